This design comes from an exercise in tuning for small area, a short achievable clock period and few clock cycles per item on the open sky130 flow, not from production work. RTL that was checked went through simulation tests only; none was proved equivalent to the original. Order is by start time. A run may have started before the one above it ended, and the first run may already hold edits. Some runs may be left out. An edit can pass the tests and still lose a function that they never use. Only the layout flow was run in runs 6 to 10, 13 to 17, 21 and 24; the RTL was not checked for function there.

## flow/config.mk

```make
export PLATFORM = sky130hd
export DESIGN_NAME = mod_mul64_module
export DESIGN_NICKNAME = mod_mul64_module
export VERILOG_FILES = /design/flow/design.v
export SDC_FILE = /design/flow/constraint.sdc
export NUM_CORES = 4
export LEC_CHECK = 0
export CAP_MARGIN = 20
export CORE_MARGIN = 2
export CORE_UTILIZATION = 40
export SLEW_MARGIN = 20
```

## flow/constraint.sdc

```tcl
create_clock -name core_clock -period 6.0 [get_ports {clk}]
set_input_delay 1.2000 -clock core_clock [delete_from_list [all_inputs] [get_ports {clk}]]
set_output_delay 1.2000 -clock core_clock [all_outputs]
set_load 0.01 [all_outputs]
```

## flow/design.v

```verilog
`timescale 1ns / 1ps
module mul_module
#(
    parameter A_WIDTH = 64,
    parameter B_WIDTH = 64,
    parameter P_WIDTH = A_WIDTH + B_WIDTH
)
(
    input clk,
    input rst,
    input start,
    input [A_WIDTH-1:0] A,
    input [B_WIDTH-1:0] B,
    output [P_WIDTH-1:0] P,
    output done,
    output [7:0] cnt
    );
    reg [1:0] state;
    localparam IDLE = 2'b00;
    localparam CALC = 2'b01;
    localparam DONE = 2'b10;
    reg [B_WIDTH-1:0] B_reg;
    reg [P_WIDTH-1:0] P_reg;
    reg done_reg;
    reg [7:0] count;
    always@(posedge clk, posedge rst) begin
        if(rst) begin
            state <= IDLE;
            B_reg <= 'b0;
            P_reg <= 'b0;
            count <= 'b0;
            done_reg <= 1'b0;
        end
        else begin
            case(state)
                IDLE: begin
                    if(start) begin
                        B_reg <= B;
                        P_reg <= 'b0;
                        count <= 'b0;
                        done_reg <= 1'b0;
                        state <= CALC;
                    end
                end
                CALC: begin
                    if(count < B_WIDTH) begin
                        P_reg <= {P_reg[P_WIDTH-2:0], 1'b0} + (B_reg[B_WIDTH-1] ? {{B_WIDTH{1'b0}}, A} : {P_WIDTH{1'b0}});
                        B_reg <= {B_reg[B_WIDTH-2:0], 1'b0};  
                        count <= count + 1;
                    end
                    else begin
                        done_reg <= 1'b1;
                        state <= DONE;
                    end
                end
                DONE: begin
                    if(!start) begin
                        state <= IDLE;
                        done_reg <= 1'b0;
                    end
                end
                default: state <= IDLE;  
            endcase
        end
    end
    assign P = P_reg;
    assign done = done_reg;
    assign cnt = count;
endmodule
`timescale 1ns / 1ps
module div_module
#(  parameter N = 64,
    parameter M = 64
)
(
    input clk,
    input rst,
    input start,
    input [N-1:0] dividend,
    input [M-1:0] divisor,
    output [N-1:0] quotient,
    output [M-1:0] remainder,
    output done,
    output [7:0] cnt
);
    reg [1:0] state;
    localparam IDLE = 2'b00;
    localparam CALC = 2'b01;
    localparam DONE = 2'b10;
    reg [N-1:0] dividend_reg;
    reg [M-1:0] divisor_reg;
    reg [N-1:0] quotient_reg;
    reg [M:0] remainder_reg;
    reg [7:0] count;
    reg done_reg;
    always@(posedge clk, posedge rst) begin
        if(rst) begin
            state <= IDLE;
            dividend_reg <= 'b0;
            divisor_reg <= 'b0;
            quotient_reg <= 'b0;
            remainder_reg <= 'b0;
            count <= 'b0;
            done_reg <= 1'b0;
        end
        else begin
            case(state)
                IDLE: begin
                    if(start) begin
                        state <= CALC;
                        dividend_reg <= dividend;  
                        divisor_reg <= divisor;    
                        quotient_reg <= 'b0;  
                        remainder_reg <= 'b0;  
                        count <= 'b0;  
                        done_reg <= 1'b0;  
                    end
                end
                CALC: begin
                    if(count < N) begin
                        if({remainder_reg[M-1:0], dividend_reg[N-1]} >= divisor_reg) begin
                            remainder_reg <= {remainder_reg[M-1:0], dividend_reg[N-1]} - {1'b0, divisor_reg};  
                            quotient_reg <= {quotient_reg[N-2:0], 1'b1};  
                        end
                        else begin
                            remainder_reg <= {remainder_reg[M-1:0], dividend_reg[N-1]};  
                            quotient_reg <= {quotient_reg[N-2:0], 1'b0};
                        end
                        dividend_reg <= {dividend_reg[N-2:0], 1'b0};  
                        count <= count + 1'b1;  
                    end
                    else begin
                        done_reg <= 1'b1;  
                        state <= DONE;  
                    end
                end
                DONE: begin
                    if(!start) begin
                        state <= IDLE;  
                        done_reg <= 1'b0;
                    end
                end
                default: state <= IDLE;  
            endcase
        end
    end
    assign quotient = quotient_reg;
    assign remainder = remainder_reg[M-1:0];
    assign done = done_reg;
    assign cnt = count;
endmodule
`timescale 1ns / 1ps
module mod_mul64_module
#(
    parameter A_WIDTH = 64,
    parameter B_WIDTH = 64,
    parameter N_WIDTH = 64
)
(
    input clk,
    input rst,
    input start,
    input [A_WIDTH-1:0] A,
    input [B_WIDTH-1:0] B,
    input [N_WIDTH-1:0] N,
    output [N_WIDTH-1:0] P,
    output done
);
    reg [1:0] state;
    localparam IDLE = 2'b00;
    localparam WAIT_MUL = 2'b01;
    localparam WAIT_DIV = 2'b10;
    localparam DONE = 2'b11;
    wire [A_WIDTH+B_WIDTH-1:0] mul_result;
    wire [N_WIDTH-1:0] mod_result;
    reg mul_start, div_start;
    wire mul_done, div_done;
    reg done_reg;
    mul_module #(
        .A_WIDTH(A_WIDTH),
        .B_WIDTH(B_WIDTH),
        .P_WIDTH(A_WIDTH + B_WIDTH)
    )
    mul_module_inst(
        .clk(clk),
        .rst(rst),
        .start(mul_start),
        .A(A),
        .B(B),
        .P(mul_result),
        .done(mul_done),
        .cnt()
    );
    div_module #(
        .N(A_WIDTH + B_WIDTH),
        .M(N_WIDTH)
    )
    div_module_inst(
        .clk(clk),
        .rst(rst),
        .start(div_start),
        .dividend(mul_result),
        .divisor(N),
        .quotient(),
        .remainder(mod_result),
        .done(div_done),
        .cnt()
    );
    always @(posedge clk, posedge rst) begin
        if (rst) begin
            state <= IDLE;
            done_reg <= 1'b0;
            mul_start <= 1'b0;
            div_start <= 1'b0;
        end
        else begin
            case (state)
                IDLE: begin
                    if (start) begin
                        state <= WAIT_MUL;
                        done_reg <= 1'b0;
                        mul_start <= 1'b1;
                        div_start <= 1'b0;
                    end
                end
                WAIT_MUL: begin
                    if (mul_done) begin
                        state <= WAIT_DIV;
                        mul_start <= 1'b0;
                        div_start <= 1'b1;
                    end
                end
                WAIT_DIV: begin
                    if (div_done) begin
                        state <= DONE;
                        div_start <= 1'b0;
                        done_reg <= 1'b1;
                    end
                end
                DONE: begin
                    if (!start) begin
                        state <= IDLE;
                    end
                end
                default: state <= IDLE;
            endcase
        end
    end
    assign P = mod_result;
    assign done = done_reg;
endmodule
```

## flow/run.sh

```bash
#!/bin/bash
# synth_recipe.tcl (not shown) runs the flow's synth.tcl, then flattens the netlist and writes it again
# the make line also repeats each setting of config.mk as NAME=value (left out here)
make -C /OpenROAD-flow-scripts/flow DESIGN_CONFIG=/design/flow/config.mk WORK_HOME=/design/flow/orfs CLKGATE_MAP_FILE= SYNTH_SCRIPT=/design/flow/synth_recipe.tcl finish
```

==> results of run 1 <==
[how the worst max path moves through the flow]
stage,cells after the start,startpoint,end,slack [ps]
floorplan,1,rst,div_module_inst.count[0],-1630
global placement,15,A[2],mul_module_inst.P_reg[98],640
detailed placement,15,A[4],mul_module_inst.P_reg[98],560
CTS,15,mul_module_inst.B_reg[63],mul_module_inst.P_reg[106],1140
global route,15,mul_module_inst.B_reg[63],mul_module_inst.P_reg[106],680
finish,15,A[2],mul_module_inst.P_reg[106],1120
[critical path, cell delays in order]
cell and delay, ps:
clkdlybuf4s50_1 390, and2_1 190, ha_1 290, a21oi_1 80
nand4b_1 260, a2111oi_2 600, nand4bb_1 240, nand4b_1 220
a2111oi_2 450, buf_4 200, o211ai_1 150, a21oi_4 230
nor2_2 200, o311a_1 410, a221o_1 260
[layout by cell type (no fill, tap or decap), types with 73 or more instances in the layout]
master	n
nand2_1	627
dfrtp_1	475
o21ai_0	436
clkdlybuf4s50_1	259
a21oi_1	177
nor2_1	172
mux2i_1	143
ha_1	133
inv_1	110
xor2_1	81
nand3_1	79
xnor2_1	78
and2_1	73
[through the flow]
stage | setup slack (ps) | hold slack (ps) | instance area (µm²)
6_report | 1120 | 476 | 34500
5_1_grt | 678 | 495 | 34500
4_1_cts | 1140 | 481 | 34500
3_5_place_dp | 562 | 466 | 32600
3_3_place_gp | 638 | 460 | 32600
2_1_floorplan | -1630 | 446 | 29200
[routing by layer]
metal,vias up,global-route usage (%)
met5,-,0
met4,0,5.52
met3,112,2.65
met2,535,33.2
met1,11900,30.1
li1,12400,-
[Yosys cell counts (23+ instances only)]
library cell,n
and3_1,45
nand4_1,70
and2_1,73
dfrtp_1,475
mux2i_1,143
o21bai_1,25
a21o_1,72
a31oi_1,69
inv_1,112
xnor2_1,78
nand2_1,628
o21ai_0,436
nor3_1,34
a22o_1,23
ha_1,133
nand3_1,79
xor2_1,81
a21oi_1,177
clkbuf_1,201
nor2_1,175
[area by class of cell]
type                       count  area share (%)
clock buffer                  79            4.75
clock inverter                18           0.548
inverter                     112            1.23
multi-input combinational   2640            46.9
sequential                   475            34.5
tap                          959            3.48
timing repair buffer         289            8.56
[cells by family after synthesis]
family | share of synthesized area, %
mux | 4.97
flops | 40.6
fa+ha+maj | 5.83
xor+xnor | 4.76
buf+inv | 4.33
compound gates | 20.4
simple gates | 19.0
==> metrics.md, run 1 <==
| Metric | Value |
|---|---|
| WHS Path Cells | 2 |
| Min-delay src | div_module_inst.dividend_reg[126] |
| GRT Total Usage | 20.9% |
| Post-synthesis cell area | 29200 µm² |
| Crit Path Max Fanout | 24 |
| Initial antenna violation count | 0 |
| Critical path arrival | 5370 ps |
| DIE WIDTH | 274 µm |
| Clock-pin transition on the worst setup and hold timing paths | 60 ps |
| Most used DFF post-synth | dfrtp_1 |
| Port Buffers | 259 |
| DRC Markers | 0 |
| Max-cap violations | 0 |
| H-tree Lvls | 2 |
| Chip height | 274 µm |
| Seq. cell area | 11900 µm² |
| Num rows | 99 |
| Endpoint type of the worst setup path | flop |
| # hold bufs at CTS | 0 |
| Minimum clock period | 4880 ps |
| Die area | 75300 µm² |
| Layout Skew | 21.6 ps |
| Max layer used | met4 |
| Worst r2r dst | mul_module_inst.P_reg[106] |
| Fill cell count | 7073 |
| Met1 Wirelength | 38300 µm |
| Clock latency (worst-skew pair) | 620 ps |
| Worst-margin pin slew | 971 ps |
| Cells on worst reg2reg path | 15 |
| Fin cells | 4572 |
| Seq cells post-synth | 475 |
| DR WL met2 | 36000 µm |
| Critical R2R Launch | mul_module_inst.B_reg[63] |
| First-pass GRT wire length | 130000 µm |
| GP Congestion | 0.922 |
| Gr ovfl total | 0 |
| Count of cell types in the netlist | 79 |
| Hold Path Sink | div_module_inst.dividend_reg[126] |
| Met3 routed WL | 3510 µm |
| Net count after synthesis | 3777 |
| CTS tree | built |
| # Post-CTS Setup Buffers | 0 |
| Via count | 24.9k |
| Worst min path class | flop to flop |
| Detailed Route Iter0 Violations | 1747 |
| Share of layout cells above drive strength 1 | 4.62% |
| Via-to-Cell Ratio | 5.45 |
| Crit Path Class | primary input to flop |
| Largest net degree at the start of global routing | 181 |
| Clock Tree Buf Depth | 3 |
| Area Growth Syn to Fin | 17.8% |
| Async SR Flop Fraction | 100% |
| Top cells by area, synth | dfrtp_1 41%, nand2_1 8.1%, o21ai_0 7.5% |
| DP Cell Count | 4475 |
| CTS Sinks | 475 |
| Seq/Total Area, Yosys | 40.6% |
| Share of the synthesized area in the top cell type | 40.6% |
| Worst Path Required | 6480 ps |
| Mean Syn Cell Area | 8.48 µm² |
| Final setup viols | 0 |
| Initial DRT Pass Iterations | 5 |
| Area of the multi-input gates | 16200 µm² |
| Final ANT Viol Nets | 0 |
| Max Clock Freq | 205 MHz |
| Post-DP HPWL | 56200 µm |
| Final core utilization | 47.4% |
| RSZ-0062 raised after global routing | false |
| Avg WL per Cell | 17.4 µm |
| Number of synthesized flops with an enable pin | 0 |
| Clk root buf | clkbuf_16 |
| Synth warn | 3 |
| Initial Utilization | 40.2% |
| I/O pin count | 260 |
| Final wirelength | 79800 µm |
| Post-Route Setup TNS | 0 ps |
| Total CTS buffers | 56 |
| Hold Violations, Final | 0 |
| Fin. max-slew vios | 0 |
| Post-CTS Resized | 0 |
| Status | complete, no violations |
| Vias in the first global route | 24.1k |
| Core Region | 72700 µm² |
| Nets | 3904 |
| Max_slew headroom | 35.3% |
| Startpoint types | primary input |
| Tcrit/Tclk final | 81.4% |
| Flop2flop setup slack | 1210 ps |
| Post-synth top area cell | dfrtp_1 |
| Antenna diode count | 0 |
| Mapped Cells | 3447 |
Testbench counts, summed over its fixed seeds: cycles 38,400, ops 192.
Power of run 1 is not shown: the default activity estimate is doubtful for this run.
==> inputs of run 2 (changes only) <==
==> flow/design.v (replaced) <==
`timescale 1ns / 1ps
module mod_mul64_module
#(
    parameter A_WIDTH = 64,
    parameter B_WIDTH = 64,
    parameter N_WIDTH = 64
)
(
    input clk,
    input rst,
    input start,
    input [A_WIDTH-1:0] A,
    input [B_WIDTH-1:0] B,
    input [N_WIDTH-1:0] N,
    output [N_WIDTH-1:0] P,
    output done
);
    localparam W = 67;
    localparam IDLE = 3'd0;
    localparam NORM = 3'd1;
    localparam LOOP = 3'd2;
    localparam CADD = 3'd3;
    localparam CONV = 3'd4;
    localparam SHR  = 3'd5;
    reg [2:0] state;
    reg done_reg;
    reg [5:0] sc;
    reg [6:0] cnt;
    reg b_reg;
    reg [63:0] n_reg;
    reg [3:0] a_hi;
    reg [W-1:0] S, C;
    wire c_zero = ~|C;
    wire in_loop = (state == LOOP);
    wire conv_fin = (state == CONV) && c_zero && !S[W-1];
    wire m2 = in_loop && (cnt != 7'd0);                     
    wire mh = ((state == SHR) || (conv_fin && sc != 6'd0));  
    wire m1 = !in_loop && !mh;                               
    wire add_n = (state == CADD) || ((state == CONV) && c_zero && S[W-1]);
    wire [W-1:0] s_in = ({W{m2}} & {S[W-2:0], 1'b0})
                      | ({W{m1}} & S)
                      | ({W{mh}} & {1'b0, S[W-1:1]});
    wire [W-1:0] c_in = ({W{m2}} & {C[W-2:0], 1'b0})
                      | ({W{!in_loop}} & C);
    wire xb = in_loop & b_reg;
    wire [W-1:0] x = {3'b000, {4{xb}} & a_hi, {60{xb}} & A[59:0]};
    wire [W-1:0] s1 = s_in ^ c_in ^ x;
    wire [W-1:0] maj1 = (s_in & c_in) | (s_in & x) | (c_in & x);
    wire [W-1:0] c1 = {maj1[W-2:0], 1'b0};
    wire [5:0] g = s1[W-1:W-6] + c1[W-1:W-6];
    wire [5:0] u = g + 6'd48;
    wire [2:0] xf = {1'b1, n_reg[62:61]};
    wire [5:0] t0 = 6'd46 - {3'b000, xf};        
    wire [5:0] tm1 = 6'd45 - {2'b00, xf, 1'b0};  
    wire ge2 = (u >= 6'd48);
    wire ge1 = (u >= 6'd47);
    wire ge0 = (u >= t0);
    wire gem1 = (u >= tm1);
    wire q_p2 = ge2;
    wire q_p1 = ge1 & !ge2;
    wire q_m1 = gem1 & !ge0;
    wire q_m2 = !gem1;
    wire sel1 = (in_loop & (q_p1 | q_m1)) | add_n;
    wire sel2 = in_loop & (q_p2 | q_m2);
    wire neg  = in_loop & (q_p2 | q_p1);
    wire [W-1:0] y = (({W{sel1}} & {3'b000, n_reg})
                   |  ({W{sel2}} & {2'b00, n_reg, 1'b0})) ^ {W{neg}};
    wire [W-1:0] s2 = s1 ^ c1 ^ y;
    wire [W-1:0] maj2 = (s1 & c1) | (s1 & y) | (c1 & y);
    wire [W-1:0] c2 = {maj2[W-2:0], neg};
    always @(posedge clk) begin
        S <= s2;
        C <= c2;
        a_hi <= A[63:60];
    end
    wire [6:0] cnt_n = cnt + 7'd1;
    wire [5:0] bidx = ~cnt_n[5:0];
    always @(posedge clk) begin
        if (state == IDLE)
            n_reg <= N;
        else if (state == NORM)
            n_reg <= {n_reg[62:0], 1'b0};
    end
    always @(posedge clk, posedge rst) begin
        if (rst) begin
            state <= IDLE;
            done_reg <= 1'b0;
            sc <= 6'd0;
            cnt <= 7'd0;
            b_reg <= 1'b0;
        end
        else begin
            case (state)
                IDLE: begin
                    b_reg <= B[63];
                    cnt <= 7'd0;
                    sc <= 6'd0;
                    if (start) begin
                        done_reg <= 1'b0;
                        state <= N[63] ? LOOP : NORM;
                    end
                end
                NORM: begin
                    sc <= sc + 6'd1;
                    if (n_reg[62])
                        state <= LOOP;
                end
                LOOP: begin
                    cnt <= cnt_n;
                    b_reg <= !cnt_n[6] & B[bidx];
                    if (cnt == {1'b0, sc} + 7'd63)
                        state <= CADD;
                end
                CADD: begin
                    state <= CONV;
                end
                CONV: begin
                    if (conv_fin) begin
                        if (sc != 6'd0) begin
                            sc <= sc - 6'd1;
                            if (sc == 6'd1) begin
                                state <= IDLE;
                                done_reg <= 1'b1;
                            end
                            else
                                state <= SHR;
                        end
                        else begin
                            state <= IDLE;
                            done_reg <= 1'b1;
                        end
                    end
                end
                SHR: begin
                    sc <= sc - 6'd1;
                    if (sc == 6'd1) begin
                        state <= IDLE;
                        done_reg <= 1'b1;
                    end
                end
                default: state <= IDLE;
            endcase
        end
    end
    assign P = S[63:0];
    assign done = done_reg;
endmodule
==> metrics.md, run 2 <==
| Metric | Value |
|---|---|
| Most frequent cells in the layout | 259 x clkdlybuf4s50_1, 192 x buf_4, 146 x inv_1 |
| Detailed Route Iter0 Violations | 870 (-50%) |
| Total CTS buffers | 26 (-54%) |
| Share of layout cells above drive strength 1 | 28.7% (+24 points) |
| Nets | 2143 (-45%) |
| Fill cell count | 3282 (-54%) |
| Mapped Cells | 1448 (-58%) |
| CP Capture Point | S[49] |
| Max_slew headroom | 35.8% (+0.56 points) |
| Status | complete, but fails checks |
| Count leader, synth | inv_1 |
| Clock-pin transition on the worst setup and hold timing paths | 60 ps (about the same) |
| Num rows | 71 (-28%) |
| Count of cell types in the netlist | 59 (-25%) |
| Async SR Flop Fraction | 8.18% (-92 points) |
| Critical Path Stages | 26 (+11) |
| Initial Utilization | 40.3% (+0.11 points) |
| Final setup viols | 128 (+128) |
| Via count | 13.0k (-48%) |
| First-pass GRT wire length | 75000 µm (-42%) |
| I/O pin count | 260 (unchanged) |
| Share of the synthesized area in the top cell type | 18.3% (-22 points) |
| Max-cap violations | 0 (unchanged) |
| Worst min path class | flop to flop |
| Buffers & Inverters on Critical Path | 4 (+2) |
| CP max stage cell | or4_4 |
| CP Launch Point | C[46] |
| Post-synthesis cell area | 15100 µm² (-48%) |
| DRC Markers | 0 (unchanged) |
| Max Clock Freq | 145 MHz (-29%) |
| Crit Path Class | flop to flop |
| Flop2flop setup slack | -910 ps (-2120 ps) |
| Worst-margin pin slew | 960 ps (-10.7 ps) |
| Most used DFF post-synth | dfxtp_1 |
| Avg WL per Cell | 21.1 µm (+21%) |
| GP Congestion | 0.941 (+2.0%) |
| Area Growth Syn to Fin | 39.5% |
| Final wirelength | 49100 µm (-38%) |
| Endpoint type of the worst setup path | flop |
| Final worst slack | -906 ps (-2020 ps) |
| Initial antenna violation count | 1 (+1) |
| Largest net degree at the start of global routing | 54 (-70%) |
| Number of synthesized flops with an enable pin | 64 (+64) |
| CTS Sinks | 220 (-54%) |
| Critical R2R Launch | C[46] |
| Clk root buf | clkbuf_16 |
| Seq cells post-synth | 220 (-54%) |
| Hold WS | 496 ps (+19.6 ps) |
| Startpoint types | flop |
| Commonest non-fill, non-tap cell in the layout | clkdlybuf4s50_1 |
| Clock latency (worst-skew pair) | 530 ps (-90 ps) |
| CTS tree | built |
| Layout Skew | 9.49 ps (-12.1 ps) |
| Seq/Total Area, Yosys | 34.0% (-6.7 points) |
| Hold Violations, Final | 0 (unchanged) |
| Clock Tree Buf Depth | 3 (unchanged) |
| RSZ-0062 raised after global routing | true |
| Cell family with most CP delay | simple AND/OR/NAND/NOR gates |
| Top cells by area, synth | dfxtp_1 18%, fa_1 17%, edfxtp_1 13% |
| Via-to-Cell Ratio | 5.57 (+2.3%) |
| Core Region | 37500 µm² (-48%) |
| Net count after synthesis | 1800 (-52%) |
| Layout check faults | setup timing |
| Post-DP HPWL | 35800 µm (-36%) |
| # hold bufs at CTS | 0 (unchanged) |
| Chip height | 198 µm (-28%) |
| Worst r2r dst | S[49] |
| Gr ovfl total | 0 (unchanged) |
| H-tree Lvls | 1 (-1) |
| Post-synth top area cell | dfxtp_1 |
| GRT Total Usage | 24.4% (+3.5 points) |
| Die area | 39400 µm² (-48%) |
| Critical path arrival | 7320 ps (+1950 ps) |
| Port Buffers | 259 (unchanged) |
| Tcrit/Tclk final | 115% (+34 points) |
| Initial DRT Pass Iterations | 5 (unchanged) |
| Vias in the first global route | 13.0k (-46%) |
| DIE WIDTH | 198 µm (-28%) |
| Synth warn | 1 (-2) |
| Worst Path Required | 6410 ps (-70 ps) |
| Fin. max-slew vios | 0 (unchanged) |
| Final ANT Viol Nets | 0 (unchanged) |
| Cells on worst reg2reg path | 26 (+11) |
| Largest stage delay, worst path | 590 ps (about the same) |
| Crit Path Max Fanout | 33 (+38%) |
| Mean Syn Cell Area | 10.4 µm² (+23%) |
| Minimum clock period | 6910 ps (+2020 ps) |
| DP Cell Count | 2223 (-50%) |
| Min-delay src | b_reg |
| Fin cells | 2323 (-49%) |
| Commonest cells in the netlist | 149 x inv_1, 138 x a21oi_1, 138 x dfxtp_1 |
==> run 2: cell count changes after synthesis, sizes merged, moves of 73 or more <==
cell    delta
fa       +128
o21ai    -421
dfxtp    +138
dfrtp    -457
nand2    -523
xor2      -73
mux2i    -142
ha       -106
nor2     -156
and2      -73
clkbuf   -110
==> run 2: per-stage QoR <==
stage	utilization [%]	worst slack [ps]	area, µm²	TNS (ps)
final	56.3	-906	21100	-97640
after global routing	56.3	-1120	21100	-127870
after CTS	55.4	-768	20800	-86000
after detailed placement	51.7	-988	19400	-113210
after global placement	51.7	-901	19400	-101570
after floorplan	-	-557	15600	-54890
==> run 2: layout make-up <==
cell class / instances / area, µm² / share of cell area, %
multi-input combinational: 912 / 9310 / 44.1
sequential: 220 / 5140 / 24.4
timing repair buffer: 482 / 4600 / 21.8
clock buffer: 42 / 815 / 3.86
tap: 511 / 639 / 3.03
inverter: 149 / 559 / 2.65
clock inverter: 6 / 32.5 / 0.154
antenna: 1 / 2.50 / 0.0119
==> run 2: cells by family (layout without fill, tap and decap cells) <==
group	count (synthesis)	after routing	share of synthesized area (%)
adder cells (fa/ha/maj)	157	157	19.4
XOR/XNOR	21	21	1.27
buffers and inverters	316	679	9.85
AO/OA/AOI/OAI	385	385	18.6
other	0	1	0
flip-flops	220	220	34.0
AND/OR/NAND/NOR	263	263	8.96
multiplexers	86	86	7.89
==> run 2: worst reg2reg max path, delay by kind of cell (launching register included) <==
kind	cells	cell delay [ps]
buffers and inverters	4	490
adder cells (fa/ha/maj)	6	1930
AND/OR/NAND/NOR	9	2740
XOR/XNOR	1	110
AO/OA/AOI/OAI	6	1150
flip-flops	1	390
==> run 2: repair_timing <==
item,in CTS,in global routing
pin swaps,32,82
endpoints found under the setup margin,129,130
setup buffers,41,7
gates resized for setup,59,46
cloned,1,5
==> run 2: worst min-delay path by stage <==
stage | to | slack [ps] | cells after the start
after detailed placement | b_reg | 490 | 2
final | b_reg | 500 | 2
after CTS | b_reg | 500 | 2
after floorplan | b_reg | 460 | 2
after global placement | b_reg | 480 | 2
after global routing | b_reg | 560 | 2
==> run 2: metal layers <==
layer | track usage [%] | routed length (µm) | vias to the layer above
met5 | 0 | 0 | -
met4 | 6.36 | 1170 | 0
met3 | 3.05 | 2870 | 76
met2 | 40.8 | 23300 | 470
met1 | 33.6 | 21700 | 6501
li1 | - | - | 5903
Testbench counts for the RTL of run 2, summed over its fixed seeds: cycles 14,378, ops 192.
Power of run 2 is not shown: the default activity estimate is doubtful for this run.
==> inputs of run 3 (changes only) <==
==> flow/design.v (replaced) <==
`timescale 1ns / 1ps
module mod_mul64_module
#(
    parameter A_WIDTH = 64,
    parameter B_WIDTH = 64,
    parameter N_WIDTH = 64
)
(
    input clk,
    input rst,
    input start,
    input [A_WIDTH-1:0] A,
    input [B_WIDTH-1:0] B,
    input [N_WIDTH-1:0] N,
    output [N_WIDTH-1:0] P,
    output done
);
    localparam W = 68;
    localparam IDLE = 3'd0;
    localparam NORM = 3'd1;
    localparam LOOP = 3'd2;
    localparam CONV = 3'd3;
    localparam SHR  = 3'd4;
    reg [2:0] state;
    reg done_reg;
    reg [5:0] sc;
    reg [6:0] cnt;
    reg b_reg;
    reg md2;     
    reg md1;     
    reg mdh;     
    reg mda;     
    reg [63:0] n_reg;
    reg [3:0] a_hi;
    reg [W-1:0] S, C;
    wire mlp = md2;
    wire mh1 = md1 & !(start & (state == IDLE));
    wire [W-1:0] s_in = ({W{md2}} & {S[W-2:0], 1'b0})
                      | ({W{mh1}} & S)
                      | ({W{mdh}} & {1'b0, S[W-1:1]});
    wire [W-1:0] c_in = ({W{md2}} & {C[W-2:0], 1'b0})
                      | ({W{mh1 | mdh}} & C);
    wire xb = mlp & b_reg;
    wire [W-1:0] x = {4'b0000, {4{xb}} & a_hi, {60{xb}} & A[59:0]};
    wire [W-1:0] s1 = s_in ^ c_in ^ x;
    wire [W-1:0] maj1 = (s_in & c_in) | (s_in & x) | (c_in & x);
    wire [W-1:0] c1 = {maj1[W-2:0], 1'b0};
    wire [7:0] e_s = S[W-2:W-9];
    wire [7:0] e_c = C[W-2:W-9];
    wire [7:0] e_x = {4'b0000, {4{b_reg}} & a_hi};
    wire [7:0] e_s1 = e_s ^ e_c ^ e_x;
    wire [7:0] e_c1 = (e_s & e_c) | (e_s & e_x) | (e_c & e_x);
    wire [6:0] f;
    add7 u_add7 (.a(e_s1[7:1]), .b(e_c1[6:0]), .s(f));
    wire neg_f = f[6];
    wire [5:0] fl = f[5:0];
    wire ge2 = !neg_f;
    wire ge1 = !neg_f | (fl == 6'd63);
    reg ge0, gem1;
    always @(*) begin
        case (n_reg[62:61])
            2'd0: begin ge0 = !neg_f | (fl >= 6'd58); gem1 = !neg_f | (fl >= 6'd53); end
            2'd1: begin ge0 = !neg_f | (fl >= 6'd57); gem1 = !neg_f | (fl >= 6'd51); end
            2'd2: begin ge0 = !neg_f | (fl >= 6'd56); gem1 = !neg_f | (fl >= 6'd49); end
            default: begin ge0 = !neg_f | (fl >= 6'd55); gem1 = !neg_f | (fl >= 6'd47); end
        endcase
    end
    wire sub2 = mlp & ge2;
    wire sub1 = mlp & ge1 & !ge2;
    wire add1 = (mlp & gem1 & !ge0) | mda;
    wire add2 = mlp & !gem1;
    wire neg = sub1 | sub2;
    wire [W-1:0] n1 = {4'b0000, n_reg};
    wire [W-1:0] n2 = {3'b000, n_reg, 1'b0};
    wire [W-1:0] y = ({W{add1}} & n1) | ({W{add2}} & n2)
                   | ({W{sub1}} & ~n1) | ({W{sub2}} & ~n2);
    wire [W-1:0] s2 = s1 ^ c1 ^ y;
    wire [W-1:0] maj2 = (s1 & c1) | (s1 & y) | (c1 & y);
    wire [W-1:0] c2 = {maj2[W-2:0], neg};
    always @(posedge clk) begin
        S <= s2;
        C <= c2;
        a_hi <= A[63:60];
    end
    wire [W-1:0] h_s = S ^ C;
    wire [W-1:0] h_c = {S[W-2:0] & C[W-2:0], 1'b0};
    wire cz_next = ~|(h_s & h_c);
    wire neg_next = h_s[W-1] ^ h_c[W-1];
    wire [6:0] cnt_n = cnt + 7'd1;
    wire [5:0] bidx = ~cnt_n[5:0];
    always @(posedge clk) begin
        if (state == IDLE)
            n_reg <= N;
        else if (state == NORM)
            n_reg <= {n_reg[62:0], 1'b0};
    end
    always @(posedge clk, posedge rst) begin
        if (rst) begin
            state <= IDLE;
            done_reg <= 1'b0;
            sc <= 6'd0;
            cnt <= 7'd0;
            b_reg <= 1'b0;
            md2 <= 1'b0;
            md1 <= 1'b1;
            mdh <= 1'b0;
            mda <= 1'b0;
        end
        else begin
            md2 <= 1'b0;
            md1 <= 1'b0;
            mdh <= 1'b0;
            mda <= 1'b0;
            case (state)
                IDLE: begin
                    b_reg <= B[63];
                    cnt <= 7'd0;
                    sc <= 6'd0;
                    if (start) begin
                        done_reg <= 1'b0;
                        if (N[63]) begin
                            state <= LOOP;
                            md2 <= 1'b1;
                        end
                        else
                            state <= NORM;
                    end
                    else
                        md1 <= 1'b1;
                end
                NORM: begin
                    sc <= sc + 6'd1;
                    if (n_reg[62]) begin
                        state <= LOOP;
                        md2 <= 1'b1;
                    end
                end
                LOOP: begin
                    cnt <= cnt_n;
                    b_reg <= !cnt_n[6] & B[bidx];
                    if (cnt == {1'b0, sc} + 7'd63) begin
                        state <= CONV;
                        md1 <= 1'b1;
                        mda <= 1'b1;
                    end
                    else
                        md2 <= 1'b1;
                end
                CONV: begin
                    md1 <= 1'b1;
                    if (!mda && cz_next) begin
                        if (neg_next)
                            mda <= 1'b1;
                        else if (sc != 6'd0) begin
                            state <= SHR;
                            md1 <= 1'b0;
                            mdh <= 1'b1;
                        end
                        else begin
                            state <= IDLE;
                            done_reg <= 1'b1;
                        end
                    end
                end
                SHR: begin
                    sc <= sc - 6'd1;
                    if (sc == 6'd1) begin
                        state <= IDLE;
                        done_reg <= 1'b1;
                        md1 <= 1'b1;
                    end
                    else
                        mdh <= 1'b1;
                end
                default: state <= IDLE;
            endcase
        end
    end
    assign P = S[63:0];
    assign done = done_reg;
endmodule
module add7 (
    input [6:0] a,
    input [6:0] b,
    output [6:0] s
);
    wire [6:0] g0 = a & b;
    wire [6:0] p0 = a ^ b;
    wire [6:0] g1, p1;
    assign g1[0] = g0[0];
    assign p1[0] = p0[0];
    genvar i;
    generate
        for (i = 1; i < 7; i = i + 1) begin : l1
            assign g1[i] = g0[i] | (p0[i] & g0[i-1]);
            assign p1[i] = p0[i] & p0[i-1];
        end
    endgenerate
    wire [6:0] g2, p2;
    assign g2[1:0] = g1[1:0];
    assign p2[1:0] = p1[1:0];
    generate
        for (i = 2; i < 7; i = i + 1) begin : l2
            assign g2[i] = g1[i] | (p1[i] & g1[i-2]);
            assign p2[i] = p1[i] & p1[i-2];
        end
    endgenerate
    wire [6:0] g3;
    assign g3[3:0] = g2[3:0];
    generate
        for (i = 4; i < 7; i = i + 1) begin : l3
            assign g3[i] = g2[i] | (p2[i] & g2[i-4]);
        end
    endgenerate
    assign s = p0 ^ {g3[5:0], 1'b0};
endmodule
==> metrics.md, run 3 <==
| Metric | Value |
|---|---|
| Detailed Route Iter0 Violations | 1482 (+70%) |
| Post-synthesis cell area | 16500 µm² (+9.3%) |
| Count leader, synth | nand2_1 |
| Initial antenna violation count | 3 (+2) |
| Largest net degree at the start of global routing | 97 (+80%) |
| Crit Path Class | flop to flop |
| Post-DP HPWL | 38200 µm (+6.6%) |
| Num rows | 74 (+4.2%) |
| Worst r2r dst | S[39] |
| Seq cells post-synth | 226 (+2.7%) |
| # Post-CTS Setup Buffers | 0 (-100%) |
| Post-synth top area cell | dfxtp_1 |
| # hold bufs at CTS | 0 (unchanged) |
| WHS Path Cells | 2 (unchanged) |
| Via-to-Cell Ratio | 5.83 (+4.6%) |
| Final wirelength | 52200 µm (+6.4%) |
| Startpoint types | flop |
| Max Clock Freq | 207 MHz (+43%) |
| Avg WL per Cell | 22.6 µm (+6.7%) |
| Initial Utilization | 40.5% (+0.13 points) |
| Port Buffers | 259 (unchanged) |
| GP Congestion | 0.840 (-11%) |
| Share of layout cells above drive strength 1 | 9.26% (-19 points) |
| Post-Route Setup TNS | 0 ps (+97640 ps) |
| I/O pin count | 260 (unchanged) |
| CTS tree | built |
| DIE WIDTH | 207 µm (+4.4%) |
| Max_slew headroom | 28.3% (-7.5 points) |
| Final ANT Viol Nets | 0 (unchanged) |
| Hold Violations, Final | 0 (unchanged) |
| Seq/Total Area, Yosys | 31.9% (-2.0 points) |
| GRT Total Usage | 24.1% (-0.33 points) |
| Nets | 2172 (+1.4%) |
| CTS Sinks | 226 (+2.7%) |
| Gr ovfl total | 0 (unchanged) |
| Mapped Cells | 1625 (+12%) |
| Critical path arrival | 5250 ps (-2070 ps) |
| Post-CTS Resized | 0 (-100%) |
| Most frequent cells in the layout | 259 x clkdlybuf4s50_1, 217 x nand2_1, 162 x inv_1 |
| Total CTS buffers | 28 (+7.7%) |
| Fill cell count | 3710 (+13%) |
| Clock Tree Buf Depth | 3 (unchanged) |
| Number of synthesized flops with an enable pin | 64 (unchanged) |
| Flop2flop setup slack | 1170 ps (+2080 ps) |
| Chip height | 207 µm (+4.4%) |
| Max-cap violations | 0 (unchanged) |
| Via count | 13.5k (+4.2%) |
| First-pass GRT wire length | 81900 µm (+9.2%) |
| Cells on worst reg2reg path | 14 (-46%) |
| Critical R2R Launch | b_reg |
| Share of the synthesized area in the top cell type | 17.0% (-1.3 points) |
| Async SR Flop Fraction | 9.73% (+1.6 points) |
| RSZ-0062 raised after global routing | false |
| Fin. max-slew vios | 0 (unchanged) |
| Count of cell types in the netlist | 71 (+20%) |
| Commonest cells in the netlist | 218 x nand2_1, 162 x inv_1, 140 x dfxtp_1 |
| Clk root buf | clkbuf_16 |
| Vias in the first global route | 13.5k (+3.8%) |
| Commonest non-fill, non-tap cell in the layout | clkdlybuf4s50_1 |
| Worst-margin pin slew | 1080 ps (+115 ps) |
| Mean Syn Cell Area | 10.2 µm² (-2.6%) |
| Area Growth Syn to Fin | 20.9% |
| Die area | 42900 µm² (+9.1%) |
| Hold Path Sink | done_reg |
| Top cells by area, synth | dfxtp_1 17%, fa_1 16%, edfxtp_1 12% |
| Synth warn | 1 (unchanged) |
| Clock-pin transition on the worst setup and hold timing paths | 60 ps (about the same) |
| Initial DRT Pass Iterations | 7 (+2) |
| Most used DFF post-synth | dfxtp_1 |
| Final setup viols | 0 (-100%) |
| Net count after synthesis | 2037 (+13%) |
| Min-delay src | done_reg |
| Status | complete, no violations |
| Core Region | 40800 µm² (+8.9%) |
| DRC Markers | 0 (unchanged) |
| Tcrit/Tclk final | 80.4% (-35 points) |
| Endpoint type of the worst setup path | flop |
| Layout Skew | 24.1 ps (+14.6 ps) |
| Clock latency (worst-skew pair) | 560 ps (+30 ps) |
| Worst Path Required | 6430 ps (+20 ps) |
| Worst min path class | flop to flop |
| Crit Path Max Fanout | 38 (+15%) |
| Minimum clock period | 4830 ps (-2080 ps) |
| H-tree Lvls | 1 (unchanged) |
==> run 3: cell types whose count changed in the layout (fill, tap and decap cells not counted), sizes merged, moves of 63 or more <==
| cell | change |
|---|---|
| buf | -201 |
| a21oi | -119 |
| nand2 | +113 |
| a22oi | +77 |
| a222oi | +67 |
| a211o | +63 |
| and3 | -63 |
| o22ai | +63 |
==> run 3: area by class of cell <==
cell class	count	area (µm²)	share of cell area, %
multi-input cells	1065	9680	48.5
diodes	1	2.50	0.0125
clock inverters	14	92.6	0.464
repair buffers	276	2770	13.9
inverters	163	612	3.06
flip-flops and latches	226	5280	26.5
clock buffers	38	861	4.31
well taps	532	666	3.33
==> run 3: kinds of logic after synthesis <==
group	share of synthesized area, %
compound gates	19.6
buf+inv	9.57
simple gates	8.01
flops	31.9
fa+ha+maj	22.5
mux	7.04
xor+xnor	1.33
==> run 3: how the worst max path moves through the flow <==
stage,startpoint,end,slack [ps]
after floorplan,b_reg,S[62],1920
after global placement,b_reg,S[26],1370
after detailed placement,b_reg,S[48],1250
after CTS,b_reg,S[33],1250
after global routing,b_reg,S[42],910
final,b_reg,S[39],1170
==> run 3: critical path: stages (launching register included) <==
cell and delay, ps:
dfrtp_1 500, nand2_1 120, fa_1 500, inv_1 50, ha_1 210, fa_1 480, a211oi_2 300, nor2_2 90
xnor2_1 200, o31ai_1 370, a31o_2 640, buf_12 300, o22ai_1 110, a211o_1 300, fa_1 500
==> run 3: layer usage <==
| layer | wire length, µm | vias to the layer above | global-route usage [%] | part of all wire [%] |
|---|---|---|---|---|
| met3 | 4480 | 81 | 4.67 | 8.6 |
| met5 | 0 | - | 0 | 0 |
| li1 | - | 6125 | - | - |
| met2 | 23900 | 632 | 37.4 | 46 |
| met4 | 1690 | 0 | 7.59 | 3.2 |
| met1 | 22100 | 6656 | 33.8 | 42 |
==> run 3: stage by stage <==
step                area (µm²)  std cells  utilization, %  worst slack (ps)  hold slack, ps
global route             20000       2315            48.9               908             559
finish                   20000       2315            48.9              1170             533
global placement         19000       2261            46.5              1370             530
detailed placement       19000       2261            46.5              1250             532
floorplan                16500       1625               -              1920             511
CTS                      19900       2313            48.8              1250             547
Testbench counts for the RTL of run 3, summed over its fixed seeds: cycles 14,350, ops 192.
Power of run 3 is not shown: the default activity estimate is doubtful for this run.
==> inputs of run 4 (changes only) <==
==> flow/design.v (replaced) <==
`timescale 1ns / 1ps
module mod_mul64_module
#(
    parameter A_WIDTH = 64,
    parameter B_WIDTH = 64,
    parameter N_WIDTH = 64
)
(
    input clk,
    input rst,
    input start,
    input [A_WIDTH-1:0] A,
    input [B_WIDTH-1:0] B,
    input [N_WIDTH-1:0] N,
    output [N_WIDTH-1:0] P,
    output done
);
    localparam W = 68;
    localparam IDLE = 3'd0;
    localparam NORM = 3'd1;
    localparam LOOP = 3'd2;
    localparam CONV = 3'd3;
    localparam SHR  = 3'd4;
    reg [2:0] state;
    reg done_reg;
    reg [5:0] sc;
    reg [6:0] cnt;
    reg b_cur;       
    reg b_nxt;       
    reg b_nn;        
    reg md2;         
    reg md1;         
    reg mdh;         
    reg mda;         
    reg t2, t1, t0, tm1;
    reg [63:0] n_reg;
    reg [7:0] u3;    
    reg [7:0] k0;    
    reg [7:0] km1;   
    reg [W-1:0] S, C;
    wire ml = md2;
    wire hold = md1 & !(start & (state == IDLE));
    wire [W-1:0] s_in = ({W{md2}} & {S[W-2:0], 1'b0})
                      | ({W{hold}} & S)
                      | ({W{mdh}} & {1'b0, S[W-1:1]});
    wire [W-1:0] c_in = ({W{md2}} & {C[W-2:0], 1'b0})
                      | ({W{hold | mdh}} & C);
    wire q_s2 = t2;
    wire q_s1 = t1 & !t2;
    wire q_a1 = (tm1 & !t0) | mda;
    wire q_a2 = !tm1;
    wire [W-1:0] n1 = {4'b0000, n_reg};
    wire [W-1:0] n2 = {3'b000, n_reg, 1'b0};
    wire [W-1:0] y = ({W{q_a1}} & n1) | ({W{q_a2}} & n2)
                   | ({W{q_s1}} & ~n1) | ({W{q_s2}} & ~n2);
    wire neg = q_s1 | q_s2;
    wire [W-1:0] s1 = s_in ^ c_in ^ y;
    wire [W-1:0] maj1 = (s_in & c_in) | (s_in & y) | (c_in & y);
    wire [W-1:0] c1 = {maj1[W-2:0], neg};
    wire xb = ml & b_cur;
    wire [W-1:0] x = {4'b0000, {64{xb}} & A};
    wire [W-1:0] s2 = s1 ^ c1 ^ x;
    wire [W-1:0] maj2 = (s1 & c1) | (s1 & x) | (c1 & x);
    wire [W-1:0] c2 = {maj2[W-2:0], 1'b0};
    always @(posedge clk) begin
        S <= s2;
        C <= c2;
    end
    wire [7:0] u1 = S[W-3:W-10];
    wire [7:0] u2 = C[W-3:W-10];
    wire [7:0] u4 = ({8{q_a1}} & {3'b000, n_reg[63:59]})
                  | ({8{q_a2}} & {2'b00, n_reg[63:58]})
                  | ({8{q_s1}} & {3'b111, ~n_reg[63:59]})
                  | ({8{q_s2}} & {2'b11, ~n_reg[63:58]});
    wire [7:0] e_s1 = u1 ^ u2 ^ u3;
    wire [7:0] e_c1 = {(u1[6:0] & u2[6:0]) | (u1[6:0] & u3[6:0]) | (u2[6:0] & u3[6:0]), 1'b0};
    wire [7:0] e_s2 = e_s1 ^ e_c1 ^ u4;
    wire [7:0] e_c2 = {(e_s1[6:0] & e_c1[6:0]) | (e_s1[6:0] & u4[6:0]) | (e_c1[6:0] & u4[6:0]), 1'b0};
    wire lt2, lt1, lt0, ltm1;
    sign3 u_s2  (.a(e_s2), .b(e_c2), .k(8'd0), .s(lt2));
    sign3 u_s1  (.a(e_s2), .b(e_c2), .k(8'd4), .s(lt1));
    sign3 u_s0  (.a(e_s2), .b(e_c2), .k(k0),   .s(lt0));
    sign3 u_sm1 (.a(e_s2), .b(e_c2), .k(km1),  .s(ltm1));
    wire ge2 = !lt2;
    wire ge1 = !lt1;
    wire ge0 = !lt0;
    wire gem1 = !ltm1;
    wire [W-1:0] h_s = S ^ C;
    wire [W-1:0] h_c = {S[W-2:0] & C[W-2:0], 1'b0};
    wire cz_next = ~|(h_s & h_c);
    wire neg_next = h_s[W-1] ^ h_c[W-1];
    wire [6:0] cnt_3 = cnt + 7'd3;
    wire b_n3 = !cnt_3[6] & B[~cnt_3[5:0]];
    wire last = (cnt == {1'b0, sc} + 7'd63);
    wire [63:0] n_next = (state == IDLE) ? N :
                         (state == NORM) ? {n_reg[62:0], 1'b0} : n_reg;
    always @(posedge clk) begin
        n_reg <= n_next;
        k0 <= {4'b0001, n_next[62:60]} + 8'd5;
        km1 <= {3'b001, n_next[62:60], 1'b0} + 8'd6;
    end
    wire [5:0] a15 = a15_n[6:1];
    wire [6:0] a15_n = {2'b00, A[63:59]} + {1'b0, A[63:59], 1'b0};
    function [7:0] u3_of(input bh, input bl);
        u3_of = (bh & bl) ? {2'b00, a15} :
                bh ? {3'b000, A[63:59]} :
                bl ? {4'b0000, A[63:60]} : 8'd0;
    endfunction
    always @(posedge clk, posedge rst) begin
        if (rst) begin
            state <= IDLE;
            done_reg <= 1'b0;
            sc <= 6'd0;
            cnt <= 7'd0;
            b_cur <= 1'b0;
            b_nxt <= 1'b0;
            b_nn <= 1'b0;
            u3 <= 8'd0;
            md2 <= 1'b0;
            md1 <= 1'b1;
            mdh <= 1'b0;
            mda <= 1'b0;
            t2 <= 1'b0;
            t1 <= 1'b0;
            t0 <= 1'b1;
            tm1 <= 1'b1;
        end
        else begin
            md2 <= 1'b0;
            md1 <= 1'b0;
            mdh <= 1'b0;
            mda <= 1'b0;
            t2 <= 1'b0;
            t1 <= 1'b0;
            t0 <= 1'b1;
            tm1 <= 1'b1;
            case (state)
                IDLE: begin
                    b_cur <= B[63];
                    b_nxt <= B[62];
                    b_nn <= B[61];
                    u3 <= u3_of(B[63], B[62]);
                    cnt <= 7'd0;
                    sc <= 6'd0;
                    if (start) begin
                        done_reg <= 1'b0;
                        if (N[63]) begin
                            state <= LOOP;
                            md2 <= 1'b1;
                            t2 <= 1'b1;
                            t1 <= 1'b1;
                        end
                        else
                            state <= NORM;
                    end
                    else
                        md1 <= 1'b1;
                end
                NORM: begin
                    sc <= sc + 6'd1;
                    if (n_reg[62]) begin
                        state <= LOOP;
                        md2 <= 1'b1;
                        t2 <= 1'b1;
                        t1 <= 1'b1;
                    end
                end
                LOOP: begin
                    cnt <= cnt + 7'd1;
                    b_cur <= b_nxt;
                    b_nxt <= b_nn;
                    b_nn <= b_n3;
                    u3 <= u3_of(b_nxt, b_nn);
                    if (last) begin
                        state <= CONV;
                        md1 <= 1'b1;
                        mda <= 1'b1;
                    end
                    else begin
                        md2 <= 1'b1;
                        t2 <= ge2;
                        t1 <= ge1;
                        t0 <= ge0;
                        tm1 <= gem1;
                    end
                end
                CONV: begin
                    md1 <= 1'b1;
                    if (!mda && cz_next) begin
                        if (neg_next)
                            mda <= 1'b1;
                        else if (sc != 6'd0) begin
                            state <= SHR;
                            md1 <= 1'b0;
                            mdh <= 1'b1;
                        end
                        else begin
                            state <= IDLE;
                            done_reg <= 1'b1;
                        end
                    end
                end
                SHR: begin
                    sc <= sc - 6'd1;
                    if (sc == 6'd1) begin
                        state <= IDLE;
                        done_reg <= 1'b1;
                        md1 <= 1'b1;
                    end
                    else
                        mdh <= 1'b1;
                end
                default: state <= IDLE;
            endcase
        end
    end
    assign P = S[63:0];
    assign done = done_reg;
endmodule
module sign3 (
    input [7:0] a,
    input [7:0] b,
    input [7:0] k,
    output s
);
    wire [7:0] x = a ^ b ^ k;
    wire [7:0] y = {(a[6:0] & b[6:0]) | (a[6:0] & k[6:0]) | (b[6:0] & k[6:0]), 1'b0};
    wire [6:0] g0 = x[6:0] & y[6:0];
    wire [6:0] p0 = x[6:0] ^ y[6:0];
    wire [6:0] g1, p1, g2, p2, g3;
    genvar i;
    generate
        for (i = 0; i < 7; i = i + 1) begin : pf
            if (i < 1) begin : a1
                assign g1[i] = g0[i];
                assign p1[i] = p0[i];
            end else begin : b1
                assign g1[i] = g0[i] | (p0[i] & g0[i-1]);
                assign p1[i] = p0[i] & p0[i-1];
            end
            if (i < 2) begin : a2
                assign g2[i] = g1[i];
                assign p2[i] = p1[i];
            end else begin : b2
                assign g2[i] = g1[i] | (p1[i] & g1[i-2]);
                assign p2[i] = p1[i] & p1[i-2];
            end
            if (i < 4) begin : a3
                assign g3[i] = g2[i];
            end else begin : b3
                assign g3[i] = g2[i] | (p2[i] & g2[i-4]);
            end
        end
    endgenerate
    assign s = x[7] ^ y[7] ^ g3[6];
endmodule
==> metrics.md, run 4 <==
| Metric | Value |
|---|---|
| Flop2flop setup slack | 1620 ps (+450 ps) |
| Initial antenna violation count | 1 (-2) |
| Count of cell types in the netlist | 70 (-1.4%) |
| Worst Path Required | 6500 ps (+70 ps) |
| # Post-CTS Setup Buffers | 0 (unchanged) |
| Startpoint types | flop |
| Largest family of logic cells by synthesized area | adder cells |
| Chip height | 214 µm (+3.5%) |
| Share of layout cells above drive strength 1 | 5.13% (-4.1 points) |
| Mean Syn Cell Area | 10.2 µm² (+0.15%) |
| Clock Tree Buf Depth | 3 (unchanged) |
| Avg WL per Cell | 21.8 µm (-3.2%) |
| Worst-margin pin slew | 1210 ps (+130 ps) |
| CTS Sinks | 242 (+7.1%) |
| Synth Area in Compound Gates | 17.0% (-2.6 points) |
| Gr ovfl total | 0 (unchanged) |
| Final setup viols | 0 (unchanged) |
| Port Buffers | 259 (unchanged) |
| GP Congestion | 0.909 (+8.2%) |
| XOR/XNOR Fraction of Synth Area | 1.68% (+0.35 points) |
| Post-DP HPWL | 39900 µm (+4.5%) |
| Portion of netlist area occupied by mux cells | 6.09% (-0.96 points) |
| Clock latency (worst-skew pair) | 580 ps (+20 ps) |
| Commonest cells in the netlist | 169 x nand2_1, 151 x fa_1, 147 x dfxtp_1 |
| Max Clock Freq | 228 MHz (+10%) |
| Clock-pin transition on the worst setup and hold timing paths | 60 ps (about the same) |
| Post-synthesis simple-gate area fraction | 10.2% (+2.1 points) |
| First-pass GRT wire length | 84700 µm (+3.4%) |
| Most frequent cells in the layout | 259 x clkdlybuf4s50_1, 167 x nand2_1, 151 x fa_1 |
| Antenna diode count | 0 (-1) |
| DP Cell Count | 2424 (+7.2%) |
| Seq/Total Area, Yosys | 31.8% (-0.16 points) |
| Most used DFF post-synth | dfxtp_1 |
| CTS tree | built |
| Crit Path Max Fanout | 20 (-47%) |
| RSZ-0062 raised after global routing | false |
| Crit Path Class | flop to flop |
| Die area | 46000 µm² (+7.1%) |
| Max_slew headroom | 19.7% (-8.6 points) |
| Final ANT Viol Nets | 0 (unchanged) |
| Clk root buf | clkbuf_16 |
| Fill cell count | 4100 (+11%) |
| Largest net degree at the start of global routing | 114 (+18%) |
| Post-synth top area cell | fa_1 |
| Fin. max-slew vios | 0 (unchanged) |
| Tcrit/Tclk final | 73.0% (-7.5 points) |
| Commonest non-fill, non-tap cell in the layout | clkdlybuf4s50_1 |
| GRT Total Usage | 23.4% (-0.68 points) |
| Minimum clock period | 4380 ps (-448 ps) |
| Top cells by area, synth | fa_1 17%, dfxtp_1 17%, edfxtp_1 10% |
| Num rows | 77 (+4.1%) |
| Count leader, synth | nand2_1 |
| Vias in the first global route | 14.1k (+4.3%) |
| Initial Utilization | 40.3% (-0.13 points) |
| I/O pin count | 260 (unchanged) |
| Seq. cell area | 5640 µm² (+6.7%) |
| Seq cells post-synth | 242 (+7.1%) |
| Final core utilization | 48.2% (-0.74 points) |
| Area Growth Syn to Fin | 19.4% |
| Initial DRT Pass Iterations | 7 (unchanged) |
| Core Region | 43900 µm² (+7.6%) |
| Final wirelength | 54200 µm (+3.7%) |
| Via count | 13.9k (+2.7%) |
| Fin cells | 2481 (+7.2%) |
| Layout Skew | 16.1 ps (-7.99 ps) |
| Post-CTS Resized | 0 (unchanged) |
| Post-synthesis cell area | 17700 µm² (+7.2%) |
| Async SR Flop Fraction | 14.0% (+4.3 points) |
| Max-cap violations | 0 (unchanged) |
| Share of the synthesized area in the top cell type | 17.1% (+0.098 points) |
| H-tree Lvls | 1 (unchanged) |
| # hold bufs at CTS | 0 (unchanged) |
| Area of the multi-input gates | 10600 µm² (+9.1%) |
| Synth warn | 1 (unchanged) |
| DRC Markers | 0 (unchanged) |
| Mapped Cells | 1740 (+7.1%) |
| Hold Violations, Final | 0 (unchanged) |
| Net count after synthesis | 2189 (+7.5%) |
| Post-Synth Adder-Cell Area | 24.6% (+2.0 points) |
| Max FFs per register | 68 |
| Nets | 2314 (+6.5%) |
| Number of synthesized flops with an enable pin | 61 (-4.7%) |
| Post-Route Setup TNS | 0 ps (unchanged) |
| Critical path arrival | 4880 ps (-370 ps) |
| Via-to-Cell Ratio | 5.59 (-4.1%) |
| Status | complete, no violations |
| DIE WIDTH | 214 µm (+3.5%) |
| Detailed Route Iter0 Violations | 1658 (+12%) |
| Total CTS buffers | 30 (+7.1%) |
| Endpoint type of the worst setup path | flop |
| Worst min path class | flop to flop |
[run 4: changes by cell type after synthesis, sizes merged, moves of 24 or more]
| cell | delta |
|---|---|
| inv | -24 |
| nand2 | -49 |
| mux2 | -61 |
| a211o | -62 |
| o22ai | -61 |
| nor2 | +74 |
| a22o | +52 |
| and3 | +60 |
| mux2i | +62 |
| o211ai | +58 |
| a22oi | -49 |
[run 4: layout make-up]
type,instances,share of cell area [%]
Clock buffer,51,4.36
Clock inverter,5,0.242
Inverter,139,2.47
Multi-Input combinational cell,1177,49.9
Sequential cell,242,26.6
Tap cell,592,3.50
Timing Repair Buffer,275,12.9
[run 4: stage by stage]
step | hold WS [ps] | setup slack (ps) | area [µm²]
after floorplan | 450 | 2170 | 17700
after global placement | 469 | 1560 | 20200
after detailed placement | 479 | 1520 | 20200
after CTS | 494 | 1680 | 21100
after global routing | 525 | 1350 | 21200
final | 491 | 1620 | 21200
[run 4: routing by layer]
layer  track usage (%)  wire (µm)  up-vias
li1                  -          -     6453
met5                 0          0        -
met3              3.79       3620       59
met2              38.2      25600      481
met1              32.4      23800     6870
met4              5.74       1080        0
[run 4: worst max-delay path, cell delays in order, from the launching register on]
cell and delay [ps]:
dfrtp_1 760, inv_1 190, nand2_2 390, o21ai_0 150, a21oi_1 340, fa_1 500
inv_1 150, fa_1 440, ha_1 290, a41oi_1 240, o21ai_0 130, maj3_1 360
a21oi_1 170, xnor2_1 140, nand2b_1 80
[run 4: worst paths after layout]
check                            from        to  depth (start not counted)
worst min register to register  u3[3]     u3[3]                          2
worst min-delay path            u3[3]     u3[3]                          2
max in group asynchronous         rst  state[0]                          3
worst max-delay path               t2        t0                         14
worst max register to register     t2        t0                         14
min in group asynchronous         rst  done_reg                          3
[run 4: cell families (layout without fill, tap and decap cells)]
family / after synthesis / after routing
compound gates: 408 / 408
simple gates: 391 / 391
buf+inv: 321 / 470
fa+ha+maj: 258 / 258
flops: 242 / 242
mux: 86 / 86
xor+xnor: 34 / 34
Testbench counts for the RTL of run 4, summed over its fixed seeds: cycles 14,248, ops 192.
Power of run 4 is not shown: the default activity estimate is doubtful for this run.
==> inputs of run 5 (changes only) <==
--- a/flow/config.mk
+++ b/flow/config.mk
@@ -8,4 +8,5 @@
 export CAP_MARGIN = 20
 export CORE_MARGIN = 2
-export CORE_UTILIZATION = 40
+export CORE_UTILIZATION = 65
+export SETUP_SLACK_MARGIN = 1.5
 export SLEW_MARGIN = 20
==> metrics.md, run 5 <==
| Metric | Value |
|---|---|
| Chip height | 169 µm (-21%) |
| Post-Route Setup TNS | 0 ps (unchanged) |
| Fin. max-slew vios | 0 (unchanged) |
| Num rows | 60 (-22%) |
| Share of the synthesized area in the top cell type | 17.1% (unchanged) |
| Area Growth Syn to Fin | 17.0% |
| Nets | 2310 (-0.17%) |
| Antenna diode count | 0 (unchanged) |
| Clk root buf | clkbuf_16 |
| Hold WS | 517 ps (+25.4 ps) |
| # hold bufs at CTS | 0 (unchanged) |
| Top cells by area, synth | fa_1 17%, dfxtp_1 17%, edfxtp_1 10% |
| DP Cell Count | 2173 (-10%) |
| Net count after synthesis | 2189 (unchanged) |
| RSZ-0062 raised after global routing | false |
| Endpoint type of the worst setup path | flop |
| First-pass GRT wire length | 79000 µm (-6.7%) |
| Critical path arrival | 4610 ps (-270 ps) |
| DRC Markers | 0 (unchanged) |
| Largest net degree at the start of global routing | 108 (-5.3%) |
| Portion of netlist area occupied by mux cells | 6.09% (unchanged) |
| Tcrit/Tclk final | 69.3% (-3.7 points) |
| Layout Skew | 8.36 ps (-7.70 ps) |
| Hold Violations, Final | 0 (unchanged) |
| Max_slew headroom | 28.9% (+9.3 points) |
| Initial antenna violation count | 0 (-1) |
| Max-cap violations | 0 (unchanged) |
| Mapped Cells | 1740 (unchanged) |
| GP Congestion | 0.972 (+7.0%) |
| # Post-CTS Setup Buffers | 0 (unchanged) |
| Worst min path class | flop to flop |
| GRT Total Usage | 35.1% (+12 points) |
| Crit Path Class | flop to flop |
| Final setup viols | 0 (unchanged) |
| Setup WS pre-CTS | 1620 ps (+98.0 ps) |
| Commonest cells in the netlist | 169 x nand2_1, 151 x fa_1, 147 x dfxtp_1 |
| Via-to-Cell Ratio | 6.49 (+16%) |
| Worst Path Required | 6460 ps (-40 ps) |
| DIE WIDTH | 169 µm (-21%) |
| Port Buffers | 259 (unchanged) |
| Fin cells | 2222 (-10%) |
| Seq/Total Area, Yosys | 31.8% (unchanged) |
| Post-Synth Adder-Cell Area | 24.6% (unchanged) |
| Commonest non-fill, non-tap cell in the layout | clkdlybuf4s50_1 |
| Vias in the first global route | 14.5k (+2.4%) |
| H-tree Lvls | 1 (unchanged) |
| Detailed Route Iter0 Violations | 2249 (+36%) |
| Crit Path Max Fanout | 36 (+80%) |
| Synth Area in Compound Gates | 17.0% (unchanged) |
| Max Clock Freq | 241 MHz (+5.3%) |
| Status | complete, no violations |
| Seq cells post-synth | 242 (unchanged) |
| Count leader, synth | nand2_1 |
| Post-DP HPWL | 36000 µm (-9.7%) |
| Area of the multi-input gates | 10600 µm² (about the same) |
| Worst-margin pin slew | 1070 ps (-139 ps) |
| Most used DFF post-synth | dfxtp_1 |
| Final wirelength | 49900 µm (-7.9%) |
| Async SR Flop Fraction | 14.0% (unchanged) |
| Clock Tree Buf Depth | 3 (unchanged) |
| Final worst slack | 1840 ps (+221 ps) |
| Post-synthesis cell area | 17700 µm² (unchanged) |
| Share of layout cells above drive strength 1 | 5.10% (-0.031 points) |
| Avg WL per Cell | 22.5 µm (+2.9%) |
| Total CTS buffers | 27 (-10%) |
| Largest family of logic cells by synthesized area | adder cells |
| Initial DRT Pass Iterations | 10 (+3) |
| Max FFs per register | 68 (unchanged) |
| Core Region | 26900 µm² (-39%) |
| Fill cell count | 1818 (-56%) |
| I/O pin count | 260 (unchanged) |
| CTS Sinks | 242 (unchanged) |
| Die area | 28600 µm² (-38%) |
| Post-synthesis simple-gate area fraction | 10.2% (unchanged) |
| Clock-pin transition on the worst setup and hold timing paths | 60 ps (about the same) |
| Post-synth top area cell | fa_1 |
| Mean Syn Cell Area | 10.2 µm² (unchanged) |
| Gr ovfl total | 0 (unchanged) |
| Startpoint types | flop |
| Final ANT Viol Nets | 0 (unchanged) |
| Number of synthesized flops with an enable pin | 61 (unchanged) |
| Initial Utilization | 65.9% (+26 points) |
| Synth warn | 1 (unchanged) |
| Via count | 14.4k (+4.0%) |
| Minimum clock period | 4160 ps (-221 ps) |
| CTS tree | built |
| Most frequent cells in the layout | 259 x clkdlybuf4s50_1, 167 x nand2_1, 151 x fa_1 |
| XOR/XNOR Fraction of Synth Area | 1.68% (unchanged) |
| Seq. cell area | 5640 µm² (about the same) |
| Clock latency (worst-skew pair) | 530 ps (-50 ps) |
| Count of cell types in the netlist | 70 (unchanged) |
[run 5: cell counts after synthesis]
No cell type changed its count.
[run 5: cell type report]
class                      instances  share of cell area, %
clock buffer                      40                   3.73
clock inverter                     9                  0.452
inverter                         139                   2.52
multi-input combinational       1177                   51.0
sequential                       242                   27.2
tap                              341                   2.06
timing repair buffer             274                   13.1
[run 5: critical path, stage by stage (launching register included)]
cell	delay (ps)
dfstp_4	840
buf_8	340
nand2_1	90
o21ai_0	80
o21ai_0	100
a21o_1	210
inv_1	90
fa_1	400
inv_1	140
fa_1	440
ha_1	310
a21oi_1	110
o21ai_0	120
maj3_1	370
a21oi_1	210
xnor2_1	140
nand2b_1	70
[run 5: path summary, 6_finish.rpt]
check	slack (ps)	cells past startpoint	startpoint	to
worst max-delay path	1840	16	tm1	t0
worst min-delay path	520	2	u3[2]	u3[2]
worst max register to register	1840	16	tm1	t0
worst min register to register	520	2	u3[2]	u3[2]
max in group asynchronous	4560	3	rst	state[0]
min in group asynchronous	1080	3	rst	u3[4]
[run 5: logic make-up after synthesis]
family / after synthesis
AND/OR/NAND/NOR: 391
XOR/XNOR: 34
AO/OA/AOI/OAI: 408
multiplexers: 86
adder cells (fa/ha/maj): 258
buffers and inverters: 321
flip-flops: 242
[run 5: timing repair]
action | CTS | global route
gates resized for setup | 0 | 4
hold endpoints to repair | 0 | 0
endpoints found under the setup margin | 0 | 2
[run 5: layer usage]
metal / up-vias / GRT usage, % / wire, µm
li1: 6448 / - / -
met1: 6995 / 46.3 / 19200
met2: 841 / 60.2 / 24200
met3: 133 / 5.54 / 4780
met4: 0 / 10.9 / 1710
met5: - / 0 / 0
[run 5: stage by stage]
step,util (%),area [µm²]
finish,77.2,20700
global route,77.2,20700
CTS,77.1,20700
detailed placement,73.9,19900
global placement,73.9,19900
floorplan,-,17700
Power of run 5 is not shown: the default activity estimate is doubtful for this run.
==> inputs of run 6 (changes only) <==
--- a/flow/design.v
+++ b/flow/design.v
@@ -33,12 +33,16 @@
     reg mdh;         
     reg mda;         
+    reg cadd;        
     reg t2, t1, t0, tm1;
     reg [63:0] n_reg;
-    reg [7:0] u3;    
-    reg [7:0] k0;    
-    reg [7:0] km1;   
+    reg [7:0] v2;    
+    reg [7:0] v1;    
+    reg [7:0] v0;    
+    reg [7:0] vm1;   
+    reg [4:0] a5;    
+    reg [5:0] a15;   
     reg [W-1:0] S, C;
     wire ml = md2;
-    wire hold = md1 & !(start & (state == IDLE));
+    wire hold = md1;
     wire [W-1:0] s_in = ({W{md2}} & {S[W-2:0], 1'b0})
                       | ({W{hold}} & S)
@@ -73,38 +77,39 @@
                   | ({8{q_s1}} & {3'b111, ~n_reg[63:59]})
                   | ({8{q_s2}} & {2'b11, ~n_reg[63:58]});
-    wire [7:0] e_s1 = u1 ^ u2 ^ u3;
-    wire [7:0] e_c1 = {(u1[6:0] & u2[6:0]) | (u1[6:0] & u3[6:0]) | (u2[6:0] & u3[6:0]), 1'b0};
-    wire [7:0] e_s2 = e_s1 ^ e_c1 ^ u4;
-    wire [7:0] e_c2 = {(e_s1[6:0] & e_c1[6:0]) | (e_s1[6:0] & u4[6:0]) | (e_c1[6:0] & u4[6:0]), 1'b0};
     wire lt2, lt1, lt0, ltm1;
-    sign3 u_s2  (.a(e_s2), .b(e_c2), .k(8'd0), .s(lt2));
-    sign3 u_s1  (.a(e_s2), .b(e_c2), .k(8'd4), .s(lt1));
-    sign3 u_s0  (.a(e_s2), .b(e_c2), .k(k0),   .s(lt0));
-    sign3 u_sm1 (.a(e_s2), .b(e_c2), .k(km1),  .s(ltm1));
+    sign4 u_s2  (.a(u1), .b(u2), .c(v2),  .d(u4), .s(lt2));
+    sign4 u_s1  (.a(u1), .b(u2), .c(v1),  .d(u4), .s(lt1));
+    sign4 u_s0  (.a(u1), .b(u2), .c(v0),  .d(u4), .s(lt0));
+    sign4 u_sm1 (.a(u1), .b(u2), .c(vm1), .d(u4), .s(ltm1));
     wire ge2 = !lt2;
     wire ge1 = !lt1;
     wire ge0 = !lt0;
     wire gem1 = !ltm1;
-    wire [W-1:0] h_s = S ^ C;
-    wire [W-1:0] h_c = {S[W-2:0] & C[W-2:0], 1'b0};
-    wire cz_next = ~|(h_s & h_c);
-    wire neg_next = h_s[W-1] ^ h_c[W-1];
+    wire c_zero = ~|C;
+    wire fin = (state == CONV) && !cadd && c_zero;
+    wire done_now = fin && !S[W-1] && (sc == 6'd0);
     wire [6:0] cnt_3 = cnt + 7'd3;
     wire b_n3 = !cnt_3[6] & B[~cnt_3[5:0]];
     wire last = (cnt == {1'b0, sc} + 7'd63);
     wire [63:0] n_next = (state == IDLE) ? N :
-                         (state == NORM) ? {n_reg[62:0], 1'b0} : n_reg;
+                         (state == NORM && !n_reg[63]) ? {n_reg[62:0], 1'b0} : n_reg;
     always @(posedge clk) begin
         n_reg <= n_next;
-        k0 <= {4'b0001, n_next[62:60]} + 8'd5;
-        km1 <= {3'b001, n_next[62:60], 1'b0} + 8'd6;
-    end
-    wire [5:0] a15 = a15_n[6:1];
+        a5 <= A[63:59];
+        a15 <= a15_n[6:1];
+    end
     wire [6:0] a15_n = {2'b00, A[63:59]} + {1'b0, A[63:59], 1'b0};
-    function [7:0] u3_of(input bh, input bl);
-        u3_of = (bh & bl) ? {2'b00, a15} :
-                bh ? {3'b000, A[63:59]} :
-                bl ? {4'b0000, A[63:60]} : 8'd0;
-    endfunction
+    wire u3_h = (state == LOOP) ? b_nxt : b_cur;
+    wire u3_l = (state == LOOP) ? b_nn : b_nxt;
+    wire [7:0] u3_n = (u3_h & u3_l) ? {2'b00, a15} :
+                      u3_h ? {3'b000, a5} :
+                      u3_l ? {4'b0000, a5[4:1]} : 8'd0;
+    wire [7:0] fx_n = {5'b00001, n_next[62:60]};
+    always @(posedge clk) begin
+        v2 <= u3_n;
+        v1 <= u3_n + 8'd4;
+        v0 <= u3_n + fx_n + 8'd5;
+        vm1 <= u3_n + {fx_n[6:0], 1'b0} + 8'd6;
+    end
     always @(posedge clk, posedge rst) begin
         if (rst) begin
@@ -116,9 +121,9 @@
             b_nxt <= 1'b0;
             b_nn <= 1'b0;
-            u3 <= 8'd0;
             md2 <= 1'b0;
             md1 <= 1'b1;
             mdh <= 1'b0;
             mda <= 1'b0;
+            cadd <= 1'b0;
             t2 <= 1'b0;
             t1 <= 1'b0;
@@ -127,4 +132,5 @@
         end
         else begin
+            cadd <= 1'b0;
             md2 <= 1'b0;
             md1 <= 1'b0;
@@ -140,17 +146,9 @@
                     b_nxt <= B[62];
                     b_nn <= B[61];
-                    u3 <= u3_of(B[63], B[62]);
                     cnt <= 7'd0;
                     sc <= 6'd0;
                     if (start) begin
                         done_reg <= 1'b0;
-                        if (N[63]) begin
-                            state <= LOOP;
-                            md2 <= 1'b1;
-                            t2 <= 1'b1;
-                            t1 <= 1'b1;
-                        end
-                        else
-                            state <= NORM;
+                        state <= NORM;
                     end
                     else
@@ -158,6 +156,7 @@
                 end
                 NORM: begin
-                    sc <= sc + 6'd1;
-                    if (n_reg[62]) begin
+                    if (!n_reg[63])
+                        sc <= sc + 6'd1;
+                    if (n_reg[63] || n_reg[62]) begin
                         state <= LOOP;
                         md2 <= 1'b1;
@@ -171,9 +170,10 @@
                     b_nxt <= b_nn;
                     b_nn <= b_n3;
-                    u3 <= u3_of(b_nxt, b_nn);
                     if (last) begin
                         state <= CONV;
                         md1 <= 1'b1;
-                        mda <= 1'b1;
+                        cadd <= 1'b1;
+                        t0 <= 1'b0;
+                        tm1 <= gem1;
                     end
                     else begin
@@ -187,7 +187,9 @@
                 CONV: begin
                     md1 <= 1'b1;
-                    if (!mda && cz_next) begin
-                        if (neg_next)
+                    if (fin) begin
+                        if (S[W-1]) begin
                             mda <= 1'b1;
+                            cadd <= 1'b1;
+                        end
                         else if (sc != 6'd0) begin
                             state <= SHR;
@@ -216,14 +218,17 @@
     end
     assign P = S[63:0];
-    assign done = done_reg;
+    assign done = done_reg | done_now;
 endmodule
-module sign3 (
+module sign4 (
     input [7:0] a,
     input [7:0] b,
-    input [7:0] k,
+    input [7:0] c,
+    input [7:0] d,
     output s
 );
-    wire [7:0] x = a ^ b ^ k;
-    wire [7:0] y = {(a[6:0] & b[6:0]) | (a[6:0] & k[6:0]) | (b[6:0] & k[6:0]), 1'b0};
+    wire [7:0] s1 = a ^ b ^ c;
+    wire [7:0] c1 = {(a[6:0] & b[6:0]) | (a[6:0] & c[6:0]) | (b[6:0] & c[6:0]), 1'b0};
+    wire [7:0] x = s1 ^ c1 ^ d;
+    wire [7:0] y = {(s1[6:0] & c1[6:0]) | (s1[6:0] & d[6:0]) | (c1[6:0] & d[6:0]), 1'b0};
     wire [6:0] g0 = x[6:0] & y[6:0];
     wire [6:0] p0 = x[6:0] ^ y[6:0];
==> flow/flow/run.sh (new file) <==
#!/bin/bash
# Standard layout, with plain buf_1 cells as the port buffers.
set -e
cp standard.sh standard_sh.txt
cp config.mk config_orig.txt
echo 'export BUFFER_PORTS_ARGS = -buffer_cell sky130_fd_sc_hd__buf_1' >> config.mk
bash standard.sh > standard.log 2>&1
==> flow/standard.sh (new file) <==
#!/bin/bash
# synth_recipe.tcl (not shown) runs the flow's synth.tcl, then flattens the netlist and writes it again
# the make line also repeats each setting of config.mk as NAME=value (left out here)
make -C /OpenROAD-flow-scripts/flow DESIGN_CONFIG=/design/flow/config.mk WORK_HOME=/design/flow/orfs CLKGATE_MAP_FILE= SYNTH_SCRIPT=/design/flow/synth_recipe.tcl "${@:-finish}"
--- a/flow/config.mk
+++ b/flow/config.mk
@@ -8,5 +8,5 @@
 export CAP_MARGIN = 20
 export CORE_MARGIN = 2
-export CORE_UTILIZATION = 65
-export SETUP_SLACK_MARGIN = 1.5
+export CORE_UTILIZATION = 40
 export SLEW_MARGIN = 20
+export BUFFER_PORTS_ARGS = -buffer_cell sky130_fd_sc_hd__buf_1
removed: flow/run.sh
==> metrics.md, run 6 <==
| Metric | Value |
|---|---|
| Clock Tree Buf Depth | 3 (unchanged) |
| CTS tree | built |
| Hold WS | 506 ps (-10.2 ps) |
| Crit Path Max Fanout | 18 (-50%) |
| Total CTS buffers | 31 (+15%) |
| Status | complete, no violations |
| Most frequent cells in the layout | 259 x buf_1, 175 x fa_1, 173 x dfxtp_1 |
| Mapped Cells | 1662 (-4.5%) |
| Min-delay src | a15[5] |
| RSZ-0062 raised after global routing | false |
| Area Growth Syn to Fin | 11.4% |
| Max FFs per register | 68 (unchanged) |
| DIE WIDTH | 214 µm (+26%) |
| Largest family of logic cells by synthesized area | adder cells |
| Seq/Total Area, Yosys | 34.2% (+2.5 points) |
| Async SR Flop Fraction | 11.0% (-3.0 points) |
| Hold Path Sink | v0[6] |
| Vias in the first global route | 13.8k (-4.3%) |
| Final setup viols | 0 (unchanged) |
| Commonest non-fill, non-tap cell in the layout | buf_1 |
| Endpoint type of the worst setup path | primary output |
| Tcrit/Tclk final | 77.1% (+7.8 points) |
| Count of cell types in the netlist | 67 (-4.3%) |
| WHS Path Cells | 2 (unchanged) |
| Num rows | 76 (+27%) |
| Nets | 2222 (-3.8%) |
| Gr ovfl total | 0 (unchanged) |
| First-pass GRT wire length | 77900 µm (-1.4%) |
| Seq cells post-synth | 263 (+8.7%) |
| Final wirelength | 49700 µm (-0.46%) |
| Chip height | 214 µm (+26%) |
| Share of the synthesized area in the top cell type | 19.9% (+2.8 points) |
| Die area | 45700 µm² (+60%) |
| Cells on worst reg2reg path | 11 (-5) |
| Final ANT Viol Nets | 0 (unchanged) |
| Minimum clock period | 4630 ps (+468 ps) |
| DRC Markers | 0 (unchanged) |
| Avg WL per Cell | 20.7 µm (-8.0%) |
| Initial DRT Pass Iterations | 8 (-2) |
| Port Buffers | 259 (unchanged) |
| Worst r2r dst | t2 |
| Most used DFF post-synth | dfxtp_1 |
| Crit Path Class | flop to primary output |
| Via count | 13.4k (-7.3%) |
| Fin. max-slew vios | 0 (unchanged) |
| Clk root buf | clkbuf_16 |
| Core Region | 43300 µm² (+61%) |
| Worst-margin pin slew | 1100 ps (+37.4 ps) |
| Net count after synthesis | 2089 (-4.6%) |
| Top cells by area, synth | fa_1 20%, dfxtp_1 20%, edfxtp_1 10% |
| Layout Skew | 23.8 ps (+15.4 ps) |
| Post-CTS Resized | 0 (unchanged) |
| Post-Route Setup TNS | 0 ps (unchanged) |
| Clock-pin transition on the worst setup and hold timing paths | 60 ps (about the same) |
| Count leader, synth | fa_1 |
| Post-synthesis simple-gate area fraction | 9.40% (-0.76 points) |
| Worst min path class | flop to flop |
| XOR/XNOR Fraction of Synth Area | 2.64% (+0.96 points) |
| Initial Utilization | 40.7% (-25 points) |
| Synth warn | 1 (unchanged) |
| GRT Total Usage | 22.0% (-13 points) |
| Seq. cell area | 6030 µm² (+6.9%) |
| Clock latency (worst-skew pair) | 600 ps (+70 ps) |
| Max Clock Freq | 216 MHz (-10%) |
| CTS Sinks | 263 (+8.7%) |
| Synth Area in Compound Gates | 18.2% (+1.2 points) |
| Area of the multi-input gates | 10100 µm² (-4.4%) |
| I/O pin count | 260 (unchanged) |
| Detailed Route Iter0 Violations | 1355 (-40%) |
| # hold bufs at CTS | 0 (unchanged) |
| Worst Path Required | 4800 ps (-1660 ps) |
| # Post-CTS Setup Buffers | 0 (unchanged) |
| Startpoint types | flop |
| Flop2flop setup slack | 1830 ps (about the same) |
| Hold Violations, Final | 0 (unchanged) |
| Largest net degree at the start of global routing | 102 (-5.6%) |
| Portion of netlist area occupied by mux cells | 3.07% (-3.0 points) |
| Share of layout cells above drive strength 1 | 6.26% (+1.2 points) |
| Post-synth top area cell | fa_1 |
| GP Congestion | 0.872 (-10%) |
| Fill cell count | 4120 (+130%) |
| Mean Syn Cell Area | 10.6 µm² (+4.0%) |
| Critical path arrival | 3430 ps (-1180 ps) |
| Post-Synth Adder-Cell Area | 24.0% (-0.61 points) |
| Commonest cells in the netlist | 175 x fa_1, 173 x dfxtp_1, 160 x nand2_1 |
| Max_slew headroom | 26.2% (-2.8 points) |
| Via-to-Cell Ratio | 5.56 (-14%) |
| Post-synthesis cell area | 17600 µm² (-0.66%) |
| Number of synthesized flops with an enable pin | 61 (unchanged) |
| H-tree Lvls | 1 (unchanged) |
| Initial antenna violation count | 1 (+1) |
| Antenna diode count | 0 (unchanged) |
| Post-DP HPWL | 36600 µm (+1.6%) |
| Critical R2R Launch | t2 |
| Max-cap violations | 0 (unchanged) |
-- run 6: cell types whose count changed after synthesis, sizes merged, moves of 16 or more --
cell	before	now
a21oi	41	24
a22o	66	124
a22oi	30	9
dfxtp	147	173
fa	151	175
ha	103	57
mux2i	68	21
nor2	93	34
nor4	4	20
-- run 6: worst max-delay path: stages, from the launching register on --
cell	delay, ps
dfrtp_1	770
nand2b_4	120
nor2_1	460
nand4_1	270
or4_4	660
nor2_4	170
a31o_2	190
buf_1	200
-- run 6: cell type report --
class	count	area share [%]
tap	585	3.73
multi-input combinational	1074	51.5
clock buffer	38	4.46
sequential	263	30.8
timing repair buffer	276	5.61
inverter	149	2.85
clock inverter	20	1.03
-- run 6: how the worst max path moves through the flow --
stage                        start        to  slack (ps)
after floorplan           state[0]  n_reg[0]          90
after global placement         tm1        t0        1980
after detailed placement        t2        t2        1890
after CTS                 state[1]      done        1370
after global routing      state[1]      done        1260
final                     state[1]      done        1370
-- run 6: cell families (layout without fill, tap and decap cells) --
group / after synthesis / after routing
AOI/OAI and AO/OA: 422 / 422
xor gates and xnor gates: 53 / 53
adders and majority gates: 232 / 232
buffers and inverters: 325 / 483
DFF: 263 / 263
muxes: 36 / 36
and+or+nand+nor: 331 / 331
-- run 6: stage by stage --
step | instance area (µm²) | setup slack, ps | util (%) | instances
6_report | 19600 | 1370 | 45.3 | 2405
5_1_grt | 19600 | 1260 | 45.3 | 2405
4_1_cts | 19600 | 1370 | 45.3 | 2405
3_5_place_dp | 18500 | 1890 | 42.8 | 2347
3_3_place_gp | 18500 | 1980 | 42.8 | 2347
2_1_floorplan | 17600 | 90.5 | - | 1662
-- run 6: per-layer routing --
| layer | share of wire (%) | up-vias | wire length (µm) | track usage [%] |
|---|---|---|---|---|
| met4 | 2.7 | 2 | 1370 | 5.68 |
| li1 | - | 6163 | - | - |
| met3 | 7.5 | 79 | 3730 | 4.06 |
| met1 | 42 | 6578 | 20900 | 28.7 |
| met5 | 0.026 | - | 13 | 0 |
| met2 | 48 | 540 | 23700 | 37.5 |
Power of run 6 is not shown: the default activity estimate is doubtful for this run.
==> inputs of run 7 (changes only) <==
--- a/flow/design.v
+++ b/flow/design.v
@@ -32,7 +32,11 @@
     reg md1;         
     reg mdh;         
-    reg mda;         
     reg cadd;        
-    reg t2, t1, t0, tm1;
+    reg q_a1;        
+    reg q_a2;        
+    reg q_s1;        
+    reg q_s2;        
+    reg neg;         
+    reg [7:0] u4;    
     reg [63:0] n_reg;
     reg [7:0] v2;    
@@ -50,13 +54,8 @@
     wire [W-1:0] c_in = ({W{md2}} & {C[W-2:0], 1'b0})
                       | ({W{hold | mdh}} & C);
-    wire q_s2 = t2;
-    wire q_s1 = t1 & !t2;
-    wire q_a1 = (tm1 & !t0) | mda;
-    wire q_a2 = !tm1;
     wire [W-1:0] n1 = {4'b0000, n_reg};
     wire [W-1:0] n2 = {3'b000, n_reg, 1'b0};
     wire [W-1:0] y = ({W{q_a1}} & n1) | ({W{q_a2}} & n2)
                    | ({W{q_s1}} & ~n1) | ({W{q_s2}} & ~n2);
-    wire neg = q_s1 | q_s2;
     wire [W-1:0] s1 = s_in ^ c_in ^ y;
     wire [W-1:0] maj1 = (s_in & c_in) | (s_in & y) | (c_in & y);
@@ -73,8 +72,4 @@
     wire [7:0] u1 = S[W-3:W-10];
     wire [7:0] u2 = C[W-3:W-10];
-    wire [7:0] u4 = ({8{q_a1}} & {3'b000, n_reg[63:59]})
-                  | ({8{q_a2}} & {2'b00, n_reg[63:58]})
-                  | ({8{q_s1}} & {3'b111, ~n_reg[63:59]})
-                  | ({8{q_s2}} & {2'b11, ~n_reg[63:58]});
     wire lt2, lt1, lt0, ltm1;
     sign4 u_s2  (.a(u1), .b(u2), .c(v2),  .d(u4), .s(lt2));
@@ -86,4 +81,12 @@
     wire ge0 = !lt0;
     wire gem1 = !ltm1;
+    wire nq_s2 = ge2;
+    wire nq_s1 = ge1 & !ge2;
+    wire nq_a1 = gem1 & !ge0;
+    wire nq_a2 = !gem1;
+    wire [7:0] u4_n = ({8{nq_a1}} & {3'b000, n_reg[63:59]})
+                    | ({8{nq_a2}} & {2'b00, n_reg[63:58]})
+                    | ({8{nq_s1}} & {3'b111, ~n_reg[63:59]})
+                    | ({8{nq_s2}} & {2'b11, ~n_reg[63:58]});
     wire c_zero = ~|C;
     wire fin = (state == CONV) && !cadd && c_zero;
@@ -124,10 +127,11 @@
             md1 <= 1'b1;
             mdh <= 1'b0;
-            mda <= 1'b0;
             cadd <= 1'b0;
-            t2 <= 1'b0;
-            t1 <= 1'b0;
-            t0 <= 1'b1;
-            tm1 <= 1'b1;
+            q_a1 <= 1'b0;
+            q_a2 <= 1'b0;
+            q_s1 <= 1'b0;
+            q_s2 <= 1'b0;
+            neg <= 1'b0;
+            u4 <= 8'd0;
         end
         else begin
@@ -136,9 +140,10 @@
             md1 <= 1'b0;
             mdh <= 1'b0;
-            mda <= 1'b0;
-            t2 <= 1'b0;
-            t1 <= 1'b0;
-            t0 <= 1'b1;
-            tm1 <= 1'b1;
+            q_a1 <= 1'b0;
+            q_a2 <= 1'b0;
+            q_s1 <= 1'b0;
+            q_s2 <= 1'b0;
+            neg <= 1'b0;
+            u4 <= 8'd0;
             case (state)
                 IDLE: begin
@@ -161,6 +166,7 @@
                         state <= LOOP;
                         md2 <= 1'b1;
-                        t2 <= 1'b1;
-                        t1 <= 1'b1;
+                        q_s2 <= 1'b1;
+                        neg <= 1'b1;
+                        u4 <= {2'b11, ~n_next[63:58]};
                     end
                 end
@@ -174,13 +180,15 @@
                         md1 <= 1'b1;
                         cadd <= 1'b1;
-                        t0 <= 1'b0;
-                        tm1 <= gem1;
+                        q_a1 <= gem1;
+                        q_a2 <= !gem1;
                     end
                     else begin
                         md2 <= 1'b1;
-                        t2 <= ge2;
-                        t1 <= ge1;
-                        t0 <= ge0;
-                        tm1 <= gem1;
+                        q_s2 <= nq_s2;
+                        q_s1 <= nq_s1;
+                        q_a1 <= nq_a1;
+                        q_a2 <= nq_a2;
+                        neg <= ge1;
+                        u4 <= u4_n;
                     end
                 end
@@ -189,5 +197,5 @@
                     if (fin) begin
                         if (S[W-1]) begin
-                            mda <= 1'b1;
+                            q_a1 <= 1'b1;
                             cadd <= 1'b1;
                         end
==> flow/run.sh (new file) <==
#!/bin/bash
# synth_recipe.tcl (not shown) runs the flow's synth.tcl, then flattens the netlist and writes it again
# the make line also repeats each setting of config.mk as NAME=value (left out here)
make -C /OpenROAD-flow-scripts/flow DESIGN_CONFIG=/design/flow/config.mk WORK_HOME=/design/flow/orfs CLKGATE_MAP_FILE= SYNTH_SCRIPT=/design/flow/synth_recipe.tcl finish
--- a/flow/config.mk
+++ b/flow/config.mk
@@ -10,3 +10,2 @@
 export CORE_UTILIZATION = 40
 export SLEW_MARGIN = 20
-export BUFFER_PORTS_ARGS = -buffer_cell sky130_fd_sc_hd__buf_1
removed: flow/flow/run.sh
removed: flow/standard.sh
==> metrics.md, run 7 <==
| Metric | Value |
|---|---|
| Status | complete, no violations |
| Count leader, synth | inv_1 |
| First-pass GRT wire length | 79200 µm (+1.7%) |
| Post-synth top area cell | fa_1 |
| Synth Area in Compound Gates | 13.9% (-4.3 points) |
| # hold bufs at CTS | 0 (unchanged) |
| Vias in the first global route | 14.0k (+0.91%) |
| Via-to-Cell Ratio | 5.48 (-1.4%) |
| Clk root buf | clkbuf_16 |
| Initial antenna violation count | 3 (+2) |
| Post-Synth Adder-Cell Area | 23.1% (-0.87 points) |
| Mapped Cells | 1666 (+0.24%) |
| Max Clock Freq | 231 MHz (+6.9%) |
| Largest net degree at the start of global routing | 121 (+19%) |
| Most frequent cells in the layout | 259 x clkdlybuf4s50_1, 182 x inv_1, 180 x fa_1 |
| Crit Path Max Fanout | 3 (-15) |
| Clock Tree Buf Depth | 3 (unchanged) |
| Total CTS buffers | 35 (+13%) |
| Commonest cells in the netlist | 182 x inv_1, 180 x fa_1, 176 x dfxtp_1 |
| Most used DFF post-synth | dfxtp_1 |
| Final setup viols | 0 (unchanged) |
| RSZ-0062 raised after global routing | false |
| Max_slew headroom | 36.4% (+10 points) |
| H-tree Lvls | 2 (+1) |
| Post-synthesis simple-gate area fraction | 8.05% (-1.4 points) |
| Minimum clock period | 4330 ps (-298 ps) |
| Critical path arrival | 3130 ps (-300 ps) |
| Async SR Flop Fraction | 13.3% (+2.3 points) |
| Worst Path Required | 4800 ps (about the same) |
| Clock latency (worst-skew pair) | 560 ps (-40 ps) |
| Core Region | 45400 µm² (+4.9%) |
| Avg WL per Cell | 20.9 µm (+1.1%) |
| DRC Markers | 0 (unchanged) |
| Count of cell types in the netlist | 74 (+10%) |
| Hold Violations, Final | 0 (unchanged) |
| Seq cells post-synth | 270 (+2.7%) |
| Net count after synthesis | 2093 (+0.19%) |
| Post-CTS Resized | 0 (unchanged) |
| CTS Sinks | 270 (+2.7%) |
| Worst min path class | flop to flop |
| GRT Total Usage | 21.4% (-0.56 points) |
| Post-Route Setup TNS | 0 ps (unchanged) |
| Max-cap violations | 0 (unchanged) |
| Share of the synthesized area in the top cell type | 19.6% (-0.35 points) |
| Max FFs per register | 68 (unchanged) |
| Post-DP HPWL | 37600 µm (+2.6%) |
| Area Growth Syn to Fin | 20.2% |
| Clock-pin transition on the worst setup and hold timing paths | 60 ps (about the same) |
| Commonest non-fill, non-tap cell in the layout | clkdlybuf4s50_1 |
| CTS tree | built |
| Chip height | 219 µm (+2.3%) |
| Startpoint types | flop |
| Seq/Total Area, Yosys | 33.5% (-0.76 points) |
| DIE WIDTH | 219 µm (+2.3%) |
| I/O pin count | 260 (unchanged) |
| Top cells by area, synth | fa_1 20%, dfxtp_1 19%, edfxtp_1 9.5% |
| # Post-CTS Setup Buffers | 0 (unchanged) |
| Tcrit/Tclk final | 72.1% (-5.0 points) |
| Initial Utilization | 40.6% (-0.079 points) |
| Number of synthesized flops with an enable pin | 58 (-4.9%) |
| Mean Syn Cell Area | 11.1 µm² (+4.4%) |
| Share of layout cells above drive strength 1 | 6.71% (+0.44 points) |
| Detailed Route Iter0 Violations | 1106 (-18%) |
| Fin. max-slew vios | 0 (unchanged) |
| Worst-margin pin slew | 947 ps (-156 ps) |
| Synth warn | 1 (unchanged) |
| Die area | 47800 µm² (+4.6%) |
| Final wirelength | 50500 µm (+1.8%) |
| Final ANT Viol Nets | 0 (unchanged) |
| GP Congestion | 0.852 (-2.3%) |
| Layout Skew | 35.9 ps (+12.1 ps) |
| XOR/XNOR Fraction of Synth Area | 2.36% (-0.27 points) |
| Nets | 2220 (-0.090%) |
| Gr ovfl total | 0 (unchanged) |
| Initial DRT Pass Iterations | 7 (-1) |
| Port Buffers | 259 (unchanged) |
| Post-synthesis cell area | 18400 µm² (+4.7%) |
| Largest family of logic cells by synthesized area | adder cells |
| Portion of netlist area occupied by mux cells | 10.0% (+6.9 points) |
| Endpoint type of the worst setup path | primary output |
| Crit Path Class | flop to primary output |
| Via count | 13.3k (-0.73%) |
| Num rows | 78 (+2.6%) |
## run 7: per-layer routing
layer / GRT usage (%) / wire length [µm] / vias to the layer above
met5: 0 / 32 / -
met2: 36.3 / 24700 / 426
li1: - / - / 6113
met1: 28.3 / 21600 / 6658
met3: 4.33 / 3360 / 62
met4: 4.24 / 835 / 6
## run 7: path summary, 6_finish.rpt
path / end / cells past startpoint / start / slack [ps]
min in group asynchronous: b_nxt / 3 / rst / 1090
worst max register to register: v0[5] / 12 / state[0] / 2270
worst min-delay path: v0[6] / 2 / a15[5] / 540
max in group asynchronous: md2 / 3 / rst / 4530
worst max-delay path: done / 6 / C[45] / 1670
worst min register to register: v0[6] / 2 / a15[5] / 540
## run 7: kinds of logic (layout without fill, tap and decap cells)
group | count (synthesis) | after routing
buf+inv | 367 | 520
compound gates | 308 | 308
simple gates | 287 | 287
flops | 270 | 270
fa+ha+maj | 232 | 232
mux | 158 | 158
xor+xnor | 44 | 44
other cells | 0 | 2
## run 7: layout make-up
type                       count  area (µm²)
clock inverter                 9         149
multi-input combinational   1029       10600
antenna                        2        5.00
clock buffer                  54        1040
fill                        4142       23200
tap                          600         751
sequential                   270        6180
timing repair buffer         275        2740
inverter                     182         683
## run 7: metrics by stage
stage               util [%]  std cells  hold WS, ps  area [µm²]  setup slack [ps]
floorplan                  -       1666          464       18400              2880
global placement        46.1       2354          529       20900              2160
detailed placement      46.1       2355          530       20900              2160
CTS                     48.7       2418          540       22100              1550
global route            48.8       2419          549       22100              1400
finish                  48.8       2421          535       22100              1670
## run 7: critical path, cell delays in order, from the launching register on
cell and delay, ps:
dfxtp_1 340, nor4_1 590, nand4_1 390, nor2_1 270
nand4b_1 180, o21bai_1 210, clkdlybuf4s50_1 590
Power of run 7 is not shown: the default activity estimate is doubtful for this run.
==> inputs of run 8 (changes only) <==
--- a/flow/config.mk
+++ b/flow/config.mk
@@ -9,3 +9,4 @@
 export CORE_MARGIN = 2
 export CORE_UTILIZATION = 40
+export SETUP_SLACK_MARGIN = 3.0
 export SLEW_MARGIN = 20
==> metrics.md, run 8 <==
| Metric | Value |
|---|---|
| Status | complete, no violations |
| Num rows | 78 (unchanged) |
| Via count | 13.8k (+4.3%) |
| Crit Path Max Fanout | 3 (unchanged) |
| Fin. max-slew vios | 0 (unchanged) |
| Crit Path Class | flop to primary output |
| Post-Route Setup TNS | 0 ps (unchanged) |
| Final setup viols | 0 (unchanged) |
| Die area | 47800 µm² (unchanged) |
| H-tree Lvls | 2 (unchanged) |
| Detailed Route Iter0 Violations | 1225 (+11%) |
| Setup WS pre-CTS | 1980 ps (-186 ps) |
| Max-cap violations | 0 (unchanged) |
| CTS Sinks | 270 (unchanged) |
| Clk root buf | clkbuf_16 |
| Worst Path Required | 4800 ps (about the same) |
| Chip height | 219 µm (unchanged) |
| Post-DP HPWL | 37900 µm (+0.69%) |
| Most frequent cells in the layout | 257 x clkdlybuf4s50_1, 177 x fa_1, 170 x inv_1 |
| Top cells by area, synth | fa_1 20%, dfxtp_1 19%, edfxtp_1 9.5% |
| Clock Tree Buf Depth | 3 (unchanged) |
| Max Clock Freq | 283 MHz (+22%) |
| Worst-margin pin slew | 818 ps (-130 ps) |
| Final ANT Viol Nets | 0 (unchanged) |
| Core Region | 45400 µm² (unchanged) |
| Clock latency (worst-skew pair) | 530 ps (-30 ps) |
| Final core utilization | 51.4% (+2.6 points) |
| Count leader, synth | inv_1 |
| Mean Syn Cell Area | 11.1 µm² (unchanged) |
| Share of the synthesized area in the top cell type | 19.6% (unchanged) |
| Async SR Flop Fraction | 13.3% (unchanged) |
| Tcrit/Tclk final | 59.0% (-13 points) |
| Fin cells | 2470 (+2.0%) |
| Antenna diode count | 0 (-2) |
| Number of synthesized flops with an enable pin | 58 (unchanged) |
| Mapped Cells | 1666 (unchanged) |
| Commonest cells in the netlist | 182 x inv_1, 180 x fa_1, 176 x dfxtp_1 |
| Startpoint types | flop |
| Minimum clock period | 3540 ps (-789 ps) |
| Share of layout cells above drive strength 1 | 14.9% (+8.2 points) |
| Seq cells post-synth | 270 (unchanged) |
| Port Buffers | 259 (unchanged) |
| Via-to-Cell Ratio | 5.60 (+2.3%) |
| Commonest non-fill, non-tap cell in the layout | clkdlybuf4s50_1 |
| Area of the multi-input gates | 11200 µm² (+5.5%) |
| Hold Violations, Final | 0 (unchanged) |
| Largest net degree at the start of global routing | 103 (-15%) |
| Endpoint type of the worst setup path | primary output |
| RSZ-0062 raised after global routing | true |
| Fill cell count | 3987 (-3.7%) |
| Max FFs per register | 68 (unchanged) |
| Worst min path class | flop to flop |
| I/O pin count | 260 (unchanged) |
| Area Growth Syn to Fin | 26.6% |
| Most used DFF post-synth | dfxtp_1 |
| First-pass GRT wire length | 84100 µm (+6.2%) |
| Post-synthesis cell area | 18400 µm² (unchanged) |
| Initial DRT Pass Iterations | 9 (+2) |
| DP Cell Count | 2354 (-0.042%) |
| Max_slew headroom | 45.1% (+8.7 points) |
| GP Congestion | 0.867 (+1.8%) |
| GRT Total Usage | 22.9% (+1.5 points) |
| Total CTS buffers | 34 (-2.9%) |
| Nets | 2272 (+2.3%) |
| Initial Utilization | 40.6% (unchanged) |
| Final worst slack | 2460 ps (+789 ps) |
| Clock-pin transition on the worst setup and hold timing paths | 60 ps (about the same) |
| DIE WIDTH | 219 µm (unchanged) |
| Layout Skew | 23.3 ps (-12.6 ps) |
| CTS tree | built |
| Seq. cell area | 6220 µm² (+0.69%) |
| Net count after synthesis | 2093 (unchanged) |
| Gr ovfl total | 0 (unchanged) |
| Final wirelength | 54600 µm (+8.0%) |
| DRC Markers | 0 (unchanged) |
| Count of cell types in the netlist | 74 (unchanged) |
| Initial antenna violation count | 1 (-2) |
| Vias in the first global route | 14.4k (+3.1%) |
| Synth warn | 1 (unchanged) |
| # hold bufs at CTS | 0 (unchanged) |
| Avg WL per Cell | 22.1 µm (+5.8%) |
| Seq/Total Area, Yosys | 33.5% (unchanged) |
| Post-synth top area cell | fa_1 |
| Critical path arrival | 2340 ps (-790 ps) |
## run 8: cell count changes in the layout (fill, tap and decap cells not counted), moves of 6 or more
cell / delta
buf_4: +29
buf_6: +17
dfxtp_1: -17
ha_1: -13
ha_4: +12
inv_1: -12
a21oi_1: -11
a21oi_2: +11
dfxtp_2: +11
nor4_1: -10
inv_2: +9
nor4_4: +9
dfxtp_4: +6
## run 8: cell families (layout without fill, tap and decap cells)
family	Yosys count	in the layout	synth area share, %
adder cells (fa/ha/maj)	232	232	23.1
buffers and inverters	367	569	9.08
AND/OR/NAND/NOR	287	289	8.05
XOR/XNOR	44	44	2.36
multiplexers	158	158	10.0
flip-flops	270	270	33.5
AO/OA/AOI/OAI	308	308	13.9
## run 8: layout make-up
cell class | instances | share of cell area (%)
multi-input cells | 1031 | 47.9
flip-flops and latches | 270 | 26.7
repair buffers | 326 | 14.0
clock buffers | 49 | 4.26
well taps | 600 | 3.22
inverters | 182 | 2.97
clock inverters | 12 | 0.939
## run 8: what timing repair did
item / 4_1_cts / 5_1_grt
pin swaps: 59 / 36
setup buffers: 41 / 10
setup endpoints to repair: 183 / 80
cloned: 3 / 1
resized for setup: 121 / 33
## run 8: worst paths after layout
path                             start    end  slack, ps  cells after the start
worst max-delay path              C[4]   done       2460                      6
worst min-delay path            a15[5]  v0[6]        510                      2
worst max register to register   C[64]  u4[1]       2830                     13
worst min register to register  a15[5]  v0[6]        510                      2
max in group asynchronous          rst    md2       4520                      3
min in group asynchronous          rst  b_nxt       1090                      3
## run 8: critical path: stages, from the launching register on
cell,delay [ps]
dfxtp_1,350
nor4_4,400
nand4_1,220
nor2_2,150
nand4b_1,240
o21bai_2,280
buf_2,170
## run 8: layer usage
layer  global-route usage (%)  routed length (µm)
met3                     5.11                4420
met4                     9.05                2060
met5                        0                   9
met2                     37.2               25600
met1                     29.7               22500
## run 8: metrics by stage
stage	hold WS (ps)	instance area [µm²]
final	506	23300
after global placement	509	20900
after detailed placement	511	20900
after floorplan	464	18400
after global routing	577	23300
after CTS	511	23100
Power of run 8 is not shown: the default activity estimate is doubtful for this run.
==> inputs of run 9 (changes only) <==
--- a/flow/design.v
+++ b/flow/design.v
@@ -16,5 +16,5 @@
     output done
 );
-    localparam W = 68;
+    localparam W = 66;
     localparam IDLE = 3'd0;
     localparam NORM = 3'd1;
@@ -54,13 +54,12 @@
     wire [W-1:0] c_in = ({W{md2}} & {C[W-2:0], 1'b0})
                       | ({W{hold | mdh}} & C);
-    wire [W-1:0] n1 = {4'b0000, n_reg};
-    wire [W-1:0] n2 = {3'b000, n_reg, 1'b0};
-    wire [W-1:0] y = ({W{q_a1}} & n1) | ({W{q_a2}} & n2)
-                   | ({W{q_s1}} & ~n1) | ({W{q_s2}} & ~n2);
+    wire [W-1:0] n1 = {2'b00, n_reg};
+    wire [W-1:0] n2 = {1'b0, n_reg, 1'b0};
+    wire [W-1:0] y = (({W{q_a1 | q_s1}} & n1) | ({W{q_a2 | q_s2}} & n2)) ^ {W{neg}};
     wire [W-1:0] s1 = s_in ^ c_in ^ y;
     wire [W-1:0] maj1 = (s_in & c_in) | (s_in & y) | (c_in & y);
     wire [W-1:0] c1 = {maj1[W-2:0], neg};
     wire xb = ml & b_cur;
-    wire [W-1:0] x = {4'b0000, {64{xb}} & A};
+    wire [W-1:0] x = {2'b00, {64{xb}} & A};
     wire [W-1:0] s2 = s1 ^ c1 ^ x;
     wire [W-1:0] maj2 = (s1 & c1) | (s1 & x) | (c1 & x);
@@ -70,11 +69,13 @@
         C <= c2;
     end
-    wire [7:0] u1 = S[W-3:W-10];
-    wire [7:0] u2 = C[W-3:W-10];
+    wire [7:0] u1 = S[65:58];
+    wire [7:0] u2 = C[65:58];
+    wire [7:0] e_s = u1 ^ u2 ^ u4;
+    wire [7:0] e_c = {(u1[6:0] & u2[6:0]) | (u1[6:0] & u4[6:0]) | (u2[6:0] & u4[6:0]), 1'b0};
     wire lt2, lt1, lt0, ltm1;
-    sign4 u_s2  (.a(u1), .b(u2), .c(v2),  .d(u4), .s(lt2));
-    sign4 u_s1  (.a(u1), .b(u2), .c(v1),  .d(u4), .s(lt1));
-    sign4 u_s0  (.a(u1), .b(u2), .c(v0),  .d(u4), .s(lt0));
-    sign4 u_sm1 (.a(u1), .b(u2), .c(vm1), .d(u4), .s(ltm1));
+    sign3 u_s2  (.a(e_s), .b(e_c), .k(v2),  .s(lt2));
+    sign3 u_s1  (.a(e_s), .b(e_c), .k(v1),  .s(lt1));
+    sign3 u_s0  (.a(e_s), .b(e_c), .k(v0),  .s(lt0));
+    sign3 u_sm1 (.a(e_s), .b(e_c), .k(vm1), .s(ltm1));
     wire ge2 = !lt2;
     wire ge1 = !lt1;
@@ -85,9 +86,13 @@
     wire nq_a1 = gem1 & !ge0;
     wire nq_a2 = !gem1;
-    wire [7:0] u4_n = ({8{nq_a1}} & {3'b000, n_reg[63:59]})
+    wire u4_first = (state == NORM);
+    wire [7:0] u4_n = u4_first ? {2'b11, ~n_next[63:58]} :
+                      ({8{nq_a1}} & {3'b000, n_reg[63:59]})
                     | ({8{nq_a2}} & {2'b00, n_reg[63:58]})
                     | ({8{nq_s1}} & {3'b111, ~n_reg[63:59]})
                     | ({8{nq_s2}} & {2'b11, ~n_reg[63:58]});
-    wire c_zero = ~|C;
+    reg c_zero;      
+    always @(posedge clk)
+        c_zero <= ~|c2;
     wire fin = (state == CONV) && !cadd && c_zero;
     wire done_now = fin && !S[W-1] && (sc == 6'd0);
@@ -98,4 +103,5 @@
                          (state == NORM && !n_reg[63]) ? {n_reg[62:0], 1'b0} : n_reg;
     always @(posedge clk) begin
+        u4 <= u4_n;
         n_reg <= n_next;
         a5 <= A[63:59];
@@ -133,5 +139,4 @@
             q_s2 <= 1'b0;
             neg <= 1'b0;
-            u4 <= 8'd0;
         end
         else begin
@@ -145,5 +150,4 @@
             q_s2 <= 1'b0;
             neg <= 1'b0;
-            u4 <= 8'd0;
             case (state)
                 IDLE: begin
@@ -168,5 +172,4 @@
                         q_s2 <= 1'b1;
                         neg <= 1'b1;
-                        u4 <= {2'b11, ~n_next[63:58]};
                     end
                 end
@@ -190,5 +193,4 @@
                         q_a2 <= nq_a2;
                         neg <= ge1;
-                        u4 <= u4_n;
                     end
                 end
@@ -228,15 +230,12 @@
     assign done = done_reg | done_now;
 endmodule
-module sign4 (
+module sign3 (
     input [7:0] a,
     input [7:0] b,
-    input [7:0] c,
-    input [7:0] d,
+    input [7:0] k,
     output s
 );
-    wire [7:0] s1 = a ^ b ^ c;
-    wire [7:0] c1 = {(a[6:0] & b[6:0]) | (a[6:0] & c[6:0]) | (b[6:0] & c[6:0]), 1'b0};
-    wire [7:0] x = s1 ^ c1 ^ d;
-    wire [7:0] y = {(s1[6:0] & c1[6:0]) | (s1[6:0] & d[6:0]) | (c1[6:0] & d[6:0]), 1'b0};
+    wire [7:0] x = a ^ b ^ k;
+    wire [7:0] y = {(a[6:0] & b[6:0]) | (a[6:0] & k[6:0]) | (b[6:0] & k[6:0]), 1'b0};
     wire [6:0] g0 = x[6:0] & y[6:0];
     wire [6:0] p0 = x[6:0] ^ y[6:0];
==> flow/flow/run.sh (new file) <==
#!/bin/bash
# Standard layout, with plain buf_1 cells as the port buffers.
set -e


echo 'export BUFFER_PORTS_ARGS = -buffer_cell sky130_fd_sc_hd__buf_1' >> config.mk
bash standard.sh > standard.log 2>&1
==> flow/standard.sh (new file) <==
#!/bin/bash
# synth_recipe.tcl (not shown) runs the flow's synth.tcl, then flattens the netlist and writes it again
# the make line also repeats each setting of config.mk as NAME=value (left out here)
make -C /OpenROAD-flow-scripts/flow DESIGN_CONFIG=/design/flow/config.mk WORK_HOME=/design/flow/orfs CLKGATE_MAP_FILE= SYNTH_SCRIPT=/design/flow/synth_recipe.tcl "${@:-finish}"
--- a/flow/config.mk
+++ b/flow/config.mk
@@ -11,2 +11,3 @@
 export SETUP_SLACK_MARGIN = 3.0
 export SLEW_MARGIN = 20
+export BUFFER_PORTS_ARGS = -buffer_cell sky130_fd_sc_hd__buf_1
removed: flow/run.sh
==> metrics.md, run 9 <==
| Metric | Value |
|---|---|
| Crit Path Max Fanout | 5 (+2) |
| Critical Path, Cell by Cell | fa_2, fa_1, ha_4, a41oi_4, nor3_4, or3b_4, a2111oi_4, a31oi_1, a31oi_1 |
| DRC Markers | 0 (unchanged) |
| # hold bufs at CTS | 0 (unchanged) |
| Synth warn | 1 (unchanged) |
| Fin cells | 2518 (+1.9%) |
| Startpoint types | flop |
| Share of layout cells above drive strength 1 | 16.5% (+1.6 points) |
| Async SR Flop Fraction | 10.9% (-2.5 points) |
| Max Clock Freq | 299 MHz (+5.9%) |
| Count leader, synth | inv_1 |
| Seq/Total Area, Yosys | 34.1% (+0.66 points) |
| Via-to-Cell Ratio | 5.69 (+1.5%) |
| Port Buffers | 259 (unchanged) |
| Minimum clock period | 3340 ps (-198 ps) |
| Max_slew headroom | 41.6% (-3.5 points) |
| Post-Route Setup TNS | 0 ps (unchanged) |
| Critical R2R Launch | S[60] |
| Min-delay src | a15[5] |
| Avg WL per Cell | 22.6 µm (+2.4%) |
| Detailed Route Iter0 Violations | 1538 (+26%) |
| Hold Violations, Final | 0 (unchanged) |
| Final ANT Viol Nets | 0 (unchanged) |
| Final setup viols | 0 (unchanged) |
| Count of cell types in the netlist | 74 (unchanged) |
| Final core utilization | 49.2% (-2.2 points) |
| Number of synthesized flops with an enable pin | 58 (unchanged) |
| Vias in the first global route | 14.6k (+1.3%) |
| Post-synthesis cell area | 17800 µm² (-3.5%) |
| DIE WIDTH | 215 µm (-1.7%) |
| Initial antenna violation count | 10 (+9) |
| Net count after synthesis | 2090 (-0.14%) |
| Commonest non-fill, non-tap cell in the layout | buf_1 |
| Largest stage delay, worst path | 580 ps (+180 ps) |
| Synth Area in Compound Gates | 18.0% (+4.0 points) |
| GP Congestion | 0.878 (+1.3%) |
| Initial DRT Pass Iterations | 10 (+1) |
| Commonest cells in the netlist | 206 x inv_1, 180 x dfxtp_1, 160 x fa_1 |
| Chip height | 215 µm (-1.7%) |
| Portion of netlist area occupied by mux cells | 3.64% (-6.4 points) |
| XOR/XNOR Fraction of Synth Area | 5.35% (+3.0 points) |
| CTS tree | built |
| Clock-pin transition on the worst setup and hold timing paths | 70 ps (about the same) |
| Worst min path class | flop to flop |
| Most frequent cells in the layout | 258 x buf_1, 191 x inv_1, 167 x dfxtp_1 |
| Gr ovfl total | 0 (unchanged) |
| Max FFs per register | 66 (-2.9%) |
| Core Region | 44000 µm² (-3.0%) |
| Via count | 14.3k (+3.5%) |
| RSZ-0062 raised after global routing | true |
| Worst Path Required | 6480 ps (+1680 ps) |
| Tcrit/Tclk final | 55.7% (-3.3 points) |
| DP Cell Count | 2365 (+0.47%) |
| Post-DP HPWL | 38300 µm (+1.1%) |
| Initial Utilization | 40.4% (-0.20 points) |
| Final worst slack | 2660 ps (+198 ps) |
| Clk root buf | clkbuf_16 |
| Critical path arrival | 3820 ps (+1480 ps) |
| Mean Syn Cell Area | 10.6 µm² (-4.5%) |
| CP Launch Point | S[60] |
| Nets | 2305 (+1.5%) |
| Post-synthesis simple-gate area fraction | 7.69% (-0.35 points) |
| CP max stage cell | fa_2 |
| Area Growth Syn to Fin | 21.7% |
| Post-Synth Adder-Cell Area | 21.5% (-1.6 points) |
| Endpoint type of the worst setup path | flop |
| Largest net degree at the start of global routing | 93 (-9.7%) |
| Max-cap violations | 0 (unchanged) |
| I/O pin count | 260 (unchanged) |
| Num rows | 77 (-1.3%) |
| Most used DFF post-synth | dfxtp_1 |
| First-pass GRT wire length | 86400 µm (+2.7%) |
| Mapped Cells | 1685 (+1.1%) |
| Total CTS buffers | 31 (-8.8%) |
| Clock latency (worst-skew pair) | 580 ps (+50 ps) |
| H-tree Lvls | 1 (-1) |
| Crit Path Class | flop to flop |
| Fin. max-slew vios | 0 (unchanged) |
| Final wirelength | 57000 µm (+4.4%) |
| Status | complete, no violations |
| Setup WS pre-CTS | 2130 ps (+153 ps) |
| Top cell by count, worst path | a31oi_1 |
| Clock Tree Buf Depth | 3 (unchanged) |
| GRT Total Usage | 23.9% (+1.0 points) |
| Die area | 46200 µm² (-3.4%) |
| Layout Skew | 11.7 ps (-11.6 ps) |
| Largest family of logic cells by synthesized area | adder cells |
| Share of the synthesized area in the top cell type | 20.3% (+0.70 points) |
| Post-synth top area cell | dfxtp_1 |
| Worst-margin pin slew | 875 ps (+57.8 ps) |
| Seq cells post-synth | 267 (-1.1%) |
| CTS Sinks | 267 (-1.1%) |
| Top cells by area, synth | dfxtp_1 20%, fa_1 18%, edfxtp_1 9.8% |
run 9: cell types whose count changed after synthesis, moves of 8 or more:
cell / before / now
a22oi_1: 4 / 139
mux2i_1: 136 / 50
a22o_1: 130 / 62
nand2_1: 110 / 45
xor2_1: 11 / 74
inv_1: 182 / 206
fa_1: 180 / 160
mux4_2: 19 / 6
nand3_1: 8 / 20
a21oi_1: 26 / 34
buf_1: 11 / 19
o21ai_0: 15 / 23
run 9: routing by layer:
metal	vias up	track usage [%]	share of wire (%)
li1	6413	-	-
met1	7122	31.4	40
met2	670	39.8	49
met3	100	5.10	8.7
met4	14	6.71	2.6
met5	-	0	0.16
run 9: worst paths after layout:
path	to	slack (ps)	depth (start not counted)
max in group asynchronous	md1	5020	3
setup reg to reg	u4[4]	2660	9
hold reg to reg	v0[6]	550	2
min in group asynchronous	sc[4]	650	3
hold / removal	v0[6]	550	2
setup / recovery	u4[4]	2660	9
run 9: critical path: cells and delay by family (launching register included):
kind	cells	cell delay (ps)
adders and majority gates	3	1300
AOI/OAI and AO/OA	4	1020
and+or+nand+nor	2	560
DFF	1	360
run 9: logic make-up (layout without fill, tap and decap cells):
group,Yosys count,after routing
compound gates,408,408
xor+xnor,103,103
fa+ha+maj,210,210
buf+inv,391,624
flops,267,267
mux,57,57
other cells,0,1
simple gates,249,256
run 9: stage by stage:
step,hold slack [ps],cell area [µm²]
finish,547,21600
detailed placement,542,18800
global route,573,21600
CTS,543,21100
global placement,526,18800
floorplan,463,18000
run 9: repair_timing:
action / in CTS / in global routing
setup endpoints to repair: 24 / 25
setup buffers: 50 / 34
pin swaps: 55 / 68
cloned: 10 / 0
gates resized for setup: 132 / 64
run 9: layout make-up:
class | instances | area (µm²)
clock inverter | 21 | 169
tap | 592 | 741
clock buffer | 37 | 828
antenna | 1 | 2.50
inverter | 208 | 795
timing repair buffer | 358 | 2080
fill | 3979 | 22400
multi-input combinational | 1034 | 10900
sequential | 267 | 6120
Power of run 9 is not shown: the default activity estimate is doubtful for this run.
==> inputs of run 10 (changes only) <==
--- a/flow/config.mk
+++ b/flow/config.mk
@@ -6,4 +6,5 @@
 export NUM_CORES = 4
 export LEC_CHECK = 0
+export ABC_CLOCK_PERIOD_IN_PS = 3000
 export CAP_MARGIN = 20
 export CORE_MARGIN = 2
==> metrics.md, run 10 <==
| Metric | Value |
|---|---|
| Port Buffers | 259 (unchanged) |
| Most frequent cells in the layout | 258 x buf_1, 191 x inv_1, 167 x dfxtp_1 |
| Max FFs per register | 66 (unchanged) |
| Post-DP HPWL | 38300 µm (unchanged) |
| Critical Path, Cell by Cell | fa_2, fa_1, ha_4, a41oi_4, nor3_4, or3b_4, a2111oi_4, a31oi_1, a31oi_1 |
| Total CTS buffers | 31 (unchanged) |
| Max Clock Freq | 299 MHz (unchanged) |
| Global-route met2 utilization | 39.8% (unchanged) |
| Largest net degree at the start of global routing | 93 (unchanged) |
| Worst-margin pin slew | 875 ps (unchanged) |
| Initial DRT Pass Iterations | 10 (unchanged) |
| Most used DFF post-synth | dfxtp_1 |
| Largest stage delay, worst path | 580 ps (about the same) |
| Largest family of logic cells by synthesized area | adder cells |
| Initial antenna violation count | 10 (unchanged) |
| Max-cap violations | 0 (unchanged) |
| Clock latency (worst-skew pair) | 580 ps (about the same) |
| Share of the synthesized area in the top cell type | 20.3% (unchanged) |
| Chip height | 215 µm (unchanged) |
| Setup WS pre-CTS | 2130 ps (unchanged) |
| Post-synth top area cell | dfxtp_1 |
| H-tree Lvls | 1 (unchanged) |
| GRT busiest layer | met2 |
| Post-Synth Adder-Cell Area | 21.5% (unchanged) |
| GRT Total Usage | 23.9% (unchanged) |
| Core Region | 44000 µm² (unchanged) |
| DRC Markers | 0 (unchanged) |
| Num rows | 77 (unchanged) |
| DIE WIDTH | 215 µm (unchanged) |
| Top cells by area, synth | dfxtp_1 20%, fa_1 18%, edfxtp_1 9.8% |
| Commonest cells in the netlist | 206 x inv_1, 180 x dfxtp_1, 160 x fa_1 |
| Portion of netlist area occupied by mux cells | 3.64% (unchanged) |
| Nets | 2305 (unchanged) |
| Seq/Total Area, Yosys | 34.1% (unchanged) |
| Startpoint types | flop |
| Final ANT Viol Nets | 0 (unchanged) |
| Clk root buf | clkbuf_16 |
| Synth warn | 1 (unchanged) |
| Post-synthesis simple-gate area fraction | 7.69% (unchanged) |
| Worst Path Required | 6480 ps (about the same) |
| Endpoint type of the worst setup path | flop |
| Seq cells post-synth | 267 (unchanged) |
| Clock Tree Buf Depth | 3 (unchanged) |
| Initial Utilization | 40.4% (unchanged) |
| Post-synthesis cell area | 17800 µm² (unchanged) |
| Area Growth Syn to Fin | 21.7% (unchanged) |
| Clock-pin transition on the worst setup and hold timing paths | 70 ps (about the same) |
| Async SR Flop Fraction | 10.9% (unchanged) |
| Met1 GRT Util | 31.4% (unchanged) |
| Worst min path class | flop to flop |
| CTS Sinks | 267 (unchanged) |
| Gr ovfl total | 0 (unchanged) |
| Max_slew headroom | 41.6% (unchanged) |
| Net count after synthesis | 2090 (unchanged) |
| Mapped Cells | 1685 (unchanged) |
| RSZ-0062 raised after global routing | true |
| Post-Route Setup TNS | 0 ps (unchanged) |
| Via count | 14.3k (unchanged) |
| Layout Skew | 11.7 ps (unchanged) |
| Final worst slack | 2660 ps (unchanged) |
| Tcrit/Tclk final | 55.7% (unchanged) |
| Detailed Route Iter0 Violations | 1538 (unchanged) |
| Hold Violations, Final | 0 (unchanged) |
| CTS tree | built |
| Count leader, synth | inv_1 |
| GP Congestion | 0.878 (unchanged) |
| Crit Path Max Fanout | 5 (unchanged) |
| Final wirelength | 57000 µm (unchanged) |
| Mean Syn Cell Area | 10.6 µm² (unchanged) |
| XOR/XNOR Fraction of Synth Area | 5.35% (unchanged) |
| CP max stage cell | fa_2 |
| Via-to-Cell Ratio | 5.69 (unchanged) |
| Avg WL per Cell | 22.6 µm (unchanged) |
| Crit Path Class | flop to flop |
| Synth Area in Compound Gates | 18.0% (unchanged) |
| Commonest non-fill, non-tap cell in the layout | buf_1 |
| Count of cell types in the netlist | 74 (unchanged) |
| Number of synthesized flops with an enable pin | 58 (unchanged) |
| Critical path arrival | 3820 ps (about the same) |
| Fin. max-slew vios | 0 (unchanged) |
| Final setup viols | 0 (unchanged) |
| M3 GR Usage | 5.10% (unchanged) |
| Vias in the first global route | 14.6k (unchanged) |
| I/O pin count | 260 (unchanged) |
| Status | complete, no violations |
| Minimum clock period | 3340 ps (unchanged) |
| First-pass GRT wire length | 86400 µm (unchanged) |
| Top cell by count, worst path | a31oi_1 |
| Die area | 46200 µm² (unchanged) |
| Share of layout cells above drive strength 1 | 16.5% (unchanged) |
## run 10: routing by layer
layer  wire length [µm]  vias up  share of wire (%)
met5                 93        -               0.16
met4               1480       14                2.6
met3               4940      100                8.7
met2              27700      670                 49
met1              22800     7122                 40
li1                   -     6413                  -
## run 10: critical path, delay by kind of cell (launching register included)
family | cells | cell delay [ps]
and+or+nand+nor | 2 | 560
DFF | 1 | 360
AOI/OAI and AO/OA | 4 | 1020
adders and majority gates | 3 | 1300
## run 10: cell families (layout without fill, tap and decap cells)
kind of cell	after synthesis	after routing
fa+ha+maj	210	210
compound gates	408	408
buf+inv	391	624
other cells	0	1
mux	57	57
xor+xnor	103	103
flops	267	267
simple gates	249	256
## run 10: cell type report
class,instances,area [µm²]
Antenna cell,1,2.50
Clock buffer,37,828
Clock inverter,21,169
Fill cell,3979,22400
Inverter,208,795
Multi-Input combinational cell,1034,10900
Sequential cell,267,6120
Tap cell,592,741
Timing Repair Buffer,358,2080
## run 10: worst paths after layout
check / start / endpoint / slack [ps] / cells past startpoint
max: S[60] / u4[4] / 2660 / 9
min: a15[5] / v0[6] / 550 / 2
max reg2reg: S[60] / u4[4] / 2660 / 9
min reg2reg: a15[5] / v0[6] / 550 / 2
max in group asynchronous: rst / md1 / 5020 / 3
min in group asynchronous: rst / sc[4] / 650 / 3
## run 10: what timing repair did
item / 4_1_cts / 5_1_grt
pin swaps: 55 / 68
hold buffers: 0 / 0
resized for setup: 132 / 64
cloned: 10 / 0
setup buffers: 50 / 34
endpoints found under the setup margin: 24 / 25
## run 10: per-stage QoR
step / util, % / hold WS (ps) / area (µm²) / instances
final: 49.2 / 547 / 21600 / 2518
after global routing: 49.2 / 573 / 21600 / 2517
after CTS: 47.8 / 543 / 21100 / 2483
after detailed placement: 42.7 / 542 / 18800 / 2365
after global placement: 42.7 / 526 / 18800 / 2365
after floorplan: - / 463 / 18000 / 1685
Power of run 10 is not shown: the default activity estimate is doubtful for this run.
==> inputs of run 11 (changes only) <==
--- a/flow/design.v
+++ b/flow/design.v
@@ -109,6 +109,6 @@
     end
     wire [6:0] a15_n = {2'b00, A[63:59]} + {1'b0, A[63:59], 1'b0};
-    wire u3_h = (state == LOOP) ? b_nxt : b_cur;
-    wire u3_l = (state == LOOP) ? b_nn : b_nxt;
+    wire u3_h = b_nxt;
+    wire u3_l = b_nn;
     wire [7:0] u3_n = (u3_h & u3_l) ? {2'b00, a15} :
                       u3_h ? {3'b000, a5} :
@@ -152,7 +152,6 @@
             case (state)
                 IDLE: begin
-                    b_cur <= B[63];
-                    b_nxt <= B[62];
-                    b_nn <= B[61];
+                    b_nxt <= B[63];
+                    b_nn <= B[62];
                     cnt <= 7'd0;
                     sc <= 6'd0;
@@ -168,4 +167,7 @@
                         sc <= sc + 6'd1;
                     if (n_reg[63] || n_reg[62]) begin
+                        b_cur <= b_nxt;
+                        b_nxt <= b_nn;
+                        b_nn <= B[61];
                         state <= LOOP;
                         md2 <= 1'b1;
==> flow/flow/run.sh (replaced) <==
#!/bin/bash
# The standard layout (standard.sh), with plain buf_1 cells as the
# port buffers instead of the default clkdlybuf4s50_1. The make output goes
# to standard.log; ORFS keeps each step's log under orfs/logs.
set -e
echo 'export BUFFER_PORTS_ARGS = -buffer_cell sky130_fd_sc_hd__buf_1' >> config.mk
bash standard.sh > standard.log 2>&1
--- a/flow/config.mk
+++ b/flow/config.mk
@@ -6,5 +6,4 @@
 export NUM_CORES = 4
 export LEC_CHECK = 0
-export ABC_CLOCK_PERIOD_IN_PS = 3000
 export CAP_MARGIN = 20
 export CORE_MARGIN = 2
==> metrics.md, run 11 <==
| Metric | Value |
|---|---|
| Detailed Route Iter0 Violations | 1299 (-16%) |
| Crit Path Max Fanout | 16 (+11) |
| Top cell by count, worst path | fa_1 |
| Seq/Total Area, Yosys | 35.2% (+1.1 points) |
| Share of the synthesized area in the top cell type | 20.9% (+0.65 points) |
| Cell family with most CP delay | simple AND/OR/NAND/NOR gates |
| Max FFs per register | 66 (unchanged) |
| Startpoint types | flop |
| Mean Syn Cell Area | 11.0 µm² (+3.9%) |
| Most used DFF post-synth | dfxtp_1 |
| Num rows | 76 (-1.3%) |
| Tcrit/Tclk final | 56.2% (+0.52 points) |
| Max_slew headroom | 40.8% (-0.78 points) |
| Port Buffers | 259 (unchanged) |
| Status | complete, no violations |
| Commonest non-fill, non-tap cell in the layout | buf_1 |
| Vias in the first global route | 13.5k (-7.2%) |
| Post-Route Setup TNS | 0 ps (unchanged) |
| Via-to-Cell Ratio | 5.68 (-0.12%) |
| Crit Path Class | flop to flop |
| Core Region | 42800 µm² (-2.8%) |
| GRT Total Usage | 22.3% (-1.6 points) |
| Final worst slack | 2630 ps (-31.1 ps) |
| Total CTS buffers | 31 (unchanged) |
| Critical path arrival | 3870 ps (+50 ps) |
| Max-cap violations | 0 (unchanged) |
| Fin. max-slew vios | 0 (unchanged) |
| Worst-margin pin slew | 885 ps (+9.60 ps) |
| Largest stage delay, worst path | 550 ps (-30 ps) |
| Area of the multi-input gates | 10000 µm² (-8.1%) |
| Synth warn | 1 (unchanged) |
| H-tree Lvls | 1 (unchanged) |
| Setup WS pre-CTS | 1620 ps (-511 ps) |
| Count of cell types in the netlist | 65 (-12%) |
| GP Congestion | 0.881 (+0.38%) |
| Initial DRT Pass Iterations | 6 (-4) |
| Initial antenna violation count | 2 (-8) |
| Number of synthesized flops with an enable pin | 58 (unchanged) |
| Clock-pin transition on the worst setup and hold timing paths | 70 ps (about the same) |
| Fill cell count | 3949 (-0.75%) |
| Final wirelength | 51400 µm (-9.8%) |
| Avg WL per Cell | 22.0 µm (-2.7%) |
| Net count after synthesis | 1976 (-5.5%) |
| RSZ-0062 raised after global routing | true |
| Via count | 13.3k (-7.4%) |
| Area Growth Syn to Fin | 18.1% |
| Die area | 44800 µm² (-3.1%) |
| Layout Skew | 14.1 ps (+2.44 ps) |
| Commonest cells in the netlist | 208 x inv_1, 180 x dfxtp_1, 160 x fa_1 |
| Nets | 2167 (-6.0%) |
| Final setup viols | 0 (unchanged) |
| Seq cells post-synth | 267 (unchanged) |
| Endpoint type of the worst setup path | flop |
| Max Clock Freq | 297 MHz (-0.92%) |
| Minimum clock period | 3370 ps (+31.1 ps) |
| CP max stage cell | fa_1 |
| Share of layout cells above drive strength 1 | 15.7% (-0.80 points) |
| First-pass GRT wire length | 77100 µm (-11%) |
| Critical Path, Cell by Cell | or2_4, buf_4, a22oi_1, xor2_1, fa_1, inv_1, fa_1, nor4_4, nand4_1, nor4_2 |
| Most frequent cells in the layout | 258 x buf_1, 203 x inv_1, 164 x dfxtp_1 |
| Post-DP HPWL | 35200 µm (-8.1%) |
| Chip height | 212 µm (-1.5%) |
| Post-synth top area cell | dfxtp_1 |
| Clk root buf | clkbuf_16 |
| Clock latency (worst-skew pair) | 600 ps (+20 ps) |
| CTS tree | built |
| Top cells by area, synth | dfxtp_1 21%, fa_1 19%, edfxtp_1 10% |
| Hold WS | 507 ps (-40.2 ps) |
| Final core utilization | 47.5% (-1.6 points) |
| Async SR Flop Fraction | 10.9% (unchanged) |
| Count leader, synth | inv_1 |
| Seq. cell area | 6130 µm² (+0.20%) |
| Mapped Cells | 1571 (-6.8%) |
| I/O pin count | 260 (unchanged) |
| Hold Violations, Final | 0 (unchanged) |
| DRC Markers | 0 (unchanged) |
| Gr ovfl total | 0 (unchanged) |
| Initial Utilization | 40.3% (-0.13 points) |
| Worst Path Required | 6500 ps (+20 ps) |
| Buffers & Inverters on Critical Path | 2 (+2) |
| Clock Tree Buf Depth | 3 (unchanged) |
| Final ANT Viol Nets | 0 (unchanged) |
| Largest net degree at the start of global routing | 96 (+3.2%) |
| Post-synthesis cell area | 17200 µm² (-3.1%) |
| Worst min path class | flop to flop |
| DIE WIDTH | 212 µm (-1.5%) |
| CTS Sinks | 267 (unchanged) |
[run 11: changes by cell type in the layout (fill, tap and decap cells not counted), sizes merged, moves of 7 or more]
cell / delta
buf: -27
mux2: +10
a31oi: -11
o21ai: +10
nand3: -7
mux2i: -44
nand2: -21
mux4: +14
nor2: -10
[run 11: area by class of cell]
cell class              count  share of cell area (%)
repair buffers            328                    8.17
multi-input cells         926                    49.3
well taps                 546                    3.36
diodes                      1                  0.0123
inverters                 208                    3.85
flip-flops and latches    267                    30.2
clock buffers              34                    3.92
clock inverters            24                    1.25
[run 11: cells by family after synthesis]
group           Yosys count  synth area share [%]
buf+inv                 385                  9.90
compound gates          368                  16.7
flops                   267                  35.2
fa+ha+maj               210                  22.2
simple gates            203                  6.65
xor+xnor                101                  5.66
mux                      37                  3.68
[run 11: final timing paths]
path / from / endpoint / slack (ps) / cells past startpoint
worst min register to register: a15[5] / v0[6] / 510 / 2
max in group asynchronous: rst / neg / 5010 / 3
worst max register to register: q_a1 / c_zero / 2630 / 10
min in group asynchronous: rst / cnt[1] / 650 / 3
worst max-delay path: q_a1 / c_zero / 2630 / 10
worst min-delay path: a15[5] / v0[6] / 510 / 2
[run 11: timing repair]
item	4_1_cts	5_1_grt
pin swaps	35	19
setup endpoints to repair	208	28
setup buffers	38	17
gates cloned	5	2
hold buffers	0	0
resized for setup	107	33
[run 11: worst register-to-register path, cell delays in order, from the launching register on]
cell and delay [ps]:
dfrtp_1 440, or2_4 390, buf_4 250, a22oi_1 190, xor2_1 150, fa_1 550
inv_1 50, fa_1 430, nor4_4 390, nand4_1 170, nor4_2 270
[run 11: stage by stage]
| stage | cells | cell area (µm²) |
|---|---|---|
| CTS | 2314 | 20000 |
| detailed placement | 2213 | 18100 |
| floorplan | 1571 | 17300 |
| global route | 2334 | 20300 |
| global placement | 2213 | 18100 |
| finish | 2334 | 20300 |
[run 11: routing by layer]
metal	vias to the layer above	global-route usage, %	wire (µm)
met5	-	0	17
li1	5948	-	-
met2	578	37.8	25000
met3	104	4.69	4100
met4	2	6.80	1590
met1	6625	28.6	20700
Testbench counts for the RTL of run 11, summed over its fixed seeds: cycles 14,291, ops 192.
Power of run 11 is not shown: the default activity estimate is doubtful for this run.
==> inputs of run 12 (changes only) <==
--- a/flow/config.mk
+++ b/flow/config.mk
@@ -9,4 +9,5 @@
 export CORE_MARGIN = 2
 export CORE_UTILIZATION = 40
+export CTS_BUF_LIST = sky130_fd_sc_hd__clkbuf_4 sky130_fd_sc_hd__clkbuf_8
 export SETUP_SLACK_MARGIN = 3.0
 export SLEW_MARGIN = 20
==> metrics.md, run 12 <==
| Metric | Value |
|---|---|
| Status | complete, no violations |
| Number of synthesized flops with an enable pin | 58 (unchanged) |
| DIE WIDTH | 212 µm (unchanged) |
| Share of the synthesized area in the top cell type | 20.9% (unchanged) |
| H-tree Lvls | 2 (+1) |
| CP max stage cell | or4_4 |
| Crit Path Max Fanout | 65 (+49) |
| Tcrit/Tclk final | 55.9% (-0.32 points) |
| Die area | 44800 µm² (unchanged) |
| Worst-margin pin slew | 884 ps (-0.638 ps) |
| Critical path arrival | 3870 ps (about the same) |
| Most used DFF post-synth | dfxtp_1 |
| Net count after synthesis | 1976 (unchanged) |
| Vias in the first global route | 13.7k (+0.98%) |
| Mean Syn Cell Area | 11.0 µm² (unchanged) |
| Initial antenna violation count | 3 (+1) |
| GP Congestion | 0.881 (unchanged) |
| Top cell by count, worst path | fa_1 |
| Post-Route Setup TNS | 0 ps (unchanged) |
| Post-synthesis cell area | 17200 µm² (unchanged) |
| Startpoint types | flop |
| Detailed Route Iter0 Violations | 1352 (+4.1%) |
| Setup WS pre-CTS | 1620 ps (unchanged) |
| Seq/Total Area, Yosys | 35.2% (unchanged) |
| DP Cell Count | 2213 (unchanged) |
| Top cells by area, synth | dfxtp_1 21%, fa_1 19%, edfxtp_1 10% |
| Initial Utilization | 40.3% (unchanged) |
| Max_slew headroom | 40.8% (+0.043 points) |
| Async SR Flop Fraction | 10.9% (unchanged) |
| Max Clock Freq | 298 MHz (+0.57%) |
| Buffers & Inverters on Critical Path | 2 (unchanged) |
| Total CTS buffers | 48 (+55%) |
| DRC Markers | 0 (unchanged) |
| Worst min path class | flop to flop |
| Crit Path Class | flop to flop |
| Fin. max-slew vios | 0 (unchanged) |
| RSZ-0062 raised after global routing | true |
| Final worst slack | 2650 ps (+19.2 ps) |
| Avg WL per Cell | 21.9 µm (-0.55%) |
| Most frequent cells in the layout | 258 x buf_1, 203 x inv_1, 167 x dfxtp_1 |
| Count leader, synth | inv_1 |
| Synth warn | 1 (unchanged) |
| Cell family with most CP delay | simple AND/OR/NAND/NOR gates |
| Seq cells post-synth | 267 (unchanged) |
| Commonest non-fill, non-tap cell in the layout | buf_1 |
| Mapped Cells | 1571 (unchanged) |
| Clock Tree Buf Depth | 3 (unchanged) |
| Num rows | 76 (unchanged) |
| Fill cell count | 3965 (+0.41%) |
| Fin cells | 2367 (+1.4%) |
| Hold Violations, Final | 0 (unchanged) |
| First-pass GRT wire length | 77500 µm (+0.49%) |
| Worst Path Required | 6520 ps (+20 ps) |
| Layout Skew | 28.1 ps (+14.0 ps) |
| Clk root buf | clkbuf_8 |
| # hold bufs at CTS | 0 (unchanged) |
| Clock-pin transition on the worst setup and hold timing paths | 60 ps (about the same) |
| Share of layout cells above drive strength 1 | 17.2% (+1.6 points) |
| Area Growth Syn to Fin | 18.1% (about the same) |
| Commonest cells in the netlist | 208 x inv_1, 180 x dfxtp_1, 160 x fa_1 |
| Via count | 13.3k (+0.038%) |
| Final wirelength | 51800 µm (+0.86%) |
| Post-synth top area cell | dfxtp_1 |
| Critical Path, Cell by Cell | clkbuf_8, a222oi_1, fa_1, inv_1, fa_1, or4_4, nor4_4, nand3_2, nor4_2 |
| Endpoint type of the worst setup path | flop |
| Gr ovfl total | 0 (unchanged) |
| Core Region | 42800 µm² (unchanged) |
| Antenna diode count | 0 (-1) |
| Via-to-Cell Ratio | 5.60 (-1.4%) |
| Largest stage delay, worst path | 570 ps (+20 ps) |
| CTS Sinks | 267 (unchanged) |
| Port Buffers | 259 (unchanged) |
| Chip height | 212 µm (unchanged) |
| Max FFs per register | 66 (unchanged) |
| Largest net degree at the start of global routing | 96 (unchanged) |
| I/O pin count | 260 (unchanged) |
| Count of cell types in the netlist | 65 (unchanged) |
| Clock latency (worst-skew pair) | 630 ps (+30 ps) |
| Nets | 2186 (+0.88%) |
| Max-cap violations | 0 (unchanged) |
| GRT Total Usage | 22.7% (+0.38 points) |
| Minimum clock period | 3350 ps (-19.2 ps) |
| Final setup viols | 0 (unchanged) |
| Post-DP HPWL | 35200 µm (unchanged) |
| Initial DRT Pass Iterations | 7 (+1) |
| Final ANT Viol Nets | 0 (unchanged) |
| CTS tree | built |
## run 12: changes by cell type in the layout (fill, tap and decap cells not counted), moves of 3 or more
cell,change
clkbuf_8,+59
clkbuf_16,-31
clkbuf_4,+14
dfxtp_2,-4
buf_6,+3
bufinv_16,-3
clkinv_4,-3
dfxtp_1,+3
nor3_1,-3
nor3_2,+3
or2_2,+3
## run 12: metrics by stage
| stage | util (%) | hold WS, ps | cell area [µm²] |
|---|---|---|---|
| 2_1_floorplan | - | 446 | 17300 |
| 3_3_place_gp | 42.4 | 474 | 18100 |
| 3_5_place_dp | 42.4 | 491 | 18100 |
| 4_1_cts | 46.8 | 511 | 20000 |
| 5_1_grt | 47.6 | 540 | 20400 |
| 6_report | 47.6 | 514 | 20400 |
## run 12: tightest hold or removal path, stage by stage, from the launching register on
cell	delay (ps)
dfxtp_1	310
a22oi_1	110
inv_1	60
## run 12: logic make-up (layout without fill, tap and decap cells)
kind of cell	count (synthesis)	after routing	synth area share, %
AOI/OAI and AO/OA	368	368	16.7
buffers and inverters	385	626	9.90
adders and majority gates	210	210	22.2
muxes	37	37	3.68
and+or+nand+nor	203	212	6.65
xor gates and xnor gates	101	101	5.66
DFF	267	267	35.2
## run 12: worst paths after layout
path	start	endpoint	slack [ps]	depth (start not counted)
min in group asynchronous	rst	done_reg	640	3
max	mdh	c_zero	2650	9
min	a5[0]	vm1[0]	510	2
max reg2reg	mdh	c_zero	2650	9
min reg2reg	a5[0]	vm1[0]	510	2
max in group asynchronous	rst	md2	5010	3
## run 12: cell type report
cell class	count	area (µm²)	area share, %
Clock inverter	17	120	0.590
Timing Repair Buffer	328	1650	8.09
Sequential cell	267	6130	30.1
Inverter	208	787	3.87
Tap cell	546	683	3.36
Clock buffer	73	917	4.51
Multi-Input combinational cell	928	10100	49.5
## run 12: repair_timing
action / CTS / global route
buffers inserted: 41 / 14
endpoints found under the hold margin: 0 / 0
gates cloned: 7 / 2
resized for setup: 102 / 40
endpoints found under the setup margin: 205 / 15
pin swaps: 39 / 32
## run 12: routing by layer
| metal | share of wire [%] | up-vias | GRT usage (%) | wire length (µm) |
|---|---|---|---|---|
| li1 | - | 5997 | - | - |
| met1 | 41 | 6579 | 28.7 | 21000 |
| met2 | 49 | 577 | 38.2 | 25200 |
| met3 | 7.6 | 105 | 4.90 | 3930 |
| met4 | 3.2 | 4 | 8.47 | 1680 |
| met5 | 0.039 | - | 0 | 20 |
Power of run 12 is not shown: the default activity estimate is doubtful for this run.
==> inputs of run 13 (changes only) <==
--- a/flow/design.v
+++ b/flow/design.v
@@ -33,10 +33,7 @@
     reg mdh;         
     reg cadd;        
-    reg q_a1;        
-    reg q_a2;        
-    reg q_s1;        
-    reg q_s2;        
-    reg neg;         
-    reg [7:0] u4;    
+    reg t2, t1, t0, tm1;
+    reg ca1;         
+    reg ca2;         
     reg [63:0] n_reg;
     reg [7:0] v2;    
@@ -56,5 +53,12 @@
     wire [W-1:0] n1 = {2'b00, n_reg};
     wire [W-1:0] n2 = {1'b0, n_reg, 1'b0};
-    wire [W-1:0] y = (({W{q_a1 | q_s1}} & n1) | ({W{q_a2 | q_s2}} & n2)) ^ {W{neg}};
+    wire q_a1 = tm1 & !t0;      
+    wire q_a2 = !tm1;           
+    wire q_s1 = t1 & !t2;       
+    wire q_s2 = t2;             
+    wire neg = t1;              
+    wire sel1 = q_a1 | q_s1 | ca1;
+    wire sel2 = q_a2 | q_s2 | ca2;
+    wire [W-1:0] y = (({W{sel1}} & n1) | ({W{sel2}} & n2)) ^ {W{neg}};
     wire [W-1:0] s1 = s_in ^ c_in ^ y;
     wire [W-1:0] maj1 = (s_in & c_in) | (s_in & y) | (c_in & y);
@@ -71,25 +75,17 @@
     wire [7:0] u1 = S[65:58];
     wire [7:0] u2 = C[65:58];
-    wire [7:0] e_s = u1 ^ u2 ^ u4;
-    wire [7:0] e_c = {(u1[6:0] & u2[6:0]) | (u1[6:0] & u4[6:0]) | (u2[6:0] & u4[6:0]), 1'b0};
+    wire [7:0] u4 = ({8{q_a1}} & {3'b000, n_reg[63:59]})
+                  | ({8{q_a2}} & {2'b00, n_reg[63:58]})
+                  | ({8{q_s1}} & {3'b111, ~n_reg[63:59]})
+                  | ({8{q_s2}} & {2'b11, ~n_reg[63:58]});
     wire lt2, lt1, lt0, ltm1;
-    sign3 u_s2  (.a(e_s), .b(e_c), .k(v2),  .s(lt2));
-    sign3 u_s1  (.a(e_s), .b(e_c), .k(v1),  .s(lt1));
-    sign3 u_s0  (.a(e_s), .b(e_c), .k(v0),  .s(lt0));
-    sign3 u_sm1 (.a(e_s), .b(e_c), .k(vm1), .s(ltm1));
+    sign4 u_s2  (.a(u1), .b(u2), .c(v2),  .d(u4), .s(lt2));
+    sign4 u_s1  (.a(u1), .b(u2), .c(v1),  .d(u4), .s(lt1));
+    sign4 u_s0  (.a(u1), .b(u2), .c(v0),  .d(u4), .s(lt0));
+    sign4 u_sm1 (.a(u1), .b(u2), .c(vm1), .d(u4), .s(ltm1));
     wire ge2 = !lt2;
     wire ge1 = !lt1;
     wire ge0 = !lt0;
     wire gem1 = !ltm1;
-    wire nq_s2 = ge2;
-    wire nq_s1 = ge1 & !ge2;
-    wire nq_a1 = gem1 & !ge0;
-    wire nq_a2 = !gem1;
-    wire u4_first = (state == NORM);
-    wire [7:0] u4_n = u4_first ? {2'b11, ~n_next[63:58]} :
-                      ({8{nq_a1}} & {3'b000, n_reg[63:59]})
-                    | ({8{nq_a2}} & {2'b00, n_reg[63:58]})
-                    | ({8{nq_s1}} & {3'b111, ~n_reg[63:59]})
-                    | ({8{nq_s2}} & {2'b11, ~n_reg[63:58]});
     reg c_zero;      
     always @(posedge clk)
@@ -103,5 +99,4 @@
                          (state == NORM && !n_reg[63]) ? {n_reg[62:0], 1'b0} : n_reg;
     always @(posedge clk) begin
-        u4 <= u4_n;
         n_reg <= n_next;
         a5 <= A[63:59];
@@ -134,9 +129,10 @@
             mdh <= 1'b0;
             cadd <= 1'b0;
-            q_a1 <= 1'b0;
-            q_a2 <= 1'b0;
-            q_s1 <= 1'b0;
-            q_s2 <= 1'b0;
-            neg <= 1'b0;
+            t2 <= 1'b0;
+            t1 <= 1'b0;
+            t0 <= 1'b1;
+            tm1 <= 1'b1;
+            ca1 <= 1'b0;
+            ca2 <= 1'b0;
         end
         else begin
@@ -145,9 +141,10 @@
             md1 <= 1'b0;
             mdh <= 1'b0;
-            q_a1 <= 1'b0;
-            q_a2 <= 1'b0;
-            q_s1 <= 1'b0;
-            q_s2 <= 1'b0;
-            neg <= 1'b0;
+            t2 <= 1'b0;
+            t1 <= 1'b0;
+            t0 <= 1'b1;
+            tm1 <= 1'b1;
+            ca1 <= 1'b0;
+            ca2 <= 1'b0;
             case (state)
                 IDLE: begin
@@ -172,6 +169,6 @@
                         state <= LOOP;
                         md2 <= 1'b1;
-                        q_s2 <= 1'b1;
-                        neg <= 1'b1;
+                        t2 <= 1'b1;
+                        t1 <= 1'b1;
                     end
                 end
@@ -185,14 +182,13 @@
                         md1 <= 1'b1;
                         cadd <= 1'b1;
-                        q_a1 <= gem1;
-                        q_a2 <= !gem1;
+                        ca1 <= gem1;
+                        ca2 <= !gem1;
                     end
                     else begin
                         md2 <= 1'b1;
-                        q_s2 <= nq_s2;
-                        q_s1 <= nq_s1;
-                        q_a1 <= nq_a1;
-                        q_a2 <= nq_a2;
-                        neg <= ge1;
+                        t2 <= ge2;
+                        t1 <= ge1;
+                        t0 <= ge0;
+                        tm1 <= gem1;
                     end
                 end
@@ -201,5 +197,5 @@
                     if (fin) begin
                         if (S[W-1]) begin
-                            q_a1 <= 1'b1;
+                            ca1 <= 1'b1;
                             cadd <= 1'b1;
                         end
@@ -232,12 +228,15 @@
     assign done = done_reg | done_now;
 endmodule
-module sign3 (
+module sign4 (
     input [7:0] a,
     input [7:0] b,
-    input [7:0] k,
+    input [7:0] c,
+    input [7:0] d,
     output s
 );
-    wire [7:0] x = a ^ b ^ k;
-    wire [7:0] y = {(a[6:0] & b[6:0]) | (a[6:0] & k[6:0]) | (b[6:0] & k[6:0]), 1'b0};
+    wire [7:0] s1 = a ^ b ^ c;
+    wire [7:0] c1 = {(a[6:0] & b[6:0]) | (a[6:0] & c[6:0]) | (b[6:0] & c[6:0]), 1'b0};
+    wire [7:0] x = s1 ^ c1 ^ d;
+    wire [7:0] y = {(s1[6:0] & c1[6:0]) | (s1[6:0] & d[6:0]) | (c1[6:0] & d[6:0]), 1'b0};
     wire [6:0] g0 = x[6:0] & y[6:0];
     wire [6:0] p0 = x[6:0] ^ y[6:0];
==> metrics.md, run 13 <==
| Metric | Value |
|---|---|
| Cell area after layout | 20500 µm² (+0.94%) |
| Clock latency (worst-skew pair) | 630 ps (about the same) |
| Die area | 45400 µm² (+1.5%) |
| CTS tree | built |
| Seq/Total Area, Yosys | 34.2% (-1.0 points) |
| Count leader, synth | inv_1 |
| Post-DP HPWL | 35500 µm (+1.0%) |
| Clock-pin transition on the worst setup and hold timing paths | 60 ps (about the same) |
| Critical Path, Cell by Cell | or3b_4, buf_12, a22oi_2, xor2_1, fa_1, inv_1, fa_2, nor4_4, nand2_2, nor4_2, nand3_1, nor4_2 |
| Tcrit/Tclk final | 61.7% (+5.8 points) |
| Clock Tree Buf Depth | 3 (unchanged) |
| Chip height | 213 µm (+0.76%) |
| Clk root buf | clkbuf_8 |
| Most frequent cells in the layout | 258 x buf_1, 193 x inv_1, 162 x dfxtp_1 |
| Final ANT Viol Nets | 0 (unchanged) |
| Minimum clock period | 3700 ps (+351 ps) |
| Commonest cells in the netlist | 195 x inv_1, 172 x fa_1, 170 x dfxtp_1 |
| Largest stage delay, worst path | 550 ps (-20 ps) |
| Post-Route Setup TNS | 0 ps (unchanged) |
| DP Area | 18500 µm² (+2.0%) |
| Worst min path class | flop to flop |
| Fin. max-slew vios | 0 (unchanged) |
| Detailed Route Iter0 Violations | 1183 (-13%) |
| Mean Syn Cell Area | 11.0 µm² (+0.73%) |
| Status | complete, no violations |
| Largest net degree at the start of global routing | 67 (-30%) |
| Final wirelength | 50100 µm (-3.4%) |
| Post-synthesis cell area | 17500 µm² (+1.6%) |
| Top cell by count, worst path | nor4_2 |
| Synth warn | 1 (unchanged) |
| Gr ovfl total | 0 (unchanged) |
| Post-synth top area cell | fa_1 |
| Max-cap violations | 0 (unchanged) |
| Core Region | 43200 µm² (+0.89%) |
| Count of cell types in the netlist | 78 (+20%) |
| CP max stage cell | dfstp_2 |
| DRC Markers | 0 (unchanged) |
| H-tree Lvls | 2 (unchanged) |
| Avg WL per Cell | 20.7 µm (-5.3%) |
| Worst Path Required | 6530 ps (about the same) |
| Mapped Cells | 1584 (+0.83%) |
| GP Congestion | 0.863 (-2.1%) |
| Final setup viols | 0 (unchanged) |
| Number of synthesized flops with an enable pin | 61 (+5.2%) |
| Num rows | 76 (unchanged) |
| Top cells by area, synth | fa_1 20%, dfxtp_1 19%, edfxtp_1 10% |
| Max Clock Freq | 270 MHz (-9.5%) |
| First-pass GRT wire length | 76700 µm (-1.1%) |
| Via-to-Cell Ratio | 5.46 (-2.5%) |
| Critical path arrival | 4230 ps (+360 ps) |
| Port Buffers | 259 (unchanged) |
| GRT Total Usage | 22.0% (-0.66 points) |
| Share of layout cells above drive strength 1 | 17.8% (+0.53 points) |
| Net count after synthesis | 2007 (+1.6%) |
| Max_slew headroom | 47.0% (+6.1 points) |
| DIE WIDTH | 213 µm (+0.76%) |
| Crit Path Max Fanout | 10 (-85%) |
| Endpoint type of the worst setup path | flop |
| Max FFs per register | 66 (unchanged) |
| Initial antenna violation count | 0 (-3) |
| Hold Violations, Final | 0 (unchanged) |
| RSZ-0062 raised after global routing | true |
| Commonest non-fill, non-tap cell in the layout | buf_1 |
| CTS Sinks | 261 (-2.2%) |
| Nets | 2214 (+1.3%) |
| Async SR Flop Fraction | 11.5% (+0.63 points) |
| Initial DRT Pass Iterations | 8 (+1) |
| Vias in the first global route | 13.6k (-0.57%) |
| Via count | 13.2k (-0.55%) |
| Buffers & Inverters on Critical Path | 2 (unchanged) |
| Layout Skew | 13.8 ps (-14.3 ps) |
| Worst-margin pin slew | 796 ps (-88.7 ps) |
| Startpoint types | flop |
| Crit Path Class | flop to flop |
| I/O pin count | 260 (unchanged) |
| Area Growth Syn to Fin | 17.4% |
| Total CTS buffers | 47 (-2.1%) |
| Most used DFF post-synth | dfxtp_1 |
| Fill cell count | 4039 (+1.9%) |
| Share of the synthesized area in the top cell type | 19.7% (-1.2 points) |
| Initial Utilization | 40.5% (+0.27 points) |
| Seq cells post-synth | 261 (-2.2%) |
| Cell family with most CP delay | simple AND/OR/NAND/NOR gates |
-- run 13: changes by cell type after synthesis, moves of 7 or more --
| cell | previous run | this run |
|---|---|---|
| nand2_1 | 24 | 38 |
| dfxtp_1 | 180 | 170 |
| nor3_1 | 12 | 5 |
| o21bai_1 | 0 | 8 |
| o21ai_0 | 29 | 18 |
| o21ai_1 | 4 | 11 |
| fa_1 | 160 | 172 |
| buf_1 | 22 | 7 |
| a21oi_1 | 28 | 20 |
| inv_1 | 208 | 195 |
| xnor2_1 | 21 | 38 |
-- run 13: layout make-up --
class                   count  area, µm²  area share, %
repair buffers            327       1630           7.91
clock buffers              81        933           4.54
inverters                 196        736           3.58
clock inverters             6       45.0          0.219
well taps                 585        732           3.56
multi-input cells         958      10400           50.8
flip-flops and latches    261       6030           29.3
diodes                      1       2.50         0.0122
-- run 13: cells by family (layout without fill, tap and decap cells) --
kind of cell	Yosys count	count (layout)	synth area share, %
fa+ha+maj	228	228	23.7
mux	34	34	3.21
compound gates	357	357	16.2
buf+inv	367	610	9.43
other cells	0	1	0
xor+xnor	118	118	6.14
flops	261	261	34.2
simple gates	219	221	7.14
-- run 13: path summary, 6_finish.rpt --
path / startpoint / cells past startpoint / to / slack [ps]
max in group asynchronous: rst / 3 / state[1] / 5030
setup / recovery: tm1 / 12 / c_zero / 2300
hold / removal: a15[5] / 2 / v0[6] / 510
setup reg to reg: tm1 / 12 / c_zero / 2300
min in group asynchronous: rst / 3 / b_nn / 630
hold reg to reg: a15[5] / 2 / v0[6] / 510
-- run 13: metrics by stage --
step | cells | hold slack (ps) | worst slack (ps) | util [%]
after floorplan | 1584 | 454 | 2610 | -
after global routing | 2414 | 515 | 2140 | 47.6
after CTS | 2394 | 509 | 2410 | 46.6
after global placement | 2272 | 507 | 1580 | 42.8
after detailed placement | 2272 | 500 | 1550 | 42.8
final | 2415 | 509 | 2300 | 47.6
-- run 13: repair_timing --
| item | CTS | global route |
|---|---|---|
| pin swaps | 22 | 23 |
| setup endpoints to repair | 207 | 36 |
| setup buffers | 32 | 20 |
| gates cloned | 3 | 0 |
| gates resized for setup | 76 | 64 |
| hold buffers | 0 | 0 |
-- run 13: per-layer routing --
metal	GRT usage [%]	routed length, µm	vias to the layer above
li1	-	-	5998
met1	29.2	21400	6613
met2	35.2	23600	500
met3	5.12	3810	78
met4	8.24	1330	0
met5	0	0	-
-- run 13: worst min-delay path, stage by stage (launching register included) --
cell,delay [ps]
dfxtp_1,300
nand3_1,100
nor2_1,60
Power of run 13 is not shown: the default activity estimate is doubtful for this run.
==> inputs of run 14 (changes only) <==
--- a/flow/design.v
+++ b/flow/design.v
@@ -88,7 +88,17 @@
     wire ge0 = !lt0;
     wire gem1 = !ltm1;
-    reg c_zero;      
-    always @(posedge clk)
-        c_zero <= ~|c2;
+    reg [8:0] cz_grp;
+    always @(posedge clk) begin
+        cz_grp[0] <= ~|c2[7:0];
+        cz_grp[1] <= ~|c2[15:8];
+        cz_grp[2] <= ~|c2[23:16];
+        cz_grp[3] <= ~|c2[31:24];
+        cz_grp[4] <= ~|c2[39:32];
+        cz_grp[5] <= ~|c2[47:40];
+        cz_grp[6] <= ~|c2[55:48];
+        cz_grp[7] <= ~|c2[63:56];
+        cz_grp[8] <= ~|c2[W-1:64];
+    end
+    wire c_zero = &cz_grp;
     wire fin = (state == CONV) && !cadd && c_zero;
     wire done_now = fin && !S[W-1] && (sc == 6'd0);
==> metrics.md, run 14 <==
| Metric | Value |
|---|---|
| Port Buffers | 259 (unchanged) |
| Seq/Total Area, Yosys | 34.4% (+0.16 points) |
| Seq cells post-synth | 269 (+3.1%) |
| Gr ovfl total | 0 (unchanged) |
| Critical Path, Cell by Cell | or3b_4, buf_12, a22oi_2, xnor2_1, fa_1, inv_1, fa_2, or4_4, nor4b_4 |
| Post-synthesis cell area | 17900 µm² (+2.2%) |
| Worst-margin pin slew | 857 ps (+61.2 ps) |
| Layout Skew | 25.3 ps (+11.6 ps) |
| Die area | 46400 µm² (+2.2%) |
| Detailed Route Iter0 Violations | 1292 (+9.2%) |
| Count of cell types in the netlist | 76 (-2.6%) |
| Crit Path Class | flop to flop |
| Status | complete, no violations |
| Top cells by area, synth | dfxtp_1 20%, fa_1 19%, edfxtp_1 10% |
| Clock latency (worst-skew pair) | 620 ps (about the same) |
| Startpoint types | flop |
| Post-DP HPWL | 35500 µm (-0.12%) |
| Critical Path Stages | 9 (-3) |
| WHS Path Cells | 2 (unchanged) |
| Num rows | 77 (+1.3%) |
| Initial DRT Pass Iterations | 8 (unchanged) |
| Endpoint type of the worst setup path | flop |
| Max FFs per register | 66 (unchanged) |
| Area Growth Syn to Fin | 19.3% |
| Minimum clock period | 3420 ps (-279 ps) |
| Initial Utilization | 40.4% (-0.094 points) |
| Async SR Flop Fraction | 11.2% (-0.34 points) |
| Min-delay src | a15[5] |
| Cells on worst reg2reg path | 9 (-3) |
| Vias in the first global route | 14.1k (+4.2%) |
| Most frequent cells in the layout | 258 x buf_1, 194 x inv_1, 175 x dfxtp_1 |
| Worst min path class | flop to flop |
| H-tree Lvls | 2 (unchanged) |
| Fin. max-slew vios | 0 (unchanged) |
| Max Clock Freq | 292 MHz (+8.1%) |
| Commonest non-fill, non-tap cell in the layout | buf_1 |
| Number of synthesized flops with an enable pin | 61 (unchanged) |
| Count leader, synth | inv_1 |
| Share of the synthesized area in the top cell type | 19.9% (+0.25 points) |
| Net count after synthesis | 2050 (+2.1%) |
| RSZ-0062 raised after global routing | true |
| Buffers & Inverters on Critical Path | 2 (unchanged) |
| Clock Tree Buf Depth | 3 (unchanged) |
| Hold Violations, Final | 0 (unchanged) |
| Mapped Cells | 1627 (+2.7%) |
| Post-Route Setup TNS | 0 ps (unchanged) |
| Crit Path Max Fanout | 8 (-2) |
| Clock-pin transition on the worst setup and hold timing paths | 70 ps (about the same) |
| Worst Path Required | 6530 ps (about the same) |
| Hold Path Sink | v0[6] |
| Final setup viols | 0 (unchanged) |
| Chip height | 215 µm (+1.1%) |
| Via count | 13.9k (+5.1%) |
| GP Congestion | 0.818 (-5.2%) |
| I/O pin count | 260 (unchanged) |
| Flop2flop setup slack | 2580 ps (+280 ps) |
| CTS Sinks | 269 (+3.1%) |
| Final ANT Viol Nets | 0 (unchanged) |
| First-pass GRT wire length | 80900 µm (+5.5%) |
| Most used DFF post-synth | dfxtp_1 |
| CP max stage cell | dfstp_2 |
| Nets | 2275 (+2.8%) |
| Total CTS buffers | 48 (+2.1%) |
| DRC Markers | 0 (unchanged) |
| # hold bufs at CTS | 0 (unchanged) |
| Largest net degree at the start of global routing | 112 (+67%) |
| DIE WIDTH | 215 µm (+1.1%) |
| Mean Syn Cell Area | 11.0 µm² (-0.51%) |
| Commonest cells in the netlist | 197 x inv_1, 178 x dfxtp_1, 172 x fa_1 |
| Share of layout cells above drive strength 1 | 17.9% (+0.11 points) |
| Core Region | 44200 µm² (+2.4%) |
| Max-cap violations | 0 (unchanged) |
| GRT Total Usage | 22.4% (+0.42 points) |
| Critical R2R Launch | tm1 |
| Largest stage delay, worst path | 610 ps (+60 ps) |
| Critical path arrival | 3950 ps (-280 ps) |
| Via-to-Cell Ratio | 5.58 (+2.1%) |
| CTS tree | built |
| Post-synth top area cell | dfxtp_1 |
| Final wirelength | 53400 µm (+6.6%) |
| Tcrit/Tclk final | 57.1% (-4.6 points) |
| Worst r2r dst | cz_grp[3] |
| Max_slew headroom | 42.9% (-4.1 points) |
| Avg WL per Cell | 21.5 µm (+3.6%) |
| Clk root buf | clkbuf_8 |
| Initial antenna violation count | 3 (+3) |
| Synth warn | 1 (unchanged) |
| Cell family with most CP delay | simple AND/OR/NAND/NOR gates |
run 14: cell type report:
type,count,area (µm²)
Clock buffer,83,998
Fill cell,4091,22900
Timing Repair Buffer,345,1860
Multi-Input combinational cell,989,10700
Antenna cell,3,7.51
Inverter,199,749
Sequential cell,269,6170
Tap cell,592,741
Clock inverter,5,55.1
run 14: timing repair:
action	CTS	global route
endpoints found under the setup margin	143	26
pin swaps	35	30
buffers inserted	54	15
gates cloned	7	2
resized for setup	89	47
run 14: worst max-delay path by stage:
stage	end	from	slack (ps)
final	cz_grp[3]	tm1	2580
after CTS	cz_grp[1]	tm1	2560
after global placement	cz_grp[5]	tm1	1890
after detailed placement	cz_grp[3]	tm1	1670
after floorplan	cz_grp[5]	tm1	2650
after global routing	cz_grp[3]	t0	2500
run 14: logic make-up (layout without fill, tap and decap cells):
kind of cell | count (synthesis) | count (layout) | share of synthesized area [%]
buffers and inverters | 373 | 632 | 9.55
AOI/OAI and AO/OA | 370 | 370 | 16.2
DFF | 269 | 269 | 34.4
and+or+nand+nor | 243 | 247 | 7.60
adders and majority gates | 228 | 228 | 23.2
xor gates and xnor gates | 114 | 114 | 5.81
muxes | 30 | 30 | 3.34
other | 0 | 3 | 0
run 14: metrics by stage:
stage          util (%)  hold WS [ps]  setup WS, ps  cells  area (µm²)
2_1_floorplan         -           454          2650   1627       18200
3_3_place_gp       42.8           498          1890   2316       18900
3_5_place_dp       42.8           498          1670   2316       18900
4_1_cts            47.4           501          2560   2465       20900
5_1_grt            48.2           518          2500   2484       21300
6_report           48.3           493          2580   2485       21300
run 14: metal layers:
layer	wire length [µm]	vias up	global-route usage, %
li1	-	6198	-
met1	22900	6987	29.5
met2	25000	564	36.5
met3	3420	113	4.06
met4	2080	0	9.63
met5	0	-	0
run 14: worst register-to-register path: stages, from the launching register on:
cell	delay, ps
dfstp_2	610
or3b_4	490
buf_12	190
a22oi_2	170
xnor2_1	110
fa_1	540
inv_1	60
fa_2	340
or4_4	560
nor4b_4	270
Power of run 14 is not shown: the default activity estimate is doubtful for this run.
==> inputs of run 15 (changes only) <==
--- a/flow/design.v
+++ b/flow/design.v
@@ -33,7 +33,10 @@
     reg mdh;         
     reg cadd;        
-    reg t2, t1, t0, tm1;
-    reg ca1;         
-    reg ca2;         
+    reg q_a1;        
+    reg q_a2;        
+    reg q_s1;        
+    reg q_s2;        
+    reg neg;         
+    reg [7:0] u4;    
     reg [63:0] n_reg;
     reg [7:0] v2;    
@@ -53,12 +56,5 @@
     wire [W-1:0] n1 = {2'b00, n_reg};
     wire [W-1:0] n2 = {1'b0, n_reg, 1'b0};
-    wire q_a1 = tm1 & !t0;      
-    wire q_a2 = !tm1;           
-    wire q_s1 = t1 & !t2;       
-    wire q_s2 = t2;             
-    wire neg = t1;              
-    wire sel1 = q_a1 | q_s1 | ca1;
-    wire sel2 = q_a2 | q_s2 | ca2;
-    wire [W-1:0] y = (({W{sel1}} & n1) | ({W{sel2}} & n2)) ^ {W{neg}};
+    wire [W-1:0] y = (({W{q_a1 | q_s1}} & n1) | ({W{q_a2 | q_s2}} & n2)) ^ {W{neg}};
     wire [W-1:0] s1 = s_in ^ c_in ^ y;
     wire [W-1:0] maj1 = (s_in & c_in) | (s_in & y) | (c_in & y);
@@ -75,17 +71,25 @@
     wire [7:0] u1 = S[65:58];
     wire [7:0] u2 = C[65:58];
-    wire [7:0] u4 = ({8{q_a1}} & {3'b000, n_reg[63:59]})
-                  | ({8{q_a2}} & {2'b00, n_reg[63:58]})
-                  | ({8{q_s1}} & {3'b111, ~n_reg[63:59]})
-                  | ({8{q_s2}} & {2'b11, ~n_reg[63:58]});
+    wire [7:0] e_s = u1 ^ u2 ^ u4;
+    wire [7:0] e_c = {(u1[6:0] & u2[6:0]) | (u1[6:0] & u4[6:0]) | (u2[6:0] & u4[6:0]), 1'b0};
     wire lt2, lt1, lt0, ltm1;
-    sign4 u_s2  (.a(u1), .b(u2), .c(v2),  .d(u4), .s(lt2));
-    sign4 u_s1  (.a(u1), .b(u2), .c(v1),  .d(u4), .s(lt1));
-    sign4 u_s0  (.a(u1), .b(u2), .c(v0),  .d(u4), .s(lt0));
-    sign4 u_sm1 (.a(u1), .b(u2), .c(vm1), .d(u4), .s(ltm1));
+    sign3 u_s2  (.a(e_s), .b(e_c), .k(v2),  .s(lt2));
+    sign3 u_s1  (.a(e_s), .b(e_c), .k(v1),  .s(lt1));
+    sign3 u_s0  (.a(e_s), .b(e_c), .k(v0),  .s(lt0));
+    sign3 u_sm1 (.a(e_s), .b(e_c), .k(vm1), .s(ltm1));
     wire ge2 = !lt2;
     wire ge1 = !lt1;
     wire ge0 = !lt0;
     wire gem1 = !ltm1;
+    wire nq_s2 = ge2;
+    wire nq_s1 = ge1 & !ge2;
+    wire nq_a1 = gem1 & !ge0;
+    wire nq_a2 = !gem1;
+    wire u4_first = (state == NORM);
+    wire [7:0] u4_n = u4_first ? {2'b11, ~n_next[63:58]} :
+                      ({8{nq_a1}} & {3'b000, n_reg[63:59]})
+                    | ({8{nq_a2}} & {2'b00, n_reg[63:58]})
+                    | ({8{nq_s1}} & {3'b111, ~n_reg[63:59]})
+                    | ({8{nq_s2}} & {2'b11, ~n_reg[63:58]});
     reg [8:0] cz_grp;
     always @(posedge clk) begin
@@ -106,7 +110,12 @@
     wire b_n3 = !cnt_3[6] & B[~cnt_3[5:0]];
     wire last = (cnt == {1'b0, sc} + 7'd63);
-    wire [63:0] n_next = (state == IDLE) ? N :
-                         (state == NORM && !n_reg[63]) ? {n_reg[62:0], 1'b0} : n_reg;
-    always @(posedge clk) begin
+    wire n_ld = (state == IDLE);
+    wire n_sh = (state == NORM) && !n_reg[63];
+    wire n_hd = !n_ld && !n_sh;
+    wire [63:0] n_next = ({64{n_ld}} & N)
+                       | ({64{n_sh}} & {n_reg[62:0], 1'b0})
+                       | ({64{n_hd}} & n_reg);
+    always @(posedge clk) begin
+        u4 <= u4_n;
         n_reg <= n_next;
         a5 <= A[63:59];
@@ -139,10 +148,9 @@
             mdh <= 1'b0;
             cadd <= 1'b0;
-            t2 <= 1'b0;
-            t1 <= 1'b0;
-            t0 <= 1'b1;
-            tm1 <= 1'b1;
-            ca1 <= 1'b0;
-            ca2 <= 1'b0;
+            q_a1 <= 1'b0;
+            q_a2 <= 1'b0;
+            q_s1 <= 1'b0;
+            q_s2 <= 1'b0;
+            neg <= 1'b0;
         end
         else begin
@@ -151,10 +159,9 @@
             md1 <= 1'b0;
             mdh <= 1'b0;
-            t2 <= 1'b0;
-            t1 <= 1'b0;
-            t0 <= 1'b1;
-            tm1 <= 1'b1;
-            ca1 <= 1'b0;
-            ca2 <= 1'b0;
+            q_a1 <= 1'b0;
+            q_a2 <= 1'b0;
+            q_s1 <= 1'b0;
+            q_s2 <= 1'b0;
+            neg <= 1'b0;
             case (state)
                 IDLE: begin
@@ -179,6 +186,6 @@
                         state <= LOOP;
                         md2 <= 1'b1;
-                        t2 <= 1'b1;
-                        t1 <= 1'b1;
+                        q_s2 <= 1'b1;
+                        neg <= 1'b1;
                     end
                 end
@@ -192,13 +199,14 @@
                         md1 <= 1'b1;
                         cadd <= 1'b1;
-                        ca1 <= gem1;
-                        ca2 <= !gem1;
+                        q_a1 <= gem1;
+                        q_a2 <= !gem1;
                     end
                     else begin
                         md2 <= 1'b1;
-                        t2 <= ge2;
-                        t1 <= ge1;
-                        t0 <= ge0;
-                        tm1 <= gem1;
+                        q_s2 <= nq_s2;
+                        q_s1 <= nq_s1;
+                        q_a1 <= nq_a1;
+                        q_a2 <= nq_a2;
+                        neg <= ge1;
                     end
                 end
@@ -207,5 +215,5 @@
                     if (fin) begin
                         if (S[W-1]) begin
-                            ca1 <= 1'b1;
+                            q_a1 <= 1'b1;
                             cadd <= 1'b1;
                         end
@@ -238,15 +246,12 @@
     assign done = done_reg | done_now;
 endmodule
-module sign4 (
+module sign3 (
     input [7:0] a,
     input [7:0] b,
-    input [7:0] c,
-    input [7:0] d,
+    input [7:0] k,
     output s
 );
-    wire [7:0] s1 = a ^ b ^ c;
-    wire [7:0] c1 = {(a[6:0] & b[6:0]) | (a[6:0] & c[6:0]) | (b[6:0] & c[6:0]), 1'b0};
-    wire [7:0] x = s1 ^ c1 ^ d;
-    wire [7:0] y = {(s1[6:0] & c1[6:0]) | (s1[6:0] & d[6:0]) | (c1[6:0] & d[6:0]), 1'b0};
+    wire [7:0] x = a ^ b ^ k;
+    wire [7:0] y = {(a[6:0] & b[6:0]) | (a[6:0] & k[6:0]) | (b[6:0] & k[6:0]), 1'b0};
     wire [6:0] g0 = x[6:0] & y[6:0];
     wire [6:0] p0 = x[6:0] ^ y[6:0];
==> metrics.md, run 15 <==
| Metric | Value |
|---|---|
| Status | complete, no violations |
| WHS Path Cells | 2 (unchanged) |
| CTS tree | built |
| Nets | 2365 (+4.0%) |
| DIE WIDTH | 212 µm (-1.5%) |
| Detailed Route Iter0 Violations | 1312 (+1.5%) |
| Avg WL per Cell | 20.6 µm (-4.3%) |
| Hold WS | 479 ps (-14.3 ps) |
| Max-cap violations | 0 (unchanged) |
| Count of cell types in the netlist | 71 (-6.6%) |
| Async SR Flop Fraction | 10.5% (-0.61 points) |
| Max FFs per register | 66 (unchanged) |
| Mapped Cells | 1736 (+6.7%) |
| Post-Route Setup TNS | 0 ps (unchanged) |
| Largest stage delay, worst path | 560 ps (-50 ps) |
| Top cell by count, worst path | fa_1 |
| First-pass GRT wire length | 80700 µm (-0.16%) |
| Fill cell count | 4007 (-2.1%) |
| # hold bufs at CTS | 0 (unchanged) |
| Via count | 14.1k (+1.6%) |
| Top cells by area, synth | dfxtp_1 28%, fa_1 18%, a22oi_1 8.2% |
| Crit Path Max Fanout | 6 (-2) |
| Number of synthesized flops with an enable pin | 0 (-100%) |
| Num rows | 76 (-1.3%) |
| Share of layout cells above drive strength 1 | 19.9% (+2.1 points) |
| Via-to-Cell Ratio | 5.44 (-2.5%) |
| H-tree Lvls | 2 (unchanged) |
| Gr ovfl total | 0 (unchanged) |
| Startpoint types | flop |
| DP Cell Count | 2406 (+3.9%) |
| Initial antenna violation count | 2 (-1) |
| Chip height | 212 µm (-1.5%) |
| Worst Path Required | 6440 ps (-90 ps) |
| Final setup viols | 0 (unchanged) |
| Mean Syn Cell Area | 10.0 µm² (-9.1%) |
| Final ANT Viol Nets | 0 (unchanged) |
| Worst-margin pin slew | 1010 ps (+153 ps) |
| Initial Utilization | 40.4% (-0.073 points) |
| CP Launch Point | C[63] |
| I/O pin count | 260 (unchanged) |
| Fin. max-slew vios | 0 (unchanged) |
| Layout Skew | 31.8 ps (+6.47 ps) |
| Post-synth top area cell | dfxtp_1 |
| Area Growth Syn to Fin | 22.8% |
| Final wirelength | 53200 µm (-0.30%) |
| Total CTS buffers | 51 (+6.3%) |
| Commonest cells in the netlist | 246 x dfxtp_1, 202 x inv_1, 189 x a22oi_1 |
| Critical Path, Cell by Cell | fa_1, inv_2, fa_1, inv_1, ha_4, and3_1, a221o_1, a21oi_4, xor2_4, mux2i_1, a41oi_2 |
| Count leader, synth | dfxtp_1 |
| Critical path arrival | 3730 ps (-220 ps) |
| Core Region | 43000 µm² (-2.8%) |
| Vias in the first global route | 14.3k (+0.73%) |
| Max Clock Freq | 304 MHz (+4.0%) |
| Endpoint type of the worst setup path | flop |
| RSZ-0062 raised after global routing | true |
| Seq/Total Area, Yosys | 32.6% (-1.8 points) |
| Hold Violations, Final | 0 (unchanged) |
| GP Congestion | 0.852 (+4.2%) |
| Clock-pin transition on the worst setup and hold timing paths | 60 ps (about the same) |
| Net count after synthesis | 2141 (+4.4%) |
| Most frequent cells in the layout | 258 x buf_1, 236 x dfxtp_1, 192 x inv_1 |
| Max_slew headroom | 32.7% (-10 points) |
| Largest net degree at the start of global routing | 72 (-36%) |
| Clk root buf | clkbuf_8 |
| Cells on worst reg2reg path | 11 (+2) |
| DRC Markers | 0 (unchanged) |
| Synth warn | 1 (unchanged) |
| Critical R2R Launch | C[63] |
| Share of the synthesized area in the top cell type | 28.4% (+8.5 points) |
| Post-DP HPWL | 35100 µm (-1.1%) |
| Die area | 45100 µm² (-2.9%) |
| Worst min path class | flop to flop |
| GRT Total Usage | 23.2% (+0.77 points) |
| CP max stage cell | fa_1 |
| Tcrit/Tclk final | 54.9% (-2.2 points) |
| Fin cells | 2588 (+4.1%) |
| Most used DFF post-synth | dfxtp_1 |
| Clock latency (worst-skew pair) | 610 ps (about the same) |
| Port Buffers | 259 (unchanged) |
| Clock Tree Buf Depth | 3 (unchanged) |
| Min-delay src | n_reg[56] |
| Initial DRT Pass Iterations | 7 (-1) |
| Minimum clock period | 3290 ps (-131 ps) |
| Seq cells post-synth | 275 (+2.2%) |
| Post-synthesis cell area | 17400 µm² (-3.0%) |
| CTS Sinks | 275 (+2.2%) |
| Commonest non-fill, non-tap cell in the layout | buf_1 |
| Crit Path Class | flop to flop |
==> run 15: path summary, 6_finish.rpt <==
check	end	slack [ps]
worst max-delay path	u4[1]	2710
worst min-delay path	n_reg[56]	480
worst max register to register	u4[1]	2710
worst min register to register	n_reg[56]	480
max in group asynchronous	mdh	5000
min in group asynchronous	cnt[1]	650
==> run 15: per-layer routing <==
metal	track usage, %	routed length (µm)	vias to the layer above
met4	6.25	1240	0
li1	-	-	6481
met2	39.4	25400	613
met1	30.7	22400	6902
met3	3.93	4180	85
met5	0	0	-
==> run 15: cells by family (layout without fill, tap and decap cells) <==
kind of cell	after synthesis	after routing	share of synthesized area, %
flip-flops	275	275	32.6
other	0	2	0
multiplexers	38	38	3.41
AO/OA/AOI/OAI	369	369	16.4
buffers and inverters	391	647	9.97
adder cells (fa/ha/maj)	210	210	22.1
XOR/XNOR	106	108	5.56
AND/OR/NAND/NOR	347	354	9.99
==> run 15: critical path: cells and delay by family, from the launching register on <==
family	cells	cell delay [ps]
buffers and inverters	2	140
AND/OR/NAND/NOR	1	170
multiplexers	1	250
flip-flops	1	330
adder cells (fa/ha/maj)	3	1250
AO/OA/AOI/OAI	3	840
XOR/XNOR	1	150
==> run 15: layout make-up <==
| type | count | area (µm²) | share of cell area, % |
|---|---|---|---|
| sequential | 275 | 5690 | 26.7 |
| clock inverter | 14 | 131 | 0.616 |
| multi-input combinational | 1079 | 11000 | 51.5 |
| antenna | 2 | 5.00 | 0.0235 |
| tap | 585 | 732 | 3.43 |
| timing repair inverter | 1 | 8.76 | 0.0411 |
| inverter | 203 | 785 | 3.68 |
| timing repair buffer | 349 | 2000 | 9.38 |
| clock buffer | 80 | 988 | 4.64 |
==> run 15: through the flow <==
step           utilization [%]  setup slack, ps  cell area (µm²)
3_5_place_dp              42.5             2050            18300
3_3_place_gp              42.5             2170            18300
2_1_floorplan                -             2990            17400
6_report                  49.6             2710            21300
5_1_grt                   49.6             2620            21300
4_1_cts                   48.2             2700            20700
==> run 15: repair_timing <==
action | in CTS | in global routing
cloned | 14 | 4
pin swaps | 66 | 69
resized for setup | 156 | 77
endpoints found under the setup margin | 81 | 27
setup buffers | 48 | 20
Power of run 15 is not shown: the default activity estimate is doubtful for this run.
==> inputs of run 16 (changes only) <==
--- a/flow/config.mk
+++ b/flow/config.mk
@@ -10,5 +10,5 @@
 export CORE_UTILIZATION = 40
 export CTS_BUF_LIST = sky130_fd_sc_hd__clkbuf_4 sky130_fd_sc_hd__clkbuf_8
-export SETUP_SLACK_MARGIN = 3.0
+export SETUP_SLACK_MARGIN = 3.6
 export SLEW_MARGIN = 20
 export BUFFER_PORTS_ARGS = -buffer_cell sky130_fd_sc_hd__buf_1
==> metrics.md, run 16 <==
| Metric | Value |
|---|---|
| Status | complete, no violations |
| Commonest cells in the netlist | 246 x dfxtp_1, 202 x inv_1, 189 x a22oi_1 |
| DIE WIDTH | 212 µm (unchanged) |
| GP Congestion | 0.854 (+0.22%) |
| Minimum clock period | 3270 ps (-25.1 ps) |
| Core Region | 43000 µm² (unchanged) |
| CTS tree | built |
| I/O pin count | 260 (unchanged) |
| Most used DFF post-synth | dfxtp_1 |
| Commonest non-fill, non-tap cell in the layout | buf_1 |
| Initial DRT Pass Iterations | 11 (+4) |
| Largest stage delay, worst path | 630 ps (+70 ps) |
| Clock latency (worst-skew pair) | 630 ps (+20 ps) |
| Number of synthesized flops with an enable pin | 0 (unchanged) |
| H-tree Lvls | 2 (unchanged) |
| Die area | 45100 µm² (unchanged) |
| Port Buffers | 259 (unchanged) |
| Final setup viols | 0 (unchanged) |
| Via-to-Cell Ratio | 5.60 (+3.0%) |
| Vias in the first global route | 14.8k (+3.7%) |
| Max_slew headroom | 36.7% (+4.0 points) |
| Area Growth Syn to Fin | 32.5% |
| Async SR Flop Fraction | 10.5% (unchanged) |
| Fill cell count | 3761 (-6.1%) |
| Initial Utilization | 40.4% (unchanged) |
| Final ANT Viol Nets | 0 (unchanged) |
| Buffers & Inverters on Critical Path | 1 (-1) |
| Total CTS buffers | 48 (-5.9%) |
| Post-Route Setup TNS | 0 ps (unchanged) |
| Share of layout cells above drive strength 1 | 35.6% (+16 points) |
| Net count after synthesis | 2141 (unchanged) |
| Clock Tree Buf Depth | 3 (unchanged) |
| Max FFs per register | 66 (unchanged) |
| Avg WL per Cell | 22.2 µm (+8.1%) |
| Top cells by area, synth | dfxtp_1 28%, fa_1 18%, a22oi_1 8.2% |
| Max-cap violations | 0 (unchanged) |
| Tcrit/Tclk final | 54.5% (-0.42 points) |
| Clock-pin transition on the worst setup and hold timing paths | 70 ps (about the same) |
| Mapped Cells | 1736 (unchanged) |
| DRC Markers | 0 (unchanged) |
| Clk root buf | clkbuf_8 |
| Post-synthesis cell area | 17400 µm² (unchanged) |
| Area of the multi-input gates | 11600 µm² (+6.0%) |
| Final wirelength | 59100 µm (+11%) |
| Count leader, synth | dfxtp_1 |
| Detailed Route Iter0 Violations | 1395 (+6.3%) |
| Chip height | 212 µm (unchanged) |
| Most frequent cells in the layout | 213 x buf_1, 193 x dfxtp_1, 149 x nand2_1 |
| RSZ-0062 raised after global routing | true |
| Fin. max-slew vios | 0 (unchanged) |
| GRT Total Usage | 25.2% (+2.0 points) |
| Via count | 14.9k (+5.8%) |
| Gr ovfl total | 0 (unchanged) |
| Max Clock Freq | 306 MHz (+0.77%) |
| Endpoint type of the worst setup path | flop |
| Count of cell types in the netlist | 71 (unchanged) |
| Initial antenna violation count | 5 (+3) |
| Post-synth top area cell | dfxtp_1 |
| Num rows | 76 (unchanged) |
| Hold Violations, Final | 0 (unchanged) |
| Nets | 2435 (+3.0%) |
| Post-DP HPWL | 34500 µm (-1.7%) |
| Crit Path Max Fanout | 6 (unchanged) |
| Layout Skew | 26.7 ps (-5.13 ps) |
| Worst min path class | flop to flop |
| First-pass GRT wire length | 86000 µm (+6.5%) |
| Synth warn | 1 (unchanged) |
| Startpoint types | flop |
| CTS Sinks | 275 (unchanged) |
| Seq cells post-synth | 275 (unchanged) |
| Seq/Total Area, Yosys | 32.6% (unchanged) |
| Largest net degree at the start of global routing | 67 (-6.9%) |
| Worst Path Required | 6530 ps (+90 ps) |
| Cell family with most CP delay | adder cells |
| Share of the synthesized area in the top cell type | 28.4% (unchanged) |
| Seq. cell area | 5760 µm² (+1.3%) |
| Critical Path, Cell by Cell | fa_2, fa_1, ha_1, a41o_1, a221o_1, a21oi_4, buf_12, xor2_4, mux2i_1, a41oi_1 |
| Worst-margin pin slew | 942 ps (-67.5 ps) |
| Crit Path Class | flop to flop |
| CP max stage cell | fa_2 |
| Mean Syn Cell Area | 10.0 µm² (unchanged) |
| Critical path arrival | 3800 ps (+70 ps) |
==> run 16: what timing repair did <==
| action | CTS | global route |
|---|---|---|
| setup endpoints to repair | 292 | 162 |
| hold buffers | 0 | 0 |
| setup buffers | 98 | 37 |
| cloned | 22 | 6 |
| resized for setup | 326 | 172 |
| pin swaps | 162 | 115 |
==> run 16: cell families after synthesis <==
| logic type | count (synthesis) | share of synthesized area [%] |
|---|---|---|
| AOI/OAI and AO/OA | 369 | 16.4 |
| xor gates and xnor gates | 106 | 5.56 |
| adders and majority gates | 210 | 22.1 |
| buffers and inverters | 391 | 9.97 |
| DFF | 275 | 32.6 |
| muxes | 38 | 3.41 |
| and+or+nand+nor | 347 | 9.99 |
==> run 16: worst min-delay path, cell delays in order, from the launching register on <==
cell	delay, ps
dfxtp_1	290
nand3_1	90
nor2_1	50
==> run 16: metal layers <==
metal  track usage (%)  share of wire, %
met5                 0             0.022
met4              12.1               4.7
met3              5.02               8.6
met2              41.1                48
met1              32.1                39
==> run 16: cell type report <==
cell class,instances,area share [%]
Clock inverter,15,0.691
Timing Repair Buffer,414,12.8
Antenna cell,2,0.0218
Inverter,203,3.37
Multi-Input combinational cell,1087,50.6
Sequential cell,275,25.1
Timing Repair inverter,1,0.0218
Clock buffer,75,4.30
Tap cell,585,3.18
==> run 16: path summary, 6_finish.rpt <==
check | slack [ps] | start | endpoint | cells past startpoint
worst max-delay path | 2730 | S[60] | u4[0] | 10
worst min-delay path | 480 | a15[5] | v0[6] | 2
worst max register to register | 2730 | S[60] | u4[0] | 10
worst min register to register | 480 | a15[5] | v0[6] | 2
max in group asynchronous | 4990 | rst | md2 | 3
min in group asynchronous | 670 | rst | sc[4] | 3
==> run 16: per-stage QoR <==
step           instances  cell area [µm²]  hold WS, ps  setup slack, ps  utilization (%)
2_1_floorplan       1736            17900          435             3030                -
3_3_place_gp        2402            18600          464             2410             43.2
3_5_place_dp        2402            18600          469             2260             43.2
4_1_cts             2612            21900          487             2730             51.0
5_1_grt             2656            23000          523             2660             53.5
6_report            2657            23000          483             2730             53.5
Power of run 16 is not shown: the default activity estimate is doubtful for this run.
==> inputs of run 17 (changes only) <==
--- a/flow/design.v
+++ b/flow/design.v
@@ -33,8 +33,6 @@
     reg mdh;         
     reg cadd;        
-    reg q_a1;        
-    reg q_a2;        
-    reg q_s1;        
-    reg q_s2;        
+    reg sel1;        
+    reg sel2;        
     reg neg;         
     reg [7:0] u4;    
@@ -56,5 +54,5 @@
     wire [W-1:0] n1 = {2'b00, n_reg};
     wire [W-1:0] n2 = {1'b0, n_reg, 1'b0};
-    wire [W-1:0] y = (({W{q_a1 | q_s1}} & n1) | ({W{q_a2 | q_s2}} & n2)) ^ {W{neg}};
+    wire [W-1:0] y = (({W{sel1}} & n1) | ({W{sel2}} & n2)) ^ {W{neg}};
     wire [W-1:0] s1 = s_in ^ c_in ^ y;
     wire [W-1:0] maj1 = (s_in & c_in) | (s_in & y) | (c_in & y);
@@ -92,15 +90,10 @@
                     | ({8{nq_s1}} & {3'b111, ~n_reg[63:59]})
                     | ({8{nq_s2}} & {2'b11, ~n_reg[63:58]});
-    reg [8:0] cz_grp;
-    always @(posedge clk) begin
-        cz_grp[0] <= ~|c2[7:0];
-        cz_grp[1] <= ~|c2[15:8];
-        cz_grp[2] <= ~|c2[23:16];
-        cz_grp[3] <= ~|c2[31:24];
-        cz_grp[4] <= ~|c2[39:32];
-        cz_grp[5] <= ~|c2[47:40];
-        cz_grp[6] <= ~|c2[55:48];
-        cz_grp[7] <= ~|c2[63:56];
-        cz_grp[8] <= ~|c2[W-1:64];
+    reg [16:0] cz_grp;
+    integer g;
+    always @(posedge clk) begin
+        for (g = 0; g < 16; g = g + 1)
+            cz_grp[g] <= ~|c2[4*g +: 4];
+        cz_grp[16] <= ~|c2[W-1:64];
     end
     wire c_zero = &cz_grp;
@@ -148,8 +141,6 @@
             mdh <= 1'b0;
             cadd <= 1'b0;
-            q_a1 <= 1'b0;
-            q_a2 <= 1'b0;
-            q_s1 <= 1'b0;
-            q_s2 <= 1'b0;
+            sel1 <= 1'b0;
+            sel2 <= 1'b0;
             neg <= 1'b0;
         end
@@ -159,8 +150,6 @@
             md1 <= 1'b0;
             mdh <= 1'b0;
-            q_a1 <= 1'b0;
-            q_a2 <= 1'b0;
-            q_s1 <= 1'b0;
-            q_s2 <= 1'b0;
+            sel1 <= 1'b0;
+            sel2 <= 1'b0;
             neg <= 1'b0;
             case (state)
@@ -186,5 +175,5 @@
                         state <= LOOP;
                         md2 <= 1'b1;
-                        q_s2 <= 1'b1;
+                        sel2 <= 1'b1;
                         neg <= 1'b1;
                     end
@@ -199,13 +188,11 @@
                         md1 <= 1'b1;
                         cadd <= 1'b1;
-                        q_a1 <= gem1;
-                        q_a2 <= !gem1;
+                        sel1 <= gem1;
+                        sel2 <= !gem1;
                     end
                     else begin
                         md2 <= 1'b1;
-                        q_s2 <= nq_s2;
-                        q_s1 <= nq_s1;
-                        q_a1 <= nq_a1;
-                        q_a2 <= nq_a2;
+                        sel1 <= nq_s1 | nq_a1;
+                        sel2 <= nq_s2 | nq_a2;
                         neg <= ge1;
                     end
@@ -215,5 +202,5 @@
                     if (fin) begin
                         if (S[W-1]) begin
-                            q_a1 <= 1'b1;
+                            sel1 <= 1'b1;
                             cadd <= 1'b1;
                         end
--- a/flow/config.mk
+++ b/flow/config.mk
@@ -10,5 +10,5 @@
 export CORE_UTILIZATION = 40
 export CTS_BUF_LIST = sky130_fd_sc_hd__clkbuf_4 sky130_fd_sc_hd__clkbuf_8
-export SETUP_SLACK_MARGIN = 3.6
+export SETUP_SLACK_MARGIN = 3.0
 export SLEW_MARGIN = 20
 export BUFFER_PORTS_ARGS = -buffer_cell sky130_fd_sc_hd__buf_1
==> metrics.md, run 17 <==
| Metric | Value |
|---|---|
| Largest net degree at the start of global routing | 94 (+40%) |
| Post-synthesis cell area | 17600 µm² (+1.4%) |
| Mapped Cells | 1757 (+1.2%) |
| DP Cell Count | 2427 (+1.0%) |
| Clock latency (worst-skew pair) | 620 ps (about the same) |
| Initial antenna violation count | 1 (-4) |
| Chip height | 214 µm (+0.68%) |
| Gr ovfl total | 0 (unchanged) |
| Commonest non-fill, non-tap cell in the layout | buf_1 |
| Portion of netlist area occupied by mux cells | 3.42% (+0.010 points) |
| First-pass GRT wire length | 78400 µm (-8.8%) |
| Count of cell types in the netlist | 73 (+2.8%) |
| Status | complete, no violations |
| Largest stage delay, worst path | 410 ps (-220 ps) |
| XOR/XNOR Fraction of Synth Area | 5.67% (+0.11 points) |
| Number of synthesized flops with an enable pin | 0 (unchanged) |
| Share of layout cells above drive strength 1 | 14.0% (-22 points) |
| Post-Synth Adder-Cell Area | 21.8% (-0.30 points) |
| Worst min path class | flop to flop |
| Core Region | 43300 µm² (+0.66%) |
| Max_slew headroom | 42.9% (+6.1 points) |
| Tcrit/Tclk final | 56.9% (+2.5 points) |
| Detailed Route Iter0 Violations | 1328 (-4.8%) |
| RSZ-0062 raised after global routing | true |
| Final setup viols | 0 (unchanged) |
| Die area | 45700 µm² (+1.4%) |
| Minimum clock period | 3420 ps (+148 ps) |
| Crit Path Max Fanout | 2 (-4) |
| Total CTS buffers | 51 (+6.3%) |
| Seq/Total Area, Yosys | 32.8% (+0.18 points) |
| CP max stage cell | dfrtp_1 |
| Avg WL per Cell | 20.2 µm (-9.1%) |
| Clock Tree Buf Depth | 3 (unchanged) |
| Post-Route Setup TNS | 0 ps (unchanged) |
| Critical Path, Cell by Cell | nand4b_1, nor3_2, nand3_1, nor2_2, a31o_2, buf_6 |
| Buffers & Inverters on Critical Path | 1 (unchanged) |
| Post-synthesis simple-gate area fraction | 9.49% (-0.49 points) |
| Seq cells post-synth | 281 (+2.2%) |
| Most frequent cells in the layout | 258 x buf_1, 242 x dfxtp_1, 202 x inv_1 |
| Post-DP HPWL | 35100 µm (+1.6%) |
| Largest family of logic cells by synthesized area | adder cells |
| Fin. max-slew vios | 0 (unchanged) |
| Initial DRT Pass Iterations | 9 (-2) |
| Initial Utilization | 40.7% (+0.29 points) |
| Worst Path Required | 4800 ps (-1730 ps) |
| DIE WIDTH | 214 µm (+0.68%) |
| Clk root buf | clkbuf_8 |
| Final wirelength | 52100 µm (-12%) |
| Mean Syn Cell Area | 10.0 µm² (+0.17%) |
| Layout Skew | 14.4 ps (-12.2 ps) |
| Via-to-Cell Ratio | 5.43 (-3.2%) |
| DRC Markers | 0 (unchanged) |
| Final ANT Viol Nets | 0 (unchanged) |
| CTS tree | built |
| Area Growth Syn to Fin | 17.2% |
| Cell family with most CP delay | simple AND/OR/NAND/NOR gates |
| CTS Sinks | 281 (+2.2%) |
| Vias in the first global route | 13.9k (-5.7%) |
| Critical path arrival | 2220 ps (-1580 ps) |
| GP Congestion | 0.833 (-2.5%) |
| Synth warn | 1 (unchanged) |
| Max Clock Freq | 293 MHz (-4.3%) |
| Commonest cells in the netlist | 254 x dfxtp_1, 208 x inv_1, 188 x a22oi_1 |
| Share of the synthesized area in the top cell type | 28.9% (+0.52 points) |
| Crit Path Class | flop to primary output |
| Net count after synthesis | 2162 (+0.98%) |
| Most used DFF post-synth | dfxtp_1 |
| Synth Area in Compound Gates | 16.9% (+0.44 points) |
| Num rows | 76 (unchanged) |
| I/O pin count | 260 (unchanged) |
| Fin cells | 2577 (-3.0%) |
| Post-synth top area cell | dfxtp_1 |
| Async SR Flop Fraction | 9.61% (-0.94 points) |
| Clock-pin transition on the worst setup and hold timing paths | 60 ps (about the same) |
| H-tree Lvls | 2 (unchanged) |
| Nets | 2358 (-3.2%) |
| GRT Total Usage | 22.3% (-2.9 points) |
| Via count | 14.0k (-6.1%) |
| Port Buffers | 259 (unchanged) |
| Top cells by area, synth | dfxtp_1 29%, fa_1 18%, a22oi_1 8.0% |
| Worst-margin pin slew | 857 ps (-85.3 ps) |
| Count leader, synth | dfxtp_1 |
| Startpoint types | flop |
| Max-cap violations | 0 (unchanged) |
| Max FFs per register | 66 (unchanged) |
| Endpoint type of the worst setup path | primary output |
| Hold Violations, Final | 0 (unchanged) |
## run 17: metal layers
metal	GRT usage (%)	routed length, µm	vias to the layer above
met1	30.0	22600	6891
met3	4.17	3780	84
met4	8.21	1530	0
met2	35.9	24200	543
li1	-	-	6468
met5	0	0	-
## run 17: cell families after synthesis
family	count (synthesis)
buf+inv	395
compound gates	383
simple gates	345
flops	281
fa+ha+maj	210
xor+xnor	104
mux	39
## run 17: path summary, 6_finish.rpt
| check | slack [ps] | end | from | depth (start not counted) |
|---|---|---|---|---|
| worst max-delay path | 2580 | done | cadd | 6 |
| worst min-delay path | 480 | n_reg[56] | n_reg[56] | 2 |
| worst max register to register | 2670 | u4[3] | u4[3] | 13 |
| min in group asynchronous | 620 | cnt[4] | rst | 3 |
| worst min register to register | 480 | n_reg[56] | n_reg[56] | 2 |
| max in group asynchronous | 5060 | md1 | rst | 3 |
## run 17: tightest hold or removal path, cell delays in order, from the launching register on
cell and delay (ps):
dfxtp_1 330, nand2_1 60, nand2_1 40
## run 17: what timing repair did
action / in CTS / in global routing
setup endpoints to repair: 166 / 26
hold buffers: 0 / 0
gates cloned: 4 / 3
pin swaps: 27 / 11
resized for setup: 74 / 33
setup buffers: 35 / 16
## run 17: area by class of cell
| class | instances | area, µm² |
|---|---|---|
| clock buffer | 84 | 1020 |
| tap | 585 | 732 |
| fill | 4081 | 22600 |
| antenna | 1 | 2.50 |
| sequential | 281 | 5800 |
| multi-input combinational | 1082 | 10400 |
| clock inverter | 7 | 110 |
| inverter | 208 | 787 |
| timing repair buffer | 329 | 1800 |
## run 17: metrics by stage
stage | instance area [µm²] | setup slack [ps] | hold slack, ps | util [%]
after floorplan | 17600 | 2970 | 435 | -
after global placement | 18500 | 2240 | 464 | 42.7
after detailed placement | 18500 | 2080 | 467 | 42.7
after CTS | 20300 | 2620 | 478 | 46.9
after global routing | 20600 | 2530 | 492 | 47.7
final | 20600 | 2580 | 476 | 47.7
Power of run 17 is not shown: the default activity estimate is doubtful for this run.
==> inputs of run 18 (changes only) <==
==> flow/design.v: back to that of run 11 <==
--- a/flow/config.mk
+++ b/flow/config.mk
@@ -10,5 +10,5 @@
 export CORE_UTILIZATION = 40
 export CTS_BUF_LIST = sky130_fd_sc_hd__clkbuf_4 sky130_fd_sc_hd__clkbuf_8
-export SETUP_SLACK_MARGIN = 3.0
+export SETUP_SLACK_MARGIN = 2.5
 export SLEW_MARGIN = 20
 export BUFFER_PORTS_ARGS = -buffer_cell sky130_fd_sc_hd__buf_1
==> metrics.md, run 18 <==
| Metric | Value |
|---|---|
| Initial DRT Pass Iterations | 9 (unchanged) |
| GRT Total Usage | 22.0% (-0.24 points) |
| CP max stage cell | dfstp_4 |
| Post-synthesis cell area | 17200 µm² (-2.0%) |
| Count leader, synth | inv_1 |
| Cell family with most CP delay | simple AND/OR/NAND/NOR gates |
| DIE WIDTH | 212 µm (-1.0%) |
| Clock latency (worst-skew pair) | 650 ps (+30 ps) |
| CTS tree | built |
| Seq cells post-synth | 267 (-5.0%) |
| Endpoint type of the worst setup path | flop |
| Status | complete, no violations |
| H-tree Lvls | 2 (unchanged) |
| Post-synth top area cell | dfxtp_1 |
| CTS Sinks | 267 (-5.0%) |
| Share of the synthesized area in the top cell type | 20.9% (-8.0 points) |
| Setup WS pre-CTS | 1600 ps (-474 ps) |
| GP Congestion | 0.926 (+11%) |
| DP Cell Count | 2214 (-8.8%) |
| Area of the multi-input gates | 9680 µm² (-6.7%) |
| Layout Skew | 55.2 ps (+40.8 ps) |
| First-pass GRT wire length | 75900 µm (-3.2%) |
| Initial Utilization | 40.3% (-0.39 points) |
| Clk root buf | clkbuf_8 |
| Seq/Total Area, Yosys | 35.2% (+2.5 points) |
| Clock Tree Buf Depth | 3 (unchanged) |
| Top cell by count, worst path | fa_1 |
| Port Buffers | 259 (unchanged) |
| Post-Route Setup TNS | 0 ps (unchanged) |
| Antenna diode count | 0 (-1) |
| Via count | 13.1k (-6.4%) |
| Largest stage delay, worst path | 790 ps (+380 ps) |
| Clock-pin transition on the worst setup and hold timing paths | 60 ps (about the same) |
| RSZ-0062 raised after global routing | true |
| Mapped Cells | 1571 (-11%) |
| Largest net degree at the start of global routing | 66 (-30%) |
| Fin. max-slew vios | 0 (unchanged) |
| Post-DP HPWL | 35800 µm (+2.1%) |
| Commonest non-fill, non-tap cell in the layout | buf_1 |
| Commonest cells in the netlist | 208 x inv_1, 180 x dfxtp_1, 160 x fa_1 |
| Max FFs per register | 66 (unchanged) |
| Most used DFF post-synth | dfxtp_1 |
| Crit Path Max Fanout | 29 (+27) |
| Most frequent cells in the layout | 259 x buf_1, 208 x inv_1, 178 x dfxtp_1 |
| I/O pin count | 260 (unchanged) |
| Hold Violations, Final | 0 (unchanged) |
| Final worst slack | 2540 ps (-43.4 ps) |
| # hold bufs at CTS | 0 (unchanged) |
| Via-to-Cell Ratio | 5.64 (+4.0%) |
| DP Area | 18100 µm² (-2.0%) |
| DRC Markers | 0 (unchanged) |
| Final ANT Viol Nets | 0 (unchanged) |
| Worst Path Required | 6550 ps (+1750 ps) |
| Fin cells | 2321 (-9.9%) |
| Num rows | 76 (unchanged) |
| Fill cell count | 4053 (-0.69%) |
| Share of layout cells above drive strength 1 | 11.6% (-2.4 points) |
| Nets | 2138 (-9.3%) |
| Avg WL per Cell | 21.6 µm (+6.9%) |
| Gr ovfl total | 0 (unchanged) |
| Mean Syn Cell Area | 11.0 µm² (+9.5%) |
| Cell area after layout | 19600 µm² (-5.1%) |
| Initial antenna violation count | 0 (-1) |
| Area Growth Syn to Fin | 13.6% |
| Max_slew headroom | 35.4% (-7.5 points) |
| Minimum clock period | 3460 ps (+43.4 ps) |
| Startpoint types | flop |
| Async SR Flop Fraction | 10.9% (+1.3 points) |
| Worst-margin pin slew | 965 ps (+108 ps) |
| Net count after synthesis | 1976 (-8.6%) |
| Final wirelength | 50100 µm (-3.8%) |
| Critical Path, Cell by Cell | or2_4, buf_6, a22oi_1, fa_1, inv_1, fa_1, nor4_1, nand3_1, nor4_2 |
| Tcrit/Tclk final | 57.7% (+0.72 points) |
| Worst min path class | flop to flop |
| Number of synthesized flops with an enable pin | 58 (+58) |
| Detailed Route Iter0 Violations | 1414 (+6.5%) |
| Buffers & Inverters on Critical Path | 2 (+1) |
| Crit Path Class | flop to flop |
| Max-cap violations | 0 (unchanged) |
| Top cells by area, synth | dfxtp_1 21%, fa_1 19%, edfxtp_1 10% |
| Max Clock Freq | 289 MHz (-1.3%) |
| Final setup viols | 0 (unchanged) |
| Count of cell types in the netlist | 65 (-11%) |
| Chip height | 212 µm (-1.0%) |
| Vias in the first global route | 13.4k (-3.7%) |
| Critical path arrival | 4010 ps (+1790 ps) |
| Seq. cell area | 6090 µm² (+5.0%) |
| Core Region | 42800 µm² (-1.1%) |
| Total CTS buffers | 50 (-2.0%) |
| Synth warn | 1 (unchanged) |
| Die area | 44800 µm² (-2.0%) |
==> run 18: worst min-delay path: stages (launching register included) <==
cell,delay (ps)
dfxtp_1,300
nand3_1,100
nor2_1,60
==> run 18: repair_timing <==
action	in CTS	in global routing
buffers inserted	5	1
gates resized for setup	16	36
pin swaps	3	4
endpoints found under the setup margin	44	44
cloned	3	4
==> run 18: kinds of logic (layout without fill, tap and decap cells) <==
| family | after synthesis | after routing | share of synthesized area [%] |
|---|---|---|---|
| buffers and inverters | 385 | 582 | 9.90 |
| XOR/XNOR | 101 | 101 | 5.66 |
| multiplexers | 37 | 37 | 3.68 |
| flip-flops | 267 | 267 | 35.2 |
| adder cells (fa/ha/maj) | 210 | 210 | 22.2 |
| AO/OA/AOI/OAI | 368 | 368 | 16.7 |
| AND/OR/NAND/NOR | 203 | 210 | 6.65 |
==> run 18: cell type report <==
class	instances	share of cell area [%]
Multi-Input combinational cell	926	49.4
Clock inverter	9	0.473
Clock buffer	85	5.40
Timing Repair Buffer	280	6.11
Tap cell	546	3.49
Inverter	208	3.99
Sequential cell	267	31.1
==> run 18: metal layers <==
layer / track usage (%) / wire length (µm) / vias up
met5: 0 / 0 / -
met4: 7.24 / 1400 / 0
met3: 4.81 / 3820 / 80
met2: 36.2 / 24000 / 563
met1: 29.0 / 20900 / 6552
li1: - / - / 5902
==> run 18: worst paths after layout <==
| kind | cells after the start | endpoint | start | slack, ps |
|---|---|---|---|---|
| hold / removal | 2 | v0[6] | a15[5] | 510 |
| min in group asynchronous | 3 | sc[4] | rst | 620 |
| max in group asynchronous | 3 | md1 | rst | 5030 |
| setup / recovery | 9 | c_zero | md1 | 2540 |
| setup reg to reg | 9 | c_zero | md1 | 2540 |
| hold reg to reg | 2 | v0[6] | a15[5] | 510 |
==> run 18: through the flow <==
step | utilization (%) | hold WS [ps]
global route | 45.8 | 545
CTS | 45.3 | 506
finish | 45.8 | 506
floorplan | - | 446
global placement | 42.3 | 480
detailed placement | 42.3 | 495
Testbench counts for the RTL of run 18, summed over its fixed seeds: cycles 14,291, ops 192.
Power of run 18 is not shown: the default activity estimate is doubtful for this run.
==> inputs of run 19 (changes only) <==
--- a/flow/config.mk
+++ b/flow/config.mk
@@ -10,5 +10,6 @@
 export CORE_UTILIZATION = 40
 export CTS_BUF_LIST = sky130_fd_sc_hd__clkbuf_4 sky130_fd_sc_hd__clkbuf_8
-export SETUP_SLACK_MARGIN = 2.5
+export PLACE_DENSITY = 0.72
+export SETUP_SLACK_MARGIN = 3.0
 export SLEW_MARGIN = 20
 export BUFFER_PORTS_ARGS = -buffer_cell sky130_fd_sc_hd__buf_1
==> metrics.md, run 19 <==
| Metric | Value |
|---|---|
| Status | complete, no violations |
| Number of synthesized flops with an enable pin | 58 (unchanged) |
| Hold Violations, Final | 0 (unchanged) |
| Max FFs per register | 66 (unchanged) |
| Final ANT Viol Nets | 0 (unchanged) |
| Post-synthesis cell area | 17200 µm² (unchanged) |
| Worst Path Required | 6500 ps (-50 ps) |
| Post-Synth Adder-Cell Area | 22.2% (unchanged) |
| Area of the multi-input gates | 9860 µm² (+1.9%) |
| Largest family of logic cells by synthesized area | adder cells |
| CTS Sinks | 267 (unchanged) |
| Detailed Route Iter0 Violations | 1436 (+1.6%) |
| Fill cell count | 3923 (-3.2%) |
| Minimum clock period | 3390 ps (-70.5 ps) |
| Worst min path class | flop to flop |
| First-pass GRT wire length | 77100 µm (+1.6%) |
| RSZ-0062 raised after global routing | true |
| Clock latency (worst-skew pair) | 590 ps (-60 ps) |
| Largest stage delay, worst path | 540 ps (-250 ps) |
| Fin cells | 2353 (+1.4%) |
| Layout Skew | 23.5 ps (-31.7 ps) |
| Share of the synthesized area in the top cell type | 20.9% (unchanged) |
| GRT Total Usage | 22.1% (+0.10 points) |
| Most frequent cells in the layout | 258 x buf_1, 205 x inv_1, 168 x dfxtp_1 |
| Top cell by count, worst path | fa_1 |
| # hold bufs at CTS | 0 (unchanged) |
| Commonest cells in the netlist | 208 x inv_1, 180 x dfxtp_1, 160 x fa_1 |
| Commonest non-fill, non-tap cell in the layout | buf_1 |
| Clock-pin transition on the worst setup and hold timing paths | 70 ps (about the same) |
| Post-synth top area cell | dfxtp_1 |
| Async SR Flop Fraction | 10.9% (unchanged) |
| Initial DRT Pass Iterations | 9 (unchanged) |
| Largest net degree at the start of global routing | 70 (+6.1%) |
| H-tree Lvls | 2 (unchanged) |
| GP Congestion | 0.884 (-4.6%) |
| Max-cap violations | 0 (unchanged) |
| Endpoint type of the worst setup path | flop |
| Portion of netlist area occupied by mux cells | 3.68% (unchanged) |
| Initial antenna violation count | 5 (+5) |
| Num rows | 76 (unchanged) |
| Critical path arrival | 3890 ps (-120 ps) |
| Mean Syn Cell Area | 11.0 µm² (unchanged) |
| Synth Area in Compound Gates | 16.7% (unchanged) |
| Final wirelength | 50600 µm (+0.83%) |
| Avg WL per Cell | 21.5 µm (-0.54%) |
| Seq/Total Area, Yosys | 35.2% (unchanged) |
| Initial Utilization | 40.3% (unchanged) |
| Crit Path Class | flop to flop |
| Count of cell types in the netlist | 65 (unchanged) |
| Post-synthesis simple-gate area fraction | 6.65% (unchanged) |
| Via-to-Cell Ratio | 5.76 (+2.0%) |
| Most used DFF post-synth | dfxtp_1 |
| Mapped Cells | 1571 (unchanged) |
| Seq cells post-synth | 267 (unchanged) |
| Max Clock Freq | 295 MHz (+2.1%) |
| Area Growth Syn to Fin | 16.4% |
| Top cells by area, synth | dfxtp_1 21%, fa_1 19%, edfxtp_1 10% |
| Tcrit/Tclk final | 56.5% (-1.2 points) |
| Critical Path, Cell by Cell | or2_4, buf_12, a22oi_1, xor2_1, fa_1, inv_1, fa_1, nor4_2, nand2_1, nor4_4, nand3_1, nor4_1 |
| Gr ovfl total | 0 (unchanged) |
| Vias in the first global route | 13.8k (+2.7%) |
| DIE WIDTH | 212 µm (unchanged) |
| Synth warn | 1 (unchanged) |
| Worst-margin pin slew | 1030 ps (+60.3 ps) |
| Count leader, synth | inv_1 |
| DRC Markers | 0 (unchanged) |
| Via count | 13.5k (+3.4%) |
| Post-Route Setup TNS | 0 ps (unchanged) |
| Clk root buf | clkbuf_8 |
| Share of layout cells above drive strength 1 | 15.5% (+3.9 points) |
| I/O pin count | 260 (unchanged) |
| Die area | 44800 µm² (unchanged) |
| Chip height | 212 µm (unchanged) |
| Final setup viols | 0 (unchanged) |
| Max_slew headroom | 31.7% (-3.7 points) |
| Startpoint types | flop |
| Fin. max-slew vios | 0 (unchanged) |
| DP Cell Count | 2211 (-0.14%) |
| Clock Tree Buf Depth | 3 (unchanged) |
| CP max stage cell | fa_1 |
| Nets | 2174 (+1.7%) |
| Core Region | 42800 µm² (unchanged) |
| Crit Path Max Fanout | 44 (+52%) |
| Net count after synthesis | 1976 (unchanged) |
| Post-DP HPWL | 35300 µm (-1.5%) |
| XOR/XNOR Fraction of Synth Area | 5.66% (unchanged) |
| CTS tree | built |
| Port Buffers | 259 (unchanged) |
| Total CTS buffers | 47 (-6.0%) |
| Seq. cell area | 6120 µm² (+0.45%) |
-- run 19: cell types whose count changed in the layout (fill, tap and decap cells not counted), sizes merged --
| cell | change |
|---|---|
| inv | +2 |
| clkinv | -5 |
| clkbuf | -3 |
| diode | +2 |
| or2 | -5 |
| buf | +41 |
| bufinv | -1 |
| bufbuf | +1 |
-- run 19: cell families after synthesis --
group                    after synthesis
buffers and inverters                385
flip-flops                           267
AND/OR/NAND/NOR                      203
multiplexers                          37
AO/OA/AOI/OAI                        368
XOR/XNOR                             101
adder cells (fa/ha/maj)              210
-- run 19: worst paths after layout --
path | from | to | slack (ps) | cells after the start
worst min-delay path | a5[0] | vm1[0] | 510 | 2
worst max register to register | q_a2 | c_zero | 2610 | 12
worst min register to register | a5[0] | vm1[0] | 510 | 2
worst max-delay path | q_a2 | c_zero | 2610 | 12
max in group asynchronous | rst | md1 | 5000 | 3
min in group asynchronous | rst | b_nxt | 660 | 3
-- run 19: what timing repair did --
item | 4_1_cts | 5_1_grt
buffers inserted | 33 | 17
pin swaps | 30 | 17
endpoints found under the setup margin | 80 | 17
gates cloned | 4 | 1
gates resized for setup | 95 | 27
-- run 19: per-stage QoR --
stage                     worst slack (ps)  hold WS (ps)  util, %  instance area [µm²]
after global placement                2020           477     42.3                18100
after global routing                  2510           531     46.9                20000
after CTS                             2650           511     46.2                19800
after floorplan                       2940           446        -                17300
final                                 2610           510     46.9                20100
after detailed placement              1890           498     42.3                18100
-- run 19: final cells by class --
cell class | instances | area share (%)
clock inverter | 5 | 0.156
multi-input combinational | 921 | 49.2
inverter | 208 | 3.89
tap | 546 | 3.41
clock buffer | 80 | 4.62
timing repair buffer | 324 | 8.20
antenna | 2 | 0.0250
sequential | 267 | 30.5
-- run 19: per-layer routing --
metal,wire (µm),part of all wire [%],GRT usage (%),up-vias
li1,-,-,-,5962
met1,20300,40,28.8,6756
met2,24200,48,37.1,708
met3,4490,8.9,4.49,113
met4,1550,3.1,7.09,4
met5,30,0.059,0,-
-- run 19: worst max-delay path: cells and delay by family, from the launching register on --
family                   cells  cell delay (ps)
XOR/XNOR                     1              120
AO/OA/AOI/OAI                1              230
buffers and inverters        2              260
flip-flops                   1              400
adder cells (fa/ha/maj)      2              940
AND/OR/NAND/NOR              6             1340
Power of run 19 is not shown: the default activity estimate is doubtful for this run.
==> inputs of run 20 (changes only) <==
==> flow/flow/run.sh (replaced) <==
#!/bin/bash
# The standard layout (standard.sh) with two changes:
#  - plain buf_1 cells as the port buffers instead of clkdlybuf4s50_1;
#  - clock tree synthesis without dummy loads (same arguments as the
#    standard flow otherwise).
# The make output goes to standard.log; ORFS keeps each step's log under
# orfs/logs.
set -e
cat >> config.mk <<'CFG'
export BUFFER_PORTS_ARGS = -buffer_cell sky130_fd_sc_hd__buf_1
export CTS_ARGS = -sink_clustering_enable -repair_clock_nets -dont_use_dummy_load -buf_list {sky130_fd_sc_hd__clkbuf_4 sky130_fd_sc_hd__clkbuf_8}
CFG
bash standard.sh > standard.log 2>&1
--- a/flow/config.mk
+++ b/flow/config.mk
@@ -10,6 +10,6 @@
 export CORE_UTILIZATION = 40
 export CTS_BUF_LIST = sky130_fd_sc_hd__clkbuf_4 sky130_fd_sc_hd__clkbuf_8
-export PLACE_DENSITY = 0.72
 export SETUP_SLACK_MARGIN = 3.0
 export SLEW_MARGIN = 20
 export BUFFER_PORTS_ARGS = -buffer_cell sky130_fd_sc_hd__buf_1
+export CTS_ARGS = -sink_clustering_enable -repair_clock_nets -dont_use_dummy_load -buf_list {sky130_fd_sc_hd__clkbuf_4 sky130_fd_sc_hd__clkbuf_8}
==> metrics.md, run 20 <==
| Metric | Value |
|---|---|
| Startpoint types | flop |
| Post-DP HPWL | 35200 µm (-0.35%) |
| Fill cell count | 3951 (+0.71%) |
| Initial DRT Pass Iterations | 9 (unchanged) |
| CP max stage cell | or4_4 |
| Worst Path Required | 6480 ps (-20 ps) |
| Final worst slack | 2600 ps (-13.9 ps) |
| Vias in the first global route | 13.6k (-1.5%) |
| Net count after synthesis | 1976 (unchanged) |
| Detailed Route Iter0 Violations | 1248 (-13%) |
| Most used DFF post-synth | dfxtp_1 |
| Initial antenna violation count | 2 (-3) |
| Avg WL per Cell | 22.1 µm (+2.7%) |
| Die area | 44800 µm² (unchanged) |
| CTS Sinks | 267 (unchanged) |
| Post-synthesis cell area | 17200 µm² (unchanged) |
| Share of layout cells above drive strength 1 | 17.7% (+2.2 points) |
| Met1 Wirelength | 21000 µm (+3.2%) |
| Tcrit/Tclk final | 56.7% (+0.23 points) |
| Flop2flop setup slack | 2600 ps (about the same) |
| Number of synthesized flops with an enable pin | 58 (unchanged) |
| Async SR Flop Fraction | 10.9% (unchanged) |
| Cell area after layout | 20300 µm² (+1.3%) |
| CTS tree | built |
| Initial Utilization | 40.3% (unchanged) |
| Via-to-Cell Ratio | 5.68 (-1.3%) |
| Critical Path, Cell by Cell | or2_4, buf_12, a22oi_2, xor2_2, fa_1, inv_1, fa_2, or4_4, nor4_4, nand3_2, nor4_2 |
| Max layer used | met5 |
| Worst-margin pin slew | 879 ps (-146 ps) |
| Mean Syn Cell Area | 11.0 µm² (unchanged) |
| Chip height | 212 µm (unchanged) |
| Layout Skew | 72.4 ps (+48.9 ps) |
| Total CTS buffers | 48 (+2.1%) |
| Largest net degree at the start of global routing | 96 (+37%) |
| Max_slew headroom | 41.2% (+9.5 points) |
| H-tree Lvls | 2 (unchanged) |
| GP Congestion | 0.881 (-0.27%) |
| Hold Violations, Final | 0 (unchanged) |
| First-pass GRT wire length | 77200 µm (about the same) |
| Clk root buf | clkbuf_8 |
| Antenna diode count | 0 (-2) |
| DIE WIDTH | 212 µm (unchanged) |
| Core Region | 42800 µm² (unchanged) |
| Final wirelength | 51800 µm (+2.4%) |
| Max FFs per register | 66 (unchanged) |
| Endpoint type of the worst setup path | flop |
| Crit Path Max Fanout | 8 (-82%) |
| Clock latency (worst-skew pair) | 630 ps (+40 ps) |
| Area Growth Syn to Fin | 17.9% |
| Final setup viols | 0 (unchanged) |
| Mapped Cells | 1571 (unchanged) |
| Port Buffers | 259 (unchanged) |
| Count leader, synth | inv_1 |
| Fin. max-slew vios | 0 (unchanged) |
| Nets | 2207 (+1.5%) |
| Critical path arrival | 3880 ps (about the same) |
| Post-Route Setup TNS | 0 ps (unchanged) |
| Clock Tree Buf Depth | 3 (unchanged) |
| Seq. cell area | 6130 µm² (+0.12%) |
| Max-cap violations | 0 (unchanged) |
| Post-synth top area cell | dfxtp_1 |
| Area of the multi-input gates | 10200 µm² (+3.7%) |
| Setup WS pre-CTS | 1620 ps (-277 ps) |
| Commonest non-fill, non-tap cell in the layout | buf_1 |
| Commonest cells in the netlist | 208 x inv_1, 180 x dfxtp_1, 160 x fa_1 |
| Clock-pin transition on the worst setup and hold timing paths | 60 ps (about the same) |
| Most frequent cells in the layout | 258 x buf_1, 204 x inv_1, 169 x dfxtp_1 |
| DR WL met2 | 25300 µm (+4.7%) |
| Worst min path class | flop to flop |
| Share of the synthesized area in the top cell type | 20.9% (unchanged) |
| Max Clock Freq | 294 MHz (-0.41%) |
| Synth warn | 1 (unchanged) |
| Seq/Total Area, Yosys | 35.2% (unchanged) |
| Met3 routed WL | 3840 µm (-14%) |
| Num rows | 76 (unchanged) |
| Gr ovfl total | 0 (unchanged) |
| Largest stage delay, worst path | 580 ps (+40 ps) |
| Crit Path Class | flop to flop |
| Final ANT Viol Nets | 0 (unchanged) |
| Via count | 13.3k (-1.6%) |
| DRC Markers | 0 (unchanged) |
| RSZ-0062 raised after global routing | true |
| DP Area | 18100 µm² (about the same) |
| Minimum clock period | 3400 ps (+13.9 ps) |
| GRT Total Usage | 22.6% (+0.44 points) |
| I/O pin count | 260 (unchanged) |
| Top cells by area, synth | dfxtp_1 21%, fa_1 19%, edfxtp_1 10% |
| Count of cell types in the netlist | 65 (unchanged) |
| Seq cells post-synth | 267 (unchanged) |
| Status | complete, no violations |
## run 20: cells by family after synthesis
| family | after synthesis | synth area share, % |
|---|---|---|
| AND/OR/NAND/NOR | 203 | 6.65 |
| AO/OA/AOI/OAI | 368 | 16.7 |
| flip-flops | 267 | 35.2 |
| adder cells (fa/ha/maj) | 210 | 22.2 |
| XOR/XNOR | 101 | 5.66 |
| buffers and inverters | 385 | 9.90 |
| multiplexers | 37 | 3.68 |
## run 20: per-stage QoR
stage	util, %	instances	hold WS (ps)
final	47.5	2346	512
after CTS	46.1	2313	517
after global routing	47.5	2346	546
after floorplan	-	1571	446
after global placement	42.4	2213	474
after detailed placement	42.4	2213	491
## run 20: final timing paths
check                           cells after the start     end   start
worst min-delay path                                2   v0[6]  a15[5]
worst max register to register                     11  c_zero    q_s1
max in group asynchronous                           3    q_a2     rst
worst min register to register                      2   v0[6]  a15[5]
min in group asynchronous                           3    b_nn     rst
worst max-delay path                               11  c_zero    q_s1
## run 20: cell type report
| type | instances | area share [%] |
|---|---|---|
| repair buffers | 351 | 9.02 |
| multi-input cells | 926 | 50.3 |
| clock buffers | 48 | 3.25 |
| inverters | 208 | 3.86 |
| well taps | 546 | 3.36 |
| flip-flops and latches | 267 | 30.2 |
## run 20: what timing repair did
| item | 4_1_cts | 5_1_grt |
|---|---|---|
| hold buffers | 0 | 0 |
| buffers inserted | 46 | 32 |
| pin swaps | 41 | 46 |
| resized for setup | 107 | 68 |
| endpoints found under the setup margin | 193 | 16 |
| endpoints found under the hold margin | 0 | 0 |
| gates cloned | 6 | 1 |
## run 20: metal layers
layer / global-route usage, % / up-vias
met5: 0 / -
met2: 38.2 / 576
li1: - / 5992
met4: 8.21 / 2
met1: 28.5 / 6639
met3: 4.93 / 113
## run 20: worst max-delay path, delay by kind of cell (launching register included)
kind / cells / cell delay, ps
adder cells (fa/ha/maj): 2 / 890
buffers and inverters: 2 / 230
flip-flops: 1 / 380
AND/OR/NAND/NOR: 5 / 1480
XOR/XNOR: 1 / 110
AO/OA/AOI/OAI: 1 / 210
Power of run 20 is not shown: the default activity estimate is doubtful for this run.
==> inputs of run 21 (changes only) <==
--- a/flow/design.v
+++ b/flow/design.v
@@ -92,7 +92,17 @@
                     | ({8{nq_s1}} & {3'b111, ~n_reg[63:59]})
                     | ({8{nq_s2}} & {2'b11, ~n_reg[63:58]});
-    reg c_zero;      
-    always @(posedge clk)
-        c_zero <= ~|c2;
+    reg [8:0] cz_grp;
+    always @(posedge clk) begin
+        cz_grp[0] <= ~|c2[7:0];
+        cz_grp[1] <= ~|c2[15:8];
+        cz_grp[2] <= ~|c2[23:16];
+        cz_grp[3] <= ~|c2[31:24];
+        cz_grp[4] <= ~|c2[39:32];
+        cz_grp[5] <= ~|c2[47:40];
+        cz_grp[6] <= ~|c2[55:48];
+        cz_grp[7] <= ~|c2[63:56];
+        cz_grp[8] <= ~|c2[W-1:64];
+    end
+    wire c_zero = &cz_grp;
     wire fin = (state == CONV) && !cadd && c_zero;
     wire done_now = fin && !S[W-1] && (sc == 6'd0);
@@ -100,6 +110,10 @@
     wire b_n3 = !cnt_3[6] & B[~cnt_3[5:0]];
     wire last = (cnt == {1'b0, sc} + 7'd63);
-    wire [63:0] n_next = (state == IDLE) ? N :
-                         (state == NORM && !n_reg[63]) ? {n_reg[62:0], 1'b0} : n_reg;
+    wire n_ld = (state == IDLE);
+    wire n_sh = (state == NORM) && !n_reg[63];
+    wire n_hd = !n_ld && !n_sh;
+    wire [63:0] n_next = ({64{n_ld}} & N)
+                       | ({64{n_sh}} & {n_reg[62:0], 1'b0})
+                       | ({64{n_hd}} & n_reg);
     always @(posedge clk) begin
         u4 <= u4_n;
--- a/flow/flow/run.sh
+++ b/flow/flow/run.sh
@@ -9,5 +9,5 @@
 cat >> config.mk <<'CFG'
 export BUFFER_PORTS_ARGS = -buffer_cell sky130_fd_sc_hd__buf_1
-export CTS_ARGS = -sink_clustering_enable -repair_clock_nets -dont_use_dummy_load -buf_list {sky130_fd_sc_hd__clkbuf_4 sky130_fd_sc_hd__clkbuf_8}
+export CTS_ARGS = -sink_clustering_enable -repair_clock_nets -dont_use_dummy_load -sink_clustering_size 14 -sink_clustering_max_diameter 70 -buf_list {sky130_fd_sc_hd__clkbuf_4 sky130_fd_sc_hd__clkbuf_8}
 CFG
 bash standard.sh > standard.log 2>&1
--- a/flow/config.mk
+++ b/flow/config.mk
@@ -13,3 +13,3 @@
 export SLEW_MARGIN = 20
 export BUFFER_PORTS_ARGS = -buffer_cell sky130_fd_sc_hd__buf_1
-export CTS_ARGS = -sink_clustering_enable -repair_clock_nets -dont_use_dummy_load -buf_list {sky130_fd_sc_hd__clkbuf_4 sky130_fd_sc_hd__clkbuf_8}
+export CTS_ARGS = -sink_clustering_enable -repair_clock_nets -dont_use_dummy_load -sink_clustering_size 14 -sink_clustering_max_diameter 70 -buf_list {sky130_fd_sc_hd__clkbuf_4 sky130_fd_sc_hd__clkbuf_8}
==> metrics.md, run 21 <==
| Metric | Value |
|---|---|
| Flop2flop setup slack | 2640 ps (+50 ps) |
| Crit Path Class | flop to flop |
| Worst-margin pin slew | 1020 ps (+138 ps) |
| Area Growth Syn to Fin | 18.1% |
| Critical path arrival | 3840 ps (-40 ps) |
| Mean Syn Cell Area | 10.0 µm² (-8.9%) |
| Clock Tree Buf Depth | 3 (unchanged) |
| Fill cell count | 4060 (+2.8%) |
| Initial Utilization | 40.4% (+0.10 points) |
| Final setup viols | 0 (unchanged) |
| Clock-pin transition on the worst setup and hold timing paths | 100 ps (+40 ps) |
| Critical Path, Cell by Cell | fa_1, inv_2, fa_1, inv_1, ha_1, and3_1, a221o_1, a21oi_4, xor2_4, mux2i_1, a41oi_1 |
| Detailed Route Iter0 Violations | 1223 (-2.0%) |
| Count of cell types in the netlist | 71 (+9.2%) |
| Mapped Cells | 1736 (+11%) |
| Largest net degree at the start of global routing | 68 (-29%) |
| Share of layout cells above drive strength 1 | 16.4% (-1.3 points) |
| Share of the synthesized area in the top cell type | 28.4% (+7.5 points) |
| Seq. cell area | 5690 µm² (-7.2%) |
| H-tree Lvls | 1 (-1) |
| Top cell by count, worst path | fa_1 |
| Number of synthesized flops with an enable pin | 0 (-100%) |
| Via count | 13.8k (+3.3%) |
| Worst Path Required | 6490 ps (about the same) |
| Chip height | 212 µm (+0.34%) |
| Startpoint types | flop |
| Layout Skew | 29.4 ps (-43.0 ps) |
| GRT Total Usage | 22.8% (+0.19 points) |
| DR WL met2 | 25000 µm (-1.1%) |
| Commonest non-fill, non-tap cell in the layout | buf_1 |
| DIE WIDTH | 212 µm (+0.34%) |
| Die area | 45100 µm² (+0.69%) |
| CTS Sinks | 275 (+3.0%) |
| Most used DFF post-synth | dfxtp_1 |
| Port Buffers | 259 (unchanged) |
| Synth warn | 1 (unchanged) |
| Post-DP HPWL | 35100 µm (-0.18%) |
| Seq/Total Area, Yosys | 32.6% (-2.7 points) |
| Top cells by area, synth | dfxtp_1 28%, fa_1 18%, a22oi_1 8.2% |
| Gr ovfl total | 0 (unchanged) |
| Tcrit/Tclk final | 55.9% (-0.80 points) |
| Post-Route Setup TNS | 0 ps (unchanged) |
| Final core utilization | 47.7% (+0.22 points) |
| Net count after synthesis | 2141 (+8.4%) |
| Final wirelength | 52300 µm (+1.0%) |
| RSZ-0062 raised after global routing | true |
| Area of the multi-input gates | 10900 µm² (+6.6%) |
| CTS tree | built |
| First-pass GRT wire length | 79500 µm (+2.9%) |
| Via-to-Cell Ratio | 5.48 (-3.6%) |
| GP Congestion | 0.852 (-3.3%) |
| Max Clock Freq | 298 MHz (+1.4%) |
| Clk root buf | clkbuf_8 |
| Worst min path class | flop to flop |
| Async SR Flop Fraction | 10.5% (-0.32 points) |
| Most frequent cells in the layout | 258 x buf_1, 236 x dfxtp_1, 195 x inv_1 |
| Initial DRT Pass Iterations | 9 (unchanged) |
| Met3 routed WL | 3680 µm (-4.1%) |
| Max layer used | met4 |
| Commonest cells in the netlist | 246 x dfxtp_1, 202 x inv_1, 189 x a22oi_1 |
| Fin. max-slew vios | 0 (unchanged) |
| Nets | 2334 (+5.8%) |
| Largest stage delay, worst path | 550 ps (-30 ps) |
| Count leader, synth | dfxtp_1 |
| Vias in the first global route | 13.8k (+1.8%) |
| Max FFs per register | 66 (unchanged) |
| Crit Path Max Fanout | 6 (-2) |
| # hold bufs at CTS | 0 (unchanged) |
| Core Region | 43000 µm² (+0.44%) |
| Initial antenna violation count | 1 (-1) |
| Total CTS buffers | 25 (-48%) |
| Final ANT Viol Nets | 0 (unchanged) |
| Seq cells post-synth | 275 (+3.0%) |
| Num rows | 76 (unchanged) |
| I/O pin count | 260 (unchanged) |
| DRC Markers | 0 (unchanged) |
| Post-synth top area cell | dfxtp_1 |
| Hold Violations, Final | 0 (unchanged) |
| Minimum clock period | 3360 ps (-48.2 ps) |
| Max_slew headroom | 32.2% (-9.0 points) |
| Endpoint type of the worst setup path | flop |
| Post-synthesis cell area | 17400 µm² (+0.70%) |
| Met1 Wirelength | 22200 µm (+6.1%) |
| Clock latency (worst-skew pair) | 580 ps (-50 ps) |
| Max-cap violations | 0 (unchanged) |
| CP max stage cell | fa_1 |
| Avg WL per Cell | 20.8 µm (-5.7%) |
| Status | complete, no violations |
==> run 21: cell types whose count changed in the layout (fill, tap and decap cells not counted), moves of 23 or more <==
cell,before,now
a22o_1,59,11
a22oi_1,116,157
clkbuf_8,48,25
dfxtp_1,169,236
edfxtp_1,58,0
nand2_1,23,152
xnor2_1,21,62
xnor2_2,1,27
xor2_1,68,12
==> run 21: worst paths after layout <==
check,startpoint,to,cells after the start
max in group asynchronous,rst,mdh,3
worst max register to register,S[63],u4[2],11
worst min register to register,a15[5],v0[6],2
worst min-delay path,a15[5],v0[6],2
min in group asynchronous,rst,sc[1],3
worst max-delay path,S[63],u4[2],11
==> run 21: per-stage QoR <==
stage	worst slack [ps]	hold WS, ps	area (µm²)	cells
4_1_cts	2680	479	19900	2485
2_1_floorplan	2990	435	17400	1736
3_5_place_dp	2050	469	18300	2406
5_1_grt	2550	487	20500	2512
6_report	2640	478	20500	2513
3_3_place_gp	2170	462	18300	2406
==> run 21: final cells by class <==
cell class	count	area share, %
Multi-Input combinational cell	1077	53.2
Sequential cell	275	27.8
Timing Repair Buffer	346	9.97
Inverter	203	3.78
Tap cell	585	3.57
Clock buffer	25	1.68
Timing Repair inverter	1	0.0427
Antenna cell	1	0.0122
==> run 21: critical path: cells and delay by family (launching register included) <==
family / cells / cell delay [ps]
xor gates and xnor gates: 1 / 250
muxes: 1 / 110
AOI/OAI and AO/OA: 3 / 930
adders and majority gates: 3 / 1310
buffers and inverters: 2 / 130
DFF: 1 / 380
and+or+nand+nor: 1 / 150
==> run 21: logic make-up (layout without fill, tap and decap cells) <==
group	after synthesis	count (layout)	share of synthesized area, %
other	0	1	0
flip-flops	275	275	32.6
AO/OA/AOI/OAI	369	369	16.4
XOR/XNOR	106	107	5.56
adder cells (fa/ha/maj)	210	210	22.1
multiplexers	38	38	3.41
buffers and inverters	391	575	9.97
AND/OR/NAND/NOR	347	353	9.99
==> run 21: layer usage <==
| metal | vias to the layer above | track usage (%) |
|---|---|---|
| met2 | 579 | 38.8 |
| met3 | 81 | 2.98 |
| met1 | 6736 | 30.7 |
| li1 | 6367 | - |
| met5 | - | 0 |
| met4 | 0 | 5.71 |
==> run 21: timing repair <==
action                     4_1_cts  5_1_grt
buffers inserted                39       25
pin swaps                       74       70
gates resized for setup        158       69
setup endpoints to repair       80       27
cloned                          15        2
Power of run 21 is not shown: the default activity estimate is doubtful for this run.
==> inputs of run 22 (changes only) <==
--- a/flow/design.v
+++ b/flow/design.v
@@ -92,17 +92,7 @@
                     | ({8{nq_s1}} & {3'b111, ~n_reg[63:59]})
                     | ({8{nq_s2}} & {2'b11, ~n_reg[63:58]});
-    reg [8:0] cz_grp;
-    always @(posedge clk) begin
-        cz_grp[0] <= ~|c2[7:0];
-        cz_grp[1] <= ~|c2[15:8];
-        cz_grp[2] <= ~|c2[23:16];
-        cz_grp[3] <= ~|c2[31:24];
-        cz_grp[4] <= ~|c2[39:32];
-        cz_grp[5] <= ~|c2[47:40];
-        cz_grp[6] <= ~|c2[55:48];
-        cz_grp[7] <= ~|c2[63:56];
-        cz_grp[8] <= ~|c2[W-1:64];
-    end
-    wire c_zero = &cz_grp;
+    reg c_zero;      
+    always @(posedge clk)
+        c_zero <= ~|c2;
     wire fin = (state == CONV) && !cadd && c_zero;
     wire done_now = fin && !S[W-1] && (sc == 6'd0);
@@ -110,10 +100,6 @@
     wire b_n3 = !cnt_3[6] & B[~cnt_3[5:0]];
     wire last = (cnt == {1'b0, sc} + 7'd63);
-    wire n_ld = (state == IDLE);
-    wire n_sh = (state == NORM) && !n_reg[63];
-    wire n_hd = !n_ld && !n_sh;
-    wire [63:0] n_next = ({64{n_ld}} & N)
-                       | ({64{n_sh}} & {n_reg[62:0], 1'b0})
-                       | ({64{n_hd}} & n_reg);
+    wire [63:0] n_next = (state == IDLE) ? N :
+                         (state == NORM && !n_reg[63]) ? {n_reg[62:0], 1'b0} : n_reg;
     always @(posedge clk) begin
         u4 <= u4_n;
--- a/flow/config.mk
+++ b/flow/config.mk
@@ -6,10 +6,10 @@
 export NUM_CORES = 4
 export LEC_CHECK = 0
-export CAP_MARGIN = 20
+export CAP_MARGIN = 5
 export CORE_MARGIN = 2
 export CORE_UTILIZATION = 40
 export CTS_BUF_LIST = sky130_fd_sc_hd__clkbuf_4 sky130_fd_sc_hd__clkbuf_8
 export SETUP_SLACK_MARGIN = 3.0
-export SLEW_MARGIN = 20
+export SLEW_MARGIN = 5
 export BUFFER_PORTS_ARGS = -buffer_cell sky130_fd_sc_hd__buf_1
 export CTS_ARGS = -sink_clustering_enable -repair_clock_nets -dont_use_dummy_load -sink_clustering_size 14 -sink_clustering_max_diameter 70 -buf_list {sky130_fd_sc_hd__clkbuf_4 sky130_fd_sc_hd__clkbuf_8}
==> metrics.md, run 22 <==
| Metric | Value |
|---|---|
| Status | complete, no violations |
| DIE WIDTH | 212 µm (-0.34%) |
| First-pass GRT wire length | 76100 µm (-4.3%) |
| Clock Tree Buf Depth | 3 (unchanged) |
| Clock-pin transition on the worst setup and hold timing paths | 90 ps (about the same) |
| Clk root buf | clkbuf_8 |
| Via count | 13.1k (-4.6%) |
| Worst min path class | flop to flop |
| Detailed Route Iter0 Violations | 1155 (-5.6%) |
| Number of synthesized flops with an enable pin | 58 (+58) |
| Seq cells post-synth | 267 (-2.9%) |
| Share of layout cells above drive strength 1 | 14.1% (-2.3 points) |
| Commonest cells in the netlist | 208 x inv_1, 180 x dfxtp_1, 160 x fa_1 |
| Hold Violations, Final | 0 (unchanged) |
| Mean Syn Cell Area | 11.0 µm² (+9.7%) |
| Post-synth top area cell | dfxtp_1 |
| Die area | 44800 µm² (-0.68%) |
| DRC Markers | 0 (unchanged) |
| Max Clock Freq | 289 MHz (-3.2%) |
| RSZ-0062 raised after global routing | true |
| Count leader, synth | inv_1 |
| Final setup viols | 0 (unchanged) |
| Gr ovfl total | 0 (unchanged) |
| Nets | 2161 (-7.4%) |
| Count of cell types in the netlist | 65 (-8.5%) |
| Most frequent cells in the layout | 258 x buf_1, 203 x inv_1, 169 x dfxtp_1 |
| Worst Path Required | 6470 ps (-20 ps) |
| Post-DP HPWL | 35200 µm (+0.18%) |
| I/O pin count | 260 (unchanged) |
| Layout Skew | 93.1 ps (+63.7 ps) |
| GP Congestion | 0.881 (+3.4%) |
| Worst-margin pin slew | 878 ps (-139 ps) |
| Core Region | 42800 µm² (-0.44%) |
| Final ANT Viol Nets | 0 (unchanged) |
| Net count after synthesis | 1976 (-7.7%) |
| Final wirelength | 50400 µm (-3.7%) |
| GRT Total Usage | 22.0% (-0.79 points) |
| CTS tree | built |
| Minimum clock period | 3460 ps (+109 ps) |
| Vias in the first global route | 13.4k (-3.0%) |
| Chip height | 212 µm (-0.34%) |
| Startpoint types | flop |
| Initial Utilization | 40.3% (-0.10 points) |
| Mapped Cells | 1571 (-9.5%) |
| Num rows | 76 (unchanged) |
| Most used DFF post-synth | dfxtp_1 |
| Post-Route Setup TNS | 0 ps (unchanged) |
| Endpoint type of the worst setup path | flop |
| Max FFs per register | 66 (unchanged) |
| Tcrit/Tclk final | 57.7% (+1.8 points) |
| H-tree Lvls | 1 (unchanged) |
| Clock latency (worst-skew pair) | 630 ps (+50 ps) |
| Async SR Flop Fraction | 10.9% (+0.32 points) |
| Total CTS buffers | 25 (unchanged) |
| Crit Path Max Fanout | 5 (-1) |
| Max-cap violations | 0 (unchanged) |
| Critical path arrival | 3930 ps (+90 ps) |
| Top cells by area, synth | dfxtp_1 21%, fa_1 19%, edfxtp_1 10% |
| Crit Path Class | flop to flop |
| Fin. max-slew vios | 0 (unchanged) |
| Synth warn | 1 (unchanged) |
| Via-to-Cell Ratio | 5.70 (+4.1%) |
| Largest net degree at the start of global routing | 96 (+41%) |
| Post-synthesis cell area | 17200 µm² (-0.69%) |
| Port Buffers | 259 (unchanged) |
| Share of the synthesized area in the top cell type | 20.9% (-7.5 points) |
| Avg WL per Cell | 21.9 µm (+5.0%) |
| Max_slew headroom | 41.3% (+9.0 points) |
| Initial antenna violation count | 1 (unchanged) |
| Seq/Total Area, Yosys | 35.2% (+2.7 points) |
| Initial DRT Pass Iterations | 8 (-1) |
| Area Growth Syn to Fin | 14.0% |
| Commonest non-fill, non-tap cell in the layout | buf_1 |
| CTS Sinks | 267 (-2.9%) |
## run 22: cell types whose count changed after synthesis, moves of 8 or more
cell | previous run | this run
a22oi_1 | 189 | 133
o21ai_0 | 21 | 29
or3_1 | 10 | 1
nor4b_1 | 9 | 1
xor2_1 | 13 | 73
nor4_1 | 5 | 19
and3_1 | 61 | 70
dfxtp_1 | 246 | 180
edfxtp_1 | 0 | 58
a22o_1 | 11 | 59
nand2_1 | 153 | 24
nor2_1 | 34 | 26
xnor2_1 | 90 | 21
## run 22: cells by family after synthesis
family	share of synthesized area, %
AND/OR/NAND/NOR	6.65
XOR/XNOR	5.66
flip-flops	35.2
adder cells (fa/ha/maj)	22.2
AO/OA/AOI/OAI	16.7
buffers and inverters	9.90
multiplexers	3.68
## run 22: layer usage
layer,global-route usage [%],part of all wire (%)
met5,0,0.099
met4,5.73,2.4
met1,29.0,42
met2,37.4,49
met3,3.81,6.6
## run 22: cell type report
class,count,area [µm²]
Clock buffer,25,344
Timing Repair Buffer,329,1670
Inverter,208,783
Antenna cell,3,7.51
Multi-Input combinational cell,925,10000
Tap cell,546,683
Fill cell,4000,23100
Sequential cell,267,6130
## run 22: stage by stage
step / instance area [µm²] / worst slack, ps / utilization [%] / hold WS (ps) / instances
6_report: 19700 / 2540 / 45.9 / 508 / 2303
5_1_grt: 19600 / 2470 / 45.9 / 538 / 2301
4_1_cts: 19300 / 2570 / 45.2 / 512 / 2288
3_5_place_dp: 18100 / 1620 / 42.4 / 491 / 2213
3_3_place_gp: 18100 / 1720 / 42.4 / 474 / 2213
2_1_floorplan: 17300 / 2940 / - / 446 / 1571
## run 22: worst max-delay path, stage by stage, from the launching register on
cell     delay (ps)
dfrtp_2         490
buf_4           170
or2_4           290
a22oi_2         180
xor2_1          120
fa_1            560
inv_1            50
fa_1            390
or4_4           540
nor4_4          280
nand3_2         120
nor4_2          190
## run 22: final timing paths
kind	from	to	slack, ps	depth (start not counted)
min in group asynchronous	rst	cnt[1]	680	3
setup reg to reg	q_a2	c_zero	2540	11
hold reg to reg	a15[5]	v0[6]	510	2
max in group asynchronous	rst	cnt[0]	4950	3
hold / removal	a15[5]	v0[6]	510	2
setup / recovery	q_a2	c_zero	2540	11
## run 22: what timing repair did
item | CTS | global route
gates cloned | 5 | 1
gates resized for setup | 102 | 37
endpoints found under the setup margin | 209 | 48
pin swaps | 33 | 24
hold buffers | 0 | 0
buffers inserted | 45 | 11
Testbench counts for the RTL of run 22, summed over its fixed seeds: cycles 14,291, ops 192.
Power of run 22 is not shown: the default activity estimate is doubtful for this run.
==> inputs of run 23 (changes only) <==
--- a/flow/config.mk
+++ b/flow/config.mk
@@ -6,10 +6,10 @@
 export NUM_CORES = 4
 export LEC_CHECK = 0
-export CAP_MARGIN = 5
+export CAP_MARGIN = 20
 export CORE_MARGIN = 2
 export CORE_UTILIZATION = 40
 export CTS_BUF_LIST = sky130_fd_sc_hd__clkbuf_4 sky130_fd_sc_hd__clkbuf_8
 export SETUP_SLACK_MARGIN = 3.0
-export SLEW_MARGIN = 5
+export SLEW_MARGIN = 20
 export BUFFER_PORTS_ARGS = -buffer_cell sky130_fd_sc_hd__buf_1
 export CTS_ARGS = -sink_clustering_enable -repair_clock_nets -dont_use_dummy_load -sink_clustering_size 14 -sink_clustering_max_diameter 70 -buf_list {sky130_fd_sc_hd__clkbuf_4 sky130_fd_sc_hd__clkbuf_8}
==> metrics.md, run 23 <==
| Metric | Value |
|---|---|
| Count leader, synth | inv_1 |
| Net count after synthesis | 1976 (unchanged) |
| Startpoint types | flop |
| Count of cell types in the netlist | 65 (unchanged) |
| Worst-margin pin slew | 878 ps (unchanged) |
| Flop2flop setup slack | 2540 ps (about the same) |
| Clk root buf | clkbuf_8 |
| Initial DRT Pass Iterations | 8 (unchanged) |
| Most used DFF post-synth | dfxtp_1 |
| DRC Markers | 0 (unchanged) |
| Area of the multi-input gates | 10000 µm² (unchanged) |
| Crit Path Class | flop to flop |
| Initial Utilization | 40.3% (unchanged) |
| Minimum clock period | 3460 ps (unchanged) |
| CP Capture Point | c_zero |
| Cells on worst reg2reg path | 11 (unchanged) |
| Core Region | 42800 µm² (unchanged) |
| Post-Synth Adder-Cell Area | 22.2% (unchanged) |
| Fin cells | 2303 (unchanged) |
| Post-Route Setup TNS | 0 ps (unchanged) |
| Endpoint type of the worst setup path | flop |
| Seq/Total Area, Yosys | 35.2% (unchanged) |
| Async SR Flop Fraction | 10.9% (unchanged) |
| Post-synth top area cell | dfxtp_1 |
| Num rows | 76 (unchanged) |
| WHS Path Cells | 2 (unchanged) |
| DIE WIDTH | 212 µm (unchanged) |
| Clock latency (worst-skew pair) | 630 ps (about the same) |
| Chip height | 212 µm (unchanged) |
| Final setup viols | 0 (unchanged) |
| Seq. cell area | 6130 µm² (unchanged) |
| Critical R2R Launch | q_a2 |
| Synth Area in Compound Gates | 16.7% (unchanged) |
| Clock Tree Buf Depth | 3 (unchanged) |
| CTS tree | built |
| Status | complete, no violations |
| Die area | 44800 µm² (unchanged) |
| H-tree Lvls | 1 (unchanged) |
| CTS Sinks | 267 (unchanged) |
| Top cell by count, worst path | fa_1 |
| GRT Total Usage | 22.0% (unchanged) |
| Buffers & Inverters on Critical Path | 2 (unchanged) |
| Port Buffers | 259 (unchanged) |
| First-pass GRT wire length | 76100 µm (unchanged) |
| Mean Syn Cell Area | 11.0 µm² (unchanged) |
| Layout Skew | 93.1 ps (unchanged) |
| Max FFs per register | 66 (unchanged) |
| Fin. max-slew vios | 0 (unchanged) |
| Nets | 2161 (unchanged) |
| Total CTS buffers | 25 (unchanged) |
| Top cells by area, synth | dfxtp_1 21%, fa_1 19%, edfxtp_1 10% |
| GP Congestion | 0.881 (unchanged) |
| Worst r2r dst | c_zero |
| Max Clock Freq | 289 MHz (unchanged) |
| Post-synthesis cell area | 17200 µm² (unchanged) |
| Vias in the first global route | 13.4k (unchanged) |
| Most frequent cells in the layout | 258 x buf_1, 203 x inv_1, 169 x dfxtp_1 |
| Max-cap violations | 0 (unchanged) |
| Commonest cells in the netlist | 208 x inv_1, 180 x dfxtp_1, 160 x fa_1 |
| Final ANT Viol Nets | 0 (unchanged) |
| Crit Path Max Fanout | 5 (unchanged) |
| Hold Violations, Final | 0 (unchanged) |
| Initial antenna violation count | 1 (unchanged) |
| Portion of netlist area occupied by mux cells | 3.68% (unchanged) |
| Detailed Route Iter0 Violations | 1155 (unchanged) |
| Share of layout cells above drive strength 1 | 14.1% (unchanged) |
| Critical Path, Cell by Cell | buf_4, or2_4, a22oi_2, xor2_1, fa_1, inv_1, fa_1, or4_4, nor4_4, nand3_2, nor4_2 |
| Seq cells post-synth | 267 (unchanged) |
| XOR/XNOR Fraction of Synth Area | 5.66% (unchanged) |
| Final worst slack | 2540 ps (unchanged) |
| Setup WS pre-CTS | 1620 ps (unchanged) |
| Largest net degree at the start of global routing | 96 (unchanged) |
| Clock-pin transition on the worst setup and hold timing paths | 90 ps (about the same) |
| Largest family of logic cells by synthesized area | adder cells |
| Cell family with most CP delay | simple AND/OR/NAND/NOR gates |
| DP Cell Count | 2213 (unchanged) |
| Worst min path class | flop to flop |
| Commonest non-fill, non-tap cell in the layout | buf_1 |
| Post-DP HPWL | 35200 µm (unchanged) |
| Mapped Cells | 1571 (unchanged) |
| Largest stage delay, worst path | 560 ps (about the same) |
| Area Growth Syn to Fin | 14.0% (unchanged) |
| Via-to-Cell Ratio | 5.70 (unchanged) |
| Tcrit/Tclk final | 57.7% (unchanged) |
| CP Launch Point | q_a2 |
| Avg WL per Cell | 21.9 µm (unchanged) |
| # hold bufs at CTS | 0 (unchanged) |
| Worst Path Required | 6470 ps (about the same) |
| RSZ-0062 raised after global routing | true |
| Synth warn | 1 (unchanged) |
| Number of synthesized flops with an enable pin | 58 (unchanged) |
| Fill cell count | 4000 (unchanged) |
| Gr ovfl total | 0 (unchanged) |
| Final wirelength | 50400 µm (unchanged) |
| Critical Path Stages | 11 (unchanged) |
| Share of the synthesized area in the top cell type | 20.9% (unchanged) |
| Post-synthesis simple-gate area fraction | 6.65% (unchanged) |
| I/O pin count | 260 (unchanged) |
| Via count | 13.1k (unchanged) |
| Max_slew headroom | 41.3% (unchanged) |
| CP max stage cell | fa_1 |
| Critical path arrival | 3930 ps (about the same) |
==> run 23: cell counts after synthesis <==
Identical to the previous run, type by type.
==> run 23: how the worst min path moves through the flow <==
stage	start	end	slack, ps
floorplan	a5[0]	vm1[0]	450
global placement	a5[0]	vm1[0]	470
detailed placement	a5[0]	vm1[0]	490
CTS	a5[0]	vm1[0]	510
global route	a5[0]	vm1[0]	540
finish	a15[5]	v0[6]	510
==> run 23: tightest hold or removal path: cells and delay by family (launching register included) <==
| kind | cells | cell delay, ps |
|---|---|---|
| simple gates | 2 | 150 |
| flops | 1 | 310 |
==> run 23: cell type report <==
type / instances / share of cell area [%]
repair buffers: 329 / 8.52
multi-input cells: 925 / 51.1
inverters: 208 / 3.99
flip-flops and latches: 267 / 31.2
well taps: 546 / 3.48
clock buffers: 25 / 1.75
diodes: 3 / 0.0382
==> run 23: through the flow <==
stage               hold slack [ps]  area [µm²]  util [%]
floorplan                       446       17300         -
global placement                474       18100      42.4
detailed placement              491       18100      42.4
CTS                             512       19300      45.2
global route                    538       19600      45.9
finish                          508       19700      45.9
==> run 23: metal layers <==
| metal | wire [µm] | part of all wire (%) | up-vias | GRT usage [%] |
|---|---|---|---|---|
| li1 | - | - | 5904 | - |
| met1 | 21100 | 42 | 6633 | 29.0 |
| met2 | 24600 | 49 | 520 | 37.4 |
| met3 | 3330 | 6.6 | 66 | 3.81 |
| met4 | 1220 | 2.4 | 2 | 5.73 |
| met5 | 50 | 0.099 | - | 0 |
==> run 23: cells by family after synthesis <==
family	count (synthesis)
xor gates and xnor gates	101
AOI/OAI and AO/OA	368
adders and majority gates	210
and+or+nand+nor	203
muxes	37
DFF	267
buffers and inverters	385
==> run 23: timing repair <==
action,4_1_cts,5_1_grt
pin swaps,33,24
gates resized for setup,102,37
buffers inserted,45,11
setup endpoints to repair,209,48
gates cloned,5,1
Power of run 23 is not shown: the default activity estimate is doubtful for this run.
==> inputs of run 24 (changes only) <==
--- a/flow/design.v
+++ b/flow/design.v
@@ -38,5 +38,4 @@
     reg q_s2;        
     reg neg;         
-    reg [7:0] u4;    
     reg [63:0] n_reg;
     reg [7:0] v2;    
@@ -71,11 +70,13 @@
     wire [7:0] u1 = S[65:58];
     wire [7:0] u2 = C[65:58];
-    wire [7:0] e_s = u1 ^ u2 ^ u4;
-    wire [7:0] e_c = {(u1[6:0] & u2[6:0]) | (u1[6:0] & u4[6:0]) | (u2[6:0] & u4[6:0]), 1'b0};
+    wire [7:0] u4 = ({8{q_a1}} & {3'b000, n_reg[63:59]})
+                  | ({8{q_a2}} & {2'b00, n_reg[63:58]})
+                  | ({8{q_s1}} & {3'b111, ~n_reg[63:59]})
+                  | ({8{q_s2}} & {2'b11, ~n_reg[63:58]});
     wire lt2, lt1, lt0, ltm1;
-    sign3 u_s2  (.a(e_s), .b(e_c), .k(v2),  .s(lt2));
-    sign3 u_s1  (.a(e_s), .b(e_c), .k(v1),  .s(lt1));
-    sign3 u_s0  (.a(e_s), .b(e_c), .k(v0),  .s(lt0));
-    sign3 u_sm1 (.a(e_s), .b(e_c), .k(vm1), .s(ltm1));
+    sign4 u_s2  (.a(u1), .b(u2), .c(v2),  .d(u4), .s(lt2));
+    sign4 u_s1  (.a(u1), .b(u2), .c(v1),  .d(u4), .s(lt1));
+    sign4 u_s0  (.a(u1), .b(u2), .c(v0),  .d(u4), .s(lt0));
+    sign4 u_sm1 (.a(u1), .b(u2), .c(vm1), .d(u4), .s(ltm1));
     wire ge2 = !lt2;
     wire ge1 = !lt1;
@@ -86,13 +87,17 @@
     wire nq_a1 = gem1 & !ge0;
     wire nq_a2 = !gem1;
-    wire u4_first = (state == NORM);
-    wire [7:0] u4_n = u4_first ? {2'b11, ~n_next[63:58]} :
-                      ({8{nq_a1}} & {3'b000, n_reg[63:59]})
-                    | ({8{nq_a2}} & {2'b00, n_reg[63:58]})
-                    | ({8{nq_s1}} & {3'b111, ~n_reg[63:59]})
-                    | ({8{nq_s2}} & {2'b11, ~n_reg[63:58]});
-    reg c_zero;      
-    always @(posedge clk)
-        c_zero <= ~|c2;
+    reg [8:0] cz_grp;
+    always @(posedge clk) begin
+        cz_grp[0] <= ~|c2[7:0];
+        cz_grp[1] <= ~|c2[15:8];
+        cz_grp[2] <= ~|c2[23:16];
+        cz_grp[3] <= ~|c2[31:24];
+        cz_grp[4] <= ~|c2[39:32];
+        cz_grp[5] <= ~|c2[47:40];
+        cz_grp[6] <= ~|c2[55:48];
+        cz_grp[7] <= ~|c2[63:56];
+        cz_grp[8] <= ~|c2[W-1:64];
+    end
+    wire c_zero = &cz_grp;
     wire fin = (state == CONV) && !cadd && c_zero;
     wire done_now = fin && !S[W-1] && (sc == 6'd0);
@@ -103,5 +108,4 @@
                          (state == NORM && !n_reg[63]) ? {n_reg[62:0], 1'b0} : n_reg;
     always @(posedge clk) begin
-        u4 <= u4_n;
         n_reg <= n_next;
         a5 <= A[63:59];
@@ -232,12 +236,15 @@
     assign done = done_reg | done_now;
 endmodule
-module sign3 (
+module sign4 (
     input [7:0] a,
     input [7:0] b,
-    input [7:0] k,
+    input [7:0] c,
+    input [7:0] d,
     output s
 );
-    wire [7:0] x = a ^ b ^ k;
-    wire [7:0] y = {(a[6:0] & b[6:0]) | (a[6:0] & k[6:0]) | (b[6:0] & k[6:0]), 1'b0};
+    wire [7:0] s1 = a ^ b ^ c;
+    wire [7:0] c1 = {(a[6:0] & b[6:0]) | (a[6:0] & c[6:0]) | (b[6:0] & c[6:0]), 1'b0};
+    wire [7:0] x = s1 ^ c1 ^ d;
+    wire [7:0] y = {(s1[6:0] & c1[6:0]) | (s1[6:0] & d[6:0]) | (c1[6:0] & d[6:0]), 1'b0};
     wire [6:0] g0 = x[6:0] & y[6:0];
     wire [6:0] p0 = x[6:0] ^ y[6:0];
==> metrics.md, run 24 <==
| Metric | Value |
|---|---|
| Final ANT Viol Nets | 0 (unchanged) |
| Area Growth Syn to Fin | 17.8% |
| Critical R2R Launch | q_a2 |
| Async SR Flop Fraction | 10.8% (-0.041 points) |
| Hold Violations, Final | 0 (unchanged) |
| Cell area after layout | 20900 µm² (+6.2%) |
| DIE WIDTH | 215 µm (+1.4%) |
| Final core utilization | 47.4% (+1.5 points) |
| Final worst slack | 2650 ps (+113 ps) |
| Core Region | 44000 µm² (+2.9%) |
| Fin. max-slew vios | 0 (unchanged) |
| Worst min path class | flop to flop |
| Count of cell types in the netlist | 62 (-4.6%) |
| Status | complete, no violations |
| CP Launch Point | cz_grp[3] |
| Post-DP HPWL | 34400 µm (-2.3%) |
| GP Congestion | 0.863 (-2.1%) |
| H-tree Lvls | 1 (unchanged) |
| Number of synthesized flops with an enable pin | 61 (+5.2%) |
| GRT Total Usage | 22.5% (+0.47 points) |
| Final setup viols | 0 (unchanged) |
| Commonest non-fill, non-tap cell in the layout | buf_1 |
| Endpoint type of the worst setup path | primary output |
| Worst Path Required | 4800 ps (-1670 ps) |
| Post-Route Setup TNS | 0 ps (unchanged) |
| Clk root buf | clkbuf_8 |
| # hold bufs at CTS | 0 (unchanged) |
| Nets | 2250 (+4.1%) |
| Via count | 13.5k (+2.7%) |
| Initial Utilization | 40.3% (about the same) |
| Startpoint types | flop |
| Mapped Cells | 1612 (+2.6%) |
| Vias in the first global route | 14.0k (+4.6%) |
| GRT busiest layer | met2 |
| Port Buffers | 259 (unchanged) |
| CTS tree | built |
| Clock latency (worst-skew pair) | 600 ps (-30 ps) |
| Met1 GRT Util | 29.2% (+0.13 points) |
| CTS Sinks | 268 (+0.37%) |
| DRC Markers | 0 (unchanged) |
| Post-synth top area cell | dfxtp_1 |
| Initial DRT Pass Iterations | 9 (+1) |
| Num rows | 77 (+1.3%) |
| Max FFs per register | 66 (unchanged) |
| Commonest cells in the netlist | 189 x inv_1, 178 x dfxtp_1, 169 x fa_1 |
| Most frequent cells in the layout | 258 x buf_1, 186 x inv_1, 164 x dfxtp_1 |
| Post-synthesis cell area | 17700 µm² (+2.9%) |
| Net count after synthesis | 2034 (+2.9%) |
| Max-cap violations | 0 (unchanged) |
| Setup WS pre-CTS | 2030 ps (+415 ps) |
| Most used DFF post-synth | dfxtp_1 |
| Avg WL per Cell | 21.6 µm (-1.3%) |
| RSZ-0062 raised after global routing | true |
| DP Area | 18700 µm² (+3.4%) |
| Detailed Route Iter0 Violations | 1085 (-6.1%) |
| Max Clock Freq | 298 MHz (+3.4%) |
| Die area | 46000 µm² (+2.8%) |
| Mean Syn Cell Area | 11.0 µm² (+0.26%) |
| Synth warn | 1 (unchanged) |
| Chip height | 215 µm (+1.4%) |
| Crit Path Max Fanout | 2 (-3) |
| First-pass GRT wire length | 80600 µm (+5.9%) |
| Count leader, synth | inv_1 |
| Total CTS buffers | 24 (-4.0%) |
| Seq cells post-synth | 268 (+0.37%) |
| Initial antenna violation count | 1 (unchanged) |
| Minimum clock period | 3350 ps (-113 ps) |
| Flop2flop setup slack | 2750 ps (+210 ps) |
| Worst-margin pin slew | 1030 ps (+156 ps) |
| M3 GR Usage | 3.94% (+0.13 points) |
| Gr ovfl total | 0 (unchanged) |
| Final wirelength | 52200 µm (+3.7%) |
| Via-to-Cell Ratio | 5.57 (-2.2%) |
| CP Capture Point | done |
| Clock Tree Buf Depth | 3 (unchanged) |
| Top cells by area, synth | dfxtp_1 20%, fa_1 19%, edfxtp_1 10% |
| Crit Path Class | flop to primary output |
| Cells on worst reg2reg path | 8 (-3) |
| Share of the synthesized area in the top cell type | 20.1% (-0.81 points) |
| Global-route met2 utilization | 36.9% (-0.47 points) |
| Share of layout cells above drive strength 1 | 18.0% (+3.9 points) |
| Clock-pin transition on the worst setup and hold timing paths | 90 ps (about the same) |
| Worst r2r dst | cz_grp[2] |
| Max_slew headroom | 31.0% (-10 points) |
| I/O pin count | 260 (unchanged) |
| Tcrit/Tclk final | 55.9% (-1.9 points) |
| Seq/Total Area, Yosys | 34.5% (-0.70 points) |
| Largest net degree at the start of global routing | 69 (-28%) |
| Critical path arrival | 2150 ps (-1780 ps) |
| Layout Skew | 55.2 ps (-38.0 ps) |
[run 24: worst min-delay path by stage]
stage	startpoint	cells after the start	slack, ps	end
floorplan	a5[0]	2	450	vm1[0]
global placement	a15[5]	2	470	v0[6]
detailed placement	a15[5]	2	480	v0[6]
CTS	a15[5]	2	500	v0[6]
global route	a15[5]	2	520	v0[6]
finish	a15[5]	2	500	v0[6]
[run 24: final cells by class]
cell class	count	area, µm²
repair buffers	349	2010
diodes	1	2.50
well taps	592	741
multi-input cells	995	10900
inverters	190	722
clock buffers	24	330
fillers	4089	23200
flip-flops and latches	268	6180
[run 24: cells by family after synthesis]
logic type      share of synthesized area (%)
compound gates                           16.5
xor+xnor                                 5.71
fa+ha+maj                                23.2
buf+inv                                  9.13
flops                                    34.5
mux                                      3.87
simple gates                             7.04
[run 24: metrics by stage]
| step | instances | hold WS (ps) |
|---|---|---|
| CTS | 2399 | 500 |
| global placement | 2304 | 472 |
| floorplan | 1612 | 446 |
| detailed placement | 2304 | 478 |
| global route | 2419 | 524 |
| finish | 2419 | 500 |
[run 24: metal layers]
metal / part of all wire [%] / vias up
met1: 42 / 6721
met3: 7.1 / 99
li1: - / 6096
met5: 0 / -
met2: 47 / 561
met4: 4.1 / 0
[run 24: critical path: stages, from the launching register on]
cell and delay [ps]:
dfxtp_1 420, nand4_1 150, or4_4 570, nor2_4 120
a21o_1 170, buf_6 130
[run 24: timing repair]
action	4_1_cts	5_1_grt
buffers inserted	58	19
resized for setup	131	84
setup endpoints to repair	56	22
cloned	13	0
pin swaps	46	73
Power of run 24 is not shown: the default activity estimate is doubtful for this run.
==> inputs of run 25 (changes only) <==
--- a/flow/design.v
+++ b/flow/design.v
@@ -38,4 +38,5 @@
     reg q_s2;        
     reg neg;         
+    reg [7:0] u4;    
     reg [63:0] n_reg;
     reg [7:0] v2;    
@@ -70,13 +71,11 @@
     wire [7:0] u1 = S[65:58];
     wire [7:0] u2 = C[65:58];
-    wire [7:0] u4 = ({8{q_a1}} & {3'b000, n_reg[63:59]})
-                  | ({8{q_a2}} & {2'b00, n_reg[63:58]})
-                  | ({8{q_s1}} & {3'b111, ~n_reg[63:59]})
-                  | ({8{q_s2}} & {2'b11, ~n_reg[63:58]});
+    wire [7:0] e_s = u1 ^ u2 ^ u4;
+    wire [7:0] e_c = {(u1[6:0] & u2[6:0]) | (u1[6:0] & u4[6:0]) | (u2[6:0] & u4[6:0]), 1'b0};
     wire lt2, lt1, lt0, ltm1;
-    sign4 u_s2  (.a(u1), .b(u2), .c(v2),  .d(u4), .s(lt2));
-    sign4 u_s1  (.a(u1), .b(u2), .c(v1),  .d(u4), .s(lt1));
-    sign4 u_s0  (.a(u1), .b(u2), .c(v0),  .d(u4), .s(lt0));
-    sign4 u_sm1 (.a(u1), .b(u2), .c(vm1), .d(u4), .s(ltm1));
+    sign3 u_s2  (.a(e_s), .b(e_c), .k(v2),  .s(lt2));
+    sign3 u_s1  (.a(e_s), .b(e_c), .k(v1),  .s(lt1));
+    sign3 u_s0  (.a(e_s), .b(e_c), .k(v0),  .s(lt0));
+    sign3 u_sm1 (.a(e_s), .b(e_c), .k(vm1), .s(ltm1));
     wire ge2 = !lt2;
     wire ge1 = !lt1;
@@ -87,4 +86,10 @@
     wire nq_a1 = gem1 & !ge0;
     wire nq_a2 = !gem1;
+    wire u4_first = (state == NORM);
+    wire [7:0] u4_n = u4_first ? {2'b11, ~n_next[63:58]} :
+                      ({8{nq_a1}} & {3'b000, n_reg[63:59]})
+                    | ({8{nq_a2}} & {2'b00, n_reg[63:58]})
+                    | ({8{nq_s1}} & {3'b111, ~n_reg[63:59]})
+                    | ({8{nq_s2}} & {2'b11, ~n_reg[63:58]});
     reg [8:0] cz_grp;
     always @(posedge clk) begin
@@ -108,4 +113,5 @@
                          (state == NORM && !n_reg[63]) ? {n_reg[62:0], 1'b0} : n_reg;
     always @(posedge clk) begin
+        u4 <= u4_n;
         n_reg <= n_next;
         a5 <= A[63:59];
@@ -236,15 +242,12 @@
     assign done = done_reg | done_now;
 endmodule
-module sign4 (
+module sign3 (
     input [7:0] a,
     input [7:0] b,
-    input [7:0] c,
-    input [7:0] d,
+    input [7:0] k,
     output s
 );
-    wire [7:0] s1 = a ^ b ^ c;
-    wire [7:0] c1 = {(a[6:0] & b[6:0]) | (a[6:0] & c[6:0]) | (b[6:0] & c[6:0]), 1'b0};
-    wire [7:0] x = s1 ^ c1 ^ d;
-    wire [7:0] y = {(s1[6:0] & c1[6:0]) | (s1[6:0] & d[6:0]) | (c1[6:0] & d[6:0]), 1'b0};
+    wire [7:0] x = a ^ b ^ k;
+    wire [7:0] y = {(a[6:0] & b[6:0]) | (a[6:0] & k[6:0]) | (b[6:0] & k[6:0]), 1'b0};
     wire [6:0] g0 = x[6:0] & y[6:0];
     wire [6:0] p0 = x[6:0] ^ y[6:0];
==> metrics.md, run 25 <==
| Metric | Value |
|---|---|
| Total CTS buffers | 27 (+13%) |
| DRC Markers | 0 (unchanged) |
| Num rows | 76 (-1.3%) |
| Worst min path class | flop to flop |
| Count of cell types in the netlist | 78 (+26%) |
| Status | complete, no violations |
| Tcrit/Tclk final | 53.7% (-2.1 points) |
| Post-synthesis simple-gate area fraction | 6.91% (-0.13 points) |
| RSZ-0062 raised after global routing | true |
| Core Region | 43100 µm² (-2.2%) |
| Avg WL per Cell | 21.7 µm (+0.44%) |
| Flop2flop setup slack | 2780 ps (+30 ps) |
| Detailed Route Iter0 Violations | 1280 (+18%) |
| Seq/Total Area, Yosys | 35.6% (+1.1 points) |
| Post-Route Setup TNS | 0 ps (unchanged) |
| Crit Path Class | flop to flop |
| Minimum clock period | 3220 ps (-126 ps) |
| Max-cap violations | 0 (unchanged) |
| Mapped Cells | 1582 (-1.9%) |
| Fin. max-slew vios | 0 (unchanged) |
| Gr ovfl total | 0 (unchanged) |
| Top cells by area, synth | dfxtp_1 22%, fa_1 18%, edfxtp_1 10% |
| Most used DFF post-synth | dfxtp_1 |
| Net count after synthesis | 1987 (-2.3%) |
| Post-Synth Adder-Cell Area | 21.9% (-1.3 points) |
| Initial Utilization | 40.6% (+0.33 points) |
| # hold bufs at CTS | 0 (unchanged) |
| Largest family of logic cells by synthesized area | adder cells |
| Vias in the first global route | 13.2k (-5.6%) |
| Seq cells post-synth | 275 (+2.6%) |
| Die area | 45400 µm² (-1.3%) |
| Commonest cells in the netlist | 201 x inv_1, 188 x dfxtp_1, 160 x fa_1 |
| Clock-pin transition on the worst setup and hold timing paths | 80 ps (about the same) |
| Largest net degree at the start of global routing | 67 (-2.9%) |
| XOR/XNOR Fraction of Synth Area | 6.21% (+0.50 points) |
| Layout Skew | 33.7 ps (-21.5 ps) |
| Max Clock Freq | 310 MHz (+3.9%) |
| Post-synthesis cell area | 17500 µm² (-1.4%) |
| Nets | 2180 (-3.1%) |
| First-pass GRT wire length | 76700 µm (-4.8%) |
| Count leader, synth | inv_1 |
| Area Growth Syn to Fin | 16.7% |
| CTS tree | built |
| H-tree Lvls | 1 (unchanged) |
| Final ANT Viol Nets | 0 (unchanged) |
| Synth Area in Compound Gates | 16.3% (-0.24 points) |
| CTS Sinks | 275 (+2.6%) |
| Portion of netlist area occupied by mux cells | 3.45% (-0.43 points) |
| Clk root buf | clkbuf_8 |
| Final worst slack | 2780 ps (+126 ps) |
| Worst-margin pin slew | 939 ps (-95.2 ps) |
| Initial antenna violation count | 3 (+2) |
| CP max stage cell | fa_1 |
| Chip height | 213 µm (-0.67%) |
| Final setup viols | 0 (unchanged) |
| Hold WS | 487 ps (-13.6 ps) |
| Number of synthesized flops with an enable pin | 58 (-4.9%) |
| Critical Path, Cell by Cell | fa_2, fa_1, ha_4, a21oi_2, o221ai_4, buf_12, xnor2_4, nor4_1, a31oi_1, a22oi_1 |
| Worst Path Required | 6470 ps (+1670 ps) |
| Synth warn | 1 (unchanged) |
| GP Congestion | 0.846 (-2.0%) |
| Async SR Flop Fraction | 10.5% (-0.28 points) |
| Via-to-Cell Ratio | 5.58 (+0.15%) |
| Max FFs per register | 66 (unchanged) |
| Cell family with most CP delay | adder cells |
| Share of the synthesized area in the top cell type | 21.5% (+1.4 points) |
| Startpoint types | flop |
| Buffers & Inverters on Critical Path | 1 (unchanged) |
| DIE WIDTH | 213 µm (-0.67%) |
| Via count | 13.2k (-2.2%) |
| Post-synth top area cell | dfxtp_1 |
| Initial DRT Pass Iterations | 13 (+4) |
| Clock latency (worst-skew pair) | 600 ps (about the same) |
| Post-DP HPWL | 35100 µm (+2.1%) |
| I/O pin count | 260 (unchanged) |
| Max_slew headroom | 37.2% (+6.1 points) |
| Setup WS pre-CTS | 2210 ps (+177 ps) |
| Share of layout cells above drive strength 1 | 16.8% (-1.3 points) |
| Most frequent cells in the layout | 258 x buf_1, 198 x inv_1, 173 x dfxtp_1 |
| GRT Total Usage | 22.0% (-0.43 points) |
| Endpoint type of the worst setup path | flop |
| Commonest non-fill, non-tap cell in the layout | buf_1 |
| Hold Violations, Final | 0 (unchanged) |
| Largest stage delay, worst path | 630 ps (+60 ps) |
| Final wirelength | 51200 µm (-1.9%) |
| Mean Syn Cell Area | 11.1 µm² (+0.51%) |
| Critical path arrival | 3700 ps (+1550 ps) |
| Port Buffers | 259 (unchanged) |
| Clock Tree Buf Depth | 3 (unchanged) |
| Crit Path Max Fanout | 8 (+6) |
-- run 25: through the flow --
stage                     area, µm²  std cells  util (%)
after global routing          20400       2358      47.3
after floorplan               17600       1582         -
after CTS                     19700       2332      45.7
final                         20400       2362      47.4
after detailed placement      18400       2264      42.8
after global placement        18400       2264      42.8
-- run 25: what timing repair did --
action                                  4_1_cts  5_1_grt
endpoints found under the setup margin      128       25
cloned                                        6        2
buffers inserted                             35       24
gates resized for setup                     113       85
pin swaps                                    45       50
-- run 25: kinds of logic (layout without fill, tap and decap cells) --
group / after synthesis / count (layout)
buffers and inverters: 377 / 565
other: 0 / 4
adders and majority gates: 210 / 210
muxes: 37 / 37
and+or+nand+nor: 211 / 214
DFF: 275 / 275
xor gates and xnor gates: 110 / 110
AOI/OAI and AO/OA: 362 / 362
-- run 25: worst paths after layout --
kind / startpoint / end / depth (start not counted)
worst max-delay path: u4[4] / u4[0] / 10
worst min-delay path: a15[5] / v0[6] / 2
worst max register to register: u4[4] / u4[0] / 10
worst min register to register: a15[5] / v0[6] / 2
max in group asynchronous: rst / state[1] / 3
min in group asynchronous: rst / neg / 3
-- run 25: metal layers --
layer  track usage (%)  routed length, µm  vias up
met1              30.2              21700     6578
met4              5.57               1220        2
met5                 0                 18        -
li1                  -                  -     5947
met3              4.52               4210       71
met2              35.6              24000      581
-- run 25: final cells by class --
type | count | area (µm²)
fillers | 3958 | 22700
inverters | 202 | 771
flip-flops and latches | 275 | 6300
diodes | 4 | 10.0
repair inverters | 1 | 8.76
multi-input cells | 933 | 10400
clock buffers | 27 | 372
repair buffers | 335 | 1830
well taps | 585 | 732
-- run 25: tightest hold or removal path, delay by kind of cell, from the launching register on --
kind             cells  cell delay, ps
and+or+nand+nor      2             140
DFF                  1             300
Testbench counts for the RTL of run 25, summed over its fixed seeds: cycles 14,291, ops 192.
Power of run 25 is not shown: the default activity estimate is doubtful for this run.
==> inputs of run 26 (changes only) <==
--- a/flow/design.v
+++ b/flow/design.v
@@ -33,4 +33,5 @@
     reg mdh;         
     reg cadd;        
+    reg cv;          
     reg q_a1;        
     reg q_a2;        
@@ -106,5 +107,5 @@
     wire c_zero = &cz_grp;
     wire fin = (state == CONV) && !cadd && c_zero;
-    wire done_now = fin && !S[W-1] && (sc == 6'd0);
+    wire done_now = cv && c_zero && !S[W-1];
     wire [6:0] cnt_3 = cnt + 7'd3;
     wire b_n3 = !cnt_3[6] & B[~cnt_3[5:0]];
@@ -144,4 +145,5 @@
             mdh <= 1'b0;
             cadd <= 1'b0;
+            cv <= 1'b0;
             q_a1 <= 1'b0;
             q_a2 <= 1'b0;
@@ -152,4 +154,5 @@
         else begin
             cadd <= 1'b0;
+            cv <= 1'b0;
             md2 <= 1'b0;
             md1 <= 1'b0;
@@ -209,5 +212,7 @@
                 CONV: begin
                     md1 <= 1'b1;
+                    cv <= (sc == 6'd0);
                     if (fin) begin
+                        cv <= 1'b0;
                         if (S[W-1]) begin
                             q_a1 <= 1'b1;
==> metrics.md, run 26 <==
| Metric | Value |
|---|---|
| Worst-margin pin slew | 1130 ps (+187 ps) |
| Initial Utilization | 40.3% (-0.30 points) |
| Post-DP HPWL | 34800 µm (-0.84%) |
| Count of cell types in the netlist | 78 (unchanged) |
| Vias in the first global route | 13.6k (+2.9%) |
| Fin. max-slew vios | 0 (unchanged) |
| Final ANT Viol Nets | 0 (unchanged) |
| Critical R2R Launch | C[62] |
| Crit Path Class | flop to flop |
| Port Buffers | 259 (unchanged) |
| Final wirelength | 50800 µm (-0.72%) |
| H-tree Lvls | 1 (unchanged) |
| Most frequent cells in the layout | 258 x buf_1, 201 x inv_1, 174 x dfxtp_1 |
| Count leader, synth | inv_1 |
| Num rows | 77 (+1.3%) |
| Top cells by area, synth | dfxtp_1 21%, fa_1 18%, edfxtp_1 9.8% |
| Crit Path Max Fanout | 5 (-3) |
| Cells on worst reg2reg path | 9 (-1) |
| Max FFs per register | 66 (unchanged) |
| Buffers & Inverters on Critical Path | 0 (-1) |
| RSZ-0062 raised after global routing | true |
| Synth warn | 1 (unchanged) |
| Cell area after layout | 20400 µm² (+0.18%) |
| Avg WL per Cell | 21.2 µm (-2.0%) |
| CP max stage cell | fa_1 |
| DRC Markers | 0 (unchanged) |
| Clock Tree Buf Depth | 3 (unchanged) |
| GRT Total Usage | 21.3% (-0.68 points) |
| Post-Route Setup TNS | 0 ps (unchanged) |
| Share of the synthesized area in the top cell type | 21.2% (-0.31 points) |
| Layout Skew | 63.7 ps (+30.0 ps) |
| Seq cells post-synth | 276 (+0.36%) |
| # hold bufs at CTS | 0 (unchanged) |
| Mapped Cells | 1626 (+2.8%) |
| Area Growth Syn to Fin | 15.2% |
| DP Area | 18700 µm² (+1.3%) |
| Hold Violations, Final | 0 (unchanged) |
| Detailed Route Iter0 Violations | 1200 (-6.3%) |
| Clk root buf | clkbuf_8 |
| Status | complete, no violations |
| Post-synth top area cell | dfxtp_1 |
| Endpoint type of the worst setup path | flop |
| Final setup viols | 0 (unchanged) |
| Number of synthesized flops with an enable pin | 58 (unchanged) |
| Share of layout cells above drive strength 1 | 16.8% (+0.045 points) |
| Initial DRT Pass Iterations | 7 (-6) |
| Max_slew headroom | 24.9% (-12 points) |
| Largest stage delay, worst path | 610 ps (-20 ps) |
| Async SR Flop Fraction | 10.9% (+0.32 points) |
| Core Region | 44000 µm² (+2.2%) |
| Flop2flop setup slack | 2880 ps (+110 ps) |
| Minimum clock period | 3120 ps (-109 ps) |
| Max Clock Freq | 321 MHz (+3.5%) |
| Nets | 2205 (+1.1%) |
| Commonest cells in the netlist | 204 x inv_1, 188 x dfxtp_1, 160 x fa_1 |
| Chip height | 215 µm (+0.71%) |
| Most used DFF post-synth | dfxtp_1 |
| DIE WIDTH | 215 µm (+0.71%) |
| Initial antenna violation count | 3 (unchanged) |
| WHS Path Cells | 2 (unchanged) |
| CTS Sinks | 276 (+0.36%) |
| Seq/Total Area, Yosys | 35.3% (-0.37 points) |
| Net count after synthesis | 2031 (+2.2%) |
| CTS tree | built |
| Critical Path, Cell by Cell | fa_2, fa_1, ha_4, a21oi_2, o221ai_2, a211oi_2, o22ai_2, mux2_4, a31oi_1 |
| Via-to-Cell Ratio | 5.62 (+0.73%) |
| GP Congestion | 0.868 (+2.7%) |
| Hold Path Sink | v0[6] |
| I/O pin count | 260 (unchanged) |
| Critical path arrival | 3620 ps (-80 ps) |
| Largest net degree at the start of global routing | 69 (+3.0%) |
| Max-cap violations | 0 (unchanged) |
| Die area | 46100 µm² (+1.4%) |
| Hold WS | 473 ps (-13.1 ps) |
| Clock-pin transition on the worst setup and hold timing paths | 100 ps (+20 ps) |
| Total CTS buffers | 26 (-3.7%) |
| Fill cell count | 4124 (+4.2%) |
| Via count | 13.5k (+2.1%) |
| Tcrit/Tclk final | 51.9% (-1.8 points) |
| Worst min path class | flop to flop |
| Worst Path Required | 6500 ps (+30 ps) |
| Gr ovfl total | 0 (unchanged) |
| Commonest non-fill, non-tap cell in the layout | buf_1 |
| Worst r2r dst | u4[2] |
| Startpoint types | flop |
| Clock latency (worst-skew pair) | 600 ps (about the same) |
| Min-delay src | a15[5] |
| Cell family with most CP delay | adder cells |
| Post-synthesis cell area | 17700 µm² (+1.5%) |
| Mean Syn Cell Area | 10.9 µm² (-1.3%) |
| First-pass GRT wire length | 77800 µm (+1.4%) |
==> run 26: changes by cell type in the layout (fill, tap and decap cells not counted), moves of 7 or more <==
cell	previous run	this run
a22oi_1	109	102
a22oi_2	23	31
buf_4	49	41
nor2_1	35	44
o21ai_0	21	28
==> run 26: through the flow <==
stage | cells | util, % | setup WS [ps]
2_1_floorplan | 1626 | - | 2980
3_3_place_gp | 2313 | 42.4 | 2200
3_5_place_dp | 2313 | 42.4 | 2030
4_1_cts | 2375 | 45.3 | 2940
5_1_grt | 2391 | 46.4 | 2800
6_report | 2394 | 46.4 | 2880
==> run 26: worst max path at each step <==
stage / start / to / cells after the start
after global placement: neg / cz_grp[2] / 8
after CTS: S[60] / u4[3] / 9
after floorplan: md1 / cz_grp[5] / 9
after global routing: q_a2 / cz_grp[6] / 10
after detailed placement: neg / cz_grp[3] / 8
final: C[62] / u4[2] / 9
==> run 26: logic make-up (layout without fill, tap and decap cells) <==
kind of cell             count (synthesis)  after routing  share of synthesized area [%]
XOR/XNOR                               102            102                           5.65
buffers and inverters                  381            547                           9.63
adder cells (fa/ha/maj)                210            210                           21.6
multiplexers                            44             44                           3.71
AND/OR/NAND/NOR                        238            243                           7.52
other                                    0              4                              0
AO/OA/AOI/OAI                          375            376                           16.6
flip-flops                             276            276                           35.3
==> run 26: metal layers <==
metal,up-vias,GRT usage (%),routed length [µm]
met5,-,0,13
met2,518,35.3,23800
met3,71,3.38,3300
met1,6799,29.0,22300
met4,2,6.25,1410
li1,6065,-,-
==> run 26: layout make-up <==
cell class	count	area [µm²]	area share, %
timing repair inverter	1	8.76	0.0429
timing repair buffer	315	1620	7.92
tap	592	741	3.62
clock buffer	26	358	1.75
inverter	205	788	3.86
multi-input combinational	975	10600	51.9
sequential	276	6310	30.9
antenna	4	10.0	0.0490
==> run 26: worst reg2reg max path: stages, from the launching register on <==
cell and delay, ps:
dfxtp_1 430, fa_2 540, fa_1 610, ha_4 220, a21oi_2 180, o221ai_2 120, a211oi_2 340, o22ai_2 160
mux2_4 290, a31oi_1 180
==> run 26: what timing repair did <==
action                     4_1_cts  5_1_grt
cloned                           8        3
setup endpoints to repair      117       56
setup buffers                   28       12
gates resized for setup        125       72
pin swaps                       39       42
Testbench counts for the RTL of run 26, summed over its fixed seeds: cycles 14,291, ops 192.
Power of run 26 is not shown: the default activity estimate is doubtful for this run.
==> inputs of run 27 (changes only) <==
--- a/flow/design.v
+++ b/flow/design.v
@@ -88,20 +88,14 @@
     wire nq_a2 = !gem1;
     wire u4_first = (state == NORM);
-    wire [7:0] u4_n = u4_first ? {2'b11, ~n_next[63:58]} :
-                      ({8{nq_a1}} & {3'b000, n_reg[63:59]})
-                    | ({8{nq_a2}} & {2'b00, n_reg[63:58]})
-                    | ({8{nq_s1}} & {3'b111, ~n_reg[63:59]})
-                    | ({8{nq_s2}} & {2'b11, ~n_reg[63:58]});
-    reg [8:0] cz_grp;
-    always @(posedge clk) begin
-        cz_grp[0] <= ~|c2[7:0];
-        cz_grp[1] <= ~|c2[15:8];
-        cz_grp[2] <= ~|c2[23:16];
-        cz_grp[3] <= ~|c2[31:24];
-        cz_grp[4] <= ~|c2[39:32];
-        cz_grp[5] <= ~|c2[47:40];
-        cz_grp[6] <= ~|c2[55:48];
-        cz_grp[7] <= ~|c2[63:56];
-        cz_grp[8] <= ~|c2[W-1:64];
+    wire [7:0] u4_n = ({8{nq_a1 & !u4_first}} & {3'b000, n_next[63:59]})
+                    | ({8{nq_a2 & !u4_first}} & {2'b00, n_next[63:58]})
+                    | ({8{nq_s1 & !u4_first}} & {3'b111, ~n_next[63:59]})
+                    | ({8{nq_s2 | u4_first}} & {2'b11, ~n_next[63:58]});
+    reg [16:0] cz_grp;
+    integer g;
+    always @(posedge clk) begin
+        for (g = 0; g < 16; g = g + 1)
+            cz_grp[g] <= ~|c2[4*g +: 4];
+        cz_grp[16] <= ~|c2[W-1:64];
     end
     wire c_zero = &cz_grp;
==> metrics.md, run 27 <==
| Metric | Value |
|---|---|
| RSZ-0062 raised after global routing | true |
| Seq/Total Area, Yosys | 36.3% (+1.0 points) |
| Endpoint type of the worst setup path | flop |
| Die area | 45900 µm² (-0.26%) |
| WHS Path Cells | 2 (unchanged) |
| Detailed Route Iter0 Violations | 1168 (-2.7%) |
| Synth warn | 1 (unchanged) |
| Clk root buf | clkbuf_8 |
| First-pass GRT wire length | 76600 µm (-1.4%) |
| Cells on worst reg2reg path | 11 (+2) |
| DRC Markers | 0 (unchanged) |
| Max_slew headroom | 44.0% (+19 points) |
| Largest net degree at the start of global routing | 75 (+8.7%) |
| Max FFs per register | 66 (unchanged) |
| Fin. max-slew vios | 0 (unchanged) |
| Layout Skew | 59.2 ps (-4.55 ps) |
| CTS Sinks | 284 (+2.9%) |
| Port Buffers | 259 (unchanged) |
| Clock-pin transition on the worst setup and hold timing paths | 100 ps (about the same) |
| Hold Path Sink | v0[6] |
| Crit Path Class | flop to flop |
| Worst Path Required | 6520 ps (+20 ps) |
| Crit Path Max Fanout | 13 (+8) |
| Cell area after layout | 19800 µm² (-3.3%) |
| Total CTS buffers | 27 (+3.8%) |
| # hold bufs at CTS | 0 (unchanged) |
| Gr ovfl total | 0 (unchanged) |
| Tcrit/Tclk final | 54.2% (+2.3 points) |
| Final ANT Viol Nets | 0 (unchanged) |
| Most frequent cells in the layout | 258 x buf_1, 198 x inv_1, 181 x dfxtp_1 |
| Final wirelength | 49700 µm (-2.3%) |
| I/O pin count | 260 (unchanged) |
| Num rows | 77 (unchanged) |
| Worst r2r dst | u4[5] |
| Worst-margin pin slew | 840 ps (-286 ps) |
| Max Clock Freq | 307 MHz (-4.3%) |
| Chip height | 214 µm (-0.13%) |
| Area Growth Syn to Fin | 11.8% |
| GP Congestion | 0.840 (-3.2%) |
| Critical R2R Launch | C[61] |
| CTS tree | built |
| Post-synth top area cell | dfxtp_1 |
| Worst min path class | flop to flop |
| Async SR Flop Fraction | 10.6% (-0.31 points) |
| Vias in the first global route | 13.6k (-0.31%) |
| Critical path arrival | 3770 ps (+150 ps) |
| GRT Total Usage | 21.1% (-0.22 points) |
| DIE WIDTH | 214 µm (-0.13%) |
| Hold Violations, Final | 0 (unchanged) |
| Clock Tree Buf Depth | 3 (unchanged) |
| Top cells by area, synth | dfxtp_1 22%, fa_1 18%, edfxtp_1 9.8% |
| Fin cells | 2365 (-1.2%) |
| Share of the synthesized area in the top cell type | 22.2% (+0.96 points) |
| H-tree Lvls | 1 (unchanged) |
| Core Region | 43900 µm² (-0.22%) |
| Startpoint types | flop |
| DP Cell Count | 2297 (-0.69%) |
| Via count | 13.1k (-2.9%) |
| Initial antenna violation count | 5 (+2) |
| Post-DP HPWL | 35200 µm (+1.0%) |
| Clock latency (worst-skew pair) | 620 ps (+20 ps) |
| Max-cap violations | 0 (unchanged) |
| Post-Route Setup TNS | 0 ps (unchanged) |
| Status | complete, no violations |
| Share of layout cells above drive strength 1 | 11.6% (-5.2 points) |
| Avg WL per Cell | 21.0 µm (-1.1%) |
| Mapped Cells | 1603 (-1.4%) |
| Commonest non-fill, non-tap cell in the layout | buf_1 |
| Via-to-Cell Ratio | 5.52 (-1.7%) |
| Min-delay src | a15[5] |
| Most used DFF post-synth | dfxtp_1 |
| Mean Syn Cell Area | 11.0 µm² (+1.2%) |
| Initial DRT Pass Iterations | 9 (+2) |
| Count of cell types in the netlist | 79 (+1.3%) |
| Post-synthesis cell area | 17700 µm² (-0.26%) |
| Net count after synthesis | 2008 (-1.1%) |
| Commonest cells in the netlist | 203 x inv_1, 196 x dfxtp_1, 160 x fa_1 |
| Number of synthesized flops with an enable pin | 58 (unchanged) |
| Seq cells post-synth | 284 (+2.9%) |
| DP Area | 18600 µm² (-0.12%) |
| Flop2flop setup slack | 2750 ps (-140 ps) |
| Minimum clock period | 3250 ps (+139 ps) |
| Nets | 2177 (-1.3%) |
| Final setup viols | 0 (unchanged) |
| Initial Utilization | 40.3% (about the same) |
| Count leader, synth | inv_1 |
-- run 27: cell types whose count changed after synthesis, moves of 6 or more --
cell / change
xor2_1: +64
xnor2_1: -60
nand2_1: +24
nor2_1: -18
clkbuf_1: -14
nor4_1: +13
o21ai_0: -10
a21oi_1: -9
and3_1: -8
dfxtp_1: +8
nor4b_1: -8
or4_1: -8
mux2_2: -7
mux2i_1: -6
-- run 27: kinds of logic after synthesis --
family | after synthesis | synth area share [%]
compound gates | 366 | 16.6
simple gates | 232 | 7.24
flops | 284 | 36.3
mux | 31 | 2.93
fa+ha+maj | 210 | 21.6
xor+xnor | 106 | 5.81
buf+inv | 374 | 9.52
-- run 27: timing repair --
| action | 4_1_cts | 5_1_grt |
|---|---|---|
| resized for setup | 73 | 29 |
| cloned | 2 | 1 |
| buffers inserted | 27 | 8 |
| pin swaps | 31 | 15 |
| endpoints found under the setup margin | 166 | 24 |
-- run 27: per-layer routing --
| metal | GRT usage (%) | routed length (µm) | vias up |
|---|---|---|---|
| met4 | 6.62 | 1380 | 6 |
| met3 | 4.40 | 3660 | 82 |
| met2 | 34.9 | 23500 | 524 |
| li1 | - | - | 5947 |
| met1 | 27.9 | 21100 | 6507 |
| met5 | 0 | 37 | - |
-- run 27: area by class of cell --
cell class	count	area (µm²)
Fill cell	4182	24200
Multi-Input combinational cell	947	9940
Sequential cell	284	6470
Timing Repair Buffer	309	1480
Inverter	203	764
Tap cell	592	741
Clock buffer	27	372
Antenna cell	3	7.51
-- run 27: critical path, cell delays in order, from the launching register on --
cell and delay (ps):
dfxtp_4 380, fa_2 560, inv_4 60, buf_4 130
fa_1 470, inv_1 40, ha_1 260, and4_1 190
a21oi_1 240, a211o_1 190, nand2_2 220, a221o_1 420
-- run 27: per-stage QoR --
stage | setup WS, ps | utilization (%) | hold slack (ps)
6_report | 2750 | 45.0 | 478
5_1_grt | 2650 | 45.0 | 504
4_1_cts | 2770 | 44.6 | 483
3_5_place_dp | 2090 | 42.4 | 470
3_3_place_gp | 2240 | 42.4 | 469
2_1_floorplan | 3000 | - | 437
-- run 27: worst max path at each step --
stage	start	cells after the start	slack, ps	endpoint
finish	C[61]	11	2750	u4[5]
global route	u4[2]	9	2650	u4[3]
CTS	u4[5]	10	2770	u4[5]
detailed placement	md1	8	2090	cz_grp[7]
global placement	md1	8	2240	cz_grp[5]
floorplan	C[62]	9	3000	u4[1]
Testbench counts for the RTL of run 27, summed over its fixed seeds: cycles 14,291, ops 192.
Power of run 27 is not shown: the default activity estimate is doubtful for this run.
==> inputs of run 28 (changes only) <==
--- a/flow/design.v
+++ b/flow/design.v
@@ -88,14 +88,20 @@
     wire nq_a2 = !gem1;
     wire u4_first = (state == NORM);
-    wire [7:0] u4_n = ({8{nq_a1 & !u4_first}} & {3'b000, n_next[63:59]})
-                    | ({8{nq_a2 & !u4_first}} & {2'b00, n_next[63:58]})
-                    | ({8{nq_s1 & !u4_first}} & {3'b111, ~n_next[63:59]})
-                    | ({8{nq_s2 | u4_first}} & {2'b11, ~n_next[63:58]});
-    reg [16:0] cz_grp;
-    integer g;
-    always @(posedge clk) begin
-        for (g = 0; g < 16; g = g + 1)
-            cz_grp[g] <= ~|c2[4*g +: 4];
-        cz_grp[16] <= ~|c2[W-1:64];
+    wire [7:0] u4_n = u4_first ? {2'b11, ~n_next[63:58]} :
+                      ({8{nq_a1}} & {3'b000, n_reg[63:59]})
+                    | ({8{nq_a2}} & {2'b00, n_reg[63:58]})
+                    | ({8{nq_s1}} & {3'b111, ~n_reg[63:59]})
+                    | ({8{nq_s2}} & {2'b11, ~n_reg[63:58]});
+    reg [8:0] cz_grp;
+    always @(posedge clk) begin
+        cz_grp[0] <= ~|c2[7:0];
+        cz_grp[1] <= ~|c2[15:8];
+        cz_grp[2] <= ~|c2[23:16];
+        cz_grp[3] <= ~|c2[31:24];
+        cz_grp[4] <= ~|c2[39:32];
+        cz_grp[5] <= ~|c2[47:40];
+        cz_grp[6] <= ~|c2[55:48];
+        cz_grp[7] <= ~|c2[63:56];
+        cz_grp[8] <= ~|c2[W-1:64];
     end
     wire c_zero = &cz_grp;
--- a/flow/config.mk
+++ b/flow/config.mk
@@ -12,4 +12,5 @@
 export SETUP_SLACK_MARGIN = 3.0
 export SLEW_MARGIN = 20
+export TNS_END_PERCENT = 10
 export BUFFER_PORTS_ARGS = -buffer_cell sky130_fd_sc_hd__buf_1
 export CTS_ARGS = -sink_clustering_enable -repair_clock_nets -dont_use_dummy_load -sink_clustering_size 14 -sink_clustering_max_diameter 70 -buf_list {sky130_fd_sc_hd__clkbuf_4 sky130_fd_sc_hd__clkbuf_8}
==> metrics.md, run 28 <==
| Metric | Value |
|---|---|
| Post-synthesis cell area | 17700 µm² (+0.26%) |
| Seq cells post-synth | 276 (-2.8%) |
| Initial Utilization | 40.3% (about the same) |
| Share of layout cells above drive strength 1 | 12.9% (+1.3 points) |
| Net count after synthesis | 2031 (+1.1%) |
| Status | complete, no violations |
| Most used DFF post-synth | dfxtp_1 |
| CTS Sinks | 276 (-2.8%) |
| Count of cell types in the netlist | 78 (-1.3%) |
| Detailed Route Iter0 Violations | 1242 (+6.3%) |
| Most frequent cells in the layout | 259 x buf_1, 200 x inv_1, 179 x dfxtp_1 |
| H-tree Lvls | 1 (unchanged) |
| DRC Markers | 0 (unchanged) |
| Share of the synthesized area in the top cell type | 21.2% (-0.96 points) |
| Max FFs per register | 66 (unchanged) |
| Crit Path Max Fanout | 16 (+3) |
| Worst Path Required | 6500 ps (-20 ps) |
| First-pass GRT wire length | 79000 µm (+3.0%) |
| Largest stage delay, worst path | 550 ps (about the same) |
| Worst-margin pin slew | 854 ps (+14.1 ps) |
| Critical R2R Launch | q_s2 |
| Cells on worst reg2reg path | 9 (-2) |
| Crit Path Class | flop to flop |
| Final ANT Viol Nets | 0 (unchanged) |
| Final core utilization | 45.4% (+0.36 points) |
| GRT Total Usage | 21.8% (+0.68 points) |
| WHS Path Cells | 2 (unchanged) |
| Chip height | 215 µm (+0.13%) |
| Final setup viols | 0 (unchanged) |
| Mean Syn Cell Area | 10.9 µm² (-1.2%) |
| Num rows | 77 (unchanged) |
| Max_slew headroom | 43.1% (-0.94 points) |
| Count leader, synth | inv_1 |
| Clock Tree Buf Depth | 3 (unchanged) |
| Initial antenna violation count | 4 (-1) |
| Top cell by count, worst path | fa_1 |
| Buffers & Inverters on Critical Path | 2 (-1) |
| Post-Route Setup TNS | 0 ps (unchanged) |
| Async SR Flop Fraction | 10.9% (+0.31 points) |
| Nets | 2185 (+0.37%) |
| Flop2flop setup slack | 2840 ps (+90 ps) |
| Top cells by area, synth | dfxtp_1 21%, fa_1 18%, edfxtp_1 9.8% |
| Seq/Total Area, Yosys | 35.3% (-1.0 points) |
| Tcrit/Tclk final | 52.7% (-1.5 points) |
| Post-DP HPWL | 35200 µm (+0.13%) |
| Fin cells | 2374 (+0.38%) |
| DP Cell Count | 2314 (+0.74%) |
| Layout Skew | 93.2 ps (+34.1 ps) |
| Number of synthesized flops with an enable pin | 58 (unchanged) |
| Clock latency (worst-skew pair) | 640 ps (+20 ps) |
| Gr ovfl total | 0 (unchanged) |
| Commonest cells in the netlist | 204 x inv_1, 188 x dfxtp_1, 160 x fa_1 |
| Fin. max-slew vios | 0 (unchanged) |
| Fill cell count | 4185 (+0.072%) |
| Max-cap violations | 0 (unchanged) |
| Critical path arrival | 3670 ps (-100 ps) |
| Initial DRT Pass Iterations | 7 (-2) |
| DIE WIDTH | 215 µm (+0.13%) |
| Clk root buf | clkbuf_8 |
| Clock-pin transition on the worst setup and hold timing paths | 100 ps (about the same) |
| Via-to-Cell Ratio | 5.59 (+1.3%) |
| Min-delay src | a5[0] |
| Port Buffers | 259 (unchanged) |
| Minimum clock period | 3160 ps (-90.8 ps) |
| Synth warn | 1 (unchanged) |
| Largest net degree at the start of global routing | 72 (-4.0%) |
| Total CTS buffers | 27 (unchanged) |
| Max Clock Freq | 316 MHz (+2.9%) |
| Core Region | 44000 µm² (+0.22%) |
| RSZ-0062 raised after global routing | true |
| Vias in the first global route | 13.8k (+1.5%) |
| Via count | 13.3k (+1.6%) |
| Post-synth top area cell | dfxtp_1 |
| Endpoint type of the worst setup path | flop |
| Worst min path class | flop to flop |
| Critical Path, Cell by Cell | or2_4, buf_12, a22oi_2, xnor2_1, fa_1, inv_1, fa_1, or4_4, nor4b_4 |
| Cell family with most CP delay | simple AND/OR/NAND/NOR gates |
| Mapped Cells | 1626 (+1.4%) |
| Final wirelength | 50700 µm (+2.1%) |
| Commonest non-fill, non-tap cell in the layout | buf_1 |
| Hold Path Sink | vm1[0] |
| Startpoint types | flop |
| CP max stage cell | fa_1 |
| Die area | 46100 µm² (+0.26%) |
| Avg WL per Cell | 21.3 µm (+1.7%) |
| Worst r2r dst | cz_grp[4] |
| CTS tree | built |
| GP Congestion | 0.894 (+6.4%) |
| I/O pin count | 260 (unchanged) |
| Hold Violations, Final | 0 (unchanged) |
| Area Growth Syn to Fin | 12.6% |
==> run 28: changes by cell type in the layout (fill, tap and decap cells not counted), sizes merged, moves of 5 or more <==
cell | previous run | this run
nor4b | 1 | 8
dfxtp | 196 | 188
nor4 | 19 | 5
xor2 | 74 | 8
buf | 308 | 295
nor2 | 29 | 46
and3 | 51 | 59
a21oi | 23 | 32
or4 | 0 | 9
nand2 | 62 | 38
xnor2 | 29 | 87
mux2 | 7 | 14
and2 | 4 | 9
mux2i | 8 | 14
==> run 28: how the worst max path moves through the flow <==
stage          startpoint  cells after the start   endpoint
2_1_floorplan        q_s2                     10  cz_grp[7]
3_3_place_gp          neg                      7  cz_grp[3]
3_5_place_dp          neg                      8  cz_grp[5]
4_1_cts              q_s2                      9  cz_grp[3]
5_1_grt             u4[5]                     11      u4[3]
6_report             q_s2                      9  cz_grp[4]
==> run 28: timing repair <==
| action | 4_1_cts | 5_1_grt |
|---|---|---|
| hold buffers | 0 | 0 |
| cloned | 7 | 0 |
| setup endpoints to repair | 81 | 24 |
| setup buffers | 10 | 12 |
| pin swaps | 18 | 24 |
| resized for setup | 84 | 46 |
==> run 28: metal layers <==
| layer | wire length [µm] | up-vias | global-route usage, % |
|---|---|---|---|
| li1 | - | 6020 | - |
| met1 | 21700 | 6589 | 29.5 |
| met2 | 23500 | 586 | 35.1 |
| met3 | 3950 | 85 | 3.97 |
| met4 | 1510 | 0 | 7.87 |
| met5 | 0 | - | 0 |
==> run 28: area by class of cell <==
class                   count  area [µm²]  area share (%)
clock buffers              27         372            1.86
repair buffers            299        1510            7.53
well taps                 592         741            3.71
diodes                      4        10.0          0.0501
multi-input cells         970       10300            51.4
flip-flops and latches    276        6290            31.5
repair inverters            1        8.76          0.0438
inverters                 205         786            3.93
==> run 28: cells by family (layout without fill, tap and decap cells) <==
group	count (synthesis)	after routing	share of synthesized area (%)
buf+inv	381	532	9.63
compound gates	375	375	16.6
flops	276	276	35.3
simple gates	238	239	7.52
fa+ha+maj	210	210	21.6
xor+xnor	102	102	5.65
mux	44	44	3.71
other cells	0	4	0
==> run 28: per-stage QoR <==
stage                     setup WS [ps]  hold WS [ps]  instance area (µm²)
after floorplan                    2910           435                17800
after global placement             2220           453                18700
after detailed placement           2090           465                18700
after CTS                          2860           477                19700
after global routing               2760           505                20000
final                              2840           469                20000
==> run 28: tightest hold or removal path: stages (launching register included) <==
cell	delay (ps)
dfxtp_1	320
a22oi_1	80
inv_1	60
Testbench counts for the RTL of run 28, summed over its fixed seeds: cycles 14,291, ops 192.
Power of run 28 is not shown: the default activity estimate is doubtful for this run.
==> inputs of run 29 (changes only) <==
--- a/flow/config.mk
+++ b/flow/config.mk
@@ -12,5 +12,5 @@
 export SETUP_SLACK_MARGIN = 3.0
 export SLEW_MARGIN = 20
-export TNS_END_PERCENT = 10
+export TNS_END_PERCENT = 30
 export BUFFER_PORTS_ARGS = -buffer_cell sky130_fd_sc_hd__buf_1
 export CTS_ARGS = -sink_clustering_enable -repair_clock_nets -dont_use_dummy_load -sink_clustering_size 14 -sink_clustering_max_diameter 70 -buf_list {sky130_fd_sc_hd__clkbuf_4 sky130_fd_sc_hd__clkbuf_8}
==> metrics.md, run 29 <==
| Metric | Value |
|---|---|
| Num rows | 77 (unchanged) |
| Top cell by count, worst path | a21o_1 |
| Final ANT Viol Nets | 0 (unchanged) |
| H-tree Lvls | 1 (unchanged) |
| Largest net degree at the start of global routing | 72 (unchanged) |
| First-pass GRT wire length | 79700 µm (+0.88%) |
| Setup WS pre-CTS | 2090 ps (unchanged) |
| Count of cell types in the netlist | 78 (unchanged) |
| Initial DRT Pass Iterations | 10 (+3) |
| Area of the multi-input gates | 10400 µm² (+1.5%) |
| Port Buffers | 259 (unchanged) |
| Status | complete, no violations |
| Share of the synthesized area in the top cell type | 21.2% (unchanged) |
| Fin. max-slew vios | 0 (unchanged) |
| Critical Path, Cell by Cell | fa_2, buf_6, fa_1, ha_4, a21o_1, a21o_1, nor3_4, o22ai_4, mux2_4, a31oi_1 |
| Worst Path Required | 6530 ps (+30 ps) |
| Layout Skew | 82.4 ps (-10.8 ps) |
| Tcrit/Tclk final | 52.2% (-0.50 points) |
| Clock Tree Buf Depth | 3 (unchanged) |
| Critical path arrival | 3670 ps (about the same) |
| Worst min path class | flop to flop |
| Endpoint type of the worst setup path | flop |
| Minimum clock period | 3130 ps (-29.8 ps) |
| Max FFs per register | 66 (unchanged) |
| Commonest cells in the netlist | 204 x inv_1, 188 x dfxtp_1, 160 x fa_1 |
| Number of synthesized flops with an enable pin | 58 (unchanged) |
| CP max stage cell | fa_2 |
| Most used DFF post-synth | dfxtp_1 |
| Mapped Cells | 1626 (unchanged) |
| Die area | 46100 µm² (unchanged) |
| Post-Route Setup TNS | 0 ps (unchanged) |
| Net count after synthesis | 2031 (unchanged) |
| GP Congestion | 0.894 (unchanged) |
| Hold WS | 470 ps (+0.892 ps) |
| Initial antenna violation count | 4 (unchanged) |
| Async SR Flop Fraction | 10.9% (unchanged) |
| Seq cells post-synth | 276 (unchanged) |
| Post-synthesis cell area | 17700 µm² (unchanged) |
| CTS tree | built |
| Max-cap violations | 0 (unchanged) |
| Post-synth top area cell | dfxtp_1 |
| Clock latency (worst-skew pair) | 630 ps (about the same) |
| Via-to-Cell Ratio | 5.59 (-0.11%) |
| Fill cell count | 4172 (-0.31%) |
| Seq/Total Area, Yosys | 35.3% (unchanged) |
| Top cells by area, synth | dfxtp_1 21%, fa_1 18%, edfxtp_1 9.8% |
| Synth warn | 1 (unchanged) |
| Share of layout cells above drive strength 1 | 14.7% (+1.7 points) |
| Largest stage delay, worst path | 540 ps (about the same) |
| # hold bufs at CTS | 0 (unchanged) |
| Max_slew headroom | 43.5% (+0.42 points) |
| Seq. cell area | 6290 µm² (about the same) |
| Post-DP HPWL | 35200 µm (unchanged) |
| Final core utilization | 45.8% (+0.45 points) |
| RSZ-0062 raised after global routing | true |
| Most frequent cells in the layout | 259 x buf_1, 199 x inv_1, 178 x dfxtp_1 |
| Mean Syn Cell Area | 10.9 µm² (unchanged) |
| Nets | 2185 (unchanged) |
| Chip height | 215 µm (unchanged) |
| CTS Sinks | 276 (unchanged) |
| Count leader, synth | inv_1 |
| Final setup viols | 0 (unchanged) |
| Avg WL per Cell | 21.6 µm (+1.2%) |
| Core Region | 44000 µm² (unchanged) |
| Startpoint types | flop |
| Clk root buf | clkbuf_8 |
| I/O pin count | 260 (unchanged) |
| Detailed Route Iter0 Violations | 1255 (+1.0%) |
| Crit Path Class | flop to flop |
| Crit Path Max Fanout | 5 (-11) |
| Final worst slack | 2870 ps (+29.8 ps) |
| DRC Markers | 0 (unchanged) |
| Commonest non-fill, non-tap cell in the layout | buf_1 |
| Hold Violations, Final | 0 (unchanged) |
| Total CTS buffers | 27 (unchanged) |
| Area Growth Syn to Fin | 13.7% |
| GRT Total Usage | 22.0% (+0.20 points) |
| Gr ovfl total | 0 (unchanged) |
| Max Clock Freq | 319 MHz (+0.95%) |
| Clock-pin transition on the worst setup and hold timing paths | 100 ps (about the same) |
| DIE WIDTH | 215 µm (unchanged) |
| Final wirelength | 51300 µm (+1.3%) |
| Initial Utilization | 40.3% (unchanged) |
| Via count | 13.3k (-0.068%) |
| Worst-margin pin slew | 848 ps (-6.35 ps) |
| Vias in the first global route | 13.9k (+0.65%) |
run 29: logic make-up (layout without fill, tap and decap cells):
family	Yosys count	in the layout	synth area share (%)
compound gates	375	375	16.6
mux	44	44	3.71
xor+xnor	102	102	5.65
simple gates	238	239	7.52
other cells	0	5	0
fa+ha+maj	210	210	21.6
flops	276	276	35.3
buf+inv	381	532	9.63
run 29: cell type report:
cell class	instances	area share, %
repair buffers	299	7.63
clock buffers	27	1.84
flip-flops and latches	276	31.2
inverters	205	3.91
well taps	592	3.67
repair inverters	1	0.0434
multi-input cells	970	51.7
diodes	5	0.0620
run 29: final timing paths:
check	startpoint	endpoint	slack, ps	depth (start not counted)
max	C[62]	u4[4]	2870	10
min reg2reg	a5[0]	vm1[0]	470	2
max reg2reg	C[62]	u4[4]	2870	10
min	a5[0]	vm1[0]	470	2
min in group asynchronous	rst	cnt[0]	640	3
max in group asynchronous	rst	cnt[1]	4950	3
run 29: repair_timing:
item	4_1_cts	5_1_grt
gates cloned	7	2
gates resized for setup	123	47
pin swaps	35	32
endpoints found under the setup margin	81	23
setup buffers	16	4
run 29: critical path: cells and delay by family (launching register included):
| family | cells | cell delay [ps] |
|---|---|---|
| compound gates | 4 | 690 |
| fa+ha+maj | 3 | 1240 |
| buf+inv | 1 | 160 |
| flops | 1 | 380 |
| mux | 1 | 270 |
| simple gates | 1 | 310 |
run 29: through the flow:
step / std cells / area [µm²]
floorplan: 1626 / 17800
global placement: 2314 / 18700
detailed placement: 2314 / 18700
CTS: 2364 / 19900
global route: 2371 / 20200
finish: 2375 / 20200
run 29: routing by layer:
metal  global-route usage [%]  up-vias  part of all wire [%]
li1                         -     6032                     -
met1                     29.6     6558                    42
met2                     35.8      593                    47
met3                     4.11       88                   8.2
met4                     7.57        0                   3.1
met5                        0        -                     0
Power of run 29 is not shown: the default activity estimate is doubtful for this run.
==> inputs of run 30 (changes only) <==
--- a/flow/config.mk
+++ b/flow/config.mk
@@ -12,5 +12,5 @@
 export SETUP_SLACK_MARGIN = 3.0
 export SLEW_MARGIN = 20
-export TNS_END_PERCENT = 30
+export TNS_END_PERCENT = 3
 export BUFFER_PORTS_ARGS = -buffer_cell sky130_fd_sc_hd__buf_1
 export CTS_ARGS = -sink_clustering_enable -repair_clock_nets -dont_use_dummy_load -sink_clustering_size 14 -sink_clustering_max_diameter 70 -buf_list {sky130_fd_sc_hd__clkbuf_4 sky130_fd_sc_hd__clkbuf_8}
==> metrics.md, run 30 <==
| Metric | Value |
|---|---|
| CTS tree | built |
| Area of the multi-input gates | 10300 µm² (-1.4%) |
| Total CTS buffers | 27 (unchanged) |
| DRC Markers | 0 (unchanged) |
| Chip height | 215 µm (unchanged) |
| GRT Total Usage | 21.8% (-0.20 points) |
| Fill cell count | 4182 (+0.24%) |
| Num rows | 77 (unchanged) |
| CP Launch Point | q_s2 |
| Final ANT Viol Nets | 0 (unchanged) |
| Buffers & Inverters on Critical Path | 2 (+1) |
| Clock Tree Buf Depth | 3 (unchanged) |
| Top cells by area, synth | dfxtp_1 21%, fa_1 18%, edfxtp_1 9.8% |
| Port Buffers | 259 (unchanged) |
| DIE WIDTH | 215 µm (unchanged) |
| CTS Sinks | 276 (unchanged) |
| Nets | 2185 (unchanged) |
| Count leader, synth | inv_1 |
| Critical R2R Launch | q_s2 |
| Max_slew headroom | 44.0% (+0.50 points) |
| Max Clock Freq | 316 MHz (-0.90%) |
| Number of synthesized flops with an enable pin | 58 (unchanged) |
| Largest net degree at the start of global routing | 72 (unchanged) |
| Via count | 13.2k (-0.30%) |
| Vias in the first global route | 13.8k (-0.63%) |
| Worst-margin pin slew | 840 ps (-7.54 ps) |
| Cell area after layout | 20000 µm² (-0.97%) |
| Async SR Flop Fraction | 10.9% (unchanged) |
| Post-synthesis cell area | 17700 µm² (unchanged) |
| Hold WS | 469 ps (-0.699 ps) |
| Mapped Cells | 1626 (unchanged) |
| Status | complete, no violations |
| Max FFs per register | 66 (unchanged) |
| Worst r2r dst | cz_grp[4] |
| Startpoint types | flop |
| Share of the synthesized area in the top cell type | 21.2% (unchanged) |
| Clock latency (worst-skew pair) | 630 ps (about the same) |
| Worst min path class | flop to flop |
| Final wirelength | 50500 µm (-1.5%) |
| Seq. cell area | 6280 µm² (about the same) |
| Gr ovfl total | 0 (unchanged) |
| Top cell by count, worst path | fa_1 |
| Seq/Total Area, Yosys | 35.3% (unchanged) |
| Net count after synthesis | 2031 (unchanged) |
| Tcrit/Tclk final | 52.7% (+0.47 points) |
| Most frequent cells in the layout | 259 x buf_1, 200 x inv_1, 179 x dfxtp_1 |
| Crit Path Class | flop to flop |
| Detailed Route Iter0 Violations | 1359 (+8.3%) |
| GP Congestion | 0.894 (unchanged) |
| Commonest non-fill, non-tap cell in the layout | buf_1 |
| Post-DP HPWL | 35200 µm (unchanged) |
| Avg WL per Cell | 21.3 µm (-1.4%) |
| Initial Utilization | 40.3% (unchanged) |
| H-tree Lvls | 1 (unchanged) |
| Clock-pin transition on the worst setup and hold timing paths | 100 ps (about the same) |
| Die area | 46100 µm² (unchanged) |
| Area Growth Syn to Fin | 12.6% |
| Max-cap violations | 0 (unchanged) |
| Commonest cells in the netlist | 204 x inv_1, 188 x dfxtp_1, 160 x fa_1 |
| Mean Syn Cell Area | 10.9 µm² (unchanged) |
| Post-synth top area cell | dfxtp_1 |
| Final setup viols | 0 (unchanged) |
| # hold bufs at CTS | 0 (unchanged) |
| Clk root buf | clkbuf_8 |
| Flop2flop setup slack | 2840 ps (-30 ps) |
| First-pass GRT wire length | 79000 µm (-0.87%) |
| Layout Skew | 91.0 ps (+8.60 ps) |
| Crit Path Max Fanout | 16 (+11) |
| Cells on worst reg2reg path | 9 (-1) |
| Share of layout cells above drive strength 1 | 12.8% (-1.9 points) |
| Hold Path Sink | vm1[0] |
| Seq cells post-synth | 276 (unchanged) |
| Min-delay src | a5[0] |
| Hold Violations, Final | 0 (unchanged) |
| Critical path arrival | 3660 ps (about the same) |
| Worst Path Required | 6500 ps (-30 ps) |
| Initial antenna violation count | 4 (unchanged) |
| CP max stage cell | fa_1 |
| Endpoint type of the worst setup path | flop |
| Count of cell types in the netlist | 78 (unchanged) |
| DP Area | 18700 µm² (unchanged) |
| Fin. max-slew vios | 0 (unchanged) |
| Cell family with most CP delay | simple AND/OR/NAND/NOR gates |
| Via-to-Cell Ratio | 5.58 (-0.22%) |
| Post-Route Setup TNS | 0 ps (unchanged) |
| Critical Path, Cell by Cell | or2_4, buf_12, a22oi_2, xnor2_1, fa_1, inv_1, fa_1, or4_4, nor4b_4 |
| Minimum clock period | 3160 ps (+28.3 ps) |
| RSZ-0062 raised after global routing | true |
| Final core utilization | 45.4% (-0.45 points) |
| WHS Path Cells | 2 (unchanged) |
| I/O pin count | 260 (unchanged) |
| Initial DRT Pass Iterations | 9 (-1) |
| Core Region | 44000 µm² (unchanged) |
| Largest stage delay, worst path | 550 ps (about the same) |
| Most used DFF post-synth | dfxtp_1 |
| Synth warn | 1 (unchanged) |
-- run 30: cell counts after synthesis --
Identical to the previous run, type by type.
-- run 30: layout make-up --
class                   instances  share of cell area, %
repair buffers                299                   7.53
inverters                     205                   3.93
diodes                          3                 0.0376
flip-flops and latches        276                   31.5
clock buffers                  27                   1.86
well taps                     592                   3.71
multi-input cells             970                   51.4
repair inverters                1                 0.0438
-- run 30: metrics by stage --
step	cells	setup WS, ps
floorplan	1626	2910
global route	2371	2760
detailed placement	2314	2090
finish	2373	2840
CTS	2358	2860
global placement	2314	2220
-- run 30: kinds of logic after synthesis --
group	Yosys count	share of synthesized area, %
AND/OR/NAND/NOR	238	7.52
multiplexers	44	3.71
XOR/XNOR	102	5.65
buffers and inverters	381	9.63
adder cells (fa/ha/maj)	210	21.6
flip-flops	276	35.3
AO/OA/AOI/OAI	375	16.6
-- run 30: worst max path at each step --
stage	end	slack (ps)	cells after the start
detailed placement	cz_grp[5]	2090	8
floorplan	cz_grp[7]	2910	10
CTS	cz_grp[3]	2860	9
finish	cz_grp[4]	2840	9
global route	u4[3]	2760	11
global placement	cz_grp[3]	2220	7
-- run 30: timing repair --
item                                    in CTS  in global routing
pin swaps                                   18                 24
gates cloned                                 7                  0
buffers inserted                            10                 12
endpoints found under the setup margin      81                 24
resized for setup                           80                 48
-- run 30: metal layers --
metal / global-route usage [%] / part of all wire [%] / wire, µm
met5: 0 / 0 / 0
met4: 7.87 / 3.1 / 1550
met3: 4.07 / 8.0 / 4060
met2: 35.0 / 46 / 23400
met1: 29.5 / 43 / 21600
-- run 30: worst reg2reg max path: cells and delay by family (launching register included) --
kind | cells | cell delay, ps
simple gates | 3 | 1140
flops | 1 | 370
buf+inv | 2 | 230
xor+xnor | 1 | 110
compound gates | 1 | 230
fa+ha+maj | 2 | 950
Power of run 30 is not shown: the default activity estimate is doubtful for this run.
==> inputs of run 31 (changes only) <==
--- a/flow/config.mk
+++ b/flow/config.mk
@@ -10,7 +10,7 @@
 export CORE_UTILIZATION = 40
 export CTS_BUF_LIST = sky130_fd_sc_hd__clkbuf_4 sky130_fd_sc_hd__clkbuf_8
-export SETUP_SLACK_MARGIN = 3.0
+export SETUP_SLACK_MARGIN = 3.4
 export SLEW_MARGIN = 20
-export TNS_END_PERCENT = 3
+export TNS_END_PERCENT = 10
 export BUFFER_PORTS_ARGS = -buffer_cell sky130_fd_sc_hd__buf_1
 export CTS_ARGS = -sink_clustering_enable -repair_clock_nets -dont_use_dummy_load -sink_clustering_size 14 -sink_clustering_max_diameter 70 -buf_list {sky130_fd_sc_hd__clkbuf_4 sky130_fd_sc_hd__clkbuf_8}
==> metrics.md, run 31 <==
| Metric | Value |
|---|---|
| Status | complete, no violations |
| Largest net degree at the start of global routing | 72 (unchanged) |
| Seq cells post-synth | 276 (unchanged) |
| Final setup viols | 0 (unchanged) |
| Fin. max-slew vios | 0 (unchanged) |
| Hold WS | 470 ps (+1.02 ps) |
| Critical path arrival | 3640 ps (-20 ps) |
| Mapped Cells | 1626 (unchanged) |
| Crit Path Class | flop to flop |
| Share of layout cells above drive strength 1 | 16.9% (+4.0 points) |
| Worst r2r dst | cz_grp[1] |
| Port Buffers | 259 (unchanged) |
| Startpoint types | flop |
| Tcrit/Tclk final | 51.8% (-0.90 points) |
| Area Growth Syn to Fin | 15.3% |
| Endpoint type of the worst setup path | flop |
| Max_slew headroom | 40.9% (-3.1 points) |
| Setup WS pre-CTS | 2090 ps (unchanged) |
| Number of synthesized flops with an enable pin | 58 (unchanged) |
| GP Congestion | 0.894 (unchanged) |
| Top cell by count, worst path | fa_1 |
| Avg WL per Cell | 21.7 µm (+1.7%) |
| Count leader, synth | inv_1 |
| Chip height | 215 µm (unchanged) |
| Final worst slack | 2890 ps (+54.3 ps) |
| Crit Path Max Fanout | 12 (-4) |
| Initial antenna violation count | 4 (unchanged) |
| Post-Route Setup TNS | 0 ps (unchanged) |
| Vias in the first global route | 13.9k (+1.0%) |
| Most used DFF post-synth | dfxtp_1 |
| I/O pin count | 260 (unchanged) |
| DRC Markers | 0 (unchanged) |
| Post-synthesis cell area | 17700 µm² (unchanged) |
| Core Region | 44000 µm² (unchanged) |
| Post-DP HPWL | 35200 µm (unchanged) |
| Post-synth top area cell | dfxtp_1 |
| Worst min path class | flop to flop |
| Layout Skew | 81.7 ps (-9.39 ps) |
| Area of the multi-input gates | 10500 µm² (+2.5%) |
| WHS Path Cells | 2 (unchanged) |
| DIE WIDTH | 215 µm (unchanged) |
| Most frequent cells in the layout | 258 x buf_1, 197 x inv_1, 171 x dfxtp_1 |
| Net count after synthesis | 2031 (unchanged) |
| Nets | 2204 (+0.87%) |
| H-tree Lvls | 1 (unchanged) |
| Final wirelength | 51800 µm (+2.5%) |
| Clock-pin transition on the worst setup and hold timing paths | 100 ps (about the same) |
| Clk root buf | clkbuf_8 |
| Critical R2R Launch | q_s1 |
| Flop2flop setup slack | 2890 ps (+50 ps) |
| Total CTS buffers | 27 (unchanged) |
| Via count | 13.4k (+1.4%) |
| Gr ovfl total | 0 (unchanged) |
| Minimum clock period | 3110 ps (-54.3 ps) |
| Worst Path Required | 6530 ps (+30 ps) |
| Top cells by area, synth | dfxtp_1 21%, fa_1 18%, edfxtp_1 9.8% |
| Commonest non-fill, non-tap cell in the layout | buf_1 |
| Detailed Route Iter0 Violations | 1293 (-4.9%) |
| Commonest cells in the netlist | 204 x inv_1, 188 x dfxtp_1, 160 x fa_1 |
| GRT Total Usage | 22.1% (+0.30 points) |
| Async SR Flop Fraction | 10.9% (unchanged) |
| Max-cap violations | 0 (unchanged) |
| Hold Path Sink | vm1[0] |
| Seq. cell area | 6300 µm² (+0.30%) |
| Fill cell count | 4130 (-1.2%) |
| Hold Violations, Final | 0 (unchanged) |
| Max FFs per register | 66 (unchanged) |
| CTS Sinks | 276 (unchanged) |
| Max Clock Freq | 322 MHz (+1.7%) |
| Mean Syn Cell Area | 10.9 µm² (unchanged) |
| First-pass GRT wire length | 80000 µm (+1.3%) |
| Initial DRT Pass Iterations | 8 (-1) |
| Initial Utilization | 40.3% (unchanged) |
| Num rows | 77 (unchanged) |
| RSZ-0062 raised after global routing | true |
| Synth warn | 1 (unchanged) |
| Clock latency (worst-skew pair) | 630 ps (about the same) |
| Count of cell types in the netlist | 78 (unchanged) |
| Seq/Total Area, Yosys | 35.3% (unchanged) |
| Worst-margin pin slew | 877 ps (+37.2 ps) |
| Share of the synthesized area in the top cell type | 21.2% (unchanged) |
| Min-delay src | a5[0] |
| Cells on worst reg2reg path | 9 (unchanged) |
| CTS tree | built |
| Clock Tree Buf Depth | 3 (unchanged) |
| Largest stage delay, worst path | 550 ps (about the same) |
| CP max stage cell | or4_1 |
| Critical Path, Cell by Cell | or2_4, buf_8, a22oi_1, xnor2_1, fa_1, inv_1, fa_1, or4_1, nor4b_2 |
| Final ANT Viol Nets | 0 (unchanged) |
| Via-to-Cell Ratio | 5.61 (+0.61%) |
| Die area | 46100 µm² (unchanged) |
-- run 31: cell types whose count changed in the layout (fill, tap and decap cells not counted), sizes merged --
cell | before | now
inv | 203 | 202
bufbuf | 4 | 3
clkinvlp | 1 | 2
buf | 295 | 313
clkbuf | 27 | 29
-- run 31: critical path: cells and delay by family, from the launching register on --
kind | cells | cell delay (ps)
and+or+nand+nor | 3 | 1110
buffers and inverters | 2 | 230
xor gates and xnor gates | 1 | 130
AOI/OAI and AO/OA | 1 | 190
adders and majority gates | 2 | 950
DFF | 1 | 400
-- run 31: cell type report --
type                            count  area share, %
Clock buffer                       27           1.82
Timing Repair inverter              1         0.0428
Sequential cell                   276           30.8
Timing Repair Buffer              318           8.35
Tap cell                          592           3.62
Inverter                          205           3.87
Antenna cell                        3         0.0367
Multi-Input combinational cell    970           51.5
-- run 31: how the worst max path moves through the flow --
stage / cells after the start / slack (ps) / start / endpoint
floorplan: 10 / 2910 / q_s2 / cz_grp[7]
global placement: 7 / 2220 / neg / cz_grp[3]
detailed placement: 8 / 2090 / neg / cz_grp[5]
CTS: 9 / 2860 / q_a1 / cz_grp[3]
global route: 9 / 2790 / q_s1 / cz_grp[6]
finish: 9 / 2890 / q_s1 / cz_grp[1]
-- run 31: per-layer routing --
metal	vias to the layer above	wire length, µm	GRT usage (%)	share of wire [%]
met2	610	23900	35.9	46
met5	-	0	0	0
met3	88	4210	4.09	8.1
met1	6661	22000	29.7	43
li1	6059	-	-	-
met4	0	1660	7.73	3.2
-- run 31: kinds of logic (layout without fill, tap and decap cells) --
group                    count (synthesis)  in the layout  share of synthesized area, %
XOR/XNOR                               102            102                          5.65
AND/OR/NAND/NOR                        238            239                          7.52
AO/OA/AOI/OAI                          375            375                          16.6
buffers and inverters                  381            551                          9.63
flip-flops                             276            276                          35.3
multiplexers                            44             44                          3.71
adder cells (fa/ha/maj)                210            210                          21.6
other                                    0              3                             0
-- run 31: stage by stage --
stage                     std cells  utilization [%]  instance area, µm²
after floorplan                1626                -               17800
after global placement         2314             42.4               18700
after detailed placement       2314             42.4               18700
after CTS                      2378             45.5               20100
after global routing           2390             46.5               20500
final                          2392             46.5               20500
-- run 31: repair_timing --
item | 4_1_cts | 5_1_grt
pin swaps | 41 | 32
endpoints found under the setup margin | 224 | 126
buffers inserted | 30 | 9
gates resized for setup | 143 | 63
hold buffers | 0 | 0
gates cloned | 7 | 2
Power of run 31 is not shown: the default activity estimate is doubtful for this run.
==> inputs of run 32 (changes only) <==
--- a/flow/flow/run.sh
+++ b/flow/flow/run.sh
@@ -2,6 +2,6 @@
 # The standard layout (standard.sh) with two changes:
 #  - plain buf_1 cells as the port buffers instead of clkdlybuf4s50_1;
-#  - clock tree synthesis without dummy loads (same arguments as the
-#    standard flow otherwise).
+#  - clock tree synthesis without dummy loads, with sink clusters of at most
+#    14 flip-flops within 70 um (the standard flow's arguments otherwise).
 # The make output goes to standard.log; ORFS keeps each step's log under
 # orfs/logs.
--- a/flow/config.mk
+++ b/flow/config.mk
@@ -10,7 +10,7 @@
 export CORE_UTILIZATION = 40
 export CTS_BUF_LIST = sky130_fd_sc_hd__clkbuf_4 sky130_fd_sc_hd__clkbuf_8
-export SETUP_SLACK_MARGIN = 3.4
+export SETUP_SLACK_MARGIN = 3.0
 export SLEW_MARGIN = 20
-export TNS_END_PERCENT = 10
+export TNS_END_PERCENT = 3
 export BUFFER_PORTS_ARGS = -buffer_cell sky130_fd_sc_hd__buf_1
 export CTS_ARGS = -sink_clustering_enable -repair_clock_nets -dont_use_dummy_load -sink_clustering_size 14 -sink_clustering_max_diameter 70 -buf_list {sky130_fd_sc_hd__clkbuf_4 sky130_fd_sc_hd__clkbuf_8}
==> metrics.md, run 32 <==
| Metric | Value |
|---|---|
| Status | complete, no violations |
| Count of cell types in the netlist | 78 (unchanged) |
| Minimum clock period | 3160 ps (+54.3 ps) |
| Cell area after layout | 20000 µm² (-2.4%) |
| Net count after synthesis | 2031 (unchanged) |
| Fin. max-slew vios | 0 (unchanged) |
| Chip height | 215 µm (unchanged) |
| DRC Markers | 0 (unchanged) |
| Critical Path, Cell by Cell | or2_4, buf_12, a22oi_2, xnor2_1, fa_1, inv_1, fa_1, or4_4, nor4b_4 |
| Nets | 2185 (-0.86%) |
| Port Buffers | 259 (unchanged) |
| Final wirelength | 50500 µm (-2.5%) |
| Avg WL per Cell | 21.3 µm (-1.7%) |
| Layout Skew | 91.0 ps (+9.39 ps) |
| WHS Path Cells | 2 (unchanged) |
| Largest family of logic cells by synthesized area | adder cells |
| Top cells by area, synth | dfxtp_1 21%, fa_1 18%, edfxtp_1 9.8% |
| Die area | 46100 µm² (unchanged) |
| Crit Path Class | flop to flop |
| Most used DFF post-synth | dfxtp_1 |
| CTS Sinks | 276 (unchanged) |
| GP Congestion | 0.894 (unchanged) |
| Count leader, synth | inv_1 |
| DP Area | 18700 µm² (unchanged) |
| Commonest cells in the netlist | 204 x inv_1, 188 x dfxtp_1, 160 x fa_1 |
| Post-synthesis cell area | 17700 µm² (unchanged) |
| Max_slew headroom | 44.0% (+3.1 points) |
| Startpoint types | flop |
| Critical Path Stages | 9 (unchanged) |
| Crit Path Max Fanout | 16 (+4) |
| Share of layout cells above drive strength 1 | 12.8% (-4.0 points) |
| XOR/XNOR Fraction of Synth Area | 5.65% (unchanged) |
| GRT Total Usage | 21.8% (-0.30 points) |
| Critical path arrival | 3660 ps (+20 ps) |
| Hold Violations, Final | 0 (unchanged) |
| Initial DRT Pass Iterations | 9 (+1) |
| Via-to-Cell Ratio | 5.58 (-0.60%) |
| First-pass GRT wire length | 79000 µm (-1.3%) |
| Num rows | 77 (unchanged) |
| Gr ovfl total | 0 (unchanged) |
| Worst Path Required | 6500 ps (-30 ps) |
| Cell family with most CP delay | simple AND/OR/NAND/NOR gates |
| Worst-margin pin slew | 840 ps (-37.2 ps) |
| Most frequent cells in the layout | 259 x buf_1, 200 x inv_1, 179 x dfxtp_1 |
| Portion of netlist area occupied by mux cells | 3.71% (unchanged) |
| Worst min path class | flop to flop |
| Endpoint type of the worst setup path | flop |
| Post-Route Setup TNS | 0 ps (unchanged) |
| CP max stage cell | fa_1 |
| Async SR Flop Fraction | 10.9% (unchanged) |
| Detailed Route Iter0 Violations | 1359 (+5.1%) |
| Number of synthesized flops with an enable pin | 58 (unchanged) |
| Synth Area in Compound Gates | 16.6% (unchanged) |
| Post-Synth Adder-Cell Area | 21.6% (unchanged) |
| Synth warn | 1 (unchanged) |
| Largest stage delay, worst path | 550 ps (about the same) |
| Max Clock Freq | 316 MHz (-1.7%) |
| Final ANT Viol Nets | 0 (unchanged) |
| Initial antenna violation count | 4 (unchanged) |
| Via count | 13.2k (-1.4%) |
| RSZ-0062 raised after global routing | true |
| Post-synth top area cell | dfxtp_1 |
| Area Growth Syn to Fin | 12.6% |
| Tcrit/Tclk final | 52.7% (+0.90 points) |
| Post-synthesis simple-gate area fraction | 7.52% (unchanged) |
| Final setup viols | 0 (unchanged) |
| Max FFs per register | 66 (unchanged) |
| Max-cap violations | 0 (unchanged) |
| DIE WIDTH | 215 µm (unchanged) |
| Initial Utilization | 40.3% (unchanged) |
| Mapped Cells | 1626 (unchanged) |
| Clock latency (worst-skew pair) | 630 ps (about the same) |
| Cells on worst reg2reg path | 9 (unchanged) |
| Top cell by count, worst path | fa_1 |
| Buffers & Inverters on Critical Path | 2 (unchanged) |
| Clk root buf | clkbuf_8 |
| Share of the synthesized area in the top cell type | 21.2% (unchanged) |
| Commonest non-fill, non-tap cell in the layout | buf_1 |
| Total CTS buffers | 27 (unchanged) |
| Post-DP HPWL | 35200 µm (unchanged) |
| H-tree Lvls | 1 (unchanged) |
| I/O pin count | 260 (unchanged) |
| Clock-pin transition on the worst setup and hold timing paths | 100 ps (about the same) |
| Vias in the first global route | 13.8k (-1.0%) |
| Core Region | 44000 µm² (unchanged) |
| Mean Syn Cell Area | 10.9 µm² (unchanged) |
| Largest net degree at the start of global routing | 72 (unchanged) |
| CTS tree | built |
| Seq cells post-synth | 276 (unchanged) |
| Clock Tree Buf Depth | 3 (unchanged) |
| Seq/Total Area, Yosys | 35.3% (unchanged) |
## run 32: what timing repair did
action	in CTS	in global routing
pin swaps	18	24
hold buffers	0	0
resized for setup	80	48
setup endpoints to repair	81	24
setup buffers	10	12
cloned	7	0
## run 32: final timing paths
path	end	start	slack, ps
setup / recovery	cz_grp[4]	q_s2	2840
hold / removal	vm1[0]	a5[0]	470
setup reg to reg	cz_grp[4]	q_s2	2840
hold reg to reg	vm1[0]	a5[0]	470
max in group asynchronous	cnt[1]	rst	4950
min in group asynchronous	b_nn	rst	640
## run 32: layout make-up
type	instances	area (µm²)
antenna	3	7.51
timing repair buffer	299	1510
tap	592	741
sequential	276	6280
clock buffer	27	372
timing repair inverter	1	8.76
multi-input combinational	970	10300
inverter	205	786
fill	4182	24000
## run 32: cells by family (layout without fill, tap and decap cells)
kind of cell | count (synthesis) | in the layout
buf+inv | 381 | 532
fa+ha+maj | 210 | 210
other cells | 0 | 3
flops | 276 | 276
xor+xnor | 102 | 102
simple gates | 238 | 239
compound gates | 375 | 375
mux | 44 | 44
## run 32: per-layer routing
metal	vias to the layer above	track usage, %	share of wire [%]
met5	-	0	0
met4	0	7.87	3.1
met3	88	4.07	8.0
met2	561	35.0	46
met1	6558	29.5	43
li1	6024	-	-
## run 32: tightest hold or removal path, stage by stage (launching register included)
cell     delay (ps)
dfxtp_1         320
a22oi_1          80
inv_1            60
## run 32: through the flow
| step | worst slack (ps) | utilization (%) | hold WS, ps | instances |
|---|---|---|---|---|
| finish | 2840 | 45.4 | 469 | 2373 |
| global placement | 2220 | 42.4 | 453 | 2314 |
| detailed placement | 2090 | 42.4 | 465 | 2314 |
| CTS | 2860 | 44.6 | 477 | 2358 |
| floorplan | 2910 | - | 435 | 1626 |
| global route | 2760 | 45.4 | 505 | 2371 |
Power of run 32 is not shown: the default activity estimate is doubtful for this run.
==> inputs of run 33 (changes only) <==
--- a/flow/design.v
+++ b/flow/design.v
@@ -88,20 +88,14 @@
     wire nq_a2 = !gem1;
     wire u4_first = (state == NORM);
-    wire [7:0] u4_n = u4_first ? {2'b11, ~n_next[63:58]} :
-                      ({8{nq_a1}} & {3'b000, n_reg[63:59]})
-                    | ({8{nq_a2}} & {2'b00, n_reg[63:58]})
-                    | ({8{nq_s1}} & {3'b111, ~n_reg[63:59]})
-                    | ({8{nq_s2}} & {2'b11, ~n_reg[63:58]});
-    reg [8:0] cz_grp;
-    always @(posedge clk) begin
-        cz_grp[0] <= ~|c2[7:0];
-        cz_grp[1] <= ~|c2[15:8];
-        cz_grp[2] <= ~|c2[23:16];
-        cz_grp[3] <= ~|c2[31:24];
-        cz_grp[4] <= ~|c2[39:32];
-        cz_grp[5] <= ~|c2[47:40];
-        cz_grp[6] <= ~|c2[55:48];
-        cz_grp[7] <= ~|c2[63:56];
-        cz_grp[8] <= ~|c2[W-1:64];
+    wire [7:0] u4_n = ({8{nq_a1 & !u4_first}} & {3'b000, n_next[63:59]})
+                    | ({8{nq_a2 & !u4_first}} & {2'b00, n_next[63:58]})
+                    | ({8{nq_s1 & !u4_first}} & {3'b111, ~n_next[63:59]})
+                    | ({8{nq_s2 | u4_first}} & {2'b11, ~n_next[63:58]});
+    reg [16:0] cz_grp;
+    integer g;
+    always @(posedge clk) begin
+        for (g = 0; g < 16; g = g + 1)
+            cz_grp[g] <= ~|c2[4*g +: 4];
+        cz_grp[16] <= ~|c2[W-1:64];
     end
     wire c_zero = &cz_grp;
==> metrics.md, run 33 <==
| Metric | Value |
|---|---|
| Status | complete, no violations |
| Max Clock Freq | 310 MHz (-2.1%) |
| Largest stage delay, worst path | 660 ps (+110 ps) |
| Detailed Route Iter0 Violations | 1333 (-1.9%) |
| Via count | 13.0k (-1.9%) |
| Startpoint types | flop |
| Net count after synthesis | 2008 (-1.1%) |
| Vias in the first global route | 13.2k (-4.2%) |
| Clock latency (worst-skew pair) | 610 ps (-20 ps) |
| Clock Tree Buf Depth | 3 (unchanged) |
| Fill cell count | 4225 (+1.0%) |
| Mapped Cells | 1603 (-1.4%) |
| GRT Total Usage | 20.7% (-1.1 points) |
| Critical Path, Cell by Cell | fa_2, fa_1, ha_4, a211oi_2, nor2_2, o31a_1, nor4_4, buf_6, nor3_4, o221ai_2 |
| Count leader, synth | inv_1 |
| Max-cap violations | 0 (unchanged) |
| Share of the synthesized area in the top cell type | 22.2% (+0.96 points) |
| Largest net degree at the start of global routing | 82 (+14%) |
| Commonest cells in the netlist | 203 x inv_1, 196 x dfxtp_1, 160 x fa_1 |
| Seq cells post-synth | 284 (+2.9%) |
| Top cells by area, synth | dfxtp_1 22%, fa_1 18%, edfxtp_1 9.8% |
| Via-to-Cell Ratio | 5.55 (-0.43%) |
| Layout Skew | 43.4 ps (-47.7 ps) |
| First-pass GRT wire length | 75000 µm (-5.0%) |
| DRC Markers | 0 (unchanged) |
| DIE WIDTH | 214 µm (-0.13%) |
| Most used DFF post-synth | dfxtp_1 |
| Mean Syn Cell Area | 11.0 µm² (+1.2%) |
| Share of layout cells above drive strength 1 | 8.84% (-4.0 points) |
| Max_slew headroom | 42.3% (-1.7 points) |
| Worst Path Required | 6530 ps (+30 ps) |
| Port Buffers | 259 (unchanged) |
| Commonest non-fill, non-tap cell in the layout | buf_1 |
| Count of cell types in the netlist | 79 (+1.3%) |
| Minimum clock period | 3230 ps (+67.9 ps) |
| Final wirelength | 48100 µm (-4.9%) |
| Initial Utilization | 40.3% (about the same) |
| Num rows | 77 (unchanged) |
| Final setup viols | 0 (unchanged) |
| Hold Violations, Final | 0 (unchanged) |
| Critical path arrival | 3760 ps (+100 ps) |
| CTS tree | built |
| Seq/Total Area, Yosys | 36.3% (+1.0 points) |
| CP max stage cell | fa_2 |
| Setup WS pre-CTS | 2030 ps (-58.1 ps) |
| Post-Route Setup TNS | 0 ps (unchanged) |
| Core Region | 43900 µm² (-0.22%) |
| Die area | 45900 µm² (-0.26%) |
| CTS Sinks | 284 (+2.9%) |
| I/O pin count | 260 (unchanged) |
| Final ANT Viol Nets | 0 (unchanged) |
| Initial antenna violation count | 4 (unchanged) |
| Synth warn | 1 (unchanged) |
| Post-synthesis cell area | 17700 µm² (-0.26%) |
| H-tree Lvls | 1 (unchanged) |
| GP Congestion | 0.851 (-4.9%) |
| Initial DRT Pass Iterations | 11 (+2) |
| # hold bufs at CTS | 0 (unchanged) |
| Number of synthesized flops with an enable pin | 58 (unchanged) |
| Avg WL per Cell | 20.5 µm (-3.5%) |
| Tcrit/Tclk final | 53.8% (+1.1 points) |
| Async SR Flop Fraction | 10.6% (-0.31 points) |
| Final worst slack | 2770 ps (-67.9 ps) |
| Endpoint type of the worst setup path | flop |
| Worst min path class | flop to flop |
| Clock-pin transition on the worst setup and hold timing paths | 100 ps (about the same) |
| Nets | 2149 (-1.6%) |
| Post-DP HPWL | 34800 µm (-1.1%) |
| Gr ovfl total | 0 (unchanged) |
| Chip height | 214 µm (-0.13%) |
| Hold WS | 480 ps (+10.8 ps) |
| Crit Path Class | flop to flop |
| Post-synth top area cell | dfxtp_1 |
| RSZ-0062 raised after global routing | true |
| Crit Path Max Fanout | 5 (-11) |
| Fin. max-slew vios | 0 (unchanged) |
| Most frequent cells in the layout | 259 x buf_1, 201 x inv_1, 184 x dfxtp_1 |
| Max FFs per register | 66 (unchanged) |
| Total CTS buffers | 25 (-7.4%) |
| Area Growth Syn to Fin | 9.26% |
| Clk root buf | clkbuf_8 |
| Worst-margin pin slew | 866 ps (+25.4 ps) |
==> run 33: cells by family after synthesis <==
family	after synthesis	synth area share, %
AOI/OAI and AO/OA	366	16.6
xor gates and xnor gates	106	5.81
buffers and inverters	374	9.52
DFF	284	36.3
and+or+nand+nor	232	7.24
adders and majority gates	210	21.6
muxes	31	2.93
==> run 33: worst paths after layout <==
kind / slack (ps) / cells past startpoint / start / end
setup / recovery: 2770 / 10 / u4[4] / u4[1]
hold / removal: 480 / 2 / a15[5] / v0[6]
setup reg to reg: 2770 / 10 / u4[4] / u4[1]
hold reg to reg: 480 / 2 / a15[5] / v0[6]
max in group asynchronous: 4990 / 3 / rst / mdh
min in group asynchronous: 660 / 3 / rst / md2
==> run 33: layout make-up <==
class	instances	area [µm²]	share of cell area, %
antenna	5	12.5	0.0647
clock buffer	25	344	1.78
inverter	203	762	3.94
multi-input combinational	948	9800	50.7
sequential	284	6450	33.4
tap	592	741	3.83
timing repair buffer	282	1210	6.28
==> run 33: per-layer routing <==
| metal | wire (µm) | vias to the layer above | global-route usage, % | part of all wire, % |
|---|---|---|---|---|
| li1 | - | 5913 | - | - |
| met2 | 22400 | 546 | 33.8 | 47 |
| met1 | 20700 | 6458 | 27.7 | 43 |
| met3 | 3610 | 68 | 4.06 | 7.5 |
| met4 | 1410 | 0 | 6.67 | 2.9 |
| met5 | 0 | - | 0 | 0 |
==> run 33: repair_timing <==
item / in CTS / in global routing
resized for setup: 57 / 3
endpoints found under the setup margin: 167 / 36
gates cloned: 3 / 0
setup buffers: 8 / 2
hold endpoints to repair: 0 / 0
pin swaps: 21 / 7
==> run 33: per-stage QoR <==
stage | area [µm²] | utilization, % | std cells
4_1_cts | 19300 | 43.9 | 2332
3_5_place_dp | 18600 | 42.4 | 2296
3_3_place_gp | 18600 | 42.4 | 2296
5_1_grt | 19300 | 44.0 | 2336
2_1_floorplan | 17700 | - | 1603
6_report | 19300 | 44.0 | 2339
==> run 33: worst max-delay path, delay by kind of cell (launching register included) <==
family	cells	cell delay [ps]
compound gates	3	800
fa+ha+maj	3	1380
buf+inv	1	170
flops	1	340
simple gates	3	440
Testbench counts for the RTL of run 33, summed over its fixed seeds: cycles 14,291, ops 192.
Power of run 33 is not shown: the default activity estimate is doubtful for this run.
==> inputs of run 34 (changes only) <==
--- a/flow/config.mk
+++ b/flow/config.mk
@@ -10,5 +10,5 @@
 export CORE_UTILIZATION = 40
 export CTS_BUF_LIST = sky130_fd_sc_hd__clkbuf_4 sky130_fd_sc_hd__clkbuf_8
-export SETUP_SLACK_MARGIN = 3.0
+export SETUP_SLACK_MARGIN = 2.7
 export SLEW_MARGIN = 20
 export TNS_END_PERCENT = 3
==> metrics.md, run 34 <==
| Metric | Value |
|---|---|
| Max Clock Freq | 296 MHz (-4.5%) |
| Crit Path Class | flop to flop |
| Top cells by area, synth | dfxtp_1 22%, fa_1 18%, edfxtp_1 9.8% |
| Critical path arrival | 3930 ps (+170 ps) |
| Status | complete, no violations |
| Post-DP HPWL | 35200 µm (+1.2%) |
| Final wirelength | 47400 µm (-1.4%) |
| Worst min path class | flop to flop |
| GRT Total Usage | 20.5% (-0.20 points) |
| Avg WL per Cell | 20.3 µm (-1.0%) |
| Worst Path Required | 6540 ps (about the same) |
| Total CTS buffers | 27 (+8.0%) |
| Most used DFF post-synth | dfxtp_1 |
| Nets | 2142 (-0.33%) |
| Fin. max-slew vios | 0 (unchanged) |
| Port Buffers | 259 (unchanged) |
| CTS tree | built |
| Largest stage delay, worst path | 630 ps (-30 ps) |
| Minimum clock period | 3380 ps (+153 ps) |
| Die area | 45900 µm² (unchanged) |
| Tcrit/Tclk final | 56.4% (+2.5 points) |
| First-pass GRT wire length | 74800 µm (-0.30%) |
| Endpoint type of the worst setup path | flop |
| Max FFs per register | 66 (unchanged) |
| DRC Markers | 0 (unchanged) |
| Via count | 12.8k (-1.2%) |
| Max_slew headroom | 42.7% (+0.38 points) |
| Buffers & Inverters on Critical Path | 3 (+2) |
| Mean Syn Cell Area | 11.0 µm² (unchanged) |
| Post-Route Setup TNS | 0 ps (unchanged) |
| Post-synthesis cell area | 17700 µm² (unchanged) |
| Commonest cells in the netlist | 203 x inv_1, 196 x dfxtp_1, 160 x fa_1 |
| Vias in the first global route | 13.2k (+0.083%) |
| Clock latency (worst-skew pair) | 610 ps (about the same) |
| CTS Sinks | 284 (unchanged) |
| Share of the synthesized area in the top cell type | 22.2% (unchanged) |
| Count of cell types in the netlist | 79 (unchanged) |
| Max-cap violations | 0 (unchanged) |
| DIE WIDTH | 214 µm (unchanged) |
| Cell family with most CP delay | adder cells |
| Num rows | 77 (unchanged) |
| Async SR Flop Fraction | 10.6% (unchanged) |
| Top cell by count, worst path | inv_1 |
| Largest net degree at the start of global routing | 87 (+6.1%) |
| Number of synthesized flops with an enable pin | 58 (unchanged) |
| Seq/Total Area, Yosys | 36.3% (unchanged) |
| Count leader, synth | inv_1 |
| Via-to-Cell Ratio | 5.51 (-0.83%) |
| CP max stage cell | fa_2 |
| Initial Utilization | 40.3% (unchanged) |
| Hold Violations, Final | 0 (unchanged) |
| Gr ovfl total | 0 (unchanged) |
| H-tree Lvls | 1 (unchanged) |
| GP Congestion | 0.816 (-4.1%) |
| I/O pin count | 260 (unchanged) |
| Clk root buf | clkbuf_8 |
| Critical Path, Cell by Cell | inv_1, fa_2, fa_1, inv_1, ha_1, o2111ai_1, o221ai_2, buf_4, xor2_2, or3_1, nand3_1, a41o_1 |
| Initial DRT Pass Iterations | 10 (-1) |
| Chip height | 214 µm (unchanged) |
| Share of layout cells above drive strength 1 | 6.86% (-2.0 points) |
| Mapped Cells | 1603 (unchanged) |
| # hold bufs at CTS | 0 (unchanged) |
| Startpoint types | flop |
| Clock Tree Buf Depth | 3 (unchanged) |
| Core Region | 43900 µm² (unchanged) |
| RSZ-0062 raised after global routing | true |
| Final ANT Viol Nets | 0 (unchanged) |
| Worst-margin pin slew | 860 ps (-5.66 ps) |
| Net count after synthesis | 2008 (unchanged) |
| Seq cells post-synth | 284 (unchanged) |
| Layout Skew | 39.8 ps (-3.60 ps) |
| Synth warn | 1 (unchanged) |
| Initial antenna violation count | 5 (+1) |
| Final setup viols | 0 (unchanged) |
| Crit Path Max Fanout | 4 (-1) |
| Most frequent cells in the layout | 259 x buf_1, 203 x inv_1, 194 x dfxtp_1 |
| Commonest non-fill, non-tap cell in the layout | buf_1 |
| Area Growth Syn to Fin | 7.93% |
| Final core utilization | 43.5% (-0.53 points) |
| Post-synth top area cell | dfxtp_1 |
| Clock-pin transition on the worst setup and hold timing paths | 100 ps (about the same) |
| Detailed Route Iter0 Violations | 1124 (-16%) |
[run 34: cell counts after synthesis]
Identical to the previous run, type by type.
[run 34: area by class of cell]
class                   instances  area (µm²)
well taps                     592         741
flip-flops and latches        284        6430
fillers                      4241       24800
clock buffers                  27         372
inverters                     203         762
repair buffers                275        1110
multi-input cells             946        9670
diodes                          3        7.51
[run 34: worst reg2reg max path: stages (launching register included)]
cell,delay [ps]
dfxtp_1,400
inv_1,80
fa_2,630
fa_1,440
inv_1,100
ha_1,260
o2111ai_1,260
o221ai_2,140
buf_4,170
xor2_2,170
or3_1,400
nand3_1,100
a41o_1,180
[run 34: worst paths after layout]
path	startpoint	endpoint	slack [ps]	cells past startpoint
max	S[64]	q_a1	2620	12
min	a15[5]	v0[6]	460	2
max reg2reg	S[64]	q_a1	2620	12
min reg2reg	a15[5]	v0[6]	460	2
max in group asynchronous	rst	state[1]	4980	3
min in group asynchronous	rst	q_a1	670	3
[run 34: timing repair]
item	CTS	global route
pin swaps	1	2
setup buffers	0	1
resized for setup	8	16
setup endpoints to repair	156	30
gates cloned	1	0
[run 34: per-layer routing]
layer  GRT usage, %  vias to the layer above  part of all wire [%]
li1               -                     5876                     -
met1           27.5                     6376                    43
met2           34.3                      501                    48
met3           3.49                       69                   6.9
met4           5.58                        6                   2.5
met5              0                        -                 0.063
[run 34: through the flow]
step,hold WS [ps],cell area (µm²),setup WS (ps),std cells
6_report,462,19100,2620,2330
5_1_grt,482,19100,2480,2329
4_1_cts,466,19000,2430,2326
3_5_place_dp,454,18600,2030,2298
3_3_place_gp,454,18600,2170,2298
2_1_floorplan,437,17700,2920,1603
[run 34: cells by family after synthesis]
logic type               synth area share (%)
AO/OA/AOI/OAI                            16.6
AND/OR/NAND/NOR                          7.24
XOR/XNOR                                 5.81
flip-flops                               36.3
buffers and inverters                    9.52
adder cells (fa/ha/maj)                  21.6
multiplexers                             2.93
Power of run 34 is not shown: the default activity estimate is doubtful for this run.
==> inputs of run 35 (changes only) <==
--- a/flow/config.mk
+++ b/flow/config.mk
@@ -10,5 +10,5 @@
 export CORE_UTILIZATION = 40
 export CTS_BUF_LIST = sky130_fd_sc_hd__clkbuf_4 sky130_fd_sc_hd__clkbuf_8
-export SETUP_SLACK_MARGIN = 2.7
+export SETUP_SLACK_MARGIN = 3.3
 export SLEW_MARGIN = 20
 export TNS_END_PERCENT = 3
==> metrics.md, run 35 <==
| Metric | Value |
|---|---|
| Total CTS buffers | 28 (+3.7%) |
| Mapped Cells | 1603 (unchanged) |
| Count leader, synth | inv_1 |
| Clk root buf | clkbuf_8 |
| Async SR Flop Fraction | 10.6% (unchanged) |
| Clock Tree Buf Depth | 3 (unchanged) |
| Clock latency (worst-skew pair) | 600 ps (about the same) |
| Port Buffers | 259 (unchanged) |
| Num rows | 77 (unchanged) |
| Buffers & Inverters on Critical Path | 2 (-1) |
| Count of cell types in the netlist | 79 (unchanged) |
| Hold Violations, Final | 0 (unchanged) |
| Tcrit/Tclk final | 56.1% (-0.33 points) |
| # hold bufs at CTS | 0 (unchanged) |
| Startpoint types | flop |
| Final setup viols | 0 (unchanged) |
| Initial Utilization | 40.3% (unchanged) |
| CTS Sinks | 284 (unchanged) |
| Net count after synthesis | 2008 (unchanged) |
| First-pass GRT wire length | 77500 µm (+3.6%) |
| Post-synthesis cell area | 17700 µm² (unchanged) |
| Via count | 13.1k (+2.5%) |
| Critical path arrival | 3880 ps (-50 ps) |
| Crit Path Class | flop to flop |
| Initial DRT Pass Iterations | 9 (-1) |
| Post-DP HPWL | 35500 µm (+0.79%) |
| Chip height | 214 µm (unchanged) |
| Nets | 2181 (+1.8%) |
| Portion of netlist area occupied by mux cells | 2.93% (unchanged) |
| Crit Path Max Fanout | 5 (+1) |
| Post-synthesis simple-gate area fraction | 7.24% (unchanged) |
| Largest net degree at the start of global routing | 69 (-21%) |
| Flop2flop setup slack | 2640 ps (+20 ps) |
| Worst Path Required | 6510 ps (-30 ps) |
| Most used DFF post-synth | dfxtp_1 |
| Final wirelength | 49900 µm (+5.4%) |
| Largest stage delay, worst path | 530 ps (-100 ps) |
| GRT busiest layer | met2 |
| Minimum clock period | 3360 ps (-19.7 ps) |
| Synth warn | 1 (unchanged) |
| Fill cell count | 4195 (-1.1%) |
| Max Clock Freq | 297 MHz (+0.58%) |
| Status | complete, no violations |
| Seq. cell area | 6460 µm² (+0.37%) |
| Fin. max-slew vios | 0 (unchanged) |
| Area Growth Syn to Fin | 12.2% |
| Cell family with most CP delay | adder cells |
| Max FFs per register | 66 (unchanged) |
| DRC Markers | 0 (unchanged) |
| Final core utilization | 45.2% (+1.7 points) |
| Number of synthesized flops with an enable pin | 58 (unchanged) |
| Clock-pin transition on the worst setup and hold timing paths | 90 ps (about the same) |
| Core Region | 43900 µm² (unchanged) |
| Largest family of logic cells by synthesized area | adder cells |
| Share of the synthesized area in the top cell type | 22.2% (unchanged) |
| Worst r2r dst | u4[1] |
| Endpoint type of the worst setup path | flop |
| Max_slew headroom | 34.4% (-8.3 points) |
| Met1 GRT Util | 28.8% (+1.2 points) |
| GP Congestion | 0.838 (+2.7%) |
| Cells on worst reg2reg path | 11 (-1) |
| Commonest cells in the netlist | 203 x inv_1, 196 x dfxtp_1, 160 x fa_1 |
| Post-Synth Adder-Cell Area | 21.6% (unchanged) |
| CTS tree | built |
| Avg WL per Cell | 21.1 µm (+3.7%) |
| Global-route met2 utilization | 34.8% (+0.48 points) |
| Most frequent cells in the layout | 259 x buf_1, 195 x inv_1, 186 x dfxtp_1 |
| Cell area after layout | 19900 µm² (+4.0%) |
| Initial antenna violation count | 4 (-1) |
| Seq cells post-synth | 284 (unchanged) |
| Mean Syn Cell Area | 11.0 µm² (unchanged) |
| Die area | 45900 µm² (unchanged) |
| Share of layout cells above drive strength 1 | 11.4% (+4.5 points) |
| DP Area | 18700 µm² (+0.48%) |
| Vias in the first global route | 13.6k (+2.5%) |
| CP Capture Point | u4[1] |
| Critical R2R Launch | S[60] |
| Final ANT Viol Nets | 0 (unchanged) |
| Gr ovfl total | 0 (unchanged) |
| Detailed Route Iter0 Violations | 1164 (+3.6%) |
| Post-synth top area cell | dfxtp_1 |
| Top cells by area, synth | dfxtp_1 22%, fa_1 18%, edfxtp_1 9.8% |
| Via-to-Cell Ratio | 5.55 (+0.77%) |
| Seq/Total Area, Yosys | 36.3% (unchanged) |
| M3 GR Usage | 4.23% (+0.74 points) |
| RSZ-0062 raised after global routing | true |
| Critical Path Stages | 11 (-1) |
| Area of the multi-input gates | 9950 µm² (+2.9%) |
| Post-Route Setup TNS | 0 ps (unchanged) |
| CP max stage cell | fa_1 |
| GRT Total Usage | 21.4% (+0.88 points) |
| XOR/XNOR Fraction of Synth Area | 5.81% (unchanged) |
| DIE WIDTH | 214 µm (unchanged) |
| Commonest non-fill, non-tap cell in the layout | buf_1 |
| CP Launch Point | S[60] |
| Worst min path class | flop to flop |
| Critical Path, Cell by Cell | fa_2, buf_4, fa_1, ha_1, a41o_1, a221o_1, a21oi_4, buf_6, xnor2_4, a21oi_1, o221ai_2 |
| Layout Skew | 52.1 ps (+12.4 ps) |
| H-tree Lvls | 1 (unchanged) |
| Worst-margin pin slew | 984 ps (+124 ps) |
| Max-cap violations | 0 (unchanged) |
| Synth Area in Compound Gates | 16.6% (unchanged) |
| I/O pin count | 260 (unchanged) |
-- run 35: worst register-to-register path: cells and delay by family, from the launching register on --
kind / cells / cell delay, ps
adders and majority gates: 3 / 1280
AOI/OAI and AO/OA: 5 / 1140
DFF: 1 / 380
buffers and inverters: 2 / 300
xor gates and xnor gates: 1 / 160
-- run 35: logic make-up (layout without fill, tap and decap cells) --
group / Yosys count / in the layout
AND/OR/NAND/NOR: 232 / 233
other: 0 / 3
flip-flops: 284 / 284
XOR/XNOR: 106 / 107
adder cells (fa/ha/maj): 210 / 210
AO/OA/AOI/OAI: 366 / 366
multiplexers: 31 / 31
buffers and inverters: 374 / 543
-- run 35: worst min-delay path by stage --
stage	cells after the start	slack [ps]	endpoint	start
floorplan	2	440	v0[6]	a15[5]
finish	2	480	v0[6]	a15[5]
global placement	2	470	v0[6]	a15[5]
CTS	2	480	v0[6]	a15[5]
detailed placement	2	470	v0[6]	a15[5]
global route	2	540	v0[6]	a15[5]
-- run 35: layout make-up --
cell class,instances,share of cell area (%)
Inverter,203,3.84
Sequential cell,284,32.5
Antenna cell,3,0.0378
Timing Repair Buffer,312,7.79
Tap cell,592,3.73
Multi-Input combinational cell,947,50.1
Clock buffer,28,1.94
-- run 35: per-stage QoR --
step                      instances  setup slack [ps]  hold WS [ps]
after floorplan                1603              3080           437
after detailed placement       2297              2110           468
final                          2369              2640           485
after global routing           2368              2540           544
after global placement         2297              2230           473
after CTS                      2338              2700           482
-- run 35: timing repair --
item / CTS / global route
setup endpoints to repair: 169 / 105
cloned: 3 / 1
pin swaps: 9 / 25
gates resized for setup: 36 / 42
setup buffers: 10 / 27
-- run 35: layer usage --
metal	wire (µm)	part of all wire, %	up-vias
met5	13	0.026	-
met4	1650	3.3	2
met3	3720	7.4	83
met2	23200	47	534
met1	21300	43	6555
li1	-	-	5969
Power of run 35 is not shown: the default activity estimate is doubtful for this run.

## separate check: timing with driven ports
The flow's constraints put no driver on any port. The routed layouts listed below were extracted and timed again, unchanged, in two steps.
Step 1 assumes that a clkbuf_16 drives the clock port and a buf_2 every other input.
Step 2 moves the port delays by t, midway between the first and last clock arrival at a register: inputs arrive t later, outputs are due t later. That takes back most of the time a late clock gives input paths.
Three values: ideal ports, drivers, drivers and shift; two values: the first two.
run | shift t [ns] | setup slack, ns | latest minus earliest clock arrival (ns)
run 1 | 0.671 | 1.117 / 1.089 / 0.418 | 0.026 / 0.026
run 2 | 0.587 | -0.906 / -0.906 / -0.906 | 0.011 / 0.011
run 3 | 0.599 | 1.174 / 1.174 / 1.174 | 0.025 / 0.024
run 4 | 0.625 | 1.622 / 1.622 / 1.446 | 0.018 / 0.017
run 5 | 0.572 | 1.843 / 1.843 / 1.533 | 0.011 / 0.012
run 6 | 0.635 | 1.375 / 1.325 / 1.834 | 0.025 / 0.026
run 7 | 0.588 | 1.673 / 1.621 / 2.209 | 0.039 / 0.038
run 8 | 0.573 | 2.462 / 2.410 / 2.706 | 0.023 / 0.023
run 9 | 0.635 | 2.660 / 2.660 / 2.660 | 0.013 / 0.012
run 10 | 0.635 | 2.660 / 2.660 / 2.660 | 0.013 / 0.012
run 11 | 0.649 | 2.629 / 2.629 / 2.629 | 0.016 / 0.015
run 12 | 0.667 | 2.648 / 2.648 / 2.648 | 0.034 / 0.033
run 13 | 0.672 | 2.298 / 2.298 / 2.298 | 0.015 / 0.014
run 14 | 0.657 | 2.576 / 2.576 / 2.576 | 0.025 / 0.025
run 15 | 0.646 | 2.707 / 2.707 / 2.707 | 0.032 / 0.032
run 16 | 0.671 | 2.732 / 2.732 / 2.732 | 0.028 / 0.028
run 17 | 0.671 | 2.583 / 2.529 / 2.669 | 0.016 / 0.017
run 18 | 0.674 | 2.540 / 2.540 / 2.540 | 0.061 / 0.062
run 19 | 0.627 | 2.611 / 2.611 / 2.611 | 0.023 / 0.023
run 20 | 0.645 | 2.597 / 2.597 / 2.597 | 0.074 / 0.074
run 21 | 0.621 | 2.645 / 2.645 / 2.645 | 0.031 / 0.031
run 22 | 0.630 | 2.536 / 2.536 / 2.536 | 0.097 / 0.096
run 23 | 0.630 | 2.536 / 2.536 / 2.536 | 0.097 / 0.096
run 24 | 0.635 | 2.649 / 2.589 / 2.755 | 0.055 / 0.055
run 25 | 0.638 | 2.775 / 2.775 / 2.775 | 0.043 / 0.042
run 26 | 0.625 | 2.885 / 2.885 / 2.885 | 0.065 / 0.065
run 27 | 0.650 | 2.745 / 2.745 / 2.745 | 0.059 / 0.060
run 28 | 0.639 | 2.836 / 2.814 / 2.836 | 0.094 / 0.093
run 29 | 0.636 | 2.866 / 2.852 / 2.866 | 0.082 / 0.082
run 30 | 0.639 | 2.838 / 2.820 / 2.838 | 0.091 / 0.091
run 31 | 0.639 | 2.892 / 2.892 / 2.892 | 0.082 / 0.081
run 32 | 0.639 | 2.838 / 2.820 / 2.838 | 0.091 / 0.091
run 33 | 0.642 | 2.770 / 2.770 / 2.770 | 0.046 / 0.046
run 34 | 0.639 | 2.617 / 2.617 / 2.617 | 0.045 / 0.044
run 35 | 0.633 | 2.637 / 2.637 / 2.637 | 0.071 / 0.071
The setup slack of run 1, which loses most, moves by -0.028 ns with the drivers and by -0.699 ns with both steps.
